From an optimization exercise on the open Yosys and OpenROAD flow, aimed at small area; shortcuts taken in it are not production practice. At most, simulation tests tie the RTL to the original design; equivalence was not proved. Runs are listed by start time; runs that overlapped did not see each other's results, and the first one shown may already differ from the original design. Some runs may be left out. An edit can pass the tests and still lose a function that they never use. For run 3, only the layout was checked, not whether the RTL still works. The flow treats the clock pin as an ideal source, which a real chip does not have. No activity file was given, so power comes from the tool's default toggle rates.

$ cat flow/run.sh
#!/bin/bash
# synth_recipe.tcl (not shown) runs the flow's synth.tcl, then flattens the netlist and writes it again
# the make line also repeats each setting of config.mk as NAME=value (left out here)
make -C /OpenROAD-flow-scripts/flow DESIGN_CONFIG=/design/flow/config.mk WORK_HOME=/design/flow/orfs CLKGATE_MAP_FILE= SYNTH_SCRIPT=/design/flow/synth_recipe.tcl finish
$ cat flow/config.mk
export PLATFORM = sky130hd
export DESIGN_NAME = pixel_generation
export DESIGN_NICKNAME = pixel_generation
export VERILOG_FILES = /design/flow/design.v
export SDC_FILE = /design/flow/constraint.sdc
export NUM_CORES = 4
export LEC_CHECK = 0
export CAP_MARGIN = 20
export CORE_MARGIN = 2
export CORE_UTILIZATION = 40
export SLEW_MARGIN = 20
$ cat flow/constraint.sdc
create_clock -name core_clock -period 10.0 [get_ports {clk}]
set_input_delay 2.0000 -clock core_clock [delete_from_list [all_inputs] [get_ports {clk}]]
set_output_delay 2.0000 -clock core_clock [all_outputs]
set_load 0.01 [all_outputs]
$ cat flow/design.v
`timescale 1ns / 1ps
module pixel_generation(
    input clk,                               
    input reset,                             
    input video_on,                          
    input [9:0] x, y,    
    input KEY_UP, KEY_DOWN, KEY_LEFT, KEY_RIGHT,
    output reg [11:0] rgb                    
    );
    reg [1:0] direction;
    reg [1:0] game_state;
    reg [1:0] lives_rem;
    reg game_result;
    reg [1:0] gs;                            
    reg gr;                                  
    parameter X_MAX = 639;                   
    parameter Y_MAX = 479;                   
    parameter SQ_RGB = 12'h00F;              
    parameter BG_RGB = 12'h000;              
    parameter SQUARE_SIZE = 32;              
    parameter SQUARE_VELOCITY_POS = 1;           
    parameter SQUARE_VELOCITY_NEG = 1;
    parameter RECT_RGB = 12'hFFF;
    parameter FLAG_RGB = 12'hF00;
    parameter FLAG_STICK_RGB = 12'hFF0;
    parameter GAME_OVER_RGB = 12'hF0F;
    parameter GAME_START_RGB = 12'h000;
    parameter START_RGB = 12'hFFF;
    parameter WON_RGB = 12'hFFF;
    parameter LOST_RGB = 12'hFFF;
    parameter LIVES_RGB = 12'hF0F;
    wire refresh_tick;
    assign refresh_tick = ((y == 481) && (x == 0)) ? 1 : 0;
    wire [9:0] sq_x_l, sq_x_r;               
    wire [9:0] sq_y_t, sq_y_b;               
    reg [9:0] sq_x_reg, sq_y_reg;            
    wire [9:0] sq_x_next, sq_y_next;         
    reg [9:0] x_delta_reg, y_delta_reg;      
    reg [9:0] x_delta_next, y_delta_next;    
    always @(posedge clk or posedge reset)
        if(reset) begin
            sq_x_reg <= 0;
            sq_y_reg <= 430;
            x_delta_reg <= SQUARE_VELOCITY_POS;
            y_delta_reg <= SQUARE_VELOCITY_POS;
            direction <= 2'b00;
            game_state <= 2'b00;
            lives_rem <= 2'b11;
            game_result <= 1'b0;
        end
        else begin
            gs = game_state;
            gr = game_result;
            if (gs == 2'b00 && KEY_UP) gs = 2'b01;
            if (gs == 2'b10 && KEY_UP) begin
                gs = 2'b00;
                lives_rem  <= 2'b11;
            end
            if (gs == 2'b01) begin
            if (gs == 2'b01) begin
                if (
                ((direction == 2'b10) &&!((sq_x_reg - x_delta_reg) >= 100 &&(sq_x_reg - x_delta_reg) <= 200 && (sq_y_reg >= 50-31) && (sq_y_reg <= 150)) &&
                            !((sq_x_reg - x_delta_reg) >= 120 && (sq_x_reg - x_delta_reg) <= 140 && (sq_y_reg >= 0) && (sq_y_reg <= 70)) &&
                            !((sq_x_reg - x_delta_reg) >= 240 && (sq_x_reg - x_delta_reg) <= 280 && (sq_y_reg >= 120-31) && (sq_y_reg <= 180)) &&
                            !((sq_x_reg - x_delta_reg) >= 320 && (sq_x_reg - x_delta_reg) <= 340 && (sq_y_reg >= 0) && (sq_y_reg <= 90)) && 
                            !((sq_x_reg - x_delta_reg) >= 470 && (sq_x_reg - x_delta_reg) <= 590 && (sq_y_reg >= 35-31) && (sq_y_reg <= 150)) &&
                            !((sq_x_reg - x_delta_reg) >= 550 && (sq_x_reg - x_delta_reg) <= 640 && (sq_y_reg >= 250-31) && (sq_y_reg <= 270)) &&
                            !((sq_x_reg - x_delta_reg) >= 500 && (sq_x_reg - x_delta_reg) <= 530 && (sq_y_reg >= 320-31) && (sq_y_reg <= 480)) &&
                            !((sq_x_reg - x_delta_reg) >= 140 && (sq_x_reg - x_delta_reg) <= 220 && (sq_y_reg >= 380-31) && (sq_y_reg <= 480)) &&
                            !((sq_x_reg - x_delta_reg) >= 180 && (sq_x_reg - x_delta_reg) <= 280 && (sq_y_reg >= 300-31) && (sq_y_reg <= 320)) &&
                            !((sq_x_reg - x_delta_reg) >= 260 && (sq_x_reg - x_delta_reg) <= 370 && (sq_y_reg >= 230-31) && (sq_y_reg <= 250)) &&
                            !((sq_x_reg - x_delta_reg) >= 60 &&  (sq_x_reg - x_delta_reg) <= 90 &&   (sq_y_reg >= 160-31) && (sq_y_reg <= 180)) &&
                            !((sq_x_reg - x_delta_reg) >= 320 && (sq_x_reg - x_delta_reg) <= 340 && (sq_y_reg >= 280-31) && (sq_y_reg <= 300)) &&
                            !((sq_x_reg - x_delta_reg) >= 420 && (sq_x_reg - x_delta_reg) <= 440 && (sq_y_reg >= 290-31) && (sq_y_reg <= 320)) &&
                            !((sq_x_reg - x_delta_reg) >= 60 && (sq_x_reg - x_delta_reg) <= 140 && (sq_y_reg >= 260-31) && (sq_y_reg <= 290)) &&
                            !((sq_x_reg - x_delta_reg) >= 490 && (sq_x_reg - x_delta_reg) <= 510 && (sq_y_reg >= 180-31) && (sq_y_reg <= 280)) &&
                            !((sq_x_reg - x_delta_reg) >= 490 && (sq_x_reg - x_delta_reg) <= 510 && (sq_y_reg >= 180-31) && (sq_y_reg <= 280)) &&    
                            !((sq_x_reg - x_delta_reg) >= 120 && (sq_x_reg - x_delta_reg) <= 140 && (sq_y_reg >= 270-31) && (sq_y_reg <= 320))) 
                            ||
                   ((direction == 2'b11) &&!((sq_x_reg + x_delta_reg +16 ) >= 100 && (sq_x_reg + x_delta_reg +16) <= 200 && (sq_y_reg >= 50-31) && (sq_y_reg <= 150)) &&
                            !((sq_x_reg + x_delta_reg +16 ) >= 120 && (sq_x_reg + x_delta_reg +16) <= 140 && (sq_y_reg >= 0) && (sq_y_reg <= 70)) &&
                            !((sq_x_reg + x_delta_reg +16 ) >= 240 && (sq_x_reg + x_delta_reg +16) <= 280 && (sq_y_reg >= 120-31) && (sq_y_reg <= 180)) &&
                            !((sq_x_reg + x_delta_reg +16 ) >= 320 && (sq_x_reg + x_delta_reg +16) <= 340 && (sq_y_reg >= 0 ) && (sq_y_reg <= 90)) && 
                            !((sq_x_reg + x_delta_reg +16 ) >= 470 && (sq_x_reg + x_delta_reg +16) <= 590 && (sq_y_reg >= 35-31 ) && (sq_y_reg <= 150)) &&
                            !((sq_x_reg + x_delta_reg +16 ) >= 550 && (sq_x_reg + x_delta_reg +16) <= 640 && (sq_y_reg >= 250-31) && (sq_y_reg <= 270)) &&
                            !((sq_x_reg + x_delta_reg +16 ) >= 500 && (sq_x_reg + x_delta_reg +16) <= 530 && (sq_y_reg >= 320-31) && (sq_y_reg <= 480)) &&
                            !((sq_x_reg + x_delta_reg +16 ) >= 140 && (sq_x_reg + x_delta_reg +16) <= 220 && (sq_y_reg >= 380-31) && (sq_y_reg <= 480)) &&
                            !((sq_x_reg + x_delta_reg +16 ) >= 180 && (sq_x_reg + x_delta_reg +16) <= 280 && (sq_y_reg >= 300-31) && (sq_y_reg <= 320)) &&
                            !((sq_x_reg + x_delta_reg +16 ) >= 260 && (sq_x_reg + x_delta_reg +16) <= 370 && (sq_y_reg >= 230-31) && (sq_y_reg <= 250)) &&
                            !((sq_x_reg + x_delta_reg +16 ) >= 60 &&  (sq_x_reg + x_delta_reg +16) <= 90 &&  (sq_y_reg >= 160-31) && (sq_y_reg <= 180)) &&
                            !((sq_x_reg + x_delta_reg +16 ) >= 320 && (sq_x_reg + x_delta_reg +16) <= 340 && (sq_y_reg >= 280-31) && (sq_y_reg <= 300)) &&
                            !((sq_x_reg + x_delta_reg +16 ) >= 420 && (sq_x_reg + x_delta_reg +16) <= 440 && (sq_y_reg >= 290-31) && (sq_y_reg <= 320)) &&
                            !((sq_x_reg + x_delta_reg +16 ) >= 60 && (sq_x_reg + x_delta_reg +16) <= 140 && (sq_y_reg >= 260-31) && (sq_y_reg <= 290)) &&
                            !((sq_x_reg + x_delta_reg + 16) >= 490 && (sq_x_reg + x_delta_reg+16) <= 510 && (sq_y_reg >= 180-31) && (sq_y_reg <= 280)) &&
                            !((sq_x_reg + x_delta_reg + 16) >= 490 && (sq_x_reg + x_delta_reg+16) <= 510 && (sq_y_reg >= 180-31) && (sq_y_reg <= 280)) &&  
                            !((sq_x_reg + x_delta_reg +16 ) >= 120 && (sq_x_reg + x_delta_reg +16) <= 140 && (sq_y_reg >= 270-31) && (sq_y_reg <= 320)))
                            ||
                  ((direction == 2'b00) &&!((sq_y_reg - y_delta_reg) >= 50 &&  (sq_y_reg - y_delta_reg) <= 150 && (sq_x_reg >= 100-15) && (sq_x_reg <= 200)) &&
                            !((sq_y_reg - y_delta_reg) >= 0 &&   (sq_y_reg - y_delta_reg) <= 70 && (sq_x_reg >= 120-15) && (sq_x_reg <= 140)) &&
                            !((sq_y_reg - y_delta_reg) >= 120 && (sq_y_reg - y_delta_reg) <= 180 && (sq_x_reg >= 220) && (sq_x_reg <= 280)) &&
                            !((sq_y_reg - y_delta_reg) >= 0 &&   (sq_y_reg - y_delta_reg) <= 90 && (sq_x_reg >= 320-15) && (sq_x_reg <= 340))  &&
                            !((sq_y_reg - y_delta_reg) >= 35 &&   (sq_y_reg - y_delta_reg) <= 150 && (sq_x_reg >= 470-15) && (sq_x_reg <= 590)) &&
                            !((sq_y_reg - y_delta_reg) >= 250 && (sq_y_reg - y_delta_reg) <= 270 && (sq_x_reg >= 550-15) && (sq_x_reg <= 640)) && 
                            !((sq_y_reg - y_delta_reg) >= 320 && (sq_y_reg - y_delta_reg) <= 480 && (sq_x_reg >= 500-15) && (sq_x_reg <= 530)) &&
                            !((sq_y_reg - y_delta_reg) >= 380 && (sq_y_reg - y_delta_reg) <= 480 && (sq_x_reg >= 140-15) && (sq_x_reg <= 220)) &&
                            !((sq_y_reg - y_delta_reg) >= 300 && (sq_y_reg - y_delta_reg) <= 320 && (sq_x_reg >= 180-15) && (sq_x_reg <= 280))  &&
                            !((sq_y_reg - y_delta_reg) >= 230 && (sq_y_reg - y_delta_reg) <= 250 && (sq_x_reg >= 260-15) && (sq_x_reg <= 370)) &&
                            !((sq_y_reg - y_delta_reg) >= 160 && (sq_y_reg - y_delta_reg) <= 180 && (sq_x_reg >= 60-15) && (sq_x_reg <= 90)) &&
                            !((sq_y_reg - y_delta_reg) >= 280 && (sq_y_reg - y_delta_reg) <= 300 && (sq_x_reg >= 320-15) && (sq_x_reg <= 340)) &&
                            !((sq_y_reg - y_delta_reg) >= 290 && (sq_y_reg - y_delta_reg) <= 320 && (sq_x_reg >= 420-15) && (sq_x_reg <= 440)) &&
                            !((sq_y_reg - y_delta_reg) >= 260 && (sq_y_reg - y_delta_reg) <= 290 && (sq_x_reg >= 60-15) && (sq_x_reg <= 140)) &&
                            !((sq_y_reg - y_delta_reg) >= 180 &&   (sq_y_reg - y_delta_reg) <= 280 && (sq_x_reg >= 490-15) && (sq_x_reg <= 510)) &&
                            !((sq_y_reg - y_delta_reg) >= 180 &&   (sq_y_reg - y_delta_reg) <= 280 && (sq_x_reg >= 490-15) && (sq_x_reg <= 510)) &&  
                            !((sq_y_reg - y_delta_reg) >= 270 && (sq_y_reg - y_delta_reg) <= 320 && (sq_x_reg >= 120-15) && (sq_x_reg <= 140)))
                            ||
                    ((direction == 2'b01) && !((sq_y_reg + y_delta_reg +32) >= 50 && (sq_y_reg + y_delta_reg +32) <= 150 && (sq_x_reg >= 100-15) && (sq_x_reg <= 200)) &&
                            !((sq_y_reg + y_delta_reg +32) >= 0 && (sq_y_reg + y_delta_reg +32) <= 70 && (sq_x_reg >= 120-15) && (sq_x_reg <= 140)) &&
                            !((sq_y_reg + y_delta_reg +32) >= 120 && (sq_y_reg + y_delta_reg +32) <= 180 && (sq_x_reg >= 220) && (sq_x_reg <= 280)) &&
                            !((sq_y_reg + y_delta_reg +32) >= 0 && (sq_y_reg + y_delta_reg +32) <= 90 && (sq_x_reg >= 320-15) && (sq_x_reg <= 340))  &&
                            !((sq_y_reg + y_delta_reg +32) >= 35 && (sq_y_reg + y_delta_reg +32) <= 150 && (sq_x_reg >= 470-15) && (sq_x_reg <= 590)) &&
                            !((sq_y_reg + y_delta_reg +32) >= 250 && (sq_y_reg + y_delta_reg +32) <= 270 && (sq_x_reg >= 550-15) && (sq_x_reg <= 640)) && 
                            !((sq_y_reg + y_delta_reg +32) >= 320 && (sq_y_reg + y_delta_reg +32) <= 480 && (sq_x_reg >= 500-15) && (sq_x_reg <= 530)) &&
                            !((sq_y_reg + y_delta_reg +32) >= 380 && (sq_y_reg + y_delta_reg +32) <= 480 && (sq_x_reg >= 140-15) && (sq_x_reg <= 220)) &&
                            !((sq_y_reg + y_delta_reg +32) >= 300 && (sq_y_reg + y_delta_reg +32) <= 320 && (sq_x_reg >= 180-15) && (sq_x_reg <= 280))  &&
                            !((sq_y_reg + y_delta_reg +32) >= 230 && (sq_y_reg + y_delta_reg +32) <= 250 && (sq_x_reg >= 260-15) && (sq_x_reg <= 370)) &&
                            !((sq_y_reg + y_delta_reg +32) >= 160 && (sq_y_reg + y_delta_reg +32) <= 180 && (sq_x_reg >= 60-15) && (sq_x_reg <= 90)) &&
                            !((sq_y_reg + y_delta_reg +32) >= 280 && (sq_y_reg + y_delta_reg +32) <= 300 && (sq_x_reg >= 320-15) && (sq_x_reg <= 340)) &&
                            !((sq_y_reg + y_delta_reg +32) >= 290 && (sq_y_reg + y_delta_reg +32) <= 320 && (sq_x_reg >= 420-15) && (sq_x_reg <= 440)) &&
                            !((sq_y_reg + y_delta_reg +32) >= 260 && (sq_y_reg + y_delta_reg +32) <= 290 && (sq_x_reg >= 60-15) && (sq_x_reg <= 140)) &&
                            !((sq_y_reg + y_delta_reg +32) >= 180 && (sq_y_reg + y_delta_reg +32) <= 280 && (sq_x_reg >= 490-15) && (sq_x_reg <= 510)) &&
                            !((sq_y_reg + y_delta_reg +32) >= 180 && (sq_y_reg + y_delta_reg +32) <= 280 && (sq_x_reg >= 490-15) && (sq_x_reg <= 510)) &&  
                            !((sq_y_reg + y_delta_reg +32) >= 270 && (sq_y_reg + y_delta_reg +32) <= 320 && (sq_x_reg >= 120-15) && (sq_x_reg <= 140)))
                ) begin
                    sq_x_reg <= sq_x_next;
                    sq_y_reg <= sq_y_next;
                    x_delta_reg <= x_delta_next;
                    y_delta_reg <= y_delta_next;
                end
                else begin
                    if (lives_rem == 2'b11) lives_rem <= 2'b10; 
                    else if (lives_rem == 2'b10) lives_rem <= 2'b01;
                    else if (lives_rem == 2'b01) lives_rem <= 2'b00;  
                end                                 
                if (KEY_UP) direction <= 2'b00;  
                else if (KEY_DOWN) direction <= 2'b01;  
                else if (KEY_LEFT) direction <= 2'b10;  
                else if (KEY_RIGHT) direction <= 2'b11;  
                if (sq_x_r >= 610 && sq_y_t <= 30) begin
                    gs = 2'b10;
                    gr = 1'b1;
                    sq_x_reg <= 0;
                    sq_y_reg <= 430;
                end
                else if (lives_rem == 2'b00) begin
                    gs = 2'b10;
                    gr = 1'b0;
                    sq_x_reg <= 0;
                    sq_y_reg <= 430;
                end
            end
        end
            game_state <= gs;
            game_result <= gr;
    end
    assign sq_x_l = sq_x_reg;                    
    assign sq_y_t = sq_y_reg;                    
    assign sq_x_r = (sq_x_l + SQUARE_SIZE) - 16;    
    assign sq_y_b = sq_y_t + SQUARE_SIZE - 1;    
    wire sq_on;
    assign sq_on = (sq_x_l <= x) && (x <= sq_x_r) && (sq_y_t <= y) && (y <= sq_y_b) && game_state == 2'b01;
    assign sq_x_next = (refresh_tick) ?
    (sq_x_r >= X_MAX) ? sq_x_reg - x_delta_reg :   
    (sq_x_l <= 0) ? sq_x_reg + x_delta_reg :
    ((direction == 2'b10) &&!((sq_x_reg - x_delta_reg) >= 100 &&(sq_x_reg - x_delta_reg) <= 200 && (sq_y_reg >= 50-31) && (sq_y_reg <= 150)) &&
                            !((sq_x_reg - x_delta_reg) >= 120 && (sq_x_reg - x_delta_reg) <= 140 && (sq_y_reg >= 0) && (sq_y_reg <= 70)) &&
                            !((sq_x_reg - x_delta_reg) >= 240 && (sq_x_reg - x_delta_reg) <= 280 && (sq_y_reg >= 120-31) && (sq_y_reg <= 180)) &&
                            !((sq_x_reg - x_delta_reg) >= 320 && (sq_x_reg - x_delta_reg) <= 340 && (sq_y_reg >= 0) && (sq_y_reg <= 90)) && 
                            !((sq_x_reg - x_delta_reg) >= 490 && (sq_x_reg - x_delta_reg) <= 510 && (sq_y_reg >= 180-31) && (sq_y_reg <= 280)) &&    
                            !((sq_x_reg - x_delta_reg) >= 470 && (sq_x_reg - x_delta_reg) <= 590 && (sq_y_reg >= 35-31) && (sq_y_reg <= 150)) &&
                            !((sq_x_reg - x_delta_reg) >= 550 && (sq_x_reg - x_delta_reg) <= 640 && (sq_y_reg >= 250-31) && (sq_y_reg <= 270)) &&
                            !((sq_x_reg - x_delta_reg) >= 500 && (sq_x_reg - x_delta_reg) <= 530 && (sq_y_reg >= 320-31) && (sq_y_reg <= 480)) &&
                            !((sq_x_reg - x_delta_reg) >= 140 && (sq_x_reg - x_delta_reg) <= 220 && (sq_y_reg >= 380-31) && (sq_y_reg <= 480)) &&
                            !((sq_x_reg - x_delta_reg) >= 180 && (sq_x_reg - x_delta_reg) <= 280 && (sq_y_reg >= 300-31) && (sq_y_reg <= 320)) &&
                            !((sq_x_reg - x_delta_reg) >= 260 && (sq_x_reg - x_delta_reg) <= 370 && (sq_y_reg >= 230-31) && (sq_y_reg <= 250)) &&
                            !((sq_x_reg - x_delta_reg) >= 60 &&  (sq_x_reg - x_delta_reg) <= 90 &&   (sq_y_reg >= 160-31) && (sq_y_reg <= 180)) &&
                            !((sq_x_reg - x_delta_reg) >= 320 && (sq_x_reg - x_delta_reg) <= 340 && (sq_y_reg >= 280-31) && (sq_y_reg <= 300)) &&
                            !((sq_x_reg - x_delta_reg) >= 420 && (sq_x_reg - x_delta_reg) <= 440 && (sq_y_reg >= 290-31) && (sq_y_reg <= 320)) &&
                            !((sq_x_reg - x_delta_reg) >= 60 && (sq_x_reg - x_delta_reg) <= 140 && (sq_y_reg >= 260-31) && (sq_y_reg <= 290)) &&
                            !((sq_x_reg - x_delta_reg) >= 120 && (sq_x_reg - x_delta_reg) <= 140 && (sq_y_reg >= 270-31) && (sq_y_reg <= 320)))
                            ? (sq_x_reg - x_delta_reg) :
    ((direction == 2'b11) &&!((sq_x_reg + x_delta_reg +16 ) >= 100 && (sq_x_reg + x_delta_reg +16) <= 200 && (sq_y_reg >= 50-31) && (sq_y_reg <= 150)) &&
                            !((sq_x_reg + x_delta_reg +16 ) >= 120 && (sq_x_reg + x_delta_reg +16) <= 140 && (sq_y_reg >= 0) && (sq_y_reg <= 70)) &&
                            !((sq_x_reg + x_delta_reg +16 ) >= 240 && (sq_x_reg + x_delta_reg +16) <= 280 && (sq_y_reg >= 120-31) && (sq_y_reg <= 180)) &&
                            !((sq_x_reg + x_delta_reg +16 ) >= 320 && (sq_x_reg + x_delta_reg +16) <= 340 && (sq_y_reg >= 0 ) && (sq_y_reg <= 90)) && 
                            !((sq_x_reg + x_delta_reg + 16) >= 490 && (sq_x_reg + x_delta_reg+16) <= 510 && (sq_y_reg >= 180-31) && (sq_y_reg <= 280)) && 
                            !((sq_x_reg + x_delta_reg +16 ) >= 470 && (sq_x_reg + x_delta_reg +16) <= 590 && (sq_y_reg >= 35-31 ) && (sq_y_reg <= 150)) &&
                            !((sq_x_reg + x_delta_reg +16 ) >= 550 && (sq_x_reg + x_delta_reg +16) <= 640 && (sq_y_reg >= 250-31) && (sq_y_reg <= 270)) &&
                            !((sq_x_reg + x_delta_reg +16 ) >= 500 && (sq_x_reg + x_delta_reg +16) <= 530 && (sq_y_reg >= 320-31) && (sq_y_reg <= 480)) &&
                            !((sq_x_reg + x_delta_reg +16 ) >= 140 && (sq_x_reg + x_delta_reg +16) <= 220 && (sq_y_reg >= 380-31) && (sq_y_reg <= 480)) &&
                            !((sq_x_reg + x_delta_reg +16 ) >= 180 && (sq_x_reg + x_delta_reg +16) <= 280 && (sq_y_reg >= 300-31) && (sq_y_reg <= 320)) &&
                            !((sq_x_reg + x_delta_reg +16 ) >= 260 && (sq_x_reg + x_delta_reg +16) <= 370 && (sq_y_reg >= 230-31) && (sq_y_reg <= 250)) &&
                            !((sq_x_reg + x_delta_reg +16 ) >= 60 &&  (sq_x_reg + x_delta_reg +16) <= 90 &&  (sq_y_reg >= 160-31) && (sq_y_reg <= 180)) &&
                            !((sq_x_reg + x_delta_reg +16 ) >= 320 && (sq_x_reg + x_delta_reg +16) <= 340 && (sq_y_reg >= 280-31) && (sq_y_reg <= 300)) &&
                            !((sq_x_reg + x_delta_reg +16 ) >= 420 && (sq_x_reg + x_delta_reg +16) <= 440 && (sq_y_reg >= 290-31) && (sq_y_reg <= 320)) &&
                            !((sq_x_reg + x_delta_reg +16 ) >= 60 && (sq_x_reg + x_delta_reg +16) <= 140 && (sq_y_reg >= 260-31) && (sq_y_reg <= 290)) &&
                            !((sq_x_reg + x_delta_reg +16 ) >= 120 && (sq_x_reg + x_delta_reg +16) <= 140 && (sq_y_reg >= 270-31) && (sq_y_reg <= 320)))
                            ? (sq_x_reg + x_delta_reg) : sq_x_reg :
    sq_x_reg;
assign sq_y_next = (refresh_tick) ?
    (sq_y_t <= 0) ? sq_y_reg + y_delta_reg :     
    (sq_y_b >= Y_MAX) ? sq_y_reg - y_delta_reg :
    ((direction == 2'b00) &&!((sq_y_reg - y_delta_reg) >= 50 &&  (sq_y_reg - y_delta_reg) <= 150 && (sq_x_reg >= 100-15) && (sq_x_reg <= 200)) &&
                            !((sq_y_reg - y_delta_reg) >= 0 &&   (sq_y_reg - y_delta_reg) <= 70 && (sq_x_reg >= 120-15) && (sq_x_reg <= 140)) &&
                            !((sq_y_reg - y_delta_reg) >= 120 && (sq_y_reg - y_delta_reg) <= 180 && (sq_x_reg >= 220) && (sq_x_reg <= 280)) &&
                            !((sq_y_reg - y_delta_reg) >= 0 &&   (sq_y_reg - y_delta_reg) <= 90 && (sq_x_reg >= 320-15) && (sq_x_reg <= 340))  &&
                            !((sq_y_reg - y_delta_reg) >= 180 &&   (sq_y_reg - y_delta_reg) <= 280 && (sq_x_reg >= 490-15) && (sq_x_reg <= 510)) &&
                            !((sq_y_reg - y_delta_reg) >= 35 &&   (sq_y_reg - y_delta_reg) <= 150 && (sq_x_reg >= 470-15) && (sq_x_reg <= 590)) &&
                            !((sq_y_reg - y_delta_reg) >= 250 && (sq_y_reg - y_delta_reg) <= 270 && (sq_x_reg >= 550-15) && (sq_x_reg <= 640)) && 
                            !((sq_y_reg - y_delta_reg) >= 320 && (sq_y_reg - y_delta_reg) <= 480 && (sq_x_reg >= 500-15) && (sq_x_reg <= 530)) &&
                            !((sq_y_reg - y_delta_reg) >= 380 && (sq_y_reg - y_delta_reg) <= 480 && (sq_x_reg >= 140-15) && (sq_x_reg <= 220)) &&
                            !((sq_y_reg - y_delta_reg) >= 300 && (sq_y_reg - y_delta_reg) <= 320 && (sq_x_reg >= 180-15) && (sq_x_reg <= 280))  &&
                            !((sq_y_reg - y_delta_reg) >= 230 && (sq_y_reg - y_delta_reg) <= 250 && (sq_x_reg >= 260-15) && (sq_x_reg <= 370)) &&
                            !((sq_y_reg - y_delta_reg) >= 160 && (sq_y_reg - y_delta_reg) <= 180 && (sq_x_reg >= 60-15) && (sq_x_reg <= 90)) &&
                            !((sq_y_reg - y_delta_reg) >= 280 && (sq_y_reg - y_delta_reg) <= 300 && (sq_x_reg >= 320-15) && (sq_x_reg <= 340)) &&
                            !((sq_y_reg - y_delta_reg) >= 290 && (sq_y_reg - y_delta_reg) <= 320 && (sq_x_reg >= 420-15) && (sq_x_reg <= 440)) &&
                            !((sq_y_reg - y_delta_reg) >= 260 && (sq_y_reg - y_delta_reg) <= 290 && (sq_x_reg >= 60-15) && (sq_x_reg <= 140)) &&
                            !((sq_y_reg - y_delta_reg) >= 270 && (sq_y_reg - y_delta_reg) <= 320 && (sq_x_reg >= 120-15) && (sq_x_reg <= 140)))
                            ? (sq_y_reg - y_delta_reg) :
    ((direction == 2'b01) && !((sq_y_reg + y_delta_reg +32) >= 50 && (sq_y_reg + y_delta_reg +32) <= 150 && (sq_x_reg >= 100-15) && (sq_x_reg <= 200)) &&
                            !((sq_y_reg + y_delta_reg +32) >= 0 && (sq_y_reg + y_delta_reg +32) <= 70 && (sq_x_reg >= 120-15) && (sq_x_reg <= 140)) &&
                            !((sq_y_reg + y_delta_reg +32) >= 120 && (sq_y_reg + y_delta_reg +32) <= 180 && (sq_x_reg >= 220) && (sq_x_reg <= 280)) &&
                            !((sq_y_reg + y_delta_reg +32) >= 0 && (sq_y_reg + y_delta_reg +32) <= 90 && (sq_x_reg >= 320-15) && (sq_x_reg <= 340))  &&
                            !((sq_y_reg + y_delta_reg +32) >= 35 && (sq_y_reg + y_delta_reg +32) <= 150 && (sq_x_reg >= 470-15) && (sq_x_reg <= 590)) &&
                            !((sq_y_reg + y_delta_reg +32) >= 180 && (sq_y_reg + y_delta_reg +32) <= 280 && (sq_x_reg >= 490-15) && (sq_x_reg <= 510)) &&
                            !((sq_y_reg + y_delta_reg +32) >= 250 && (sq_y_reg + y_delta_reg +32) <= 270 && (sq_x_reg >= 550-15) && (sq_x_reg <= 640)) && 
                            !((sq_y_reg + y_delta_reg +32) >= 320 && (sq_y_reg + y_delta_reg +32) <= 480 && (sq_x_reg >= 500-15) && (sq_x_reg <= 530)) &&
                            !((sq_y_reg + y_delta_reg +32) >= 380 && (sq_y_reg + y_delta_reg +32) <= 480 && (sq_x_reg >= 140-15) && (sq_x_reg <= 220)) &&
                            !((sq_y_reg + y_delta_reg +32) >= 300 && (sq_y_reg + y_delta_reg +32) <= 320 && (sq_x_reg >= 180-15) && (sq_x_reg <= 280))  &&
                            !((sq_y_reg + y_delta_reg +32) >= 230 && (sq_y_reg + y_delta_reg +32) <= 250 && (sq_x_reg >= 260-15) && (sq_x_reg <= 370)) &&
                            !((sq_y_reg + y_delta_reg +32) >= 160 && (sq_y_reg + y_delta_reg +32) <= 180 && (sq_x_reg >= 60-15) && (sq_x_reg <= 90)) &&
                            !((sq_y_reg + y_delta_reg +32) >= 280 && (sq_y_reg + y_delta_reg +32) <= 300 && (sq_x_reg >= 320-15) && (sq_x_reg <= 340)) &&
                            !((sq_y_reg + y_delta_reg +32) >= 290 && (sq_y_reg + y_delta_reg +32) <= 320 && (sq_x_reg >= 420-15) && (sq_x_reg <= 440)) &&
                            !((sq_y_reg + y_delta_reg +32) >= 260 && (sq_y_reg + y_delta_reg +32) <= 290 && (sq_x_reg >= 60-15) && (sq_x_reg <= 140)) &&
                            !((sq_y_reg + y_delta_reg +32) >= 270 && (sq_y_reg + y_delta_reg +32) <= 320 && (sq_x_reg >= 120-15) && (sq_x_reg <= 140)))
                            ? (sq_y_reg + y_delta_reg) : sq_y_reg:
    sq_y_reg;
    always @* begin
        x_delta_next = x_delta_reg;
        y_delta_next = y_delta_reg;
       if(sq_y_t < 1)                               
           y_delta_next = 1;                        
       else if(sq_x_r >= X_MAX)                    
           x_delta_next = 1;                        
       else if (sq_x_r >= 300) 
           x_delta_next = 2;
    end
    wire rect_on;
    assign rect_on = ((x >= 100 && x <= 200) && (y >= 50 && y <= 150) ||
               (x >= 120 && x <= 140) && (y >= 0 && y <= 70) ||
               (x >= 240 && x <= 280) && (y >= 120 && y <= 180) ||
               (x >= 320 && x <= 340) && (y >= 0 && y <= 90) ||
               (x >= 490 && x <=510) &&  (y>= 180 && y <=280) ||      
               (x >= 470 && x <= 590) && (y >= 35 && y <= 150) ||
               (x >= 550 && x <= 640) && (y >= 250 && y <= 270) ||
               (x >= 500 && x <= 530) && (y >= 320 && y <= 480) ||
               (x >= 140 && x <= 220) && (y >= 380 && y <= 480) ||
               (x >= 180 && x <= 280) && (y >= 300 && y <= 320) ||
               (x >= 260 && x <= 370) && (y >= 230 && y <= 250) ||
               (x >= 60 && x <= 90) && (y >= 160 && y <= 180) ||
               (x >= 320 && x <= 340) && (y >= 280 && y <= 300) ||
               (x >= 420 && x <= 440) && (y >= 290 && y <= 320) ||
               (x >= 60 && x <= 140) && (y >= 260 && y <= 290) ||
               (x >= 120 && x <= 140) && (y >= 270 && y <= 320)) && (game_state == 2'b01);
    wire flag_on;
    assign flag_on = ((x >= 610 && x <= 630) && (y >= 0 && y <= 30) && (game_state == 2'b01));
    wire flag_stick_on;
    assign flag_stick_on = ((x >= 630 && x <= 635) && (y >= 0 && y <= 50) && (game_state == 2'b01));
    wire s_on;
    assign s_on = ((x >= 100 && x <= 140) && (y >= 200 && y <= 220) ||   
                   (x >= 100 && x <= 120) && (y >= 220 && y <= 240) ||   
                   (x >= 100 && x <= 140) && (y >= 240 && y <= 260) ||   
                   (x >= 120 && x <= 140) && (y >= 260 && y <= 280) ||   
                   (x >= 100 && x <= 140) && (y >= 280 && y <= 300)) && game_state == 2'b00;    
    wire t_on;
    assign t_on = ((x >= 160 && x <= 200) && (y >= 200 && y <= 220) ||   
                   (x >= 175 && x <= 185) && (y >= 200 && y <= 300)) && game_state == 2'b00;
    wire a_on;
    assign a_on = ((x >= 220 && x <= 240) && (y >= 200 && y <= 300) ||   
                   (x >= 240 && x <= 260) && (y >= 200 && y <= 220) ||   
                   (x >= 240 && x <= 260) && (y >= 240 && y <= 260) ||   
                   (x >= 260 && x <= 280) && (y >= 200 && y <= 300)) && game_state == 2'b00;    
    wire r_on;
    assign r_on =((x >= 300 && x <= 315) && (y >= 200 && y <= 250) ||   
                   (x >= 315 && x <= 325) && (y >= 200 && y <= 215) ||   
                   (x >= 325 && x <= 340) && (y >= 200 && y <= 250) ||
                   (x >= 315 && x <= 325) && (y >= 225 && y <= 250) ||
                   (x >= 300 && x <= 320) && (y >= 250 && y <= 300) ||
                   (x >= 335 && x <= 345) && (y >= 250 && y <= 290)) && game_state == 2'b00;  
    wire t2_on;
    assign t2_on = ((x >= 360 && x <= 400) && (y >= 200 && y <= 220) ||   
                    (x >= 375 && x <= 385) && (y >= 220 && y <= 300)) && game_state == 2'b00;    
    wire won_on;
     assign won_on = (
    ((x >= 290) && (x <= 300) && (y >= 210) && (y <= 260)) ||
    ((x >= 310) && (x <= 320) && (y >= 220) && (y <= 260)) ||
    ((x >= 330) && (x <= 340) && (y >= 210) && (y <= 260)) ||
    ((x >= 300) && (x <= 310) && (y >= 250) && (y <= 260)) ||
    ((x >= 320) && (x <= 330) && (y >= 250) && (y <= 260)) ||
    ((x >= 360) && (x <= 370) && (y >= 210) && (y <= 260)) ||
    ((x >= 380) && (x <= 390) && (y >= 210) && (y <= 260)) ||
    ((x >= 370) && (x <= 380) && (y >= 210) && (y <= 220)) ||
    ((x >= 370) && (x <= 380) && (y >= 250) && (y <= 260)) ||
    ((x >= 410) && (x <= 420) && (y >= 210) && (y <= 260)) ||
    ((x >= 430) && (x <= 440) && (y >= 210) && (y <= 260)) ||
    ((x >= 420) && (x <= 430) && (y >= 210) && (y <= 220))
) && (game_state == 2'b10) && (game_result == 1'b1);
    wire loss_on;
    assign loss_on =  (
    ((x >= 280) && (x <= 290) && (y >= 200) && (y <= 240)) ||
    ((x >= 290) && (x <= 320) && (y >= 230) && (y <= 240)) ||
    ((x >= 330) && (x <= 340) && (y >= 200) && (y <= 240)) ||
    ((x >= 360) && (x <= 370) && (y >= 200) && (y <= 240)) ||
    ((x >= 340) && (x <= 360) && (y >= 200) && (y <= 210)) ||
    ((x >= 340) && (x <= 360) && (y >= 230) && (y <= 240)) ||
    ((x >= 390) && (x <= 420) && (y >= 200) && (y <= 210)) ||
    ((x >= 390) && (x <= 400) && (y >= 210) && (y <= 220)) ||
    ((x >= 390) && (x <= 420) && (y >= 220) && (y <= 230)) ||
    ((x >= 410) && (x <= 420) && (y >= 230) && (y <= 240)) ||
    ((x >= 390) && (x <= 420) && (y >= 240) && (y <= 250)) ||
    ((x >= 440) && (x <= 470) && (y >= 200) && (y <= 210)) ||
    ((x >= 450) && (x <= 460) && (y >= 210) && (y <= 240)))
 && (game_state == 2'b10) && (game_result == 1'b0);
    wire three_on;
    assign three_on = (
    ((x >= 535) && (x <= 600) && (y >= 400) && (y <= 420)) ||
    ((x >= 535) && (x <= 600) && (y >= 440) && (y <= 460)) ||
    ((x >= 535) && (x <= 600) && (y >= 480) && (y <= 500)) ||
    ((x >= 535) && (x <= 600) && (y >= 520) && (y <= 540)) && game_state == 2'b01 && lives_rem == 2'b11);
    wire two_on;
    assign two_on = (
    ((x >= 5) && (x <= 15) && (y >= 5) && (y <= 10)) ||
    ((x >= 12) && (x <= 15) && (y >= 10) && (y <= 17)) ||
    ((x >= 5) && (x <= 12) && (y >= 15) && (y <= 17)) ||
    ((x >= 5) && (x <= 8) && (y >= 17) && (y <= 24)) ||
    ((x >= 5) && (x <= 15) && (y >= 24) && (y <= 34)) && game_state == 2'b01 && lives_rem == 2'b10
) ;
    wire one_on;
    assign one_on = (((x >= 5) && (x <= 10) && (y >= 5) && (y <= 25))
    && game_state == 2'b01 && lives_rem == 2'b01
    ); 
    always @*
        if (~video_on)
            rgb = 12'h000;           
        else if (sq_on)
            rgb = SQ_RGB;            
        else if (rect_on)
            rgb = RECT_RGB;          
        else if (flag_on)
            rgb = FLAG_RGB;
        else if (flag_stick_on)
            rgb = FLAG_STICK_RGB;
        else if (s_on && game_state == 2'b00)
            rgb = 12'hF00;           
        else if (t_on && game_state == 2'b00)
            rgb = 12'h0F0;           
        else if (a_on && game_state == 2'b00)
            rgb = 12'h00F;           
        else if (r_on && game_state == 2'b00)
            rgb = 12'h0F0;        
        else if (t2_on && game_state == 2'b00)
            rgb = 12'hF00;           
        else if (won_on && game_state == 2'b10 && game_result == 1'b1)
            rgb = 12'h000;
        else if (loss_on && game_state == 2'b10 && game_result == 1'b0)
            rgb = 12'h000;
        else if (!loss_on && !won_on && game_state == 2'b10)  
            rgb = GAME_OVER_RGB;     
        else
            rgb = BG_RGB;          
endmodule
==> key figures, run 1 <==
Status
  – Run status: no timing/DRC/antenna violations

Cells and area
  – Fillers: 2,864
  – Most frequent cells in the layout: 177 x nor2_1, 159 x nand2_1, 150 x a21oi_1
  – Layout cell share with drive strength beyond 1: 6.002%
  – Nets@finish: 1,749
  – N_diodes: 0
  – Commonest non-fill, non-tap cell in the layout: nor2_1
  – Non-filler instance count after layout: 2,007
  – Area grow syn2layout: 4.933%

Synthesis
  – EDFF count, synth: 0
  – Synthesis warning total: 1
  – Top cells by area, synth: a21oi_1 6.8%, o21ai_0 6.6%, ha_1 6.3%, nor2_1 6.0%, nand2_1 5.4%
  – Synth Flop Type: dfrtp_1
  – Seq/Total Area, Yosys: 6.709%
  – Post-synth top area share: 6.834%
  – Flops & latches, synth: 29
  – Mapped Nets: 1,811
  – Top cell type by total area after synthesis: a21oi_1
  – Post-Syn Area: 0.01098 mm²
  – Synthesized netlist cell count: 1,727
  – Syn_area_per_cell: 6.360 µm²
  – Synth cell types: 101
  – Fraction of registers with async set/reset: 100.0%

Power
  – Lkg Pwr: 3.980 nW
  – Share of total power in sequential cells: 9.7%
  – P_sw: 1.584 mW
  – Clock power frac: 6.7%
  – Internal power: 901.7 µW
  – Combinational power share: 83.6%
  – Power density over the cells: 215.7 mW/mm²
  – Switching part of the total: 63.73%
  – Peak VDD IR: 103.9 µV

STA
  – Slew HR: 19.94%
  – Tmin final: 8.373 ns
  – Pins Over Slew Limit: 0
  – Final Hold Fails: 0
  – Period utilization: 83.73%
  – RSZ-0062 raised after global routing: no
  – Fmax achieved: 119.4 MHz
  – Worst Tran Pin Value: 1.192 ns
  – Setup Skew: 0.007504 ns
  – Setup_tns: 0 ns
  – Number of setup violations in the final report: 0

Min path
  – Hold Path Class: reg2reg
  – Min-Delay Endpoint: x_delta_reg[0]$_DFFE_PP1P_
  – Hold path depth: 2
  – Critical hold path startpoint: x_delta_reg[0]$_DFFE_PP1P_

Clock tree
  – Num CTS Buffers: 5
  – Reg clk slew, reported paths: 0.06 ns
  – CTS tree: done
  – Clock Path Buffers: 2
  – Root Driver: clkbuf_16
  – Clock latency (worst-skew pair): 0.28 ns
  – CTS H-tree depth: 2
  – Post-cts resize count: 0
  – Hold buffers post-CTS: 0
  – Setup Fix Bufs, Post-CTS: 0
  – Clock tree sinks: 29

Global route
  – GR Overflow Total: 0
  – Vias in the first global route: 13,340
  – First-pass GRT wire length: 81,120 µm
  – Largest net degree at the start of global routing: 53
  – Initial antenna violation count: 0
  – Gr usage total: 35.97%

Worst setup path
  – Worst Setup Start Kind: input pin
  – Worst Path Required: 8.00 ns
  – R2r worst-path depth: 15
  – Arrival time worst endpoint: 6.37 ns
  – Worst r2r src: sq_y_reg[0]$_DFFE_PP0P_
  – Worst Setup Path Type: in2out
  – FF-to-FF End: sq_y_reg[2]$_DFFE_PP1P_
  – Crit. End Element: primary output
  – R2r setup slk: 4.14 ns
  – Worst-path fanout max: 13

Detailed routing
  – Vias per inst: 7.284
  – Post-route ant nets: 0
  – Post-route DRC: 0
  – DRT Pass-1 Iters: 9
  – DR iter-0 viols: 2,652
  – DR WL/cell: 26.66 µm
  – Routed via count: 14,620
  – Total routed wirelength: 53,500 µm

Floorplan
  – Die ar.: 0.02880 mm²
  – I/O pin cnt: 39
  – Die Y: 169.7 µm
  – Initial Utilization: 40.76%
  – Site row count: 60
  – Die Width: 169.7 µm
  – Core footprint: 0.02695 mm²

Placed design
  – Hpwl dp: 40,010 µm
  – Final GP Congestion: 1.041
  – # placed instances: 1,999
  – Port Buffers: 38

Flow run
  – Maxcap violations: 0
-- synth_stat cells, drive strengths merged (11+ instances only) --
library cell,count
nand2b,30
xnor2,37
mux2i,12
or3,23
dfrtp,20
o22ai,21
o211ai,26
a31oi,46
a21boi,15
a21oi,150
nand4,40
or4,14
a21o,12
nand3,69
nor2b,18
buf,64
clkbuf,75
and3,15
nand2,159
o31ai,24
nor2,177
o32ai,11
a211oi,19
nor3,58
o21ai,151
o2111ai,11
nor4,42
ha,55
inv,61
or2,17
and2,16
o21a,31
-- routing by layer --
layer / part of all wire (%) / vias up / track usage [%]
li1: - / 6470 / -
met1: 40 / 6723 / 48.36
met2: 44 / 1200 / 57.62
met3: 11 / 225 / 4.827
met4: 5.1 / 0 / 15.46
met5: 0 / - / 0
-- area by class of cell --
class / count / area [µm²] / share of cell area [%]
Clock buffer: 7 / 152.6 / 1.324
Clock inverter: 1 / 5.005 / 0.04342
Inverter: 66 / 247.7 / 2.149
Multi-Input combinational cell: 1493 / 9336 / 81.00
Sequential cell: 29 / 737.0 / 6.394
Tap cell: 341 / 426.7 / 3.702
Timing Repair Buffer: 70 / 620.6 / 5.384
-- critical path, stage by stage --
cell	delay [ns]
clkdlybuf4s50_1	0.67
or2_2	0.48
or3_1	0.40
nor3_1	0.14
a21oi_1	0.06
nor2_1	0.10
a21oi_1	0.15
a211o_1	0.36
a2111oi_0	0.53
a2111o_1	0.19
nand2_1	0.07
a21boi_0	0.15
a31oi_1	0.43
clkdlybuf4s50_1	0.63
-- logic make-up after synthesis --
| family | count (synthesis) | synth area share, % |
|---|---|---|
| flops | 29 | 6.709 |
| mux | 16 | 1.504 |
| xor+xnor | 47 | 3.748 |
| simple gates | 719 | 33.32 |
| buf+inv | 205 | 8.293 |
| compound gates | 654 | 39.80 |
| fa+ha+maj | 57 | 6.629 |
-- worst max path at each step --
stage          from      end  slack [ns]  cells past startpoint
2_1_floorplan  y[6]  rgb[10]        3.08                     15
3_3_place_gp   y[7]   rgb[2]        1.71                     14
3_5_place_dp   y[7]   rgb[2]        1.60                     14
5_1_grt        y[7]   rgb[0]        1.30                     14
6_report       y[7]   rgb[2]        1.63                     14
4_1_cts        y[7]   rgb[2]        1.60                     14
-- through the flow --
| step | util, % | setup slack, ns | instance area (µm²) | power, mW | hold slack [ns] |
|---|---|---|---|---|---|
| 6_report | 42.77 | 1.627 | 11530 | 2.486 | 0.4976 |
| 3_5_place_dp | 42.18 | 1.600 | 11370 | 2.209 | 0.4781 |
| 2_1_floorplan | - | 3.080 | 10980 | 1.769 | 0.4559 |
| 5_1_grt | 42.77 | 1.300 | 11530 | 2.631 | 0.5489 |
| 4_1_cts | 42.77 | 1.599 | 11530 | 2.386 | 0.4943 |
| 3_3_place_gp | 42.18 | 1.713 | 11370 | 2.231 | 0.4753 |
-- power groups by stage --
stage / logic (mW) / registers [mW] / clock network (mW)
after floorplan: 1.56 / 0.204 / 0
after global placement: 1.99 / 0.237 / 0
after detailed placement: 1.97 / 0.238 / 0
after CTS: 1.98 / 0.236 / 0.169
after global routing: 2.21 / 0.246 / 0.174
final: 2.08 / 0.242 / 0.167
==> run 2: changes to the inputs <==
==> flow/design.v (replaced) <==
`timescale 1ns / 1ps
module pixel_generation(
    input clk,
    input reset,
    input video_on,
    input [9:0] x, y,
    input KEY_UP, KEY_DOWN, KEY_LEFT, KEY_RIGHT,
    output reg [11:0] rgb
    );
    reg [2:0] st;
    reg [9:0] sx;           
    reg [8:0] sy;           
    reg       dx2;          
    reg [1:0] dir;          
    function ge(input [9:0] a, input [9:0] c);
        integer i;
        begin
            ge = 1'b1;
            for (i = 0; i < 10; i = i + 1)
                ge = c[i] ? (a[i] & ge) : (a[i] | ge);
        end
    endfunction
    function le(input [9:0] a, input [9:0] c);
        integer i;
        begin
            le = 1'b1;
            for (i = 0; i < 10; i = i + 1)
                le = c[i] ? (~a[i] | le) : (~a[i] & le);
        end
    endfunction
    function [10:0] add10(input [9:0] a, input [9:0] b, input ci);
        integer i;
        reg c;
        begin
            c = ci;
            for (i = 0; i < 10; i = i + 1) begin
                add10[i] = a[i] ^ b[i] ^ c;
                c = (a[i] & b[i]) | (a[i] & c) | (b[i] & c);
            end
            add10[10] = c;
        end
    endfunction
    function gev(input [9:0] a, input [9:0] b);
        integer i;
        begin
            gev = 1'b1;
            for (i = 0; i < 10; i = i + 1)
                gev = (a[i] & ~b[i]) | ((a[i] | ~b[i]) & gev);
        end
    endfunction
    wire play  = st[2];
    wire start = ~st[2] & ~st[1];
    wire over  = ~st[2] & st[1];
    function hbox(input [9:0] p, input [8:0] q);
        hbox = (ge(p, 100) && le(p, 200) && ge(q, 19)  && le(q, 150)) ||
               (ge(p, 120) && le(p, 140) &&              le(q, 70))  ||
               (ge(p, 240) && le(p, 280) && ge(q, 89)  && le(q, 180)) ||
               (ge(p, 320) && le(p, 340) &&              le(q, 90))  ||
               (ge(p, 470) && le(p, 590) && ge(q, 4)   && le(q, 150)) ||
               (ge(p, 550) && le(p, 640) && ge(q, 219) && le(q, 270)) ||
               (ge(p, 500) && le(p, 530) && ge(q, 289))             ||
               (ge(p, 140) && le(p, 220) && ge(q, 349))             ||
               (ge(p, 180) && le(p, 280) && ge(q, 269) && le(q, 320)) ||
               (ge(p, 260) && le(p, 370) && ge(q, 199) && le(q, 250)) ||
               (ge(p, 60)  && le(p, 90)  && ge(q, 129) && le(q, 180)) ||
               (ge(p, 320) && le(p, 340) && ge(q, 249) && le(q, 300)) ||
               (ge(p, 420) && le(p, 440) && ge(q, 259) && le(q, 320)) ||
               (ge(p, 60)  && le(p, 140) && ge(q, 229) && le(q, 290)) ||
               (ge(p, 490) && le(p, 510) && ge(q, 149) && le(q, 280)) ||
               (ge(p, 120) && le(p, 140) && ge(q, 239) && le(q, 320));
    endfunction
    function vbox(input [9:0] c, input [9:0] r);
        vbox = (ge(r, 50)  && le(r, 150) && ge(c, 85)  && le(c, 200)) ||
               (            le(r, 70)  && ge(c, 105) && le(c, 140)) ||
               (ge(r, 120) && le(r, 180) && ge(c, 220) && le(c, 280)) ||
               (            le(r, 90)  && ge(c, 305) && le(c, 340)) ||
               (ge(r, 35)  && le(r, 150) && ge(c, 455) && le(c, 590)) ||
               (ge(r, 250) && le(r, 270) && ge(c, 535) && le(c, 640)) ||
               (ge(r, 320) && le(r, 480) && ge(c, 485) && le(c, 530)) ||
               (ge(r, 380) && le(r, 480) && ge(c, 125) && le(c, 220)) ||
               (ge(r, 300) && le(r, 320) && ge(c, 165) && le(c, 280)) ||
               (ge(r, 230) && le(r, 250) && ge(c, 245) && le(c, 370)) ||
               (ge(r, 160) && le(r, 180) && ge(c, 45)  && le(c, 90))  ||
               (ge(r, 280) && le(r, 300) && ge(c, 305) && le(c, 340)) ||
               (ge(r, 290) && le(r, 320) && ge(c, 405) && le(c, 440)) ||
               (ge(r, 260) && le(r, 290) && ge(c, 45)  && le(c, 140)) ||
               (ge(r, 180) && le(r, 280) && ge(c, 475) && le(c, 510)) ||
               (ge(r, 270) && le(r, 320) && ge(c, 105) && le(c, 140));
    endfunction
    wire tick   = (y == 10'd481) && (x == 10'd0);
    wire x_edge = ge(sx, 623) && le(sx, 1007);    
    wire x_zero = (sx == 10'd0);
    wire y_zero = (sy == 9'd0);
    wire y_edge = (sy[8:6] == 3'b111);            
    wire d_up = (dir == 2'b00), d_dn = (dir == 2'b01);
    wire d_lf = (dir == 2'b10), d_rt = (dir == 2'b11);
    wire        x_minus = x_edge | d_lf;
    wire [10:0] s_c  = add10(sx, x_minus ? {{9{1'b1}}, ~dx2} : {8'd0, dx2, ~dx2}, 1'b0);
    wire [9:0]  s    = s_c[9:0];
    wire [10:0] ph_c = add10(s, {5'd0, d_rt, 4'd0}, 1'b0);
    wire [9:0]  ph   = ph_c[9:0];
    wire r_edge_kill = d_rt & x_edge & ~((sx == 10'd623) & ~dx2);
    wire blk_h = hbox(ph, sy) & ~r_edge_kill;
    wire [10:0] t_c  = add10({1'b0, sy}, d_up ? 10'h3ff : 10'd1, 1'b0);
    wire [9:0]  t    = t_c[9:0];
    wire [10:0] pv_c = add10(t, {4'd0, d_dn, 5'd0}, 1'b0);
    wire [9:0]  pv   = pv_c[9:0];
    wire blk_v = vbox(sx, pv);
    wire blocked = dir[1] ? blk_h : blk_v;
    wire ok = ~blocked;
    reg [9:0] sx_n;
    reg [8:0] sy_n;
    always @* begin
        sx_n = sx;
        sy_n = sy;
        if (tick) begin
            if (x_zero)                      sx_n = {8'd0, dx2, ~dx2};
            else if (x_edge | dir[1])        sx_n = s;
            if (y_zero)                      sy_n = 9'd1;
            else if (y_edge)                 sy_n = 9'd447;
            else if (~dir[1])                sy_n = t[8:0];
        end
    end
    reg dx2_n;
    always @* begin
        dx2_n = dx2;
        if (y_zero)                dx2_n = dx2;
        else if (x_edge)           dx2_n = 1'b0;
        else if (ge(sx, 284) && le(sx, 1007)) dx2_n = 1'b1;
    end
    wire win = ge(sx, 594) && le(sx, 1007) && le({1'b0, sy}, 30);
    wire lives0 = (st[1:0] == 2'b00);
    always @(posedge clk or posedge reset) begin
        if (reset) begin
            st  <= 3'b000;
            sx  <= 10'd0;
            sy  <= 9'd430;
            dx2 <= 1'b0;
            dir <= 2'b00;
        end else begin
            if (over) begin
                if (KEY_UP) st <= 3'b000;
            end else if (play || KEY_UP) begin
                if (ok) begin
                    sx  <= sx_n;
                    sy  <= sy_n;
                    dx2 <= dx2_n;
                end
                if (KEY_UP)         dir <= 2'b00;
                else if (KEY_DOWN)  dir <= 2'b01;
                else if (KEY_LEFT)  dir <= 2'b10;
                else if (KEY_RIGHT) dir <= 2'b11;
                if (win) begin
                    st <= 3'b011;
                    sx <= 10'd0;
                    sy <= 9'd430;
                end else if (play && lives0) begin
                    st <= 3'b010;
                    sx <= 10'd0;
                    sy <= 9'd430;
                end else if (play) begin
                    if (!ok) st[1:0] <= {st[1] & st[0], ~st[0]};
                end else begin
                    st <= ok ? 3'b111 : 3'b110;
                end
            end
        end
    end
    wire [10:0] sxr_c = add10(sx, 10'd16, 1'b0);                
    wire [10:0] syb_c = add10({1'b0, sy}, 10'd31, 1'b0);        
    wire sq_on = gev(x, sx) && (sxr_c[10] || gev(sxr_c[9:0], x)) &&
                 gev(y, {1'b0, sy}) && gev(syb_c[9:0], y);
    wire rect_on =
        (ge(x, 100) && le(x, 200)) && (ge(y, 50) && le(y, 150)) ||
        (ge(x, 120) && le(x, 140)) && (le(y, 70)) ||
        (ge(x, 240) && le(x, 280)) && (ge(y, 120) && le(y, 180)) ||
        (ge(x, 320) && le(x, 340)) && (le(y, 90)) ||
        (ge(x, 490) && le(x, 510)) && (ge(y, 180) && le(y, 280)) ||
        (ge(x, 470) && le(x, 590)) && (ge(y, 35) && le(y, 150)) ||
        (ge(x, 550))             && (ge(y, 250) && le(y, 270)) ||
        (ge(x, 500) && le(x, 530)) && (ge(y, 320)) ||
        (ge(x, 140) && le(x, 220)) && (ge(y, 380)) ||
        (ge(x, 180) && le(x, 280)) && (ge(y, 300) && le(y, 320)) ||
        (ge(x, 260) && le(x, 370)) && (ge(y, 230) && le(y, 250)) ||
        (ge(x, 60) && le(x, 90))   && (ge(y, 160) && le(y, 180)) ||
        (ge(x, 320) && le(x, 340)) && (ge(y, 280) && le(y, 300)) ||
        (ge(x, 420) && le(x, 440)) && (ge(y, 290) && le(y, 320)) ||
        (ge(x, 60) && le(x, 140))  && (ge(y, 260) && le(y, 290)) ||
        (ge(x, 120) && le(x, 140)) && (ge(y, 270) && le(y, 320));
    wire flag_on  = (ge(x, 610) && le(x, 630)) && (le(y, 30));
    wire stick_on = (ge(x, 630) && le(x, 635)) && (le(y, 50));
    wire s_on = (ge(x, 100) && le(x, 140)) && (ge(y, 200) && le(y, 220)) ||
                (ge(x, 100) && le(x, 120)) && (ge(y, 220) && le(y, 240)) ||
                (ge(x, 100) && le(x, 140)) && (ge(y, 240) && le(y, 260)) ||
                (ge(x, 120) && le(x, 140)) && (ge(y, 260) && le(y, 280)) ||
                (ge(x, 100) && le(x, 140)) && (ge(y, 280) && le(y, 300));
    wire t_on = (ge(x, 160) && le(x, 200)) && (ge(y, 200) && le(y, 220)) ||
                (ge(x, 175) && le(x, 185)) && (ge(y, 200) && le(y, 300));
    wire a_on = (ge(x, 220) && le(x, 240)) && (ge(y, 200) && le(y, 300)) ||
                (ge(x, 240) && le(x, 260)) && (ge(y, 200) && le(y, 220)) ||
                (ge(x, 240) && le(x, 260)) && (ge(y, 240) && le(y, 260)) ||
                (ge(x, 260) && le(x, 280)) && (ge(y, 200) && le(y, 300));
    wire r_on = (ge(x, 300) && le(x, 315)) && (ge(y, 200) && le(y, 250)) ||
                (ge(x, 315) && le(x, 325)) && (ge(y, 200) && le(y, 215)) ||
                (ge(x, 325) && le(x, 340)) && (ge(y, 200) && le(y, 250)) ||
                (ge(x, 315) && le(x, 325)) && (ge(y, 225) && le(y, 250)) ||
                (ge(x, 300) && le(x, 320)) && (ge(y, 250) && le(y, 300)) ||
                (ge(x, 335) && le(x, 345)) && (ge(y, 250) && le(y, 290));
    wire t2_on = (ge(x, 360) && le(x, 400)) && (ge(y, 200) && le(y, 220)) ||
                 (ge(x, 375) && le(x, 385)) && (ge(y, 220) && le(y, 300));
    wire won_on =
        (ge(x, 290) && le(x, 300) && ge(y, 210) && le(y, 260)) ||
        (ge(x, 310) && le(x, 320) && ge(y, 220) && le(y, 260)) ||
        (ge(x, 330) && le(x, 340) && ge(y, 210) && le(y, 260)) ||
        (ge(x, 300) && le(x, 310) && ge(y, 250) && le(y, 260)) ||
        (ge(x, 320) && le(x, 330) && ge(y, 250) && le(y, 260)) ||
        (ge(x, 360) && le(x, 370) && ge(y, 210) && le(y, 260)) ||
        (ge(x, 380) && le(x, 390) && ge(y, 210) && le(y, 260)) ||
        (ge(x, 370) && le(x, 380) && ge(y, 210) && le(y, 220)) ||
        (ge(x, 370) && le(x, 380) && ge(y, 250) && le(y, 260)) ||
        (ge(x, 410) && le(x, 420) && ge(y, 210) && le(y, 260)) ||
        (ge(x, 430) && le(x, 440) && ge(y, 210) && le(y, 260)) ||
        (ge(x, 420) && le(x, 430) && ge(y, 210) && le(y, 220));
    wire loss_on =
        (ge(x, 280) && le(x, 290) && ge(y, 200) && le(y, 240)) ||
        (ge(x, 290) && le(x, 320) && ge(y, 230) && le(y, 240)) ||
        (ge(x, 330) && le(x, 340) && ge(y, 200) && le(y, 240)) ||
        (ge(x, 360) && le(x, 370) && ge(y, 200) && le(y, 240)) ||
        (ge(x, 340) && le(x, 360) && ge(y, 200) && le(y, 210)) ||
        (ge(x, 340) && le(x, 360) && ge(y, 230) && le(y, 240)) ||
        (ge(x, 390) && le(x, 420) && ge(y, 200) && le(y, 210)) ||
        (ge(x, 390) && le(x, 400) && ge(y, 210) && le(y, 220)) ||
        (ge(x, 390) && le(x, 420) && ge(y, 220) && le(y, 230)) ||
        (ge(x, 410) && le(x, 420) && ge(y, 230) && le(y, 240)) ||
        (ge(x, 390) && le(x, 420) && ge(y, 240) && le(y, 250)) ||
        (ge(x, 440) && le(x, 470) && ge(y, 200) && le(y, 210)) ||
        (ge(x, 450) && le(x, 460) && ge(y, 210) && le(y, 240));
    wire sq = play & sq_on;
    wire msg = st[0] ? won_on : loss_on;
    wire r_b = (play & ~sq & (rect_on | flag_on | stick_on)) |
               (start & (s_on | t2_on)) |
               (over & ~msg);
    wire g_b = (play & ~sq & (rect_on | (~flag_on & stick_on))) |
               (start & (t_on | r_on));
    wire b_b = (play & (sq_on | rect_on)) |
               (start & a_on) |
               (over & ~msg);
    always @* begin
        rgb[11:8] = {4{video_on & r_b}};
        rgb[7:4]  = {4{video_on & g_b}};
        rgb[3:0]  = {4{video_on & b_b}};
    end
endmodule
--- a/flow/config.mk
+++ b/flow/config.mk
@@ -7,2 +7,3 @@
 export LEC_CHECK = 0
+export ABC_AREA = 1
 export CAP_MARGIN = 20
==> run 2 against run 1 <==
Against the previous run: global-route usage is 6.7 points lower; setup slack better by 0.53 ns; worst hold slack better by 0.062 ns; via count is 41% lower; still clean on timing, DRC and antenna; clock skew is 0.0037 ns higher; cell count is 25% lower; area after synthesis is 37% lower; die area is 36% lower; final area is 36% lower; critical path depth is 1 higher; non-clock buffer count is 29 lower.
==> key figures, run 2 <==
Status
  – Run status: no timing/DRC/antenna violations (unchanged)

STA
  – Number of setup violations in the final report: 0 (unchanged)
  – Hold Slack: 0.5593 ns (was 0.4976 ns)
  – Final Hold Fails: 0 (unchanged)
  – Tmin final: 7.846 ns (was 8.373 ns)
  – Period utilization: 78.46% (was 83.73%)
  – RSZ-0062 raised after global routing: no (unchanged)
  – Pins Over Slew Limit: 0 (unchanged)
  – Fmax achieved: 127.5 MHz (was 119.4 MHz)
  – Setup_tns: 0 ns (unchanged)
  – Worst Tran Pin Value: 0.7773 ns (was 1.192 ns)
  – Setup Skew: 0.01121 ns (was 0.007504 ns)
  – Slew HR: 48.01% (was 19.94%)

Cells and area
  – Fillers: 1,946 (was 2,864)
  – Commonest non-fill, non-tap cell in the layout: nand2_1 (was nor2_1)
  – Nets@finish: 1,347 (was 1,749)
  – Layout cell share with drive strength beyond 1: 6.058% (was 6.002%)
  – Top reg by flops: sx
  – N_diodes: 0 (unchanged)
  – Largest register FFs: 10
  – Area grow syn2layout: 5.728% (was 4.933%)
  – Most frequent cells in the layout: 412 x nand2_1, 155 x inv_1, 132 x nor2_1 (was 177 x nor2_1, 159 x nand2_1, 150 x a21oi_1)

Synthesis
  – Count leader, synth: nand2_1 (was nor2_1)
  – Syn_area_per_cell: 5.431 µm² (was 6.360 µm²)
  – Synth Flop Type: dfrtp_1 (unchanged)
  – Fraction of registers with async set/reset: 100.0% (unchanged)
  – Seq/Total Area, Yosys: 9.114% (was 6.709%)
  – Top cell type by total area after synthesis: nand2_1 (was a21oi_1)
  – Synthesis warning total: 1 (unchanged)
  – Synth cell types: 55 (was 101)
  – EDFF count, synth: 0 (unchanged)
  – Mapped Nets: 1,354 (was 1,811)
  – Post-Syn Area: 0.006947 mm² (was 0.01098 mm²)
  – Post-synth top area share: 22.26% (was 6.834%)
  – Flops & latches, synth: 25 (was 29)
  – Synthesized netlist cell count: 1,279 (was 1,727)
  – Top cells by area, synth: nand2_1 22%, nand3_1 8.9%, inv_1 8.4%, nor2_1 7.1%, dfrtp_1 6.8% (was a21oi_1 6.8%, o21ai_0 6.6%, ha_1 6.3%, nor2_1 6.0%, nand2_1 5.4%)
  – Synth top cells by count: 412 x nand2_1, 156 x inv_1, 132 x nor2_1, 124 x nand3_1, 79 x o21ai_0 (was 177 x nor2_1, 159 x nand2_1, 150 x a21oi_1, 145 x o21ai_0, 73 x clkbuf_1)

Detailed routing
  – DR WL/cell: 18.29 µm (was 26.66 µm)
  – DRT Pass-1 Iters: 8 (was 9)
  – Post-route ant nets: 0 (unchanged)
  – Total routed wirelength: 27,360 µm (was 53,500 µm)
  – DR iter-0 viols: 1,296 (was 2,652)
  – Post-route DRC: 0 (unchanged)
  – Routed via count: 8,553 (was 14,620)
  – Vias per inst: 5.717 (was 7.284)

Floorplan
  – Die ar.: 0.01844 mm² (was 0.02880 mm²)
  – Core footprint: 0.01712 mm² (was 0.02695 mm²)
  – Die Y: 135.8 µm (was 169.7 µm)
  – Die Width: 135.8 µm (was 169.7 µm)
  – I/O pin cnt: 39 (unchanged)
  – Initial Utilization: 40.58% (was 40.76%)
  – Site row count: 48 (was 60)

Global route
  – First-pass GRT wire length: 42,370 µm (was 81,120 µm)
  – Initial antenna violation count: 0 (unchanged)
  – Largest net degree at the start of global routing: 26 (was 53)
  – Vias in the first global route: 7,529 (was 13,340)
  – GR Overflow Total: 0 (unchanged)
  – Gr usage total: 29.27% (was 35.97%)

Placed design
  – Port Buffers: 38 (unchanged)
  – Hpwl dp: 22,440 µm (was 40,010 µm)
  – Final GP Congestion: 1.031 (was 1.041)

Clock tree
  – Post-cts resize count: 0 (unchanged)
  – Clock latency (worst-skew pair): 0.27 ns (was 0.28 ns)
  – CTS tree: done (unchanged)
  – Num CTS Buffers: 3 (was 5)
  – CTS H-tree depth: 1 (was 2)
  – Hold buffers post-CTS: 0 (unchanged)
  – Reg clk slew, reported paths: 0.07 ns (was 0.06 ns)
  – Setup Fix Bufs, Post-CTS: 0 (unchanged)
  – Clock Path Buffers: 2 (unchanged)
  – Clock tree sinks: 25 (was 29)
  – Root Driver: clkbuf_16 (unchanged)

Min path
  – Hold Path Class: reg2reg (unchanged)

Worst setup path
  – Crit. End Element: primary output (unchanged)
  – Arrival time worst endpoint: 5.85 ns (was 6.37 ns)
  – Slowest stage cell, crit path: clkdlybuf4s50_1 (unchanged)
  – Worst-path fanout max: 21 (was 13)
  – Crit path cell chain: clkdlybuf4s50_1 > inv_1 > nand2_1 > nor2_1 > nand3_1 > a21oi_1 > nand3_1 > nand2_1 > nor3_1 > nand3_1 > nor2_1 > nand2_1 > nand3_1 > a21oi_1 > clkdlybuf4s50_1 (was clkdlybuf4s50_1 > or2_2 > or3_1 > nor3_1 > a21oi_1 > nor2_1 > a21oi_1 > a211o_1 > a2111oi_0 > a2111o_1 > nand2_1 > a21boi_0 > a31oi_1 > clkdlybuf4s50_1)
  – CP max stage delay: 0.81 ns (was 0.67 ns)
  – Crit path buffers/inverters: 3 (was 2)
  – Worst Setup Path Type: in2out (unchanged)
  – Worst Setup Start Kind: input pin (unchanged)
  – Cell mode on critical path: nand3_1
  – Worst Path Required: 8.00 ns (about the same)
  – Delay-heaviest family, CP: buffers and inverters (was compound AO/OA/AOI/OAI gates)

Flow run
  – Maxcap violations: 0 (unchanged)
==> run 2: cell type report <==
type	instances	area, µm²	area share [%]
multi-input combinational	1032	5308	72.27
clock inverter	1	5.005	0.06814
timing repair buffer	41	402.9	5.486
sequential	25	633.1	8.620
tap	225	281.5	3.833
clock buffer	3	75.07	1.022
inverter	169	639.4	8.705
==> run 2: metrics by stage <==
step                      setup WS (ns)  instance area [µm²]  util (%)  cells
after floorplan                   3.630                 6947         -   1279
after global placement            2.277                 7264     42.44   1492
after detailed placement          2.253                 7264     42.44   1492
after CTS                         2.246                 7345     42.91   1496
after global routing              1.883                 7345     42.91   1496
final                             2.154                 7345     42.91   1496
==> run 2: tightest hold or removal path: stages, from the launching register on <==
cell and delay [ns]:
dfstp_2 0.42, nand2_1 0.09, o21ai_2 0.05
==> run 2: cell families after synthesis <==
| group | share of synthesized area (%) |
|---|---|
| compound gates | 18.82 |
| flops | 9.114 |
| buf+inv | 14.48 |
| xor+xnor | 0.1261 |
| fa+ha+maj | 10.37 |
| simple gates | 47.08 |
==> run 2: worst paths after layout <==
kind | startpoint | end | slack, ns | cells after the start
min reg2reg | sy[1]$_DFFE_PP1P_ | sy[1]$_DFFE_PP1P_ | 0.56 | 2
max | x[5] | rgb[7] | 2.15 | 15
max reg2reg | sx[6]$_DFFE_PP0P_ | sx[6]$_DFFE_PP0P_ | 2.57 | 36
min in group asynchronous | reset | st[0]$_DFFE_PP0P_ | 2.11 | 2
max in group asynchronous | reset | sy[1]$_DFFE_PP1P_ | 7.50 | 2
min | sy[1]$_DFFE_PP1P_ | sy[1]$_DFFE_PP1P_ | 0.56 | 2
==> run 2: metal layers <==
metal	track usage [%]	part of all wire [%]	vias to the layer above
li1	-	-	4148
met1	45.61	48	3911
met2	42.59	41	455
met3	5.125	10	39
met4	3.819	1.2	0
met5	0	0	-
Power of run 2 is not shown: the default activity estimate is doubtful for this run.
==> run 3: changes to the inputs <==
--- a/flow/design.v
+++ b/flow/design.v
@@ -102,3 +102,2 @@
     wire r_edge_kill = d_rt & x_edge & ~((sx == 10'd623) & ~dx2);
-    wire blk_h = hbox(ph, sy) & ~r_edge_kill;
     wire [10:0] t_c  = add10({1'b0, sy}, d_up ? 10'h3ff : 10'd1, 1'b0);
@@ -107,4 +106,5 @@
     wire [9:0]  pv   = pv_c[9:0];
-    wire blk_v = vbox(sx, pv);
-    wire blocked = dir[1] ? blk_h : blk_v;
+    wire [9:0] bu = dir[1] ? ph : sx;
+    wire [9:0] bv = dir[1] ? {1'b0, sy} : pv;
+    wire blocked = dir[1] ? (hbox(bu, bv[8:0]) & ~r_edge_kill) : vbox(bu, bv);
     wire ok = ~blocked;
==> flow/flow/run.sh (new file) <==
#!/bin/bash
# Layout flow: the standard flow, except that synthesis maps the logic
# with an area-oriented ABC script (flow/area.abc) instead of ORFS's
# delay-oriented one. Registers, floorplan, power grid, placement, CTS and
# routing are exactly the standard flow's.
set -euo pipefail
WORK=$(pwd)
sed "s|SYNTH_SCRIPT=[^ ]*|SYNTH_SCRIPT=$WORK/flow/my_synth.tcl|" standard.sh > my_standard.sh
grep -q "SYNTH_SCRIPT=$WORK/flow/my_synth.tcl" my_standard.sh
bash my_standard.sh > flow_make.log 2>&1
==> flow/flow/area.abc (new file) <==
strash; dch; map -a; topo
==> flow/flow/my_synth.tcl (new file) <==
proc synth {args} { yosys synth -nofsm -noshare {*}$args }
# area-oriented mapping: same synthesis, own ABC script
set ::my_abc_script [file join [file dirname [file normalize [info script]]] area.abc]
proc abc {args} {
  set i [lsearch -exact $args -script]
  if {$i >= 0} { set args [lreplace $args $i [expr {$i + 1}] -script $::my_abc_script] }
  yosys abc {*}$args
}
source $::env(SCRIPTS_DIR)/synth.tcl
# left out here: clear keep_hierarchy, flatten, clean up, hide names made inside functions, write 1_2_yosys.v
==> flow/standard.sh (new file) <==
#!/bin/bash
# synth_recipe.tcl (not shown) runs the flow's synth.tcl, then flattens the netlist and writes it again
# the make line also repeats each setting of config.mk as NAME=value (left out here)
make -C /OpenROAD-flow-scripts/flow DESIGN_CONFIG=/design/flow/config.mk WORK_HOME=/design/flow/orfs CLKGATE_MAP_FILE= SYNTH_SCRIPT=/design/flow/synth_recipe.tcl "${@:-finish}"
removed: flow/run.sh
==> run 3 against run 2 <==
Against the previous run: clock skew down 0.0053 ns; first-iteration DRC count decreased by 9.3%; maximum frequency shrank 14%; global-route usage hardly changed; register-to-register slack lost 1.7 ns; core utilization up 2.7 points; critical path depth rose by 28; routed wire length shrank 14%; cell count is 16% lower; worst hold slack worse by 0.017 ns; critical endpoint is now sx[5]$_DFFE_PP0P_.
==> key figures, run 3 <==
Detailed routing
  – Routed via count: 7,933 (was 8,553)
  – Total routed wirelength: 23,660 µm (was 27,360 µm)
  – DRT Pass-1 Iters: 7 (was 8)
  – Vias per inst: 6.346 (was 5.717)
  – DR WL/cell: 18.92 µm (was 18.29 µm)
  – DR iter-0 viols: 1,175 (was 1,296)
  – Post-route ant nets: 0 (unchanged)
  – Post-route DRC: 0 (unchanged)

Synthesis
  – Synthesis warning total: 1 (unchanged)
  – Syn_area_per_cell: 5.714 µm² (was 5.431 µm²)
  – EDFF count, synth: 0 (unchanged)
  – Synth Flop Type: dfrtp_1 (unchanged)
  – Top cell type by total area after synthesis: nor2_1 (was nand2_1)
  – Post-Syn Area: 0.005828 mm² (was 0.006947 mm²)
  – Count leader, synth: nor2_1 (was nand2_1)
  – Synthesized netlist cell count: 1,020 (was 1,279)
  – Synth cell types: 44 (was 55)
  – Flops & latches, synth: 25 (unchanged)
  – Top cells by area, synth: nor2_1 13%, clkinv_1 11%, nand2_1 8.9%, o21ai_0 8.5%, a21oi_1 8.2% (was nand2_1 22%, nand3_1 8.9%, inv_1 8.4%, nor2_1 7.1%, dfrtp_1 6.8%)
  – Fraction of registers with async set/reset: 100.0% (unchanged)
  – Seq/Total Area, Yosys: 10.86% (was 9.114%)
  – Mapped Nets: 1,090 (was 1,354)
  – Synth top cells by count: 208 x nor2_1, 164 x clkinv_1, 138 x nand2_1, 99 x o21ai_0, 95 x a21oi_1 (was 412 x nand2_1, 156 x inv_1, 132 x nor2_1, 124 x nand3_1, 79 x o21ai_0)
  – Post-synth top area share: 13.40% (was 22.26%)

Worst setup path
  – CP max stage delay: 0.46 ns (was 0.81 ns)
  – Worst Path Required: 10.18 ns (was 8.00 ns)
  – Crit. End Element: register (was primary output)
  – Worst Setup Start Kind: register (was input pin)
  – Cell mode on critical path: clkinv_1 (was nand3_1)
  – Slowest stage cell, crit path: dfrtp_1 (was clkdlybuf4s50_1)
  – Worst Setup Path Type: reg2reg (was in2out)
  – Worst-path fanout max: 20 (was 21)
  – Arrival time worst endpoint: 9.34 ns (was 5.85 ns)

Flow run
  – Maxcap violations: 0 (unchanged)

Placed design
  – Hpwl dp: 18,950 µm (was 22,440 µm)
  – Port Buffers: 38 (unchanged)
  – Final GP Congestion: 1.047 (was 1.031)

Floorplan
  – Die ar.: 0.01555 mm² (was 0.01844 mm²)
  – Die Y: 124.7 µm (was 135.8 µm)
  – I/O pin cnt: 39 (unchanged)
  – Initial Utilization: 40.56% (was 40.58%)
  – Site row count: 44 (was 48)
  – Core footprint: 0.01437 mm² (was 0.01712 mm²)
  – Die Width: 124.7 µm (was 135.8 µm)

Cells and area
  – Commonest non-fill, non-tap cell in the layout: nor2_1 (was nand2_1)
  – Top reg by flops: sx (unchanged)
  – Layout cell share with drive strength beyond 1: 3.189% (was 6.058%)
  – Most frequent cells in the layout: 208 x nor2_1, 163 x clkinv_1, 138 x nand2_1 (was 412 x nand2_1, 155 x inv_1, 132 x nor2_1)
  – Fillers: 1,556 (was 1,946)
  – N_diodes: 0 (unchanged)
  – Nets@finish: 1,137 (was 1,347)
  – Largest register FFs: 10 (unchanged)
  – Area grow syn2layout: 12.37% (was 5.728%)

Clock tree
  – CTS H-tree depth: 1 (unchanged)
  – Clock tree sinks: 25 (unchanged)
  – Num CTS Buffers: 3 (unchanged)
  – Setup Fix Bufs, Post-CTS: 0 (unchanged)
  – Reg clk slew, reported paths: 0.07 ns (about the same)
  – Clock Path Buffers: 2 (unchanged)
  – Hold buffers post-CTS: 0 (unchanged)
  – Clock latency (worst-skew pair): 0.27 ns (about the same)
  – Root Driver: clkbuf_16 (unchanged)
  – Post-cts resize count: 0 (unchanged)
  – CTS tree: done (unchanged)

Global route
  – Largest net degree at the start of global routing: 31 (was 26)
  – Initial antenna violation count: 0 (unchanged)
  – Gr usage total: 29.26% (was 29.27%)
  – First-pass GRT wire length: 37,490 µm (was 42,370 µm)
  – Vias in the first global route: 7,306 (was 7,529)
  – GR Overflow Total: 0 (unchanged)

STA
  – Worst Tran Pin Value: 1.101 ns (was 0.7773 ns)
  – Pins Over Slew Limit: 0 (unchanged)
  – RSZ-0062 raised after global routing: no (unchanged)
  – Setup Skew: 0.005954 ns (was 0.01121 ns)
  – Setup_tns: 0 ns (unchanged)
  – Final Hold Fails: 0 (unchanged)
  – Period utilization: 91.57% (was 78.46%)
  – Slew HR: 24.73% (was 48.01%)
  – Fmax achieved: 109.2 MHz (was 127.5 MHz)
  – Tmin final: 9.157 ns (was 7.846 ns)
  – Number of setup violations in the final report: 0 (unchanged)

Status
  – Run status: no timing/DRC/antenna violations (unchanged)

Min path
  – Hold Path Class: reg2reg (unchanged)
run 3: cell types whose count changed in the layout (fill, tap and decap cells not counted), sizes merged, moves of 11 or more:
cell | previous run | this run
nor4 | 5 | 16
a31oi | 6 | 33
inv | 166 | 1
nand3 | 126 | 40
nand2 | 423 | 138
nor2 | 149 | 208
a21oi | 56 | 95
clkinv | 4 | 164
run 3: critical path, delay by kind of cell (launching register included):
kind / cells / cell delay (ns)
AOI/OAI and AO/OA: 8 / 1.54
adders and majority gates: 13 / 3.55
buffers and inverters: 10 / 1.70
DFF: 1 / 0.46
and+or+nand+nor: 12 / 1.83
run 3: metal layers:
layer	up-vias	part of all wire, %	global-route usage, %
met2	603	45	48.99
met1	3486	39	37.09
li1	3691	-	-
met5	-	0	0
met4	0	6.6	16.33
met3	153	9.1	2.448
run 3: final cells by class:
cell class / count / area, µm² / area share, %
timing repair buffer: 51 / 478.0 / 7.298
sequential: 25 / 633.1 / 9.668
tap: 184 / 230.2 / 3.515
clock buffer: 3 / 75.07 / 1.146
clock inverter: 1 / 5.005 / 0.07642
inverter: 164 / 615.6 / 9.400
multi-input combinational: 822 / 4512 / 68.90
run 3: per-stage QoR:
step                instances  setup WS (ns)  hold WS [ns]  util, %  area (µm²)
finish                   1250         0.8431        0.5425    45.58        6549
global route             1250        0.03306        0.5662    45.58        6549
CTS                      1250         0.9404        0.5469    45.58        6549
detailed placement       1246         0.9736        0.5357    45.02        6469
global placement         1246          1.130        0.5242    45.02        6469
floorplan                1020          1.040        0.4826        -        5828
run 3: kinds of logic after synthesis:
| family | Yosys count | share of synthesized area, % |
|---|---|---|
| buffers and inverters | 173 | 11.72 |
| AND/OR/NAND/NOR | 461 | 33.28 |
| XOR/XNOR | 5 | 0.7515 |
| adder cells (fa/ha/maj) | 43 | 11.29 |
| AO/OA/AOI/OAI | 313 | 32.10 |
| flip-flops | 25 | 10.86 |
run 3: path summary, 6_finish.rpt:
check / from / endpoint / slack [ns] / cells past startpoint
max in group asynchronous: reset / sx[7]$_DFFE_PP0P_ / 7.49 / 2
min in group asynchronous: reset / st[0]$_DFFE_PP0P_ / 2.12 / 2
max reg2reg: sx[4]$_DFFE_PP0P_ / sx[5]$_DFFE_PP0P_ / 0.84 / 43
min: sy[2]$_DFFE_PP1P_ / sy[2]$_DFFE_PP1P_ / 0.54 / 2
min reg2reg: sy[2]$_DFFE_PP1P_ / sy[2]$_DFFE_PP1P_ / 0.54 / 2
max: sx[4]$_DFFE_PP0P_ / sx[5]$_DFFE_PP0P_ / 0.84 / 43
Power of run 3 is not shown: default switching activity piles up to over one toggle a cycle in this logic, so the estimate is an artifact.
==> run 4: changes to the inputs <==
==> flow/design.v (replaced) <==
`timescale 1ns / 1ps
module pixel_generation(
    input clk,
    input reset,
    input video_on,
    input [9:0] x, y,
    input KEY_UP, KEY_DOWN, KEY_LEFT, KEY_RIGHT,
    output [11:0] rgb
    );
    reg [2:0] st;
    reg [9:0] sx;           
    reg [8:0] sy;           
    reg       dx2;          
    reg [1:0] dir;          
    wire [2:0] st_d;
    wire [9:0] sx_d;
    wire [8:0] sy_d;
    wire       dx2_e, dx2_v;
    wire [1:0] dir_d;
  wire new_n89, new_n90, new_n91, new_n92, new_n93, new_n94, new_n95,
    new_n96, new_n97, new_n98, new_n99, new_n100, new_n101, new_n102,
    new_n103, new_n104, new_n105, new_n106, new_n107, new_n108, new_n109,
    new_n110, new_n111, new_n112, new_n113, new_n114, new_n115, new_n116,
    new_n117, new_n118, new_n119, new_n120, new_n121, new_n122, new_n123,
    new_n124, new_n125, new_n126, new_n127, new_n128, new_n129, new_n130,
    new_n131, new_n132, new_n133, new_n134, new_n135, new_n136, new_n137,
    new_n138, new_n139, new_n140, new_n141, new_n142, new_n143, new_n144,
    new_n145, new_n146, new_n147, new_n148, new_n149, new_n150, new_n151,
    new_n152, new_n153, new_n154, new_n155, new_n156, new_n157, new_n158,
    new_n159, new_n160, new_n161, new_n162, new_n163, new_n164, new_n165,
    new_n166, new_n167, new_n168, new_n169, new_n170, new_n171, new_n172,
    new_n173, new_n174, new_n175, new_n176, new_n177, new_n178, new_n179,
    new_n180, new_n181, new_n182, new_n183, new_n184, new_n185, new_n186,
    new_n187, new_n188, new_n189, new_n190, new_n191, new_n192, new_n193,
    new_n194, new_n195, new_n196, new_n197, new_n198, new_n199, new_n200,
    new_n201, new_n202, new_n203, new_n204, new_n205, new_n206, new_n207,
    new_n208, new_n209, new_n210, new_n211, new_n212, new_n213, new_n214,
    new_n215, new_n216, new_n217, new_n218, new_n219, new_n220, new_n221,
    new_n222, new_n223, new_n224, new_n225, new_n226, new_n227, new_n228,
    new_n229, new_n230, new_n231, new_n232, new_n233, new_n234, new_n235,
    new_n236, new_n237, new_n238, new_n239, new_n240, new_n241, new_n242,
    new_n243, new_n244, new_n245, new_n246, new_n247, new_n248, new_n249,
    new_n250, new_n251, new_n252, new_n253, new_n254, new_n255, new_n256,
    new_n257, new_n258, new_n259, new_n260, new_n261, new_n262, new_n263,
    new_n264, new_n265, new_n266, new_n267, new_n268, new_n269, new_n270,
    new_n271, new_n272, new_n273, new_n274, new_n275, new_n276, new_n277,
    new_n278, new_n279, new_n280, new_n281, new_n282, new_n283, new_n284,
    new_n285, new_n286, new_n287, new_n288, new_n289, new_n290, new_n291,
    new_n292, new_n293, new_n294, new_n295, new_n296, new_n297, new_n298,
    new_n299, new_n300, new_n301, new_n302, new_n303, new_n304, new_n305,
    new_n306, new_n307, new_n308, new_n309, new_n310, new_n311, new_n312,
    new_n313, new_n314, new_n315, new_n316, new_n317, new_n318, new_n319,
    new_n320, new_n321, new_n322, new_n323, new_n324, new_n325, new_n326,
    new_n327, new_n328, new_n329, new_n330, new_n331, new_n332, new_n333,
    new_n334, new_n335, new_n336, new_n337, new_n338, new_n339, new_n340,
    new_n341, new_n342, new_n343, new_n344, new_n345, new_n346, new_n347,
    new_n348, new_n349, new_n350, new_n351, new_n352, new_n353, new_n354,
    new_n355, new_n356, new_n357, new_n358, new_n359, new_n360, new_n361,
    new_n362, new_n363, new_n364, new_n365, new_n366, new_n367, new_n368,
    new_n369, new_n370, new_n371, new_n372, new_n373, new_n374, new_n375,
    new_n376, new_n377, new_n378, new_n379, new_n380, new_n381, new_n382,
    new_n383, new_n384, new_n385, new_n386, new_n387, new_n388, new_n389,
    new_n390, new_n391, new_n392, new_n393, new_n394, new_n395, new_n396,
    new_n397, new_n398, new_n399, new_n400, new_n401, new_n402, new_n403,
    new_n404, new_n405, new_n406, new_n407, new_n408, new_n409, new_n410,
    new_n411, new_n412, new_n413, new_n414, new_n415, new_n416, new_n417,
    new_n418, new_n419, new_n420, new_n421, new_n422, new_n423, new_n424,
    new_n425, new_n426, new_n427, new_n428, new_n429, new_n430, new_n431,
    new_n432, new_n433, new_n434, new_n435, new_n436, new_n437, new_n438,
    new_n439, new_n440, new_n441, new_n442, new_n443, new_n444, new_n445,
    new_n446, new_n447, new_n448, new_n449, new_n450, new_n451, new_n452,
    new_n453, new_n454, new_n455, new_n456, new_n457, new_n458, new_n459,
    new_n460, new_n461, new_n462, new_n463, new_n464, new_n465, new_n466,
    new_n467, new_n468, new_n469, new_n470, new_n471, new_n472, new_n473,
    new_n474, new_n475, new_n476, new_n477, new_n478, new_n479, new_n480,
    new_n481, new_n482, new_n483, new_n484, new_n485, new_n486, new_n487,
    new_n488, new_n489, new_n490, new_n491, new_n492, new_n493, new_n494,
    new_n495, new_n496, new_n497, new_n498, new_n499, new_n500, new_n501,
    new_n502, new_n503, new_n504, new_n505, new_n506, new_n507, new_n508,
    new_n509, new_n510, new_n511, new_n512, new_n513, new_n514, new_n515,
    new_n516, new_n517, new_n518, new_n519, new_n520, new_n521, new_n522,
    new_n523, new_n524, new_n525, new_n526, new_n527, new_n528, new_n529,
    new_n530, new_n531, new_n532, new_n533, new_n534, new_n535, new_n536,
    new_n537, new_n538, new_n539, new_n540, new_n541, new_n542, new_n543,
    new_n544, new_n545, new_n546, new_n547, new_n548, new_n549, new_n550,
    new_n551, new_n552, new_n553, new_n554, new_n555, new_n556, new_n557,
    new_n558, new_n559, new_n560, new_n561, new_n562, new_n563, new_n564,
    new_n565, new_n566, new_n567, new_n568, new_n569, new_n570, new_n571,
    new_n572, new_n573, new_n574, new_n575, new_n576, new_n577, new_n578,
    new_n579, new_n580, new_n582, new_n583, new_n584, new_n585, new_n586,
    new_n587, new_n588, new_n589, new_n590, new_n591, new_n592, new_n593,
    new_n594, new_n595, new_n596, new_n597, new_n598, new_n599, new_n600,
    new_n601, new_n602, new_n603, new_n604, new_n605, new_n606, new_n607,
    new_n608, new_n609, new_n610, new_n611, new_n612, new_n613, new_n614,
    new_n615, new_n616, new_n617, new_n618, new_n619, new_n620, new_n621,
    new_n622, new_n623, new_n624, new_n625, new_n626, new_n627, new_n628,
    new_n629, new_n630, new_n631, new_n632, new_n633, new_n634, new_n635,
    new_n636, new_n638, new_n639, new_n640, new_n641, new_n642, new_n643,
    new_n644, new_n645, new_n646, new_n647, new_n648, new_n649, new_n650,
    new_n651, new_n652, new_n653, new_n654, new_n655, new_n656, new_n657,
    new_n658, new_n659, new_n661, new_n662, new_n663, new_n664, new_n665,
    new_n666, new_n667, new_n668, new_n669, new_n670, new_n672, new_n673,
    new_n674, new_n675, new_n676, new_n677, new_n678, new_n679, new_n680,
    new_n681, new_n682, new_n683, new_n684, new_n685, new_n686, new_n687,
    new_n688, new_n689, new_n690, new_n691, new_n692, new_n693, new_n694,
    new_n695, new_n696, new_n697, new_n698, new_n699, new_n700, new_n701,
    new_n702, new_n703, new_n704, new_n705, new_n706, new_n707, new_n708,
    new_n709, new_n710, new_n711, new_n712, new_n713, new_n714, new_n715,
    new_n716, new_n717, new_n718, new_n719, new_n720, new_n721, new_n722,
    new_n723, new_n724, new_n725, new_n726, new_n727, new_n728, new_n729,
    new_n730, new_n731, new_n732, new_n733, new_n734, new_n735, new_n736,
    new_n737, new_n738, new_n739, new_n740, new_n741, new_n742, new_n743,
    new_n744, new_n745, new_n746, new_n747, new_n748, new_n749, new_n750,
    new_n751, new_n752, new_n753, new_n754, new_n755, new_n756, new_n757,
    new_n758, new_n759, new_n760, new_n761, new_n762, new_n763, new_n764,
    new_n765, new_n766, new_n767, new_n768, new_n769, new_n770, new_n771,
    new_n772, new_n773, new_n774, new_n775, new_n776, new_n777, new_n778,
    new_n779, new_n780, new_n781, new_n782, new_n783, new_n784, new_n785,
    new_n786, new_n787, new_n788, new_n789, new_n790, new_n791, new_n792,
    new_n793, new_n794, new_n795, new_n796, new_n797, new_n798, new_n799,
    new_n800, new_n801, new_n802, new_n803, new_n804, new_n805, new_n806,
    new_n807, new_n808, new_n809, new_n810, new_n811, new_n812, new_n813,
    new_n814, new_n815, new_n816, new_n817, new_n818, new_n819, new_n820,
    new_n821, new_n822, new_n823, new_n824, new_n825, new_n826, new_n827,
    new_n828, new_n829, new_n830, new_n831, new_n832, new_n833, new_n834,
    new_n835, new_n836, new_n837, new_n838, new_n839, new_n840, new_n841,
    new_n842, new_n843, new_n844, new_n845, new_n846, new_n847, new_n848,
    new_n849, new_n850, new_n851, new_n852, new_n853, new_n854, new_n855,
    new_n856, new_n857, new_n858, new_n859, new_n860, new_n861, new_n862,
    new_n863, new_n864, new_n865, new_n866, new_n867, new_n868, new_n869,
    new_n870, new_n871, new_n872, new_n873, new_n874, new_n875, new_n876,
    new_n877, new_n878, new_n879, new_n880, new_n881, new_n882, new_n883,
    new_n884, new_n885, new_n886, new_n887, new_n888, new_n889, new_n890,
    new_n891, new_n892, new_n893, new_n894, new_n895, new_n896, new_n897,
    new_n898, new_n899, new_n900, new_n901, new_n902, new_n903, new_n904,
    new_n905, new_n906, new_n907, new_n908, new_n909, new_n910, new_n911,
    new_n912, new_n913, new_n914, new_n915, new_n916, new_n917, new_n918,
    new_n919, new_n920, new_n921, new_n922, new_n923, new_n924, new_n925,
    new_n926, new_n927, new_n928, new_n929, new_n930, new_n931, new_n932,
    new_n933, new_n934, new_n935, new_n936, new_n937, new_n938, new_n939,
    new_n940, new_n941, new_n942, new_n943, new_n944, new_n945, new_n946,
    new_n947, new_n948, new_n949, new_n950, new_n951, new_n952, new_n953,
    new_n954, new_n955, new_n956, new_n957, new_n958, new_n959, new_n960,
    new_n961, new_n962, new_n963, new_n964, new_n965, new_n966, new_n967,
    new_n968, new_n969, new_n970, new_n971, new_n972, new_n973, new_n974,
    new_n975, new_n976, new_n977, new_n978, new_n979, new_n980, new_n981,
    new_n982, new_n983, new_n984, new_n985, new_n986, new_n987, new_n988,
    new_n989, new_n990, new_n991, new_n992, new_n993, new_n994, new_n995,
    new_n996, new_n997, new_n998, new_n999, new_n1000, new_n1001,
    new_n1002, new_n1003, new_n1004, new_n1005, new_n1006, new_n1007,
    new_n1008, new_n1009, new_n1010, new_n1011, new_n1012, new_n1013,
    new_n1014, new_n1015, new_n1016, new_n1017, new_n1018, new_n1019,
    new_n1020, new_n1021, new_n1022, new_n1023, new_n1024, new_n1025,
    new_n1026, new_n1027, new_n1028, new_n1029, new_n1030, new_n1031,
    new_n1032, new_n1033, new_n1034, new_n1035, new_n1036, new_n1037,
    new_n1038, new_n1039, new_n1040, new_n1041, new_n1042, new_n1043,
    new_n1044, new_n1045, new_n1046, new_n1047, new_n1048, new_n1049,
    new_n1050, new_n1051, new_n1052, new_n1053, new_n1054, new_n1055,
    new_n1056, new_n1057, new_n1058, new_n1059, new_n1060, new_n1061,
    new_n1062, new_n1063, new_n1064, new_n1065, new_n1066, new_n1067,
    new_n1068, new_n1069, new_n1070, new_n1071, new_n1072, new_n1073,
    new_n1074, new_n1075, new_n1076, new_n1077, new_n1078, new_n1079,
    new_n1080, new_n1081, new_n1082, new_n1083, new_n1084, new_n1085,
    new_n1086, new_n1087, new_n1088, new_n1089, new_n1090, new_n1091,
    new_n1092, new_n1093, new_n1094, new_n1095, new_n1096, new_n1097,
    new_n1098, new_n1099, new_n1100, new_n1101, new_n1102, new_n1103,
    new_n1104, new_n1105, new_n1106, new_n1107, new_n1108, new_n1109,
    new_n1110, new_n1111, new_n1112, new_n1113, new_n1114, new_n1115,
    new_n1116, new_n1117, new_n1118, new_n1119, new_n1120, new_n1121,
    new_n1122, new_n1123, new_n1124, new_n1125, new_n1126, new_n1127,
    new_n1128, new_n1129, new_n1130, new_n1131, new_n1132, new_n1133,
    new_n1134, new_n1135, new_n1136, new_n1137, new_n1138, new_n1139,
    new_n1140, new_n1141, new_n1142, new_n1143, new_n1144, new_n1145,
    new_n1146, new_n1147, new_n1148, new_n1149, new_n1150, new_n1151,
    new_n1152, new_n1153, new_n1154, new_n1155, new_n1156, new_n1157,
    new_n1158, new_n1159, new_n1160, new_n1161, new_n1162, new_n1163,
    new_n1164, new_n1165, new_n1166, new_n1167, new_n1168, new_n1169,
    new_n1170, new_n1171, new_n1172, new_n1173, new_n1174, new_n1175,
    new_n1176, new_n1177, new_n1178, new_n1179, new_n1180, new_n1181,
    new_n1182, new_n1183, new_n1184, new_n1185, new_n1186, new_n1187,
    new_n1188, new_n1189, new_n1190, new_n1191, new_n1192, new_n1193,
    new_n1194, new_n1195, new_n1196, new_n1197, new_n1199, new_n1200,
    new_n1201, new_n1202, new_n1203, new_n1204, new_n1207, new_n1208,
    new_n1209, new_n1210, new_n1211, new_n1212, new_n1213, new_n1214,
    new_n1215, new_n1216, new_n1217, new_n1218, new_n1219, new_n1220,
    new_n1221, new_n1222, new_n1223, new_n1224, new_n1225, new_n1226,
    new_n1227, new_n1229, new_n1230, new_n1231, new_n1232, new_n1233,
    new_n1234, new_n1236, new_n1237, new_n1238, new_n1240, new_n1241,
    new_n1243, new_n1244, new_n1246, new_n1247, new_n1249, new_n1250,
    new_n1252, new_n1253, new_n1255, new_n1256, new_n1258, new_n1259,
    new_n1261, new_n1262, new_n1263, new_n1264, new_n1265, new_n1266,
    new_n1267, new_n1268, new_n1269, new_n1271, new_n1272, new_n1273,
    new_n1274, new_n1275, new_n1277, new_n1278, new_n1280, new_n1281,
    new_n1283, new_n1284, new_n1285, new_n1286, new_n1288, new_n1289,
    new_n1291, new_n1292, new_n1293, new_n1294, new_n1296, new_n1297,
    new_n1299, new_n1300, new_n1301, new_n1302, new_n1303, new_n1305,
    new_n1306, new_n1307, new_n1308, new_n1309, new_n1311, new_n1312,
    new_n1313, new_n1314, new_n1315, new_n1316, new_n1317, new_n1319,
    new_n1320;
  assign new_n89 = ~x[2] & sx[2];
  assign new_n90 = ~x[1] & sx[1];
  assign new_n91 = ~new_n89 & ~new_n90;
  assign new_n92 = x[1] & ~sx[1];
  assign new_n93 = x[0] & ~sx[0];
  assign new_n94 = ~new_n92 & ~new_n93;
  assign new_n95 = new_n91 & ~new_n94;
  assign new_n96 = x[2] & ~sx[2];
  assign new_n97 = ~new_n95 & ~new_n96;
  assign new_n98 = ~x[3] & sx[3];
  assign new_n99 = ~new_n97 & ~new_n98;
  assign new_n100 = x[3] & ~sx[3];
  assign new_n101 = ~new_n99 & ~new_n100;
  assign new_n102 = x[4] & ~sx[4];
  assign new_n103 = ~x[0] & sx[0];
  assign new_n104 = ~new_n98 & ~new_n103;
  assign new_n105 = new_n91 & new_n104;
  assign new_n106 = ~new_n102 & ~new_n105;
  assign new_n107 = new_n101 & new_n106;
  assign new_n108 = ~x[4] & sx[4];
  assign new_n109 = ~x[5] & sx[5];
  assign new_n110 = ~new_n108 & ~new_n109;
  assign new_n111 = ~new_n107 & new_n110;
  assign new_n112 = x[5] & ~sx[5];
  assign new_n113 = x[6] & ~sx[6];
  assign new_n114 = ~x[6] & sx[6];
  assign new_n115 = ~new_n113 & ~new_n114;
  assign new_n116 = ~new_n112 & new_n115;
  assign new_n117 = ~new_n111 & new_n116;
  assign new_n118 = ~x[7] & sx[7];
  assign new_n119 = x[7] & ~sx[7];
  assign new_n120 = new_n114 & ~new_n119;
  assign new_n121 = ~new_n118 & ~new_n120;
  assign new_n122 = ~new_n117 & new_n121;
  assign new_n123 = x[9] & ~sx[9];
  assign new_n124 = x[8] & ~sx[8];
  assign new_n125 = ~new_n123 & ~new_n124;
  assign new_n126 = ~new_n122 & new_n125;
  assign new_n127 = y[4] & ~sy[4];
  assign new_n128 = ~y[4] & sy[4];
  assign new_n129 = y[3] & ~sy[3];
  assign new_n130 = ~y[3] & sy[3];
  assign new_n131 = y[2] & ~sy[2];
  assign new_n132 = ~y[2] & sy[2];
  assign new_n133 = ~y[1] & sy[1];
  assign new_n134 = ~y[0] & sy[0];
  assign new_n135 = ~new_n133 & ~new_n134;
  assign new_n136 = y[1] & ~sy[1];
  assign new_n137 = ~new_n135 & ~new_n136;
  assign new_n138 = ~new_n132 & ~new_n137;
  assign new_n139 = ~new_n131 & ~new_n138;
  assign new_n140 = ~new_n130 & ~new_n139;
  assign new_n141 = ~new_n129 & ~new_n140;
  assign new_n142 = ~new_n128 & ~new_n141;
  assign new_n143 = ~new_n127 & ~new_n142;
  assign new_n144 = ~y[8] & sy[8];
  assign new_n145 = y[8] & ~sy[8];
  assign new_n146 = ~new_n144 & ~new_n145;
  assign new_n147 = y[7] & ~sy[7];
  assign new_n148 = y[6] & ~sy[6];
  assign new_n149 = y[5] & ~sy[5];
  assign new_n150 = ~new_n148 & ~new_n149;
  assign new_n151 = ~new_n147 & new_n150;
  assign new_n152 = new_n146 & new_n151;
  assign new_n153 = new_n143 & new_n152;
  assign new_n154 = ~y[5] & sy[5];
  assign new_n155 = ~new_n149 & ~new_n154;
  assign new_n156 = ~new_n143 & ~new_n155;
  assign new_n157 = ~new_n102 & ~new_n108;
  assign new_n158 = ~new_n101 & ~new_n157;
  assign new_n159 = ~x[4] & ~x[5];
  assign new_n160 = ~x[6] & new_n159;
  assign new_n161 = x[5] & ~new_n108;
  assign new_n162 = ~new_n113 & ~new_n161;
  assign new_n163 = ~sx[5] & ~new_n162;
  assign new_n164 = sx[5] & sx[6];
  assign new_n165 = sx[4] & new_n164;
  assign new_n166 = x[5] & x[6];
  assign new_n167 = ~new_n108 & new_n109;
  assign new_n168 = ~new_n166 & ~new_n167;
  assign new_n169 = ~sx[6] & ~new_n168;
  assign new_n170 = ~new_n165 & ~new_n169;
  assign new_n171 = ~new_n163 & new_n170;
  assign new_n172 = ~new_n160 & ~new_n171;
  assign new_n173 = ~new_n158 & ~new_n172;
  assign new_n174 = ~x[8] & sx[8];
  assign new_n175 = ~new_n124 & ~new_n174;
  assign new_n176 = ~new_n119 & new_n165;
  assign new_n177 = new_n175 & new_n176;
  assign new_n178 = ~new_n173 & ~new_n177;
  assign new_n179 = new_n119 & ~new_n165;
  assign new_n180 = ~y[6] & sy[6];
  assign new_n181 = ~new_n148 & ~new_n180;
  assign new_n182 = ~new_n154 & ~new_n181;
  assign new_n183 = ~new_n179 & ~new_n182;
  assign new_n184 = ~y[8] & ~y[9];
  assign new_n185 = ~y[7] & sy[7];
  assign new_n186 = ~new_n184 & new_n185;
  assign new_n187 = ~new_n146 & ~new_n186;
  assign new_n188 = ~new_n147 & ~new_n185;
  assign new_n189 = ~new_n180 & ~new_n188;
  assign new_n190 = ~new_n187 & ~new_n189;
  assign new_n191 = new_n183 & new_n190;
  assign new_n192 = new_n118 & new_n165;
  assign new_n193 = ~new_n175 & ~new_n192;
  assign new_n194 = new_n123 & ~new_n174;
  assign new_n195 = y[9] & ~new_n144;
  assign new_n196 = ~x[9] & sx[9];
  assign new_n197 = ~new_n195 & ~new_n196;
  assign new_n198 = ~new_n194 & new_n197;
  assign new_n199 = ~new_n193 & new_n198;
  assign new_n200 = new_n191 & new_n199;
  assign new_n201 = ~new_n178 & new_n200;
  assign new_n202 = ~new_n156 & new_n201;
  assign new_n203 = ~new_n153 & new_n202;
  assign new_n204 = ~new_n126 & new_n203;
  assign new_n205 = st[2] & ~new_n204;
  assign new_n206 = ~x[8] & ~x[9];
  assign new_n207 = ~x[7] & new_n206;
  assign new_n208 = ~x[0] & ~x[1];
  assign new_n209 = x[2] & ~new_n208;
  assign new_n210 = x[3] & new_n209;
  assign new_n211 = new_n160 & new_n206;
  assign new_n212 = ~new_n210 & new_n211;
  assign new_n213 = ~new_n207 & ~new_n212;
  assign new_n214 = ~x[2] & ~x[3];
  assign new_n215 = ~x[4] & new_n214;
  assign new_n216 = new_n166 & ~new_n215;
  assign new_n217 = ~x[7] & ~new_n216;
  assign new_n218 = ~new_n213 & ~new_n217;
  assign new_n219 = x[3] & x[4];
  assign new_n220 = ~x[7] & ~new_n219;
  assign new_n221 = new_n218 & ~new_n220;
  assign new_n222 = ~x[3] & ~new_n209;
  assign new_n223 = x[4] & ~new_n222;
  assign new_n224 = x[8] & ~x[9];
  assign new_n225 = ~x[7] & new_n224;
  assign new_n226 = x[6] & new_n225;
  assign new_n227 = ~x[5] & new_n226;
  assign new_n228 = ~new_n223 & new_n227;
  assign new_n229 = y[3] & y[4];
  assign new_n230 = y[0] & y[1];
  assign new_n231 = ~y[2] & ~new_n230;
  assign new_n232 = new_n229 & ~new_n231;
  assign new_n233 = ~y[5] & ~new_n232;
  assign new_n234 = y[6] & ~new_n233;
  assign new_n235 = new_n228 & ~new_n234;
  assign new_n236 = ~new_n221 & ~new_n235;
  assign new_n237 = ~y[8] & ~new_n236;
  assign new_n238 = x[7] & new_n224;
  assign new_n239 = ~x[1] & ~x[2];
  assign new_n240 = new_n219 & ~new_n239;
  assign new_n241 = ~x[5] & ~new_n240;
  assign new_n242 = new_n238 & ~new_n241;
  assign new_n243 = ~x[2] & new_n208;
  assign new_n244 = x[3] & ~new_n243;
  assign new_n245 = x[4] & new_n244;
  assign new_n246 = ~x[6] & ~new_n245;
  assign new_n247 = ~new_n215 & new_n246;
  assign new_n248 = new_n242 & new_n247;
  assign new_n249 = ~new_n221 & ~new_n248;
  assign new_n250 = ~y[2] & ~y[3];
  assign new_n251 = ~y[1] & new_n250;
  assign new_n252 = ~y[4] & new_n251;
  assign new_n253 = y[5] & ~new_n252;
  assign new_n254 = ~y[6] & ~new_n253;
  assign new_n255 = ~new_n249 & ~new_n254;
  assign new_n256 = ~x[6] & ~x[7];
  assign new_n257 = ~x[5] & new_n256;
  assign new_n258 = ~new_n245 & new_n257;
  assign new_n259 = x[8] & ~new_n258;
  assign new_n260 = ~x[9] & ~new_n259;
  assign new_n261 = y[4] & y[5];
  assign new_n262 = ~y[6] & ~y[7];
  assign new_n263 = ~new_n261 & new_n262;
  assign new_n264 = y[2] & y[3];
  assign new_n265 = y[5] & new_n264;
  assign new_n266 = new_n263 & ~new_n265;
  assign new_n267 = x[4] & x[5];
  assign new_n268 = ~new_n214 & new_n267;
  assign new_n269 = ~x[6] & new_n206;
  assign new_n270 = ~new_n268 & new_n269;
  assign new_n271 = ~new_n207 & ~new_n270;
  assign new_n272 = ~new_n266 & new_n271;
  assign new_n273 = new_n260 & new_n272;
  assign new_n274 = ~new_n255 & ~new_n273;
  assign new_n275 = ~y[0] & new_n252;
  assign new_n276 = ~y[5] & new_n275;
  assign new_n277 = y[6] & ~new_n276;
  assign new_n278 = y[8] & ~new_n277;
  assign new_n279 = ~new_n274 & new_n278;
  assign new_n280 = ~new_n237 & ~new_n279;
  assign new_n281 = ~y[7] & ~new_n280;
  assign new_n282 = y[6] & y[7];
  assign new_n283 = y[5] & new_n282;
  assign new_n284 = ~y[1] & ~y[2];
  assign new_n285 = new_n229 & ~new_n284;
  assign new_n286 = new_n283 & new_n285;
  assign new_n287 = ~y[8] & new_n286;
  assign new_n288 = y[1] & y[2];
  assign new_n289 = y[0] & new_n288;
  assign new_n290 = y[3] & new_n289;
  assign new_n291 = ~y[5] & new_n262;
  assign new_n292 = ~y[4] & new_n291;
  assign new_n293 = y[8] & new_n292;
  assign new_n294 = ~new_n290 & new_n293;
  assign new_n295 = ~new_n287 & ~new_n294;
  assign new_n296 = ~x[8] & new_n256;
  assign new_n297 = x[1] & x[2];
  assign new_n298 = ~x[3] & ~new_n297;
  assign new_n299 = ~x[4] & new_n298;
  assign new_n300 = x[5] & ~new_n299;
  assign new_n301 = new_n296 & ~new_n300;
  assign new_n302 = x[9] & ~new_n301;
  assign new_n303 = ~new_n295 & new_n302;
  assign new_n304 = ~new_n250 & new_n261;
  assign new_n305 = ~y[6] & ~new_n304;
  assign new_n306 = ~y[8] & ~new_n305;
  assign new_n307 = ~y[0] & ~y[1];
  assign new_n308 = ~y[2] & new_n307;
  assign new_n309 = new_n229 & ~new_n308;
  assign new_n310 = y[8] & new_n291;
  assign new_n311 = ~new_n309 & new_n310;
  assign new_n312 = ~new_n306 & ~new_n311;
  assign new_n313 = x[0] & x[1];
  assign new_n314 = x[2] & new_n313;
  assign new_n315 = new_n219 & new_n314;
  assign new_n316 = ~x[3] & ~x[4];
  assign new_n317 = x[6] & ~new_n316;
  assign new_n318 = x[5] & new_n224;
  assign new_n319 = new_n317 & new_n318;
  assign new_n320 = ~x[4] & new_n239;
  assign new_n321 = x[7] & ~new_n320;
  assign new_n322 = new_n319 & new_n321;
  assign new_n323 = ~new_n315 & new_n322;
  assign new_n324 = ~new_n312 & new_n323;
  assign new_n325 = ~new_n303 & ~new_n324;
  assign new_n326 = ~new_n281 & new_n325;
  assign new_n327 = ~y[9] & ~new_n326;
  assign new_n328 = y[5] & y[6];
  assign new_n329 = new_n229 & new_n328;
  assign new_n330 = ~y[7] & ~new_n329;
  assign new_n331 = ~y[2] & ~y[7];
  assign new_n332 = y[8] & ~new_n331;
  assign new_n333 = ~new_n330 & new_n332;
  assign new_n334 = ~y[9] & ~new_n333;
  assign new_n335 = x[4] & x[6];
  assign new_n336 = new_n210 & new_n335;
  assign new_n337 = ~x[4] & ~x[6];
  assign new_n338 = x[2] & x[3];
  assign new_n339 = new_n337 & ~new_n338;
  assign new_n340 = ~x[5] & new_n339;
  assign new_n341 = ~new_n166 & ~new_n340;
  assign new_n342 = ~new_n336 & new_n341;
  assign new_n343 = ~new_n334 & new_n342;
  assign new_n344 = ~y[5] & ~y[6];
  assign new_n345 = ~y[3] & ~new_n289;
  assign new_n346 = y[4] & ~new_n345;
  assign new_n347 = new_n344 & ~new_n346;
  assign new_n348 = y[7] & ~new_n347;
  assign new_n349 = new_n184 & ~new_n348;
  assign new_n350 = x[6] & x[7];
  assign new_n351 = new_n159 & ~new_n244;
  assign new_n352 = new_n350 & ~new_n351;
  assign new_n353 = ~new_n251 & new_n261;
  assign new_n354 = new_n262 & ~new_n353;
  assign new_n355 = ~new_n352 & ~new_n354;
  assign new_n356 = new_n349 & new_n355;
  assign new_n357 = ~new_n343 & ~new_n356;
  assign new_n358 = ~new_n217 & ~new_n357;
  assign new_n359 = new_n206 & ~new_n358;
  assign new_n360 = new_n184 & ~new_n261;
  assign new_n361 = ~y[3] & new_n307;
  assign new_n362 = ~new_n250 & ~new_n361;
  assign new_n363 = ~y[9] & new_n292;
  assign new_n364 = ~new_n362 & new_n363;
  assign new_n365 = ~new_n184 & ~new_n364;
  assign new_n366 = new_n184 & ~new_n282;
  assign new_n367 = ~new_n360 & ~new_n366;
  assign new_n368 = ~new_n365 & new_n367;
  assign new_n369 = y[7] & ~new_n232;
  assign new_n370 = new_n368 & new_n369;
  assign new_n371 = ~new_n360 & ~new_n370;
  assign new_n372 = ~x[2] & ~new_n313;
  assign new_n373 = ~x[3] & new_n372;
  assign new_n374 = x[4] & ~new_n373;
  assign new_n375 = new_n166 & new_n374;
  assign new_n376 = new_n160 & new_n214;
  assign new_n377 = ~x[7] & ~new_n376;
  assign new_n378 = ~y[3] & ~y[4];
  assign new_n379 = ~new_n288 & new_n378;
  assign new_n380 = new_n283 & ~new_n379;
  assign new_n381 = ~x[9] & new_n380;
  assign new_n382 = new_n377 & new_n381;
  assign new_n383 = ~new_n375 & new_n382;
  assign new_n384 = ~new_n371 & new_n383;
  assign new_n385 = ~new_n230 & new_n250;
  assign new_n386 = y[5] & ~new_n385;
  assign new_n387 = new_n263 & ~new_n386;
  assign new_n388 = ~x[9] & new_n350;
  assign new_n389 = x[4] & ~new_n298;
  assign new_n390 = ~x[5] & ~new_n389;
  assign new_n391 = new_n388 & ~new_n390;
  assign new_n392 = ~x[7] & new_n159;
  assign new_n393 = new_n313 & new_n338;
  assign new_n394 = new_n392 & ~new_n393;
  assign new_n395 = ~new_n256 & ~new_n394;
  assign new_n396 = ~x[8] & ~new_n395;
  assign new_n397 = ~new_n391 & ~new_n396;
  assign new_n398 = ~new_n387 & ~new_n397;
  assign new_n399 = new_n349 & new_n398;
  assign new_n400 = y[8] & ~new_n262;
  assign new_n401 = ~y[9] & ~new_n400;
  assign new_n402 = new_n268 & new_n388;
  assign new_n403 = ~x[5] & new_n296;
  assign new_n404 = ~new_n374 & new_n403;
  assign new_n405 = ~new_n402 & ~new_n404;
  assign new_n406 = ~new_n401 & ~new_n405;
  assign new_n407 = ~new_n206 & ~new_n406;
  assign new_n408 = ~new_n399 & new_n407;
  assign new_n409 = ~new_n384 & new_n408;
  assign new_n410 = ~new_n359 & ~new_n409;
  assign new_n411 = new_n267 & new_n338;
  assign new_n412 = new_n256 & ~new_n411;
  assign new_n413 = y[8] & new_n387;
  assign new_n414 = new_n250 & new_n292;
  assign new_n415 = ~y[9] & ~new_n414;
  assign new_n416 = new_n413 & new_n415;
  assign new_n417 = ~new_n213 & new_n416;
  assign new_n418 = y[7] & ~new_n361;
  assign new_n419 = new_n304 & new_n418;
  assign new_n420 = new_n366 & ~new_n419;
  assign new_n421 = x[6] & new_n219;
  assign new_n422 = ~new_n372 & new_n421;
  assign new_n423 = y[5] & y[7];
  assign new_n424 = ~new_n166 & new_n423;
  assign new_n425 = new_n207 & new_n424;
  assign new_n426 = ~new_n422 & new_n425;
  assign new_n427 = new_n420 & new_n426;
  assign new_n428 = ~new_n417 & ~new_n427;
  assign new_n429 = ~new_n412 & ~new_n428;
  assign new_n430 = new_n265 & ~new_n307;
  assign new_n431 = ~y[9] & new_n263;
  assign new_n432 = ~new_n430 & new_n431;
  assign new_n433 = ~new_n229 & new_n291;
  assign new_n434 = y[8] & ~new_n433;
  assign new_n435 = new_n432 & new_n434;
  assign new_n436 = new_n228 & new_n435;
  assign new_n437 = ~x[8] & new_n388;
  assign new_n438 = new_n267 & new_n437;
  assign new_n439 = ~new_n225 & ~new_n438;
  assign new_n440 = ~new_n330 & ~new_n439;
  assign new_n441 = new_n420 & new_n440;
  assign new_n442 = new_n260 & new_n441;
  assign new_n443 = ~new_n436 & ~new_n442;
  assign new_n444 = ~new_n429 & new_n443;
  assign new_n445 = ~new_n410 & new_n444;
  assign new_n446 = ~new_n327 & new_n445;
  assign new_n447 = new_n205 & new_n446;
  assign new_n448 = new_n282 & ~new_n378;
  assign new_n449 = ~y[5] & new_n184;
  assign new_n450 = new_n448 & new_n449;
  assign new_n451 = y[2] & new_n229;
  assign new_n452 = ~new_n307 & new_n451;
  assign new_n453 = new_n450 & ~new_n452;
  assign new_n454 = ~x[5] & ~x[6];
  assign new_n455 = new_n208 & new_n214;
  assign new_n456 = x[4] & ~new_n455;
  assign new_n457 = new_n454 & ~new_n456;
  assign new_n458 = x[7] & ~new_n457;
  assign new_n459 = new_n453 & ~new_n458;
  assign new_n460 = ~new_n209 & new_n316;
  assign new_n461 = ~new_n454 & ~new_n460;
  assign new_n462 = ~new_n166 & ~new_n461;
  assign new_n463 = y[4] & ~new_n385;
  assign new_n464 = new_n450 & ~new_n463;
  assign new_n465 = new_n449 & ~new_n451;
  assign new_n466 = ~new_n366 & ~new_n465;
  assign new_n467 = new_n184 & new_n345;
  assign new_n468 = ~new_n449 & ~new_n467;
  assign new_n469 = new_n466 & ~new_n468;
  assign new_n470 = ~new_n464 & ~new_n469;
  assign new_n471 = ~new_n370 & new_n470;
  assign new_n472 = new_n462 & ~new_n471;
  assign new_n473 = ~new_n459 & ~new_n472;
  assign new_n474 = ~x[5] & new_n299;
  assign new_n475 = new_n238 & ~new_n474;
  assign new_n476 = ~new_n473 & new_n475;
  assign new_n477 = new_n308 & new_n467;
  assign new_n478 = ~new_n360 & ~new_n477;
  assign new_n479 = new_n159 & new_n239;
  assign new_n480 = new_n317 & ~new_n479;
  assign new_n481 = ~new_n223 & new_n480;
  assign new_n482 = ~new_n375 & new_n481;
  assign new_n483 = x[5] & new_n337;
  assign new_n484 = new_n373 & new_n483;
  assign new_n485 = new_n219 & new_n454;
  assign new_n486 = ~new_n484 & ~new_n485;
  assign new_n487 = ~new_n482 & new_n486;
  assign new_n488 = new_n184 & ~new_n448;
  assign new_n489 = ~new_n283 & new_n488;
  assign new_n490 = new_n225 & ~new_n489;
  assign new_n491 = ~new_n487 & new_n490;
  assign new_n492 = new_n242 & new_n462;
  assign new_n493 = ~new_n159 & ~new_n267;
  assign new_n494 = new_n226 & new_n493;
  assign new_n495 = new_n224 & ~new_n454;
  assign new_n496 = new_n392 & new_n455;
  assign new_n497 = ~new_n256 & ~new_n496;
  assign new_n498 = new_n495 & ~new_n497;
  assign new_n499 = ~new_n494 & ~new_n498;
  assign new_n500 = ~new_n492 & new_n499;
  assign new_n501 = new_n380 & ~new_n500;
  assign new_n502 = y[4] & ~new_n251;
  assign new_n503 = new_n449 & ~new_n502;
  assign new_n504 = ~new_n366 & ~new_n503;
  assign new_n505 = ~x[3] & ~new_n314;
  assign new_n506 = new_n335 & ~new_n505;
  assign new_n507 = ~new_n166 & ~new_n337;
  assign new_n508 = ~x[3] & ~x[6];
  assign new_n509 = new_n238 & ~new_n508;
  assign new_n510 = new_n507 & new_n509;
  assign new_n511 = ~new_n506 & new_n510;
  assign new_n512 = new_n239 & new_n316;
  assign new_n513 = ~x[4] & ~new_n512;
  assign new_n514 = ~new_n210 & new_n513;
  assign new_n515 = new_n511 & new_n514;
  assign new_n516 = new_n504 & new_n515;
  assign new_n517 = ~new_n501 & ~new_n516;
  assign new_n518 = ~new_n491 & new_n517;
  assign new_n519 = ~new_n478 & ~new_n518;
  assign new_n520 = ~new_n494 & ~new_n511;
  assign new_n521 = new_n464 & ~new_n520;
  assign new_n522 = ~st[0] & ~new_n521;
  assign new_n523 = ~new_n519 & new_n522;
  assign new_n524 = ~new_n476 & new_n523;
  assign new_n525 = new_n160 & new_n505;
  assign new_n526 = x[1] & new_n338;
  assign new_n527 = ~x[4] & ~new_n526;
  assign new_n528 = x[5] & ~new_n527;
  assign new_n529 = new_n246 & new_n528;
  assign new_n530 = ~new_n525 & ~new_n529;
  assign new_n531 = new_n238 & ~new_n530;
  assign new_n532 = ~new_n411 & ~new_n482;
  assign new_n533 = new_n226 & ~new_n532;
  assign new_n534 = new_n498 & new_n514;
  assign new_n535 = ~new_n492 & ~new_n534;
  assign new_n536 = ~new_n533 & new_n535;
  assign new_n537 = ~new_n531 & new_n536;
  assign new_n538 = new_n504 & ~new_n537;
  assign new_n539 = new_n224 & ~new_n497;
  assign new_n540 = new_n267 & ~new_n298;
  assign new_n541 = ~x[6] & ~new_n540;
  assign new_n542 = new_n466 & ~new_n541;
  assign new_n543 = new_n539 & new_n542;
  assign new_n544 = ~new_n339 & new_n495;
  assign new_n545 = new_n184 & ~new_n286;
  assign new_n546 = new_n544 & ~new_n545;
  assign new_n547 = ~x[7] & ~new_n494;
  assign new_n548 = new_n546 & new_n547;
  assign new_n549 = ~new_n543 & ~new_n548;
  assign new_n550 = ~new_n538 & new_n549;
  assign new_n551 = ~new_n365 & ~new_n550;
  assign new_n552 = ~x[7] & new_n335;
  assign new_n553 = x[7] & new_n337;
  assign new_n554 = ~new_n552 & ~new_n553;
  assign new_n555 = new_n318 & new_n502;
  assign new_n556 = ~new_n554 & new_n555;
  assign new_n557 = new_n453 & new_n556;
  assign new_n558 = st[0] & ~new_n557;
  assign new_n559 = ~new_n551 & new_n558;
  assign new_n560 = ~new_n524 & ~new_n559;
  assign new_n561 = st[1] & ~new_n560;
  assign new_n562 = ~new_n368 & ~new_n453;
  assign new_n563 = ~new_n377 & ~new_n439;
  assign new_n564 = ~new_n562 & new_n563;
  assign new_n565 = new_n225 & new_n241;
  assign new_n566 = new_n247 & new_n565;
  assign new_n567 = new_n267 & ~new_n455;
  assign new_n568 = ~x[5] & ~new_n338;
  assign new_n569 = ~new_n159 & ~new_n568;
  assign new_n570 = new_n437 & new_n569;
  assign new_n571 = ~new_n567 & new_n570;
  assign new_n572 = ~new_n566 & ~new_n571;
  assign new_n573 = ~new_n184 & ~new_n432;
  assign new_n574 = ~new_n489 & ~new_n573;
  assign new_n575 = ~new_n572 & new_n574;
  assign new_n576 = ~new_n564 & ~new_n575;
  assign new_n577 = ~st[1] & ~new_n576;
  assign new_n578 = ~st[2] & ~new_n577;
  assign new_n579 = ~new_n561 & new_n578;
  assign new_n580 = video_on & ~new_n579;
  assign rgb[0] = ~new_n447 & new_n580;
  assign new_n582 = y[4] & new_n290;
  assign new_n583 = x[6] & ~x[8];
  assign new_n584 = x[9] & ~y[7];
  assign new_n585 = new_n583 & new_n584;
  assign new_n586 = new_n184 & new_n585;
  assign new_n587 = x[5] & ~x[7];
  assign new_n588 = new_n344 & new_n587;
  assign new_n589 = ~new_n512 & new_n588;
  assign new_n590 = new_n586 & new_n589;
  assign new_n591 = ~new_n506 & new_n590;
  assign new_n592 = ~new_n582 & new_n591;
  assign new_n593 = y[4] & new_n386;
  assign new_n594 = ~x[7] & ~y[6];
  assign new_n595 = ~new_n338 & new_n594;
  assign new_n596 = new_n540 & new_n595;
  assign new_n597 = new_n586 & new_n596;
  assign new_n598 = ~new_n593 & new_n597;
  assign new_n599 = ~new_n592 & ~new_n598;
  assign new_n600 = new_n446 & new_n599;
  assign new_n601 = video_on & new_n205;
  assign new_n602 = ~new_n600 & new_n601;
  assign new_n603 = ~new_n592 & new_n602;
  assign new_n604 = new_n228 & ~new_n460;
  assign new_n605 = new_n412 & new_n544;
  assign new_n606 = ~new_n604 & ~new_n605;
  assign new_n607 = ~new_n489 & ~new_n606;
  assign new_n608 = ~new_n275 & new_n283;
  assign new_n609 = new_n495 & new_n507;
  assign new_n610 = new_n547 & new_n609;
  assign new_n611 = new_n608 & new_n610;
  assign new_n612 = ~new_n607 & ~new_n611;
  assign new_n613 = ~new_n371 & ~new_n612;
  assign new_n614 = ~new_n497 & new_n546;
  assign new_n615 = ~x[4] & ~new_n393;
  assign new_n616 = ~new_n240 & ~new_n615;
  assign new_n617 = ~new_n453 & ~new_n616;
  assign new_n618 = x[7] & ~new_n454;
  assign new_n619 = new_n206 & new_n618;
  assign new_n620 = ~new_n489 & new_n619;
  assign new_n621 = ~new_n352 & new_n620;
  assign new_n622 = ~new_n617 & new_n621;
  assign new_n623 = ~new_n614 & ~new_n622;
  assign new_n624 = ~new_n573 & ~new_n623;
  assign new_n625 = ~new_n229 & new_n450;
  assign new_n626 = new_n610 & new_n625;
  assign new_n627 = ~new_n287 & ~new_n413;
  assign new_n628 = ~y[9] & new_n565;
  assign new_n629 = new_n395 & new_n628;
  assign new_n630 = ~new_n627 & new_n629;
  assign new_n631 = ~new_n626 & ~new_n630;
  assign new_n632 = ~new_n624 & new_n631;
  assign new_n633 = ~new_n613 & new_n632;
  assign new_n634 = video_on & ~st[2];
  assign new_n635 = ~st[1] & new_n634;
  assign new_n636 = ~new_n633 & new_n635;
  assign rgb[4] = new_n603 | new_n636;
  assign new_n638 = ~new_n435 & new_n562;
  assign new_n639 = new_n218 & ~new_n638;
  assign new_n640 = new_n506 & new_n587;
  assign new_n641 = x[7] & new_n508;
  assign new_n642 = new_n479 & new_n641;
  assign new_n643 = ~new_n640 & ~new_n642;
  assign new_n644 = new_n224 & ~new_n573;
  assign new_n645 = ~new_n643 & new_n644;
  assign new_n646 = new_n207 & new_n216;
  assign new_n647 = ~new_n245 & new_n646;
  assign new_n648 = ~new_n478 & new_n647;
  assign new_n649 = ~new_n645 & ~new_n648;
  assign new_n650 = new_n466 & ~new_n649;
  assign new_n651 = ~new_n238 & ~new_n319;
  assign new_n652 = new_n459 & ~new_n651;
  assign new_n653 = new_n221 & new_n416;
  assign new_n654 = ~new_n652 & ~new_n653;
  assign new_n655 = ~new_n650 & new_n654;
  assign new_n656 = ~new_n639 & new_n655;
  assign new_n657 = ~st[1] & ~new_n656;
  assign new_n658 = ~new_n561 & ~new_n657;
  assign new_n659 = new_n634 & ~new_n658;
  assign rgb[8] = new_n602 | new_n659;
  assign new_n661 = sx[7] & sx[8];
  assign new_n662 = new_n165 & new_n661;
  assign new_n663 = sx[9] & ~new_n662;
  assign new_n664 = ~sx[7] & ~sx[8];
  assign new_n665 = sx[2] & sx[3];
  assign new_n666 = sx[0] & sx[1];
  assign new_n667 = new_n665 & new_n666;
  assign new_n668 = ~sx[4] & ~new_n667;
  assign new_n669 = new_n164 & ~new_n668;
  assign new_n670 = new_n664 & ~new_n669;
  assign dx2_v = ~new_n663 | new_n670;
  assign new_n672 = dir[0] & dx2_v;
  assign new_n673 = ~sx[0] & ~dx2;
  assign new_n674 = dir[0] & new_n673;
  assign new_n675 = dir[1] & ~new_n674;
  assign new_n676 = sx[1] & new_n675;
  assign new_n677 = new_n672 & new_n676;
  assign new_n678 = sx[4] & new_n665;
  assign new_n679 = new_n677 & new_n678;
  assign new_n680 = dx2_v & ~new_n675;
  assign new_n681 = sx[0] & ~dx2;
  assign new_n682 = ~new_n672 & new_n681;
  assign new_n683 = ~new_n680 & ~new_n682;
  assign new_n684 = ~sx[1] & new_n683;
  assign new_n685 = ~new_n672 & new_n684;
  assign new_n686 = ~sx[2] & new_n685;
  assign new_n687 = ~sx[3] & new_n686;
  assign new_n688 = ~sx[4] & new_n687;
  assign new_n689 = ~new_n679 & ~new_n688;
  assign new_n690 = sx[5] & ~new_n689;
  assign new_n691 = ~sx[5] & ~new_n688;
  assign new_n692 = ~new_n679 & new_n691;
  assign new_n693 = ~new_n690 & ~new_n692;
  assign new_n694 = new_n665 & new_n677;
  assign new_n695 = ~new_n687 & ~new_n694;
  assign new_n696 = sx[4] & ~new_n695;
  assign new_n697 = ~sx[4] & new_n695;
  assign new_n698 = ~new_n696 & ~new_n697;
  assign new_n699 = dir[0] & dir[1];
  assign new_n700 = new_n698 & new_n699;
  assign new_n701 = new_n693 & new_n700;
  assign new_n702 = sx[5] & ~new_n679;
  assign new_n703 = ~new_n691 & ~new_n702;
  assign new_n704 = sx[6] & ~new_n703;
  assign new_n705 = ~sx[6] & new_n703;
  assign new_n706 = ~new_n704 & ~new_n705;
  assign new_n707 = new_n701 & ~new_n706;
  assign new_n708 = ~sx[5] & ~sx[6];
  assign new_n709 = ~new_n164 & ~new_n708;
  assign new_n710 = new_n703 & ~new_n709;
  assign new_n711 = ~sx[7] & ~new_n710;
  assign new_n712 = sx[7] & new_n710;
  assign new_n713 = ~new_n711 & ~new_n712;
  assign new_n714 = new_n707 & new_n713;
  assign new_n715 = ~sx[4] & ~sx[7];
  assign new_n716 = sx[4] & sx[7];
  assign new_n717 = ~new_n715 & ~new_n716;
  assign new_n718 = new_n710 & ~new_n717;
  assign new_n719 = ~sx[8] & ~new_n718;
  assign new_n720 = sx[8] & new_n718;
  assign new_n721 = ~new_n719 & ~new_n720;
  assign new_n722 = new_n714 & ~new_n721;
  assign new_n723 = ~new_n714 & new_n721;
  assign new_n724 = ~new_n722 & ~new_n723;
  assign new_n725 = sx[2] & new_n677;
  assign new_n726 = ~new_n686 & ~new_n725;
  assign new_n727 = sx[3] & ~new_n726;
  assign new_n728 = ~sx[3] & new_n726;
  assign new_n729 = ~new_n727 & ~new_n728;
  assign new_n730 = ~dx2 & dir[1];
  assign new_n731 = sx[0] & ~new_n730;
  assign new_n732 = ~sx[0] & new_n730;
  assign new_n733 = ~new_n731 & ~new_n732;
  assign new_n734 = sx[1] & ~new_n683;
  assign new_n735 = ~new_n684 & ~new_n734;
  assign new_n736 = new_n733 & new_n735;
  assign new_n737 = ~new_n729 & new_n736;
  assign new_n738 = ~new_n677 & ~new_n685;
  assign new_n739 = sx[2] & ~new_n738;
  assign new_n740 = ~sx[2] & new_n738;
  assign new_n741 = ~new_n739 & ~new_n740;
  assign new_n742 = ~new_n729 & ~new_n741;
  assign new_n743 = ~new_n737 & ~new_n742;
  assign new_n744 = new_n724 & new_n743;
  assign new_n745 = ~new_n698 & ~new_n699;
  assign new_n746 = ~new_n700 & ~new_n745;
  assign new_n747 = new_n693 & new_n746;
  assign new_n748 = ~new_n706 & new_n747;
  assign new_n749 = ~sx[1] & ~new_n675;
  assign new_n750 = ~new_n676 & ~new_n733;
  assign new_n751 = ~new_n749 & new_n750;
  assign new_n752 = new_n742 & ~new_n751;
  assign new_n753 = new_n748 & ~new_n752;
  assign new_n754 = ~new_n707 & ~new_n713;
  assign new_n755 = ~new_n714 & ~new_n754;
  assign new_n756 = ~new_n753 & ~new_n755;
  assign new_n757 = ~new_n724 & new_n756;
  assign new_n758 = ~new_n744 & ~new_n757;
  assign new_n759 = new_n718 & new_n758;
  assign new_n760 = sx[9] & ~new_n759;
  assign new_n761 = ~sx[9] & new_n759;
  assign new_n762 = ~new_n760 & ~new_n761;
  assign new_n763 = sx[8] & new_n714;
  assign new_n764 = ~new_n762 & new_n763;
  assign new_n765 = new_n762 & ~new_n763;
  assign new_n766 = ~new_n764 & ~new_n765;
  assign new_n767 = new_n724 & ~new_n766;
  assign new_n768 = new_n729 & new_n741;
  assign new_n769 = ~new_n736 & new_n768;
  assign new_n770 = ~new_n701 & new_n706;
  assign new_n771 = ~new_n707 & ~new_n770;
  assign new_n772 = ~new_n693 & ~new_n700;
  assign new_n773 = ~new_n701 & ~new_n772;
  assign new_n774 = ~new_n746 & ~new_n773;
  assign new_n775 = ~new_n771 & new_n774;
  assign new_n776 = ~new_n769 & new_n775;
  assign new_n777 = new_n755 & ~new_n776;
  assign new_n778 = new_n767 & ~new_n777;
  assign new_n779 = dir[0] & ~dir[1];
  assign new_n780 = ~sy[0] & dir[0];
  assign new_n781 = ~dir[1] & ~new_n780;
  assign new_n782 = sy[1] & dir[0];
  assign new_n783 = sy[0] & ~dir[1];
  assign new_n784 = sy[0] & ~dir[0];
  assign new_n785 = new_n781 & ~new_n784;
  assign new_n786 = sy[1] & ~new_n785;
  assign new_n787 = ~sy[1] & new_n785;
  assign new_n788 = ~new_n786 & ~new_n787;
  assign new_n789 = ~new_n783 & ~new_n788;
  assign new_n790 = ~new_n782 & ~new_n789;
  assign new_n791 = new_n781 & ~new_n790;
  assign new_n792 = sy[1] & sy[2];
  assign new_n793 = ~sy[2] & ~new_n791;
  assign new_n794 = sy[2] & new_n791;
  assign new_n795 = ~new_n793 & ~new_n794;
  assign new_n796 = ~new_n788 & new_n795;
  assign new_n797 = ~new_n792 & ~new_n796;
  assign new_n798 = new_n791 & ~new_n797;
  assign new_n799 = sy[3] & new_n792;
  assign new_n800 = ~sy[1] & ~dir[0];
  assign new_n801 = ~new_n799 & ~new_n800;
  assign new_n802 = ~sy[2] & ~sy[3];
  assign new_n803 = ~dir[0] & ~new_n802;
  assign new_n804 = ~new_n801 & ~new_n803;
  assign new_n805 = new_n791 & new_n804;
  assign new_n806 = sy[4] & ~new_n805;
  assign new_n807 = ~sy[4] & new_n805;
  assign new_n808 = ~new_n806 & ~new_n807;
  assign new_n809 = sy[3] & ~new_n798;
  assign new_n810 = ~sy[3] & new_n798;
  assign new_n811 = ~new_n809 & ~new_n810;
  assign new_n812 = ~new_n808 & ~new_n811;
  assign new_n813 = ~sy[0] & dir[1];
  assign new_n814 = ~new_n783 & ~new_n813;
  assign new_n815 = ~new_n790 & new_n814;
  assign new_n816 = ~new_n795 & ~new_n815;
  assign new_n817 = new_n812 & ~new_n816;
  assign new_n818 = new_n808 & new_n811;
  assign new_n819 = ~new_n796 & new_n818;
  assign new_n820 = ~new_n817 & ~new_n819;
  assign new_n821 = new_n798 & ~new_n820;
  assign new_n822 = ~sy[5] & ~new_n821;
  assign new_n823 = sy[5] & new_n821;
  assign new_n824 = ~new_n822 & ~new_n823;
  assign new_n825 = new_n779 & new_n824;
  assign new_n826 = ~new_n779 & ~new_n824;
  assign new_n827 = ~new_n825 & ~new_n826;
  assign new_n828 = new_n821 & new_n827;
  assign new_n829 = ~new_n825 & ~new_n828;
  assign new_n830 = sy[6] & ~new_n829;
  assign new_n831 = ~sy[6] & new_n829;
  assign new_n832 = ~new_n830 & ~new_n831;
  assign new_n833 = ~new_n817 & ~new_n827;
  assign new_n834 = new_n832 & ~new_n833;
  assign new_n835 = ~sy[7] & ~sy[8];
  assign new_n836 = sy[6] & new_n825;
  assign new_n837 = ~sy[6] & ~dir[0];
  assign new_n838 = sy[6] & dir[0];
  assign new_n839 = ~new_n837 & ~new_n838;
  assign new_n840 = new_n828 & ~new_n839;
  assign new_n841 = ~new_n836 & ~new_n840;
  assign new_n842 = new_n835 & new_n841;
  assign new_n843 = ~new_n834 & new_n842;
  assign new_n844 = sy[7] & new_n840;
  assign new_n845 = ~sy[7] & ~new_n840;
  assign new_n846 = ~new_n844 & ~new_n845;
  assign new_n847 = new_n836 & ~new_n846;
  assign new_n848 = ~new_n836 & new_n846;
  assign new_n849 = ~new_n847 & ~new_n848;
  assign new_n850 = ~new_n832 & new_n849;
  assign new_n851 = ~new_n827 & new_n850;
  assign new_n852 = new_n808 & new_n850;
  assign new_n853 = new_n788 & ~new_n814;
  assign new_n854 = new_n795 & ~new_n811;
  assign new_n855 = ~new_n853 & new_n854;
  assign new_n856 = new_n852 & ~new_n855;
  assign new_n857 = ~new_n851 & ~new_n856;
  assign new_n858 = ~sy[6] & ~sy[7];
  assign new_n859 = sy[6] & sy[7];
  assign new_n860 = ~new_n858 & ~new_n859;
  assign new_n861 = ~new_n841 & ~new_n860;
  assign new_n862 = sy[8] & ~new_n861;
  assign new_n863 = ~sy[8] & new_n861;
  assign new_n864 = ~new_n862 & ~new_n863;
  assign new_n865 = ~new_n812 & ~new_n827;
  assign new_n866 = ~new_n864 & ~new_n865;
  assign new_n867 = ~new_n857 & new_n866;
  assign new_n868 = ~new_n843 & ~new_n867;
  assign new_n869 = sy[0] & new_n804;
  assign new_n870 = ~sy[0] & ~new_n782;
  assign new_n871 = ~new_n800 & new_n802;
  assign new_n872 = new_n870 & new_n871;
  assign new_n873 = ~new_n869 & ~new_n872;
  assign new_n874 = new_n827 & new_n873;
  assign new_n875 = ~new_n857 & ~new_n874;
  assign new_n876 = new_n816 & new_n853;
  assign new_n877 = new_n818 & new_n876;
  assign new_n878 = ~new_n827 & new_n877;
  assign new_n879 = new_n832 & ~new_n878;
  assign new_n880 = new_n849 & ~new_n879;
  assign new_n881 = ~new_n864 & new_n880;
  assign new_n882 = ~new_n875 & new_n881;
  assign new_n883 = new_n868 & ~new_n882;
  assign new_n884 = new_n736 & ~new_n741;
  assign new_n885 = new_n729 & ~new_n884;
  assign new_n886 = ~new_n746 & ~new_n885;
  assign new_n887 = ~new_n706 & new_n773;
  assign new_n888 = ~new_n886 & new_n887;
  assign new_n889 = ~new_n755 & ~new_n888;
  assign new_n890 = ~new_n883 & ~new_n889;
  assign new_n891 = new_n811 & new_n816;
  assign new_n892 = new_n852 & new_n891;
  assign new_n893 = ~new_n851 & ~new_n892;
  assign new_n894 = ~new_n864 & ~new_n893;
  assign new_n895 = ~new_n755 & ~new_n771;
  assign new_n896 = ~new_n746 & ~new_n769;
  assign new_n897 = new_n773 & ~new_n896;
  assign new_n898 = new_n895 & ~new_n897;
  assign new_n899 = ~new_n795 & new_n811;
  assign new_n900 = new_n808 & new_n851;
  assign new_n901 = new_n899 & new_n900;
  assign new_n902 = ~new_n898 & ~new_n901;
  assign new_n903 = new_n894 & new_n902;
  assign new_n904 = ~new_n890 & ~new_n903;
  assign new_n905 = new_n778 & ~new_n904;
  assign new_n906 = ~new_n743 & ~new_n773;
  assign new_n907 = ~new_n774 & ~new_n906;
  assign new_n908 = ~new_n724 & new_n762;
  assign new_n909 = new_n755 & new_n908;
  assign new_n910 = new_n746 & new_n885;
  assign new_n911 = new_n693 & new_n910;
  assign new_n912 = ~new_n771 & ~new_n911;
  assign new_n913 = new_n909 & new_n912;
  assign new_n914 = new_n907 & new_n913;
  assign new_n915 = new_n882 & new_n914;
  assign new_n916 = new_n849 & new_n864;
  assign new_n917 = ~new_n832 & new_n864;
  assign new_n918 = new_n796 & new_n814;
  assign new_n919 = ~new_n808 & new_n918;
  assign new_n920 = new_n865 & ~new_n919;
  assign new_n921 = new_n917 & new_n920;
  assign new_n922 = ~new_n916 & ~new_n921;
  assign new_n923 = new_n741 & new_n751;
  assign new_n924 = ~new_n729 & ~new_n923;
  assign new_n925 = new_n774 & new_n924;
  assign new_n926 = new_n713 & new_n771;
  assign new_n927 = new_n908 & new_n926;
  assign new_n928 = ~new_n925 & new_n927;
  assign new_n929 = new_n729 & new_n923;
  assign new_n930 = new_n774 & ~new_n929;
  assign new_n931 = new_n771 & ~new_n930;
  assign new_n932 = new_n724 & ~new_n755;
  assign new_n933 = ~new_n931 & new_n932;
  assign new_n934 = new_n766 & new_n933;
  assign new_n935 = ~new_n928 & ~new_n934;
  assign new_n936 = new_n893 & ~new_n935;
  assign new_n937 = ~new_n808 & new_n874;
  assign new_n938 = new_n850 & ~new_n937;
  assign new_n939 = ~new_n755 & ~new_n907;
  assign new_n940 = ~new_n774 & new_n895;
  assign new_n941 = new_n774 & ~new_n885;
  assign new_n942 = new_n926 & ~new_n941;
  assign new_n943 = ~new_n940 & ~new_n942;
  assign new_n944 = new_n767 & new_n943;
  assign new_n945 = ~new_n939 & new_n944;
  assign new_n946 = ~new_n938 & new_n945;
  assign new_n947 = ~new_n936 & ~new_n946;
  assign new_n948 = ~new_n922 & ~new_n947;
  assign new_n949 = ~new_n811 & new_n918;
  assign new_n950 = new_n900 & ~new_n949;
  assign new_n951 = ~new_n864 & ~new_n950;
  assign new_n952 = ~new_n729 & new_n884;
  assign new_n953 = new_n775 & new_n952;
  assign new_n954 = new_n755 & ~new_n953;
  assign new_n955 = new_n724 & new_n766;
  assign new_n956 = ~new_n954 & new_n955;
  assign new_n957 = ~new_n951 & new_n956;
  assign new_n958 = new_n832 & new_n846;
  assign new_n959 = new_n812 & new_n827;
  assign new_n960 = new_n788 & new_n816;
  assign new_n961 = new_n959 & ~new_n960;
  assign new_n962 = new_n958 & new_n961;
  assign new_n963 = new_n864 & ~new_n962;
  assign new_n964 = ~new_n773 & new_n895;
  assign new_n965 = new_n924 & new_n964;
  assign new_n966 = ~new_n775 & ~new_n965;
  assign new_n967 = ~new_n963 & new_n966;
  assign new_n968 = new_n957 & new_n967;
  assign new_n969 = ~new_n948 & ~new_n968;
  assign new_n970 = ~new_n915 & new_n969;
  assign new_n971 = ~new_n808 & ~new_n899;
  assign new_n972 = new_n827 & new_n971;
  assign new_n973 = new_n917 & ~new_n972;
  assign new_n974 = ~new_n916 & ~new_n973;
  assign new_n975 = new_n811 & new_n853;
  assign new_n976 = new_n917 & new_n975;
  assign new_n977 = new_n974 & ~new_n976;
  assign new_n978 = ~new_n751 & ~new_n768;
  assign new_n979 = new_n910 & ~new_n978;
  assign new_n980 = ~new_n773 & ~new_n979;
  assign new_n981 = new_n771 & ~new_n980;
  assign new_n982 = ~new_n755 & ~new_n981;
  assign new_n983 = ~new_n849 & new_n982;
  assign new_n984 = new_n767 & new_n983;
  assign new_n985 = ~new_n977 & new_n984;
  assign new_n986 = new_n827 & ~new_n898;
  assign new_n987 = new_n985 & new_n986;
  assign new_n988 = ~new_n910 & new_n964;
  assign new_n989 = ~new_n724 & ~new_n988;
  assign new_n990 = ~new_n766 & ~new_n989;
  assign new_n991 = ~new_n977 & new_n990;
  assign new_n992 = new_n849 & ~new_n959;
  assign new_n993 = ~new_n774 & new_n926;
  assign new_n994 = ~new_n768 & ~new_n773;
  assign new_n995 = new_n993 & ~new_n994;
  assign new_n996 = new_n724 & ~new_n995;
  assign new_n997 = ~new_n850 & ~new_n996;
  assign new_n998 = ~new_n992 & new_n997;
  assign new_n999 = new_n991 & new_n998;
  assign new_n1000 = new_n812 & ~new_n876;
  assign new_n1001 = new_n851 & ~new_n1000;
  assign new_n1002 = ~new_n864 & ~new_n1001;
  assign new_n1003 = new_n729 & new_n748;
  assign new_n1004 = new_n923 & new_n1003;
  assign new_n1005 = new_n909 & ~new_n1004;
  assign new_n1006 = ~new_n1002 & new_n1005;
  assign new_n1007 = new_n974 & new_n981;
  assign new_n1008 = new_n1006 & new_n1007;
  assign new_n1009 = ~new_n999 & ~new_n1008;
  assign new_n1010 = ~new_n987 & new_n1009;
  assign new_n1011 = new_n771 & new_n939;
  assign new_n1012 = new_n908 & new_n1011;
  assign new_n1013 = new_n747 & ~new_n952;
  assign new_n1014 = new_n895 & new_n1013;
  assign new_n1015 = new_n908 & new_n1014;
  assign new_n1016 = ~new_n1012 & ~new_n1015;
  assign new_n1017 = ~new_n868 & ~new_n1016;
  assign new_n1018 = ~new_n932 & new_n990;
  assign new_n1019 = new_n881 & new_n1018;
  assign new_n1020 = new_n852 & ~new_n854;
  assign new_n1021 = ~new_n743 & ~new_n746;
  assign new_n1022 = new_n773 & ~new_n1021;
  assign new_n1023 = new_n724 & ~new_n771;
  assign new_n1024 = ~new_n1022 & new_n1023;
  assign new_n1025 = ~new_n851 & ~new_n1024;
  assign new_n1026 = ~new_n1020 & new_n1025;
  assign new_n1027 = new_n1019 & new_n1026;
  assign new_n1028 = ~new_n769 & ~new_n773;
  assign new_n1029 = new_n993 & ~new_n1028;
  assign new_n1030 = new_n767 & ~new_n1029;
  assign new_n1031 = new_n748 & new_n769;
  assign new_n1032 = ~new_n755 & ~new_n1031;
  assign new_n1033 = new_n795 & new_n959;
  assign new_n1034 = new_n849 & ~new_n1033;
  assign new_n1035 = ~new_n1032 & ~new_n1034;
  assign new_n1036 = new_n1030 & new_n1035;
  assign new_n1037 = new_n746 & ~new_n752;
  assign new_n1038 = new_n964 & ~new_n1037;
  assign new_n1039 = new_n955 & new_n1038;
  assign new_n1040 = new_n927 & new_n1022;
  assign new_n1041 = ~new_n1039 & ~new_n1040;
  assign new_n1042 = ~new_n1036 & new_n1041;
  assign new_n1043 = new_n827 & new_n958;
  assign new_n1044 = ~new_n877 & new_n1043;
  assign new_n1045 = ~new_n850 & ~new_n864;
  assign new_n1046 = ~new_n1044 & new_n1045;
  assign new_n1047 = ~new_n1042 & new_n1046;
  assign new_n1048 = new_n864 & new_n1043;
  assign new_n1049 = new_n748 & new_n755;
  assign new_n1050 = new_n724 & ~new_n1049;
  assign new_n1051 = new_n820 & ~new_n1050;
  assign new_n1052 = ~new_n758 & new_n1051;
  assign new_n1053 = ~new_n766 & new_n1052;
  assign new_n1054 = new_n1048 & new_n1053;
  assign new_n1055 = ~new_n1047 & ~new_n1054;
  assign new_n1056 = ~new_n1027 & new_n1055;
  assign new_n1057 = ~new_n1017 & new_n1056;
  assign new_n1058 = new_n1010 & new_n1057;
  assign new_n1059 = new_n970 & new_n1058;
  assign new_n1060 = ~new_n905 & new_n1059;
  assign new_n1061 = sx[0] & sx[7];
  assign new_n1062 = sx[9] & new_n1061;
  assign new_n1063 = ~dir[1] & ~new_n1062;
  assign new_n1064 = ~new_n1060 & new_n1063;
  assign new_n1065 = ~new_n755 & ~new_n1003;
  assign new_n1066 = new_n755 & new_n1003;
  assign new_n1067 = ~new_n1065 & ~new_n1066;
  assign new_n1068 = new_n905 & new_n1067;
  assign new_n1069 = ~sy[0] & ~sy[1];
  assign new_n1070 = sy[2] & ~new_n1069;
  assign new_n1071 = new_n818 & ~new_n1070;
  assign new_n1072 = new_n1048 & ~new_n1071;
  assign new_n1073 = ~new_n894 & ~new_n1072;
  assign new_n1074 = new_n778 & ~new_n1073;
  assign new_n1075 = ~new_n878 & new_n985;
  assign new_n1076 = ~new_n1074 & ~new_n1075;
  assign new_n1077 = new_n747 & new_n768;
  assign new_n1078 = new_n895 & ~new_n1077;
  assign new_n1079 = ~new_n1076 & ~new_n1078;
  assign new_n1080 = ~new_n834 & ~new_n846;
  assign new_n1081 = new_n834 & new_n846;
  assign new_n1082 = ~new_n1080 & ~new_n1081;
  assign new_n1083 = new_n864 & ~new_n1082;
  assign new_n1084 = new_n857 & ~new_n1083;
  assign new_n1085 = new_n1012 & ~new_n1084;
  assign new_n1086 = new_n827 & ~new_n877;
  assign new_n1087 = new_n850 & ~new_n1086;
  assign new_n1088 = ~new_n742 & new_n747;
  assign new_n1089 = new_n927 & new_n1088;
  assign new_n1090 = ~new_n1039 & ~new_n1089;
  assign new_n1091 = ~new_n864 & ~new_n1090;
  assign new_n1092 = ~new_n816 & new_n959;
  assign new_n1093 = new_n818 & ~new_n918;
  assign new_n1094 = ~new_n827 & new_n1093;
  assign new_n1095 = new_n742 & ~new_n746;
  assign new_n1096 = new_n964 & new_n1095;
  assign new_n1097 = ~sx[9] & ~sy[8];
  assign new_n1098 = new_n757 & new_n1097;
  assign new_n1099 = ~new_n1096 & new_n1098;
  assign new_n1100 = ~new_n1094 & new_n1099;
  assign new_n1101 = ~new_n1092 & new_n1100;
  assign new_n1102 = new_n958 & new_n1101;
  assign new_n1103 = ~new_n1091 & ~new_n1102;
  assign new_n1104 = ~new_n1087 & ~new_n1103;
  assign new_n1105 = ~new_n1085 & ~new_n1104;
  assign new_n1106 = new_n735 & ~new_n741;
  assign new_n1107 = new_n729 & ~new_n1106;
  assign new_n1108 = ~new_n746 & ~new_n1107;
  assign new_n1109 = ~new_n835 & ~new_n1108;
  assign new_n1110 = new_n887 & new_n1109;
  assign new_n1111 = new_n1006 & new_n1110;
  assign new_n1112 = ~sy[0] & new_n960;
  assign new_n1113 = ~new_n827 & new_n1112;
  assign new_n1114 = ~new_n865 & ~new_n1113;
  assign new_n1115 = new_n832 & new_n1114;
  assign new_n1116 = new_n849 & ~new_n1115;
  assign new_n1117 = ~new_n1050 & ~new_n1116;
  assign new_n1118 = new_n991 & new_n1117;
  assign new_n1119 = ~new_n1111 & ~new_n1118;
  assign new_n1120 = new_n1105 & new_n1119;
  assign new_n1121 = new_n864 & ~new_n1081;
  assign new_n1122 = ~new_n729 & new_n735;
  assign new_n1123 = ~new_n742 & ~new_n1122;
  assign new_n1124 = ~new_n746 & ~new_n1123;
  assign new_n1125 = new_n773 & ~new_n1124;
  assign new_n1126 = new_n895 & ~new_n1125;
  assign new_n1127 = ~new_n1121 & ~new_n1126;
  assign new_n1128 = new_n957 & new_n1127;
  assign new_n1129 = ~new_n773 & ~new_n1123;
  assign new_n1130 = ~new_n774 & ~new_n1129;
  assign new_n1131 = new_n927 & new_n1130;
  assign new_n1132 = ~new_n934 & ~new_n1131;
  assign new_n1133 = ~new_n901 & ~new_n1132;
  assign new_n1134 = ~new_n808 & ~new_n891;
  assign new_n1135 = new_n851 & ~new_n1134;
  assign new_n1136 = new_n773 & ~new_n1095;
  assign new_n1137 = ~new_n755 & ~new_n1136;
  assign new_n1138 = new_n944 & ~new_n1137;
  assign new_n1139 = ~new_n1135 & new_n1138;
  assign new_n1140 = ~new_n1133 & ~new_n1139;
  assign new_n1141 = ~new_n922 & ~new_n1140;
  assign new_n1142 = ~new_n827 & new_n892;
  assign new_n1143 = new_n913 & new_n1136;
  assign new_n1144 = new_n881 & new_n1143;
  assign new_n1145 = ~new_n1142 & new_n1144;
  assign new_n1146 = ~new_n827 & new_n856;
  assign new_n1147 = new_n1023 & ~new_n1088;
  assign new_n1148 = new_n1019 & ~new_n1147;
  assign new_n1149 = ~new_n1146 & new_n1148;
  assign new_n1150 = ~new_n827 & ~new_n855;
  assign new_n1151 = new_n834 & ~new_n1150;
  assign new_n1152 = new_n849 & ~new_n1151;
  assign new_n1153 = ~new_n768 & new_n775;
  assign new_n1154 = new_n755 & ~new_n1153;
  assign new_n1155 = ~new_n864 & new_n1154;
  assign new_n1156 = ~new_n1152 & new_n1155;
  assign new_n1157 = new_n1030 & new_n1156;
  assign new_n1158 = ~new_n1149 & ~new_n1157;
  assign new_n1159 = ~new_n1145 & new_n1158;
  assign new_n1160 = ~new_n1141 & new_n1159;
  assign new_n1161 = ~new_n1128 & new_n1160;
  assign new_n1162 = new_n1120 & new_n1161;
  assign new_n1163 = ~new_n1079 & new_n1162;
  assign new_n1164 = ~new_n1068 & new_n1163;
  assign new_n1165 = sx[1] & ~dx2;
  assign new_n1166 = dir[0] & ~new_n1165;
  assign new_n1167 = ~dx2_v & new_n1166;
  assign new_n1168 = dir[1] & ~new_n1167;
  assign new_n1169 = ~new_n1164 & new_n1168;
  assign new_n1170 = ~new_n1064 & ~new_n1169;
  assign new_n1171 = KEY_UP & ~st[2];
  assign new_n1172 = st[1] & new_n1171;
  assign new_n1173 = KEY_UP & ~new_n1172;
  assign new_n1174 = ~st[2] & ~new_n1173;
  assign new_n1175 = new_n1170 & ~new_n1174;
  assign new_n1176 = ~sx[1] & ~sx[2];
  assign new_n1177 = ~sx[3] & new_n1176;
  assign new_n1178 = sx[4] & sx[6];
  assign new_n1179 = ~new_n1177 & new_n1178;
  assign new_n1180 = ~new_n164 & new_n664;
  assign new_n1181 = ~new_n1179 & new_n1180;
  assign new_n1182 = ~sy[5] & ~sy[6];
  assign new_n1183 = new_n835 & new_n1182;
  assign new_n1184 = sy[0] & sy[4];
  assign new_n1185 = new_n799 & new_n1184;
  assign new_n1186 = new_n1183 & ~new_n1185;
  assign new_n1187 = ~new_n1181 & new_n1186;
  assign new_n1188 = new_n663 & new_n1187;
  assign new_n1189 = st[2] & ~new_n1188;
  assign new_n1190 = ~st[0] & new_n1189;
  assign new_n1191 = new_n1175 & ~new_n1190;
  assign new_n1192 = ~KEY_UP & st[0];
  assign new_n1193 = ~new_n1189 & new_n1192;
  assign new_n1194 = ~st[0] & st[2];
  assign new_n1195 = st[1] & new_n1194;
  assign new_n1196 = ~new_n1170 & new_n1195;
  assign new_n1197 = ~new_n1193 & ~new_n1196;
  assign st_d[0] = new_n1191 | ~new_n1197;
  assign new_n1199 = ~st[1] & new_n1194;
  assign new_n1200 = ~new_n1188 & ~new_n1199;
  assign new_n1201 = ~new_n1174 & ~new_n1200;
  assign new_n1202 = ~st[1] & ~new_n1171;
  assign new_n1203 = ~new_n1201 & new_n1202;
  assign new_n1204 = ~new_n1172 & ~new_n1203;
  assign st_d[1] = ~new_n1196 & new_n1204;
  assign st_d[2] = ~new_n1174 & new_n1200;
  assign new_n1207 = ~x[7] & y[8];
  assign new_n1208 = ~y[9] & new_n1207;
  assign new_n1209 = new_n455 & new_n1208;
  assign new_n1210 = new_n211 & new_n1209;
  assign new_n1211 = new_n252 & new_n1210;
  assign new_n1212 = new_n608 & new_n1211;
  assign new_n1213 = new_n1175 & new_n1212;
  assign new_n1214 = new_n1200 & new_n1213;
  assign new_n1215 = ~sx[7] & new_n708;
  assign new_n1216 = ~sx[0] & ~sx[4];
  assign new_n1217 = ~sx[8] & ~sx[9];
  assign new_n1218 = new_n1216 & new_n1217;
  assign new_n1219 = new_n1177 & new_n1218;
  assign new_n1220 = new_n1215 & new_n1219;
  assign new_n1221 = ~dir[1] & ~new_n1220;
  assign new_n1222 = dx2_v & new_n1221;
  assign new_n1223 = ~dx2 & ~new_n1222;
  assign new_n1224 = new_n1214 & new_n1223;
  assign new_n1225 = sx[0] & ~new_n1201;
  assign new_n1226 = ~new_n1224 & ~new_n1225;
  assign new_n1227 = sx[0] & new_n1224;
  assign sx_d[0] = ~new_n1226 & ~new_n1227;
  assign new_n1229 = ~new_n1201 & ~new_n1213;
  assign new_n1230 = sx[1] & new_n1229;
  assign new_n1231 = ~dx2 & new_n1220;
  assign new_n1232 = new_n735 & ~new_n1220;
  assign new_n1233 = ~new_n1231 & ~new_n1232;
  assign new_n1234 = new_n1214 & new_n1233;
  assign sx_d[1] = new_n1230 | new_n1234;
  assign new_n1236 = new_n1214 & ~new_n1220;
  assign new_n1237 = new_n741 & new_n1236;
  assign new_n1238 = sx[2] & new_n1229;
  assign sx_d[2] = new_n1237 | new_n1238;
  assign new_n1240 = new_n729 & new_n1236;
  assign new_n1241 = sx[3] & new_n1229;
  assign sx_d[3] = new_n1240 | new_n1241;
  assign new_n1243 = new_n698 & new_n1236;
  assign new_n1244 = sx[4] & new_n1229;
  assign sx_d[4] = new_n1243 | new_n1244;
  assign new_n1246 = new_n693 & new_n1236;
  assign new_n1247 = sx[5] & new_n1229;
  assign sx_d[5] = new_n1246 | new_n1247;
  assign new_n1249 = ~new_n706 & new_n1236;
  assign new_n1250 = sx[6] & new_n1229;
  assign sx_d[6] = new_n1249 | new_n1250;
  assign new_n1252 = new_n713 & new_n1236;
  assign new_n1253 = sx[7] & new_n1229;
  assign sx_d[7] = new_n1252 | new_n1253;
  assign new_n1255 = new_n721 & new_n1236;
  assign new_n1256 = sx[8] & new_n1229;
  assign sx_d[8] = new_n1255 | new_n1256;
  assign new_n1258 = ~new_n762 & new_n1236;
  assign new_n1259 = sx[9] & new_n1229;
  assign sx_d[9] = new_n1258 | new_n1259;
  assign new_n1261 = ~sy[0] & ~new_n1213;
  assign new_n1262 = sy[8] & new_n859;
  assign new_n1263 = ~sy[4] & new_n802;
  assign new_n1264 = new_n1069 & new_n1263;
  assign new_n1265 = new_n1183 & new_n1264;
  assign new_n1266 = ~new_n1262 & ~new_n1265;
  assign new_n1267 = ~new_n814 & new_n1266;
  assign new_n1268 = new_n1213 & new_n1267;
  assign new_n1269 = ~new_n1201 & ~new_n1268;
  assign sy_d[0] = ~new_n1261 & new_n1269;
  assign new_n1271 = new_n1214 & new_n1266;
  assign new_n1272 = new_n788 & new_n1271;
  assign new_n1273 = new_n1213 & ~new_n1265;
  assign new_n1274 = ~new_n1201 & ~new_n1273;
  assign new_n1275 = ~sy[1] & new_n1274;
  assign sy_d[1] = ~new_n1272 & ~new_n1275;
  assign new_n1277 = ~new_n795 & new_n1271;
  assign new_n1278 = ~sy[2] & new_n1274;
  assign sy_d[2] = ~new_n1277 & ~new_n1278;
  assign new_n1280 = new_n811 & new_n1271;
  assign new_n1281 = ~sy[3] & new_n1274;
  assign sy_d[3] = ~new_n1280 & ~new_n1281;
  assign new_n1283 = sy[4] & new_n1229;
  assign new_n1284 = new_n808 & ~new_n1262;
  assign new_n1285 = new_n1200 & ~new_n1284;
  assign new_n1286 = new_n1273 & new_n1285;
  assign sy_d[4] = new_n1283 | new_n1286;
  assign new_n1288 = ~new_n824 & new_n1271;
  assign new_n1289 = ~sy[5] & new_n1274;
  assign sy_d[5] = ~new_n1288 & ~new_n1289;
  assign new_n1291 = ~new_n825 & new_n832;
  assign new_n1292 = ~new_n836 & ~new_n1291;
  assign new_n1293 = new_n1271 & ~new_n1292;
  assign new_n1294 = sy[6] & new_n1229;
  assign sy_d[6] = new_n1293 | new_n1294;
  assign new_n1296 = ~new_n846 & new_n1271;
  assign new_n1297 = ~sy[7] & new_n1274;
  assign sy_d[7] = ~new_n1296 & ~new_n1297;
  assign new_n1299 = new_n1048 & new_n1273;
  assign new_n1300 = sy[8] & ~new_n1299;
  assign new_n1301 = ~new_n834 & new_n844;
  assign new_n1302 = new_n1273 & new_n1301;
  assign new_n1303 = ~new_n1201 & ~new_n1302;
  assign sy_d[8] = new_n1300 | ~new_n1303;
  assign new_n1305 = ~new_n678 & new_n1215;
  assign new_n1306 = sx[8] & ~sx[9];
  assign new_n1307 = ~new_n1305 & new_n1306;
  assign new_n1308 = ~new_n663 & ~new_n1307;
  assign new_n1309 = ~new_n1265 & ~new_n1308;
  assign dx2_e = new_n1175 & new_n1309;
  assign new_n1311 = KEY_RIGHT & st[2];
  assign new_n1312 = ~dir[0] & ~new_n1311;
  assign new_n1313 = KEY_LEFT & st[2];
  assign new_n1314 = ~new_n1312 & ~new_n1313;
  assign new_n1315 = ~KEY_DOWN & ~new_n1173;
  assign new_n1316 = ~new_n1174 & ~new_n1315;
  assign new_n1317 = ~new_n1314 & ~new_n1316;
  assign dir_d[0] = ~new_n1173 & ~new_n1317;
  assign new_n1319 = ~dir[1] & ~new_n1311;
  assign new_n1320 = ~new_n1313 & new_n1319;
  assign dir_d[1] = ~new_n1316 & ~new_n1320;
  assign rgb[1] = rgb[0];
  assign rgb[2] = rgb[0];
  assign rgb[3] = rgb[0];
  assign rgb[5] = rgb[4];
  assign rgb[6] = rgb[4];
  assign rgb[7] = rgb[4];
  assign rgb[9] = rgb[8];
  assign rgb[10] = rgb[8];
  assign rgb[11] = rgb[8];
    always @(posedge clk or posedge reset) begin
        if (reset) begin
            st  <= 3'b000;
            sx  <= 10'd0;
            sy  <= 9'd430;
            dx2 <= 1'b0;
            dir <= 2'b00;
        end else begin
            st  <= st_d;
            sx  <= sx_d;
            sy  <= sy_d;
            if (dx2_e) dx2 <= dx2_v;
            dir <= dir_d;
        end
    end
endmodule
==> flow/flow/run.sh (replaced) <==
#!/bin/bash
# Layout flow: the standard flow (standard.sh), except that
#  - synthesis maps the logic with an area-oriented ABC script (flow/area.abc)
#    instead of ORFS's delay-oriented one (flow/my_synth.tcl), and
#  - the port buffers are sky130_fd_sc_hd__buf_1 cells.
# Registers, floorplan, power grid, placement, CTS and routing are the
# standard flow's.
set -euo pipefail
WORK=$(pwd)
sed "s|SYNTH_SCRIPT=[^ ]*|SYNTH_SCRIPT=$WORK/flow/my_synth.tcl 'BUFFER_PORTS_ARGS=-buffer_cell sky130_fd_sc_hd__buf_1'|" standard.sh > my_standard.sh
grep -q "SYNTH_SCRIPT=$WORK/flow/my_synth.tcl" my_standard.sh
bash my_standard.sh > flow_make.log 2>&1
==> flow/flow/area.abc (replaced) <==
strash; &get -n; &dch; &nf -R 1000 -p; &put; topo
==> run 4 against run 3 <==
Against the previous run: still clean on timing, DRC and antenna; maximum frequency is 0.38% higher; routed wire length shrank 16%; sequential cell count unchanged; global-route usage increased by 0.74 points; final area shrank 17%; first-iteration DRC count decreased by 0.68%; die area shrank 14%; non-clock buffer count fell by 4; clock-buffer cell count unchanged; area after synthesis fell by 15%; via count shrank 17%; largest cell class unchanged.
==> key figures, run 4 <==
Status
  – Run status: no timing/DRC/antenna violations (unchanged)

Synthesis
  – Post-Syn Area: 0.004959 mm² (was 0.005828 mm²)
  – Synth cell types: 59 (was 44)
  – Flops & latches, synth: 25 (unchanged)
  – Mapped Nets: 850 (was 1,090)
  – Synth top cells by count: 116 x nor2_1, 112 x nand2_1, 93 x a21oi_1, 66 x o21ai_0, 45 x nor3_1 (was 208 x nor2_1, 164 x clkinv_1, 138 x nand2_1, 99 x o21ai_0, 95 x a21oi_1)
  – EDFF count, synth: 0 (unchanged)
  – Count leader, synth: nor2_1 (unchanged)
  – Synth Flop Type: dfrtp_1 (unchanged)
  – Post-synth top area share: 9.589% (was 13.40%)
  – Synthesized netlist cell count: 796 (was 1,020)
  – Seq/Total Area, Yosys: 12.77% (was 10.86%)
  – Top cells by area, synth: dfrtp_1 9.6%, a21oi_1 9.4%, nor2_1 8.8%, nand2_1 8.5%, ha_1 6.8% (was nor2_1 13%, clkinv_1 11%, nand2_1 8.9%, o21ai_0 8.5%, a21oi_1 8.2%)
  – Synthesis warning total: 1 (unchanged)
  – Top cell type by total area after synthesis: dfrtp_1 (was nor2_1)
  – Fraction of registers with async set/reset: 100.0% (unchanged)
  – Syn_area_per_cell: 6.229 µm² (was 5.714 µm²)

Placed design
  – Final GP Congestion: 1.020 (was 1.047)
  – Hpwl dp: 15,810 µm (was 18,950 µm)
  – Port Buffers: 38 (unchanged)

Cells and area
  – N_diodes: 0 (unchanged)
  – Nets@finish: 893 (was 1,137)
  – Top reg by flops: sx (unchanged)
  – Commonest non-fill, non-tap cell in the layout: nor2_1 (unchanged)
  – Most frequent cells in the layout: 116 x nor2_1, 112 x nand2_1, 93 x a21oi_1 (was 208 x nor2_1, 163 x clkinv_1, 138 x nand2_1)
  – Layout cell share with drive strength beyond 1: 2.387% (was 3.189%)
  – Final core occ: 44.92% (was 45.58%)
  – Fillers: 1,314 (was 1,556)
  – Largest register FFs: 10 (unchanged)
  – Area grow syn2layout: 9.261% (was 12.37%)

Worst setup path
  – Slowest stage cell, crit path: xnor2_1 (was dfrtp_1)
  – Worst-path fanout max: 9 (was 20)
  – Worst r2r src: sy[0]$_DFF_PP0_ (was sx[4]$_DFFE_PP0P_)
  – Setup crit start: sy[0]$_DFF_PP0_ (was sx[4]$_DFFE_PP0P_)
  – Worst Path Required: 10.21 ns (was 10.18 ns)
  – Cell mode on critical path: nand2_1 (was clkinv_1)
  – Worst Setup Path Type: reg2reg (unchanged)
  – CP max stage delay: 0.69 ns (was 0.46 ns)
  – Arrival time worst endpoint: 9.33 ns (was 9.34 ns)
  – Crit. End Element: register (unchanged)
  – Worst Setup Start Kind: register (unchanged)

Clock tree
  – Root Driver: clkbuf_16 (unchanged)
  – Clock tree sinks: 25 (unchanged)
  – CTS H-tree depth: 1 (unchanged)
  – Clock latency (worst-skew pair): 0.27 ns (about the same)
  – Hold buffers post-CTS: 0 (unchanged)
  – Num CTS Buffers: 3 (unchanged)
  – Reg clk slew, reported paths: 0.07 ns (about the same)
  – Clock Path Buffers: 2 (unchanged)
  – CTS tree: done (unchanged)
  – Setup Fix Bufs, Post-CTS: 0 (unchanged)

STA
  – Setup_tns: 0 ns (unchanged)
  – Final Hold Fails: 0 (unchanged)
  – Worst Tran Pin Value: 1.017 ns (was 1.101 ns)
  – Fmax achieved: 109.6 MHz (was 109.2 MHz)
  – Pins Over Slew Limit: 0 (unchanged)
  – RSZ-0062 raised after global routing: no (unchanged)
  – Number of setup violations in the final report: 0 (unchanged)
  – Hold Slack: 0.5449 ns (was 0.5425 ns)
  – Setup Skew: 0.003737 ns (was 0.005954 ns)
  – Tmin final: 9.122 ns (was 9.157 ns)
  – Period utilization: 91.22% (was 91.57%)
  – Slew HR: 32.18% (was 24.73%)

Global route
  – Largest net degree at the start of global routing: 26 (was 31)
  – Vias in the first global route: 5,777 (was 7,306)
  – GR Overflow Total: 0 (unchanged)
  – Gr usage total: 30.00% (was 29.26%)
  – Initial antenna violation count: 0 (unchanged)
  – First-pass GRT wire length: 31,730 µm (was 37,490 µm)

Min path
  – Hold Path Class: reg2reg (unchanged)
  – Critical hold path startpoint: sy[5]$_DFF_PP1_ (was sy[2]$_DFFE_PP1P_)

Detailed routing
  – Post-route DRC: 0 (unchanged)
  – Total routed wirelength: 19,910 µm (was 23,660 µm)
  – Routed via count: 6,590 (was 7,933)
  – DRT Pass-1 Iters: 6 (was 7)
  – Post-route ant nets: 0 (unchanged)
  – DR iter-0 viols: 1,167 (was 1,175)
  – Vias per inst: 6.551 (was 6.346)
  – DR WL/cell: 19.80 µm (was 18.92 µm)

Floorplan
  – Core footprint: 0.01206 mm² (was 0.01437 mm²)
  – Initial Utilization: 41.11% (was 40.56%)
  – Site row count: 40 (was 44)
  – Die Y: 115.3 µm (was 124.7 µm)
  – Die ar.: 0.01330 mm² (was 0.01555 mm²)
  – I/O pin cnt: 39 (unchanged)
  – Die Width: 115.3 µm (was 124.7 µm)

Power
  – Lkg Pwr: 1.899 nW
  – Power density over the cells: 154.1 mW/mm²
  – Peak VDD IR: 64.50 µV

Flow run
  – Maxcap violations: 0 (unchanged)
run 4: changes by cell type after synthesis, sizes merged, moves of 17 or more:
cell	delta
xnor2	+17
clkinv	-124
o21ai	-33
nand2	-26
nor2	-92
run 4: final timing paths:
kind,slack [ns],cells after the start,end
worst max register to register,0.88,36,sx[4]$_DFF_PP0_
worst min register to register,0.54,2,sy[5]$_DFF_PP1_
worst max-delay path,0.88,36,sx[4]$_DFF_PP0_
worst min-delay path,0.54,2,sy[5]$_DFF_PP1_
min in group asynchronous,1.61,2,sx[3]$_DFF_PP0_
max in group asynchronous,7.93,3,sy[7]$_DFF_PP1_
run 4: report_power, final:
group,internal [mW],switching [mW],leakage (nW)
Sequential,0.114,0.0315,0.317
Combinational,0.184,0.411,1.54
Clock,0.0541,0.0399,0.0409
run 4: logic make-up after synthesis:
| kind of cell | share of synthesized area (%) |
|---|---|
| muxes | 0.4290 |
| AOI/OAI and AO/OA | 32.48 |
| DFF | 12.77 |
| and+or+nand+nor | 37.37 |
| xor gates and xnor gates | 4.946 |
| buffers and inverters | 4.390 |
| adders and majority gates | 7.620 |
run 4: what timing repair did:
action                     in CTS  in global routing
gates resized for setup         0                  1
setup endpoints to repair       0                  8
hold endpoints to repair        0                  0
run 4: area by class of cell:
cell class / instances / area (µm²) / area share, %
clock inverter: 1 / 5.005 / 0.09238
sequential: 25 / 633.1 / 11.69
clock buffer: 3 / 75.07 / 1.386
timing repair buffer: 47 / 230.2 / 4.249
multi-input combinational: 722 / 4114 / 75.94
inverter: 40 / 150.1 / 2.771
tap: 168 / 210.2 / 3.880
run 4: metrics by stage:
step / instance area (µm²) / setup slack, ns / power, mW / std cells
after CTS: 5384 / 0.8640 / 0.8093 / 1005
after detailed placement: 5304 / 0.9358 / 0.7115 / 1001
after global placement: 5304 / 0.7130 / 0.7311 / 1001
after floorplan: 4959 / 2.724 / 0.5388 / 796
after global routing: 5418 / 0.03351 / 0.9022 / 1006
final: 5418 / 0.8783 / 0.8351 / 1006
run 4: per-layer routing:
layer  GRT usage, %  vias up  wire length (µm)
li1               -     3046                 -
met5              0        -                 0
met1          47.34     2985              9135
met4          3.052        0               248
met2          42.07      522              7860
met3          7.169       37              2669
run 4: worst max-delay path: cells and delay by family (launching register included):
family	cells	cell delay, ns
flip-flops	1	0.49
AO/OA/AOI/OAI	11	2.56
XOR/XNOR	5	1.81
buffers and inverters	1	0.19
adder cells (fa/ha/maj)	2	0.65
AND/OR/NAND/NOR	17	3.37
==> run 5: changes to the inputs <==
--- a/flow/flow/run.sh
+++ b/flow/flow/run.sh
@@ -3,3 +3,4 @@
 #  - synthesis maps the logic with an area-oriented ABC script (flow/area.abc)
-#    instead of ORFS's delay-oriented one (flow/my_synth.tcl), and
+#    instead of ORFS's delay-oriented one, and without extracting adder
+#    cells first (flow/my_synth.tcl), and
 #  - the port buffers are sky130_fd_sc_hd__buf_1 cells.
--- a/flow/flow/my_synth.tcl
+++ b/flow/flow/my_synth.tcl
@@ -8,2 +8,4 @@
 }
+# no adder extraction: ABC maps the adders' gates with the rest of the logic
+proc extract_fa {args} { }
 source $::env(SCRIPTS_DIR)/synth.tcl
==> run 5 against run 4 <==
Against the previous run: sequential power shrank 4%; sequential share of layout area grew 0.38 points; synthesized cell count shrank 1.6%; setup slack gained 0.28 ns; area after synthesis shrank 2.8%; largest cell class unchanged; critical endpoint is now sx[0]$_DFF_PP0_; final area shrank 3.1%; core utilization shrank 0.86 points; worst hold slack gained 0.034 ns; still clean on timing, DRC and antenna; cell count shrank 3.4%.
==> key figures, run 5 <==
Worst setup path
  – R2r setup slk: 1.15 ns (was 0.88 ns)
  – FF-to-FF End: sx[0]$_DFF_PP0_ (was sx[4]$_DFF_PP0_)
  – Slowest stage cell, crit path: dfrtp_1 (was xnor2_1)
  – Worst Setup Start Kind: register (unchanged)
  – Crit. End Element: register (unchanged)
  – Setup crit start: sy[0]$_DFF_PP0_ (unchanged)
  – R2r worst-path depth: 36 (unchanged)
  – Worst Path Required: 10.19 ns (was 10.21 ns)
  – Worst r2r src: sy[0]$_DFF_PP0_ (unchanged)
  – CP max stage delay: 0.52 ns (was 0.69 ns)
  – Worst-path fanout max: 9 (unchanged)
  – Arrival time worst endpoint: 9.03 ns (was 9.33 ns)
  – Worst Setup Path Type: reg2reg (unchanged)

Synthesis
  – Synthesized netlist cell count: 783 (was 796)
  – EDFF count, synth: 0 (unchanged)
  – Post-synth top area share: 9.862% (was 9.589%)
  – Synth Area in Adders: 1.038% (was 7.620%)
  – Count leader, synth: nand2_1 (was nor2_1)
  – Mapped Nets: 810 (was 850)
  – Fraction of registers with async set/reset: 100.0% (unchanged)
  – Top cell type by total area after synthesis: dfrtp_1 (unchanged)
  – Seq/Total Area, Yosys: 13.13% (was 12.77%)
  – Top cells by area, synth: dfrtp_1 9.9%, nand2_1 9.2%, nor2_1 8.6%, o21ai_0 8.4%, a21oi_1 7.8% (was dfrtp_1 9.6%, a21oi_1 9.4%, nor2_1 8.8%, nand2_1 8.5%, ha_1 6.8%)
  – Largest family of logic cells by synthesized area: simple AND/OR/NAND/NOR gates (unchanged)
  – Syn_area_per_cell: 6.157 µm² (was 6.229 µm²)
  – Simple-gate area share of the yosys netlist: 39.01% (was 37.37%)
  – Synth Flop Type: dfrtp_1 (unchanged)
  – Compound-Gate Fraction of Synth Area: 34.96% (was 32.48%)
  – Synthesis warning total: 1 (unchanged)
  – Post-Synth XOR/XNOR Area: 7.994% (was 4.946%)
  – Flops & latches, synth: 25 (unchanged)
  – Synth top cells by count: 118 x nand2_1, 110 x nor2_1, 81 x o21ai_0, 75 x a21oi_1, 37 x nor3_1 (was 116 x nor2_1, 112 x nand2_1, 93 x a21oi_1, 66 x o21ai_0, 45 x nor3_1)
  – Post-Syn Area: 0.004821 mm² (was 0.004959 mm²)
  – Mux contribution to synthesized area: 0.4412% (was 0.4290%)
  – Synth cell types: 61 (was 59)

Cells and area
  – Top reg by flops: sx (unchanged)
  – Multi-input gate area: 0.004040 mm² (was 0.004114 mm²)
  – Commonest non-fill, non-tap cell in the layout: nand2_1 (was nor2_1)
  – Most frequent cells in the layout: 118 x nand2_1, 109 x nor2_1, 81 x o21ai_0 (was 116 x nor2_1, 112 x nand2_1, 93 x a21oi_1)
  – Register area: 633.1 µm² (unchanged)
  – Fillers: 1,288 (was 1,314)
  – Design Area, Final: 0.005248 mm² (was 0.005418 mm²)
  – Layout cell share with drive strength beyond 1: 2.667% (was 2.387%)
  – Area grow syn2layout: 8.850% (was 9.261%)
  – Nets@finish: 853 (was 893)
  – N_diodes: 0 (unchanged)
  – Largest register FFs: 10 (unchanged)

Placed design
  – Final GP Congestion: 1.035 (was 1.020)
  – Port Buffers: 38 (unchanged)
  – Pre-CTS WS: 0.9069 ns (was 0.9358 ns)
  – Placed Area: 0.005147 mm² (was 0.005304 mm²)
  – Hpwl dp: 14,620 µm (was 15,810 µm)

Min path
  – Min-Delay Endpoint: sy[5]$_DFF_PP1_ (unchanged)
  – Hold Path Class: reg2reg (unchanged)
  – Hold path depth: 2 (unchanged)
  – Critical hold path startpoint: sy[5]$_DFF_PP1_ (unchanged)

Clock tree
  – Root Driver: clkbuf_16 (unchanged)
  – Hold buffers post-CTS: 0 (unchanged)
  – Clock Path Buffers: 2 (unchanged)
  – Num CTS Buffers: 3 (unchanged)
  – Clock tree sinks: 25 (unchanged)
  – CTS H-tree depth: 1 (unchanged)
  – Clock latency (worst-skew pair): 0.27 ns (about the same)
  – Reg clk slew, reported paths: 0.07 ns (about the same)
  – CTS tree: done (unchanged)

STA
  – Period utilization: 88.45% (was 91.22%)
  – Fmax achieved: 113.1 MHz (was 109.6 MHz)
  – Tmin final: 8.845 ns (was 9.122 ns)
  – Final Hold Fails: 0 (unchanged)
  – Setup_tns: 0 ns (unchanged)
  – Final worst slack: 1.155 ns (was 0.8783 ns)
  – Worst Tran Pin Value: 1.026 ns (was 1.017 ns)
  – RSZ-0062 raised after global routing: no (unchanged)
  – Setup Skew: 0.004952 ns (was 0.003737 ns)
  – Slew HR: 31.60% (was 32.18%)
  – Number of setup violations in the final report: 0 (unchanged)
  – Pins Over Slew Limit: 0 (unchanged)

Global route
  – First-pass GRT wire length: 29,620 µm (was 31,730 µm)
  – Initial antenna violation count: 0 (unchanged)
  – GR Overflow Total: 0 (unchanged)
  – Largest net degree at the start of global routing: 28 (was 26)
  – Gr usage total: 28.25% (was 30.00%)
  – Vias in the first global route: 5,420 (was 5,777)

Detailed routing
  – DR iter-0 viols: 1,203 (was 1,167)
  – Total routed wirelength: 18,770 µm (was 19,910 µm)
  – DRT Pass-1 Iters: 6 (unchanged)
  – DR WL/cell: 19.31 µm (was 19.80 µm)
  – Post-route DRC: 0 (unchanged)
  – Routed via count: 6,431 (was 6,590)
  – Post-route ant nets: 0 (unchanged)
  – Vias per inst: 6.616 (was 6.551)

Power
  – Peak VDD IR: 55.60 µV (was 64.50 µV)
  – Share of total power in sequential cells: 18.2% (was 17.4%)
  – Clock power frac: 12.3% (was 11.3%)
  – Power density over the cells: 145.7 mW/mm² (was 154.1 mW/mm²)
  – P_sw: 434.4 µW (was 482.7 µW)
  – Internal power: 330.4 µW (was 352.4 µW)
  – Combinational power share: 69.5% (was 71.3%)
  – Switching part of the total: 56.80% (was 57.80%)
  – Lkg Pwr: 1.731 nW (was 1.899 nW)

Floorplan
  – Site row count: 40 (unchanged)
  – I/O pin cnt: 39 (unchanged)
  – Initial Utilization: 40.47% (was 41.11%)
  – Core footprint: 0.01191 mm² (was 0.01206 mm²)
  – Die Y: 113.8 µm (was 115.3 µm)
  – Die Width: 113.8 µm (was 115.3 µm)
  – Die ar.: 0.01295 mm² (was 0.01330 mm²)

Flow run
  – Maxcap violations: 0 (unchanged)

Status
  – Run status: no timing/DRC/antenna violations (unchanged)
## run 5: cell count changes in the layout (fill, tap and decap cells not counted), moves of 10 or more
cell,delta
a21oi_1,-18
nand3_1,+10
o21ai_0,+15
clkinv_1,-14
ha_1,-27
## run 5: cell families after synthesis
| group | after synthesis |
|---|---|
| muxes | 2 |
| AOI/OAI and AO/OA | 272 |
| buffers and inverters | 35 |
| DFF | 25 |
| and+or+nand+nor | 400 |
| adders and majority gates | 5 |
| xor gates and xnor gates | 44 |
## run 5: per-stage QoR
step           utilization, %  instances  hold slack [ns]  total power, mW
2_1_floorplan               -        783           0.5088           0.4949
3_3_place_gp            43.21        968           0.5445           0.6634
4_1_cts                 43.91        972           0.5769           0.7429
6_report                44.05        972           0.5784           0.7648
5_1_grt                 44.05        972           0.5996           0.8242
3_5_place_dp            43.21        968           0.5635           0.6441
## run 5: final cells by class
| type | count | area share (%) |
|---|---|---|
| clock buffer | 3 | 1.431 |
| clock inverter | 1 | 0.1431 |
| inverter | 26 | 1.860 |
| multi-input combinational | 723 | 76.99 |
| sequential | 25 | 12.06 |
| tap | 147 | 3.505 |
| timing repair buffer | 47 | 4.006 |
## run 5: per-layer routing
layer | share of wire [%] | track usage, % | wire, µm
met4 | 1.6 | 4.390 | 299
met1 | 46 | 45.08 | 8598
met3 | 13 | 6.908 | 2518
met5 | 0 | 0 | 0
met2 | 39 | 38.40 | 7351
## run 5: worst max-delay path by stage
| stage | to | slack (ns) | cells after the start |
|---|---|---|---|
| 2_1_floorplan | sy[6]$_DFF_PP0_ | 2.83 | 35 |
| 3_3_place_gp | sy[6]$_DFF_PP0_ | 1.27 | 35 |
| 3_5_place_dp | sy[6]$_DFF_PP0_ | 0.91 | 35 |
| 4_1_cts | sy[6]$_DFF_PP0_ | 0.85 | 35 |
| 5_1_grt | sx[8]$_DFF_PP0_ | 0.02 | 36 |
| 6_report | sx[0]$_DFF_PP0_ | 1.15 | 36 |
## run 5: critical path: cells and delay by family, from the launching register on
kind / cells / cell delay, ns
flops: 1 / 0.52
buf+inv: 1 / 0.17
compound gates: 14 / 2.73
xor+xnor: 7 / 2.79
simple gates: 14 / 2.52
## run 5: power groups by stage
stage / clock [mW] / combinational [mW] / sequential (mW)
6_report: 0.0939 / 0.532 / 0.139
3_3_place_gp: 0 / 0.523 / 0.140
4_1_cts: 0.0972 / 0.508 / 0.138
2_1_floorplan: 0 / 0.366 / 0.129
5_1_grt: 0.101 / 0.582 / 0.141
3_5_place_dp: 0 / 0.505 / 0.139
## run 5: repair_timing
item	CTS	global route
buffers inserted	0	0
resized for setup	0	3
setup endpoints to repair	0	18
==> run 6: changes to the inputs <==
--- a/flow/config.mk
+++ b/flow/config.mk
@@ -8,5 +8,5 @@
 export ABC_AREA = 1
-export CAP_MARGIN = 20
+export CAP_MARGIN = 0
 export CORE_MARGIN = 2
 export CORE_UTILIZATION = 40
-export SLEW_MARGIN = 20
+export SLEW_MARGIN = 0
==> run 6 against run 5 <==
Against the previous run: clock skew is the same; worst hold slack is the same; register-to-register slack is essentially flat; maximum frequency is the same; first-iteration DRC count is the same; sequential cell count is the same; critical path depth is the same; still clean; largest cell class unchanged; synthesized cell count is the same; critical path type unchanged; sequential share of layout area is the same; non-clock buffer count is the same; power is the same; highest routed layer unchanged; routed wire length is the same.
==> key figures, run 6 <==
Detailed routing
  – DR WL/cell: 19.31 µm (unchanged)
  – Routed via count: 6,431 (unchanged)
  – Vias per inst: 6.616 (unchanged)
  – Post-route ant nets: 0 (unchanged)
  – DR iter-0 viols: 1,203 (unchanged)
  – Total routed wirelength: 18,770 µm (unchanged)
  – DRT Pass-1 Iters: 6 (unchanged)
  – Post-route DRC: 0 (unchanged)

STA
  – Number of setup violations in the final report: 0 (unchanged)
  – Final Hold Fails: 0 (unchanged)
  – Hold Slack: 0.5784 ns (unchanged)
  – Slew HR: 31.60% (unchanged)
  – Pins Over Slew Limit: 0 (unchanged)
  – RSZ-0062 raised after global routing: no (unchanged)
  – Period utilization: 88.45% (unchanged)
  – Setup Skew: 0.004952 ns (unchanged)
  – Worst Tran Pin Value: 1.026 ns (unchanged)
  – Tmin final: 8.845 ns (unchanged)
  – Setup_tns: 0 ns (unchanged)
  – Fmax achieved: 113.1 MHz (unchanged)

Worst setup path
  – Arrival time worst endpoint: 9.03 ns (about the same)
  – Slowest stage cell, crit path: dfrtp_1 (unchanged)
  – Worst r2r src: sy[0]$_DFF_PP0_ (unchanged)
  – Worst Setup Start Kind: register (unchanged)
  – CP max stage delay: 0.52 ns (about the same)
  – R2r worst-path depth: 36 (unchanged)
  – R2r setup slk: 1.15 ns (about the same)
  – Crit. End Element: register (unchanged)
  – Worst Setup Path Type: reg2reg (unchanged)
  – Worst Path Required: 10.19 ns (about the same)
  – FF-to-FF End: sx[0]$_DFF_PP0_ (unchanged)
  – Worst-path fanout max: 9 (unchanged)

Synthesis
  – Synthesis warning total: 1 (unchanged)
  – Mapped Nets: 810 (unchanged)
  – Flops & latches, synth: 25 (unchanged)
  – Seq/Total Area, Yosys: 13.13% (unchanged)
  – Top cell type by total area after synthesis: dfrtp_1 (unchanged)
  – Synth top cells by count: 118 x nand2_1, 110 x nor2_1, 81 x o21ai_0, 75 x a21oi_1, 37 x nor3_1 (unchanged)
  – Post-Syn Area: 0.004821 mm² (unchanged)
  – Synthesized netlist cell count: 783 (unchanged)
  – Top cells by area, synth: dfrtp_1 9.9%, nand2_1 9.2%, nor2_1 8.6%, o21ai_0 8.4%, a21oi_1 7.8% (unchanged)
  – Post-synth top area share: 9.862% (unchanged)
  – EDFF count, synth: 0 (unchanged)
  – Synth Flop Type: dfrtp_1 (unchanged)
  – Synth cell types: 61 (unchanged)
  – Syn_area_per_cell: 6.157 µm² (unchanged)
  – Count leader, synth: nand2_1 (unchanged)
  – Fraction of registers with async set/reset: 100.0% (unchanged)

Floorplan
  – Site row count: 40 (unchanged)
  – Initial Utilization: 40.47% (unchanged)
  – Die ar.: 0.01295 mm² (unchanged)
  – Die Y: 113.8 µm (unchanged)
  – I/O pin cnt: 39 (unchanged)
  – Core footprint: 0.01191 mm² (unchanged)
  – Die Width: 113.8 µm (unchanged)

Placed design
  – # placed instances: 968 (unchanged)
  – Port Buffers: 38 (unchanged)
  – Placed Area: 0.005147 mm² (unchanged)
  – Final GP Congestion: 1.035 (unchanged)
  – Hpwl dp: 14,620 µm (unchanged)

Global route
  – GR Util met3: 6.908% (unchanged)
  – Top Usage Layer GRT: met1 (unchanged)
  – Vias in the first global route: 5,420 (unchanged)
  – Largest net degree at the start of global routing: 28 (unchanged)
  – Initial antenna violation count: 0 (unchanged)
  – First-pass GRT wire length: 29,620 µm (unchanged)
  – GR Util met1: 45.08% (unchanged)
  – GR Overflow Total: 0 (unchanged)
  – Gr usage total: 28.25% (unchanged)
  – Met2 Track Usage GR: 38.40% (unchanged)

Clock tree
  – CTS H-tree depth: 1 (unchanged)
  – Num CTS Buffers: 3 (unchanged)
  – Clock Path Buffers: 2 (unchanged)
  – Reg clk slew, reported paths: 0.07 ns (about the same)
  – CTS tree: done (unchanged)
  – Hold buffers post-CTS: 0 (unchanged)
  – Clock tree sinks: 25 (unchanged)
  – Root Driver: clkbuf_16 (unchanged)
  – Clock latency (worst-skew pair): 0.27 ns (about the same)

Cells and area
  – Largest register FFs: 10 (unchanged)
  – Commonest non-fill, non-tap cell in the layout: nand2_1 (unchanged)
  – Area grow syn2layout: 8.850% (unchanged)
  – Non-filler instance count after layout: 972 (unchanged)
  – Layout cell share with drive strength beyond 1: 2.667% (unchanged)
  – Fillers: 1,288 (unchanged)
  – Register area: 633.1 µm² (unchanged)
  – Design Area, Final: 0.005248 mm² (unchanged)
  – Most frequent cells in the layout: 118 x nand2_1, 109 x nor2_1, 81 x o21ai_0 (unchanged)
  – N_diodes: 0 (unchanged)
  – Nets@finish: 853 (unchanged)
  – Top reg by flops: sx (unchanged)
  – Multi-input gate area: 0.004040 mm² (unchanged)

Min path
  – Min-Delay Endpoint: sy[5]$_DFF_PP1_ (unchanged)
  – Hold path depth: 2 (unchanged)
  – Hold Path Class: reg2reg (unchanged)
  – Critical hold path startpoint: sy[5]$_DFF_PP1_ (unchanged)

Status
  – Run status: no timing/DRC/antenna violations (unchanged)

Power
  – Lkg Pwr: 1.731 nW (unchanged)
  – Peak VDD IR: 55.60 µV (unchanged)
  – Power density over the cells: 145.7 mW/mm² (unchanged)

Flow run
  – Maxcap violations: 0 (unchanged)
run 6: per-layer routing:
metal  wire (µm)  vias up  part of all wire [%]
met5           0        -                     0
met4         299        0                   1.6
met3        2518       43                    13
met2        7351      484                    39
met1        8598     2873                    46
li1            -     3031                     -
run 6: layout make-up:
class / instances / share of cell area (%)
tap: 147 / 3.505
clock inverter: 1 / 0.1431
inverter: 26 / 1.860
sequential: 25 / 12.06
multi-input combinational: 723 / 76.99
clock buffer: 3 / 1.431
timing repair buffer: 47 / 4.006
run 6: how the worst max path moves through the flow:
stage                           end  cells past startpoint       startpoint  slack [ns]
detailed placement  sy[6]$_DFF_PP0_                     35  sy[0]$_DFF_PP0_        0.91
global route        sx[8]$_DFF_PP0_                     36  sy[0]$_DFF_PP0_        0.02
finish              sx[0]$_DFF_PP0_                     36  sy[0]$_DFF_PP0_        1.15
global placement    sy[6]$_DFF_PP0_                     35  sy[0]$_DFF_PP0_        1.27
CTS                 sy[6]$_DFF_PP0_                     35  sy[0]$_DFF_PP0_        0.85
floorplan           sy[6]$_DFF_PP0_                     35  sy[0]$_DFF_PP0_        2.83
run 6: critical path: cells and delay by family, from the launching register on:
family          cells  cell delay, ns
xor+xnor            7            2.79
simple gates       14            2.52
compound gates     14            2.73
buf+inv             1            0.17
flops               1            0.52
run 6: cell families after synthesis:
logic type      share of synthesized area [%]
simple gates                            39.01
compound gates                          34.96
xor+xnor                                7.994
buf+inv                                 3.426
flops                                   13.13
fa+ha+maj                               1.038
mux                                    0.4412
run 6: metrics by stage:
stage / total power, mW / setup slack (ns) / utilization, %
6_report: 0.7648 / 1.155 / 44.05
5_1_grt: 0.8242 / 0.02436 / 44.05
4_1_cts: 0.7429 / 0.8509 / 43.91
3_5_place_dp: 0.6441 / 0.9069 / 43.21
3_3_place_gp: 0.6634 / 1.271 / 43.21
2_1_floorplan: 0.4949 / 2.835 / -
run 6: power by group:
part	leakage [nW]	internal [mW]	switching, mW
Combinational	1.38	0.165	0.367
Sequential	0.317	0.111	0.0280
Clock	0.0371	0.0545	0.0394
run 6: what timing repair did:
action / 4_1_cts / 5_1_grt
setup endpoints to repair: 0 / 18
buffers inserted: 0 / 0
gates resized for setup: 0 / 3
==> run 7: changes to the inputs <==
--- a/flow/flow/run.sh
+++ b/flow/flow/run.sh
@@ -10,3 +10,3 @@
 WORK=$(pwd)
-sed "s|SYNTH_SCRIPT=[^ ]*|SYNTH_SCRIPT=$WORK/flow/my_synth.tcl 'BUFFER_PORTS_ARGS=-buffer_cell sky130_fd_sc_hd__buf_1'|" standard.sh > my_standard.sh
+sed "s|SYNTH_SCRIPT=[^ ]*|SYNTH_SCRIPT=$WORK/flow/my_synth.tcl 'BUFFER_PORTS_ARGS=-buffer_cell sky130_fd_sc_hd__buf_1' 'MIN_BUF_CELL_AND_PORTS=sky130_fd_sc_hd__buf_1 A X'|" standard.sh > my_standard.sh
 grep -q "SYNTH_SCRIPT=$WORK/flow/my_synth.tcl" my_standard.sh
--- a/flow/config.mk
+++ b/flow/config.mk
@@ -8,5 +8,5 @@
 export ABC_AREA = 1
-export CAP_MARGIN = 0
+export CAP_MARGIN = 20
 export CORE_MARGIN = 2
 export CORE_UTILIZATION = 40
-export SLEW_MARGIN = 0
+export SLEW_MARGIN = 20
==> run 7 against run 6 <==
Against the previous run: still clean on timing, DRC and antenna; clock power fell by 3.8%; register-to-register slack got worse by 0.09 ns; via count rose by 3.2%; sequential share of layout area rose by 0.052 points; maximum frequency fell by 0.95%; clock skew fell by 0.0015 ns; combinational power rose by 3%; setup slack got worse by 0.085 ns; core utilization rose by 1.1 points; global-route usage rose by 3.4 points; critical path depth did not move.
==> key figures, run 7 <==
Detailed routing
  – Post-route DRC: 0 (unchanged)
  – WL met3: 2701 µm (was 2518 µm)
  – DR iter-0 viols: 1,022 (was 1,203)
  – Metal2 WL: 8252 µm (was 7351 µm)
  – Highest Signal Layer: met4 (unchanged)
  – Vias per inst: 6.856 (was 6.616)
  – Routed via count: 6,637 (was 6,431)
  – Routed length on met1: 9392 µm (was 8598 µm)
  – Total routed wirelength: 20,740 µm (was 18,770 µm)
  – Post-route ant nets: 0 (unchanged)
  – DRT Pass-1 Iters: 7 (was 6)
  – DR WL/cell: 21.42 µm (was 19.31 µm)

Power
  – Peak VDD IR: 73.27 µV (was 55.60 µV)
  – Switching part of the total: 57.48% (was 56.80%)
  – Clock power frac: 11.6% (was 12.3%)
  – Share of total power in sequential cells: 18.2% (about the same)
  – Internal power: 330.7 µW (was 330.4 µW)
  – Power density over the cells: 148.8 mW/mm² (was 145.7 mW/mm²)
  – Lkg Pwr: 1.725 nW (was 1.731 nW)
  – Combinational power share: 70.2% (was 69.5%)
  – Total Power: 777.7 µW (was 764.8 µW)
  – P_sw: 447.0 µW (was 434.4 µW)

Floorplan
  – Initial Utilization: 41.39% (was 40.47%)
  – Die Y: 113.4 µm (was 113.8 µm)
  – Die ar.: 0.01286 mm² (was 0.01295 mm²)
  – Site row count: 39 (was 40)
  – Core footprint: 0.01156 mm² (was 0.01191 mm²)
  – I/O pin cnt: 39 (unchanged)
  – Die Width: 113.4 µm (was 113.8 µm)

Cells and area
  – Largest register FFs: 10 (unchanged)
  – Fillers: 1,248 (was 1,288)
  – Non-filler instance count after layout: 968 (was 972)
  – Top reg by flops: sx (unchanged)
  – Area grow syn2layout: 9.148% (was 8.850%)
  – Layout cell share with drive strength beyond 1: 2.424% (was 2.667%)
  – Design Area, Final: 0.005225 mm² (was 0.005248 mm²)
  – Nets@finish: 853 (unchanged)
  – N_diodes: 0 (unchanged)
  – Most frequent cells in the layout: 118 x nand2_1, 109 x nor2_1, 81 x o21ai_0 (unchanged)
  – Final core occ: 45.18% (was 44.05%)
  – Commonest non-fill, non-tap cell in the layout: nand2_1 (unchanged)

Synthesis
  – Post-Synth XOR/XNOR Area: 8.050% (was 7.994%)
  – Compound-Gate Fraction of Synth Area: 35.21% (was 34.96%)
  – Mapped Nets: 810 (unchanged)
  – Flops & latches, synth: 25 (unchanged)
  – Largest family of logic cells by synthesized area: simple AND/OR/NAND/NOR gates (unchanged)
  – Post-synth top area share: 9.932% (was 9.862%)
  – Top cell type by total area after synthesis: dfrtp_1 (unchanged)
  – Syn_area_per_cell: 6.114 µm² (was 6.157 µm²)
  – Synth Flop Type: dfrtp_1 (unchanged)
  – Synthesized netlist cell count: 783 (unchanged)
  – EDFF count, synth: 0 (unchanged)
  – Simple-gate area share of the yosys netlist: 39.28% (was 39.01%)
  – Synth cell types: 61 (unchanged)
  – Seq/Total Area, Yosys: 13.23% (was 13.13%)
  – Mux contribution to synthesized area: 0.4443% (was 0.4412%)
  – Top cells by area, synth: dfrtp_1 9.9%, nand2_1 9.3%, nor2_1 8.6%, o21ai_0 8.5%, a21oi_1 7.8% (was dfrtp_1 9.9%, nand2_1 9.2%, nor2_1 8.6%, o21ai_0 8.4%, a21oi_1 7.8%)
  – Count leader, synth: nand2_1 (unchanged)
  – Fraction of registers with async set/reset: 100.0% (unchanged)
  – Post-Syn Area: 0.004787 mm² (was 0.004821 mm²)
  – Synth top cells by count: 118 x nand2_1, 110 x nor2_1, 81 x o21ai_0, 75 x a21oi_1, 37 x nor3_1 (unchanged)
  – Synth Area in Adders: 1.045% (was 1.038%)
  – Synthesis warning total: 1 (unchanged)

Worst setup path
  – Worst Path Required: 10.20 ns (was 10.19 ns)
  – Worst Setup Path Type: reg2reg (unchanged)
  – CP max stage delay: 0.53 ns (was 0.52 ns)
  – Worst r2r src: sy[0]$_DFF_PP0_ (unchanged)
  – Slowest stage cell, crit path: dfrtp_1 (unchanged)
  – Cell mode on critical path: nor2_1
  – Worst-path fanout max: 11 (was 9)
  – Setup crit start: sy[0]$_DFF_PP0_ (unchanged)
  – R2r setup slk: 1.07 ns (was 1.15 ns)
  – Arrival time worst endpoint: 9.13 ns (was 9.03 ns)
  – Crit. End Element: register (unchanged)
  – Worst Setup Start Kind: register (unchanged)

Placed design
  – # placed instances: 964 (was 968)
  – Port Buffers: 38 (unchanged)
  – Final GP Congestion: 0.9991 (was 1.035)
  – Hpwl dp: 16,600 µm (was 14,620 µm)
  – Placed Area: 0.005142 mm² (was 0.005147 mm²)
  – Pre-CTS WS: 1.134 ns (was 0.9069 ns)

Min path
  – Hold Path Class: reg2reg (unchanged)
  – Critical hold path startpoint: sy[3]$_DFF_PP1_ (was sy[5]$_DFF_PP1_)

Clock tree
  – Clock tree sinks: 25 (unchanged)
  – CTS tree: done (unchanged)
  – Num CTS Buffers: 3 (unchanged)
  – Reg clk slew, reported paths: 0.06 ns (was 0.07 ns)
  – CTS H-tree depth: 1 (unchanged)
  – Setup Fix Bufs, Post-CTS: 0 (unchanged)
  – Clock latency (worst-skew pair): 0.26 ns (was 0.27 ns)
  – Clock Path Buffers: 2 (unchanged)
  – Root Driver: clkbuf_16 (unchanged)

STA
  – Number of setup violations in the final report: 0 (unchanged)
  – Fmax achieved: 112.0 MHz (was 113.1 MHz)
  – Setup_tns: 0 ns (unchanged)
  – Slew HR: 37.83% (was 31.60%)
  – Setup Skew: 0.003491 ns (was 0.004952 ns)
  – Final Hold Fails: 0 (unchanged)
  – Pins Over Slew Limit: 0 (unchanged)
  – Worst Tran Pin Value: 0.9268 ns (was 1.026 ns)
  – Hold Slack: 0.5722 ns (was 0.5784 ns)
  – Final worst slack: 1.070 ns (was 1.155 ns)
  – Tmin final: 8.930 ns (was 8.845 ns)
  – RSZ-0062 raised after global routing: no (unchanged)
  – Period utilization: 89.30% (was 88.45%)

Global route
  – Largest net degree at the start of global routing: 28 (unchanged)
  – Initial antenna violation count: 1 (was 0)
  – Gr usage total: 31.68% (was 28.25%)
  – First-pass GRT wire length: 32,640 µm (was 29,620 µm)
  – Vias in the first global route: 5,931 (was 5,420)
  – GR Overflow Total: 0 (unchanged)

Status
  – Run status: no timing/DRC/antenna violations (unchanged)

Flow run
  – Maxcap violations: 0 (unchanged)
[run 7: changes by cell type in the layout (fill, tap and decap cells not counted), sizes merged]
cell      change
buf           -1
clkinvlp      -1
clkbuf        +2
[run 7: cell families (layout without fill, tap and decap cells)]
kind of cell    after synthesis  in the layout
buf+inv                      35             77
simple gates                400            400
xor+xnor                     44             44
flops                        25             25
compound gates              272            272
fa+ha+maj                     5              5
mux                           2              2
[run 7: path summary, 6_finish.rpt]
check                                        to  depth (start not counted)
worst min register to register  sy[3]$_DFF_PP1_                          2
worst min-delay path            sy[3]$_DFF_PP1_                          2
min in group asynchronous       st[2]$_DFF_PP0_                          2
max in group asynchronous       sx[4]$_DFF_PP0_                          2
worst max register to register  sy[6]$_DFF_PP0_                         36
worst max-delay path            sy[6]$_DFF_PP0_                         36
[run 7: power groups by stage]
stage | Combinational [mW] | Clock, mW | Sequential (mW)
2_1_floorplan | 0.359 | 0 | 0.129
6_report | 0.546 | 0.0903 | 0.141
5_1_grt | 0.591 | 0.0958 | 0.144
4_1_cts | 0.525 | 0.0918 | 0.140
3_3_place_gp | 0.539 | 0 | 0.141
3_5_place_dp | 0.522 | 0 | 0.141
[run 7: layout make-up]
type	count	area (µm²)	share of cell area, %
multi-input combinational	723	4025	77.04
sequential	25	633.1	12.12
timing repair buffer	47	211.5	4.047
tap	143	178.9	3.424
inverter	26	97.59	1.868
clock buffer	4	78.83	1.509
[run 7: timing repair]
item | in CTS | in global routing
setup endpoints to repair | 0 | 11
hold buffers | 0 | 0
resized for setup | 0 | 1
[run 7: critical path: cells and delay by family (launching register included)]
kind                      cells  cell delay, ns
and+or+nand+nor              15            2.97
xor gates and xnor gates      7            2.76
AOI/OAI and AO/OA            12            2.22
DFF                           1            0.53
buffers and inverters         2            0.36
[run 7: per-layer routing]
metal  vias to the layer above  GRT usage [%]
met1                      3089          48.80
met3                        50          8.820
li1                       3028              -
met2                       470          43.99
met4                         0          5.691
met5                         -              0
==> run 8: changes to the inputs <==
--- a/flow/flow/run.sh
+++ b/flow/flow/run.sh
@@ -10,3 +10,3 @@
 WORK=$(pwd)
-sed "s|SYNTH_SCRIPT=[^ ]*|SYNTH_SCRIPT=$WORK/flow/my_synth.tcl 'BUFFER_PORTS_ARGS=-buffer_cell sky130_fd_sc_hd__buf_1' 'MIN_BUF_CELL_AND_PORTS=sky130_fd_sc_hd__buf_1 A X'|" standard.sh > my_standard.sh
+sed "s|SYNTH_SCRIPT=[^ ]*|SYNTH_SCRIPT=$WORK/flow/my_synth.tcl 'BUFFER_PORTS_ARGS=-buffer_cell sky130_fd_sc_hd__buf_1' SYNTH_INSBUF=0|" standard.sh > my_standard.sh
 grep -q "SYNTH_SCRIPT=$WORK/flow/my_synth.tcl" my_standard.sh
==> run 8 against run 7 <==
Against the previous run: critical endpoint is now sy[7]$_DFF_PP1_; cell count rose by 0.31%; setup slack improved by 0.077 ns; clock power rose by 3.0%; highest routed layer unchanged; largest cell class unchanged; register-to-register slack improved by 0.08 ns; critical path type unchanged; final area rose by 0.69%; still clean on timing, DRC and antenna.
==> key figures, run 8 <==
Detailed routing
  – Highest Signal Layer: met4 (unchanged)
  – Vias per inst: 6.880 (was 6.856)
  – Post-route ant nets: 0 (unchanged)
  – Routed length on met1: 10,000 µm (was 9392 µm)
  – Total routed wirelength: 21,590 µm (was 20,740 µm)
  – Metal2 WL: 8219 µm (was 8252 µm)
  – DR iter-0 viols: 870 (was 1,022)
  – DR WL/cell: 22.23 µm (was 21.42 µm)
  – Routed via count: 6,680 (was 6,637)
  – WL met3: 3156 µm (was 2701 µm)
  – DRT Pass-1 Iters: 17 (was 7)
  – Post-route DRC: 0 (unchanged)

Floorplan
  – Site row count: 39 (unchanged)
  – I/O pin cnt: 39 (unchanged)
  – Die ar.: 0.01277 mm² (was 0.01286 mm²)
  – Die Y: 113.0 µm (was 113.4 µm)
  – Core footprint: 0.01152 mm² (was 0.01156 mm²)
  – Initial Utilization: 41.28% (was 41.39%)
  – Die Width: 113.0 µm (was 113.4 µm)

Clock tree
  – Clock tree sinks: 25 (unchanged)
  – Hold buffers post-CTS: 0 (unchanged)
  – Clock latency (worst-skew pair): 0.27 ns (was 0.26 ns)
  – Num CTS Buffers: 3 (unchanged)
  – Clock Path Buffers: 2 (unchanged)
  – Root Driver: clkbuf_16 (unchanged)
  – Reg clk slew, reported paths: 0.07 ns (was 0.06 ns)
  – Setup Fix Bufs, Post-CTS: 0 (unchanged)
  – CTS H-tree depth: 1 (unchanged)
  – Post-cts resize count: 0 (unchanged)
  – CTS tree: done (unchanged)

Synthesis
  – Top cells by area, synth: dfrtp_1 10%, nand2_1 9.3%, nor2_1 8.7%, o21ai_0 8.5%, a21oi_1 7.9% (was dfrtp_1 9.9%, nand2_1 9.3%, nor2_1 8.6%, o21ai_0 8.5%, a21oi_1 7.8%)
  – Post-synth top area share: 10.00% (was 9.932%)
  – Top cell type by total area after synthesis: dfrtp_1 (unchanged)
  – EDFF count, synth: 0 (unchanged)
  – Synth Flop Type: dfrtp_1 (unchanged)
  – Count leader, synth: nand2_1 (unchanged)
  – Synth top cells by count: 118 x nand2_1, 110 x nor2_1, 81 x o21ai_0, 75 x a21oi_1, 37 x nor3_1 (unchanged)
  – Mapped Nets: 801 (was 810)
  – Syn_area_per_cell: 6.141 µm² (was 6.114 µm²)
  – Synthesis warning total: 1 (unchanged)
  – Seq/Total Area, Yosys: 13.32% (was 13.23%)
  – Synth cell types: 60 (was 61)
  – Flops & latches, synth: 25 (unchanged)
  – Synthesized netlist cell count: 774 (was 783)
  – Post-Syn Area: 0.004753 mm² (was 0.004787 mm²)
  – Fraction of registers with async set/reset: 100.0% (unchanged)

Power
  – Clock power frac: 11.8% (was 11.6%)
  – Internal power: 332.6 µW (was 330.7 µW)
  – Share of total power in sequential cells: 17.7% (was 18.2%)
  – P_sw: 456.6 µW (was 447.0 µW)
  – Combinational power share: 70.5% (was 70.2%)
  – Power density over the cells: 150.0 mW/mm² (was 148.8 mW/mm²)
  – Switching part of the total: 57.86% (was 57.48%)
  – Lkg Pwr: 1.753 nW (was 1.725 nW)
  – Peak VDD IR: 69.15 µV (was 73.27 µV)
  – Total Power: 789.2 µW (was 777.7 µW)

Placed design
  – Final GP Congestion: 1.026 (was 0.9991)
  – Port Buffers: 38 (unchanged)
  – Hpwl dp: 16,940 µm (was 16,600 µm)
  – Placed Area: 0.005165 mm² (was 0.005142 mm²)

Global route
  – Gr usage total: 32.93% (was 31.68%)
  – GR Overflow Total: 0 (unchanged)
  – Vias in the first global route: 5,916 (was 5,931)
  – First-pass GRT wire length: 33,420 µm (was 32,640 µm)
  – Initial antenna violation count: 0 (was 1)
  – Largest net degree at the start of global routing: 28 (unchanged)

STA
  – Worst Tran Pin Value: 0.9332 ns (was 0.9268 ns)
  – Slew HR: 37.79% (was 37.83%)
  – Period utilization: 88.53% (was 89.30%)
  – Fmax achieved: 113.0 MHz (was 112.0 MHz)
  – Tmin final: 8.853 ns (was 8.930 ns)
  – Number of setup violations in the final report: 0 (unchanged)
  – Setup Skew: 0.001555 ns (was 0.003491 ns)
  – RSZ-0062 raised after global routing: no (unchanged)
  – Setup_tns: 0 ns (unchanged)
  – Pins Over Slew Limit: 0 (unchanged)
  – Final Hold Fails: 0 (unchanged)

Worst setup path
  – Worst Setup Path Type: reg2reg (unchanged)
  – Cell mode on critical path: nor2_1 (unchanged)
  – R2r setup slk: 1.15 ns (was 1.07 ns)
  – Worst Setup Start Kind: register (unchanged)
  – Slowest stage cell, crit path: xor2_1 (was dfrtp_1)
  – FF-to-FF End: sy[7]$_DFF_PP1_ (was sy[6]$_DFF_PP0_)
  – Crit. End Element: register (unchanged)
  – R2r worst-path depth: 35 (was 36)
  – Arrival time worst endpoint: 9.00 ns (was 9.13 ns)
  – Worst-path fanout max: 9 (was 11)
  – Worst Path Required: 10.15 ns (was 10.20 ns)
  – Setup crit start: sy[0]$_DFF_PP0_ (unchanged)
  – Worst r2r src: sy[0]$_DFF_PP0_ (unchanged)
  – Crit path buffers/inverters: 1 (was 2)
  – Delay-heaviest family, CP: simple AND/OR/NAND/NOR gates (unchanged)
  – CP max stage delay: 0.53 ns (about the same)

Min path
  – Hold path depth: 2 (unchanged)
  – Hold Path Class: reg2reg (unchanged)
  – Critical hold path startpoint: sy[5]$_DFF_PP1_ (was sy[3]$_DFF_PP1_)
  – Min-Delay Endpoint: sy[5]$_DFF_PP1_ (was sy[3]$_DFF_PP1_)

Cells and area
  – Layout cell share with drive strength beyond 1: 3.019% (was 2.424%)
  – Top reg by flops: sx (unchanged)
  – Area grow syn2layout: 10.69% (was 9.148%)
  – N_diodes: 0 (unchanged)
  – Most frequent cells in the layout: 118 x nand2_1, 109 x nor2_1, 81 x o21ai_0 (unchanged)
  – Commonest non-fill, non-tap cell in the layout: nand2_1 (unchanged)
  – Largest register FFs: 10 (unchanged)
  – Nets@finish: 856 (was 853)
  – Design Area, Final: 0.005261 mm² (was 0.005225 mm²)
  – Final core occ: 45.69% (was 45.18%)

Status
  – Run status: no timing/DRC/antenna violations (unchanged)

Flow run
  – Maxcap violations: 0 (unchanged)
==> run 8: cell type report <==
| cell class | count | area (µm²) |
|---|---|---|
| Multi-Input combinational cell | 723 | 4040 |
| Sequential cell | 25 | 633.1 |
| Timing Repair Buffer | 50 | 232.7 |
| Fill cell | 1256 | 6255 |
| Inverter | 26 | 97.59 |
| Clock buffer | 4 | 78.83 |
| Tap cell | 143 | 178.9 |
==> run 8: how the worst max path moves through the flow <==
stage / end / cells after the start
2_1_floorplan: sy[6]$_DFF_PP0_ / 35
3_3_place_gp: sy[6]$_DFF_PP0_ / 35
3_5_place_dp: sx[2]$_DFF_PP0_ / 36
4_1_cts: sx[2]$_DFF_PP0_ / 36
5_1_grt: sx[5]$_DFF_PP0_ / 36
6_report: sy[7]$_DFF_PP1_ / 35
==> run 8: routing by layer <==
| layer | global-route usage [%] | vias to the layer above |
|---|---|---|
| met5 | 0 | - |
| met4 | 3.577 | 0 |
| met1 | 52.76 | 3157 |
| met2 | 42.63 | 471 |
| li1 | - | 3024 |
| met3 | 11.57 | 28 |
==> run 8: kinds of logic (layout without fill, tap and decap cells) <==
| group | count (synthesis) | count (layout) | synth area share [%] |
|---|---|---|---|
| simple gates | 400 | 400 | 39.56 |
| flops | 25 | 25 | 13.32 |
| mux | 2 | 2 | 0.4475 |
| fa+ha+maj | 5 | 5 | 1.053 |
| buf+inv | 26 | 80 | 2.053 |
| compound gates | 272 | 272 | 35.46 |
| xor+xnor | 44 | 44 | 8.107 |
==> run 8: power groups by stage <==
stage | clock network, mW | logic, mW | registers, mW
floorplan | 0 | 0.354 | 0.129
global placement | 0 | 0.539 | 0.138
detailed placement | 0 | 0.524 | 0.140
CTS | 0.0940 | 0.528 | 0.138
global route | 0.0980 | 0.598 | 0.141
finish | 0.0930 | 0.556 | 0.140
==> run 8: stage by stage <==
step	setup slack, ns	hold WS (ns)	instances
finish	1.147	0.5750	971
CTS	0.9326	0.5675	971
floorplan	2.835	0.5088	774
detailed placement	0.9654	0.5576	967
global placement	1.241	0.5587	967
global route	0.2276	0.6004	971
==> run 8: worst reg2reg max path: cells and delay by family, from the launching register on <==
family                    cells  cell delay, ns
xor gates and xnor gates      7            2.79
and+or+nand+nor              15            2.81
AOI/OAI and AO/OA            12            2.46
DFF                           1            0.51
buffers and inverters         1            0.18
==> run 9: changes to the inputs <==
--- a/flow/flow/run.sh
+++ b/flow/flow/run.sh
@@ -10,3 +10,3 @@
 WORK=$(pwd)
-sed "s|SYNTH_SCRIPT=[^ ]*|SYNTH_SCRIPT=$WORK/flow/my_synth.tcl 'BUFFER_PORTS_ARGS=-buffer_cell sky130_fd_sc_hd__buf_1' SYNTH_INSBUF=0|" standard.sh > my_standard.sh
+sed "s|SYNTH_SCRIPT=[^ ]*|SYNTH_SCRIPT=$WORK/flow/my_synth.tcl 'BUFFER_PORTS_ARGS=-buffer_cell sky130_fd_sc_hd__buf_1' 'MIN_BUF_CELL_AND_PORTS=sky130_fd_sc_hd__buf_1 A X'|" standard.sh > my_standard.sh
 grep -q "SYNTH_SCRIPT=$WORK/flow/my_synth.tcl" my_standard.sh
--- a/flow/config.mk
+++ b/flow/config.mk
@@ -11,2 +11,3 @@
 export CORE_UTILIZATION = 40
+export CTS_BUF_LIST = sky130_fd_sc_hd__clkbuf_8
 export SLEW_MARGIN = 20
==> run 9 against run 8 <==
Against the previous run: area after synthesis rose by 0.71%; critical path depth rose by 1; sequential power about the same; first-iteration DRC count grew 17%; still clean on timing, DRC and antenna; critical endpoint is now sy[6]$_DFF_PP0_; clock-buffer cell count decreased by 1; highest routed layer unchanged; largest cell class unchanged; via count down 2.0%; routed wire length is 4.3% lower.
==> key figures, run 9 <==
Global route
  – Initial antenna violation count: 1 (was 0)
  – Gr usage total: 31.65% (was 32.93%)
  – Vias in the first global route: 5,947 (was 5,916)
  – Largest net degree at the start of global routing: 28 (unchanged)
  – First-pass GRT wire length: 32,620 µm (was 33,420 µm)
  – GR Overflow Total: 0 (unchanged)

Cells and area
  – Area grow syn2layout: 8.494% (was 10.69%)
  – Most frequent cells in the layout: 118 x nand2_1, 109 x nor2_1, 81 x o21ai_0 (unchanged)
  – Final core occ: 44.91% (was 45.69%)
  – Multi-input gate area: 0.004025 mm² (was 0.004040 mm²)
  – Top reg by flops: sx (unchanged)
  – Largest register FFs: 10 (unchanged)
  – Non-filler instance count after layout: 969 (was 971)
  – Nets@finish: 853 (was 856)
  – Register area: 633.1 µm² (unchanged)
  – Layout cell share with drive strength beyond 1: 2.424% (was 3.019%)
  – Commonest non-fill, non-tap cell in the layout: nand2_1 (unchanged)
  – Fillers: 1,246 (was 1,256)

Detailed routing
  – DR WL/cell: 21.33 µm (was 22.23 µm)
  – Routed via count: 6,548 (was 6,680)
  – DR iter-0 viols: 1,022 (was 870)
  – DRT Pass-1 Iters: 6 (was 17)
  – Post-route ant nets: 0 (unchanged)
  – Vias per inst: 6.757 (was 6.880)
  – Total routed wirelength: 20,670 µm (was 21,590 µm)
  – Post-route DRC: 0 (unchanged)

Synthesis
  – Synth cell types: 61 (was 60)
  – Synth top cells by count: 118 x nand2_1, 110 x nor2_1, 81 x o21ai_0, 75 x a21oi_1, 37 x nor3_1 (unchanged)
  – Fraction of registers with async set/reset: 100.0% (unchanged)
  – Synthesized netlist cell count: 783 (was 774)
  – Mapped Nets: 810 (was 801)
  – Syn_area_per_cell: 6.114 µm² (was 6.141 µm²)
  – Count leader, synth: nand2_1 (unchanged)
  – EDFF count, synth: 0 (unchanged)
  – Seq/Total Area, Yosys: 13.23% (was 13.32%)
  – Synthesis warning total: 1 (unchanged)
  – Post-Syn Area: 0.004787 mm² (was 0.004753 mm²)
  – Top cell type by total area after synthesis: dfrtp_1 (unchanged)
  – Top cells by area, synth: dfrtp_1 9.9%, nand2_1 9.3%, nor2_1 8.6%, o21ai_0 8.5%, a21oi_1 7.8% (was dfrtp_1 10%, nand2_1 9.3%, nor2_1 8.7%, o21ai_0 8.5%, a21oi_1 7.9%)
  – Synth Flop Type: dfrtp_1 (unchanged)
  – Flops & latches, synth: 25 (unchanged)
  – Post-synth top area share: 9.932% (was 10.00%)

Worst setup path
  – Worst r2r src: sy[0]$_DFF_PP0_ (unchanged)
  – Worst Setup Start Kind: register (unchanged)
  – Crit path buffers/inverters: 2 (was 1)
  – R2r worst-path depth: 36 (was 35)
  – Delay-heaviest family, CP: simple AND/OR/NAND/NOR gates (unchanged)
  – Cell mode on critical path: nor2_1 (unchanged)
  – R2r setup slk: 1.08 ns (was 1.15 ns)
  – Critical path depth: 36 (was 35)
  – CP max stage delay: 0.54 ns (was 0.53 ns)
  – Slowest stage cell, crit path: dfrtp_1 (was xor2_1)
  – Arrival time worst endpoint: 9.14 ns (was 9.00 ns)
  – Worst Setup Path Type: reg2reg (unchanged)
  – FF-to-FF End: sy[6]$_DFF_PP0_ (was sy[7]$_DFF_PP1_)
  – Worst Path Required: 10.22 ns (was 10.15 ns)
  – Worst-path fanout max: 11 (was 9)
  – Crit. End Element: register (unchanged)

STA
  – Slew HR: 38.09% (was 37.79%)
  – Setup_tns: 0 ns (unchanged)
  – RSZ-0062 raised after global routing: no (unchanged)
  – Tmin final: 8.922 ns (was 8.853 ns)
  – Final Hold Fails: 0 (unchanged)
  – Period utilization: 89.22% (was 88.53%)
  – Hold Slack: 0.5759 ns (was 0.5750 ns)
  – Pins Over Slew Limit: 0 (unchanged)
  – Number of setup violations in the final report: 0 (unchanged)
  – Worst Tran Pin Value: 0.9229 ns (was 0.9332 ns)
  – Final worst slack: 1.078 ns (was 1.147 ns)
  – Setup Skew: 0.004904 ns (was 0.001555 ns)
  – Fmax achieved: 112.1 MHz (was 113.0 MHz)

Clock tree
  – Num CTS Buffers: 3 (unchanged)
  – Clock tree sinks: 25 (unchanged)
  – Reg clk slew, reported paths: 0.09 ns (was 0.07 ns)
  – Root Driver: clkbuf_8 (was clkbuf_16)
  – Setup Fix Bufs, Post-CTS: 0 (unchanged)
  – CTS tree: done (unchanged)
  – Post-cts resize count: 0 (unchanged)
  – Clock Path Buffers: 2 (unchanged)
  – Clock latency (worst-skew pair): 0.28 ns (was 0.27 ns)
  – Hold buffers post-CTS: 0 (unchanged)
  – CTS H-tree depth: 1 (unchanged)

Flow run
  – Maxcap violations: 0 (unchanged)

Power
  – Clock power frac: 8.2% (was 11.8%)
  – Power density over the cells: 144.0 mW/mm² (was 150.0 mW/mm²)
  – Switching part of the total: 59.41% (was 57.86%)
  – Combinational power share: 72.9% (was 70.5%)
  – Lkg Pwr: 1.714 nW (was 1.753 nW)
  – Internal power: 303.6 µW (was 332.6 µW)
  – Share of total power in sequential cells: 18.9% (was 17.7%)
  – Peak VDD IR: 69.36 µV (was 69.15 µV)
  – P_sw: 444.3 µW (was 456.6 µW)

Min path
  – Hold path depth: 2 (unchanged)
  – Hold Path Class: reg2reg (unchanged)
  – Critical hold path startpoint: sy[3]$_DFF_PP1_ (was sy[5]$_DFF_PP1_)
  – Min-Delay Endpoint: sy[3]$_DFF_PP1_ (was sy[5]$_DFF_PP1_)

Floorplan
  – Site row count: 39 (unchanged)
  – Core footprint: 0.01156 mm² (was 0.01152 mm²)
  – Die Y: 113.4 µm (was 113.0 µm)
  – Die Width: 113.4 µm (was 113.0 µm)
  – Initial Utilization: 41.39% (was 41.28%)
  – Die ar.: 0.01286 mm² (was 0.01277 mm²)
  – I/O pin cnt: 39 (unchanged)

Status
  – Run status: no timing/DRC/antenna violations (unchanged)

Placed design
  – Port Buffers: 38 (unchanged)
  – # placed instances: 964 (was 967)
  – Pre-CTS WS: 1.134 ns (was 0.9654 ns)
  – Final GP Congestion: 0.9991 (was 1.026)
  – Hpwl dp: 16,600 µm (was 16,940 µm)
[run 9: changes by cell type after synthesis, sizes merged]
| cell | change |
|---|---|
| buf | +9 |
[run 9: logic make-up after synthesis]
kind of cell	Yosys count	share of synthesized area [%]
AO/OA/AOI/OAI	272	35.21
XOR/XNOR	44	8.050
adder cells (fa/ha/maj)	5	1.046
buffers and inverters	35	2.744
flip-flops	25	13.23
multiplexers	2	0.4443
AND/OR/NAND/NOR	400	39.28
[run 9: final cells by class]
class / instances / area share, %
Antenna cell: 1 / 0.04818
Clock buffer: 3 / 0.7950
Clock inverter: 1 / 0.07227
Inverter: 26 / 1.879
Multi-Input combinational cell: 723 / 77.50
Sequential cell: 25 / 12.19
Tap cell: 143 / 3.445
Timing Repair Buffer: 47 / 4.071
[run 9: how the worst max path moves through the flow]
stage	from	to	slack [ns]
floorplan	sy[0]$_DFF_PP0_	sy[6]$_DFF_PP0_	2.83
global placement	sy[0]$_DFF_PP0_	sy[6]$_DFF_PP0_	1.31
detailed placement	sy[0]$_DFF_PP0_	sy[6]$_DFF_PP0_	1.13
CTS	sy[0]$_DFF_PP0_	sy[6]$_DFF_PP0_	1.07
global route	sy[0]$_DFF_PP0_	sx[3]$_DFF_PP0_	0.04
finish	sy[0]$_DFF_PP0_	sy[6]$_DFF_PP0_	1.08
[run 9: through the flow]
step	area [µm²]	total power, mW
final	5194	0.7479
after detailed placement	5142	0.6636
after global placement	5142	0.6802
after CTS	5187	0.7261
after global routing	5191	0.8006
after floorplan	4787	0.4884
[run 9: power by group through the flow]
| stage | Sequential, mW | Combinational, mW | Clock [mW] |
|---|---|---|---|
| 3_3_place_gp | 0.141 | 0.539 | 0 |
| 6_report | 0.141 | 0.545 | 0.0612 |
| 4_1_cts | 0.140 | 0.525 | 0.0618 |
| 5_1_grt | 0.144 | 0.591 | 0.0664 |
| 2_1_floorplan | 0.129 | 0.359 | 0 |
| 3_5_place_dp | 0.141 | 0.522 | 0 |
[run 9: metal layers]
layer  vias up  GRT usage [%]  share of wire, %
met5         -              0                 0
met4         0          5.935               1.6
met3        36          8.874                12
met2       442          43.87                40
met1      3041          48.67                46
li1       3029              -                 -
[run 9: tightest hold or removal path, cell delays in order (launching register included)]
cell and delay [ns]:
dfstp_2 0.42, nor2_1 0.11, a21oi_1 0.05
==> run 10: changes to the inputs <==
==> flow/design.v (replaced) <==
`timescale 1ns / 1ps
module pixel_generation(
    input clk,
    input reset,
    input video_on,
    input [9:0] x, y,
    input KEY_UP, KEY_DOWN, KEY_LEFT, KEY_RIGHT,
    output [11:0] rgb
    );
    reg [2:0] st;
    reg [9:0] sx;           
    reg [8:0] sy;           
    reg       dx2;          
    reg [1:0] dir;          
    wire [2:0] st_d;
    wire [9:0] sx_d;
    wire [8:0] sy_d;
    wire       dx2_e, dx2_v;
    wire [1:0] dir_d;
  wire new_n89, new_n90, new_n91, new_n92, new_n93, new_n94, new_n95,
    new_n96, new_n97, new_n98, new_n99, new_n100, new_n101, new_n102,
    new_n103, new_n104, new_n105, new_n106, new_n107, new_n108, new_n109,
    new_n110, new_n111, new_n112, new_n113, new_n114, new_n115, new_n116,
    new_n117, new_n118, new_n119, new_n120, new_n121, new_n122, new_n123,
    new_n124, new_n125, new_n126, new_n127, new_n128, new_n129, new_n130,
    new_n131, new_n132, new_n133, new_n134, new_n135, new_n136, new_n137,
    new_n138, new_n139, new_n140, new_n141, new_n142, new_n143, new_n144,
    new_n145, new_n146, new_n147, new_n148, new_n149, new_n150, new_n151,
    new_n152, new_n153, new_n154, new_n155, new_n156, new_n157, new_n158,
    new_n159, new_n160, new_n161, new_n162, new_n163, new_n164, new_n165,
    new_n166, new_n167, new_n168, new_n169, new_n170, new_n171, new_n172,
    new_n173, new_n174, new_n175, new_n176, new_n177, new_n178, new_n179,
    new_n180, new_n181, new_n182, new_n183, new_n184, new_n185, new_n186,
    new_n187, new_n188, new_n189, new_n190, new_n191, new_n192, new_n193,
    new_n194, new_n195, new_n196, new_n197, new_n198, new_n199, new_n200,
    new_n201, new_n202, new_n203, new_n204, new_n205, new_n206, new_n207,
    new_n208, new_n209, new_n210, new_n211, new_n212, new_n213, new_n214,
    new_n215, new_n216, new_n217, new_n218, new_n219, new_n220, new_n221,
    new_n222, new_n223, new_n224, new_n225, new_n226, new_n227, new_n228,
    new_n229, new_n230, new_n231, new_n232, new_n233, new_n234, new_n235,
    new_n236, new_n237, new_n238, new_n239, new_n240, new_n241, new_n242,
    new_n243, new_n244, new_n245, new_n246, new_n247, new_n248, new_n249,
    new_n250, new_n251, new_n252, new_n253, new_n254, new_n255, new_n256,
    new_n257, new_n258, new_n259, new_n260, new_n261, new_n262, new_n263,
    new_n264, new_n265, new_n266, new_n267, new_n268, new_n269, new_n270,
    new_n271, new_n272, new_n273, new_n274, new_n275, new_n276, new_n277,
    new_n278, new_n279, new_n280, new_n281, new_n282, new_n283, new_n284,
    new_n285, new_n286, new_n287, new_n288, new_n289, new_n290, new_n291,
    new_n292, new_n293, new_n294, new_n295, new_n296, new_n297, new_n298,
    new_n299, new_n300, new_n301, new_n302, new_n303, new_n304, new_n305,
    new_n306, new_n307, new_n308, new_n309, new_n310, new_n311, new_n312,
    new_n313, new_n314, new_n315, new_n316, new_n317, new_n318, new_n319,
    new_n320, new_n321, new_n322, new_n323, new_n324, new_n325, new_n326,
    new_n327, new_n328, new_n329, new_n330, new_n331, new_n332, new_n333,
    new_n334, new_n335, new_n336, new_n337, new_n338, new_n339, new_n340,
    new_n341, new_n342, new_n343, new_n344, new_n345, new_n346, new_n347,
    new_n348, new_n349, new_n350, new_n351, new_n352, new_n353, new_n354,
    new_n355, new_n356, new_n357, new_n358, new_n359, new_n360, new_n361,
    new_n362, new_n363, new_n364, new_n365, new_n366, new_n367, new_n368,
    new_n369, new_n370, new_n371, new_n372, new_n373, new_n374, new_n375,
    new_n376, new_n377, new_n378, new_n379, new_n380, new_n381, new_n382,
    new_n383, new_n384, new_n385, new_n386, new_n387, new_n388, new_n389,
    new_n390, new_n391, new_n392, new_n393, new_n394, new_n395, new_n396,
    new_n397, new_n398, new_n399, new_n400, new_n401, new_n402, new_n403,
    new_n404, new_n405, new_n406, new_n407, new_n408, new_n409, new_n410,
    new_n411, new_n412, new_n413, new_n414, new_n415, new_n416, new_n417,
    new_n418, new_n419, new_n420, new_n421, new_n422, new_n423, new_n424,
    new_n425, new_n426, new_n427, new_n428, new_n429, new_n430, new_n431,
    new_n432, new_n433, new_n434, new_n435, new_n436, new_n437, new_n438,
    new_n439, new_n440, new_n441, new_n442, new_n443, new_n444, new_n445,
    new_n446, new_n447, new_n448, new_n449, new_n450, new_n451, new_n452,
    new_n453, new_n454, new_n455, new_n456, new_n457, new_n458, new_n459,
    new_n460, new_n461, new_n462, new_n463, new_n464, new_n465, new_n466,
    new_n467, new_n468, new_n469, new_n470, new_n471, new_n472, new_n473,
    new_n474, new_n475, new_n476, new_n477, new_n478, new_n479, new_n480,
    new_n481, new_n482, new_n483, new_n484, new_n485, new_n486, new_n487,
    new_n488, new_n489, new_n490, new_n491, new_n492, new_n493, new_n494,
    new_n495, new_n496, new_n497, new_n498, new_n499, new_n500, new_n501,
    new_n502, new_n503, new_n504, new_n505, new_n506, new_n507, new_n508,
    new_n509, new_n510, new_n511, new_n512, new_n513, new_n514, new_n515,
    new_n516, new_n517, new_n518, new_n519, new_n520, new_n521, new_n522,
    new_n523, new_n524, new_n525, new_n526, new_n527, new_n528, new_n529,
    new_n530, new_n531, new_n532, new_n533, new_n534, new_n535, new_n536,
    new_n537, new_n538, new_n540, new_n541, new_n542, new_n543, new_n544,
    new_n545, new_n546, new_n547, new_n548, new_n549, new_n550, new_n551,
    new_n552, new_n553, new_n554, new_n555, new_n556, new_n557, new_n558,
    new_n559, new_n560, new_n561, new_n562, new_n563, new_n564, new_n565,
    new_n566, new_n567, new_n568, new_n569, new_n570, new_n571, new_n572,
    new_n573, new_n574, new_n575, new_n576, new_n577, new_n578, new_n579,
    new_n580, new_n581, new_n583, new_n584, new_n585, new_n586, new_n587,
    new_n588, new_n589, new_n590, new_n591, new_n592, new_n593, new_n595,
    new_n596, new_n597, new_n598, new_n599, new_n600, new_n601, new_n602,
    new_n603, new_n604, new_n605, new_n606, new_n607, new_n608, new_n609,
    new_n610, new_n611, new_n612, new_n613, new_n614, new_n615, new_n616,
    new_n617, new_n618, new_n619, new_n620, new_n621, new_n622, new_n623,
    new_n624, new_n625, new_n626, new_n627, new_n628, new_n629, new_n630,
    new_n631, new_n632, new_n633, new_n634, new_n635, new_n636, new_n638,
    new_n639, new_n640, new_n641, new_n642, new_n643, new_n644, new_n645,
    new_n646, new_n647, new_n648, new_n649, new_n650, new_n651, new_n652,
    new_n653, new_n654, new_n655, new_n656, new_n657, new_n658, new_n659,
    new_n660, new_n661, new_n662, new_n663, new_n664, new_n665, new_n666,
    new_n667, new_n668, new_n669, new_n670, new_n671, new_n672, new_n673,
    new_n674, new_n675, new_n676, new_n677, new_n678, new_n679, new_n680,
    new_n681, new_n682, new_n683, new_n684, new_n685, new_n686, new_n687,
    new_n688, new_n689, new_n690, new_n691, new_n692, new_n693, new_n694,
    new_n695, new_n696, new_n697, new_n698, new_n699, new_n700, new_n701,
    new_n702, new_n703, new_n704, new_n705, new_n706, new_n707, new_n708,
    new_n709, new_n710, new_n711, new_n712, new_n713, new_n714, new_n715,
    new_n716, new_n717, new_n718, new_n719, new_n720, new_n721, new_n722,
    new_n723, new_n724, new_n725, new_n726, new_n727, new_n728, new_n729,
    new_n730, new_n731, new_n732, new_n733, new_n734, new_n735, new_n736,
    new_n737, new_n738, new_n739, new_n740, new_n741, new_n742, new_n743,
    new_n744, new_n745, new_n746, new_n747, new_n748, new_n749, new_n750,
    new_n751, new_n752, new_n753, new_n754, new_n755, new_n756, new_n757,
    new_n758, new_n759, new_n760, new_n761, new_n762, new_n763, new_n764,
    new_n765, new_n766, new_n767, new_n768, new_n769, new_n770, new_n771,
    new_n772, new_n773, new_n774, new_n775, new_n776, new_n777, new_n778,
    new_n779, new_n780, new_n781, new_n782, new_n783, new_n784, new_n785,
    new_n786, new_n787, new_n788, new_n789, new_n790, new_n791, new_n792,
    new_n793, new_n794, new_n795, new_n796, new_n797, new_n798, new_n799,
    new_n800, new_n801, new_n802, new_n803, new_n804, new_n805, new_n806,
    new_n807, new_n808, new_n809, new_n810, new_n811, new_n812, new_n813,
    new_n814, new_n815, new_n816, new_n817, new_n818, new_n819, new_n820,
    new_n821, new_n822, new_n823, new_n824, new_n825, new_n826, new_n827,
    new_n828, new_n829, new_n830, new_n831, new_n832, new_n833, new_n834,
    new_n835, new_n836, new_n837, new_n838, new_n839, new_n840, new_n841,
    new_n842, new_n843, new_n844, new_n845, new_n846, new_n847, new_n848,
    new_n849, new_n850, new_n851, new_n852, new_n853, new_n854, new_n855,
    new_n856, new_n857, new_n858, new_n859, new_n860, new_n861, new_n862,
    new_n863, new_n864, new_n865, new_n866, new_n867, new_n868, new_n869,
    new_n870, new_n871, new_n872, new_n873, new_n874, new_n875, new_n876,
    new_n877, new_n878, new_n879, new_n880, new_n881, new_n882, new_n883,
    new_n884, new_n885, new_n886, new_n887, new_n888, new_n889, new_n890,
    new_n891, new_n892, new_n893, new_n894, new_n895, new_n896, new_n897,
    new_n898, new_n899, new_n900, new_n901, new_n902, new_n903, new_n904,
    new_n905, new_n906, new_n907, new_n908, new_n909, new_n910, new_n911,
    new_n912, new_n913, new_n914, new_n915, new_n916, new_n917, new_n918,
    new_n919, new_n920, new_n921, new_n922, new_n923, new_n924, new_n925,
    new_n926, new_n927, new_n928, new_n929, new_n930, new_n931, new_n932,
    new_n933, new_n934, new_n935, new_n936, new_n937, new_n938, new_n939,
    new_n940, new_n941, new_n942, new_n943, new_n944, new_n945, new_n946,
    new_n947, new_n948, new_n949, new_n950, new_n951, new_n952, new_n953,
    new_n954, new_n955, new_n956, new_n957, new_n958, new_n959, new_n960,
    new_n961, new_n962, new_n963, new_n964, new_n965, new_n966, new_n967,
    new_n968, new_n969, new_n970, new_n971, new_n972, new_n973, new_n974,
    new_n975, new_n976, new_n977, new_n978, new_n979, new_n980, new_n981,
    new_n982, new_n983, new_n984, new_n985, new_n986, new_n987, new_n988,
    new_n989, new_n990, new_n991, new_n992, new_n993, new_n994, new_n995,
    new_n996, new_n997, new_n998, new_n999, new_n1000, new_n1001,
    new_n1002, new_n1003, new_n1004, new_n1005, new_n1006, new_n1007,
    new_n1008, new_n1009, new_n1010, new_n1011, new_n1012, new_n1013,
    new_n1014, new_n1015, new_n1016, new_n1017, new_n1018, new_n1019,
    new_n1020, new_n1021, new_n1022, new_n1023, new_n1024, new_n1025,
    new_n1026, new_n1027, new_n1028, new_n1029, new_n1030, new_n1031,
    new_n1032, new_n1033, new_n1034, new_n1035, new_n1036, new_n1037,
    new_n1038, new_n1039, new_n1040, new_n1041, new_n1042, new_n1043,
    new_n1044, new_n1045, new_n1046, new_n1047, new_n1048, new_n1049,
    new_n1050, new_n1051, new_n1052, new_n1053, new_n1054, new_n1055,
    new_n1056, new_n1057, new_n1058, new_n1059, new_n1060, new_n1061,
    new_n1062, new_n1063, new_n1064, new_n1065, new_n1066, new_n1067,
    new_n1068, new_n1069, new_n1070, new_n1071, new_n1072, new_n1073,
    new_n1074, new_n1075, new_n1076, new_n1077, new_n1078, new_n1079,
    new_n1080, new_n1081, new_n1082, new_n1083, new_n1084, new_n1085,
    new_n1086, new_n1087, new_n1088, new_n1089, new_n1090, new_n1091,
    new_n1092, new_n1093, new_n1094, new_n1095, new_n1096, new_n1097,
    new_n1098, new_n1099, new_n1100, new_n1101, new_n1102, new_n1103,
    new_n1104, new_n1105, new_n1106, new_n1107, new_n1108, new_n1109,
    new_n1110, new_n1111, new_n1112, new_n1113, new_n1114, new_n1115,
    new_n1116, new_n1117, new_n1118, new_n1119, new_n1120, new_n1121,
    new_n1122, new_n1123, new_n1124, new_n1125, new_n1126, new_n1127,
    new_n1128, new_n1129, new_n1130, new_n1131, new_n1132, new_n1133,
    new_n1135, new_n1136, new_n1137, new_n1138, new_n1139, new_n1140,
    new_n1141, new_n1144, new_n1145, new_n1146, new_n1147, new_n1148,
    new_n1149, new_n1150, new_n1151, new_n1152, new_n1153, new_n1154,
    new_n1155, new_n1157, new_n1158, new_n1160, new_n1161, new_n1163,
    new_n1164, new_n1166, new_n1167, new_n1169, new_n1170, new_n1172,
    new_n1173, new_n1175, new_n1176, new_n1178, new_n1179, new_n1181,
    new_n1182, new_n1184, new_n1185, new_n1187, new_n1188, new_n1190,
    new_n1191, new_n1193, new_n1194, new_n1196, new_n1197, new_n1199,
    new_n1200, new_n1202, new_n1203, new_n1205, new_n1206, new_n1207,
    new_n1208, new_n1210, new_n1211, new_n1212, new_n1213, new_n1215,
    new_n1216, new_n1217, new_n1218, new_n1219, new_n1220, new_n1222,
    new_n1223, new_n1224, new_n1225, new_n1226, new_n1228, new_n1229,
    new_n1230, new_n1231, new_n1232;
  assign new_n89 = y[6] & y[7];
  assign new_n90 = y[4] & y[5];
  assign new_n91 = ~y[0] & ~y[1];
  assign new_n92 = y[2] & ~new_n91;
  assign new_n93 = ~y[3] & ~new_n92;
  assign new_n94 = new_n90 & ~new_n93;
  assign new_n95 = y[7] & ~new_n94;
  assign new_n96 = y[3] & new_n90;
  assign new_n97 = y[6] & new_n96;
  assign new_n98 = ~new_n95 & ~new_n97;
  assign new_n99 = x[5] & ~x[6];
  assign new_n100 = x[3] & x[4];
  assign new_n101 = x[2] & new_n100;
  assign new_n102 = new_n99 & new_n101;
  assign new_n103 = ~x[5] & x[6];
  assign new_n104 = ~new_n101 & new_n103;
  assign new_n105 = x[0] & x[1];
  assign new_n106 = new_n100 & new_n105;
  assign new_n107 = new_n104 & ~new_n106;
  assign new_n108 = ~new_n102 & ~new_n107;
  assign new_n109 = ~x[8] & ~x[9];
  assign new_n110 = ~x[7] & new_n109;
  assign new_n111 = y[5] & y[7];
  assign new_n112 = new_n110 & new_n111;
  assign new_n113 = ~new_n108 & new_n112;
  assign new_n114 = x[5] & x[6];
  assign new_n115 = x[4] & new_n114;
  assign new_n116 = x[7] & new_n109;
  assign new_n117 = new_n115 & new_n116;
  assign new_n118 = ~x[0] & ~x[1];
  assign new_n119 = ~x[2] & new_n118;
  assign new_n120 = new_n100 & ~new_n119;
  assign new_n121 = ~x[5] & ~x[6];
  assign new_n122 = x[8] & ~x[9];
  assign new_n123 = ~x[7] & new_n122;
  assign new_n124 = new_n121 & new_n123;
  assign new_n125 = ~new_n120 & new_n124;
  assign new_n126 = ~new_n117 & ~new_n125;
  assign new_n127 = ~new_n113 & new_n126;
  assign new_n128 = ~new_n98 & ~new_n127;
  assign new_n129 = x[1] & x[2];
  assign new_n130 = ~x[3] & ~new_n129;
  assign new_n131 = x[4] & ~new_n130;
  assign new_n132 = ~x[5] & ~new_n131;
  assign new_n133 = x[3] & new_n129;
  assign new_n134 = x[0] & new_n133;
  assign new_n135 = ~x[4] & ~new_n134;
  assign new_n136 = ~x[1] & ~x[2];
  assign new_n137 = new_n100 & ~new_n136;
  assign new_n138 = ~new_n135 & ~new_n137;
  assign new_n139 = new_n132 & ~new_n138;
  assign new_n140 = x[6] & ~new_n139;
  assign new_n141 = x[9] & ~new_n140;
  assign new_n142 = x[7] & new_n122;
  assign new_n143 = x[6] & new_n142;
  assign new_n144 = ~new_n132 & new_n143;
  assign new_n145 = ~y[6] & ~y[7];
  assign new_n146 = ~y[2] & ~y[3];
  assign new_n147 = ~y[1] & new_n146;
  assign new_n148 = y[4] & ~new_n147;
  assign new_n149 = new_n145 & ~new_n148;
  assign new_n150 = ~x[4] & ~x[5];
  assign new_n151 = x[3] & ~new_n119;
  assign new_n152 = new_n150 & ~new_n151;
  assign new_n153 = x[6] & ~new_n152;
  assign new_n154 = new_n116 & ~new_n153;
  assign new_n155 = ~x[2] & ~x[3];
  assign new_n156 = ~x[4] & new_n155;
  assign new_n157 = new_n110 & new_n114;
  assign new_n158 = ~new_n156 & new_n157;
  assign new_n159 = ~new_n154 & ~new_n158;
  assign new_n160 = ~new_n149 & ~new_n159;
  assign new_n161 = ~new_n144 & ~new_n160;
  assign new_n162 = ~new_n141 & new_n161;
  assign new_n163 = y[1] & y[2];
  assign new_n164 = y[0] & new_n163;
  assign new_n165 = ~y[3] & ~new_n164;
  assign new_n166 = y[4] & ~new_n165;
  assign new_n167 = ~y[5] & ~new_n166;
  assign new_n168 = y[7] & ~new_n167;
  assign new_n169 = ~y[5] & new_n145;
  assign new_n170 = y[0] & y[1];
  assign new_n171 = ~y[2] & ~new_n170;
  assign new_n172 = ~y[3] & ~y[4];
  assign new_n173 = new_n145 & new_n172;
  assign new_n174 = new_n171 & new_n173;
  assign new_n175 = ~new_n169 & ~new_n174;
  assign new_n176 = ~new_n168 & new_n175;
  assign new_n177 = ~new_n162 & new_n176;
  assign new_n178 = ~new_n128 & ~new_n177;
  assign new_n179 = ~new_n89 & ~new_n178;
  assign new_n180 = y[5] & new_n89;
  assign new_n181 = y[3] & y[4];
  assign new_n182 = ~y[1] & ~y[2];
  assign new_n183 = new_n181 & ~new_n182;
  assign new_n184 = new_n180 & new_n183;
  assign new_n185 = ~y[8] & ~new_n184;
  assign new_n186 = ~x[4] & ~x[6];
  assign new_n187 = new_n130 & new_n186;
  assign new_n188 = x[9] & ~new_n121;
  assign new_n189 = ~new_n187 & new_n188;
  assign new_n190 = ~new_n185 & new_n189;
  assign new_n191 = ~x[5] & new_n156;
  assign new_n192 = ~x[6] & new_n191;
  assign new_n193 = ~new_n105 & new_n155;
  assign new_n194 = new_n115 & ~new_n193;
  assign new_n195 = ~new_n192 & ~new_n194;
  assign new_n196 = ~new_n171 & new_n181;
  assign new_n197 = ~new_n163 & new_n172;
  assign new_n198 = new_n180 & ~new_n197;
  assign new_n199 = new_n123 & new_n198;
  assign new_n200 = ~new_n196 & new_n199;
  assign new_n201 = new_n195 & new_n200;
  assign new_n202 = ~new_n190 & ~new_n201;
  assign new_n203 = ~new_n179 & new_n202;
  assign new_n204 = y[3] & new_n164;
  assign new_n205 = ~y[4] & ~y[5];
  assign new_n206 = new_n145 & new_n205;
  assign new_n207 = ~new_n204 & new_n206;
  assign new_n208 = y[8] & ~new_n207;
  assign new_n209 = ~new_n203 & ~new_n208;
  assign new_n210 = ~y[5] & y[8];
  assign new_n211 = ~y[4] & new_n147;
  assign new_n212 = ~y[0] & new_n211;
  assign new_n213 = y[6] & new_n212;
  assign new_n214 = new_n210 & ~new_n213;
  assign new_n215 = x[2] & x[3];
  assign new_n216 = ~new_n118 & new_n215;
  assign new_n217 = ~x[6] & new_n150;
  assign new_n218 = new_n116 & new_n217;
  assign new_n219 = ~new_n216 & new_n218;
  assign new_n220 = new_n100 & new_n157;
  assign new_n221 = ~new_n219 & ~new_n220;
  assign new_n222 = x[4] & x[5];
  assign new_n223 = ~new_n155 & new_n222;
  assign new_n224 = ~x[6] & ~new_n223;
  assign new_n225 = new_n116 & ~new_n224;
  assign new_n226 = ~new_n125 & ~new_n225;
  assign new_n227 = y[2] & y[3];
  assign new_n228 = ~y[4] & y[5];
  assign new_n229 = ~new_n227 & new_n228;
  assign new_n230 = ~new_n226 & ~new_n229;
  assign new_n231 = ~y[6] & new_n211;
  assign new_n232 = new_n99 & ~new_n120;
  assign new_n233 = new_n142 & ~new_n156;
  assign new_n234 = new_n232 & new_n233;
  assign new_n235 = ~new_n231 & new_n234;
  assign new_n236 = ~new_n230 & ~new_n235;
  assign new_n237 = y[8] & ~new_n236;
  assign new_n238 = new_n221 & ~new_n237;
  assign new_n239 = ~new_n214 & ~new_n238;
  assign new_n240 = ~y[5] & new_n181;
  assign new_n241 = ~new_n91 & new_n227;
  assign new_n242 = new_n228 & ~new_n241;
  assign new_n243 = ~new_n240 & ~new_n242;
  assign new_n244 = ~y[6] & ~new_n243;
  assign new_n245 = y[8] & ~new_n244;
  assign new_n246 = y[6] & new_n196;
  assign new_n247 = ~x[3] & new_n118;
  assign new_n248 = ~new_n155 & ~new_n247;
  assign new_n249 = x[4] & new_n248;
  assign new_n250 = new_n103 & new_n123;
  assign new_n251 = ~new_n249 & new_n250;
  assign new_n252 = ~new_n246 & new_n251;
  assign new_n253 = ~new_n245 & new_n252;
  assign new_n254 = ~new_n239 & ~new_n253;
  assign new_n255 = y[5] & y[6];
  assign new_n256 = ~y[7] & ~new_n255;
  assign new_n257 = ~new_n254 & new_n256;
  assign new_n258 = x[6] & new_n249;
  assign new_n259 = new_n216 & new_n258;
  assign new_n260 = new_n90 & new_n227;
  assign new_n261 = ~y[7] & ~new_n260;
  assign new_n262 = ~new_n215 & new_n217;
  assign new_n263 = ~new_n114 & new_n116;
  assign new_n264 = ~new_n262 & new_n263;
  assign new_n265 = ~new_n261 & new_n264;
  assign new_n266 = ~new_n259 & new_n265;
  assign new_n267 = new_n143 & new_n223;
  assign new_n268 = x[4] & ~new_n193;
  assign new_n269 = x[9] & new_n121;
  assign new_n270 = ~new_n268 & new_n269;
  assign new_n271 = ~new_n267 & ~new_n270;
  assign new_n272 = ~new_n266 & new_n271;
  assign new_n273 = ~new_n145 & ~new_n272;
  assign new_n274 = ~x[6] & ~new_n102;
  assign new_n275 = new_n110 & ~new_n274;
  assign new_n276 = ~new_n219 & ~new_n275;
  assign new_n277 = new_n146 & new_n205;
  assign new_n278 = ~new_n175 & ~new_n277;
  assign new_n279 = ~new_n276 & new_n278;
  assign new_n280 = ~new_n273 & ~new_n279;
  assign new_n281 = y[8] & ~new_n280;
  assign new_n282 = y[0] & new_n181;
  assign new_n283 = new_n169 & ~new_n183;
  assign new_n284 = ~new_n282 & new_n283;
  assign new_n285 = y[8] & ~new_n284;
  assign new_n286 = x[4] & new_n134;
  assign new_n287 = new_n90 & ~new_n146;
  assign new_n288 = ~y[8] & ~new_n287;
  assign new_n289 = ~y[6] & new_n288;
  assign new_n290 = ~x[3] & ~x[4];
  assign new_n291 = new_n114 & ~new_n290;
  assign new_n292 = ~x[4] & new_n136;
  assign new_n293 = new_n142 & ~new_n292;
  assign new_n294 = new_n291 & new_n293;
  assign new_n295 = ~new_n289 & new_n294;
  assign new_n296 = ~new_n286 & new_n295;
  assign new_n297 = ~new_n285 & new_n296;
  assign new_n298 = ~new_n281 & ~new_n297;
  assign new_n299 = ~new_n257 & new_n298;
  assign new_n300 = ~new_n209 & new_n299;
  assign new_n301 = ~y[6] & sy[6];
  assign new_n302 = y[8] & ~sy[8];
  assign new_n303 = y[7] & ~sy[7];
  assign new_n304 = ~new_n302 & ~new_n303;
  assign new_n305 = new_n301 & ~new_n304;
  assign new_n306 = ~y[4] & sy[4];
  assign new_n307 = y[4] & ~sy[4];
  assign new_n308 = ~y[3] & sy[3];
  assign new_n309 = y[3] & ~sy[3];
  assign new_n310 = ~y[2] & sy[2];
  assign new_n311 = y[2] & ~sy[2];
  assign new_n312 = ~y[1] & sy[1];
  assign new_n313 = y[1] & ~sy[1];
  assign new_n314 = ~y[0] & sy[0];
  assign new_n315 = ~new_n313 & new_n314;
  assign new_n316 = ~new_n312 & ~new_n315;
  assign new_n317 = ~new_n311 & ~new_n316;
  assign new_n318 = ~new_n310 & ~new_n317;
  assign new_n319 = ~new_n309 & ~new_n318;
  assign new_n320 = ~new_n308 & ~new_n319;
  assign new_n321 = ~new_n307 & ~new_n320;
  assign new_n322 = ~new_n306 & ~new_n321;
  assign new_n323 = y[5] & new_n322;
  assign new_n324 = y[6] & ~sy[6];
  assign new_n325 = sy[5] & ~new_n324;
  assign new_n326 = ~new_n323 & new_n325;
  assign new_n327 = ~y[7] & sy[7];
  assign new_n328 = ~new_n303 & ~new_n327;
  assign new_n329 = ~new_n326 & new_n328;
  assign new_n330 = ~new_n305 & ~new_n329;
  assign new_n331 = ~y[5] & ~new_n322;
  assign new_n332 = ~new_n323 & ~new_n331;
  assign new_n333 = ~sy[5] & ~new_n332;
  assign new_n334 = ~new_n301 & ~new_n324;
  assign new_n335 = ~new_n331 & ~new_n334;
  assign new_n336 = sx[4] & new_n150;
  assign new_n337 = ~x[6] & sx[6];
  assign new_n338 = x[6] & ~sx[6];
  assign new_n339 = ~new_n337 & ~new_n338;
  assign new_n340 = ~new_n336 & ~new_n339;
  assign new_n341 = ~x[7] & sx[7];
  assign new_n342 = x[7] & ~sx[7];
  assign new_n343 = ~new_n341 & ~new_n342;
  assign new_n344 = ~new_n337 & ~new_n343;
  assign new_n345 = ~x[8] & sx[8];
  assign new_n346 = x[8] & ~sx[8];
  assign new_n347 = ~new_n345 & ~new_n346;
  assign new_n348 = ~new_n341 & ~new_n347;
  assign new_n349 = ~new_n344 & ~new_n348;
  assign new_n350 = ~new_n340 & new_n349;
  assign new_n351 = ~x[4] & sx[4];
  assign new_n352 = x[5] & ~new_n351;
  assign new_n353 = ~new_n336 & ~new_n352;
  assign new_n354 = ~sx[5] & ~new_n353;
  assign new_n355 = x[9] & ~sx[9];
  assign new_n356 = ~new_n338 & ~new_n346;
  assign new_n357 = ~new_n355 & new_n356;
  assign new_n358 = sx[5] & ~new_n342;
  assign new_n359 = ~new_n352 & new_n358;
  assign new_n360 = new_n357 & new_n359;
  assign new_n361 = new_n302 & ~new_n327;
  assign new_n362 = ~new_n345 & new_n355;
  assign new_n363 = ~x[9] & sx[9];
  assign new_n364 = ~y[8] & sy[8];
  assign new_n365 = ~new_n363 & ~new_n364;
  assign new_n366 = ~new_n362 & new_n365;
  assign new_n367 = ~new_n361 & new_n366;
  assign new_n368 = ~new_n360 & new_n367;
  assign new_n369 = ~new_n354 & new_n368;
  assign new_n370 = new_n350 & new_n369;
  assign new_n371 = ~x[2] & sx[2];
  assign new_n372 = ~x[3] & sx[3];
  assign new_n373 = ~new_n371 & ~new_n372;
  assign new_n374 = ~x[1] & sx[1];
  assign new_n375 = x[0] & ~sx[0];
  assign new_n376 = ~new_n374 & new_n375;
  assign new_n377 = x[2] & ~sx[2];
  assign new_n378 = x[1] & ~sx[1];
  assign new_n379 = ~new_n377 & ~new_n378;
  assign new_n380 = ~new_n376 & new_n379;
  assign new_n381 = new_n373 & ~new_n380;
  assign new_n382 = x[3] & ~sx[3];
  assign new_n383 = ~new_n381 & ~new_n382;
  assign new_n384 = x[4] & ~sx[4];
  assign new_n385 = ~new_n351 & ~new_n384;
  assign new_n386 = ~new_n383 & ~new_n385;
  assign new_n387 = ~x[0] & sx[0];
  assign new_n388 = ~new_n374 & ~new_n387;
  assign new_n389 = new_n373 & new_n388;
  assign new_n390 = new_n385 & ~new_n389;
  assign new_n391 = new_n383 & new_n390;
  assign new_n392 = ~new_n386 & ~new_n391;
  assign new_n393 = new_n370 & new_n392;
  assign new_n394 = ~new_n335 & new_n393;
  assign new_n395 = ~new_n333 & new_n394;
  assign new_n396 = ~new_n330 & new_n395;
  assign new_n397 = st[2] & ~new_n396;
  assign new_n398 = new_n300 & new_n397;
  assign new_n399 = y[8] & new_n175;
  assign new_n400 = new_n145 & ~new_n243;
  assign new_n401 = new_n399 & ~new_n400;
  assign new_n402 = ~st[1] & ~new_n401;
  assign new_n403 = ~y[5] & new_n172;
  assign new_n404 = new_n89 & ~new_n403;
  assign new_n405 = ~y[8] & ~new_n404;
  assign new_n406 = new_n402 & ~new_n405;
  assign new_n407 = ~new_n172 & ~new_n240;
  assign new_n408 = new_n92 & ~new_n407;
  assign new_n409 = new_n145 & ~new_n172;
  assign new_n410 = ~new_n228 & ~new_n409;
  assign new_n411 = ~new_n408 & new_n410;
  assign new_n412 = new_n118 & new_n155;
  assign new_n413 = new_n222 & ~new_n412;
  assign new_n414 = ~new_n191 & ~new_n413;
  assign new_n415 = ~new_n411 & ~new_n414;
  assign new_n416 = ~new_n99 & ~new_n104;
  assign new_n417 = ~new_n226 & new_n416;
  assign new_n418 = ~new_n415 & new_n417;
  assign new_n419 = new_n406 & new_n418;
  assign new_n420 = ~st[2] & ~new_n419;
  assign new_n421 = ~new_n398 & ~new_n420;
  assign new_n422 = st[1] & ~st[2];
  assign new_n423 = ~new_n249 & ~new_n292;
  assign new_n424 = ~x[5] & ~new_n423;
  assign new_n425 = ~new_n290 & ~new_n424;
  assign new_n426 = ~new_n100 & ~new_n193;
  assign new_n427 = ~x[6] & ~x[7];
  assign new_n428 = ~new_n426 & new_n427;
  assign new_n429 = ~new_n425 & ~new_n428;
  assign new_n430 = new_n195 & ~new_n429;
  assign new_n431 = x[6] & ~x[7];
  assign new_n432 = new_n425 & ~new_n431;
  assign new_n433 = new_n430 & ~new_n432;
  assign new_n434 = ~x[6] & new_n100;
  assign new_n435 = ~x[0] & ~x[3];
  assign new_n436 = new_n131 & ~new_n435;
  assign new_n437 = new_n103 & ~new_n436;
  assign new_n438 = ~new_n434 & ~new_n437;
  assign new_n439 = x[7] & ~new_n438;
  assign new_n440 = ~x[3] & new_n292;
  assign new_n441 = ~x[4] & ~new_n216;
  assign new_n442 = ~new_n440 & new_n441;
  assign new_n443 = new_n439 & new_n442;
  assign new_n444 = ~new_n433 & ~new_n443;
  assign new_n445 = new_n404 & ~new_n444;
  assign new_n446 = ~x[7] & ~new_n115;
  assign new_n447 = ~new_n121 & new_n446;
  assign new_n448 = ~x[4] & ~new_n248;
  assign new_n449 = ~new_n121 & ~new_n448;
  assign new_n450 = ~new_n114 & ~new_n449;
  assign new_n451 = ~new_n138 & ~new_n150;
  assign new_n452 = new_n450 & new_n451;
  assign new_n453 = ~new_n447 & ~new_n452;
  assign new_n454 = new_n150 & ~new_n412;
  assign new_n455 = new_n198 & ~new_n454;
  assign new_n456 = ~new_n453 & new_n455;
  assign new_n457 = ~new_n445 & ~new_n456;
  assign new_n458 = new_n90 & ~new_n91;
  assign new_n459 = new_n288 & ~new_n458;
  assign new_n460 = ~new_n457 & new_n459;
  assign new_n461 = y[8] & ~new_n221;
  assign new_n462 = ~new_n436 & ~new_n440;
  assign new_n463 = ~y[8] & new_n89;
  assign new_n464 = ~y[5] & ~new_n172;
  assign new_n465 = new_n463 & new_n464;
  assign new_n466 = ~new_n408 & new_n465;
  assign new_n467 = new_n462 & ~new_n466;
  assign new_n468 = new_n123 & new_n291;
  assign new_n469 = x[4] & ~new_n412;
  assign new_n470 = new_n121 & new_n142;
  assign new_n471 = ~new_n469 & new_n470;
  assign new_n472 = ~new_n468 & ~new_n471;
  assign new_n473 = ~new_n467 & ~new_n472;
  assign new_n474 = ~new_n461 & ~new_n473;
  assign new_n475 = ~y[3] & new_n171;
  assign new_n476 = y[4] & ~new_n475;
  assign new_n477 = new_n466 & ~new_n476;
  assign new_n478 = new_n90 & ~new_n196;
  assign new_n479 = ~y[5] & ~new_n227;
  assign new_n480 = y[5] & ~new_n165;
  assign new_n481 = ~new_n479 & ~new_n480;
  assign new_n482 = ~new_n478 & ~new_n481;
  assign new_n483 = new_n463 & ~new_n482;
  assign new_n484 = ~new_n477 & ~new_n483;
  assign new_n485 = new_n450 & ~new_n484;
  assign new_n486 = new_n474 & ~new_n485;
  assign new_n487 = new_n130 & new_n150;
  assign new_n488 = x[7] & ~new_n487;
  assign new_n489 = ~new_n486 & new_n488;
  assign new_n490 = new_n140 & new_n446;
  assign new_n491 = ~new_n439 & ~new_n490;
  assign new_n492 = new_n477 & ~new_n491;
  assign new_n493 = ~st[0] & ~new_n492;
  assign new_n494 = ~new_n489 & new_n493;
  assign new_n495 = ~new_n460 & new_n494;
  assign new_n496 = new_n412 & ~new_n479;
  assign new_n497 = new_n185 & ~new_n496;
  assign new_n498 = new_n150 & ~new_n497;
  assign new_n499 = ~new_n430 & ~new_n498;
  assign new_n500 = x[6] & ~new_n499;
  assign new_n501 = ~x[4] & ~new_n215;
  assign new_n502 = x[5] & new_n501;
  assign new_n503 = ~new_n185 & ~new_n502;
  assign new_n504 = x[6] & ~new_n215;
  assign new_n505 = new_n131 & ~new_n479;
  assign new_n506 = ~x[7] & ~new_n442;
  assign new_n507 = ~new_n505 & new_n506;
  assign new_n508 = ~new_n504 & ~new_n507;
  assign new_n509 = ~new_n503 & ~new_n508;
  assign new_n510 = ~x[5] & ~x[7];
  assign new_n511 = ~new_n509 & ~new_n510;
  assign new_n512 = ~new_n500 & ~new_n511;
  assign new_n513 = ~y[5] & ~new_n148;
  assign new_n514 = new_n463 & ~new_n513;
  assign new_n515 = ~new_n92 & new_n210;
  assign new_n516 = new_n173 & new_n515;
  assign new_n517 = ~new_n514 & ~new_n516;
  assign new_n518 = ~x[4] & ~new_n133;
  assign new_n519 = new_n232 & ~new_n518;
  assign new_n520 = ~new_n130 & ~new_n435;
  assign new_n521 = new_n217 & ~new_n520;
  assign new_n522 = x[7] & ~new_n521;
  assign new_n523 = ~new_n519 & new_n522;
  assign new_n524 = ~new_n452 & new_n523;
  assign new_n525 = ~new_n517 & ~new_n524;
  assign new_n526 = ~new_n512 & new_n525;
  assign new_n527 = x[7] & new_n186;
  assign new_n528 = x[4] & new_n431;
  assign new_n529 = ~new_n527 & ~new_n528;
  assign new_n530 = x[5] & new_n148;
  assign new_n531 = ~new_n529 & new_n530;
  assign new_n532 = new_n466 & new_n531;
  assign new_n533 = st[0] & ~new_n532;
  assign new_n534 = ~new_n526 & new_n533;
  assign new_n535 = new_n122 & ~new_n534;
  assign new_n536 = ~new_n495 & new_n535;
  assign new_n537 = new_n422 & ~new_n536;
  assign new_n538 = ~new_n421 & ~new_n537;
  assign rgb[0] = video_on & ~new_n538;
  assign new_n540 = new_n163 & new_n282;
  assign new_n541 = x[9] & ~y[8];
  assign new_n542 = new_n114 & new_n541;
  assign new_n543 = new_n169 & new_n542;
  assign new_n544 = ~new_n540 & new_n543;
  assign new_n545 = new_n462 & new_n544;
  assign new_n546 = new_n145 & ~new_n215;
  assign new_n547 = ~new_n96 & new_n546;
  assign new_n548 = new_n542 & new_n547;
  assign new_n549 = new_n90 & ~new_n171;
  assign new_n550 = new_n131 & ~new_n549;
  assign new_n551 = new_n548 & new_n550;
  assign new_n552 = ~new_n545 & ~new_n551;
  assign new_n553 = new_n300 & new_n552;
  assign new_n554 = new_n397 & ~new_n553;
  assign new_n555 = ~new_n545 & new_n554;
  assign new_n556 = ~new_n138 & ~new_n466;
  assign new_n557 = new_n154 & ~new_n405;
  assign new_n558 = ~new_n556 & new_n557;
  assign new_n559 = ~x[0] & new_n440;
  assign new_n560 = ~x[5] & ~new_n559;
  assign new_n561 = new_n503 & ~new_n560;
  assign new_n562 = new_n138 & ~new_n185;
  assign new_n563 = ~new_n185 & new_n196;
  assign new_n564 = ~new_n258 & new_n404;
  assign new_n565 = ~new_n563 & new_n564;
  assign new_n566 = ~new_n562 & ~new_n565;
  assign new_n567 = ~new_n212 & ~new_n240;
  assign new_n568 = ~new_n101 & ~new_n448;
  assign new_n569 = ~new_n567 & ~new_n568;
  assign new_n570 = ~x[6] & new_n501;
  assign new_n571 = ~new_n399 & ~new_n570;
  assign new_n572 = ~new_n569 & new_n571;
  assign new_n573 = ~new_n566 & new_n572;
  assign new_n574 = ~new_n561 & ~new_n573;
  assign new_n575 = ~new_n114 & new_n123;
  assign new_n576 = ~new_n574 & new_n575;
  assign new_n577 = ~new_n558 & ~new_n576;
  assign new_n578 = ~st[2] & ~new_n121;
  assign new_n579 = new_n402 & new_n578;
  assign new_n580 = ~new_n577 & new_n579;
  assign new_n581 = ~new_n555 & ~new_n580;
  assign rgb[4] = video_on & ~new_n581;
  assign new_n583 = new_n145 & new_n243;
  assign new_n584 = ~new_n120 & new_n158;
  assign new_n585 = ~new_n583 & new_n584;
  assign new_n586 = ~new_n158 & ~new_n219;
  assign new_n587 = new_n411 & ~new_n586;
  assign new_n588 = ~new_n585 & ~new_n587;
  assign new_n589 = new_n474 & new_n588;
  assign new_n590 = ~st[2] & new_n406;
  assign new_n591 = ~new_n589 & new_n590;
  assign new_n592 = ~new_n537 & ~new_n591;
  assign new_n593 = ~new_n554 & new_n592;
  assign rgb[8] = video_on & ~new_n593;
  assign new_n595 = ~st[0] & st[2];
  assign new_n596 = ~sx[7] & ~sx[8];
  assign new_n597 = ~sx[2] & ~sx[3];
  assign new_n598 = ~sx[1] & new_n597;
  assign new_n599 = sx[4] & ~new_n598;
  assign new_n600 = ~sx[5] & ~new_n599;
  assign new_n601 = sx[6] & ~new_n600;
  assign new_n602 = new_n596 & ~new_n601;
  assign new_n603 = sx[4] & sx[5];
  assign new_n604 = sx[6] & new_n603;
  assign new_n605 = sx[7] & new_n604;
  assign new_n606 = sx[8] & new_n605;
  assign new_n607 = sx[9] & ~new_n606;
  assign new_n608 = sy[2] & sy[3];
  assign new_n609 = sy[4] & new_n608;
  assign new_n610 = sy[0] & sy[1];
  assign new_n611 = new_n609 & new_n610;
  assign new_n612 = ~sy[7] & ~sy[8];
  assign new_n613 = ~sy[5] & ~sy[6];
  assign new_n614 = new_n612 & new_n613;
  assign new_n615 = ~new_n611 & new_n614;
  assign new_n616 = new_n607 & new_n615;
  assign new_n617 = ~new_n602 & new_n616;
  assign new_n618 = new_n595 & ~new_n617;
  assign new_n619 = ~KEY_UP & ~st[2];
  assign new_n620 = ~new_n422 & ~new_n619;
  assign new_n621 = dir[0] & dir[1];
  assign new_n622 = ~sx[5] & ~sx[6];
  assign new_n623 = ~sx[7] & new_n622;
  assign new_n624 = ~sx[4] & new_n623;
  assign new_n625 = ~sx[8] & new_n624;
  assign new_n626 = ~sx[0] & ~sx[9];
  assign new_n627 = new_n598 & new_n626;
  assign new_n628 = new_n625 & new_n627;
  assign new_n629 = ~dir[0] & ~new_n628;
  assign new_n630 = sx[2] & sx[3];
  assign new_n631 = sx[1] & new_n630;
  assign new_n632 = sx[0] & sx[5];
  assign new_n633 = sx[6] & new_n632;
  assign new_n634 = new_n631 & new_n633;
  assign new_n635 = new_n596 & ~new_n604;
  assign new_n636 = ~new_n634 & new_n635;
  assign dx2_v = ~new_n607 | new_n636;
  assign new_n638 = ~new_n629 & dx2_v;
  assign new_n639 = sx[1] & new_n638;
  assign new_n640 = ~sx[1] & ~new_n638;
  assign new_n641 = ~new_n639 & ~new_n640;
  assign new_n642 = ~dir[1] & ~new_n628;
  assign new_n643 = dx2_v & new_n642;
  assign new_n644 = sx[0] & new_n638;
  assign new_n645 = ~sx[0] & ~new_n638;
  assign new_n646 = ~dx2 & ~new_n645;
  assign new_n647 = ~new_n644 & new_n646;
  assign new_n648 = ~new_n643 & ~new_n647;
  assign new_n649 = ~new_n641 & new_n648;
  assign new_n650 = ~new_n598 & ~new_n631;
  assign new_n651 = new_n649 & ~new_n650;
  assign new_n652 = ~sx[4] & ~new_n651;
  assign new_n653 = sx[4] & new_n651;
  assign new_n654 = ~new_n652 & ~new_n653;
  assign new_n655 = new_n621 & new_n654;
  assign new_n656 = ~dir[0] & ~new_n597;
  assign new_n657 = ~new_n630 & ~new_n656;
  assign new_n658 = new_n649 & ~new_n657;
  assign new_n659 = ~new_n621 & ~new_n649;
  assign new_n660 = ~new_n658 & ~new_n659;
  assign new_n661 = sx[4] & ~new_n660;
  assign new_n662 = ~sx[4] & new_n660;
  assign new_n663 = ~new_n661 & ~new_n662;
  assign new_n664 = new_n651 & ~new_n663;
  assign new_n665 = ~sx[5] & ~new_n664;
  assign new_n666 = sx[5] & new_n664;
  assign new_n667 = ~new_n665 & ~new_n666;
  assign new_n668 = new_n655 & ~new_n667;
  assign new_n669 = ~new_n655 & new_n667;
  assign new_n670 = ~new_n668 & ~new_n669;
  assign new_n671 = ~sx[4] & ~sx[5];
  assign new_n672 = ~new_n603 & ~new_n671;
  assign new_n673 = new_n664 & ~new_n672;
  assign new_n674 = sx[6] & new_n673;
  assign new_n675 = ~sx[6] & ~new_n673;
  assign new_n676 = ~new_n674 & ~new_n675;
  assign new_n677 = sx[5] & new_n655;
  assign new_n678 = new_n676 & new_n677;
  assign new_n679 = ~sx[6] & new_n671;
  assign new_n680 = ~new_n604 & ~new_n679;
  assign new_n681 = new_n664 & ~new_n680;
  assign new_n682 = ~sx[7] & new_n681;
  assign new_n683 = sx[7] & ~new_n681;
  assign new_n684 = ~new_n682 & ~new_n683;
  assign new_n685 = new_n678 & ~new_n684;
  assign new_n686 = ~new_n678 & new_n684;
  assign new_n687 = ~new_n685 & ~new_n686;
  assign new_n688 = ~new_n676 & ~new_n677;
  assign new_n689 = ~new_n678 & ~new_n688;
  assign new_n690 = ~new_n687 & ~new_n689;
  assign new_n691 = new_n670 & new_n690;
  assign new_n692 = ~sx[2] & ~new_n640;
  assign new_n693 = sx[2] & ~new_n639;
  assign new_n694 = ~new_n692 & ~new_n693;
  assign new_n695 = new_n648 & new_n694;
  assign new_n696 = ~sx[3] & new_n695;
  assign new_n697 = sx[3] & ~new_n695;
  assign new_n698 = ~new_n696 & ~new_n697;
  assign new_n699 = ~dx2 & ~new_n643;
  assign new_n700 = sx[0] & new_n699;
  assign new_n701 = ~sx[0] & ~new_n699;
  assign new_n702 = ~new_n700 & ~new_n701;
  assign new_n703 = ~sx[1] & ~new_n648;
  assign new_n704 = sx[1] & new_n648;
  assign new_n705 = ~new_n703 & ~new_n704;
  assign new_n706 = ~sx[2] & ~new_n649;
  assign new_n707 = sx[2] & new_n649;
  assign new_n708 = ~new_n706 & ~new_n707;
  assign new_n709 = ~new_n705 & ~new_n708;
  assign new_n710 = ~new_n702 & new_n709;
  assign new_n711 = ~new_n698 & ~new_n710;
  assign new_n712 = ~new_n663 & new_n711;
  assign new_n713 = new_n691 & ~new_n712;
  assign new_n714 = ~new_n605 & ~new_n624;
  assign new_n715 = new_n664 & ~new_n714;
  assign new_n716 = ~sx[8] & new_n715;
  assign new_n717 = sx[8] & ~new_n715;
  assign new_n718 = ~new_n716 & ~new_n717;
  assign new_n719 = new_n685 & new_n718;
  assign new_n720 = ~new_n685 & ~new_n718;
  assign new_n721 = ~new_n719 & ~new_n720;
  assign new_n722 = ~new_n713 & ~new_n721;
  assign new_n723 = ~new_n606 & ~new_n625;
  assign new_n724 = new_n664 & ~new_n723;
  assign new_n725 = sx[9] & ~new_n724;
  assign new_n726 = ~sx[9] & new_n724;
  assign new_n727 = ~new_n725 & ~new_n726;
  assign new_n728 = new_n677 & ~new_n718;
  assign new_n729 = new_n727 & ~new_n728;
  assign new_n730 = ~new_n727 & new_n728;
  assign new_n731 = ~new_n729 & ~new_n730;
  assign new_n732 = ~new_n722 & ~new_n731;
  assign new_n733 = sy[6] & sy[7];
  assign new_n734 = ~sy[8] & ~new_n733;
  assign new_n735 = sy[7] & sy[8];
  assign new_n736 = dir[0] & ~dir[1];
  assign new_n737 = sy[6] & new_n735;
  assign new_n738 = new_n736 & ~new_n737;
  assign new_n739 = sy[0] & new_n738;
  assign new_n740 = ~sy[2] & ~sy[3];
  assign new_n741 = ~sy[4] & ~sy[5];
  assign new_n742 = new_n740 & new_n741;
  assign new_n743 = ~sy[0] & ~sy[6];
  assign new_n744 = ~sy[1] & new_n612;
  assign new_n745 = new_n743 & new_n744;
  assign new_n746 = new_n742 & new_n745;
  assign new_n747 = ~dir[0] & ~dir[1];
  assign new_n748 = ~new_n746 & new_n747;
  assign new_n749 = ~new_n737 & ~new_n748;
  assign new_n750 = ~sy[0] & ~new_n749;
  assign new_n751 = ~new_n739 & ~new_n750;
  assign new_n752 = ~sy[1] & ~new_n751;
  assign new_n753 = sy[1] & new_n751;
  assign new_n754 = ~new_n752 & ~new_n753;
  assign new_n755 = dir[1] & ~new_n737;
  assign new_n756 = sy[0] & new_n755;
  assign new_n757 = ~sy[0] & ~new_n755;
  assign new_n758 = ~new_n746 & ~new_n757;
  assign new_n759 = ~new_n756 & new_n758;
  assign new_n760 = ~new_n754 & ~new_n759;
  assign new_n761 = sy[1] & ~sy[2];
  assign new_n762 = ~sy[1] & sy[2];
  assign new_n763 = ~new_n761 & ~new_n762;
  assign new_n764 = new_n760 & new_n763;
  assign new_n765 = ~sy[2] & ~new_n764;
  assign new_n766 = new_n739 & ~new_n763;
  assign new_n767 = sy[2] & ~new_n739;
  assign new_n768 = ~new_n766 & ~new_n767;
  assign new_n769 = ~new_n765 & new_n768;
  assign new_n770 = ~new_n608 & ~new_n740;
  assign new_n771 = new_n769 & ~new_n770;
  assign new_n772 = sy[4] & new_n771;
  assign new_n773 = ~sy[4] & ~new_n771;
  assign new_n774 = ~new_n772 & ~new_n773;
  assign new_n775 = sy[3] & ~new_n769;
  assign new_n776 = ~sy[3] & new_n769;
  assign new_n777 = ~new_n775 & ~new_n776;
  assign new_n778 = new_n774 & ~new_n777;
  assign new_n779 = ~new_n760 & new_n768;
  assign new_n780 = new_n778 & ~new_n779;
  assign new_n781 = ~new_n774 & new_n777;
  assign new_n782 = new_n754 & new_n781;
  assign new_n783 = ~new_n780 & ~new_n782;
  assign new_n784 = new_n769 & ~new_n783;
  assign new_n785 = sy[5] & ~new_n784;
  assign new_n786 = ~sy[5] & new_n784;
  assign new_n787 = ~new_n785 & ~new_n786;
  assign new_n788 = new_n736 & ~new_n787;
  assign new_n789 = sy[6] & new_n788;
  assign new_n790 = sy[5] & new_n609;
  assign new_n791 = ~new_n742 & ~new_n790;
  assign new_n792 = new_n769 & ~new_n791;
  assign new_n793 = sy[0] & sy[6];
  assign new_n794 = ~new_n743 & ~new_n793;
  assign new_n795 = new_n792 & ~new_n794;
  assign new_n796 = ~new_n789 & ~new_n795;
  assign new_n797 = ~sy[7] & new_n796;
  assign new_n798 = sy[7] & ~new_n796;
  assign new_n799 = ~new_n797 & ~new_n798;
  assign new_n800 = ~new_n760 & ~new_n768;
  assign new_n801 = ~new_n764 & ~new_n800;
  assign new_n802 = new_n754 & new_n759;
  assign new_n803 = ~new_n801 & ~new_n802;
  assign new_n804 = new_n777 & ~new_n803;
  assign new_n805 = ~new_n736 & new_n787;
  assign new_n806 = ~new_n788 & ~new_n805;
  assign new_n807 = new_n754 & new_n768;
  assign new_n808 = new_n777 & new_n807;
  assign new_n809 = new_n806 & ~new_n808;
  assign new_n810 = new_n774 & new_n809;
  assign new_n811 = ~new_n804 & new_n810;
  assign new_n812 = sy[6] & ~new_n792;
  assign new_n813 = ~sy[6] & new_n792;
  assign new_n814 = ~new_n812 & ~new_n813;
  assign new_n815 = new_n788 & new_n814;
  assign new_n816 = ~new_n788 & ~new_n814;
  assign new_n817 = ~new_n815 & ~new_n816;
  assign new_n818 = ~new_n811 & new_n817;
  assign new_n819 = new_n799 & ~new_n818;
  assign new_n820 = ~new_n735 & new_n819;
  assign new_n821 = ~new_n734 & ~new_n820;
  assign new_n822 = ~new_n799 & new_n817;
  assign new_n823 = new_n763 & new_n802;
  assign new_n824 = new_n781 & new_n823;
  assign new_n825 = ~new_n806 & new_n824;
  assign new_n826 = ~new_n799 & new_n825;
  assign new_n827 = ~new_n822 & ~new_n826;
  assign new_n828 = new_n821 & ~new_n827;
  assign new_n829 = new_n667 & new_n712;
  assign new_n830 = ~new_n689 & ~new_n829;
  assign new_n831 = new_n687 & new_n830;
  assign new_n832 = new_n828 & new_n831;
  assign new_n833 = ~new_n702 & ~new_n705;
  assign new_n834 = new_n708 & ~new_n833;
  assign new_n835 = new_n698 & ~new_n834;
  assign new_n836 = ~new_n663 & ~new_n835;
  assign new_n837 = new_n670 & ~new_n836;
  assign new_n838 = ~new_n777 & ~new_n801;
  assign new_n839 = ~new_n774 & ~new_n838;
  assign new_n840 = new_n806 & ~new_n839;
  assign new_n841 = new_n822 & ~new_n840;
  assign new_n842 = ~new_n809 & new_n841;
  assign new_n843 = ~new_n837 & ~new_n842;
  assign new_n844 = new_n832 & new_n843;
  assign new_n845 = ~new_n770 & new_n803;
  assign new_n846 = ~new_n774 & ~new_n845;
  assign new_n847 = new_n806 & ~new_n846;
  assign new_n848 = new_n821 & new_n847;
  assign new_n849 = ~new_n780 & ~new_n806;
  assign new_n850 = ~sy[8] & new_n849;
  assign new_n851 = ~new_n817 & ~new_n850;
  assign new_n852 = ~new_n799 & ~new_n851;
  assign new_n853 = ~new_n848 & new_n852;
  assign new_n854 = ~new_n778 & ~new_n806;
  assign new_n855 = new_n821 & new_n854;
  assign new_n856 = new_n689 & ~new_n837;
  assign new_n857 = new_n684 & ~new_n856;
  assign new_n858 = ~new_n663 & new_n667;
  assign new_n859 = new_n698 & ~new_n708;
  assign new_n860 = new_n858 & ~new_n859;
  assign new_n861 = ~new_n689 & ~new_n860;
  assign new_n862 = ~new_n833 & new_n858;
  assign new_n863 = new_n861 & ~new_n862;
  assign new_n864 = new_n857 & ~new_n863;
  assign new_n865 = ~new_n855 & new_n864;
  assign new_n866 = new_n853 & new_n865;
  assign new_n867 = ~new_n799 & ~new_n806;
  assign new_n868 = new_n778 & ~new_n823;
  assign new_n869 = new_n867 & ~new_n868;
  assign new_n870 = new_n817 & new_n869;
  assign new_n871 = new_n821 & ~new_n870;
  assign new_n872 = new_n705 & new_n708;
  assign new_n873 = new_n702 & new_n872;
  assign new_n874 = new_n676 & new_n858;
  assign new_n875 = ~new_n698 & new_n874;
  assign new_n876 = new_n873 & new_n875;
  assign new_n877 = ~new_n684 & new_n689;
  assign new_n878 = ~new_n876 & new_n877;
  assign new_n879 = ~new_n871 & new_n878;
  assign new_n880 = new_n734 & ~new_n819;
  assign new_n881 = ~new_n801 & new_n810;
  assign new_n882 = new_n880 & ~new_n881;
  assign new_n883 = ~new_n702 & ~new_n708;
  assign new_n884 = ~new_n709 & ~new_n883;
  assign new_n885 = new_n712 & new_n884;
  assign new_n886 = new_n670 & ~new_n885;
  assign new_n887 = ~new_n882 & ~new_n886;
  assign new_n888 = new_n879 & new_n887;
  assign new_n889 = ~new_n866 & ~new_n888;
  assign new_n890 = ~new_n844 & new_n889;
  assign new_n891 = new_n727 & ~new_n890;
  assign new_n892 = ~new_n732 & ~new_n891;
  assign new_n893 = new_n663 & new_n670;
  assign new_n894 = ~new_n689 & new_n893;
  assign new_n895 = ~new_n698 & new_n834;
  assign new_n896 = new_n894 & ~new_n895;
  assign new_n897 = new_n687 & ~new_n896;
  assign new_n898 = new_n777 & new_n779;
  assign new_n899 = new_n806 & ~new_n898;
  assign new_n900 = new_n841 & ~new_n899;
  assign new_n901 = new_n821 & new_n900;
  assign new_n902 = new_n663 & ~new_n711;
  assign new_n903 = ~new_n687 & new_n902;
  assign new_n904 = new_n663 & new_n859;
  assign new_n905 = ~new_n670 & ~new_n904;
  assign new_n906 = new_n676 & new_n905;
  assign new_n907 = ~new_n687 & ~new_n906;
  assign new_n908 = ~new_n903 & ~new_n907;
  assign new_n909 = ~new_n827 & new_n908;
  assign new_n910 = ~new_n901 & new_n909;
  assign new_n911 = new_n663 & new_n690;
  assign new_n912 = ~new_n895 & new_n911;
  assign new_n913 = ~new_n691 & ~new_n912;
  assign new_n914 = ~new_n774 & ~new_n806;
  assign new_n915 = new_n822 & new_n914;
  assign new_n916 = new_n777 & new_n801;
  assign new_n917 = new_n915 & new_n916;
  assign new_n918 = new_n913 & ~new_n917;
  assign new_n919 = new_n901 & new_n918;
  assign new_n920 = ~new_n910 & ~new_n919;
  assign new_n921 = ~new_n897 & ~new_n920;
  assign new_n922 = new_n687 & ~new_n861;
  assign new_n923 = new_n721 & ~new_n922;
  assign new_n924 = new_n663 & new_n835;
  assign new_n925 = ~new_n670 & ~new_n924;
  assign new_n926 = ~new_n684 & new_n925;
  assign new_n927 = new_n923 & ~new_n926;
  assign new_n928 = ~new_n841 & ~new_n927;
  assign new_n929 = new_n828 & new_n928;
  assign new_n930 = ~new_n698 & new_n708;
  assign new_n931 = ~new_n663 & new_n930;
  assign new_n932 = new_n670 & ~new_n931;
  assign new_n933 = new_n877 & ~new_n932;
  assign new_n934 = new_n721 & ~new_n933;
  assign new_n935 = new_n806 & ~new_n824;
  assign new_n936 = ~new_n814 & new_n935;
  assign new_n937 = new_n778 & new_n936;
  assign new_n938 = ~new_n799 & ~new_n937;
  assign new_n939 = ~new_n934 & ~new_n938;
  assign new_n940 = new_n880 & new_n939;
  assign new_n941 = new_n732 & ~new_n940;
  assign new_n942 = ~new_n929 & new_n941;
  assign new_n943 = ~new_n921 & new_n942;
  assign new_n944 = ~new_n892 & ~new_n943;
  assign new_n945 = new_n764 & ~new_n777;
  assign new_n946 = new_n915 & ~new_n945;
  assign new_n947 = new_n821 & new_n946;
  assign new_n948 = new_n799 & new_n936;
  assign new_n949 = ~new_n821 & new_n948;
  assign new_n950 = new_n778 & ~new_n807;
  assign new_n951 = new_n949 & new_n950;
  assign new_n952 = ~new_n947 & ~new_n951;
  assign new_n953 = new_n721 & new_n731;
  assign new_n954 = new_n859 & new_n894;
  assign new_n955 = new_n833 & new_n954;
  assign new_n956 = new_n687 & ~new_n955;
  assign new_n957 = new_n953 & ~new_n956;
  assign new_n958 = new_n698 & ~new_n873;
  assign new_n959 = new_n691 & new_n958;
  assign new_n960 = ~new_n894 & ~new_n959;
  assign new_n961 = new_n957 & new_n960;
  assign new_n962 = ~new_n952 & new_n961;
  assign new_n963 = ~new_n774 & new_n804;
  assign new_n964 = new_n949 & ~new_n963;
  assign new_n965 = new_n698 & ~new_n884;
  assign new_n966 = new_n874 & ~new_n965;
  assign new_n967 = ~new_n687 & ~new_n966;
  assign new_n968 = ~new_n718 & new_n967;
  assign new_n969 = new_n687 & new_n874;
  assign new_n970 = new_n718 & ~new_n835;
  assign new_n971 = new_n969 & new_n970;
  assign new_n972 = ~new_n968 & ~new_n971;
  assign new_n973 = ~new_n731 & new_n783;
  assign new_n974 = ~new_n972 & new_n973;
  assign new_n975 = new_n964 & new_n974;
  assign new_n976 = ~new_n764 & new_n777;
  assign new_n977 = new_n774 & ~new_n976;
  assign new_n978 = ~new_n806 & ~new_n977;
  assign new_n979 = new_n817 & new_n978;
  assign new_n980 = new_n799 & ~new_n979;
  assign new_n981 = ~sy[8] & ~new_n980;
  assign new_n982 = ~new_n711 & new_n893;
  assign new_n983 = new_n877 & ~new_n982;
  assign new_n984 = new_n721 & ~new_n731;
  assign new_n985 = ~new_n983 & new_n984;
  assign new_n986 = new_n981 & new_n985;
  assign new_n987 = ~new_n810 & new_n822;
  assign new_n988 = ~new_n857 & ~new_n987;
  assign new_n989 = new_n986 & new_n988;
  assign new_n990 = new_n810 & new_n838;
  assign new_n991 = ~new_n799 & ~new_n990;
  assign new_n992 = new_n670 & ~new_n834;
  assign new_n993 = new_n933 & ~new_n992;
  assign new_n994 = new_n984 & ~new_n993;
  assign new_n995 = new_n834 & new_n875;
  assign new_n996 = ~new_n687 & ~new_n995;
  assign new_n997 = new_n994 & ~new_n996;
  assign new_n998 = ~new_n991 & new_n997;
  assign new_n999 = ~new_n663 & ~new_n965;
  assign new_n1000 = new_n691 & ~new_n999;
  assign new_n1001 = new_n953 & new_n1000;
  assign new_n1002 = ~new_n718 & new_n877;
  assign new_n1003 = ~new_n731 & new_n1002;
  assign new_n1004 = new_n925 & new_n1003;
  assign new_n1005 = ~new_n1001 & ~new_n1004;
  assign new_n1006 = ~new_n998 & new_n1005;
  assign new_n1007 = ~new_n822 & ~new_n948;
  assign new_n1008 = ~new_n1006 & new_n1007;
  assign new_n1009 = new_n821 & new_n1008;
  assign new_n1010 = ~new_n989 & ~new_n1009;
  assign new_n1011 = ~new_n698 & new_n873;
  assign new_n1012 = new_n893 & ~new_n1011;
  assign new_n1013 = new_n689 & ~new_n1012;
  assign new_n1014 = ~new_n687 & new_n721;
  assign new_n1015 = ~new_n1013 & new_n1014;
  assign new_n1016 = new_n731 & ~new_n1015;
  assign new_n1017 = new_n981 & ~new_n1016;
  assign new_n1018 = new_n893 & new_n958;
  assign new_n1019 = new_n1002 & ~new_n1018;
  assign new_n1020 = ~new_n731 & ~new_n1019;
  assign new_n1021 = ~new_n900 & ~new_n1020;
  assign new_n1022 = new_n1017 & new_n1021;
  assign new_n1023 = new_n689 & ~new_n886;
  assign new_n1024 = ~new_n687 & ~new_n1023;
  assign new_n1025 = new_n984 & new_n1024;
  assign new_n1026 = new_n880 & new_n1025;
  assign new_n1027 = new_n806 & new_n913;
  assign new_n1028 = ~new_n1017 & new_n1027;
  assign new_n1029 = new_n1026 & new_n1028;
  assign new_n1030 = ~new_n1022 & ~new_n1029;
  assign new_n1031 = new_n1010 & new_n1030;
  assign new_n1032 = ~new_n975 & new_n1031;
  assign new_n1033 = ~new_n962 & new_n1032;
  assign new_n1034 = ~new_n944 & new_n1033;
  assign new_n1035 = ~new_n738 & ~new_n748;
  assign new_n1036 = sx[0] & sx[7];
  assign new_n1037 = sx[9] & new_n1036;
  assign new_n1038 = ~new_n1035 & ~new_n1037;
  assign new_n1039 = ~new_n1034 & new_n1038;
  assign new_n1040 = ~new_n901 & ~new_n964;
  assign new_n1041 = new_n858 & new_n930;
  assign new_n1042 = new_n690 & ~new_n1041;
  assign new_n1043 = ~new_n1040 & ~new_n1042;
  assign new_n1044 = ~new_n687 & ~new_n875;
  assign new_n1045 = ~new_n827 & ~new_n1044;
  assign new_n1046 = ~new_n1043 & ~new_n1045;
  assign new_n1047 = ~new_n897 & ~new_n1046;
  assign new_n1048 = new_n721 & ~new_n969;
  assign new_n1049 = ~new_n822 & ~new_n1048;
  assign new_n1050 = ~new_n869 & new_n1049;
  assign new_n1051 = new_n880 & new_n1050;
  assign new_n1052 = sy[3] & new_n803;
  assign new_n1053 = new_n915 & ~new_n1052;
  assign new_n1054 = ~new_n923 & ~new_n1053;
  assign new_n1055 = new_n828 & new_n1054;
  assign new_n1056 = ~new_n1051 & ~new_n1055;
  assign new_n1057 = ~new_n1047 & new_n1056;
  assign new_n1058 = new_n732 & ~new_n1057;
  assign new_n1059 = ~new_n853 & new_n1040;
  assign new_n1060 = new_n689 & new_n857;
  assign new_n1061 = ~new_n1059 & new_n1060;
  assign new_n1062 = ~new_n698 & ~new_n709;
  assign new_n1063 = new_n663 & ~new_n1062;
  assign new_n1064 = ~new_n612 & ~new_n1063;
  assign new_n1065 = ~new_n670 & new_n1064;
  assign new_n1066 = new_n879 & new_n1065;
  assign new_n1067 = sy[7] & ~new_n817;
  assign new_n1068 = ~new_n821 & new_n1067;
  assign new_n1069 = new_n914 & new_n976;
  assign new_n1070 = new_n780 & new_n806;
  assign new_n1071 = ~new_n954 & new_n967;
  assign new_n1072 = ~new_n1070 & new_n1071;
  assign new_n1073 = ~new_n1069 & new_n1072;
  assign new_n1074 = new_n1068 & new_n1073;
  assign new_n1075 = new_n898 & new_n915;
  assign new_n1076 = new_n905 & ~new_n1075;
  assign new_n1077 = new_n832 & new_n1076;
  assign new_n1078 = ~new_n1074 & ~new_n1077;
  assign new_n1079 = ~new_n1066 & new_n1078;
  assign new_n1080 = ~new_n1061 & new_n1079;
  assign new_n1081 = ~new_n721 & new_n727;
  assign new_n1082 = ~new_n1080 & new_n1081;
  assign new_n1083 = ~new_n849 & new_n1068;
  assign new_n1084 = ~new_n947 & ~new_n1083;
  assign new_n1085 = new_n698 & ~new_n872;
  assign new_n1086 = new_n911 & new_n1085;
  assign new_n1087 = ~new_n691 & ~new_n1086;
  assign new_n1088 = new_n957 & new_n1087;
  assign new_n1089 = ~new_n1084 & new_n1088;
  assign new_n1090 = ~new_n663 & ~new_n1085;
  assign new_n1091 = new_n670 & ~new_n1090;
  assign new_n1092 = new_n1002 & ~new_n1091;
  assign new_n1093 = ~new_n731 & ~new_n1092;
  assign new_n1094 = new_n1017 & ~new_n1093;
  assign new_n1095 = new_n870 & new_n898;
  assign new_n1096 = ~new_n907 & ~new_n915;
  assign new_n1097 = new_n986 & new_n1096;
  assign new_n1098 = ~new_n1095 & new_n1097;
  assign new_n1099 = ~new_n1094 & ~new_n1098;
  assign new_n1100 = ~new_n917 & ~new_n1099;
  assign new_n1101 = new_n860 & new_n1003;
  assign new_n1102 = ~new_n1001 & ~new_n1101;
  assign new_n1103 = new_n822 & ~new_n935;
  assign new_n1104 = ~new_n1102 & ~new_n1103;
  assign new_n1105 = new_n778 & new_n803;
  assign new_n1106 = new_n867 & ~new_n1105;
  assign new_n1107 = new_n894 & ~new_n930;
  assign new_n1108 = new_n687 & ~new_n1107;
  assign new_n1109 = new_n994 & new_n1108;
  assign new_n1110 = ~new_n822 & new_n1109;
  assign new_n1111 = ~new_n1106 & new_n1110;
  assign new_n1112 = ~new_n1104 & ~new_n1111;
  assign new_n1113 = new_n821 & ~new_n1112;
  assign new_n1114 = ~new_n825 & ~new_n1042;
  assign new_n1115 = new_n799 & new_n1114;
  assign new_n1116 = new_n1026 & new_n1115;
  assign new_n1117 = ~new_n1113 & ~new_n1116;
  assign new_n1118 = ~new_n1100 & new_n1117;
  assign new_n1119 = ~new_n1089 & new_n1118;
  assign new_n1120 = ~new_n1082 & new_n1119;
  assign new_n1121 = ~new_n1058 & new_n1120;
  assign new_n1122 = sx[1] & ~dx2;
  assign new_n1123 = dir[0] & ~new_n1122;
  assign new_n1124 = ~dx2_v & new_n1123;
  assign new_n1125 = dir[1] & ~new_n1124;
  assign new_n1126 = ~new_n1121 & new_n1125;
  assign new_n1127 = ~new_n1039 & ~new_n1126;
  assign new_n1128 = new_n620 & new_n1127;
  assign new_n1129 = ~new_n618 & new_n1128;
  assign new_n1130 = st[0] & new_n619;
  assign new_n1131 = st[1] & new_n618;
  assign new_n1132 = ~new_n1127 & new_n1131;
  assign new_n1133 = ~new_n1130 & ~new_n1132;
  assign st_d[0] = new_n1129 | ~new_n1133;
  assign new_n1135 = KEY_UP & new_n422;
  assign new_n1136 = ~st[1] & new_n595;
  assign new_n1137 = ~new_n617 & ~new_n1136;
  assign new_n1138 = st[2] & new_n1137;
  assign new_n1139 = ~new_n619 & ~new_n1138;
  assign new_n1140 = ~st[1] & ~new_n1139;
  assign new_n1141 = ~new_n1135 & ~new_n1140;
  assign st_d[1] = ~new_n1132 & new_n1141;
  assign st_d[2] = new_n620 & new_n1137;
  assign new_n1144 = y[0] & y[8];
  assign new_n1145 = new_n121 & new_n1144;
  assign new_n1146 = new_n110 & new_n1145;
  assign new_n1147 = new_n180 & new_n1146;
  assign new_n1148 = new_n211 & new_n1147;
  assign new_n1149 = new_n559 & new_n1148;
  assign new_n1150 = st_d[2] & new_n1149;
  assign new_n1151 = new_n1127 & new_n1150;
  assign new_n1152 = new_n702 & new_n1151;
  assign new_n1153 = new_n620 & ~new_n1137;
  assign new_n1154 = ~new_n1151 & ~new_n1153;
  assign new_n1155 = sx[0] & new_n1154;
  assign sx_d[0] = new_n1152 | new_n1155;
  assign new_n1157 = new_n705 & new_n1151;
  assign new_n1158 = sx[1] & new_n1154;
  assign sx_d[1] = new_n1157 | new_n1158;
  assign new_n1160 = new_n708 & new_n1151;
  assign new_n1161 = sx[2] & new_n1154;
  assign sx_d[2] = new_n1160 | new_n1161;
  assign new_n1163 = ~new_n698 & new_n1151;
  assign new_n1164 = sx[3] & new_n1154;
  assign sx_d[3] = new_n1163 | new_n1164;
  assign new_n1166 = sx[4] & new_n1154;
  assign new_n1167 = new_n654 & new_n1151;
  assign sx_d[4] = new_n1166 | new_n1167;
  assign new_n1169 = new_n667 & new_n1151;
  assign new_n1170 = sx[5] & new_n1154;
  assign sx_d[5] = new_n1169 | new_n1170;
  assign new_n1172 = new_n676 & new_n1151;
  assign new_n1173 = sx[6] & new_n1154;
  assign sx_d[6] = new_n1172 | new_n1173;
  assign new_n1175 = ~new_n684 & new_n1151;
  assign new_n1176 = sx[7] & new_n1154;
  assign sx_d[7] = new_n1175 | new_n1176;
  assign new_n1178 = ~new_n718 & new_n1151;
  assign new_n1179 = sx[8] & new_n1154;
  assign sx_d[8] = new_n1178 | new_n1179;
  assign new_n1181 = ~new_n727 & new_n1151;
  assign new_n1182 = sx[9] & new_n1154;
  assign sx_d[9] = new_n1181 | new_n1182;
  assign new_n1184 = ~new_n759 & new_n1151;
  assign new_n1185 = sy[0] & new_n1154;
  assign sy_d[0] = new_n1184 | new_n1185;
  assign new_n1187 = new_n754 & new_n1151;
  assign new_n1188 = ~sy[1] & new_n1154;
  assign sy_d[1] = ~new_n1187 & ~new_n1188;
  assign new_n1190 = new_n801 & new_n1151;
  assign new_n1191 = ~sy[2] & new_n1154;
  assign sy_d[2] = ~new_n1190 & ~new_n1191;
  assign new_n1193 = new_n777 & new_n1151;
  assign new_n1194 = ~sy[3] & new_n1154;
  assign sy_d[3] = ~new_n1193 & ~new_n1194;
  assign new_n1196 = new_n774 & new_n1151;
  assign new_n1197 = sy[4] & new_n1154;
  assign sy_d[4] = new_n1196 | new_n1197;
  assign new_n1199 = new_n787 & new_n1151;
  assign new_n1200 = ~sy[5] & new_n1154;
  assign sy_d[5] = ~new_n1199 & ~new_n1200;
  assign new_n1202 = ~new_n814 & new_n1151;
  assign new_n1203 = sy[6] & new_n1154;
  assign sy_d[6] = new_n1202 | new_n1203;
  assign new_n1205 = new_n795 & new_n1151;
  assign new_n1206 = sy[7] & ~new_n1205;
  assign new_n1207 = ~sy[7] & new_n1205;
  assign new_n1208 = ~new_n1153 & ~new_n1207;
  assign sy_d[7] = new_n1206 | ~new_n1208;
  assign new_n1210 = ~sy[8] & new_n1154;
  assign new_n1211 = ~sy[8] & ~new_n792;
  assign new_n1212 = new_n821 & ~new_n1211;
  assign new_n1213 = new_n1151 & ~new_n1212;
  assign sy_d[8] = ~new_n1210 & ~new_n1213;
  assign new_n1215 = sx[4] & new_n630;
  assign new_n1216 = new_n623 & ~new_n1215;
  assign new_n1217 = sx[8] & ~sx[9];
  assign new_n1218 = ~new_n1216 & new_n1217;
  assign new_n1219 = ~new_n607 & ~new_n1218;
  assign new_n1220 = ~new_n746 & ~new_n1219;
  assign dx2_e = new_n1128 & new_n1220;
  assign new_n1222 = ~KEY_DOWN & ~KEY_RIGHT;
  assign new_n1223 = new_n620 & ~new_n1222;
  assign new_n1224 = ~KEY_UP & ~KEY_LEFT;
  assign new_n1225 = new_n620 & ~new_n1224;
  assign new_n1226 = dir[0] & ~new_n1225;
  assign dir_d[0] = new_n1223 | new_n1226;
  assign new_n1228 = ~KEY_LEFT & ~KEY_RIGHT;
  assign new_n1229 = new_n620 & ~new_n1228;
  assign new_n1230 = ~KEY_UP & ~KEY_DOWN;
  assign new_n1231 = new_n620 & ~new_n1230;
  assign new_n1232 = dir[1] & ~new_n1231;
  assign dir_d[1] = new_n1229 | new_n1232;
  assign rgb[1] = rgb[0];
  assign rgb[2] = rgb[0];
  assign rgb[3] = rgb[0];
  assign rgb[5] = rgb[4];
  assign rgb[6] = rgb[4];
  assign rgb[7] = rgb[4];
  assign rgb[9] = rgb[8];
  assign rgb[10] = rgb[8];
  assign rgb[11] = rgb[8];
    always @(posedge clk or posedge reset) begin
        if (reset) begin
            st  <= 3'b000;
            sx  <= 10'd0;
            sy  <= 9'd430;
            dx2 <= 1'b0;
            dir <= 2'b00;
        end else begin
            st  <= st_d;
            sx  <= sx_d;
            sy  <= sy_d;
            if (dx2_e) dx2 <= dx2_v;
            dir <= dir_d;
        end
    end
endmodule
==> run 10 against run 9 <==
Against the previous run: clock power grew 4.1%; clock-buffer cell count is the same; clock skew grew 0.013 ns; synthesized cell count shrank 9.1%; area after synthesis shrank 7.0%; setup slack lost 0.34 ns; routed wire length shrank 15%; critical path depth shrank 5; cell count shrank 8.2%; largest power group unchanged.
==> key figures, run 10 <==
Detailed routing
  – Vias per inst: 6.696 (was 6.757)
  – Post-route ant nets: 0 (unchanged)
  – DR iter-0 viols: 941 (was 1,022)
  – Total routed wirelength: 17,630 µm (was 20,670 µm)
  – Post-route DRC: 0 (unchanged)
  – Routed via count: 5,959 (was 6,548)
  – DRT Pass-1 Iters: 5 (was 6)
  – DR WL/cell: 19.81 µm (was 21.33 µm)

Worst setup path
  – CP max stage delay: 0.67 ns (was 0.54 ns)
  – Delay-heaviest family, CP: simple AND/OR/NAND/NOR gates (unchanged)
  – Cell mode on critical path: nand2_1 (was nor2_1)
  – Arrival time worst endpoint: 9.43 ns (was 9.14 ns)
  – Crit path buffers/inverters: 1 (was 2)
  – Slowest stage cell, crit path: dfstp_2 (was dfrtp_1)
  – Worst-path fanout max: 13 (was 11)
  – Crit. End Element: register (unchanged)
  – Worst Setup Start Kind: register (unchanged)
  – Worst Path Required: 10.17 ns (was 10.22 ns)
  – R2r setup slk: 0.74 ns (was 1.08 ns)
  – Worst Setup Path Type: reg2reg (unchanged)

Floorplan
  – Core footprint: 0.01084 mm² (was 0.01156 mm²)
  – Die Y: 109.5 µm (was 113.4 µm)
  – Die ar.: 0.01199 mm² (was 0.01286 mm²)
  – Site row count: 38 (was 39)
  – I/O pin cnt: 39 (unchanged)
  – Die Width: 109.5 µm (was 113.4 µm)
  – Initial Utilization: 41.05% (was 41.39%)

Synthesis
  – Synth cell types: 56 (was 61)
  – Post-synth top area share: 10.68% (was 9.932%)
  – Count leader, synth: nor2_1 (was nand2_1)
  – Mapped Nets: 739 (was 810)
  – EDFF count, synth: 0 (unchanged)
  – Synthesis warning total: 1 (unchanged)
  – Top cell type by total area after synthesis: dfrtp_1 (unchanged)
  – Seq/Total Area, Yosys: 14.23% (was 13.23%)
  – Syn_area_per_cell: 6.251 µm² (was 6.114 µm²)
  – Flops & latches, synth: 25 (unchanged)
  – Top cells by area, synth: dfrtp_1 11%, o21ai_0 9.1%, nor2_1 9.0%, nand2_1 7.4%, a21oi_1 6.6% (was dfrtp_1 9.9%, nand2_1 9.3%, nor2_1 8.6%, o21ai_0 8.5%, a21oi_1 7.8%)
  – Synth Flop Type: dfrtp_1 (unchanged)
  – Synthesized netlist cell count: 712 (was 783)
  – Fraction of registers with async set/reset: 100.0% (unchanged)
  – Synth top cells by count: 107 x nor2_1, 88 x nand2_1, 81 x o21ai_0, 59 x a21oi_1 (was 118 x nand2_1, 110 x nor2_1, 81 x o21ai_0, 75 x a21oi_1, 37 x nor3_1)
  – Post-Syn Area: 0.004451 mm² (was 0.004787 mm²)

Global route
  – GR Overflow Total: 0 (unchanged)
  – Gr usage total: 29.43% (was 31.65%)
  – Largest net degree at the start of global routing: 33 (was 28)
  – Initial antenna violation count: 0 (was 1)
  – Vias in the first global route: 5,050 (was 5,947)
  – First-pass GRT wire length: 27,870 µm (was 32,620 µm)

Placed design
  – Final GP Congestion: 1.053 (was 0.9991)
  – Hpwl dp: 13,850 µm (was 16,600 µm)
  – Port Buffers: 37 (was 38)
  – # placed instances: 885 (was 964)

Power
  – Total Power: 505.6 µW (was 747.9 µW)
  – Power density over the cells: 104.2 mW/mm² (was 144.0 mW/mm²)
  – P_sw: 269.7 µW (was 444.3 µW)
  – Share of total power in sequential cells: 28.4% (was 18.9%)
  – Lkg Pwr: 1.548 nW (was 1.714 nW)
  – Internal power: 235.9 µW (was 303.6 µW)
  – Peak VDD IR: 69.66 µV (was 69.36 µV)
  – Clock power frac: 12.6% (was 8.2%)
  – Switching part of the total: 53.34% (was 59.41%)
  – Combinational power share: 59.0% (was 72.9%)

Clock tree
  – Reg clk slew, reported paths: 0.11 ns (was 0.09 ns)
  – CTS tree: done (unchanged)
  – Setup Fix Bufs, Post-CTS: 0 (unchanged)
  – CTS H-tree depth: 1 (unchanged)
  – Num CTS Buffers: 3 (unchanged)
  – Clock tree sinks: 25 (unchanged)
  – Root Driver: clkbuf_8 (unchanged)
  – Clock Path Buffers: 2 (unchanged)
  – Clock latency (worst-skew pair): 0.28 ns (about the same)

Cells and area
  – Most frequent cells in the layout: 107 x nor2_1, 88 x nand2_1, 81 x o21ai_0 (was 118 x nand2_1, 109 x nor2_1, 81 x o21ai_0)
  – Non-filler instance count after layout: 890 (was 969)
  – N_diodes: 0 (was 1)
  – Commonest non-fill, non-tap cell in the layout: nor2_1 (was nand2_1)
  – Largest register FFs: 10 (unchanged)
  – Layout cell share with drive strength beyond 1: 2.267% (was 2.424%)
  – Area grow syn2layout: 9.024% (was 8.494%)
  – Multi-input gate area: 0.003697 mm² (was 0.004025 mm²)
  – Nets@finish: 778 (was 853)
  – Top reg by flops: sx (unchanged)
  – Register area: 633.1 µm² (unchanged)
  – Fillers: 1,150 (was 1,246)

STA
  – Number of setup violations in the final report: 0 (unchanged)
  – Tmin final: 9.258 ns (was 8.922 ns)
  – Slew HR: 41.01% (was 38.09%)
  – Fmax achieved: 108.0 MHz (was 112.1 MHz)
  – Setup Skew: 0.01810 ns (was 0.004904 ns)
  – RSZ-0062 raised after global routing: no (unchanged)
  – Final Hold Fails: 0 (unchanged)
  – Period utilization: 92.58% (was 89.22%)
  – Pins Over Slew Limit: 0 (unchanged)
  – Setup_tns: 0 ns (unchanged)
  – Worst Tran Pin Value: 0.8625 ns (was 0.9229 ns)

Flow run
  – Maxcap violations: 0 (unchanged)

Min path
  – Hold Path Class: reg2reg (unchanged)

Status
  – Run status: no timing/DRC/antenna violations (unchanged)
run 10: timing repair:
item                       4_1_cts  5_1_grt
gates resized for setup          0        1
setup endpoints to repair        0       18
hold buffers                     0        0
run 10: path summary, 6_finish.rpt:
check,from,to,cells after the start
min,sy[1]$_DFF_PP1_,sy[1]$_DFF_PP1_,2
max in group asynchronous,reset,sy[7]$_DFF_PP1_,3
max reg2reg,sy[7]$_DFF_PP1_,sx[4]$_DFF_PP0_,31
min reg2reg,sy[1]$_DFF_PP1_,sy[1]$_DFF_PP1_,2
min in group asynchronous,reset,dir[1]$_DFF_PP0_,2
max,sy[7]$_DFF_PP1_,sx[4]$_DFF_PP0_,31
run 10: per-stage QoR:
stage	setup WS, ns	instance area, µm²	util (%)	hold WS (ns)
floorplan	2.814	4451	-	0.4827
global placement	0.9626	4768	43.99	0.5107
detailed placement	0.8405	4768	43.99	0.5174
CTS	0.8121	4817	44.44	0.5340
global route	0.007042	4852	44.76	0.5623
finish	0.7417	4852	44.76	0.5404
run 10: power by group through the flow:
stage	Combinational, mW	Sequential [mW]	Clock [mW]
global route	0.327	0.146	0.0710
global placement	0.285	0.144	0
finish	0.298	0.144	0.0637
detailed placement	0.283	0.145	0
CTS	0.285	0.143	0.0667
floorplan	0.199	0.133	0
run 10: area by class of cell:
cell class,instances,area share (%)
Tap cell,140,3.610
Multi-Input combinational cell,653,76.20
Clock inverter,1,0.1547
Inverter,25,1.934
Timing Repair Buffer,43,4.203
Clock buffer,3,0.8510
Sequential cell,25,13.05
run 10: layer usage:
layer / part of all wire, % / wire [µm] / vias to the layer above / track usage [%]
li1: - / - / 2778 / -
met1: 45 / 7995 / 2730 / 46.37
met2: 40 / 7050 / 415 / 40.83
met3: 13 / 2349 / 36 / 7.232
met4: 1.4 / 239 / 0 / 3.436
met5: 0 / 0 / - / 0
run 10: worst register-to-register path, delay by kind of cell, from the launching register on:
kind            cells  cell delay [ns]
simple gates       15             3.77
compound gates     11             2.34
xor+xnor            4             1.92
flops               1             0.67
buf+inv             1             0.45
run 10: cell families (layout without fill, tap and decap cells):
group	after synthesis	count (layout)	synth area share, %
AND/OR/NAND/NOR	337	337	35.39
AO/OA/AOI/OAI	273	273	38.85
XOR/XNOR	37	37	7.281
buffers and inverters	34	72	2.868
flip-flops	25	25	14.23
adder cells (fa/ha/maj)	3	3	0.6748
multiplexers	3	3	0.7028
==> run 11: changes to the inputs <==
--- a/flow/flow/run.sh
+++ b/flow/flow/run.sh
@@ -4,6 +4,7 @@
 #    instead of ORFS's delay-oriented one, and without extracting adder
-#    cells first (flow/my_synth.tcl), and
-#  - the port buffers are sky130_fd_sc_hd__buf_1 cells.
+#    cells first (flow/my_synth.tcl),
+#  - the buffers synthesis puts on outputs that share a net, and the port
+#    buffers, are sky130_fd_sc_hd__buf_1 cells.
 # Registers, floorplan, power grid, placement, CTS and routing are the
-# standard flow's.
+# standard flow's. All tool output goes to flow_make.log and ORFS's logs.
 set -euo pipefail
==> flow/flow/area.abc (replaced) <==
strash; &get -n; &dch; &nf -R 1000 -p -F 10 -A 6 -C 32; &put; topo
==> run 11 against run 10 <==
Against the previous run: still clean on timing, DRC and antenna; die area shrank 0.95%; sequential power hardly changed; via count is 0.42% lower; power down 3.8%; worst hold slack worse by 0.017 ns; sequential share of layout area is essentially flat; combinational power down 5%; register-to-register slack better by 0.43 ns; global-route usage up 2.7 points; cell count is 0.90% lower; area after synthesis shrank 0.98%; critical path type unchanged; largest cell class unchanged; highest routed layer unchanged.
==> key figures, run 11 <==
Worst setup path
  – Worst Setup Path Type: reg2reg (unchanged)
  – Worst Path Required: 10.20 ns (was 10.17 ns)
  – Worst-path fanout max: 13 (unchanged)
  – Slowest stage cell, crit path: or4_1 (was dfstp_2)
  – Worst Setup Start Kind: register (unchanged)
  – Arrival time worst endpoint: 9.03 ns (was 9.43 ns)
  – Cell mode on critical path: nor2_1 (was nand2_1)
  – CP max stage delay: 0.57 ns (was 0.67 ns)
  – Crit. End Element: register (unchanged)

Cells and area
  – Nets@finish: 770 (was 778)
  – Largest register FFs: 10 (unchanged)
  – Top reg by flops: sx (unchanged)
  – Commonest non-fill, non-tap cell in the layout: nor2_1 (unchanged)
  – N_diodes: 0 (unchanged)
  – Design Area, Final: 0.004837 mm² (was 0.004852 mm²)
  – Most frequent cells in the layout: 101 x nor2_1, 79 x nand2_1, 71 x o21ai_0 (was 107 x nor2_1, 88 x nand2_1, 81 x o21ai_0)
  – Multi-input gate area: 0.003605 mm² (was 0.003697 mm²)
  – Area grow syn2layout: 9.767% (was 9.024%)
  – Layout cell share with drive strength beyond 1: 3.100% (was 2.267%)
  – Register area: 633.1 µm² (unchanged)
  – Fillers: 1,161 (was 1,150)

Synthesis
  – Synth top cells by count: 101 x nor2_1, 79 x nand2_1, 71 x o21ai_0, 58 x a21oi_1, 36 x clkinv_1 (was 107 x nor2_1, 88 x nand2_1, 81 x o21ai_0, 59 x a21oi_1)
  – Synth cell types: 64 (was 56)
  – Syn_area_per_cell: 6.332 µm² (was 6.251 µm²)
  – Synthesized netlist cell count: 696 (was 712)
  – Mapped Nets: 723 (was 739)
  – Post-synth top area share: 10.79% (was 10.68%)
  – Flops & latches, synth: 25 (unchanged)
  – Synth Flop Type: dfrtp_1 (unchanged)
  – Count leader, synth: nor2_1 (unchanged)
  – EDFF count, synth: 0 (unchanged)
  – Synthesis warning total: 1 (unchanged)
  – Seq/Total Area, Yosys: 14.37% (was 14.23%)
  – Top cells by area, synth: dfrtp_1 11%, nor2_1 8.6%, o21ai_0 8.1%, nand2_1 6.7%, a21oi_1 6.6% (was dfrtp_1 11%, o21ai_0 9.1%, nor2_1 9.0%, nand2_1 7.4%, a21oi_1 6.6%)
  – Post-Syn Area: 0.004407 mm² (was 0.004451 mm²)
  – Top cell type by total area after synthesis: dfrtp_1 (unchanged)
  – Fraction of registers with async set/reset: 100.0% (unchanged)

Detailed routing
  – Total routed wirelength: 19,220 µm (was 17,630 µm)
  – Post-route ant nets: 0 (unchanged)
  – DR iter-0 viols: 661 (was 941)
  – DRT Pass-1 Iters: 6 (was 5)
  – Post-route DRC: 0 (unchanged)
  – DR WL/cell: 21.79 µm (was 19.81 µm)
  – Vias per inst: 6.728 (was 6.696)
  – Routed via count: 5,934 (was 5,959)

Placed design
  – Placed Area: 0.004792 mm² (was 0.004768 mm²)
  – Final GP Congestion: 0.9750 (was 1.053)
  – Pre-CTS WS: 1.562 ns (was 0.8405 ns)
  – Hpwl dp: 14,940 µm (was 13,850 µm)
  – Port Buffers: 37 (unchanged)

Floorplan
  – I/O pin cnt: 39 (unchanged)
  – Die Width: 109.0 µm (was 109.5 µm)
  – Die Y: 109.0 µm (was 109.5 µm)
  – Core footprint: 0.01079 mm² (was 0.01084 mm²)
  – Initial Utilization: 40.83% (was 41.05%)
  – Die ar.: 0.01187 mm² (was 0.01199 mm²)
  – Site row count: 38 (unchanged)

STA
  – Final Hold Fails: 0 (unchanged)
  – Setup_tns: 0 ns (unchanged)
  – Tmin final: 8.829 ns (was 9.258 ns)
  – Number of setup violations in the final report: 0 (unchanged)
  – Final worst slack: 1.171 ns (was 0.7417 ns)
  – RSZ-0062 raised after global routing: no (unchanged)
  – Slew HR: 36.09% (was 41.01%)
  – Setup Skew: 0.003388 ns (was 0.01810 ns)
  – Worst Tran Pin Value: 0.9528 ns (was 0.8625 ns)
  – Pins Over Slew Limit: 0 (unchanged)
  – Period utilization: 88.29% (was 92.58%)
  – Fmax achieved: 113.3 MHz (was 108.0 MHz)

Global route
  – GR Overflow Total: 0 (unchanged)
  – First-pass GRT wire length: 29,360 µm (was 27,870 µm)
  – Largest net degree at the start of global routing: 27 (was 33)
  – Initial antenna violation count: 0 (unchanged)
  – Gr usage total: 32.14% (was 29.43%)
  – Vias in the first global route: 5,498 (was 5,050)

Clock tree
  – Clock latency (worst-skew pair): 0.28 ns (about the same)
  – Reg clk slew, reported paths: 0.09 ns (was 0.11 ns)
  – CTS H-tree depth: 1 (unchanged)
  – Hold buffers post-CTS: 0 (unchanged)
  – Num CTS Buffers: 3 (unchanged)
  – Clock tree sinks: 25 (unchanged)
  – Setup Fix Bufs, Post-CTS: 0 (unchanged)
  – CTS tree: done (unchanged)
  – Root Driver: clkbuf_8 (unchanged)
  – Clock Path Buffers: 2 (unchanged)
  – Post-cts resize count: 0 (unchanged)

Power
  – Lkg Pwr: 1.544 nW (was 1.548 nW)
  – Peak VDD IR: 71.39 µV (was 69.66 µV)
  – Power density over the cells: 100.5 mW/mm² (was 104.2 mW/mm²)
  – Total Power: 486.2 µW (was 505.6 µW)

Flow run
  – Maxcap violations: 0 (unchanged)

Status
  – Run status: no timing/DRC/antenna violations (unchanged)

Min path
  – Hold Path Class: reg2reg (unchanged)
run 11: cell count changes in the layout (fill, tap and decap cells not counted), moves of 7 or more:
cell / before / now
clkinv_1: 25 / 36
o21ai_0: 81 / 71
buf_4: 5 / 14
nand2_1: 88 / 79
and2_0: 12 / 5
o31ai_1: 9 / 2
run 11: metal layers:
layer	global-route usage [%]	share of wire (%)	vias to the layer above
met5	0	0	-
met4	22.62	7.2	0
met3	2.152	7.3	91
met1	36.32	36	2697
li1	-	-	2754
met2	57.10	50	392
run 11: report_power, final:
group	switching [mW]	internal, mW
clock network	0.0356	0.0277
registers	0.0277	0.113
logic	0.192	0.0896
run 11: area by class of cell:
| class | instances | share of cell area, % |
|---|---|---|
| multi-input combinational | 626 | 74.52 |
| sequential | 25 | 13.09 |
| timing repair buffer | 51 | 5.044 |
| tap | 140 | 3.621 |
| inverter | 36 | 2.794 |
| clock buffer | 3 | 0.8536 |
| clock inverter | 1 | 0.07760 |
run 11: through the flow:
| stage | hold WS [ns] | cells | util (%) |
|---|---|---|---|
| 3_3_place_gp | 0.5036 | 878 | 44.40 |
| 5_1_grt | 0.5573 | 882 | 44.82 |
| 3_5_place_dp | 0.5070 | 878 | 44.40 |
| 2_1_floorplan | 0.4809 | 696 | - |
| 6_report | 0.5232 | 882 | 44.82 |
| 4_1_cts | 0.5208 | 882 | 44.82 |
run 11: worst max-delay path, delay by kind of cell, from the launching register on:
family | cells | cell delay [ns]
and+or+nand+nor | 19 | 3.55
AOI/OAI and AO/OA | 12 | 2.97
xor gates and xnor gates | 4 | 0.97
buffers and inverters | 4 | 0.79
DFF | 1 | 0.43
run 11: worst paths after layout:
kind / from / endpoint / slack [ns] / cells after the start
worst min register to register: sy[5]$_DFF_PP1_ / sy[5]$_DFF_PP1_ / 0.52 / 2
max in group asynchronous: reset / sx[5]$_DFF_PP0_ / 7.78 / 2
worst min-delay path: sy[5]$_DFF_PP1_ / sy[5]$_DFF_PP1_ / 0.52 / 2
worst max register to register: sy[2]$_DFF_PP1_ / sx[2]$_DFF_PP0_ / 1.17 / 39
worst max-delay path: sy[2]$_DFF_PP1_ / sx[2]$_DFF_PP0_ / 1.17 / 39
min in group asynchronous: reset / sy[0]$_DFF_PP0_ / 1.78 / 2
run 11: cell families after synthesis:
logic type / count (synthesis) / synth area share (%)
buffers and inverters: 45 / 3.833
AO/OA/AOI/OAI: 267 / 39.38
AND/OR/NAND/NOR: 319 / 34.30
multiplexers: 4 / 0.9370
XOR/XNOR: 35 / 6.956
flip-flops: 25 / 14.37
adder cells (fa/ha/maj): 1 / 0.2272
==> run 12: changes to the inputs <==
--- a/flow/config.mk
+++ b/flow/config.mk
@@ -12,2 +12,3 @@
 export CTS_BUF_LIST = sky130_fd_sc_hd__clkbuf_8
+export GPL_TIMING_DRIVEN = 0
 export SLEW_MARGIN = 20
==> run 12 against run 11 <==
Against the previous run: worst hold slack improved by 0.0078 ns; core utilization is 0.058 points higher; non-clock buffer count is 4 lower; first-iteration DRC count grew 8.8%; critical endpoint is now sy[4]$_DFF_PP0_; cell count shrank 0.45%; clock skew about the same; sequential power is essentially flat; die area unchanged; still clean.
==> key figures, run 12 <==
STA
  – Final worst slack: 0.6766 ns (was 1.171 ns)
  – Number of setup violations in the final report: 0 (unchanged)
  – Setup Skew: 0.003462 ns (was 0.003388 ns)
  – Setup_tns: 0 ns (unchanged)
  – Slew HR: 29.14% (was 36.09%)
  – Fmax achieved: 107.3 MHz (was 113.3 MHz)
  – RSZ-0062 raised after global routing: no (unchanged)
  – Worst Tran Pin Value: 1.052 ns (was 0.9528 ns)
  – Tmin final: 9.323 ns (was 8.829 ns)
  – Final Hold Fails: 0 (unchanged)
  – Period utilization: 93.23% (was 88.29%)
  – Pins Over Slew Limit: 0 (unchanged)

Power
  – Power density over the cells: 100.6 mW/mm² (was 100.5 mW/mm²)
  – Lkg Pwr: 1.530 nW (was 1.544 nW)
  – Peak VDD IR: 77.01 µV (was 71.39 µV)

Clock tree
  – Reg clk slew, reported paths: 0.10 ns (was 0.09 ns)
  – Root Driver: clkbuf_8 (unchanged)
  – Clock tree sinks: 25 (unchanged)
  – Setup Fix Bufs, Post-CTS: 0 (unchanged)
  – Clock Path Buffers: 2 (unchanged)
  – Num CTS Buffers: 3 (unchanged)
  – Clock latency (worst-skew pair): 0.28 ns (about the same)
  – Hold buffers post-CTS: 0 (unchanged)
  – CTS tree: done (unchanged)
  – CTS H-tree depth: 1 (unchanged)

Cells and area
  – Layout cell share with drive strength beyond 1: 2.575% (was 3.100%)
  – Multi-input gate area: 0.003654 mm² (was 0.003605 mm²)
  – N_diodes: 0 (unchanged)
  – Top reg by flops: sx (unchanged)
  – Non-filler instance count after layout: 878 (was 882)
  – Area grow syn2layout: 9.909% (was 9.767%)
  – Nets@finish: 766 (was 770)
  – Design Area, Final: 0.004843 mm² (was 0.004837 mm²)
  – Most frequent cells in the layout: 101 x nor2_1, 79 x nand2_1, 70 x o21ai_0 (was 101 x nor2_1, 79 x nand2_1, 71 x o21ai_0)
  – Fillers: 1,158 (was 1,161)
  – Register area: 633.1 µm² (unchanged)
  – Commonest non-fill, non-tap cell in the layout: nor2_1 (unchanged)
  – Largest register FFs: 10 (unchanged)

Worst setup path
  – CP max stage delay: 0.77 ns (was 0.57 ns)
  – Worst Path Required: 10.20 ns (about the same)
  – R2r setup slk: 0.68 ns (was 1.17 ns)
  – Worst Setup Path Type: reg2reg (unchanged)
  – Arrival time worst endpoint: 9.52 ns (was 9.03 ns)
  – Slowest stage cell, crit path: a2111oi_0 (was or4_1)
  – Crit. End Element: register (unchanged)
  – Worst Setup Start Kind: register (unchanged)
  – Worst-path fanout max: 13 (unchanged)
  – Cell mode on critical path: nor2_1 (unchanged)

Floorplan
  – Core footprint: 0.01079 mm² (unchanged)
  – Die Y: 109.0 µm (unchanged)
  – I/O pin cnt: 39 (unchanged)
  – Die Width: 109.0 µm (unchanged)
  – Site row count: 38 (unchanged)
  – Initial Utilization: 40.83% (unchanged)
  – Die ar.: 0.01187 mm² (unchanged)

Synthesis
  – Synth top cells by count: 101 x nor2_1, 79 x nand2_1, 71 x o21ai_0, 58 x a21oi_1, 36 x clkinv_1 (unchanged)
  – Synth Flop Type: dfrtp_1 (unchanged)
  – Synthesis warning total: 1 (unchanged)
  – Seq/Total Area, Yosys: 14.37% (unchanged)
  – Post-Syn Area: 0.004407 mm² (unchanged)
  – Synth cell types: 64 (unchanged)
  – Count leader, synth: nor2_1 (unchanged)
  – Syn_area_per_cell: 6.332 µm² (unchanged)
  – Fraction of registers with async set/reset: 100.0% (unchanged)
  – Synthesized netlist cell count: 696 (unchanged)
  – Top cell type by total area after synthesis: dfrtp_1 (unchanged)
  – Flops & latches, synth: 25 (unchanged)
  – Post-synth top area share: 10.79% (unchanged)
  – Top cells by area, synth: dfrtp_1 11%, nor2_1 8.6%, o21ai_0 8.1%, nand2_1 6.7%, a21oi_1 6.6% (unchanged)
  – EDFF count, synth: 0 (unchanged)
  – Mapped Nets: 723 (unchanged)

Placed design
  – Port Buffers: 37 (unchanged)
  – Hpwl dp: 14,960 µm (was 14,940 µm)
  – # placed instances: 873 (was 878)
  – Pre-CTS WS: 0.1608 ns (was 1.562 ns)
  – Placed Area: 0.004725 mm² (was 0.004792 mm²)
  – Final GP Congestion: 0.9747 (was 0.9750)

Status
  – Run status: no timing/DRC/antenna violations (unchanged)

Detailed routing
  – DR WL/cell: 22.30 µm (was 21.79 µm)
  – DRT Pass-1 Iters: 5 (was 6)
  – DR iter-0 viols: 719 (was 661)
  – Vias per inst: 6.831 (was 6.728)
  – Post-route ant nets: 0 (unchanged)
  – Routed via count: 5,998 (was 5,934)
  – Post-route DRC: 0 (unchanged)
  – Total routed wirelength: 19,580 µm (was 19,220 µm)

Global route
  – Initial antenna violation count: 1 (was 0)
  – Vias in the first global route: 5,431 (was 5,498)
  – Gr usage total: 33.13% (was 32.14%)
  – First-pass GRT wire length: 30,050 µm (was 29,360 µm)
  – GR Overflow Total: 0 (unchanged)
  – Largest net degree at the start of global routing: 38 (was 27)

Flow run
  – Maxcap violations: 0 (unchanged)

Min path
  – Hold Path Class: reg2reg (unchanged)
run 12: layout make-up:
class / count / share of cell area [%]
multi-input combinational: 626 / 75.43
tap: 140 / 3.617
clock buffer: 3 / 0.8525
clock inverter: 1 / 0.07750
sequential: 25 / 13.07
buffer: 9 / 0.6975
timing repair buffer: 38 / 3.462
inverter: 36 / 2.790
run 12: kinds of logic (layout without fill, tap and decap cells):
logic type | Yosys count | after routing | synth area share [%]
compound gates | 267 | 267 | 39.38
mux | 4 | 4 | 0.9370
flops | 25 | 25 | 14.37
simple gates | 319 | 319 | 34.30
buf+inv | 45 | 87 | 3.833
fa+ha+maj | 1 | 1 | 0.2272
xor+xnor | 35 | 35 | 6.956
run 12: per-stage QoR:
stage	total power, mW	utilization [%]	hold WS [ns]
after global routing	0.5196	44.88	0.5725
after global placement	0.4090	43.74	0.5127
after detailed placement	0.4105	43.77	0.5158
after CTS	0.4745	44.19	0.5307
final	0.4873	44.88	0.5310
after floorplan	0.3122	-	0.4809
run 12: worst paths after layout:
path / from / endpoint / depth (start not counted)
max: sy[5]$_DFF_PP1_ / sy[4]$_DFF_PP0_ / 30
min: sy[5]$_DFF_PP1_ / sy[5]$_DFF_PP1_ / 2
max reg2reg: sy[5]$_DFF_PP1_ / sy[4]$_DFF_PP0_ / 30
min reg2reg: sy[5]$_DFF_PP1_ / sy[5]$_DFF_PP1_ / 2
max in group asynchronous: reset / sy[8]$_DFF_PP1_ / 3
min in group asynchronous: reset / sy[0]$_DFF_PP0_ / 2
run 12: layer usage:
layer	vias to the layer above	track usage (%)	part of all wire [%]
met1	2788	37.93	37
met4	0	21.34	7.1
met2	381	58.07	50
met5	-	0	0
li1	2732	-	-
met3	97	3.766	6.7
run 12: report_power, final:
group          switching (mW)  total (mW)  internal, mW
sequential             0.0278       0.141         0.113
clock                  0.0356      0.0632        0.0276
combinational           0.195       0.283        0.0883
total                   0.258       0.487         0.229
run 12: critical path: cells and delay by family (launching register included):
| kind | cells | cell delay [ns] |
|---|---|---|
| AND/OR/NAND/NOR | 13 | 3.36 |
| AO/OA/AOI/OAI | 11 | 3.27 |
| XOR/XNOR | 4 | 1.76 |
| flip-flops | 1 | 0.42 |
| buffers and inverters | 2 | 0.40 |
run 12: repair_timing:
action	4_1_cts	5_1_grt
gates resized for setup	0	6
hold endpoints to repair	0	0
endpoints found under the setup margin	0	22
==> run 13: changes to the inputs <==
--- a/flow/config.mk
+++ b/flow/config.mk
@@ -10,5 +10,4 @@
 export CORE_MARGIN = 2
-export CORE_UTILIZATION = 40
+export CORE_UTILIZATION = 65
 export CTS_BUF_LIST = sky130_fd_sc_hd__clkbuf_8
-export GPL_TIMING_DRIVEN = 0
 export SLEW_MARGIN = 20
==> run 13 against run 12 <==
Against the previous run: still clean; global-route usage grew 12 points; non-clock buffer count shrank 3; sequential cell count is the same; setup slack gained 0.024 ns; power shrank 2.2%; sequential share of layout area grew 0.35 points.
==> key figures, run 13 <==
Status
  – Run status: no timing/DRC/antenna violations (unchanged)

Synthesis
  – Fraction of registers with async set/reset: 100.0% (unchanged)
  – Syn_area_per_cell: 6.332 µm² (unchanged)
  – Flops & latches, synth: 25 (unchanged)
  – Mapped Nets: 723 (unchanged)
  – Post-synth top area share: 10.79% (unchanged)
  – Synth cell types: 64 (unchanged)
  – Synthesis warning total: 1 (unchanged)
  – Top cell type by total area after synthesis: dfrtp_1 (unchanged)
  – Seq/Total Area, Yosys: 14.37% (unchanged)
  – Synthesized netlist cell count: 696 (unchanged)
  – Post-Syn Area: 0.004407 mm² (unchanged)
  – Count leader, synth: nor2_1 (unchanged)
  – Synth top cells by count: 101 x nor2_1, 79 x nand2_1, 71 x o21ai_0, 58 x a21oi_1, 36 x clkinv_1 (unchanged)
  – Top cells by area, synth: dfrtp_1 11%, nor2_1 8.6%, o21ai_0 8.1%, nand2_1 6.7%, a21oi_1 6.6% (unchanged)
  – Synth Flop Type: dfrtp_1 (unchanged)
  – EDFF count, synth: 0 (unchanged)

Cells and area
  – Register area: 633.1 µm² (unchanged)
  – Nets@finish: 763 (was 766)
  – Layout cell share with drive strength beyond 1: 2.449% (was 2.575%)
  – Most frequent cells in the layout: 101 x nor2_1, 79 x nand2_1, 71 x o21ai_0 (was 101 x nor2_1, 79 x nand2_1, 70 x o21ai_0)
  – Top reg by flops: sx (unchanged)
  – Multi-input gate area: 0.003612 mm² (was 0.003654 mm²)
  – Commonest non-fill, non-tap cell in the layout: nor2_1 (unchanged)
  – Fillers: 613 (was 1,158)
  – N_diodes: 0 (unchanged)
  – Area grow syn2layout: 7.070% (was 9.909%)
  – Largest register FFs: 10 (unchanged)

Floorplan
  – Die Width: 86.34 µm (was 109.0 µm)
  – Die Y: 86.34 µm (was 109.0 µm)
  – Initial Utilization: 65.96% (was 40.83%)
  – Core footprint: 0.006681 mm² (was 0.01079 mm²)
  – Die ar.: 0.007455 mm² (was 0.01187 mm²)
  – Site row count: 30 (was 38)
  – I/O pin cnt: 39 (unchanged)

Detailed routing
  – Total routed wirelength: 16,940 µm (was 19,580 µm)
  – Vias per inst: 7.572 (was 6.831)
  – DR WL/cell: 20.78 µm (was 22.30 µm)
  – Routed via count: 6,171 (was 5,998)
  – DR iter-0 viols: 777 (was 719)
  – Post-route ant nets: 0 (unchanged)
  – Post-route DRC: 0 (unchanged)
  – DRT Pass-1 Iters: 8 (was 5)

Worst setup path
  – Delay-heaviest family, CP: simple AND/OR/NAND/NOR gates (unchanged)
  – Crit. End Element: register (unchanged)
  – Crit path buffers/inverters: 3 (was 2)
  – Slowest stage cell, crit path: and4_1 (was a2111oi_0)
  – Worst Path Required: 10.18 ns (was 10.20 ns)
  – Cell mode on critical path: nor2_1 (unchanged)
  – CP max stage delay: 0.60 ns (was 0.77 ns)
  – Worst Setup Start Kind: register (unchanged)
  – Arrival time worst endpoint: 9.48 ns (was 9.52 ns)
  – R2r setup slk: 0.70 ns (was 0.68 ns)
  – Worst-path fanout max: 13 (unchanged)
  – Worst Setup Path Type: reg2reg (unchanged)

Power
  – Internal power: 230.1 µW (was 229.2 µW)
  – Power density over the cells: 101.0 mW/mm² (was 100.6 mW/mm²)
  – P_sw: 246.3 µW (was 258.0 µW)
  – Lkg Pwr: 1.508 nW (was 1.530 nW)
  – Combinational power share: 57.9% (was 58.1%)
  – Peak VDD IR: 53.54 µV (was 77.01 µV)
  – Switching part of the total: 51.69% (was 52.95%)
  – Clock power frac: 13.2% (was 13.0%)
  – Share of total power in sequential cells: 29.0% (was 28.9%)

Global route
  – Initial antenna violation count: 0 (was 1)
  – Largest net degree at the start of global routing: 26 (was 38)
  – Vias in the first global route: 5,440 (was 5,431)
  – Gr usage total: 45.47% (was 33.13%)
  – GR Overflow Total: 0 (unchanged)
  – First-pass GRT wire length: 27,390 µm (was 30,050 µm)

Placed design
  – Port Buffers: 37 (unchanged)
  – Final GP Congestion: 1.232 (was 0.9747)
  – Pre-CTS WS: 0.8926 ns (was 0.1608 ns)
  – Hpwl dp: 12,650 µm (was 14,960 µm)

STA
  – Worst Tran Pin Value: 1.033 ns (was 1.052 ns)
  – Setup_tns: 0 ns (unchanged)
  – Setup Skew: 0.008499 ns (was 0.003462 ns)
  – Period utilization: 93.00% (was 93.23%)
  – RSZ-0062 raised after global routing: no (unchanged)
  – Final Hold Fails: 0 (unchanged)
  – Tmin final: 9.300 ns (was 9.323 ns)
  – Pins Over Slew Limit: 0 (unchanged)
  – Number of setup violations in the final report: 0 (unchanged)
  – Final worst slack: 0.7004 ns (was 0.6766 ns)
  – Slew HR: 30.16% (was 29.14%)
  – Fmax achieved: 107.5 MHz (was 107.3 MHz)

Clock tree
  – Post-cts resize count: 0 (unchanged)
  – Clock tree sinks: 25 (unchanged)
  – Num CTS Buffers: 3 (unchanged)
  – Clock latency (worst-skew pair): 0.27 ns (was 0.28 ns)
  – Clock Path Buffers: 2 (unchanged)
  – CTS tree: done (unchanged)
  – Hold buffers post-CTS: 0 (unchanged)
  – Reg clk slew, reported paths: 0.09 ns (was 0.10 ns)
  – Root Driver: clkbuf_8 (unchanged)
  – Setup Fix Bufs, Post-CTS: 0 (unchanged)
  – CTS H-tree depth: 1 (unchanged)

Flow run
  – Maxcap violations: 0 (unchanged)

Min path
  – Hold Path Class: reg2reg (unchanged)
## run 13: worst reg2reg max path: cells and delay by family (launching register included)
kind / cells / cell delay [ns]
AND/OR/NAND/NOR: 14 / 3.49
buffers and inverters: 3 / 0.76
flip-flops: 1 / 0.42
XOR/XNOR: 4 / 1.33
AO/OA/AOI/OAI: 11 / 3.21
## run 13: layout make-up
type	count	area share (%)
Inverter	36	2.864
Clock buffer	3	0.8751
Clock inverter	1	0.1061
Timing Repair Buffer	44	4.057
Sequential cell	25	13.42
Multi-Input combinational cell	626	76.56
Tap cell	80	2.121
## run 13: worst paths after layout
path                                    end  cells past startpoint             from
setup / recovery            sx[9]$_DFF_PP0_                     32  sy[5]$_DFF_PP1_
hold / removal              sy[5]$_DFF_PP1_                      2  sy[5]$_DFF_PP1_
setup reg to reg            sx[9]$_DFF_PP0_                     32  sy[5]$_DFF_PP1_
hold reg to reg             sy[5]$_DFF_PP1_                      2  sy[5]$_DFF_PP1_
max in group asynchronous  dir[0]$_DFF_PP0_                      2            reset
min in group asynchronous   sx[0]$_DFF_PP0_                      2            reset
## run 13: metal layers
layer  up-vias  global-route usage (%)  wire (µm)
li1       2731                       -          -
met1      2691                   56.73       5974
met2       575                   73.71       7690
met3       174                   6.476       1819
met4         0                   28.27       1454
met5         -                       0          0
## run 13: cell families after synthesis
group                    count (synthesis)  share of synthesized area [%]
multiplexers                             4                         0.9370
flip-flops                              25                          14.37
buffers and inverters                   45                          3.833
AND/OR/NAND/NOR                        319                          34.30
adder cells (fa/ha/maj)                  1                         0.2272
AO/OA/AOI/OAI                          267                          39.38
XOR/XNOR                                35                          6.956
## run 13: power groups by stage
stage	logic, mW	clock network [mW]	registers [mW]
2_1_floorplan	0.183	0	0.130
3_3_place_gp	0.256	0	0.137
3_5_place_dp	0.261	0	0.138
4_1_cts	0.262	0.0619	0.136
5_1_grt	0.299	0.0675	0.140
6_report	0.276	0.0627	0.138
## run 13: through the flow
step                      instances  area (µm²)  util [%]  hold WS [ns]  power (mW)
final                           815        4718     70.62        0.5377      0.4764
after detailed placement        811        4664     69.81        0.5207      0.3985
after floorplan                 696        4407         -        0.4809      0.3122
after global routing            815        4718     70.62        0.5533      0.5066
after global placement          811        4664     69.81        0.5021      0.3931
after CTS                       815        4711     70.51        0.5343      0.4599
==> run 14: changes to the inputs <==
==> flow/design.v (replaced) <==
`timescale 1ns / 1ps
module pixel_generation(
    input clk,
    input reset,
    input video_on,
    input [9:0] x, y,
    input KEY_UP, KEY_DOWN, KEY_LEFT, KEY_RIGHT,
    output [11:0] rgb
    );
    reg [2:0] st;
    reg [9:0] sx;           
    reg [8:0] sy;           
    reg       dx2;          
    reg [1:0] dir;          
    wire [2:0] st_d;
    wire [9:0] sx_d;
    wire [8:0] sy_d;
    wire       dx2_e, dx2_v;
    wire [1:0] dir_d;
  wire new_n89, new_n90, new_n91, new_n92, new_n93, new_n94, new_n95,
    new_n96, new_n97, new_n98, new_n99, new_n100, new_n101, new_n102,
    new_n103, new_n104, new_n105, new_n106, new_n107, new_n108, new_n109,
    new_n110, new_n111, new_n112, new_n113, new_n114, new_n115, new_n116,
    new_n117, new_n118, new_n119, new_n120, new_n121, new_n122, new_n123,
    new_n124, new_n125, new_n126, new_n127, new_n128, new_n129, new_n130,
    new_n131, new_n132, new_n133, new_n134, new_n135, new_n136, new_n137,
    new_n138, new_n139, new_n140, new_n141, new_n142, new_n143, new_n144,
    new_n145, new_n146, new_n147, new_n148, new_n149, new_n150, new_n151,
    new_n152, new_n153, new_n154, new_n155, new_n156, new_n157, new_n158,
    new_n159, new_n160, new_n161, new_n162, new_n163, new_n164, new_n165,
    new_n166, new_n167, new_n168, new_n169, new_n170, new_n171, new_n172,
    new_n173, new_n174, new_n175, new_n176, new_n177, new_n178, new_n179,
    new_n180, new_n181, new_n182, new_n183, new_n184, new_n185, new_n186,
    new_n187, new_n188, new_n189, new_n190, new_n191, new_n192, new_n193,
    new_n194, new_n195, new_n196, new_n197, new_n198, new_n199, new_n200,
    new_n201, new_n202, new_n203, new_n204, new_n205, new_n206, new_n207,
    new_n208, new_n209, new_n210, new_n211, new_n212, new_n213, new_n214,
    new_n215, new_n216, new_n217, new_n218, new_n219, new_n220, new_n221,
    new_n222, new_n223, new_n224, new_n225, new_n226, new_n227, new_n228,
    new_n229, new_n230, new_n231, new_n232, new_n233, new_n234, new_n235,
    new_n236, new_n237, new_n238, new_n239, new_n240, new_n241, new_n242,
    new_n243, new_n244, new_n245, new_n246, new_n247, new_n248, new_n249,
    new_n250, new_n251, new_n252, new_n253, new_n254, new_n255, new_n256,
    new_n257, new_n258, new_n259, new_n260, new_n261, new_n262, new_n263,
    new_n264, new_n265, new_n266, new_n267, new_n268, new_n269, new_n270,
    new_n271, new_n272, new_n273, new_n274, new_n275, new_n276, new_n277,
    new_n278, new_n279, new_n280, new_n281, new_n282, new_n283, new_n284,
    new_n285, new_n286, new_n287, new_n288, new_n289, new_n290, new_n291,
    new_n292, new_n293, new_n294, new_n295, new_n296, new_n297, new_n298,
    new_n299, new_n300, new_n301, new_n302, new_n303, new_n304, new_n305,
    new_n306, new_n307, new_n308, new_n309, new_n310, new_n311, new_n312,
    new_n313, new_n314, new_n315, new_n316, new_n317, new_n318, new_n319,
    new_n320, new_n321, new_n322, new_n323, new_n324, new_n325, new_n326,
    new_n327, new_n328, new_n329, new_n330, new_n331, new_n332, new_n333,
    new_n334, new_n335, new_n336, new_n337, new_n338, new_n339, new_n340,
    new_n341, new_n342, new_n343, new_n344, new_n345, new_n346, new_n347,
    new_n348, new_n349, new_n350, new_n351, new_n352, new_n353, new_n354,
    new_n355, new_n356, new_n357, new_n358, new_n359, new_n360, new_n361,
    new_n362, new_n363, new_n364, new_n365, new_n366, new_n367, new_n368,
    new_n369, new_n370, new_n371, new_n372, new_n373, new_n374, new_n375,
    new_n376, new_n377, new_n378, new_n379, new_n380, new_n381, new_n382,
    new_n383, new_n384, new_n385, new_n386, new_n387, new_n388, new_n389,
    new_n390, new_n391, new_n392, new_n393, new_n394, new_n395, new_n396,
    new_n397, new_n398, new_n399, new_n400, new_n401, new_n402, new_n403,
    new_n404, new_n405, new_n406, new_n407, new_n408, new_n409, new_n410,
    new_n411, new_n412, new_n413, new_n414, new_n415, new_n416, new_n417,
    new_n418, new_n419, new_n420, new_n421, new_n422, new_n423, new_n424,
    new_n425, new_n426, new_n427, new_n428, new_n429, new_n430, new_n431,
    new_n432, new_n433, new_n434, new_n435, new_n436, new_n437, new_n438,
    new_n439, new_n440, new_n441, new_n442, new_n443, new_n444, new_n445,
    new_n446, new_n447, new_n448, new_n449, new_n450, new_n451, new_n452,
    new_n453, new_n454, new_n455, new_n456, new_n457, new_n458, new_n459,
    new_n460, new_n461, new_n462, new_n463, new_n464, new_n465, new_n466,
    new_n467, new_n468, new_n469, new_n470, new_n471, new_n472, new_n473,
    new_n474, new_n475, new_n476, new_n477, new_n478, new_n479, new_n480,
    new_n481, new_n482, new_n483, new_n484, new_n485, new_n486, new_n487,
    new_n488, new_n489, new_n490, new_n491, new_n492, new_n493, new_n494,
    new_n495, new_n496, new_n497, new_n498, new_n499, new_n500, new_n501,
    new_n502, new_n503, new_n504, new_n505, new_n506, new_n507, new_n508,
    new_n509, new_n510, new_n511, new_n512, new_n513, new_n514, new_n515,
    new_n516, new_n517, new_n518, new_n519, new_n520, new_n521, new_n522,
    new_n523, new_n524, new_n525, new_n526, new_n527, new_n528, new_n529,
    new_n530, new_n531, new_n532, new_n533, new_n534, new_n535, new_n536,
    new_n538, new_n539, new_n540, new_n541, new_n542, new_n543, new_n544,
    new_n545, new_n546, new_n547, new_n548, new_n549, new_n550, new_n551,
    new_n552, new_n553, new_n554, new_n555, new_n556, new_n557, new_n558,
    new_n559, new_n560, new_n561, new_n562, new_n563, new_n564, new_n565,
    new_n566, new_n567, new_n568, new_n569, new_n570, new_n571, new_n572,
    new_n573, new_n574, new_n575, new_n576, new_n577, new_n578, new_n580,
    new_n581, new_n582, new_n583, new_n584, new_n585, new_n586, new_n587,
    new_n588, new_n589, new_n590, new_n592, new_n593, new_n594, new_n595,
    new_n596, new_n597, new_n598, new_n599, new_n600, new_n601, new_n602,
    new_n603, new_n604, new_n605, new_n606, new_n607, new_n608, new_n609,
    new_n610, new_n611, new_n612, new_n613, new_n614, new_n615, new_n617,
    new_n618, new_n619, new_n620, new_n621, new_n622, new_n623, new_n624,
    new_n625, new_n626, new_n627, new_n628, new_n629, new_n630, new_n631,
    new_n632, new_n633, new_n634, new_n635, new_n636, new_n637, new_n638,
    new_n639, new_n640, new_n641, new_n642, new_n643, new_n644, new_n645,
    new_n646, new_n647, new_n648, new_n649, new_n650, new_n651, new_n652,
    new_n653, new_n654, new_n655, new_n656, new_n657, new_n658, new_n659,
    new_n660, new_n661, new_n662, new_n663, new_n664, new_n665, new_n666,
    new_n667, new_n668, new_n669, new_n670, new_n671, new_n672, new_n673,
    new_n674, new_n675, new_n676, new_n677, new_n678, new_n679, new_n680,
    new_n681, new_n682, new_n683, new_n684, new_n685, new_n686, new_n687,
    new_n688, new_n689, new_n690, new_n691, new_n692, new_n693, new_n694,
    new_n695, new_n696, new_n697, new_n698, new_n699, new_n700, new_n701,
    new_n702, new_n703, new_n704, new_n705, new_n706, new_n707, new_n708,
    new_n709, new_n710, new_n711, new_n712, new_n713, new_n714, new_n715,
    new_n716, new_n717, new_n718, new_n719, new_n720, new_n721, new_n722,
    new_n723, new_n724, new_n725, new_n726, new_n727, new_n728, new_n729,
    new_n730, new_n731, new_n732, new_n733, new_n734, new_n735, new_n736,
    new_n737, new_n738, new_n739, new_n740, new_n741, new_n742, new_n743,
    new_n744, new_n745, new_n746, new_n747, new_n748, new_n749, new_n750,
    new_n751, new_n752, new_n753, new_n754, new_n755, new_n756, new_n757,
    new_n758, new_n759, new_n760, new_n761, new_n762, new_n763, new_n764,
    new_n765, new_n766, new_n767, new_n768, new_n769, new_n770, new_n771,
    new_n772, new_n773, new_n774, new_n775, new_n776, new_n777, new_n778,
    new_n779, new_n780, new_n781, new_n782, new_n783, new_n784, new_n785,
    new_n786, new_n787, new_n788, new_n789, new_n790, new_n791, new_n792,
    new_n793, new_n794, new_n795, new_n796, new_n797, new_n798, new_n799,
    new_n800, new_n801, new_n802, new_n803, new_n804, new_n805, new_n806,
    new_n807, new_n808, new_n809, new_n810, new_n811, new_n812, new_n813,
    new_n814, new_n815, new_n816, new_n817, new_n818, new_n819, new_n820,
    new_n821, new_n822, new_n823, new_n824, new_n825, new_n826, new_n827,
    new_n828, new_n829, new_n830, new_n831, new_n832, new_n833, new_n834,
    new_n835, new_n836, new_n837, new_n838, new_n839, new_n840, new_n841,
    new_n842, new_n843, new_n844, new_n845, new_n846, new_n847, new_n848,
    new_n849, new_n850, new_n851, new_n852, new_n853, new_n854, new_n855,
    new_n856, new_n857, new_n858, new_n859, new_n860, new_n861, new_n862,
    new_n863, new_n864, new_n865, new_n866, new_n867, new_n868, new_n869,
    new_n870, new_n871, new_n872, new_n873, new_n874, new_n875, new_n876,
    new_n877, new_n878, new_n879, new_n880, new_n881, new_n882, new_n883,
    new_n884, new_n885, new_n886, new_n887, new_n888, new_n889, new_n890,
    new_n891, new_n892, new_n893, new_n894, new_n895, new_n896, new_n897,
    new_n898, new_n899, new_n900, new_n901, new_n902, new_n903, new_n904,
    new_n905, new_n906, new_n907, new_n908, new_n909, new_n910, new_n911,
    new_n912, new_n913, new_n914, new_n915, new_n916, new_n917, new_n918,
    new_n919, new_n920, new_n921, new_n922, new_n923, new_n924, new_n925,
    new_n926, new_n927, new_n928, new_n929, new_n930, new_n931, new_n932,
    new_n933, new_n934, new_n935, new_n936, new_n937, new_n938, new_n939,
    new_n940, new_n941, new_n942, new_n943, new_n944, new_n945, new_n946,
    new_n947, new_n948, new_n949, new_n950, new_n951, new_n952, new_n953,
    new_n954, new_n955, new_n956, new_n957, new_n958, new_n959, new_n960,
    new_n961, new_n962, new_n963, new_n964, new_n965, new_n966, new_n967,
    new_n968, new_n969, new_n970, new_n971, new_n972, new_n973, new_n974,
    new_n975, new_n976, new_n977, new_n978, new_n979, new_n980, new_n981,
    new_n982, new_n983, new_n984, new_n985, new_n986, new_n987, new_n988,
    new_n989, new_n990, new_n991, new_n992, new_n993, new_n994, new_n995,
    new_n996, new_n997, new_n998, new_n999, new_n1000, new_n1001,
    new_n1002, new_n1003, new_n1004, new_n1005, new_n1006, new_n1007,
    new_n1008, new_n1009, new_n1010, new_n1011, new_n1012, new_n1013,
    new_n1014, new_n1015, new_n1016, new_n1017, new_n1018, new_n1019,
    new_n1020, new_n1021, new_n1022, new_n1023, new_n1024, new_n1025,
    new_n1026, new_n1027, new_n1028, new_n1029, new_n1030, new_n1031,
    new_n1032, new_n1033, new_n1034, new_n1035, new_n1036, new_n1037,
    new_n1038, new_n1039, new_n1040, new_n1041, new_n1042, new_n1043,
    new_n1044, new_n1045, new_n1046, new_n1047, new_n1048, new_n1049,
    new_n1050, new_n1051, new_n1052, new_n1053, new_n1054, new_n1055,
    new_n1056, new_n1057, new_n1058, new_n1059, new_n1060, new_n1061,
    new_n1062, new_n1063, new_n1064, new_n1065, new_n1066, new_n1067,
    new_n1068, new_n1069, new_n1070, new_n1071, new_n1072, new_n1073,
    new_n1074, new_n1075, new_n1076, new_n1077, new_n1078, new_n1079,
    new_n1080, new_n1081, new_n1082, new_n1083, new_n1084, new_n1085,
    new_n1086, new_n1087, new_n1088, new_n1089, new_n1090, new_n1091,
    new_n1092, new_n1093, new_n1094, new_n1095, new_n1096, new_n1097,
    new_n1098, new_n1099, new_n1100, new_n1101, new_n1102, new_n1103,
    new_n1104, new_n1105, new_n1106, new_n1107, new_n1108, new_n1109,
    new_n1110, new_n1111, new_n1112, new_n1113, new_n1114, new_n1115,
    new_n1116, new_n1117, new_n1118, new_n1119, new_n1120, new_n1121,
    new_n1122, new_n1123, new_n1124, new_n1125, new_n1126, new_n1127,
    new_n1128, new_n1130, new_n1131, new_n1132, new_n1133, new_n1134,
    new_n1135, new_n1136, new_n1139, new_n1140, new_n1141, new_n1142,
    new_n1143, new_n1144, new_n1145, new_n1146, new_n1147, new_n1148,
    new_n1149, new_n1150, new_n1152, new_n1153, new_n1155, new_n1156,
    new_n1158, new_n1159, new_n1161, new_n1162, new_n1164, new_n1165,
    new_n1167, new_n1168, new_n1170, new_n1171, new_n1173, new_n1174,
    new_n1176, new_n1177, new_n1179, new_n1180, new_n1182, new_n1183,
    new_n1185, new_n1186, new_n1188, new_n1189, new_n1191, new_n1192,
    new_n1194, new_n1195, new_n1197, new_n1198, new_n1200, new_n1201,
    new_n1202, new_n1203, new_n1205, new_n1206, new_n1207, new_n1208,
    new_n1210, new_n1211, new_n1212, new_n1213, new_n1214, new_n1215,
    new_n1216, new_n1217, new_n1219, new_n1220, new_n1221, new_n1222,
    new_n1223, new_n1225, new_n1226, new_n1227, new_n1228, new_n1229;
  assign new_n89 = y[6] & y[7];
  assign new_n90 = y[3] & y[4];
  assign new_n91 = y[5] & y[6];
  assign new_n92 = new_n90 & new_n91;
  assign new_n93 = y[4] & y[5];
  assign new_n94 = ~y[0] & ~y[1];
  assign new_n95 = y[2] & ~new_n94;
  assign new_n96 = ~y[3] & ~new_n95;
  assign new_n97 = new_n93 & ~new_n96;
  assign new_n98 = y[7] & ~new_n97;
  assign new_n99 = ~new_n92 & ~new_n98;
  assign new_n100 = x[2] & x[3];
  assign new_n101 = x[4] & new_n100;
  assign new_n102 = x[5] & ~x[6];
  assign new_n103 = new_n101 & new_n102;
  assign new_n104 = x[3] & x[4];
  assign new_n105 = x[0] & x[1];
  assign new_n106 = new_n104 & new_n105;
  assign new_n107 = ~x[5] & x[6];
  assign new_n108 = ~new_n101 & new_n107;
  assign new_n109 = ~new_n106 & new_n108;
  assign new_n110 = ~new_n103 & ~new_n109;
  assign new_n111 = ~x[8] & ~x[9];
  assign new_n112 = ~x[7] & new_n111;
  assign new_n113 = y[5] & y[7];
  assign new_n114 = new_n112 & new_n113;
  assign new_n115 = ~new_n110 & new_n114;
  assign new_n116 = x[5] & x[6];
  assign new_n117 = x[4] & new_n116;
  assign new_n118 = x[7] & new_n111;
  assign new_n119 = new_n117 & new_n118;
  assign new_n120 = ~x[0] & ~x[1];
  assign new_n121 = ~x[2] & new_n120;
  assign new_n122 = x[3] & ~new_n121;
  assign new_n123 = x[4] & new_n122;
  assign new_n124 = ~x[5] & ~x[6];
  assign new_n125 = x[8] & ~x[9];
  assign new_n126 = ~x[7] & new_n125;
  assign new_n127 = new_n124 & new_n126;
  assign new_n128 = ~new_n123 & new_n127;
  assign new_n129 = ~new_n119 & ~new_n128;
  assign new_n130 = ~new_n115 & new_n129;
  assign new_n131 = ~new_n99 & ~new_n130;
  assign new_n132 = ~y[6] & ~y[7];
  assign new_n133 = ~y[2] & ~y[3];
  assign new_n134 = ~y[1] & new_n133;
  assign new_n135 = y[4] & ~new_n134;
  assign new_n136 = new_n132 & ~new_n135;
  assign new_n137 = ~x[3] & ~x[4];
  assign new_n138 = ~x[2] & new_n137;
  assign new_n139 = new_n112 & new_n116;
  assign new_n140 = ~new_n138 & new_n139;
  assign new_n141 = ~x[4] & ~x[5];
  assign new_n142 = ~new_n122 & new_n141;
  assign new_n143 = x[6] & ~new_n142;
  assign new_n144 = new_n118 & ~new_n143;
  assign new_n145 = ~new_n140 & ~new_n144;
  assign new_n146 = ~new_n136 & ~new_n145;
  assign new_n147 = x[1] & x[2];
  assign new_n148 = ~x[3] & ~new_n147;
  assign new_n149 = x[4] & ~new_n148;
  assign new_n150 = ~x[5] & ~new_n149;
  assign new_n151 = x[7] & new_n125;
  assign new_n152 = x[6] & new_n151;
  assign new_n153 = ~new_n150 & new_n152;
  assign new_n154 = ~x[1] & ~x[2];
  assign new_n155 = new_n104 & ~new_n154;
  assign new_n156 = x[3] & new_n147;
  assign new_n157 = x[0] & new_n156;
  assign new_n158 = ~x[4] & ~new_n157;
  assign new_n159 = ~new_n155 & ~new_n158;
  assign new_n160 = new_n150 & ~new_n159;
  assign new_n161 = x[6] & ~new_n160;
  assign new_n162 = x[9] & ~new_n161;
  assign new_n163 = ~new_n153 & ~new_n162;
  assign new_n164 = ~new_n146 & new_n163;
  assign new_n165 = y[0] & y[1];
  assign new_n166 = y[2] & new_n165;
  assign new_n167 = ~y[3] & ~new_n166;
  assign new_n168 = y[4] & ~new_n167;
  assign new_n169 = ~y[5] & ~new_n168;
  assign new_n170 = y[7] & ~new_n169;
  assign new_n171 = ~y[5] & new_n132;
  assign new_n172 = ~y[3] & ~y[4];
  assign new_n173 = new_n132 & new_n172;
  assign new_n174 = ~y[2] & ~new_n165;
  assign new_n175 = new_n173 & new_n174;
  assign new_n176 = ~new_n171 & ~new_n175;
  assign new_n177 = ~new_n170 & new_n176;
  assign new_n178 = ~new_n164 & new_n177;
  assign new_n179 = ~new_n131 & ~new_n178;
  assign new_n180 = ~new_n89 & ~new_n179;
  assign new_n181 = y[5] & new_n89;
  assign new_n182 = ~y[1] & ~y[2];
  assign new_n183 = new_n90 & ~new_n182;
  assign new_n184 = new_n181 & new_n183;
  assign new_n185 = ~y[8] & ~new_n184;
  assign new_n186 = ~x[4] & ~x[6];
  assign new_n187 = new_n148 & new_n186;
  assign new_n188 = x[9] & ~new_n124;
  assign new_n189 = ~new_n187 & new_n188;
  assign new_n190 = ~new_n185 & new_n189;
  assign new_n191 = ~x[2] & ~x[3];
  assign new_n192 = new_n141 & new_n191;
  assign new_n193 = ~x[6] & new_n192;
  assign new_n194 = ~new_n105 & new_n191;
  assign new_n195 = new_n117 & ~new_n194;
  assign new_n196 = ~new_n193 & ~new_n195;
  assign new_n197 = new_n90 & ~new_n174;
  assign new_n198 = y[1] & y[2];
  assign new_n199 = new_n172 & ~new_n198;
  assign new_n200 = new_n181 & ~new_n199;
  assign new_n201 = new_n126 & new_n200;
  assign new_n202 = ~new_n197 & new_n201;
  assign new_n203 = new_n196 & new_n202;
  assign new_n204 = ~new_n190 & ~new_n203;
  assign new_n205 = ~new_n180 & new_n204;
  assign new_n206 = y[3] & new_n166;
  assign new_n207 = ~y[4] & new_n171;
  assign new_n208 = ~new_n206 & new_n207;
  assign new_n209 = y[8] & ~new_n208;
  assign new_n210 = ~new_n205 & ~new_n209;
  assign new_n211 = ~y[5] & y[8];
  assign new_n212 = ~y[2] & new_n94;
  assign new_n213 = new_n172 & new_n212;
  assign new_n214 = y[6] & new_n213;
  assign new_n215 = new_n211 & ~new_n214;
  assign new_n216 = x[2] & ~new_n120;
  assign new_n217 = x[3] & new_n216;
  assign new_n218 = ~x[4] & ~new_n217;
  assign new_n219 = new_n118 & new_n124;
  assign new_n220 = new_n218 & new_n219;
  assign new_n221 = new_n104 & new_n139;
  assign new_n222 = ~new_n220 & ~new_n221;
  assign new_n223 = x[4] & x[5];
  assign new_n224 = ~new_n191 & new_n223;
  assign new_n225 = ~x[6] & ~new_n224;
  assign new_n226 = new_n118 & ~new_n225;
  assign new_n227 = ~new_n128 & ~new_n226;
  assign new_n228 = y[2] & y[3];
  assign new_n229 = ~y[4] & y[5];
  assign new_n230 = ~new_n228 & new_n229;
  assign new_n231 = ~new_n227 & ~new_n230;
  assign new_n232 = new_n102 & ~new_n123;
  assign new_n233 = new_n172 & new_n182;
  assign new_n234 = ~y[6] & new_n233;
  assign new_n235 = ~new_n138 & new_n151;
  assign new_n236 = ~new_n234 & new_n235;
  assign new_n237 = new_n232 & new_n236;
  assign new_n238 = ~new_n231 & ~new_n237;
  assign new_n239 = y[8] & ~new_n238;
  assign new_n240 = new_n222 & ~new_n239;
  assign new_n241 = ~new_n215 & ~new_n240;
  assign new_n242 = ~new_n95 & new_n229;
  assign new_n243 = ~y[5] & new_n172;
  assign new_n244 = ~y[5] & new_n90;
  assign new_n245 = ~new_n172 & ~new_n244;
  assign new_n246 = ~new_n243 & ~new_n245;
  assign new_n247 = ~new_n242 & ~new_n246;
  assign new_n248 = ~y[6] & ~new_n247;
  assign new_n249 = y[8] & ~new_n248;
  assign new_n250 = y[6] & new_n197;
  assign new_n251 = ~x[3] & ~new_n216;
  assign new_n252 = x[4] & ~new_n251;
  assign new_n253 = new_n107 & new_n126;
  assign new_n254 = ~new_n252 & new_n253;
  assign new_n255 = ~new_n250 & new_n254;
  assign new_n256 = ~new_n249 & new_n255;
  assign new_n257 = ~new_n241 & ~new_n256;
  assign new_n258 = ~y[7] & ~new_n91;
  assign new_n259 = ~new_n257 & new_n258;
  assign new_n260 = x[6] & new_n252;
  assign new_n261 = new_n217 & new_n260;
  assign new_n262 = new_n93 & new_n228;
  assign new_n263 = ~y[7] & ~new_n262;
  assign new_n264 = ~new_n100 & new_n186;
  assign new_n265 = ~x[5] & new_n264;
  assign new_n266 = ~new_n116 & new_n118;
  assign new_n267 = ~new_n265 & new_n266;
  assign new_n268 = ~new_n263 & new_n267;
  assign new_n269 = ~new_n261 & new_n268;
  assign new_n270 = new_n152 & new_n224;
  assign new_n271 = x[4] & ~new_n194;
  assign new_n272 = x[9] & new_n124;
  assign new_n273 = ~new_n271 & new_n272;
  assign new_n274 = ~new_n270 & ~new_n273;
  assign new_n275 = ~new_n269 & new_n274;
  assign new_n276 = ~new_n132 & ~new_n275;
  assign new_n277 = ~x[6] & ~new_n103;
  assign new_n278 = new_n112 & ~new_n277;
  assign new_n279 = ~new_n220 & ~new_n278;
  assign new_n280 = ~y[2] & new_n243;
  assign new_n281 = ~new_n176 & ~new_n280;
  assign new_n282 = ~new_n279 & new_n281;
  assign new_n283 = ~new_n276 & ~new_n282;
  assign new_n284 = y[8] & ~new_n283;
  assign new_n285 = new_n90 & ~new_n212;
  assign new_n286 = new_n171 & ~new_n285;
  assign new_n287 = y[8] & ~new_n286;
  assign new_n288 = new_n93 & ~new_n133;
  assign new_n289 = ~y[8] & ~new_n288;
  assign new_n290 = ~y[6] & new_n289;
  assign new_n291 = x[2] & new_n106;
  assign new_n292 = ~x[4] & new_n154;
  assign new_n293 = new_n116 & ~new_n137;
  assign new_n294 = new_n151 & new_n293;
  assign new_n295 = ~new_n292 & new_n294;
  assign new_n296 = ~new_n291 & new_n295;
  assign new_n297 = ~new_n290 & new_n296;
  assign new_n298 = ~new_n287 & new_n297;
  assign new_n299 = ~new_n284 & ~new_n298;
  assign new_n300 = ~new_n259 & new_n299;
  assign new_n301 = ~new_n210 & new_n300;
  assign new_n302 = ~y[6] & sy[6];
  assign new_n303 = y[8] & ~sy[8];
  assign new_n304 = y[7] & ~sy[7];
  assign new_n305 = ~new_n303 & ~new_n304;
  assign new_n306 = new_n302 & ~new_n305;
  assign new_n307 = y[4] & ~sy[4];
  assign new_n308 = ~y[4] & sy[4];
  assign new_n309 = y[3] & ~sy[3];
  assign new_n310 = ~y[3] & sy[3];
  assign new_n311 = y[2] & ~sy[2];
  assign new_n312 = ~y[2] & sy[2];
  assign new_n313 = ~y[1] & sy[1];
  assign new_n314 = ~y[0] & sy[0];
  assign new_n315 = ~new_n313 & ~new_n314;
  assign new_n316 = y[1] & ~sy[1];
  assign new_n317 = ~new_n315 & ~new_n316;
  assign new_n318 = ~new_n312 & ~new_n317;
  assign new_n319 = ~new_n311 & ~new_n318;
  assign new_n320 = ~new_n310 & ~new_n319;
  assign new_n321 = ~new_n309 & ~new_n320;
  assign new_n322 = ~new_n308 & ~new_n321;
  assign new_n323 = ~new_n307 & ~new_n322;
  assign new_n324 = y[5] & ~new_n323;
  assign new_n325 = y[6] & ~sy[6];
  assign new_n326 = sy[5] & ~new_n325;
  assign new_n327 = ~new_n324 & new_n326;
  assign new_n328 = ~y[7] & sy[7];
  assign new_n329 = ~new_n304 & ~new_n328;
  assign new_n330 = ~new_n327 & new_n329;
  assign new_n331 = ~new_n306 & ~new_n330;
  assign new_n332 = ~y[5] & new_n323;
  assign new_n333 = ~new_n324 & ~new_n332;
  assign new_n334 = ~sy[5] & ~new_n333;
  assign new_n335 = ~new_n302 & ~new_n325;
  assign new_n336 = ~new_n332 & ~new_n335;
  assign new_n337 = ~x[6] & sx[6];
  assign new_n338 = ~x[7] & sx[7];
  assign new_n339 = x[7] & ~sx[7];
  assign new_n340 = ~new_n338 & ~new_n339;
  assign new_n341 = ~new_n337 & ~new_n340;
  assign new_n342 = sx[4] & new_n141;
  assign new_n343 = x[6] & ~sx[6];
  assign new_n344 = ~new_n337 & ~new_n343;
  assign new_n345 = ~new_n342 & ~new_n344;
  assign new_n346 = ~x[8] & sx[8];
  assign new_n347 = x[8] & ~sx[8];
  assign new_n348 = ~new_n346 & ~new_n347;
  assign new_n349 = ~new_n338 & ~new_n348;
  assign new_n350 = ~new_n345 & ~new_n349;
  assign new_n351 = ~new_n341 & new_n350;
  assign new_n352 = x[9] & ~sx[9];
  assign new_n353 = ~new_n347 & ~new_n352;
  assign new_n354 = ~new_n339 & new_n353;
  assign new_n355 = ~x[4] & sx[4];
  assign new_n356 = x[5] & ~new_n355;
  assign new_n357 = sx[5] & ~new_n343;
  assign new_n358 = ~new_n356 & new_n357;
  assign new_n359 = new_n354 & new_n358;
  assign new_n360 = ~new_n342 & ~new_n356;
  assign new_n361 = ~sx[5] & ~new_n360;
  assign new_n362 = ~new_n346 & new_n352;
  assign new_n363 = new_n303 & ~new_n328;
  assign new_n364 = ~y[8] & sy[8];
  assign new_n365 = ~x[9] & sx[9];
  assign new_n366 = ~new_n364 & ~new_n365;
  assign new_n367 = ~new_n363 & new_n366;
  assign new_n368 = ~new_n362 & new_n367;
  assign new_n369 = ~new_n361 & new_n368;
  assign new_n370 = ~new_n359 & new_n369;
  assign new_n371 = new_n351 & new_n370;
  assign new_n372 = ~x[3] & sx[3];
  assign new_n373 = ~x[2] & sx[2];
  assign new_n374 = ~new_n372 & ~new_n373;
  assign new_n375 = ~x[1] & sx[1];
  assign new_n376 = x[0] & ~sx[0];
  assign new_n377 = ~new_n375 & new_n376;
  assign new_n378 = x[2] & ~sx[2];
  assign new_n379 = x[1] & ~sx[1];
  assign new_n380 = ~new_n378 & ~new_n379;
  assign new_n381 = ~new_n377 & new_n380;
  assign new_n382 = new_n374 & ~new_n381;
  assign new_n383 = x[3] & ~sx[3];
  assign new_n384 = ~new_n382 & ~new_n383;
  assign new_n385 = x[4] & ~sx[4];
  assign new_n386 = ~new_n355 & ~new_n385;
  assign new_n387 = ~new_n384 & ~new_n386;
  assign new_n388 = ~x[0] & sx[0];
  assign new_n389 = ~new_n375 & ~new_n388;
  assign new_n390 = new_n374 & new_n389;
  assign new_n391 = new_n386 & ~new_n390;
  assign new_n392 = new_n384 & new_n391;
  assign new_n393 = ~new_n387 & ~new_n392;
  assign new_n394 = new_n371 & new_n393;
  assign new_n395 = ~new_n336 & new_n394;
  assign new_n396 = ~new_n334 & new_n395;
  assign new_n397 = ~new_n331 & new_n396;
  assign new_n398 = st[2] & ~new_n397;
  assign new_n399 = new_n301 & new_n398;
  assign new_n400 = y[8] & new_n176;
  assign new_n401 = new_n132 & ~new_n247;
  assign new_n402 = new_n400 & ~new_n401;
  assign new_n403 = ~st[1] & ~new_n402;
  assign new_n404 = new_n89 & ~new_n243;
  assign new_n405 = ~y[8] & ~new_n404;
  assign new_n406 = new_n403 & ~new_n405;
  assign new_n407 = new_n120 & new_n191;
  assign new_n408 = x[4] & ~new_n407;
  assign new_n409 = x[5] & new_n408;
  assign new_n410 = ~new_n192 & ~new_n409;
  assign new_n411 = new_n95 & ~new_n245;
  assign new_n412 = new_n132 & ~new_n172;
  assign new_n413 = ~new_n229 & ~new_n412;
  assign new_n414 = ~new_n411 & new_n413;
  assign new_n415 = ~new_n410 & ~new_n414;
  assign new_n416 = ~new_n102 & ~new_n108;
  assign new_n417 = ~new_n227 & new_n416;
  assign new_n418 = ~new_n415 & new_n417;
  assign new_n419 = new_n406 & new_n418;
  assign new_n420 = ~st[2] & ~new_n419;
  assign new_n421 = ~new_n399 & ~new_n420;
  assign new_n422 = ~new_n252 & ~new_n292;
  assign new_n423 = ~x[5] & ~new_n422;
  assign new_n424 = ~new_n137 & ~new_n423;
  assign new_n425 = ~new_n104 & ~new_n194;
  assign new_n426 = ~x[6] & ~x[7];
  assign new_n427 = ~new_n425 & new_n426;
  assign new_n428 = ~new_n424 & ~new_n427;
  assign new_n429 = new_n196 & ~new_n428;
  assign new_n430 = x[6] & ~x[7];
  assign new_n431 = new_n424 & ~new_n430;
  assign new_n432 = new_n429 & ~new_n431;
  assign new_n433 = ~x[0] & ~x[3];
  assign new_n434 = new_n149 & ~new_n433;
  assign new_n435 = new_n107 & ~new_n434;
  assign new_n436 = ~x[6] & new_n104;
  assign new_n437 = ~new_n435 & ~new_n436;
  assign new_n438 = x[7] & ~new_n437;
  assign new_n439 = ~x[3] & new_n292;
  assign new_n440 = new_n218 & ~new_n439;
  assign new_n441 = new_n438 & new_n440;
  assign new_n442 = ~new_n432 & ~new_n441;
  assign new_n443 = new_n404 & ~new_n442;
  assign new_n444 = ~x[7] & ~new_n117;
  assign new_n445 = ~new_n124 & new_n444;
  assign new_n446 = ~x[4] & new_n251;
  assign new_n447 = ~new_n124 & ~new_n446;
  assign new_n448 = ~new_n116 & ~new_n447;
  assign new_n449 = ~new_n141 & ~new_n159;
  assign new_n450 = new_n448 & new_n449;
  assign new_n451 = ~new_n445 & ~new_n450;
  assign new_n452 = new_n141 & ~new_n407;
  assign new_n453 = new_n200 & ~new_n452;
  assign new_n454 = ~new_n451 & new_n453;
  assign new_n455 = ~new_n443 & ~new_n454;
  assign new_n456 = new_n93 & ~new_n94;
  assign new_n457 = new_n289 & ~new_n456;
  assign new_n458 = ~new_n455 & new_n457;
  assign new_n459 = ~y[8] & new_n89;
  assign new_n460 = ~y[5] & ~new_n172;
  assign new_n461 = new_n459 & new_n460;
  assign new_n462 = ~new_n411 & new_n461;
  assign new_n463 = ~new_n434 & ~new_n439;
  assign new_n464 = ~new_n462 & new_n463;
  assign new_n465 = new_n126 & new_n293;
  assign new_n466 = new_n124 & new_n151;
  assign new_n467 = ~new_n408 & new_n466;
  assign new_n468 = ~new_n465 & ~new_n467;
  assign new_n469 = ~new_n464 & ~new_n468;
  assign new_n470 = y[8] & ~new_n222;
  assign new_n471 = ~new_n469 & ~new_n470;
  assign new_n472 = new_n133 & ~new_n165;
  assign new_n473 = y[4] & ~new_n472;
  assign new_n474 = new_n462 & ~new_n473;
  assign new_n475 = ~y[5] & ~new_n228;
  assign new_n476 = y[5] & ~new_n167;
  assign new_n477 = ~new_n475 & ~new_n476;
  assign new_n478 = new_n93 & ~new_n197;
  assign new_n479 = ~new_n477 & ~new_n478;
  assign new_n480 = new_n459 & ~new_n479;
  assign new_n481 = ~new_n474 & ~new_n480;
  assign new_n482 = new_n448 & ~new_n481;
  assign new_n483 = new_n471 & ~new_n482;
  assign new_n484 = new_n141 & new_n148;
  assign new_n485 = x[7] & ~new_n484;
  assign new_n486 = ~new_n483 & new_n485;
  assign new_n487 = new_n161 & new_n444;
  assign new_n488 = ~new_n438 & ~new_n487;
  assign new_n489 = new_n474 & ~new_n488;
  assign new_n490 = ~st[0] & ~new_n489;
  assign new_n491 = ~new_n486 & new_n490;
  assign new_n492 = ~new_n458 & new_n491;
  assign new_n493 = ~x[4] & x[5];
  assign new_n494 = ~new_n100 & new_n493;
  assign new_n495 = ~new_n185 & ~new_n494;
  assign new_n496 = x[6] & ~new_n100;
  assign new_n497 = new_n149 & ~new_n475;
  assign new_n498 = ~x[7] & ~new_n497;
  assign new_n499 = ~new_n440 & new_n498;
  assign new_n500 = ~new_n496 & ~new_n499;
  assign new_n501 = ~new_n495 & ~new_n500;
  assign new_n502 = ~x[5] & ~x[7];
  assign new_n503 = ~new_n501 & ~new_n502;
  assign new_n504 = new_n407 & ~new_n475;
  assign new_n505 = new_n185 & ~new_n504;
  assign new_n506 = new_n141 & ~new_n505;
  assign new_n507 = ~new_n429 & ~new_n506;
  assign new_n508 = x[6] & ~new_n507;
  assign new_n509 = ~new_n503 & ~new_n508;
  assign new_n510 = ~y[5] & ~new_n135;
  assign new_n511 = new_n459 & ~new_n510;
  assign new_n512 = ~new_n95 & new_n211;
  assign new_n513 = new_n173 & new_n512;
  assign new_n514 = ~new_n511 & ~new_n513;
  assign new_n515 = ~x[4] & ~new_n156;
  assign new_n516 = new_n232 & ~new_n515;
  assign new_n517 = ~new_n148 & ~new_n433;
  assign new_n518 = new_n265 & ~new_n517;
  assign new_n519 = x[7] & ~new_n518;
  assign new_n520 = ~new_n516 & new_n519;
  assign new_n521 = ~new_n450 & new_n520;
  assign new_n522 = ~new_n514 & ~new_n521;
  assign new_n523 = ~new_n509 & new_n522;
  assign new_n524 = x[4] & new_n430;
  assign new_n525 = x[7] & new_n186;
  assign new_n526 = ~new_n524 & ~new_n525;
  assign new_n527 = x[5] & new_n135;
  assign new_n528 = ~new_n526 & new_n527;
  assign new_n529 = new_n462 & new_n528;
  assign new_n530 = st[0] & ~new_n529;
  assign new_n531 = ~new_n523 & new_n530;
  assign new_n532 = new_n125 & ~new_n531;
  assign new_n533 = ~new_n492 & new_n532;
  assign new_n534 = st[1] & ~st[2];
  assign new_n535 = ~new_n533 & new_n534;
  assign new_n536 = ~new_n421 & ~new_n535;
  assign rgb[0] = video_on & ~new_n536;
  assign new_n538 = y[4] & new_n206;
  assign new_n539 = x[9] & new_n116;
  assign new_n540 = ~y[8] & new_n171;
  assign new_n541 = new_n539 & new_n540;
  assign new_n542 = ~new_n538 & new_n541;
  assign new_n543 = new_n463 & new_n542;
  assign new_n544 = ~y[8] & ~new_n100;
  assign new_n545 = new_n132 & new_n544;
  assign new_n546 = new_n539 & new_n545;
  assign new_n547 = new_n93 & ~new_n472;
  assign new_n548 = new_n149 & ~new_n547;
  assign new_n549 = new_n546 & new_n548;
  assign new_n550 = ~new_n543 & ~new_n549;
  assign new_n551 = new_n301 & new_n550;
  assign new_n552 = new_n398 & ~new_n551;
  assign new_n553 = ~new_n543 & new_n552;
  assign new_n554 = new_n121 & new_n137;
  assign new_n555 = ~x[5] & ~new_n554;
  assign new_n556 = new_n495 & ~new_n555;
  assign new_n557 = new_n159 & ~new_n185;
  assign new_n558 = ~new_n185 & new_n197;
  assign new_n559 = ~new_n260 & new_n404;
  assign new_n560 = ~new_n558 & new_n559;
  assign new_n561 = ~new_n557 & ~new_n560;
  assign new_n562 = ~new_n213 & ~new_n244;
  assign new_n563 = ~new_n101 & ~new_n446;
  assign new_n564 = ~new_n562 & ~new_n563;
  assign new_n565 = ~new_n264 & ~new_n400;
  assign new_n566 = ~new_n564 & new_n565;
  assign new_n567 = ~new_n561 & new_n566;
  assign new_n568 = ~new_n556 & ~new_n567;
  assign new_n569 = ~new_n116 & new_n126;
  assign new_n570 = ~new_n568 & new_n569;
  assign new_n571 = ~new_n159 & ~new_n462;
  assign new_n572 = new_n144 & ~new_n405;
  assign new_n573 = ~new_n571 & new_n572;
  assign new_n574 = ~new_n570 & ~new_n573;
  assign new_n575 = ~st[2] & ~new_n124;
  assign new_n576 = new_n403 & new_n575;
  assign new_n577 = ~new_n574 & new_n576;
  assign new_n578 = ~new_n553 & ~new_n577;
  assign rgb[4] = video_on & ~new_n578;
  assign new_n580 = new_n132 & new_n247;
  assign new_n581 = ~new_n123 & new_n140;
  assign new_n582 = ~new_n580 & new_n581;
  assign new_n583 = ~new_n140 & ~new_n220;
  assign new_n584 = new_n414 & ~new_n583;
  assign new_n585 = ~new_n582 & ~new_n584;
  assign new_n586 = new_n471 & new_n585;
  assign new_n587 = ~st[2] & new_n406;
  assign new_n588 = ~new_n586 & new_n587;
  assign new_n589 = ~new_n535 & ~new_n588;
  assign new_n590 = ~new_n552 & new_n589;
  assign rgb[8] = video_on & ~new_n590;
  assign new_n592 = KEY_UP & ~st[1];
  assign new_n593 = ~st[2] & ~new_n592;
  assign new_n594 = dir[0] & dir[1];
  assign new_n595 = ~sx[7] & ~sx[8];
  assign new_n596 = ~sx[4] & ~sx[5];
  assign new_n597 = ~sx[6] & new_n596;
  assign new_n598 = new_n595 & new_n597;
  assign new_n599 = ~sx[2] & ~sx[3];
  assign new_n600 = ~sx[1] & new_n599;
  assign new_n601 = ~sx[0] & ~sx[9];
  assign new_n602 = new_n600 & new_n601;
  assign new_n603 = new_n598 & new_n602;
  assign new_n604 = ~dir[0] & ~new_n603;
  assign new_n605 = sx[5] & sx[6];
  assign new_n606 = sx[4] & new_n605;
  assign new_n607 = sx[7] & new_n606;
  assign new_n608 = sx[8] & new_n607;
  assign new_n609 = sx[9] & ~new_n608;
  assign new_n610 = sx[2] & sx[3];
  assign new_n611 = sx[1] & new_n610;
  assign new_n612 = sx[0] & new_n605;
  assign new_n613 = new_n611 & new_n612;
  assign new_n614 = new_n595 & ~new_n606;
  assign new_n615 = ~new_n613 & new_n614;
  assign dx2_v = ~new_n609 | new_n615;
  assign new_n617 = ~new_n604 & dx2_v;
  assign new_n618 = ~dir[1] & ~new_n603;
  assign new_n619 = dx2_v & new_n618;
  assign new_n620 = sx[0] & new_n617;
  assign new_n621 = ~sx[0] & ~new_n617;
  assign new_n622 = ~dx2 & ~new_n621;
  assign new_n623 = ~new_n620 & new_n622;
  assign new_n624 = ~new_n619 & ~new_n623;
  assign new_n625 = ~sx[1] & new_n624;
  assign new_n626 = ~new_n617 & new_n625;
  assign new_n627 = sx[1] & new_n617;
  assign new_n628 = new_n624 & new_n627;
  assign new_n629 = ~new_n626 & ~new_n628;
  assign new_n630 = ~new_n600 & ~new_n611;
  assign new_n631 = ~new_n629 & ~new_n630;
  assign new_n632 = ~sx[4] & ~new_n631;
  assign new_n633 = sx[4] & new_n631;
  assign new_n634 = ~new_n632 & ~new_n633;
  assign new_n635 = new_n594 & new_n634;
  assign new_n636 = sx[5] & new_n635;
  assign new_n637 = ~new_n594 & new_n629;
  assign new_n638 = ~dir[0] & ~new_n599;
  assign new_n639 = ~new_n610 & ~new_n638;
  assign new_n640 = ~new_n629 & ~new_n639;
  assign new_n641 = ~new_n637 & ~new_n640;
  assign new_n642 = sx[4] & ~new_n641;
  assign new_n643 = ~sx[4] & new_n641;
  assign new_n644 = ~new_n642 & ~new_n643;
  assign new_n645 = new_n631 & ~new_n644;
  assign new_n646 = sx[4] & sx[5];
  assign new_n647 = ~new_n596 & ~new_n646;
  assign new_n648 = new_n645 & ~new_n647;
  assign new_n649 = sx[6] & ~new_n648;
  assign new_n650 = ~sx[6] & new_n648;
  assign new_n651 = ~new_n649 & ~new_n650;
  assign new_n652 = new_n636 & ~new_n651;
  assign new_n653 = ~new_n636 & new_n651;
  assign new_n654 = ~new_n652 & ~new_n653;
  assign new_n655 = ~new_n597 & ~new_n606;
  assign new_n656 = new_n645 & ~new_n655;
  assign new_n657 = sx[7] & ~new_n656;
  assign new_n658 = ~sx[7] & new_n656;
  assign new_n659 = ~new_n657 & ~new_n658;
  assign new_n660 = new_n652 & ~new_n659;
  assign new_n661 = ~new_n652 & new_n659;
  assign new_n662 = ~new_n660 & ~new_n661;
  assign new_n663 = ~new_n654 & ~new_n662;
  assign new_n664 = ~sx[5] & ~new_n645;
  assign new_n665 = sx[5] & new_n645;
  assign new_n666 = ~new_n664 & ~new_n665;
  assign new_n667 = new_n635 & ~new_n666;
  assign new_n668 = ~new_n635 & new_n666;
  assign new_n669 = ~new_n667 & ~new_n668;
  assign new_n670 = new_n663 & new_n669;
  assign new_n671 = ~sx[2] & ~new_n626;
  assign new_n672 = sx[2] & ~new_n628;
  assign new_n673 = ~new_n671 & ~new_n672;
  assign new_n674 = sx[3] & ~new_n673;
  assign new_n675 = ~sx[3] & new_n673;
  assign new_n676 = ~new_n674 & ~new_n675;
  assign new_n677 = sx[2] & ~new_n629;
  assign new_n678 = ~sx[2] & new_n629;
  assign new_n679 = ~new_n677 & ~new_n678;
  assign new_n680 = ~dx2 & ~new_n619;
  assign new_n681 = sx[0] & ~new_n680;
  assign new_n682 = ~sx[0] & new_n680;
  assign new_n683 = ~new_n681 & ~new_n682;
  assign new_n684 = sx[1] & ~new_n624;
  assign new_n685 = ~new_n625 & ~new_n684;
  assign new_n686 = new_n683 & new_n685;
  assign new_n687 = ~new_n679 & new_n686;
  assign new_n688 = ~new_n676 & ~new_n687;
  assign new_n689 = ~new_n644 & new_n688;
  assign new_n690 = new_n670 & ~new_n689;
  assign new_n691 = ~sx[7] & new_n597;
  assign new_n692 = ~new_n607 & ~new_n691;
  assign new_n693 = new_n645 & ~new_n692;
  assign new_n694 = sx[8] & ~new_n693;
  assign new_n695 = ~sx[8] & new_n693;
  assign new_n696 = ~new_n694 & ~new_n695;
  assign new_n697 = new_n660 & new_n696;
  assign new_n698 = ~new_n660 & ~new_n696;
  assign new_n699 = ~new_n697 & ~new_n698;
  assign new_n700 = ~new_n690 & ~new_n699;
  assign new_n701 = ~new_n598 & ~new_n608;
  assign new_n702 = new_n645 & ~new_n701;
  assign new_n703 = sx[9] & ~new_n702;
  assign new_n704 = ~sx[9] & new_n702;
  assign new_n705 = ~new_n703 & ~new_n704;
  assign new_n706 = new_n636 & ~new_n696;
  assign new_n707 = new_n705 & ~new_n706;
  assign new_n708 = ~new_n705 & new_n706;
  assign new_n709 = ~new_n707 & ~new_n708;
  assign new_n710 = ~new_n700 & ~new_n709;
  assign new_n711 = sy[6] & sy[7];
  assign new_n712 = ~sy[8] & ~new_n711;
  assign new_n713 = sy[7] & sy[8];
  assign new_n714 = dir[0] & ~dir[1];
  assign new_n715 = sy[8] & new_n711;
  assign new_n716 = new_n714 & ~new_n715;
  assign new_n717 = sy[0] & new_n716;
  assign new_n718 = ~sy[2] & ~sy[3];
  assign new_n719 = ~sy[4] & ~sy[5];
  assign new_n720 = new_n718 & new_n719;
  assign new_n721 = ~sy[0] & ~sy[6];
  assign new_n722 = ~sy[7] & ~sy[8];
  assign new_n723 = ~sy[1] & new_n722;
  assign new_n724 = new_n721 & new_n723;
  assign new_n725 = new_n720 & new_n724;
  assign new_n726 = ~dir[0] & ~dir[1];
  assign new_n727 = ~new_n725 & new_n726;
  assign new_n728 = ~new_n715 & ~new_n727;
  assign new_n729 = ~sy[0] & ~new_n728;
  assign new_n730 = ~new_n717 & ~new_n729;
  assign new_n731 = sy[1] & new_n730;
  assign new_n732 = ~sy[1] & ~new_n730;
  assign new_n733 = ~new_n731 & ~new_n732;
  assign new_n734 = dir[1] & ~new_n715;
  assign new_n735 = sy[0] & ~new_n734;
  assign new_n736 = ~sy[0] & new_n734;
  assign new_n737 = ~new_n735 & ~new_n736;
  assign new_n738 = ~new_n725 & ~new_n737;
  assign new_n739 = ~new_n733 & ~new_n738;
  assign new_n740 = ~sy[1] & ~sy[2];
  assign new_n741 = sy[1] & sy[2];
  assign new_n742 = ~new_n740 & ~new_n741;
  assign new_n743 = new_n739 & ~new_n742;
  assign new_n744 = ~sy[2] & ~new_n743;
  assign new_n745 = new_n717 & new_n742;
  assign new_n746 = sy[2] & ~new_n717;
  assign new_n747 = ~new_n745 & ~new_n746;
  assign new_n748 = ~new_n744 & new_n747;
  assign new_n749 = sy[2] & sy[3];
  assign new_n750 = ~new_n718 & ~new_n749;
  assign new_n751 = new_n748 & ~new_n750;
  assign new_n752 = sy[4] & ~new_n751;
  assign new_n753 = ~sy[4] & new_n751;
  assign new_n754 = ~new_n752 & ~new_n753;
  assign new_n755 = ~sy[3] & ~new_n748;
  assign new_n756 = sy[3] & new_n748;
  assign new_n757 = ~new_n755 & ~new_n756;
  assign new_n758 = ~new_n754 & new_n757;
  assign new_n759 = ~new_n739 & new_n747;
  assign new_n760 = new_n758 & ~new_n759;
  assign new_n761 = new_n754 & ~new_n757;
  assign new_n762 = new_n733 & new_n761;
  assign new_n763 = ~new_n760 & ~new_n762;
  assign new_n764 = new_n748 & ~new_n763;
  assign new_n765 = sy[5] & ~new_n764;
  assign new_n766 = ~sy[5] & new_n764;
  assign new_n767 = ~new_n765 & ~new_n766;
  assign new_n768 = new_n714 & ~new_n767;
  assign new_n769 = sy[6] & new_n768;
  assign new_n770 = sy[4] & new_n749;
  assign new_n771 = sy[5] & new_n770;
  assign new_n772 = ~new_n720 & ~new_n771;
  assign new_n773 = new_n748 & ~new_n772;
  assign new_n774 = sy[0] & sy[6];
  assign new_n775 = ~new_n721 & ~new_n774;
  assign new_n776 = new_n773 & ~new_n775;
  assign new_n777 = ~new_n769 & ~new_n776;
  assign new_n778 = sy[7] & ~new_n777;
  assign new_n779 = ~sy[7] & new_n777;
  assign new_n780 = ~new_n778 & ~new_n779;
  assign new_n781 = ~new_n714 & new_n767;
  assign new_n782 = ~new_n768 & ~new_n781;
  assign new_n783 = new_n733 & new_n747;
  assign new_n784 = ~new_n757 & new_n783;
  assign new_n785 = new_n782 & ~new_n784;
  assign new_n786 = ~new_n754 & new_n785;
  assign new_n787 = new_n733 & new_n738;
  assign new_n788 = ~new_n739 & ~new_n747;
  assign new_n789 = ~new_n743 & ~new_n788;
  assign new_n790 = ~new_n787 & ~new_n789;
  assign new_n791 = ~new_n757 & ~new_n790;
  assign new_n792 = new_n786 & ~new_n791;
  assign new_n793 = ~sy[6] & ~new_n773;
  assign new_n794 = sy[6] & new_n773;
  assign new_n795 = ~new_n793 & ~new_n794;
  assign new_n796 = ~new_n768 & new_n795;
  assign new_n797 = new_n768 & ~new_n795;
  assign new_n798 = ~new_n796 & ~new_n797;
  assign new_n799 = ~new_n792 & new_n798;
  assign new_n800 = new_n780 & ~new_n799;
  assign new_n801 = ~new_n713 & new_n800;
  assign new_n802 = ~new_n712 & ~new_n801;
  assign new_n803 = ~new_n780 & new_n798;
  assign new_n804 = ~new_n742 & new_n787;
  assign new_n805 = new_n761 & new_n804;
  assign new_n806 = ~new_n782 & new_n805;
  assign new_n807 = ~new_n780 & new_n806;
  assign new_n808 = ~new_n803 & ~new_n807;
  assign new_n809 = new_n802 & ~new_n808;
  assign new_n810 = new_n666 & new_n689;
  assign new_n811 = ~new_n654 & ~new_n810;
  assign new_n812 = new_n662 & new_n811;
  assign new_n813 = new_n809 & new_n812;
  assign new_n814 = new_n679 & ~new_n686;
  assign new_n815 = new_n676 & ~new_n814;
  assign new_n816 = ~new_n644 & ~new_n815;
  assign new_n817 = new_n669 & ~new_n816;
  assign new_n818 = new_n757 & ~new_n789;
  assign new_n819 = new_n754 & ~new_n818;
  assign new_n820 = new_n782 & ~new_n819;
  assign new_n821 = new_n803 & ~new_n820;
  assign new_n822 = ~new_n785 & new_n821;
  assign new_n823 = ~new_n817 & ~new_n822;
  assign new_n824 = new_n813 & new_n823;
  assign new_n825 = ~new_n750 & new_n790;
  assign new_n826 = new_n754 & ~new_n825;
  assign new_n827 = new_n782 & ~new_n826;
  assign new_n828 = new_n802 & new_n827;
  assign new_n829 = ~new_n760 & ~new_n782;
  assign new_n830 = ~sy[8] & new_n829;
  assign new_n831 = ~new_n798 & ~new_n830;
  assign new_n832 = ~new_n780 & ~new_n831;
  assign new_n833 = ~new_n828 & new_n832;
  assign new_n834 = ~new_n758 & ~new_n782;
  assign new_n835 = new_n802 & new_n834;
  assign new_n836 = new_n654 & ~new_n817;
  assign new_n837 = new_n659 & ~new_n836;
  assign new_n838 = ~new_n644 & new_n666;
  assign new_n839 = new_n676 & ~new_n679;
  assign new_n840 = new_n838 & ~new_n839;
  assign new_n841 = ~new_n654 & ~new_n840;
  assign new_n842 = ~new_n686 & new_n838;
  assign new_n843 = new_n841 & ~new_n842;
  assign new_n844 = new_n837 & ~new_n843;
  assign new_n845 = ~new_n835 & new_n844;
  assign new_n846 = new_n833 & new_n845;
  assign new_n847 = ~new_n780 & ~new_n782;
  assign new_n848 = new_n758 & ~new_n804;
  assign new_n849 = new_n847 & ~new_n848;
  assign new_n850 = new_n798 & new_n849;
  assign new_n851 = new_n802 & ~new_n850;
  assign new_n852 = ~new_n651 & new_n838;
  assign new_n853 = ~new_n676 & new_n852;
  assign new_n854 = ~new_n683 & ~new_n685;
  assign new_n855 = new_n679 & new_n854;
  assign new_n856 = new_n853 & new_n855;
  assign new_n857 = new_n654 & ~new_n659;
  assign new_n858 = ~new_n856 & new_n857;
  assign new_n859 = ~new_n851 & new_n858;
  assign new_n860 = new_n712 & ~new_n800;
  assign new_n861 = new_n786 & ~new_n789;
  assign new_n862 = new_n860 & ~new_n861;
  assign new_n863 = ~new_n679 & ~new_n854;
  assign new_n864 = new_n689 & ~new_n863;
  assign new_n865 = new_n669 & ~new_n864;
  assign new_n866 = ~new_n862 & ~new_n865;
  assign new_n867 = new_n859 & new_n866;
  assign new_n868 = ~new_n846 & ~new_n867;
  assign new_n869 = ~new_n824 & new_n868;
  assign new_n870 = new_n705 & ~new_n869;
  assign new_n871 = ~new_n710 & ~new_n870;
  assign new_n872 = new_n644 & new_n669;
  assign new_n873 = ~new_n654 & new_n872;
  assign new_n874 = ~new_n676 & new_n814;
  assign new_n875 = new_n873 & ~new_n874;
  assign new_n876 = new_n662 & ~new_n875;
  assign new_n877 = ~new_n757 & new_n759;
  assign new_n878 = new_n782 & ~new_n877;
  assign new_n879 = new_n821 & ~new_n878;
  assign new_n880 = new_n802 & new_n879;
  assign new_n881 = new_n644 & ~new_n688;
  assign new_n882 = ~new_n662 & new_n881;
  assign new_n883 = new_n644 & new_n839;
  assign new_n884 = ~new_n669 & ~new_n883;
  assign new_n885 = ~new_n651 & new_n884;
  assign new_n886 = ~new_n662 & ~new_n885;
  assign new_n887 = ~new_n882 & ~new_n886;
  assign new_n888 = ~new_n808 & new_n887;
  assign new_n889 = ~new_n880 & new_n888;
  assign new_n890 = new_n644 & new_n663;
  assign new_n891 = ~new_n874 & new_n890;
  assign new_n892 = ~new_n670 & ~new_n891;
  assign new_n893 = new_n754 & ~new_n782;
  assign new_n894 = new_n803 & new_n893;
  assign new_n895 = ~new_n743 & ~new_n757;
  assign new_n896 = ~new_n788 & new_n895;
  assign new_n897 = new_n894 & new_n896;
  assign new_n898 = new_n892 & ~new_n897;
  assign new_n899 = new_n880 & new_n898;
  assign new_n900 = ~new_n889 & ~new_n899;
  assign new_n901 = ~new_n876 & ~new_n900;
  assign new_n902 = new_n662 & ~new_n841;
  assign new_n903 = new_n699 & ~new_n902;
  assign new_n904 = new_n644 & new_n815;
  assign new_n905 = ~new_n669 & ~new_n904;
  assign new_n906 = ~new_n659 & new_n905;
  assign new_n907 = new_n903 & ~new_n906;
  assign new_n908 = ~new_n821 & ~new_n907;
  assign new_n909 = new_n809 & new_n908;
  assign new_n910 = new_n782 & ~new_n805;
  assign new_n911 = new_n795 & new_n910;
  assign new_n912 = new_n758 & new_n911;
  assign new_n913 = ~new_n780 & ~new_n912;
  assign new_n914 = ~new_n676 & new_n679;
  assign new_n915 = ~new_n644 & new_n914;
  assign new_n916 = new_n669 & ~new_n915;
  assign new_n917 = new_n857 & ~new_n916;
  assign new_n918 = new_n699 & ~new_n917;
  assign new_n919 = ~new_n913 & ~new_n918;
  assign new_n920 = new_n860 & new_n919;
  assign new_n921 = new_n710 & ~new_n920;
  assign new_n922 = ~new_n909 & new_n921;
  assign new_n923 = ~new_n901 & new_n922;
  assign new_n924 = ~new_n871 & ~new_n923;
  assign new_n925 = new_n743 & new_n757;
  assign new_n926 = new_n894 & ~new_n925;
  assign new_n927 = new_n802 & new_n926;
  assign new_n928 = new_n780 & new_n911;
  assign new_n929 = ~new_n802 & new_n928;
  assign new_n930 = new_n758 & ~new_n783;
  assign new_n931 = new_n929 & new_n930;
  assign new_n932 = ~new_n927 & ~new_n931;
  assign new_n933 = new_n699 & new_n709;
  assign new_n934 = new_n839 & new_n873;
  assign new_n935 = new_n686 & new_n934;
  assign new_n936 = new_n662 & ~new_n935;
  assign new_n937 = new_n933 & ~new_n936;
  assign new_n938 = new_n676 & ~new_n855;
  assign new_n939 = new_n670 & new_n938;
  assign new_n940 = ~new_n873 & ~new_n939;
  assign new_n941 = new_n937 & new_n940;
  assign new_n942 = ~new_n932 & new_n941;
  assign new_n943 = new_n761 & ~new_n790;
  assign new_n944 = new_n929 & ~new_n943;
  assign new_n945 = new_n839 & ~new_n854;
  assign new_n946 = new_n852 & ~new_n945;
  assign new_n947 = ~new_n662 & ~new_n946;
  assign new_n948 = ~new_n696 & new_n947;
  assign new_n949 = new_n662 & new_n852;
  assign new_n950 = new_n696 & ~new_n815;
  assign new_n951 = new_n949 & new_n950;
  assign new_n952 = ~new_n948 & ~new_n951;
  assign new_n953 = ~new_n709 & new_n763;
  assign new_n954 = ~new_n952 & new_n953;
  assign new_n955 = new_n944 & new_n954;
  assign new_n956 = new_n786 & new_n818;
  assign new_n957 = ~new_n780 & ~new_n956;
  assign new_n958 = new_n852 & new_n874;
  assign new_n959 = ~new_n662 & ~new_n958;
  assign new_n960 = new_n699 & ~new_n709;
  assign new_n961 = new_n669 & ~new_n814;
  assign new_n962 = new_n917 & ~new_n961;
  assign new_n963 = new_n960 & ~new_n962;
  assign new_n964 = ~new_n959 & new_n963;
  assign new_n965 = ~new_n957 & new_n964;
  assign new_n966 = ~new_n644 & ~new_n945;
  assign new_n967 = new_n670 & ~new_n966;
  assign new_n968 = new_n933 & new_n967;
  assign new_n969 = ~new_n696 & new_n857;
  assign new_n970 = ~new_n709 & new_n969;
  assign new_n971 = new_n905 & new_n970;
  assign new_n972 = ~new_n968 & ~new_n971;
  assign new_n973 = ~new_n965 & new_n972;
  assign new_n974 = ~new_n803 & ~new_n928;
  assign new_n975 = ~new_n973 & new_n974;
  assign new_n976 = new_n802 & new_n975;
  assign new_n977 = ~new_n754 & ~new_n895;
  assign new_n978 = ~new_n782 & ~new_n977;
  assign new_n979 = new_n798 & new_n978;
  assign new_n980 = new_n780 & ~new_n979;
  assign new_n981 = ~sy[8] & ~new_n980;
  assign new_n982 = ~new_n688 & new_n872;
  assign new_n983 = new_n857 & ~new_n982;
  assign new_n984 = new_n960 & ~new_n983;
  assign new_n985 = new_n981 & new_n984;
  assign new_n986 = ~new_n786 & new_n803;
  assign new_n987 = ~new_n837 & ~new_n986;
  assign new_n988 = new_n985 & new_n987;
  assign new_n989 = ~new_n976 & ~new_n988;
  assign new_n990 = new_n654 & ~new_n865;
  assign new_n991 = ~new_n662 & ~new_n990;
  assign new_n992 = new_n960 & new_n991;
  assign new_n993 = new_n860 & new_n992;
  assign new_n994 = ~new_n676 & new_n855;
  assign new_n995 = new_n872 & ~new_n994;
  assign new_n996 = new_n654 & ~new_n995;
  assign new_n997 = ~new_n662 & new_n699;
  assign new_n998 = ~new_n996 & new_n997;
  assign new_n999 = new_n709 & ~new_n998;
  assign new_n1000 = new_n981 & ~new_n999;
  assign new_n1001 = new_n782 & new_n892;
  assign new_n1002 = ~new_n1000 & new_n1001;
  assign new_n1003 = new_n993 & new_n1002;
  assign new_n1004 = new_n872 & new_n938;
  assign new_n1005 = new_n969 & ~new_n1004;
  assign new_n1006 = ~new_n709 & ~new_n1005;
  assign new_n1007 = ~new_n879 & ~new_n1006;
  assign new_n1008 = new_n1000 & new_n1007;
  assign new_n1009 = ~new_n1003 & ~new_n1008;
  assign new_n1010 = new_n989 & new_n1009;
  assign new_n1011 = ~new_n955 & new_n1010;
  assign new_n1012 = ~new_n942 & new_n1011;
  assign new_n1013 = ~new_n924 & new_n1012;
  assign new_n1014 = ~new_n716 & ~new_n727;
  assign new_n1015 = sx[0] & sx[7];
  assign new_n1016 = sx[9] & new_n1015;
  assign new_n1017 = ~new_n1014 & ~new_n1016;
  assign new_n1018 = ~new_n1013 & new_n1017;
  assign new_n1019 = ~new_n662 & ~new_n853;
  assign new_n1020 = ~new_n808 & ~new_n1019;
  assign new_n1021 = ~new_n880 & ~new_n944;
  assign new_n1022 = new_n838 & new_n914;
  assign new_n1023 = new_n663 & ~new_n1022;
  assign new_n1024 = ~new_n1021 & ~new_n1023;
  assign new_n1025 = ~new_n1020 & ~new_n1024;
  assign new_n1026 = ~new_n876 & ~new_n1025;
  assign new_n1027 = new_n699 & ~new_n949;
  assign new_n1028 = ~new_n803 & ~new_n1027;
  assign new_n1029 = ~new_n849 & new_n1028;
  assign new_n1030 = new_n860 & new_n1029;
  assign new_n1031 = sy[3] & new_n790;
  assign new_n1032 = new_n894 & ~new_n1031;
  assign new_n1033 = ~new_n903 & ~new_n1032;
  assign new_n1034 = new_n809 & new_n1033;
  assign new_n1035 = ~new_n1030 & ~new_n1034;
  assign new_n1036 = ~new_n1026 & new_n1035;
  assign new_n1037 = new_n710 & ~new_n1036;
  assign new_n1038 = ~new_n833 & new_n1021;
  assign new_n1039 = new_n654 & new_n837;
  assign new_n1040 = ~new_n1038 & new_n1039;
  assign new_n1041 = new_n877 & new_n894;
  assign new_n1042 = new_n884 & ~new_n1041;
  assign new_n1043 = new_n813 & new_n1042;
  assign new_n1044 = sy[7] & ~new_n798;
  assign new_n1045 = ~new_n802 & new_n1044;
  assign new_n1046 = new_n893 & new_n895;
  assign new_n1047 = new_n760 & new_n782;
  assign new_n1048 = ~new_n934 & new_n947;
  assign new_n1049 = ~new_n1047 & new_n1048;
  assign new_n1050 = ~new_n1046 & new_n1049;
  assign new_n1051 = new_n1045 & new_n1050;
  assign new_n1052 = ~new_n676 & ~new_n685;
  assign new_n1053 = new_n644 & ~new_n914;
  assign new_n1054 = ~new_n1052 & new_n1053;
  assign new_n1055 = ~new_n722 & ~new_n1054;
  assign new_n1056 = ~new_n669 & new_n1055;
  assign new_n1057 = new_n859 & new_n1056;
  assign new_n1058 = ~new_n1051 & ~new_n1057;
  assign new_n1059 = ~new_n1043 & new_n1058;
  assign new_n1060 = ~new_n1040 & new_n1059;
  assign new_n1061 = ~new_n699 & new_n705;
  assign new_n1062 = ~new_n1060 & new_n1061;
  assign new_n1063 = ~new_n829 & new_n1045;
  assign new_n1064 = ~new_n927 & ~new_n1063;
  assign new_n1065 = new_n679 & ~new_n685;
  assign new_n1066 = new_n676 & ~new_n1065;
  assign new_n1067 = new_n890 & new_n1066;
  assign new_n1068 = ~new_n670 & ~new_n1067;
  assign new_n1069 = new_n937 & new_n1068;
  assign new_n1070 = ~new_n1064 & new_n1069;
  assign new_n1071 = ~new_n806 & ~new_n1023;
  assign new_n1072 = new_n780 & new_n1071;
  assign new_n1073 = new_n993 & new_n1072;
  assign new_n1074 = new_n850 & new_n877;
  assign new_n1075 = ~new_n886 & ~new_n894;
  assign new_n1076 = new_n985 & new_n1075;
  assign new_n1077 = ~new_n1074 & new_n1076;
  assign new_n1078 = ~new_n1073 & ~new_n1077;
  assign new_n1079 = new_n840 & new_n970;
  assign new_n1080 = ~new_n968 & ~new_n1079;
  assign new_n1081 = new_n803 & ~new_n910;
  assign new_n1082 = ~new_n1080 & ~new_n1081;
  assign new_n1083 = new_n758 & new_n790;
  assign new_n1084 = new_n847 & ~new_n1083;
  assign new_n1085 = new_n873 & ~new_n914;
  assign new_n1086 = new_n662 & ~new_n1085;
  assign new_n1087 = new_n963 & new_n1086;
  assign new_n1088 = ~new_n803 & new_n1087;
  assign new_n1089 = ~new_n1084 & new_n1088;
  assign new_n1090 = ~new_n1082 & ~new_n1089;
  assign new_n1091 = new_n802 & ~new_n1090;
  assign new_n1092 = ~new_n644 & ~new_n1066;
  assign new_n1093 = new_n669 & ~new_n1092;
  assign new_n1094 = new_n969 & ~new_n1093;
  assign new_n1095 = ~new_n709 & ~new_n1094;
  assign new_n1096 = ~new_n897 & ~new_n1095;
  assign new_n1097 = new_n1000 & new_n1096;
  assign new_n1098 = ~new_n1091 & ~new_n1097;
  assign new_n1099 = new_n1078 & new_n1098;
  assign new_n1100 = ~new_n1070 & new_n1099;
  assign new_n1101 = ~new_n1062 & new_n1100;
  assign new_n1102 = ~new_n1037 & new_n1101;
  assign new_n1103 = sx[1] & ~dx2;
  assign new_n1104 = dir[0] & ~new_n1103;
  assign new_n1105 = ~dx2_v & new_n1104;
  assign new_n1106 = dir[1] & ~new_n1105;
  assign new_n1107 = ~new_n1102 & new_n1106;
  assign new_n1108 = ~new_n1018 & ~new_n1107;
  assign new_n1109 = ~new_n593 & new_n1108;
  assign new_n1110 = sx[4] & ~new_n600;
  assign new_n1111 = ~sx[5] & ~new_n1110;
  assign new_n1112 = sx[6] & ~new_n1111;
  assign new_n1113 = new_n595 & ~new_n1112;
  assign new_n1114 = sy[0] & sy[1];
  assign new_n1115 = new_n770 & new_n1114;
  assign new_n1116 = ~sy[5] & ~sy[6];
  assign new_n1117 = new_n722 & new_n1116;
  assign new_n1118 = ~new_n1115 & new_n1117;
  assign new_n1119 = new_n609 & new_n1118;
  assign new_n1120 = ~new_n1113 & new_n1119;
  assign new_n1121 = ~st[0] & st[2];
  assign new_n1122 = ~new_n1120 & new_n1121;
  assign new_n1123 = new_n1109 & ~new_n1122;
  assign new_n1124 = ~KEY_UP & st[0];
  assign new_n1125 = ~st[2] & new_n1124;
  assign new_n1126 = st[1] & new_n1122;
  assign new_n1127 = ~new_n1108 & new_n1126;
  assign new_n1128 = ~new_n1125 & ~new_n1127;
  assign st_d[0] = new_n1123 | ~new_n1128;
  assign new_n1130 = ~KEY_UP & st[1];
  assign new_n1131 = new_n593 & ~new_n1130;
  assign new_n1132 = ~st[1] & st[2];
  assign new_n1133 = ~st[0] & new_n1132;
  assign new_n1134 = ~new_n1120 & ~new_n1133;
  assign new_n1135 = new_n1132 & new_n1134;
  assign new_n1136 = ~new_n1131 & ~new_n1135;
  assign st_d[1] = ~new_n1127 & new_n1136;
  assign st_d[2] = ~new_n593 & new_n1134;
  assign new_n1139 = y[0] & y[8];
  assign new_n1140 = new_n124 & new_n1139;
  assign new_n1141 = new_n112 & new_n1140;
  assign new_n1142 = new_n181 & new_n233;
  assign new_n1143 = new_n1141 & new_n1142;
  assign new_n1144 = new_n554 & new_n1143;
  assign new_n1145 = st_d[2] & new_n1144;
  assign new_n1146 = new_n1108 & new_n1145;
  assign new_n1147 = ~new_n683 & new_n1146;
  assign new_n1148 = ~new_n593 & ~new_n1134;
  assign new_n1149 = ~new_n1146 & ~new_n1148;
  assign new_n1150 = sx[0] & new_n1149;
  assign sx_d[0] = new_n1147 | new_n1150;
  assign new_n1152 = ~new_n685 & new_n1146;
  assign new_n1153 = sx[1] & new_n1149;
  assign sx_d[1] = new_n1152 | new_n1153;
  assign new_n1155 = new_n679 & new_n1146;
  assign new_n1156 = sx[2] & new_n1149;
  assign sx_d[2] = new_n1155 | new_n1156;
  assign new_n1158 = ~new_n676 & new_n1146;
  assign new_n1159 = sx[3] & new_n1149;
  assign sx_d[3] = new_n1158 | new_n1159;
  assign new_n1161 = sx[4] & new_n1149;
  assign new_n1162 = new_n634 & new_n1146;
  assign sx_d[4] = new_n1161 | new_n1162;
  assign new_n1164 = new_n666 & new_n1146;
  assign new_n1165 = sx[5] & new_n1149;
  assign sx_d[5] = new_n1164 | new_n1165;
  assign new_n1167 = ~new_n651 & new_n1146;
  assign new_n1168 = sx[6] & new_n1149;
  assign sx_d[6] = new_n1167 | new_n1168;
  assign new_n1170 = ~new_n659 & new_n1146;
  assign new_n1171 = sx[7] & new_n1149;
  assign sx_d[7] = new_n1170 | new_n1171;
  assign new_n1173 = ~new_n696 & new_n1146;
  assign new_n1174 = sx[8] & new_n1149;
  assign sx_d[8] = new_n1173 | new_n1174;
  assign new_n1176 = ~new_n705 & new_n1146;
  assign new_n1177 = sx[9] & new_n1149;
  assign sx_d[9] = new_n1176 | new_n1177;
  assign new_n1179 = ~new_n738 & new_n1146;
  assign new_n1180 = sy[0] & new_n1149;
  assign sy_d[0] = new_n1179 | new_n1180;
  assign new_n1182 = new_n733 & new_n1146;
  assign new_n1183 = ~sy[1] & new_n1149;
  assign sy_d[1] = ~new_n1182 & ~new_n1183;
  assign new_n1185 = new_n789 & new_n1146;
  assign new_n1186 = ~sy[2] & new_n1149;
  assign sy_d[2] = ~new_n1185 & ~new_n1186;
  assign new_n1188 = ~new_n757 & new_n1146;
  assign new_n1189 = ~sy[3] & new_n1149;
  assign sy_d[3] = ~new_n1188 & ~new_n1189;
  assign new_n1191 = ~new_n754 & new_n1146;
  assign new_n1192 = sy[4] & new_n1149;
  assign sy_d[4] = new_n1191 | new_n1192;
  assign new_n1194 = new_n767 & new_n1146;
  assign new_n1195 = ~sy[5] & new_n1149;
  assign sy_d[5] = ~new_n1194 & ~new_n1195;
  assign new_n1197 = new_n795 & new_n1146;
  assign new_n1198 = sy[6] & new_n1149;
  assign sy_d[6] = new_n1197 | new_n1198;
  assign new_n1200 = new_n776 & new_n1146;
  assign new_n1201 = sy[7] & ~new_n1200;
  assign new_n1202 = ~sy[7] & new_n1200;
  assign new_n1203 = ~new_n1148 & ~new_n1202;
  assign sy_d[7] = new_n1201 | ~new_n1203;
  assign new_n1205 = ~sy[8] & ~new_n773;
  assign new_n1206 = new_n802 & ~new_n1205;
  assign new_n1207 = new_n1146 & ~new_n1206;
  assign new_n1208 = ~sy[8] & new_n1149;
  assign sy_d[8] = ~new_n1207 & ~new_n1208;
  assign new_n1210 = sx[4] & new_n610;
  assign new_n1211 = ~sx[5] & ~sx[6];
  assign new_n1212 = ~sx[7] & new_n1211;
  assign new_n1213 = ~new_n1210 & new_n1212;
  assign new_n1214 = sx[8] & ~sx[9];
  assign new_n1215 = ~new_n1213 & new_n1214;
  assign new_n1216 = ~new_n609 & ~new_n1215;
  assign new_n1217 = ~new_n725 & ~new_n1216;
  assign dx2_e = new_n1109 & new_n1217;
  assign new_n1219 = ~KEY_UP & ~KEY_LEFT;
  assign new_n1220 = ~new_n593 & ~new_n1219;
  assign new_n1221 = dir[0] & ~new_n1220;
  assign new_n1222 = ~KEY_DOWN & ~KEY_RIGHT;
  assign new_n1223 = ~new_n593 & ~new_n1222;
  assign dir_d[0] = new_n1221 | new_n1223;
  assign new_n1225 = ~KEY_UP & ~KEY_DOWN;
  assign new_n1226 = ~new_n593 & ~new_n1225;
  assign new_n1227 = dir[1] & ~new_n1226;
  assign new_n1228 = ~KEY_LEFT & ~KEY_RIGHT;
  assign new_n1229 = ~new_n593 & ~new_n1228;
  assign dir_d[1] = new_n1227 | new_n1229;
  assign rgb[1] = rgb[0];
  assign rgb[2] = rgb[0];
  assign rgb[3] = rgb[0];
  assign rgb[5] = rgb[4];
  assign rgb[6] = rgb[4];
  assign rgb[7] = rgb[4];
  assign rgb[9] = rgb[8];
  assign rgb[10] = rgb[8];
  assign rgb[11] = rgb[8];
    always @(posedge clk or posedge reset) begin
        if (reset) begin
            st  <= 3'b000;
            sx  <= 10'd0;
            sy  <= 9'd430;
            dx2 <= 1'b0;
            dir <= 2'b00;
        end else begin
            st  <= st_d;
            sx  <= sx_d;
            sy  <= sy_d;
            if (dx2_e) dx2 <= dx2_v;
            dir <= dir_d;
        end
    end
endmodule
==> run 14 against run 13 <==
Against the previous run: sequential power is 4% higher; worst hold slack better by 0.0029 ns; clock-buffer cell count unchanged; power is 5.8% higher; largest cell class unchanged; highest routed layer unchanged.
==> key figures, run 14 <==
Synthesis
  – Synth cell types: 55 (was 64)
  – Synth Area in Adders: 0.4571% (was 0.2271%)
  – Post-Synth XOR/XNOR Area: 7.200% (was 6.956%)
  – Top cell type by total area after synthesis: dfrtp_1 (unchanged)
  – Largest family of logic cells by synthesized area: compound AO/OA/AOI/OAI gates (unchanged)
  – Fraction of registers with async set/reset: 100.0% (unchanged)
  – Synth Flop Type: dfrtp_1 (unchanged)
  – Top cells by area, synth: dfrtp_1 11%, o21ai_0 9.9%, nor2_1 8.7%, nand2_1 8.5%, a21oi_1 6.7% (was dfrtp_1 11%, nor2_1 8.6%, o21ai_0 8.1%, nand2_1 6.7%, a21oi_1 6.6%)
  – Synthesized netlist cell count: 712 (was 696)
  – Synthesis warning total: 1 (unchanged)
  – Count leader, synth: nor2_1 (unchanged)
  – Post-synth top area share: 10.86% (was 10.79%)
  – Seq/Total Area, Yosys: 14.46% (was 14.37%)
  – Flops & latches, synth: 25 (unchanged)
  – EDFF count, synth: 0 (unchanged)
  – Mapped Nets: 739 (was 723)
  – Mux contribution to synthesized area: 0.4857% (was 0.9370%)
  – Simple-gate area share of the yosys netlist: 36.89% (was 34.30%)
  – Synth top cells by count: 101 x nor2_1, 99 x nand2_1, 87 x o21ai_0, 59 x a21oi_1, 34 x nand3_1 (was 101 x nor2_1, 79 x nand2_1, 71 x o21ai_0, 58 x a21oi_1, 36 x clkinv_1)
  – Post-Syn Area: 0.004379 mm² (was 0.004407 mm²)
  – Compound-Gate Fraction of Synth Area: 37.26% (was 39.38%)
  – Syn_area_per_cell: 6.151 µm² (was 6.332 µm²)

Detailed routing
  – Routed via count: 6,185 (was 6,171)
  – Total routed wirelength: 16,320 µm (was 16,940 µm)
  – Post-route ant nets: 0 (unchanged)
  – DR iter-0 viols: 966 (was 777)
  – DR WL/cell: 19.71 µm (was 20.78 µm)
  – Vias per inst: 7.470 (was 7.572)
  – DRT Pass-1 Iters: 8 (unchanged)
  – Post-route DRC: 0 (unchanged)

Cells and area
  – Final core occ: 72.90% (was 70.62%)
  – N_diodes: 0 (unchanged)
  – Commonest non-fill, non-tap cell in the layout: nor2_1 (unchanged)
  – Area grow syn2layout: 6.914% (was 7.070%)
  – Top reg by flops: sx (unchanged)
  – Layout cell share with drive strength beyond 1: 2.264% (was 2.449%)
  – Non-filler instance count after layout: 828 (was 815)
  – Fillers: 544 (was 613)
  – Most frequent cells in the layout: 101 x nor2_1, 99 x nand2_1, 87 x o21ai_0 (was 101 x nor2_1, 79 x nand2_1, 71 x o21ai_0)
  – Largest register FFs: 10 (unchanged)
  – Nets@finish: 779 (was 763)

Floorplan
  – Die ar.: 0.007410 mm² (was 0.007455 mm²)
  – Die Width: 86.08 µm (was 86.34 µm)
  – Core footprint: 0.006422 mm² (was 0.006681 mm²)
  – Site row count: 29 (was 30)
  – I/O pin cnt: 39 (unchanged)
  – Die Y: 86.08 µm (was 86.34 µm)
  – Initial Utilization: 68.19% (was 65.96%)

Power
  – Peak VDD IR: 121.1 µV (was 53.54 µV)
  – Combinational power share: 59.0% (was 57.9%)
  – Share of total power in sequential cells: 28.6% (was 29.0%)
  – Clock power frac: 12.4% (was 13.2%)
  – Switching part of the total: 53.58% (was 51.69%)
  – P_sw: 269.9 µW (was 246.3 µW)
  – Lkg Pwr: 1.585 nW (was 1.508 nW)
  – Power density over the cells: 107.6 mW/mm² (was 101.0 mW/mm²)
  – Internal power: 233.8 µW (was 230.1 µW)

STA
  – Hold Slack: 0.5406 ns (was 0.5377 ns)
  – Setup Skew: 0.004110 ns (was 0.008499 ns)
  – Period utilization: 93.43% (was 93.00%)
  – RSZ-0062 raised after global routing: no (unchanged)
  – Worst Tran Pin Value: 0.9531 ns (was 1.033 ns)
  – Final Hold Fails: 0 (unchanged)
  – Tmin final: 9.343 ns (was 9.300 ns)
  – Fmax achieved: 107.0 MHz (was 107.5 MHz)
  – Number of setup violations in the final report: 0 (unchanged)
  – Slew HR: 34.82% (was 30.16%)
  – Setup_tns: 0 ns (unchanged)
  – Final worst slack: 0.6569 ns (was 0.7004 ns)
  – Pins Over Slew Limit: 0 (unchanged)

Worst setup path
  – Critical path depth: 36 (was 32)
  – Crit path to: sx[8]$_DFF_PP0_ (was sx[9]$_DFF_PP0_)
  – Delay-heaviest family, CP: simple AND/OR/NAND/NOR gates (unchanged)
  – Crit path buffers/inverters: 3 (unchanged)
  – R2r worst-path depth: 36 (was 32)
  – Cell mode on critical path: o21ai_0 (was nor2_1)
  – Worst-path fanout max: 16 (was 13)
  – CP max stage delay: 0.60 ns (about the same)
  – Arrival time worst endpoint: 9.53 ns (was 9.48 ns)
  – Crit. End Element: register (unchanged)
  – Worst Setup Start Kind: register (unchanged)
  – Worst Setup Path Type: reg2reg (unchanged)
  – Slowest stage cell, crit path: o21ai_0 (was and4_1)
  – Worst r2r src: sy[5]$_DFF_PP1_ (unchanged)
  – FF-to-FF End: sx[8]$_DFF_PP0_ (was sx[9]$_DFF_PP0_)
  – Worst Path Required: 10.19 ns (was 10.18 ns)
  – R2r setup slk: 0.66 ns (was 0.70 ns)
  – Setup crit start: sy[5]$_DFF_PP1_ (unchanged)

Placed design
  – Final GP Congestion: 1.098 (was 1.232)
  – # placed instances: 824 (was 811)
  – Pre-CTS WS: 1.176 ns (was 0.8926 ns)
  – Port Buffers: 37 (unchanged)
  – Hpwl dp: 12,360 µm (was 12,650 µm)

Clock tree
  – Hold buffers post-CTS: 0 (unchanged)
  – Setup Fix Bufs, Post-CTS: 0 (unchanged)
  – Post-cts resize count: 0 (unchanged)
  – Root Driver: clkbuf_8 (unchanged)
  – Clock tree sinks: 25 (unchanged)
  – Num CTS Buffers: 3 (unchanged)
  – CTS tree: done (unchanged)
  – Clock Path Buffers: 2 (unchanged)
  – CTS H-tree depth: 1 (unchanged)
  – Reg clk slew, reported paths: 0.09 ns (about the same)
  – Clock latency (worst-skew pair): 0.28 ns (was 0.27 ns)

Global route
  – First-pass GRT wire length: 26,570 µm (was 27,390 µm)
  – Largest net degree at the start of global routing: 29 (was 26)
  – Initial antenna violation count: 0 (unchanged)
  – Gr usage total: 44.05% (was 45.47%)
  – Vias in the first global route: 5,399 (was 5,440)
  – GR Overflow Total: 0 (unchanged)

Status
  – Run status: no timing/DRC/antenna violations (unchanged)

Flow run
  – Maxcap violations: 0 (unchanged)

Min path
  – Hold Path Class: reg2reg (unchanged)
## run 14: changes by cell type after synthesis, sizes merged, moves of 5 or more
cell,before,now
a22o,9,1
nand3,29,34
nand4,8,15
nand2b,17,24
clkinv,36,29
nand2,79,99
o21ai,71,87
## run 14: tightest hold or removal path: cells and delay by family, from the launching register on
family                 cells  cell delay (ns)
AOI/OAI and AO/OA          1             0.06
buffers and inverters      1             0.05
DFF                        1             0.43
## run 14: metrics by stage
step                power (mW)  instance area, µm²
finish                  0.5038                4682
global placement        0.4143                4633
floorplan               0.3295                4379
global route            0.5334                4682
CTS                     0.4857                4682
detailed placement      0.4224                4633
## run 14: cell families after synthesis
| logic type | count (synthesis) |
|---|---|
| compound gates | 263 |
| mux | 2 |
| fa+ha+maj | 2 |
| simple gates | 346 |
| buf+inv | 38 |
| flops | 25 |
| xor+xnor | 36 |
## run 14: routing by layer
layer  share of wire (%)  vias up  global-route usage [%]
met4                 4.4        0                   16.16
li1                    -     2752                       -
met3                  15      122                   8.277
met2                  43      625                   69.13
met5                   0        -                       0
met1                  37     2686                   60.13
## run 14: area by class of cell
cell class                 instances  area (µm²)  share of cell area (%)
clock inverter                     1       7.507                  0.1603
tap                               77       96.34                   2.058
sequential                        25       633.1                   13.52
clock buffer                       3       41.29                  0.8819
timing repair buffer              44       191.4                   4.089
inverter                          29       108.9                   2.325
multi-input combinational        649        3603                   76.96
## run 14: worst min path at each step
stage / cells after the start / from / end / slack (ns)
after global placement: 2 / sy[5]$_DFF_PP1_ / sy[5]$_DFF_PP1_ / 0.50
after floorplan: 2 / sy[5]$_DFF_PP1_ / sy[5]$_DFF_PP1_ / 0.48
final: 2 / sy[5]$_DFF_PP1_ / sy[5]$_DFF_PP1_ / 0.54
after CTS: 2 / sy[5]$_DFF_PP1_ / sy[5]$_DFF_PP1_ / 0.53
after global routing: 2 / sy[5]$_DFF_PP1_ / sy[5]$_DFF_PP1_ / 0.57
after detailed placement: 2 / sy[5]$_DFF_PP1_ / sy[5]$_DFF_PP1_ / 0.52
## run 14: power by group through the flow
stage	sequential, mW	combinational (mW)	clock [mW]
final	0.144	0.297	0.0623
after global routing	0.146	0.322	0.0657
after CTS	0.142	0.281	0.0636
after detailed placement	0.144	0.279	0
after global placement	0.143	0.272	0
after floorplan	0.132	0.197	0
==> run 15: changes to the inputs <==
--- a/flow/config.mk
+++ b/flow/config.mk
@@ -10,3 +10,3 @@
 export CORE_MARGIN = 2
-export CORE_UTILIZATION = 65
+export CORE_UTILIZATION = 72
 export CTS_BUF_LIST = sky130_fd_sc_hd__clkbuf_8
==> run 15 against run 14 <==
Against the previous run: still clean on timing, DRC and antenna; register-to-register slack improved by 0.37 ns; setup slack improved by 0.37 ns; critical path depth decreased by 1; via count grew 2.2%; maximum frequency rose by 4.2%; largest power group unchanged; highest routed layer unchanged.
==> key figures, run 15 <==
Floorplan
  – Die Width: 81.99 µm (was 86.08 µm)
  – Die ar.: 0.006722 mm² (was 0.007410 mm²)
  – I/O pin cnt: 39 (unchanged)
  – Die Y: 81.99 µm (was 86.08 µm)
  – Core footprint: 0.005886 mm² (was 0.006422 mm²)
  – Site row count: 28 (was 29)
  – Initial Utilization: 74.40% (was 68.19%)

Placed design
  – # placed instances: 819 (was 824)
  – Final GP Congestion: 1.164 (was 1.098)
  – Hpwl dp: 11,880 µm (was 12,360 µm)
  – Pre-CTS WS: 1.459 ns (was 1.176 ns)
  – Port Buffers: 37 (unchanged)

Worst setup path
  – Cell mode on critical path: o21ai_0 (unchanged)
  – Arrival time worst endpoint: 9.16 ns (was 9.53 ns)
  – R2r worst-path depth: 35 (was 36)
  – CP max stage delay: 0.58 ns (was 0.60 ns)
  – Slowest stage cell, crit path: o21ai_0 (unchanged)
  – Worst Path Required: 10.19 ns (about the same)
  – Worst Setup Start Kind: register (unchanged)
  – Worst-path fanout max: 13 (was 16)
  – Worst Setup Path Type: reg2reg (unchanged)
  – Crit. End Element: register (unchanged)

Clock tree
  – Clock Path Buffers: 2 (unchanged)
  – Reg clk slew, reported paths: 0.10 ns (was 0.09 ns)
  – Root Driver: clkbuf_8 (unchanged)
  – Clock tree sinks: 25 (unchanged)
  – Setup Fix Bufs, Post-CTS: 0 (unchanged)
  – CTS H-tree depth: 1 (unchanged)
  – Hold buffers post-CTS: 0 (unchanged)
  – Post-cts resize count: 0 (unchanged)
  – CTS tree: done (unchanged)
  – Num CTS Buffers: 3 (unchanged)
  – Clock latency (worst-skew pair): 0.27 ns (was 0.28 ns)

Synthesis
  – EDFF count, synth: 0 (unchanged)
  – Synthesized netlist cell count: 712 (unchanged)
  – Top cells by area, synth: dfrtp_1 11%, o21ai_0 9.9%, nor2_1 8.7%, nand2_1 8.5%, a21oi_1 6.7% (unchanged)
  – Syn_area_per_cell: 6.151 µm² (unchanged)
  – Synthesis warning total: 1 (unchanged)
  – Synth cell types: 55 (unchanged)
  – Synth Flop Type: dfrtp_1 (unchanged)
  – Flops & latches, synth: 25 (unchanged)
  – Count leader, synth: nor2_1 (unchanged)
  – Seq/Total Area, Yosys: 14.46% (unchanged)
  – Top cell type by total area after synthesis: dfrtp_1 (unchanged)
  – Mapped Nets: 739 (unchanged)
  – Post-Syn Area: 0.004379 mm² (unchanged)
  – Post-synth top area share: 10.86% (unchanged)
  – Fraction of registers with async set/reset: 100.0% (unchanged)
  – Synth top cells by count: 101 x nor2_1, 99 x nand2_1, 87 x o21ai_0, 59 x a21oi_1, 34 x nand3_1 (unchanged)

Cells and area
  – N_diodes: 0 (unchanged)
  – Nets@finish: 777 (was 779)
  – Top reg by flops: sx (unchanged)
  – Largest register FFs: 10 (unchanged)
  – Layout cell share with drive strength beyond 1: 2.003% (was 2.264%)
  – Non-filler instance count after layout: 824 (was 828)
  – Area grow syn2layout: 6.486% (was 6.914%)
  – Most frequent cells in the layout: 101 x nor2_1, 99 x nand2_1, 87 x o21ai_0 (unchanged)
  – Commonest non-fill, non-tap cell in the layout: nor2_1 (unchanged)

STA
  – Final Hold Fails: 0 (unchanged)
  – Number of setup violations in the final report: 0 (unchanged)
  – Final worst slack: 1.031 ns (was 0.6569 ns)
  – Period utilization: 89.69% (was 93.43%)
  – Setup_tns: 0 ns (unchanged)
  – RSZ-0062 raised after global routing: no (unchanged)
  – Worst Tran Pin Value: 1.196 ns (was 0.9531 ns)
  – Setup Skew: 0.003042 ns (was 0.004110 ns)
  – Tmin final: 8.969 ns (was 9.343 ns)
  – Slew HR: 19.66% (was 34.82%)
  – Fmax achieved: 111.5 MHz (was 107.0 MHz)
  – Pins Over Slew Limit: 0 (unchanged)

Global route
  – Gr usage total: 48.24% (was 44.05%)
  – Initial antenna violation count: 0 (unchanged)
  – First-pass GRT wire length: 25,600 µm (was 26,570 µm)
  – Vias in the first global route: 5,324 (was 5,399)
  – Largest net degree at the start of global routing: 29 (unchanged)
  – GR Overflow Total: 0 (unchanged)

Flow run
  – Maxcap violations: 0 (unchanged)

Power
  – Switching part of the total: 53.74% (was 53.58%)
  – Internal power: 230.8 µW (was 233.8 µW)
  – Power density over the cells: 107.0 mW/mm² (was 107.6 mW/mm²)
  – Share of total power in sequential cells: 28.5% (was 28.6%)
  – Combinational power share: 58.7% (was 59.0%)
  – Lkg Pwr: 1.576 nW (was 1.585 nW)
  – Clock power frac: 12.8% (was 12.4%)
  – Peak VDD IR: 92.34 µV (was 121.1 µV)
  – P_sw: 268.2 µW (was 269.9 µW)

Detailed routing
  – Vias per inst: 7.670 (was 7.470)
  – Routed via count: 6,320 (was 6,185)
  – DR iter-0 viols: 1,289 (was 966)
  – Post-route DRC: 0 (unchanged)
  – Total routed wirelength: 16,250 µm (was 16,320 µm)
  – Post-route ant nets: 0 (unchanged)
  – DR WL/cell: 19.72 µm (was 19.71 µm)
  – DRT Pass-1 Iters: 15 (was 8)

Min path
  – Hold Path Class: reg2reg (unchanged)
  – Hold path depth: 2 (unchanged)

Status
  – Run status: no timing/DRC/antenna violations (unchanged)
## run 15: cell count changes in the layout (fill, tap and decap cells not counted), sizes merged
cell and delta:
clkbuf +1, buf -3
## run 15: logic make-up (layout without fill, tap and decap cells)
logic type	after synthesis	after routing	synth area share (%)
and+or+nand+nor	346	346	36.89
AOI/OAI and AO/OA	263	263	37.26
xor gates and xnor gates	36	36	7.200
buffers and inverters	38	75	3.257
adders and majority gates	2	2	0.4572
DFF	25	25	14.46
muxes	2	2	0.4857
## run 15: critical path, delay by kind of cell (launching register included)
family                    cells  cell delay, ns
AOI/OAI and AO/OA            12            2.86
buffers and inverters         2            0.47
DFF                           1            0.42
xor gates and xnor gates      4            1.47
and+or+nand+nor              17            3.68
## run 15: path summary, 6_finish.rpt
kind | startpoint | to | slack, ns
setup / recovery | sy[5]$_DFF_PP1_ | sx[5]$_DFF_PP0_ | 1.03
hold / removal | sy[5]$_DFF_PP1_ | sy[5]$_DFF_PP1_ | 0.54
setup reg to reg | sy[5]$_DFF_PP1_ | sx[5]$_DFF_PP0_ | 1.03
hold reg to reg | sy[5]$_DFF_PP1_ | sy[5]$_DFF_PP1_ | 0.54
max in group asynchronous | reset | sy[0]$_DFF_PP0_ | 7.79
min in group asynchronous | reset | sx[4]$_DFF_PP0_ | 1.78
## run 15: area by class of cell
class / instances / area, µm²
multi-input cells: 649 / 3605
fillers: 485 / 1222
flip-flops and latches: 25 / 633.1
repair buffers: 42 / 173.9
inverters: 29 / 108.9
well taps: 75 / 93.84
clock buffers: 3 / 41.29
clock inverters: 1 / 7.507
## run 15: layer usage
metal / vias up / share of wire (%) / global-route usage (%) / wire (µm)
li1: 2759 / - / - / -
met3: 188 / 14 / 13.08 / 2312
met5: - / 0 / 0 / 0
met4: 0 / 7.1 / 22.00 / 1157
met1: 2706 / 37 / 61.05 / 5935
met2: 667 / 42 / 76.26 / 6842
## run 15: power groups by stage
stage               sequential (mW)  combinational (mW)  clock, mW
floorplan                     0.132               0.197          0
global placement              0.141               0.264          0
detailed placement            0.142               0.273          0
CTS                           0.140               0.276     0.0641
global route                  0.143               0.314     0.0682
finish                        0.142               0.293     0.0641
## run 15: through the flow
step	hold WS [ns]	power [mW]	instance area (µm²)	utilization [%]
final	0.5382	0.4990	4663	79.23
after global routing	0.5567	0.5253	4663	79.23
after CTS	0.5226	0.4798	4657	79.12
after detailed placement	0.5087	0.4144	4608	78.30
after global placement	0.4989	0.4052	4608	78.30
after floorplan	0.4810	0.3295	4379	-
==> run 16: changes to the inputs <==
--- a/flow/flow/run.sh
+++ b/flow/flow/run.sh
@@ -11,3 +11,3 @@
 WORK=$(pwd)
-sed "s|SYNTH_SCRIPT=[^ ]*|SYNTH_SCRIPT=$WORK/flow/my_synth.tcl 'BUFFER_PORTS_ARGS=-buffer_cell sky130_fd_sc_hd__buf_1' 'MIN_BUF_CELL_AND_PORTS=sky130_fd_sc_hd__buf_1 A X'|" standard.sh > my_standard.sh
+sed "s|SYNTH_SCRIPT=[^ ]*|SYNTH_SCRIPT=$WORK/flow/my_synth.tcl 'BUFFER_PORTS_ARGS=-buffer_cell sky130_fd_sc_hd__buf_1' 'MIN_BUF_CELL_AND_PORTS=sky130_fd_sc_hd__buf_1 A X' 'CTS_ARGS=-sink_clustering_enable -repair_clock_nets -buf_list sky130_fd_sc_hd__clkbuf_8 -sink_clustering_size 30 -dont_use_dummy_load'|" standard.sh > my_standard.sh
 grep -q "SYNTH_SCRIPT=$WORK/flow/my_synth.tcl" my_standard.sh
--- a/flow/config.mk
+++ b/flow/config.mk
@@ -10,3 +10,3 @@
 export CORE_MARGIN = 2
-export CORE_UTILIZATION = 72
+export CORE_UTILIZATION = 65
 export CTS_BUF_LIST = sky130_fd_sc_hd__clkbuf_8
==> run 16 against run 15 <==
Against the previous run: still clean; register-to-register slack worse by 0.33 ns; sequential power about the same; die area is 10% higher; final area up 0.24%; area after synthesis unchanged; core utilization down 6.4 points; critical path type unchanged; critical endpoint is now sx[8]$_DFF_PP0_; largest power group unchanged; highest routed layer unchanged.
==> key figures, run 16 <==
Detailed routing
  – Total routed wirelength: 16,360 µm (was 16,250 µm)
  – Routed via count: 6,202 (was 6,320)
  – Post-route DRC: 0 (unchanged)
  – Post-route ant nets: 0 (unchanged)
  – DR iter-0 viols: 996 (was 1,289)
  – Vias per inst: 7.499 (was 7.670)
  – DR WL/cell: 19.78 µm (was 19.72 µm)
  – DRT Pass-1 Iters: 11 (was 15)

Floorplan
  – Die Y: 86.08 µm (was 81.99 µm)
  – Site row count: 29 (was 28)
  – I/O pin cnt: 39 (unchanged)
  – Initial Utilization: 68.19% (was 74.40%)
  – Core footprint: 0.006422 mm² (was 0.005886 mm²)
  – Die Width: 86.08 µm (was 81.99 µm)
  – Die ar.: 0.007410 mm² (was 0.006722 mm²)

Synthesis
  – Mapped Nets: 739 (unchanged)
  – Synth cell types: 55 (unchanged)
  – Post-synth top area share: 10.86% (unchanged)
  – Post-Syn Area: 0.004379 mm² (unchanged)
  – Top cell type by total area after synthesis: dfrtp_1 (unchanged)
  – Synth top cells by count: 101 x nor2_1, 99 x nand2_1, 87 x o21ai_0, 59 x a21oi_1, 34 x nand3_1 (unchanged)
  – Syn_area_per_cell: 6.151 µm² (unchanged)
  – Synthesized netlist cell count: 712 (unchanged)
  – Flops & latches, synth: 25 (unchanged)
  – Synth Flop Type: dfrtp_1 (unchanged)
  – Synthesis warning total: 1 (unchanged)
  – EDFF count, synth: 0 (unchanged)
  – Seq/Total Area, Yosys: 14.46% (unchanged)
  – Top cells by area, synth: dfrtp_1 11%, o21ai_0 9.9%, nor2_1 8.7%, nand2_1 8.5%, a21oi_1 6.7% (unchanged)
  – Count leader, synth: nor2_1 (unchanged)
  – Fraction of registers with async set/reset: 100.0% (unchanged)

Cells and area
  – Nets@finish: 779 (was 777)
  – Fillers: 546 (was 485)
  – Commonest non-fill, non-tap cell in the layout: nor2_1 (unchanged)
  – Largest register FFs: 10 (unchanged)
  – Most frequent cells in the layout: 101 x nor2_1, 99 x nand2_1, 87 x o21ai_0 (unchanged)
  – N_diodes: 0 (unchanged)
  – Layout cell share with drive strength beyond 1: 2.133% (was 2.003%)
  – Area grow syn2layout: 6.743% (was 6.486%)
  – Top reg by flops: sx (unchanged)

Clock tree
  – Clock latency (worst-skew pair): 0.28 ns (was 0.27 ns)
  – CTS H-tree depth: 1 (unchanged)
  – Root Driver: clkbuf_8 (unchanged)
  – Hold buffers post-CTS: 0 (unchanged)
  – Clock tree sinks: 25 (unchanged)
  – Setup Fix Bufs, Post-CTS: 0 (unchanged)
  – CTS tree: done (unchanged)
  – Num CTS Buffers: 3 (unchanged)
  – Clock Path Buffers: 2 (unchanged)
  – Reg clk slew, reported paths: 0.09 ns (was 0.10 ns)
  – Post-cts resize count: 0 (unchanged)

STA
  – Period utilization: 92.96% (was 89.69%)
  – Worst Tran Pin Value: 0.9374 ns (was 1.196 ns)
  – Setup_tns: 0 ns (unchanged)
  – Slew HR: 36.84% (was 19.66%)
  – Setup Skew: 0.01699 ns (was 0.003042 ns)
  – Number of setup violations in the final report: 0 (unchanged)
  – Final Hold Fails: 0 (unchanged)
  – Pins Over Slew Limit: 0 (unchanged)
  – Final worst slack: 0.7041 ns (was 1.031 ns)
  – Fmax achieved: 107.6 MHz (was 111.5 MHz)
  – RSZ-0062 raised after global routing: no (unchanged)
  – Tmin final: 9.296 ns (was 8.969 ns)

Worst setup path
  – CP max stage delay: 0.58 ns (about the same)
  – Worst Setup Start Kind: register (unchanged)
  – Slowest stage cell, crit path: or4_1 (was o21ai_0)
  – Cell mode on critical path: o21ai_0 (unchanged)
  – Worst Path Required: 10.19 ns (about the same)
  – Worst Setup Path Type: reg2reg (unchanged)
  – Arrival time worst endpoint: 9.49 ns (was 9.16 ns)
  – Crit. End Element: register (unchanged)
  – Worst-path fanout max: 16 (was 13)

Global route
  – Vias in the first global route: 5,387 (was 5,324)
  – Largest net degree at the start of global routing: 29 (unchanged)
  – Initial antenna violation count: 0 (unchanged)
  – Gr usage total: 44.01% (was 48.24%)
  – GR Overflow Total: 0 (unchanged)
  – First-pass GRT wire length: 26,570 µm (was 25,600 µm)

Placed design
  – Hpwl dp: 12,360 µm (was 11,880 µm)
  – Final GP Congestion: 1.098 (was 1.164)
  – Pre-CTS WS: 1.176 ns (was 1.459 ns)
  – Port Buffers: 37 (unchanged)

Status
  – Run status: no timing/DRC/antenna violations (unchanged)

Power
  – Power density over the cells: 106.9 mW/mm² (was 107.0 mW/mm²)
  – Lkg Pwr: 1.585 nW (was 1.576 nW)
  – Peak VDD IR: 122.9 µV (was 92.34 µV)

Min path
  – Hold Path Class: reg2reg (unchanged)

Flow run
  – Maxcap violations: 0 (unchanged)
[run 16: cell type report]
type | count | area (µm²) | area share, %
timing repair buffer | 44 | 191.4 | 4.095
clock buffer | 3 | 41.29 | 0.8833
multi-input combinational | 649 | 3603 | 77.09
sequential | 25 | 633.1 | 13.54
inverter | 29 | 108.9 | 2.329
tap | 77 | 96.34 | 2.061
[run 16: cells by family (layout without fill, tap and decap cells)]
group	after synthesis	in the layout	synth area share (%)
muxes	2	2	0.4857
and+or+nand+nor	346	346	36.89
xor gates and xnor gates	36	36	7.200
adders and majority gates	2	2	0.4572
DFF	25	25	14.46
buffers and inverters	38	76	3.257
AOI/OAI and AO/OA	263	263	37.26
[run 16: per-stage QoR]
stage / total power, mW / hold slack (ns) / cells / util [%] / instance area [µm²]
after global placement: 0.4143 / 0.5044 / 824 / 72.14 / 4633
after global routing: 0.5287 / 0.5691 / 827 / 72.78 / 4674
after CTS: 0.4814 / 0.5272 / 827 / 72.78 / 4674
after detailed placement: 0.4224 / 0.5158 / 824 / 72.14 / 4633
after floorplan: 0.3295 / 0.4810 / 712 / - / 4379
final: 0.4999 / 0.5392 / 827 / 72.78 / 4674
[run 16: path summary, 6_finish.rpt]
kind / startpoint / end / cells past startpoint / slack [ns]
max: sy[5]$_DFF_PP1_ / sx[8]$_DFF_PP0_ / 36 / 0.70
min: sy[5]$_DFF_PP1_ / sy[5]$_DFF_PP1_ / 2 / 0.54
max reg2reg: sy[5]$_DFF_PP1_ / sx[8]$_DFF_PP0_ / 36 / 0.70
min reg2reg: sy[5]$_DFF_PP1_ / sy[5]$_DFF_PP1_ / 2 / 0.54
max in group asynchronous: reset / sy[0]$_DFF_PP0_ / 2 / 7.80
min in group asynchronous: reset / sx[0]$_DFF_PP0_ / 2 / 1.76
[run 16: per-layer routing]
| layer | vias to the layer above | part of all wire [%] | GRT usage, % |
|---|---|---|---|
| met3 | 121 | 15 | 8.566 |
| li1 | 2752 | - | - |
| met4 | 0 | 4.6 | 16.02 |
| met5 | - | 0 | 0 |
| met1 | 2723 | 38 | 59.95 |
| met2 | 606 | 43 | 69.06 |
[run 16: where the power goes]
| part | internal (mW) | switching, mW | total, mW |
|---|---|---|---|
| registers | 0.114 | 0.0305 | 0.145 |
| clock network | 0.0270 | 0.0315 | 0.0585 |
| logic | 0.0914 | 0.205 | 0.297 |
| total | 0.233 | 0.267 | 0.500 |
[run 16: critical path, delay by kind of cell (launching register included)]
kind,cells,cell delay [ns]
simple gates,17,3.67
xor+xnor,4,1.49
compound gates,12,2.89
buf+inv,3,0.73
flops,1,0.42
==> run 17: changes to the inputs <==
--- a/flow/flow/run.sh
+++ b/flow/flow/run.sh
@@ -6,3 +6,5 @@
 #  - the buffers synthesis puts on outputs that share a net, and the port
-#    buffers, are sky130_fd_sc_hd__buf_1 cells.
+#    buffers, are sky130_fd_sc_hd__buf_1 cells, and
+#  - clock tree synthesis uses sky130_fd_sc_hd__clkbuf_8 and adds no dummy
+#    loads (CTS_ARGS; otherwise ORFS's own clock_tree_synthesis arguments).
 # Registers, floorplan, power grid, placement, CTS and routing are the
--- a/flow/config.mk
+++ b/flow/config.mk
@@ -10,3 +10,3 @@
 export CORE_MARGIN = 2
-export CORE_UTILIZATION = 65
+export CORE_UTILIZATION = 70
 export CTS_BUF_LIST = sky130_fd_sc_hd__clkbuf_8
==> run 17 against run 16 <==
Against the previous run: still clean on timing, DRC and antenna; critical path depth did not move; worst hold slack improved by 0.0067 ns; power rose by 0.73%; clock-buffer cell count did not move; combinational power barely moved; sequential cell count did not move; clock skew rose by 0.0032 ns; maximum frequency fell by 1.5%; area after synthesis did not move; cell count fell by 0.48%.
==> key figures, run 17 <==
Status
  – Run status: no timing/DRC/antenna violations (unchanged)

STA
  – Period utilization: 94.41% (was 92.96%)
  – Final Hold Fails: 0 (unchanged)
  – Tmin final: 9.441 ns (was 9.296 ns)
  – Number of setup violations in the final report: 0 (unchanged)
  – Pins Over Slew Limit: 0 (unchanged)
  – Slew HR: 33.79% (was 36.84%)
  – Setup Skew: 0.02015 ns (was 0.01699 ns)
  – Fmax achieved: 105.9 MHz (was 107.6 MHz)
  – Worst Tran Pin Value: 0.9861 ns (was 0.9374 ns)
  – Setup_tns: 0 ns (unchanged)
  – RSZ-0062 raised after global routing: no (unchanged)

Clock tree
  – Hold buffers post-CTS: 0 (unchanged)
  – Post-cts resize count: 0 (unchanged)
  – Num CTS Buffers: 3 (unchanged)
  – Setup Fix Bufs, Post-CTS: 0 (unchanged)
  – CTS tree: done (unchanged)
  – Reg clk slew, reported paths: 0.08 ns (was 0.09 ns)
  – Clock latency (worst-skew pair): 0.28 ns (about the same)
  – Clock tree sinks: 25 (unchanged)

Detailed routing
  – Total routed wirelength: 16,440 µm (was 16,360 µm)
  – Post-route ant nets: 0 (unchanged)
  – Vias per inst: 7.706 (was 7.499)
  – DRT Pass-1 Iters: 16 (was 11)
  – Routed via count: 6,342 (was 6,202)
  – DR WL/cell: 19.97 µm (was 19.78 µm)
  – DR iter-0 viols: 1,577 (was 996)
  – Post-route DRC: 0 (unchanged)

Worst setup path
  – Slowest stage cell, crit path: o21ai_0 (was or4_1)
  – Worst Path Required: 10.17 ns (was 10.19 ns)
  – Crit. End Element: register (unchanged)
  – Worst Setup Start Kind: register (unchanged)
  – CP max stage delay: 0.61 ns (was 0.58 ns)
  – Arrival time worst endpoint: 9.61 ns (was 9.49 ns)
  – Cell mode on critical path: o21ai_0 (unchanged)
  – Worst-path fanout max: 18 (was 16)
  – R2r worst-path depth: 36 (unchanged)
  – Worst Setup Path Type: reg2reg (unchanged)

Synthesis
  – Fraction of registers with async set/reset: 100.0% (unchanged)
  – Synthesized netlist cell count: 712 (unchanged)
  – Synth cell types: 55 (unchanged)
  – Mapped Nets: 739 (unchanged)
  – EDFF count, synth: 0 (unchanged)
  – Syn_area_per_cell: 6.151 µm² (unchanged)
  – Synth Flop Type: dfrtp_1 (unchanged)
  – Seq/Total Area, Yosys: 14.46% (unchanged)
  – Top cells by area, synth: dfrtp_1 11%, o21ai_0 9.9%, nor2_1 8.7%, nand2_1 8.5%, a21oi_1 6.7% (unchanged)
  – Top cell type by total area after synthesis: dfrtp_1 (unchanged)
  – Count leader, synth: nor2_1 (unchanged)
  – Flops & latches, synth: 25 (unchanged)
  – Post-Syn Area: 0.004379 mm² (unchanged)
  – Synth top cells by count: 101 x nor2_1, 99 x nand2_1, 87 x o21ai_0, 59 x a21oi_1, 34 x nand3_1 (unchanged)
  – Post-synth top area share: 10.86% (unchanged)
  – Synthesis warning total: 1 (unchanged)

Power
  – Peak VDD IR: 165.7 µV (was 122.9 µV)
  – Lkg Pwr: 1.591 nW (was 1.585 nW)
  – Power density over the cells: 107.5 mW/mm² (was 106.9 mW/mm²)

Floorplan
  – Initial Utilization: 73.10% (was 68.19%)
  – Die Width: 83.10 µm (was 86.08 µm)
  – Core footprint: 0.005991 mm² (was 0.006422 mm²)
  – Die ar.: 0.006905 mm² (was 0.007410 mm²)
  – I/O pin cnt: 39 (unchanged)
  – Site row count: 28 (was 29)
  – Die Y: 83.10 µm (was 86.08 µm)

Flow run
  – Maxcap violations: 0 (unchanged)

Global route
  – Initial antenna violation count: 0 (unchanged)
  – Vias in the first global route: 5,484 (was 5,387)
  – Gr usage total: 45.77% (was 44.01%)
  – GR Overflow Total: 0 (unchanged)
  – Largest net degree at the start of global routing: 29 (unchanged)
  – First-pass GRT wire length: 26,830 µm (was 26,570 µm)

Cells and area
  – Area grow syn2layout: 6.971% (was 6.743%)
  – Largest register FFs: 10 (unchanged)
  – Commonest non-fill, non-tap cell in the layout: nor2_1 (unchanged)
  – Nets@finish: 777 (was 779)
  – Layout cell share with drive strength beyond 1: 2.005% (was 2.133%)
  – Top reg by flops: sx (unchanged)
  – Design Area, Final: 0.004684 mm² (was 0.004674 mm²)
  – Most frequent cells in the layout: 101 x nor2_1, 99 x nand2_1, 87 x o21ai_0 (unchanged)
  – Fillers: 519 (was 546)
  – N_diodes: 0 (unchanged)

Placed design
  – Hpwl dp: 12,380 µm (was 12,360 µm)
  – Final GP Congestion: 1.287 (was 1.098)
  – Port Buffers: 37 (unchanged)
  – Placed Area: 0.004608 mm² (was 0.004633 mm²)

Min path
  – Hold Path Class: reg2reg (unchanged)
  – Hold path depth: 2 (unchanged)
[run 17: cell counts after synthesis]
Identical to the previous run, type by type.
[run 17: path summary, 6_finish.rpt]
kind,startpoint,endpoint,slack [ns]
hold reg to reg,sy[5]$_DFF_PP1_,sy[5]$_DFF_PP1_,0.55
max in group asynchronous,reset,sy[3]$_DFF_PP1_,7.94
setup reg to reg,sy[5]$_DFF_PP1_,sy[4]$_DFF_PP0_,0.56
hold / removal,sy[5]$_DFF_PP1_,sy[5]$_DFF_PP1_,0.55
setup / recovery,sy[5]$_DFF_PP1_,sy[4]$_DFF_PP0_,0.56
min in group asynchronous,reset,sx[1]$_DFF_PP0_,1.59
[run 17: power breakdown]
part	internal [mW]	leakage (nW)	total (mW)	switching, mW
combinational	0.0908	1.25	0.298	0.207
clock	0.0270	0.0216	0.0599	0.0328
sequential	0.114	0.316	0.145	0.0313
total	0.232	1.59	0.504	0.272
[run 17: critical path, delay by kind of cell, from the launching register on]
family          cells  cell delay [ns]
buf+inv             3             0.68
xor+xnor            4             1.50
compound gates     12             3.06
flops               1             0.42
simple gates       17             3.66
[run 17: final cells by class]
class	count	area (µm²)	area share (%)
clock buffer	3	41.29	0.8814
inverter	29	108.9	2.324
multi-input combinational	649	3611	77.08
sequential	25	633.1	13.51
tap	75	93.84	2.003
timing repair buffer	42	196.4	4.193
[run 17: layer usage]
layer | part of all wire (%) | vias up | track usage (%)
met2 | 41 | 690 | 66.94
met4 | 5.7 | 0 | 14.75
li1 | - | 2767 | -
met3 | 16 | 176 | 15.01
met5 | 0 | - | 0
met1 | 37 | 2709 | 63.54
[run 17: kinds of logic (layout without fill, tap and decap cells)]
kind of cell | Yosys count | in the layout | synth area share [%]
AND/OR/NAND/NOR | 346 | 346 | 36.89
AO/OA/AOI/OAI | 263 | 263 | 37.26
buffers and inverters | 38 | 74 | 3.257
XOR/XNOR | 36 | 36 | 7.200
flip-flops | 25 | 25 | 14.46
adder cells (fa/ha/maj) | 2 | 2 | 0.4572
multiplexers | 2 | 2 | 0.4857
[run 17: through the flow]
step / total power [mW] / std cells / worst slack [ns] / hold slack [ns] / util [%]
6_report: 0.5035 / 823 / 0.5586 / 0.5460 / 78.20
5_1_grt: 0.5301 / 823 / 0.007131 / 0.5515 / 78.20
2_1_floorplan: 0.3295 / 712 / 2.340 / 0.4810 / -
3_5_place_dp: 0.4205 / 819 / 0.9992 / 0.5267 / 76.92
4_1_cts: 0.4794 / 822 / 0.9354 / 0.5383 / 77.61
3_3_place_gp: 0.4103 / 819 / 1.373 / 0.5044 / 76.92
==> run 18: changes to the inputs <==
==> flow/flow/run.sh (replaced) <==
#!/bin/bash
# Layout flow: the standard flow (standard.sh), except that
#  - synthesis maps the logic with an area-oriented ABC script (flow/area.abc)
#    instead of ORFS's delay-oriented one, and without extracting adder
#    cells first (flow/my_synth.tcl),
#  - the buffers synthesis puts on outputs that share a net, and the port
#    buffers, are sky130_fd_sc_hd__buf_1 cells.
# Registers, floorplan, power grid, placement, CTS and routing are the
# standard flow's. All tool output goes to flow_make.log and ORFS's logs.
set -euo pipefail
WORK=$(pwd)
sed "s|SYNTH_SCRIPT=[^ ]*|SYNTH_SCRIPT=$WORK/flow/my_synth.tcl 'BUFFER_PORTS_ARGS=-buffer_cell sky130_fd_sc_hd__buf_1' 'MIN_BUF_CELL_AND_PORTS=sky130_fd_sc_hd__buf_1 A X'|" standard.sh > my_standard.sh
grep -q "SYNTH_SCRIPT=$WORK/flow/my_synth.tcl" my_standard.sh
bash my_standard.sh > flow_make.log 2>&1
--- a/flow/config.mk
+++ b/flow/config.mk
@@ -10,4 +10,5 @@
 export CORE_MARGIN = 2
-export CORE_UTILIZATION = 70
+export CORE_UTILIZATION = 65
 export CTS_BUF_LIST = sky130_fd_sc_hd__clkbuf_8
+export PLACE_DENSITY = 0.75
 export SLEW_MARGIN = 20
==> run 18 against run 17 <==
Against the previous run: die area increased by 7.3%; clock-buffer cell count unchanged; cell count increased by 0.61%; still clean on timing, DRC and antenna; routed wire length decreased by 0.71%; critical path type unchanged; sequential share of layout area about the same; sequential power about the same; combinational power about the same; sequential cell count unchanged; synthesized cell count unchanged.
==> key figures, run 18 <==
Synthesis
  – Top cell type by total area after synthesis: dfrtp_1 (unchanged)
  – Post-Syn Area: 0.004379 mm² (unchanged)
  – Top cells by area, synth: dfrtp_1 11%, o21ai_0 9.9%, nor2_1 8.7%, nand2_1 8.5%, a21oi_1 6.7% (unchanged)
  – Post-synth top area share: 10.86% (unchanged)
  – Synth top cells by count: 101 x nor2_1, 99 x nand2_1, 87 x o21ai_0, 59 x a21oi_1, 34 x nand3_1 (unchanged)
  – Synth cell types: 55 (unchanged)
  – Fraction of registers with async set/reset: 100.0% (unchanged)
  – Synthesis warning total: 1 (unchanged)
  – Seq/Total Area, Yosys: 14.46% (unchanged)
  – Mapped Nets: 739 (unchanged)
  – EDFF count, synth: 0 (unchanged)
  – Count leader, synth: nor2_1 (unchanged)
  – Flops & latches, synth: 25 (unchanged)
  – Synthesized netlist cell count: 712 (unchanged)
  – Synth Flop Type: dfrtp_1 (unchanged)
  – Syn_area_per_cell: 6.151 µm² (unchanged)

Placed design
  – Hpwl dp: 12,360 µm (was 12,380 µm)
  – Final GP Congestion: 1.098 (was 1.287)
  – Port Buffers: 37 (unchanged)
  – Placed Area: 0.004633 mm² (was 0.004608 mm²)

Clock tree
  – Setup Fix Bufs, Post-CTS: 0 (unchanged)
  – Clock Path Buffers: 2
  – Clock latency (worst-skew pair): 0.28 ns (about the same)
  – Root Driver: clkbuf_8
  – Reg clk slew, reported paths: 0.09 ns (was 0.08 ns)
  – Hold buffers post-CTS: 0 (unchanged)
  – CTS H-tree depth: 1
  – Post-cts resize count: 0 (unchanged)
  – Num CTS Buffers: 3 (unchanged)
  – Clock tree sinks: 25 (unchanged)
  – CTS tree: done (unchanged)

Global route
  – Largest net degree at the start of global routing: 29 (unchanged)
  – GR Util met1: 60.13% (was 63.54%)
  – First-pass GRT wire length: 26,570 µm (was 26,830 µm)
  – Gr usage total: 44.05% (was 45.77%)
  – Met2 Track Usage GR: 69.13% (was 66.94%)
  – GR Overflow Total: 0 (unchanged)
  – Top Usage Layer GRT: met2 (unchanged)
  – Initial antenna violation count: 0 (unchanged)
  – Vias in the first global route: 5,399 (was 5,484)
  – GR Util met3: 8.277% (was 15.01%)

Power
  – Share of total power in sequential cells: 28.6% (was 28.9%)
  – Peak VDD IR: 121.1 µV (was 165.7 µV)
  – Switching part of the total: 53.58% (was 53.94%)
  – P_sw: 269.9 µW (was 271.6 µW)
  – Clock power frac: 12.4% (was 11.9%)
  – Internal power: 233.8 µW (was 231.9 µW)
  – Lkg Pwr: 1.585 nW (was 1.591 nW)
  – Power density over the cells: 107.6 mW/mm² (was 107.5 mW/mm²)
  – Combinational power share: 59.0% (was 59.2%)

Worst setup path
  – Slowest stage cell, crit path: o21ai_0 (unchanged)
  – R2r worst-path depth: 36 (unchanged)
  – Worst Setup Start Kind: register (unchanged)
  – Crit path buffers/inverters: 3 (unchanged)
  – FF-to-FF End: sx[8]$_DFF_PP0_ (was sy[4]$_DFF_PP0_)
  – Delay-heaviest family, CP: simple AND/OR/NAND/NOR gates (unchanged)
  – Setup crit start: sy[5]$_DFF_PP1_ (unchanged)
  – Arrival time worst endpoint: 9.53 ns (was 9.61 ns)
  – Cell mode on critical path: o21ai_0 (unchanged)
  – Worst Path Required: 10.19 ns (was 10.17 ns)
  – CP max stage delay: 0.60 ns (was 0.61 ns)
  – Worst-path fanout max: 16 (was 18)
  – R2r setup slk: 0.66 ns (was 0.56 ns)
  – Worst Setup Path Type: reg2reg (unchanged)
  – Crit. End Element: register (unchanged)
  – Worst r2r src: sy[5]$_DFF_PP1_ (unchanged)

Detailed routing
  – DR WL/cell: 19.71 µm (was 19.97 µm)
  – Total routed wirelength: 16,320 µm (was 16,440 µm)
  – DRT Pass-1 Iters: 8 (was 16)
  – DR iter-0 viols: 966 (was 1,577)
  – Vias per inst: 7.470 (was 7.706)
  – Post-route DRC: 0 (unchanged)
  – Routed via count: 6,185 (was 6,342)
  – Post-route ant nets: 0 (unchanged)

Floorplan
  – Die Width: 86.08 µm (was 83.10 µm)
  – Die Y: 86.08 µm (was 83.10 µm)
  – Site row count: 29 (was 28)
  – Die ar.: 0.007410 mm² (was 0.006905 mm²)
  – Core footprint: 0.006422 mm² (was 0.005991 mm²)
  – Initial Utilization: 68.19% (was 73.10%)
  – I/O pin cnt: 39 (unchanged)

Cells and area
  – Area grow syn2layout: 6.914% (was 6.971%)
  – Most frequent cells in the layout: 101 x nor2_1, 99 x nand2_1, 87 x o21ai_0 (unchanged)
  – Design Area, Final: 0.004682 mm² (was 0.004684 mm²)
  – Top reg by flops: sx (unchanged)
  – Nets@finish: 779 (was 777)
  – Largest register FFs: 10 (unchanged)
  – Commonest non-fill, non-tap cell in the layout: nor2_1 (unchanged)
  – Fillers: 544 (was 519)
  – N_diodes: 0 (unchanged)
  – Layout cell share with drive strength beyond 1: 2.264% (was 2.005%)

Min path
  – Critical hold path startpoint: sy[5]$_DFF_PP1_ (unchanged)
  – Hold Path Class: reg2reg (unchanged)
  – Min-Delay Endpoint: sy[5]$_DFF_PP1_ (unchanged)
  – Hold path depth: 2 (unchanged)

STA
  – Number of setup violations in the final report: 0 (unchanged)
  – Setup Skew: 0.004110 ns (was 0.02015 ns)
  – RSZ-0062 raised after global routing: no (unchanged)
  – Tmin final: 9.343 ns (was 9.441 ns)
  – Pins Over Slew Limit: 0 (unchanged)
  – Setup_tns: 0 ns (unchanged)
  – Final Hold Fails: 0 (unchanged)
  – Slew HR: 34.82% (was 33.79%)
  – Worst Tran Pin Value: 0.9531 ns (was 0.9861 ns)
  – Period utilization: 93.43% (was 94.41%)
  – Fmax achieved: 107.0 MHz (was 105.9 MHz)

Status
  – Run status: no timing/DRC/antenna violations (unchanged)

Flow run
  – Maxcap violations: 0 (unchanged)
-- run 18: cell type report --
| class | count | area [µm²] | area share [%] |
|---|---|---|---|
| inverter | 29 | 108.9 | 2.325 |
| clock inverter | 1 | 7.507 | 0.1603 |
| multi-input combinational | 649 | 3603 | 76.96 |
| timing repair buffer | 44 | 191.4 | 4.089 |
| sequential | 25 | 633.1 | 13.52 |
| clock buffer | 3 | 41.29 | 0.8819 |
| tap | 77 | 96.34 | 2.058 |
-- run 18: logic make-up (layout without fill, tap and decap cells) --
logic type | count (synthesis) | after routing | synth area share (%)
and+or+nand+nor | 346 | 346 | 36.89
AOI/OAI and AO/OA | 263 | 263 | 37.26
buffers and inverters | 38 | 77 | 3.257
xor gates and xnor gates | 36 | 36 | 7.200
DFF | 25 | 25 | 14.46
adders and majority gates | 2 | 2 | 0.4572
muxes | 2 | 2 | 0.4857
-- run 18: worst min-delay path: stages, from the launching register on --
cell,delay [ns]
dfstp_2,0.43
clkinv_1,0.05
a22oi_1,0.06
-- run 18: worst max-delay path by stage --
stage | slack (ns) | cells past startpoint | end
after floorplan | 2.34 | 33 | sx[0]$_DFF_PP0_
after global placement | 1.37 | 36 | sx[7]$_DFF_PP0_
after detailed placement | 1.18 | 36 | sx[8]$_DFF_PP0_
after CTS | 1.11 | 36 | sx[8]$_DFF_PP0_
after global routing | 0.004 | 36 | sx[3]$_DFF_PP0_
final | 0.66 | 36 | sx[8]$_DFF_PP0_
-- run 18: layer usage --
metal / share of wire, % / routed length (µm) / vias to the layer above
met2: 43 / 7074 / 625
met4: 4.4 / 724 / 0
met1: 37 / 6091 / 2686
met3: 15 / 2430 / 122
li1: - / - / 2752
met5: 0 / 0 / -
-- run 18: power by group through the flow --
stage	clock (mW)	combinational [mW]	sequential, mW
detailed placement	0	0.279	0.144
finish	0.0623	0.297	0.144
global placement	0	0.272	0.143
floorplan	0	0.197	0.132
CTS	0.0636	0.281	0.142
global route	0.0657	0.322	0.146
-- run 18: through the flow --
step	hold slack [ns]	worst slack [ns]	total power [mW]	instances	util, %
floorplan	0.4810	2.340	0.3295	712	-
global placement	0.5044	1.369	0.4143	824	72.14
global route	0.5713	0.004439	0.5334	828	72.90
detailed placement	0.5158	1.176	0.4224	824	72.14
finish	0.5406	0.6569	0.5038	828	72.90
CTS	0.5294	1.107	0.4857	828	72.90
==> run 19: changes to the inputs <==
--- a/flow/config.mk
+++ b/flow/config.mk
@@ -12,3 +12,3 @@
 export CTS_BUF_LIST = sky130_fd_sc_hd__clkbuf_8
-export PLACE_DENSITY = 0.75
+export GPL_ROUTABILITY_DRIVEN = 0
 export SLEW_MARGIN = 20
==> run 19 against run 18 <==
Against the previous run: largest cell class unchanged; routed wire length decreased by 1.4%; still clean; first-iteration DRC count up 14%; critical path type unchanged; highest routed layer unchanged; clock power up 0.6%; register-to-register slack improved by 0.18 ns; clock skew is 0.0037 ns higher.
==> key figures, run 19 <==
Synthesis
  – Top cell type by total area after synthesis: dfrtp_1 (unchanged)
  – Synth Flop Type: dfrtp_1 (unchanged)
  – Seq/Total Area, Yosys: 14.46% (unchanged)
  – Synthesized netlist cell count: 712 (unchanged)
  – Syn_area_per_cell: 6.151 µm² (unchanged)
  – Fraction of registers with async set/reset: 100.0% (unchanged)
  – EDFF count, synth: 0 (unchanged)
  – Flops & latches, synth: 25 (unchanged)
  – Post-Syn Area: 0.004379 mm² (unchanged)
  – Synthesis warning total: 1 (unchanged)
  – Top cells by area, synth: dfrtp_1 11%, o21ai_0 9.9%, nor2_1 8.7%, nand2_1 8.5%, a21oi_1 6.7% (unchanged)
  – Synth cell types: 55 (unchanged)
  – Count leader, synth: nor2_1 (unchanged)
  – Synth top cells by count: 101 x nor2_1, 99 x nand2_1, 87 x o21ai_0, 59 x a21oi_1, 34 x nand3_1 (unchanged)
  – Mapped Nets: 739 (unchanged)
  – Post-synth top area share: 10.86% (unchanged)

Floorplan
  – Die ar.: 0.007410 mm² (unchanged)
  – Core footprint: 0.006422 mm² (unchanged)
  – Initial Utilization: 68.19% (unchanged)
  – I/O pin cnt: 39 (unchanged)
  – Die Y: 86.08 µm (unchanged)
  – Site row count: 29 (unchanged)
  – Die Width: 86.08 µm (unchanged)

Worst setup path
  – Delay-heaviest family, CP: simple AND/OR/NAND/NOR gates (unchanged)
  – Critical path depth: 35 (was 36)
  – Slowest stage cell, crit path: o21ai_0 (unchanged)
  – Worst Setup Start Kind: register (unchanged)
  – Crit path buffers/inverters: 2 (was 3)
  – CP max stage delay: 0.62 ns (was 0.60 ns)
  – Arrival time worst endpoint: 9.36 ns (was 9.53 ns)
  – R2r worst-path depth: 35 (was 36)
  – Cell mode on critical path: o21ai_0 (unchanged)
  – Worst Path Required: 10.20 ns (was 10.19 ns)
  – Worst-path fanout max: 13 (was 16)
  – Worst Setup Path Type: reg2reg (unchanged)
  – Crit. End Element: register (unchanged)

STA
  – Slew HR: 35.44% (was 34.82%)
  – Final Hold Fails: 0 (unchanged)
  – Worst Tran Pin Value: 0.9615 ns (was 0.9531 ns)
  – Pins Over Slew Limit: 0 (unchanged)
  – Fmax achieved: 109.2 MHz (was 107.0 MHz)
  – Period utilization: 91.61% (was 93.43%)
  – Setup_tns: 0 ns (unchanged)
  – Setup Skew: 0.007769 ns (was 0.004110 ns)
  – RSZ-0062 raised after global routing: no (unchanged)
  – Tmin final: 9.161 ns (was 9.343 ns)
  – Number of setup violations in the final report: 0 (unchanged)

Detailed routing
  – Vias per inst: 7.518 (was 7.470)
  – Post-route DRC: 0 (unchanged)
  – DR WL/cell: 19.48 µm (was 19.71 µm)
  – DR iter-0 viols: 1,106 (was 966)
  – Routed via count: 6,210 (was 6,185)
  – DRT Pass-1 Iters: 7 (was 8)
  – Total routed wirelength: 16,090 µm (was 16,320 µm)
  – Post-route ant nets: 0 (unchanged)

Cells and area
  – Most frequent cells in the layout: 101 x nor2_1, 99 x nand2_1, 87 x o21ai_0 (unchanged)
  – Area grow syn2layout: 6.572% (was 6.914%)
  – Fillers: 590 (was 544)
  – N_diodes: 0 (unchanged)
  – Layout cell share with drive strength beyond 1: 2.003% (was 2.264%)
  – Top reg by flops: sx (unchanged)
  – Multi-input gate area: 0.003603 mm² (unchanged)
  – Largest register FFs: 10 (unchanged)
  – Register area: 633.1 µm² (unchanged)
  – Non-filler instance count after layout: 826 (was 828)
  – Nets@finish: 777 (was 779)
  – Commonest non-fill, non-tap cell in the layout: nor2_1 (unchanged)
  – Final core occ: 72.67% (was 72.90%)

Global route
  – Met2 Track Usage GR: 67.86% (was 69.13%)
  – GR Util met3: 7.507% (was 8.277%)
  – GR Overflow Total: 0 (unchanged)
  – Largest net degree at the start of global routing: 29 (unchanged)
  – Vias in the first global route: 5,457 (was 5,399)
  – Top Usage Layer GRT: met2 (unchanged)
  – Gr usage total: 43.48% (was 44.05%)
  – GR Util met1: 59.21% (was 60.13%)
  – First-pass GRT wire length: 26,490 µm (was 26,570 µm)
  – Initial antenna violation count: 0 (unchanged)

Clock tree
  – Clock Path Buffers: 2 (unchanged)
  – CTS H-tree depth: 1 (unchanged)
  – Post-cts resize count: 0 (unchanged)
  – Reg clk slew, reported paths: 0.09 ns (about the same)
  – Root Driver: clkbuf_8 (unchanged)
  – Clock latency (worst-skew pair): 0.28 ns (about the same)
  – Setup Fix Bufs, Post-CTS: 0 (unchanged)
  – Hold buffers post-CTS: 0 (unchanged)
  – Clock tree sinks: 25 (unchanged)
  – CTS tree: done (unchanged)
  – Num CTS Buffers: 3 (unchanged)

Placed design
  – Port Buffers: 37 (unchanged)
  – # placed instances: 822 (was 824)
  – Hpwl dp: 12,160 µm (was 12,360 µm)

Min path
  – Hold path depth: 2 (unchanged)
  – Hold Path Class: reg2reg (unchanged)

Flow run
  – Maxcap violations: 0 (unchanged)

Status
  – Run status: no timing/DRC/antenna violations (unchanged)

Power
  – Power density over the cells: 106.9 mW/mm² (was 107.6 mW/mm²)
  – Lkg Pwr: 1.577 nW (was 1.585 nW)
  – Peak VDD IR: 118.3 µV (was 121.1 µV)
  – Total Power: 499.0 µW (was 503.8 µW)
-- run 19: where the power goes --
part	internal (mW)	total (mW)	switching, mW
clock	0.0283	0.0627	0.0344
sequential	0.114	0.143	0.0290
combinational	0.0913	0.293	0.202
-- run 19: through the flow --
step,area (µm²),hold WS (ns),worst slack (ns)
2_1_floorplan,4379,0.4810,2.340
3_3_place_gp,4618,0.5015,1.465
3_5_place_dp,4618,0.5286,1.240
4_1_cts,4667,0.5419,1.183
5_1_grt,4667,0.5636,0.1704
6_report,4667,0.5478,0.8390
-- run 19: worst min-delay path, delay by kind of cell (launching register included) --
family | cells | cell delay (ns)
DFF | 1 | 0.42
AOI/OAI and AO/OA | 1 | 0.07
buffers and inverters | 1 | 0.06
-- run 19: worst paths after layout --
kind	start	to	slack [ns]
hold / removal	sy[1]$_DFF_PP1_	sy[1]$_DFF_PP1_	0.55
setup / recovery	sy[5]$_DFF_PP1_	sx[7]$_DFF_PP0_	0.84
max in group asynchronous	reset	st[1]$_DFF_PP0_	7.79
min in group asynchronous	reset	sx[1]$_DFF_PP0_	1.78
setup reg to reg	sy[5]$_DFF_PP1_	sx[7]$_DFF_PP0_	0.84
hold reg to reg	sy[1]$_DFF_PP1_	sy[1]$_DFF_PP1_	0.55
-- run 19: cell type report --
type / count / share of cell area (%)
Clock buffer: 3 / 0.8847
Clock inverter: 1 / 0.1609
Inverter: 29 / 2.332
Multi-Input combinational cell: 649 / 77.21
Sequential cell: 25 / 13.57
Tap cell: 77 / 2.064
Timing Repair Buffer: 42 / 3.780
-- run 19: cells by family after synthesis --
kind of cell,Yosys count,synth area share [%]
simple gates,346,36.89
compound gates,263,37.26
buf+inv,38,3.257
xor+xnor,36,7.200
flops,25,14.46
mux,2,0.4857
fa+ha+maj,2,0.4572
-- run 19: routing by layer --
metal  vias up  wire, µm
li1       2751         -
met1      2727      6039
met2       609      6925
met3       123      2318
met4         0       810
met5         -         0

-- what the ideal ports hide --
How much do the figures lean on ideal ports? The routed layouts below were timed once more, with nothing changed but the port constraints.
Step 1, drivers: a clkbuf_16 drives clk and a buf_2 each remaining input, both assumed.
Step 2, shift: input delay + t, output delay - t, t = (earliest + latest rising clock arrival at the registers) / 2. This alone moves slack from input paths to output paths.
Three values: ideal ports, drivers, drivers and shift; two values: the first two.
run	shift t [ns]	slack for setup (ns)	worst setup path after step 2	slew at the worst register clock pin (ns)
run 1	0.316	1.627 / 1.595 / 1.595	input to output	0.06 / 0.06
run 2	0.300	2.154 / 2.131 / 2.131	input to output	0.08 / 0.08
run 3	0.301	0.843 / 0.843 / 0.843	register to register	0.07 / 0.07
run 4	0.301	0.878 / 0.878 / 0.878	register to register	0.07 / 0.07
run 5	0.302	1.155 / 1.155 / 1.155	register to register	0.07 / 0.07
run 6	0.302	1.155 / 1.155 / 1.155	register to register	0.07 / 0.07
run 7	0.301	1.070 / 1.070 / 1.070	register to register	0.06 / 0.06
run 8	0.301	1.147 / 1.147 / 1.147	register to register	0.07 / 0.07
run 9	0.309	1.078 / 1.078 / 1.078	register to register	0.09 / 0.09
run 10	0.301	0.742 / 0.742 / 0.742	register to register	0.11 / 0.11
run 11	0.306	1.171 / 1.171 / 1.171	register to register	0.09 / 0.09
run 12	0.302	0.677 / 0.677 / 0.677	register to register	0.10 / 0.10
run 13	0.299	0.700 / 0.700 / 0.700	register to register	0.10 / 0.10
run 14	0.309	0.657 / 0.657 / 0.657	register to register	0.09 / 0.09
run 15	0.304	1.031 / 1.031 / 1.031	register to register	0.10 / 0.10
run 16	0.304	0.704 / 0.704 / 0.704	register to register	0.09 / 0.09
run 17	0.302	0.559 / 0.559 / 0.559	register to register	0.10 / 0.10
run 18	0.309	0.657 / 0.657 / 0.657	register to register	0.09 / 0.09
run 19	0.308	0.839 / 0.839 / 0.839	register to register	0.09 / 0.09
After both steps setup and hold are still met in every run listed. The setup slack of run 1, which loses most, moves by -0.032 ns with the drivers and by -0.032 ns with both steps.
